Source: an optimization exercise on an open RTL-to-GDS flow (aim: small area). Production flows keep margins and buffers that such runs may drop. At most, simulation tests tie the RTL to the original design; equivalence was not proved. Runs are listed by start time; runs that overlapped did not see each other's results, and the first one shown may already differ from the original design. Not every run is shown, and edits may drop behaviour that the tests do not exercise. Function not checked in runs 7 to 10, 13 to 18, 20 to 23, 29 to 33, 36 and 37: the RTL went through the layout flow alone.

[design/flow/fir_coeffs.hex]
0000
053D
FB52
FCF6
09ED
FAF0
F1F7
24AD
4DF3
24AD
F1F7
FAF0
09ED
FCF6
FB52
053D
0000
[design/flow/run.sh]
#!/bin/bash
# synth_recipe.tcl (not shown) runs the flow's synth.tcl, then flattens the netlist and writes it again
# the make line also repeats each setting of config.mk as NAME=value (left out here)
make -C /OpenROAD-flow-scripts/flow DESIGN_CONFIG=/design/flow/config.mk WORK_HOME=/design/flow/orfs CLKGATE_MAP_FILE= SYNTH_SCRIPT=/design/flow/synth_recipe.tcl finish
[design/flow/config.mk]
export PLATFORM = sky130hd
export DESIGN_NAME = fir
export DESIGN_NICKNAME = fir
export VERILOG_FILES = /design/flow/design.v
export SDC_FILE = /design/flow/constraint.sdc
export NUM_CORES = 4
export LEC_CHECK = 0
export CAP_MARGIN = 20
export CORE_MARGIN = 2
export CORE_UTILIZATION = 40
export PLACE_DENSITY = 0.6
export SLEW_MARGIN = 20
[design/flow/constraint.sdc]
create_clock -name core_clock -period 12.0 [get_ports {clk}]
set_input_delay 2.4000 -clock core_clock [delete_from_list [all_inputs] [get_ports {clk}]]
set_output_delay 2.4000 -clock core_clock [all_outputs]
set_load 0.01 [all_outputs]
[design/flow/design.v]
module fir(
    input clk,
    input rst,
    input signed [15:0] x_in,
    output reg signed [31:0] y_out
);
    parameter N = 17;
    reg signed [15:0] coeffs [0:N-1];
    reg signed [15:0] shift_reg [0:N-1];
    integer i;
    reg signed [31:0] acc;
    initial begin
        $readmemh("fir_coeffs.hex", coeffs);
    end
    always @(posedge clk or posedge rst) begin
        if (rst) begin
            for (i = 0; i < N; i = i + 1)
                shift_reg[i] <= 16'd0;
            y_out <= 32'd0;
        end else begin
            for (i = N-1; i > 0; i = i - 1)
                shift_reg[i] <= shift_reg[i-1];
            shift_reg[0] <= x_in;
            acc = 0;
            for (i = 0; i < N; i = i + 1)
                acc = acc + $signed(shift_reg[i]) * $signed(coeffs[i]);
            y_out <= acc;
        end
    end
endmodule
==> flow_summary.toml, run 1 <==
[run_status]
status = "no timing/DRC/antenna violations"

[die]
rows = 172
die_h_um = 475
die_area_um2 = 225000
io_pins = 50
initial_utilization = 0.403
core_um2 = 220000
die_w_um = 475

[drt]
routed_wirelength_um = 250000
via_per_inst = 4.61
antenna_left = 0
drcViolationCount = 0
wl_per_cell_um = 22.8
dr_total_vias = 50300
firstDrtPassIters = 7
drt_iter0_drc = 2524

[layout]
largest_reg_flops = 256
layout_common_cells = "inv_1, fa_1, ha_1, dfrtp_1, xnor2_1"
drive_above_1_share = 0.0201
area_delta_synth_final_pct = 6.88
final_common_cell = "inv_1"
fillers = 20800
nets = 11800

[logic_synthesis]
syn_inst = 7800
ys_seq_area_frac = 0.0813
ys_ff_latch = 288
synth-async-reset-ratio = 1.00
synthFlopType = "dfrtp_1"
yosysTopAreaCellShare = 0.541
syn_nets = 11700
synth_area_um2 = 88700
synth-edff-count = 0
avgSynthCellArea_um2 = 11.4
synth_top_area_cell = "fa_1"
synthDistinctLibCells = 46
synth_area_leaders = "fa_1, ha_1, inv_1"
yosysWarnings = 2

[sta]
min_period_ns = 10.97
drv_slew = 0
setup_tns_ns = 0
tightest_slew_ns = 1.04
fin_skew_ns = 0.0435
period_share = 0.914
setup_viol = 0
hold_viol = 0
slew-limit-headroom = 0.306
fmax_mhz = 91.2
rsz0062_at_grt = "false"

[worst_hold_path]
hold_class = "flop to flop"
hold_depth = 0
hp-start = "shift_reg[0][7]$_DFF_PP0_"
min_to = "shift_reg[1][7]$_DFF_PP0_"

[critical_path]
r2r-start = "shift_reg[10][10]$_DFF_PP0_"
cpMostUsedCell = "fa_1"
reg2regPathDepth = 32
timing.rr.end = "y_out[31]$_DFF_PP0_"
startpoint = "shift_reg[10][10]$_DFF_PP0_"
regToRegSetupSlack_ns = 1.03
endpoint_kind = "flop"
worst_ep_required_time_ns = 12.57
start_kind = "flop"
critPathMaxFanout = 10
cp_data_arrival_time_ns = 11.54
max_stage_delay_ns = 0.71
crit_slowest_cell = "dfrtp_1"
path_class = "flop to flop"

[place]
dp_hpwl_um = 229000
gp_congestion = 0.928
port_buffers = 49

[clocking]
clk_path_buf_depth = 3
ctsHoldBuffers = 0
postCtsSetupRepairBufs = 0
numCtsBuffers = 46
clock_latency_ns = 0.69
cts.sinks = 288
cts_tree = "yes"
htreeDepth = 2
path_clk_slew_ns = 0.06
cts_resized = 0
cts_root_buf = "clkbuf_16"

[grt]
grt_usage = 0.234
grt_pass1_vias = 60400
grt_max_degree = 120
grt_overflow = 0
grt_pass1_wl_um = 383000
antenna_found_initial = 4

[flow_run]
drv_cap = 0
worst max-delay path by stage:
stage,slack [ns],cells after the start,to
finish,1.03,32,y_out[31]$_DFF_PP0_
floorplan,0.70,29,y_out[30]$_DFF_PP0_
detailed placement,1.14,30,y_out[31]$_DFF_PP0_
CTS,1.06,30,y_out[31]$_DFF_PP0_
global route,0.75,28,y_out[31]$_DFF_PP0_
global placement,1.09,30,y_out[31]$_DFF_PP0_
routing by layer:
metal  global-route usage  up-vias  wire (um)
li1                     -    21900          -
met1                0.305    27200     105000
met2                0.409      906     126000
met3               0.0243      350       9170
met4               0.0723        0       9080
met5                    0        -          0
Yosys cell counts (2+ instances only):
cell type	number
a21oi_2	2
o31ai_2	2
ha_1	1453
fa_1	2398
o211ai_1	2
a21o_1	24
dfrtp_1	288
mux2i_1	15
a211oi_1	6
xor2_1	49
nand3_1	5
a31o_2	3
nor3_1	4
and2_1	3
nand2_1	20
and4_1	2
nor2b_1	2
a21oi_1	18
clkbuf_1	11
o21ai_0	20
a221o_1	3
inv_2	2
nand2b_1	2
o21bai_1	3
a31oi_1	2
inv_1	3250
xnor2_1	152
a211o_1	3
or2_2	14
o21a_1	2
nor2_1	24
and3_1	2
area by class of cell:
type | count | area [um2] | share of cell area
inverter | 3252 | 12200 | 0.129
clock buffer | 64 | 1340 | 0.0141
timing repair buffer | 93 | 833 | 0.00879
tap | 2958 | 3700 | 0.0391
multi-input combinational | 4247 | 69200 | 0.730
antenna | 2 | 5.00 | 0.0000528
clock inverter | 22 | 256 | 0.00271
sequential | 288 | 7210 | 0.0761
kinds of logic (layout without fill, tap and decap cells):
family	count (synthesis)	in the layout	synth area share
AO/OA/AOI/OAI	98	98	0.00796
XOR/XNOR	201	201	0.0199
adder cells (fa/ha/maj)	3851	3851	0.746
buffers and inverters	3265	3431	0.138
flip-flops	288	288	0.0813
multiplexers	16	16	0.00182
other	0	2	0
AND/OR/NAND/NOR	81	81	0.00443
per-stage QoR:
stage	setup WS, ns	utilization	hold WS, ns	instance area, um2	instances
6_report	1.03	0.431	0.352	94800	10900
5_1_grt	0.749	0.431	0.361	94800	10900
4_1_cts	1.06	0.431	0.355	94800	10900
3_5_place_dp	1.14	0.424	0.336	93200	10800
3_3_place_gp	1.09	0.424	0.344	93200	10800
2_1_floorplan	0.701	-	0.331	88700	7800
worst max-delay path, delay by kind of cell (launching register included):
kind,cells,cell delay (ns)
adder cells (fa/ha/maj),14,7.24
AO/OA/AOI/OAI,6,1.36
buffers and inverters,9,0.98
flip-flops,1,0.71
AND/OR/NAND/NOR,2,0.45
XOR/XNOR,1,0.13
Power of run 1 is not shown: default switching activity piles up to over one toggle a cycle in this logic, so the estimate is an artifact.
==> run 2: changes to the inputs <==
==> design/flow/design.v (replaced) <==
module fir(
    input clk,
    input rst,
    input signed [15:0] x_in,
    output reg signed [31:0] y_out
);
    reg [15:0] r0;
    reg [15:0] r1;
    reg [15:0] r2;
    reg [15:0] r3;
    reg [15:0] r4;
    reg [15:0] r5;
    reg [15:0] r6;
    reg [15:0] r7;
    reg [15:0] r8;
    reg [15:0] r9;
    reg [15:0] r10;
    reg [15:0] r11;
    reg [15:0] r12;
    reg [15:0] r13;
    reg [15:0] r14;
    reg [15:0] r15;
    wire s1_0 = r1[0] ^ r15[0];
    wire s1c_0 = r1[0] & r15[0];
    wire s1_1, s1c_1;
    fa u_s1_1 (.a(r1[1]), .b(r15[1]), .c(s1c_0), .s(s1_1), .co(s1c_1));
    wire s1_2, s1c_2;
    fa u_s1_2 (.a(r1[2]), .b(r15[2]), .c(s1c_1), .s(s1_2), .co(s1c_2));
    wire s1_3, s1c_3;
    fa u_s1_3 (.a(r1[3]), .b(r15[3]), .c(s1c_2), .s(s1_3), .co(s1c_3));
    wire s1_4, s1c_4;
    fa u_s1_4 (.a(r1[4]), .b(r15[4]), .c(s1c_3), .s(s1_4), .co(s1c_4));
    wire s1_5, s1c_5;
    fa u_s1_5 (.a(r1[5]), .b(r15[5]), .c(s1c_4), .s(s1_5), .co(s1c_5));
    wire s1_6, s1c_6;
    fa u_s1_6 (.a(r1[6]), .b(r15[6]), .c(s1c_5), .s(s1_6), .co(s1c_6));
    wire s1_7, s1c_7;
    fa u_s1_7 (.a(r1[7]), .b(r15[7]), .c(s1c_6), .s(s1_7), .co(s1c_7));
    wire s1_8, s1c_8;
    fa u_s1_8 (.a(r1[8]), .b(r15[8]), .c(s1c_7), .s(s1_8), .co(s1c_8));
    wire s1_9, s1c_9;
    fa u_s1_9 (.a(r1[9]), .b(r15[9]), .c(s1c_8), .s(s1_9), .co(s1c_9));
    wire s1_10, s1c_10;
    fa u_s1_10 (.a(r1[10]), .b(r15[10]), .c(s1c_9), .s(s1_10), .co(s1c_10));
    wire s1_11, s1c_11;
    fa u_s1_11 (.a(r1[11]), .b(r15[11]), .c(s1c_10), .s(s1_11), .co(s1c_11));
    wire s1_12, s1c_12;
    fa u_s1_12 (.a(r1[12]), .b(r15[12]), .c(s1c_11), .s(s1_12), .co(s1c_12));
    wire s1_13, s1c_13;
    fa u_s1_13 (.a(r1[13]), .b(r15[13]), .c(s1c_12), .s(s1_13), .co(s1c_13));
    wire s1_14, s1c_14;
    fa u_s1_14 (.a(r1[14]), .b(r15[14]), .c(s1c_13), .s(s1_14), .co(s1c_14));
    wire s1_15, s1c_15;
    fa u_s1_15 (.a(r1[15]), .b(r15[15]), .c(s1c_14), .s(s1_15), .co(s1c_15));
    wire s2_0 = r2[0] ^ r14[0];
    wire s2c_0 = r2[0] & r14[0];
    wire s2_1, s2c_1;
    fa u_s2_1 (.a(r2[1]), .b(r14[1]), .c(s2c_0), .s(s2_1), .co(s2c_1));
    wire s2_2, s2c_2;
    fa u_s2_2 (.a(r2[2]), .b(r14[2]), .c(s2c_1), .s(s2_2), .co(s2c_2));
    wire s2_3, s2c_3;
    fa u_s2_3 (.a(r2[3]), .b(r14[3]), .c(s2c_2), .s(s2_3), .co(s2c_3));
    wire s2_4, s2c_4;
    fa u_s2_4 (.a(r2[4]), .b(r14[4]), .c(s2c_3), .s(s2_4), .co(s2c_4));
    wire s2_5, s2c_5;
    fa u_s2_5 (.a(r2[5]), .b(r14[5]), .c(s2c_4), .s(s2_5), .co(s2c_5));
    wire s2_6, s2c_6;
    fa u_s2_6 (.a(r2[6]), .b(r14[6]), .c(s2c_5), .s(s2_6), .co(s2c_6));
    wire s2_7, s2c_7;
    fa u_s2_7 (.a(r2[7]), .b(r14[7]), .c(s2c_6), .s(s2_7), .co(s2c_7));
    wire s2_8, s2c_8;
    fa u_s2_8 (.a(r2[8]), .b(r14[8]), .c(s2c_7), .s(s2_8), .co(s2c_8));
    wire s2_9, s2c_9;
    fa u_s2_9 (.a(r2[9]), .b(r14[9]), .c(s2c_8), .s(s2_9), .co(s2c_9));
    wire s2_10, s2c_10;
    fa u_s2_10 (.a(r2[10]), .b(r14[10]), .c(s2c_9), .s(s2_10), .co(s2c_10));
    wire s2_11, s2c_11;
    fa u_s2_11 (.a(r2[11]), .b(r14[11]), .c(s2c_10), .s(s2_11), .co(s2c_11));
    wire s2_12, s2c_12;
    fa u_s2_12 (.a(r2[12]), .b(r14[12]), .c(s2c_11), .s(s2_12), .co(s2c_12));
    wire s2_13, s2c_13;
    fa u_s2_13 (.a(r2[13]), .b(r14[13]), .c(s2c_12), .s(s2_13), .co(s2c_13));
    wire s2_14, s2c_14;
    fa u_s2_14 (.a(r2[14]), .b(r14[14]), .c(s2c_13), .s(s2_14), .co(s2c_14));
    wire s2_15, s2c_15;
    fa u_s2_15 (.a(r2[15]), .b(r14[15]), .c(s2c_14), .s(s2_15), .co(s2c_15));
    wire s3_0 = r3[0] ^ r13[0];
    wire s3c_0 = r3[0] & r13[0];
    wire s3_1, s3c_1;
    fa u_s3_1 (.a(r3[1]), .b(r13[1]), .c(s3c_0), .s(s3_1), .co(s3c_1));
    wire s3_2, s3c_2;
    fa u_s3_2 (.a(r3[2]), .b(r13[2]), .c(s3c_1), .s(s3_2), .co(s3c_2));
    wire s3_3, s3c_3;
    fa u_s3_3 (.a(r3[3]), .b(r13[3]), .c(s3c_2), .s(s3_3), .co(s3c_3));
    wire s3_4, s3c_4;
    fa u_s3_4 (.a(r3[4]), .b(r13[4]), .c(s3c_3), .s(s3_4), .co(s3c_4));
    wire s3_5, s3c_5;
    fa u_s3_5 (.a(r3[5]), .b(r13[5]), .c(s3c_4), .s(s3_5), .co(s3c_5));
    wire s3_6, s3c_6;
    fa u_s3_6 (.a(r3[6]), .b(r13[6]), .c(s3c_5), .s(s3_6), .co(s3c_6));
    wire s3_7, s3c_7;
    fa u_s3_7 (.a(r3[7]), .b(r13[7]), .c(s3c_6), .s(s3_7), .co(s3c_7));
    wire s3_8, s3c_8;
    fa u_s3_8 (.a(r3[8]), .b(r13[8]), .c(s3c_7), .s(s3_8), .co(s3c_8));
    wire s3_9, s3c_9;
    fa u_s3_9 (.a(r3[9]), .b(r13[9]), .c(s3c_8), .s(s3_9), .co(s3c_9));
    wire s3_10, s3c_10;
    fa u_s3_10 (.a(r3[10]), .b(r13[10]), .c(s3c_9), .s(s3_10), .co(s3c_10));
    wire s3_11, s3c_11;
    fa u_s3_11 (.a(r3[11]), .b(r13[11]), .c(s3c_10), .s(s3_11), .co(s3c_11));
    wire s3_12, s3c_12;
    fa u_s3_12 (.a(r3[12]), .b(r13[12]), .c(s3c_11), .s(s3_12), .co(s3c_12));
    wire s3_13, s3c_13;
    fa u_s3_13 (.a(r3[13]), .b(r13[13]), .c(s3c_12), .s(s3_13), .co(s3c_13));
    wire s3_14, s3c_14;
    fa u_s3_14 (.a(r3[14]), .b(r13[14]), .c(s3c_13), .s(s3_14), .co(s3c_14));
    wire s3_15, s3c_15;
    fa u_s3_15 (.a(r3[15]), .b(r13[15]), .c(s3c_14), .s(s3_15), .co(s3c_15));
    wire s4_0 = r4[0] ^ r12[0];
    wire s4c_0 = r4[0] & r12[0];
    wire s4_1, s4c_1;
    fa u_s4_1 (.a(r4[1]), .b(r12[1]), .c(s4c_0), .s(s4_1), .co(s4c_1));
    wire s4_2, s4c_2;
    fa u_s4_2 (.a(r4[2]), .b(r12[2]), .c(s4c_1), .s(s4_2), .co(s4c_2));
    wire s4_3, s4c_3;
    fa u_s4_3 (.a(r4[3]), .b(r12[3]), .c(s4c_2), .s(s4_3), .co(s4c_3));
    wire s4_4, s4c_4;
    fa u_s4_4 (.a(r4[4]), .b(r12[4]), .c(s4c_3), .s(s4_4), .co(s4c_4));
    wire s4_5, s4c_5;
    fa u_s4_5 (.a(r4[5]), .b(r12[5]), .c(s4c_4), .s(s4_5), .co(s4c_5));
    wire s4_6, s4c_6;
    fa u_s4_6 (.a(r4[6]), .b(r12[6]), .c(s4c_5), .s(s4_6), .co(s4c_6));
    wire s4_7, s4c_7;
    fa u_s4_7 (.a(r4[7]), .b(r12[7]), .c(s4c_6), .s(s4_7), .co(s4c_7));
    wire s4_8, s4c_8;
    fa u_s4_8 (.a(r4[8]), .b(r12[8]), .c(s4c_7), .s(s4_8), .co(s4c_8));
    wire s4_9, s4c_9;
    fa u_s4_9 (.a(r4[9]), .b(r12[9]), .c(s4c_8), .s(s4_9), .co(s4c_9));
    wire s4_10, s4c_10;
    fa u_s4_10 (.a(r4[10]), .b(r12[10]), .c(s4c_9), .s(s4_10), .co(s4c_10));
    wire s4_11, s4c_11;
    fa u_s4_11 (.a(r4[11]), .b(r12[11]), .c(s4c_10), .s(s4_11), .co(s4c_11));
    wire s4_12, s4c_12;
    fa u_s4_12 (.a(r4[12]), .b(r12[12]), .c(s4c_11), .s(s4_12), .co(s4c_12));
    wire s4_13, s4c_13;
    fa u_s4_13 (.a(r4[13]), .b(r12[13]), .c(s4c_12), .s(s4_13), .co(s4c_13));
    wire s4_14, s4c_14;
    fa u_s4_14 (.a(r4[14]), .b(r12[14]), .c(s4c_13), .s(s4_14), .co(s4c_14));
    wire s4_15, s4c_15;
    fa u_s4_15 (.a(r4[15]), .b(r12[15]), .c(s4c_14), .s(s4_15), .co(s4c_15));
    wire s5_0 = r5[0] ^ r11[0];
    wire s5c_0 = r5[0] & r11[0];
    wire s5_1, s5c_1;
    fa u_s5_1 (.a(r5[1]), .b(r11[1]), .c(s5c_0), .s(s5_1), .co(s5c_1));
    wire s5_2, s5c_2;
    fa u_s5_2 (.a(r5[2]), .b(r11[2]), .c(s5c_1), .s(s5_2), .co(s5c_2));
    wire s5_3, s5c_3;
    fa u_s5_3 (.a(r5[3]), .b(r11[3]), .c(s5c_2), .s(s5_3), .co(s5c_3));
    wire s5_4, s5c_4;
    fa u_s5_4 (.a(r5[4]), .b(r11[4]), .c(s5c_3), .s(s5_4), .co(s5c_4));
    wire s5_5, s5c_5;
    fa u_s5_5 (.a(r5[5]), .b(r11[5]), .c(s5c_4), .s(s5_5), .co(s5c_5));
    wire s5_6, s5c_6;
    fa u_s5_6 (.a(r5[6]), .b(r11[6]), .c(s5c_5), .s(s5_6), .co(s5c_6));
    wire s5_7, s5c_7;
    fa u_s5_7 (.a(r5[7]), .b(r11[7]), .c(s5c_6), .s(s5_7), .co(s5c_7));
    wire s5_8, s5c_8;
    fa u_s5_8 (.a(r5[8]), .b(r11[8]), .c(s5c_7), .s(s5_8), .co(s5c_8));
    wire s5_9, s5c_9;
    fa u_s5_9 (.a(r5[9]), .b(r11[9]), .c(s5c_8), .s(s5_9), .co(s5c_9));
    wire s5_10, s5c_10;
    fa u_s5_10 (.a(r5[10]), .b(r11[10]), .c(s5c_9), .s(s5_10), .co(s5c_10));
    wire s5_11, s5c_11;
    fa u_s5_11 (.a(r5[11]), .b(r11[11]), .c(s5c_10), .s(s5_11), .co(s5c_11));
    wire s5_12, s5c_12;
    fa u_s5_12 (.a(r5[12]), .b(r11[12]), .c(s5c_11), .s(s5_12), .co(s5c_12));
    wire s5_13, s5c_13;
    fa u_s5_13 (.a(r5[13]), .b(r11[13]), .c(s5c_12), .s(s5_13), .co(s5c_13));
    wire s5_14, s5c_14;
    fa u_s5_14 (.a(r5[14]), .b(r11[14]), .c(s5c_13), .s(s5_14), .co(s5c_14));
    wire s5_15, s5c_15;
    fa u_s5_15 (.a(r5[15]), .b(r11[15]), .c(s5c_14), .s(s5_15), .co(s5c_15));
    wire s6_0 = r6[0] ^ r10[0];
    wire s6c_0 = r6[0] & r10[0];
    wire s6_1, s6c_1;
    fa u_s6_1 (.a(r6[1]), .b(r10[1]), .c(s6c_0), .s(s6_1), .co(s6c_1));
    wire s6_2, s6c_2;
    fa u_s6_2 (.a(r6[2]), .b(r10[2]), .c(s6c_1), .s(s6_2), .co(s6c_2));
    wire s6_3, s6c_3;
    fa u_s6_3 (.a(r6[3]), .b(r10[3]), .c(s6c_2), .s(s6_3), .co(s6c_3));
    wire s6_4, s6c_4;
    fa u_s6_4 (.a(r6[4]), .b(r10[4]), .c(s6c_3), .s(s6_4), .co(s6c_4));
    wire s6_5, s6c_5;
    fa u_s6_5 (.a(r6[5]), .b(r10[5]), .c(s6c_4), .s(s6_5), .co(s6c_5));
    wire s6_6, s6c_6;
    fa u_s6_6 (.a(r6[6]), .b(r10[6]), .c(s6c_5), .s(s6_6), .co(s6c_6));
    wire s6_7, s6c_7;
    fa u_s6_7 (.a(r6[7]), .b(r10[7]), .c(s6c_6), .s(s6_7), .co(s6c_7));
    wire s6_8, s6c_8;
    fa u_s6_8 (.a(r6[8]), .b(r10[8]), .c(s6c_7), .s(s6_8), .co(s6c_8));
    wire s6_9, s6c_9;
    fa u_s6_9 (.a(r6[9]), .b(r10[9]), .c(s6c_8), .s(s6_9), .co(s6c_9));
    wire s6_10, s6c_10;
    fa u_s6_10 (.a(r6[10]), .b(r10[10]), .c(s6c_9), .s(s6_10), .co(s6c_10));
    wire s6_11, s6c_11;
    fa u_s6_11 (.a(r6[11]), .b(r10[11]), .c(s6c_10), .s(s6_11), .co(s6c_11));
    wire s6_12, s6c_12;
    fa u_s6_12 (.a(r6[12]), .b(r10[12]), .c(s6c_11), .s(s6_12), .co(s6c_12));
    wire s6_13, s6c_13;
    fa u_s6_13 (.a(r6[13]), .b(r10[13]), .c(s6c_12), .s(s6_13), .co(s6c_13));
    wire s6_14, s6c_14;
    fa u_s6_14 (.a(r6[14]), .b(r10[14]), .c(s6c_13), .s(s6_14), .co(s6c_14));
    wire s6_15, s6c_15;
    fa u_s6_15 (.a(r6[15]), .b(r10[15]), .c(s6c_14), .s(s6_15), .co(s6c_15));
    wire s7_0 = r7[0] ^ r9[0];
    wire s7c_0 = r7[0] & r9[0];
    wire s7_1, s7c_1;
    fa u_s7_1 (.a(r7[1]), .b(r9[1]), .c(s7c_0), .s(s7_1), .co(s7c_1));
    wire s7_2, s7c_2;
    fa u_s7_2 (.a(r7[2]), .b(r9[2]), .c(s7c_1), .s(s7_2), .co(s7c_2));
    wire s7_3, s7c_3;
    fa u_s7_3 (.a(r7[3]), .b(r9[3]), .c(s7c_2), .s(s7_3), .co(s7c_3));
    wire s7_4, s7c_4;
    fa u_s7_4 (.a(r7[4]), .b(r9[4]), .c(s7c_3), .s(s7_4), .co(s7c_4));
    wire s7_5, s7c_5;
    fa u_s7_5 (.a(r7[5]), .b(r9[5]), .c(s7c_4), .s(s7_5), .co(s7c_5));
    wire s7_6, s7c_6;
    fa u_s7_6 (.a(r7[6]), .b(r9[6]), .c(s7c_5), .s(s7_6), .co(s7c_6));
    wire s7_7, s7c_7;
    fa u_s7_7 (.a(r7[7]), .b(r9[7]), .c(s7c_6), .s(s7_7), .co(s7c_7));
    wire s7_8, s7c_8;
    fa u_s7_8 (.a(r7[8]), .b(r9[8]), .c(s7c_7), .s(s7_8), .co(s7c_8));
    wire s7_9, s7c_9;
    fa u_s7_9 (.a(r7[9]), .b(r9[9]), .c(s7c_8), .s(s7_9), .co(s7c_9));
    wire s7_10, s7c_10;
    fa u_s7_10 (.a(r7[10]), .b(r9[10]), .c(s7c_9), .s(s7_10), .co(s7c_10));
    wire s7_11, s7c_11;
    fa u_s7_11 (.a(r7[11]), .b(r9[11]), .c(s7c_10), .s(s7_11), .co(s7c_11));
    wire s7_12, s7c_12;
    fa u_s7_12 (.a(r7[12]), .b(r9[12]), .c(s7c_11), .s(s7_12), .co(s7c_12));
    wire s7_13, s7c_13;
    fa u_s7_13 (.a(r7[13]), .b(r9[13]), .c(s7c_12), .s(s7_13), .co(s7c_13));
    wire s7_14, s7c_14;
    fa u_s7_14 (.a(r7[14]), .b(r9[14]), .c(s7c_13), .s(s7_14), .co(s7c_14));
    wire s7_15, s7c_15;
    fa u_s7_15 (.a(r7[15]), .b(r9[15]), .c(s7c_14), .s(s7_15), .co(s7c_15));
    wire fs1, fc2;
    fa u_fs1 (.a(~r8[0]), .b(s1_0), .c(s4_0), .s(fs1), .co(fc2));
    wire fs3, fc4;
    fa u_fs3 (.a(~s6_0), .b(s7_0), .c(fs1), .s(fs3), .co(fc4));
    wire fs5, fc6;
    fa u_fs5 (.a(r8[1]), .b(~s2_0), .c(s3_0), .s(fs5), .co(fc6));
    wire fs7, fc8;
    fa u_fs7 (.a(s1_1), .b(s4_1), .c(s7_1), .s(fs7), .co(fc8));
    wire fs9, fc10;
    fa u_fs9 (.a(s6_1), .b(~fc2), .c(fs5), .s(fs9), .co(fc10));
    wire fs11, fc12;
    fa u_fs11 (.a(fs7), .b(fc4), .c(~fs9), .s(fs11), .co(fc12));
    wire fs13, fc14;
    fa u_fs13 (.a(r8[2]), .b(s1_0), .c(s4_0), .s(fs13), .co(fc14));
    wire fs15, fc16;
    fa u_fs15 (.a(r8[0]), .b(~s7_0), .c(s2_1), .s(fs15), .co(fc16));
    wire fs17, fc18;
    fa u_fs17 (.a(s3_1), .b(fs13), .c(fc6), .s(fs17), .co(fc18));
    wire fs19, fc20;
    fa u_fs19 (.a(s1_2), .b(s4_2), .c(s7_2), .s(fs19), .co(fc20));
    wire fs21, fc22;
    fa u_fs21 (.a(s6_2), .b(~fc8), .c(fs17), .s(fs21), .co(fc22));
    wire fs23, fc24;
    fa u_fs23 (.a(fs15), .b(~fc10), .c(fs19), .s(fs23), .co(fc24));
    wire fs25, fc26;
    fa u_fs25 (.a(~fs21), .b(fc12), .c(fs23), .s(fs25), .co(fc26));
    wire fs27, fc28;
    fa u_fs27 (.a(r8[3]), .b(s3_0), .c(s6_0), .s(fs27), .co(fc28));
    wire fs29, fc30;
    fa u_fs29 (.a(fc14), .b(s1_1), .c(s4_1), .s(fs29), .co(fc30));
    wire fs31, fc32;
    fa u_fs31 (.a(~r8[1]), .b(s7_1), .c(fs27), .s(fs31), .co(fc32));
    wire fs33, fc34;
    fa u_fs33 (.a(s3_2), .b(fc18), .c(fs29), .s(fs33), .co(fc34));
    wire fs35, fc36;
    fa u_fs35 (.a(s2_2), .b(fc16), .c(fc20), .s(fs35), .co(fc36));
    wire fs37, fc38;
    fa u_fs37 (.a(~fs31), .b(s1_3), .c(s4_3), .s(fs37), .co(fc38));
    wire fs39, fc40;
    fa u_fs39 (.a(s6_3), .b(fs33), .c(fc22), .s(fs39), .co(fc40));
    wire fs41, fc42;
    fa u_fs41 (.a(s7_3), .b(fs35), .c(fc24), .s(fs41), .co(fc42));
    wire fs43, fc44;
    fa u_fs43 (.a(fs37), .b(fs41), .c(fc26), .s(fs43), .co(fc44));
    wire fs45, fc46;
    fa u_fs45 (.a(r8[4]), .b(~r8[2]), .c(r8[0]), .s(fs45), .co(fc46));
    wire fs47, fc48;
    fa u_fs47 (.a(s4_0), .b(s5_0), .c(s7_0), .s(fs47), .co(fc48));
    wire fs49, fc50;
    fa u_fs49 (.a(fs45), .b(fc28), .c(s3_1), .s(fs49), .co(fc50));
    wire fs51, fc52;
    fa u_fs51 (.a(~s2_0), .b(s6_1), .c(fs47), .s(fs51), .co(fc52));
    wire fs53, fc54;
    fa u_fs53 (.a(s1_2), .b(s4_2), .c(s7_2), .s(fs53), .co(fc54));
    wire fs55, fc56;
    fa u_fs55 (.a(fc30), .b(fs49), .c(fc32), .s(fs55), .co(fc56));
    wire fs57, fc58;
    fa u_fs57 (.a(fs51), .b(s3_3), .c(fs53), .s(fs57), .co(fc58));
    wire fs59, fc60;
    fa u_fs59 (.a(~s2_3), .b(fc34), .c(fs55), .s(fs59), .co(fc60));
    wire fs61, fc62;
    fa u_fs61 (.a(fc36), .b(s1_4), .c(s4_4), .s(fs61), .co(fc62));
    wire fs63, fc64;
    fa u_fs63 (.a(~s6_4), .b(s7_4), .c(fc38), .s(fs63), .co(fc64));
    wire fs65, fc66;
    fa u_fs65 (.a(fs57), .b(fc40), .c(fs59), .s(fs65), .co(fc66));
    wire fs67, fc68;
    fa u_fs67 (.a(fs61), .b(fc42), .c(fs63), .s(fs67), .co(fc68));
    wire fs69, fc70;
    fa u_fs69 (.a(~fs65), .b(fc44), .c(fs67), .s(fs69), .co(fc70));
    wire fs71, fc72;
    fa u_fs71 (.a(r8[5]), .b(r8[3]), .c(~r8[1]), .s(fs71), .co(fc72));
    wire fs73, fc74;
    fa u_fs73 (.a(fc46), .b(~fs71), .c(fc48), .s(fs73), .co(fc74));
    wire fs75, fc76;
    fa u_fs75 (.a(s4_1), .b(s5_1), .c(s7_1), .s(fs75), .co(fc76));
    wire fs77, fc78;
    fa u_fs77 (.a(s3_2), .b(s6_2), .c(fc50), .s(fs77), .co(fc78));
    wire fs79, fc80;
    fa u_fs79 (.a(fs75), .b(fc52), .c(fs73), .s(fs79), .co(fc80));
    wire fs81, fc82;
    fa u_fs81 (.a(fc54), .b(s1_3), .c(s4_3), .s(fs81), .co(fc82));
    wire fs83, fc84;
    fa u_fs83 (.a(s7_3), .b(fs77), .c(fc56), .s(fs83), .co(fc84));
    wire fs85, fc86;
    fa u_fs85 (.a(s2_1), .b(~fs79), .c(s2_4), .s(fs85), .co(fc86));
    wire fs87, fc88;
    fa u_fs87 (.a(s3_4), .b(fc58), .c(fs81), .s(fs87), .co(fc88));
    wire fs89, fc90;
    fa u_fs89 (.a(fs83), .b(fc60), .c(~s1_5), .s(fs89), .co(fc90));
    wire fs91, fc92;
    fa u_fs91 (.a(s4_5), .b(s7_5), .c(fc62), .s(fs91), .co(fc92));
    wire fs93, fc94;
    fa u_fs93 (.a(s6_5), .b(fs87), .c(~fs85), .s(fs93), .co(fc94));
    wire fs95, fc96;
    fa u_fs95 (.a(fc64), .b(~fc66), .c(fs91), .s(fs95), .co(fc96));
    wire fs97, fc98;
    fa u_fs97 (.a(fs89), .b(~fc68), .c(fs93), .s(fs97), .co(fc98));
    wire fs99, fc100;
    fa u_fs99 (.a(fs95), .b(fc70), .c(~fs97), .s(fs99), .co(fc100));
    wire fs101, fc102;
    fa u_fs101 (.a(r8[6]), .b(r8[2]), .c(r8[5]), .s(fs101), .co(fc102));
    wire fs103, fc104;
    fa u_fs103 (.a(r8[4]), .b(s1_0), .c(s2_0), .s(fs103), .co(fc104));
    wire fs105, fc106;
    fa u_fs105 (.a(s7_0), .b(fs101), .c(~fc72), .s(fs105), .co(fc106));
    wire fs107, fc108;
    fa u_fs107 (.a(fs103), .b(~fs105), .c(s2_2), .s(fs107), .co(fc108));
    wire fs109, fc110;
    fa u_fs109 (.a(s4_2), .b(s5_2), .c(s7_2), .s(fs109), .co(fc110));
    wire fs111, fc112;
    fa u_fs111 (.a(fc76), .b(fc74), .c(fc78), .s(fs111), .co(fc112));
    wire fs113, fc114;
    fa u_fs113 (.a(s3_3), .b(s6_3), .c(fs109), .s(fs113), .co(fc114));
    wire fs115, fc116;
    fa u_fs115 (.a(fc80), .b(s1_4), .c(s4_4), .s(fs115), .co(fc116));
    wire fs117, fc118;
    fa u_fs117 (.a(s7_4), .b(fc82), .c(fs111), .s(fs117), .co(fc118));
    wire fs119, fc120;
    fa u_fs119 (.a(~fs107), .b(fc84), .c(fs113), .s(fs119), .co(fc120));
    wire fs121, fc122;
    fa u_fs121 (.a(s3_5), .b(fc88), .c(fs115), .s(fs121), .co(fc122));
    wire fs123, fc124;
    fa u_fs123 (.a(s2_5), .b(fc86), .c(~fs117), .s(fs123), .co(fc124));
    wire fs125, fc126;
    fa u_fs125 (.a(~fs119), .b(s1_6), .c(s4_6), .s(fs125), .co(fc126));
    wire fs127, fc128;
    fa u_fs127 (.a(~s6_6), .b(s7_6), .c(fc92), .s(fs127), .co(fc128));
    wire fs129, fc130;
    fa u_fs129 (.a(fc90), .b(fs121), .c(fc94), .s(fs129), .co(fc130));
    wire fs131, fc132;
    fa u_fs131 (.a(fs123), .b(fc96), .c(fs125), .s(fs131), .co(fc132));
    wire fs133, fc134;
    fa u_fs133 (.a(~fs127), .b(fs129), .c(fc98), .s(fs133), .co(fc134));
    wire fs135, fc136;
    fa u_fs135 (.a(fs131), .b(fc100), .c(~fs133), .s(fs135), .co(fc136));
    wire fs137, fc138;
    fa u_fs137 (.a(r8[7]), .b(r8[5]), .c(~r8[3]), .s(fs137), .co(fc138));
    wire fs139, fc140;
    fa u_fs139 (.a(fs137), .b(fc104), .c(s1_1), .s(fs139), .co(fc140));
    wire fs141, fc142;
    fa u_fs141 (.a(fc102), .b(s7_1), .c(fc106), .s(fs141), .co(fc142));
    wire fs143, fc144;
    fa u_fs143 (.a(s2_1), .b(fs139), .c(~fs141), .s(fs143), .co(fc144));
    wire fs145, fc146;
    fa u_fs145 (.a(fc110), .b(s4_3), .c(s5_3), .s(fs145), .co(fc146));
    wire fs147, fc148;
    fa u_fs147 (.a(s2_3), .b(fc108), .c(fs143), .s(fs147), .co(fc148));
    wire fs149, fc150;
    fa u_fs149 (.a(s7_3), .b(fc112), .c(s3_4), .s(fs149), .co(fc150));
    wire fs151, fc152;
    fa u_fs151 (.a(s6_4), .b(fc114), .c(fs145), .s(fs151), .co(fc152));
    wire fs153, fc154;
    fa u_fs153 (.a(s1_5), .b(s4_5), .c(s7_5), .s(fs153), .co(fc154));
    wire fs155, fc156;
    fa u_fs155 (.a(fc116), .b(fc118), .c(fs149), .s(fs155), .co(fc156));
    wire fs157, fc158;
    fa u_fs157 (.a(~fs147), .b(fs151), .c(fc120), .s(fs157), .co(fc158));
    wire fs159, fc160;
    fa u_fs159 (.a(s3_6), .b(fc122), .c(fs153), .s(fs159), .co(fc160));
    wire fs161, fc162;
    fa u_fs161 (.a(s2_6), .b(~fs155), .c(fc124), .s(fs161), .co(fc162));
    wire fs163, fc164;
    fa u_fs163 (.a(~fs157), .b(s1_7), .c(s4_7), .s(fs163), .co(fc164));
    wire fs165, fc166;
    fa u_fs165 (.a(s7_7), .b(fc126), .c(fc128), .s(fs165), .co(fc166));
    wire fs167, fc168;
    fa u_fs167 (.a(s6_7), .b(fs159), .c(fc130), .s(fs167), .co(fc168));
    wire fs169, fc170;
    fa u_fs169 (.a(fs161), .b(fc132), .c(fs163), .s(fs169), .co(fc170));
    wire fs171, fc172;
    fa u_fs171 (.a(~fs165), .b(fs167), .c(fc134), .s(fs171), .co(fc172));
    wire fs173, fc174;
    fa u_fs173 (.a(fs169), .b(~fs171), .c(fc136), .s(fs173), .co(fc174));
    wire fs175, fc176;
    fa u_fs175 (.a(r8[8]), .b(r8[4]), .c(r8[7]), .s(fs175), .co(fc176));
    wire fs177, fc178;
    fa u_fs177 (.a(r8[6]), .b(s1_0), .c(s3_0), .s(fs177), .co(fc178));
    wire fs179, fc180;
    fa u_fs179 (.a(s2_0), .b(s5_0), .c(fs175), .s(fs179), .co(fc180));
    wire fs181, fc182;
    fa u_fs181 (.a(s7_0), .b(fc138), .c(fs177), .s(fs181), .co(fc182));
    wire fs183, fc184;
    fa u_fs183 (.a(~fs179), .b(s1_2), .c(s2_2), .s(fs183), .co(fc184));
    wire fs185, fc186;
    fa u_fs185 (.a(~s7_2), .b(fc140), .c(fs181), .s(fs185), .co(fc186));
    wire fs187, fc188;
    fa u_fs187 (.a(fs183), .b(fs185), .c(fc144), .s(fs187), .co(fc188));
    wire fs189, fc190;
    fa u_fs189 (.a(fc142), .b(s4_4), .c(s5_4), .s(fs189), .co(fc190));
    wire fs191, fc192;
    fa u_fs191 (.a(~s2_4), .b(s7_4), .c(fc146), .s(fs191), .co(fc192));
    wire fs193, fc194;
    fa u_fs193 (.a(fc148), .b(fs187), .c(~s3_5), .s(fs193), .co(fc194));
    wire fs195, fc196;
    fa u_fs195 (.a(s6_5), .b(fc150), .c(fc152), .s(fs195), .co(fc196));
    wire fs197, fc198;
    fa u_fs197 (.a(fs189), .b(fs191), .c(s1_6), .s(fs197), .co(fc198));
    wire fs199, fc200;
    fa u_fs199 (.a(s4_6), .b(s7_6), .c(fc154), .s(fs199), .co(fc200));
    wire fs201, fc202;
    fa u_fs201 (.a(fc156), .b(fs195), .c(fc158), .s(fs201), .co(fc202));
    wire fs203, fc204;
    fa u_fs203 (.a(fs193), .b(s2_7), .c(~s3_7), .s(fs203), .co(fc204));
    wire fs205, fc206;
    fa u_fs205 (.a(fc160), .b(fs197), .c(fs199), .s(fs205), .co(fc206));
    wire fs207, fc208;
    fa u_fs207 (.a(fc162), .b(s1_8), .c(s4_8), .s(fs207), .co(fc208));
    wire fs209, fc210;
    fa u_fs209 (.a(fs201), .b(s6_8), .c(~s7_8), .s(fs209), .co(fc210));
    wire fs211, fc212;
    fa u_fs211 (.a(fc164), .b(fc166), .c(fs203), .s(fs211), .co(fc212));
    wire fs213, fc214;
    fa u_fs213 (.a(fs205), .b(fc168), .c(~fs207), .s(fs213), .co(fc214));
    wire fs215, fc216;
    fa u_fs215 (.a(fc170), .b(~fs209), .c(fs211), .s(fs215), .co(fc216));
    wire fs217, fc218;
    fa u_fs217 (.a(fc172), .b(fs213), .c(~fs215), .s(fs217), .co(fc218));
    wire fs219, fc220;
    fa u_fs219 (.a(r8[9]), .b(r8[5]), .c(r8[0]), .s(fs219), .co(fc220));
    wire fs221, fc222;
    fa u_fs221 (.a(r8[7]), .b(s4_0), .c(s6_0), .s(fs221), .co(fc222));
    wire fs223, fc224;
    fa u_fs223 (.a(fc176), .b(fs219), .c(~fc178), .s(fs223), .co(fc224));
    wire fs225, fc226;
    fa u_fs225 (.a(s1_1), .b(~s2_1), .c(s3_1), .s(fs225), .co(fc226));
    wire fs227, fc228;
    fa u_fs227 (.a(~s5_1), .b(s7_1), .c(fs221), .s(fs227), .co(fc228));
    wire fs229, fc230;
    fa u_fs229 (.a(fc180), .b(~fc182), .c(fs223), .s(fs229), .co(fc230));
    wire fs231, fc232;
    fa u_fs231 (.a(fs225), .b(fs227), .c(s1_3), .s(fs231), .co(fc232));
    wire fs233, fc234;
    fa u_fs233 (.a(s2_3), .b(fc184), .c(fc186), .s(fs233), .co(fc234));
    wire fs235, fc236;
    fa u_fs235 (.a(s7_3), .b(fs229), .c(~fs231), .s(fs235), .co(fc236));
    wire fs237, fc238;
    fa u_fs237 (.a(fs233), .b(fc188), .c(s2_5), .s(fs237), .co(fc238));
    wire fs239, fc240;
    fa u_fs239 (.a(s4_5), .b(s5_5), .c(s7_5), .s(fs239), .co(fc240));
    wire fs241, fc242;
    fa u_fs241 (.a(fc190), .b(fc192), .c(fs235), .s(fs241), .co(fc242));
    wire fs243, fc244;
    fa u_fs243 (.a(s3_6), .b(s6_6), .c(fc196), .s(fs243), .co(fc244));
    wire fs245, fc246;
    fa u_fs245 (.a(fs237), .b(~fs239), .c(fc194), .s(fs245), .co(fc246));
    wire fs247, fc248;
    fa u_fs247 (.a(fs241), .b(s1_7), .c(s4_7), .s(fs247), .co(fc248));
    wire fs249, fc250;
    fa u_fs249 (.a(s7_7), .b(fc198), .c(fc200), .s(fs249), .co(fc250));
    wire fs251, fc252;
    fa u_fs251 (.a(fs243), .b(~fs245), .c(fc202), .s(fs251), .co(fc252));
    wire fs253, fc254;
    fa u_fs253 (.a(s3_8), .b(fc206), .c(fs247), .s(fs253), .co(fc254));
    wire fs255, fc256;
    fa u_fs255 (.a(s2_8), .b(~fs249), .c(fc204), .s(fs255), .co(fc256));
    wire fs257, fc258;
    fa u_fs257 (.a(~fs251), .b(s1_9), .c(s4_9), .s(fs257), .co(fc258));
    wire fs259, fc260;
    fa u_fs259 (.a(~s6_9), .b(s7_9), .c(fc208), .s(fs259), .co(fc260));
    wire fs261, fc262;
    fa u_fs261 (.a(fc210), .b(fs253), .c(~fc212), .s(fs261), .co(fc262));
    wire fs263, fc264;
    fa u_fs263 (.a(fs255), .b(fs257), .c(fs259), .s(fs263), .co(fc264));
    wire fs265, fc266;
    fa u_fs265 (.a(fc214), .b(~fc216), .c(fs261), .s(fs265), .co(fc266));
    wire fs267, fc268;
    fa u_fs267 (.a(~fs263), .b(fc218), .c(fs265), .s(fs267), .co(fc268));
    wire fs269, fc270;
    fa u_fs269 (.a(r8[10]), .b(r8[6]), .c(r8[1]), .s(fs269), .co(fc270));
    wire fs271, fc272;
    fa u_fs271 (.a(r8[8]), .b(s1_0), .c(~s2_0), .s(fs271), .co(fc272));
    wire fs273, fc274;
    fa u_fs273 (.a(s3_0), .b(s5_0), .c(fc220), .s(fs273), .co(fc274));
    wire fs275, fc276;
    fa u_fs275 (.a(s7_0), .b(fc222), .c(s4_1), .s(fs275), .co(fc276));
    wire fs277, fc278;
    fa u_fs277 (.a(~fs269), .b(s6_1), .c(fs271), .s(fs277), .co(fc278));
    wire fs279, fc280;
    fa u_fs279 (.a(fs273), .b(~s1_2), .c(s2_2), .s(fs279), .co(fc280));
    wire fs281, fc282;
    fa u_fs281 (.a(s3_2), .b(~s5_2), .c(s7_2), .s(fs281), .co(fc282));
    wire fs283, fc284;
    fa u_fs283 (.a(fs275), .b(fc226), .c(fc228), .s(fs283), .co(fc284));
    wire fs285, fc286;
    fa u_fs285 (.a(fc224), .b(~fs277), .c(fs279), .s(fs285), .co(fc286));
    wire fs287, fc288;
    fa u_fs287 (.a(fs281), .b(fs283), .c(s1_4), .s(fs287), .co(fc288));
    wire fs289, fc290;
    fa u_fs289 (.a(fc230), .b(~s2_4), .c(s7_4), .s(fs289), .co(fc290));
    wire fs291, fc292;
    fa u_fs291 (.a(fc232), .b(fc234), .c(fs287), .s(fs291), .co(fc292));
    wire fs293, fc294;
    fa u_fs293 (.a(fs285), .b(fc236), .c(fs289), .s(fs293), .co(fc294));
    wire fs295, fc296;
    fa u_fs295 (.a(s4_6), .b(s5_6), .c(s7_6), .s(fs295), .co(fc296));
    wire fs297, fc298;
    fa u_fs297 (.a(s2_6), .b(fc238), .c(fs291), .s(fs297), .co(fc298));
    wire fs299, fc300;
    fa u_fs299 (.a(fc240), .b(fc242), .c(fs293), .s(fs299), .co(fc300));
    wire fs301, fc302;
    fa u_fs301 (.a(s3_7), .b(s6_7), .c(fc244), .s(fs301), .co(fc302));
    wire fs303, fc304;
    fa u_fs303 (.a(~fs295), .b(fs297), .c(fc246), .s(fs303), .co(fc304));
    wire fs305, fc306;
    fa u_fs305 (.a(fs299), .b(s1_8), .c(s4_8), .s(fs305), .co(fc306));
    wire fs307, fc308;
    fa u_fs307 (.a(s7_8), .b(fc248), .c(fc250), .s(fs307), .co(fc308));
    wire fs309, fc310;
    fa u_fs309 (.a(fs301), .b(~fs303), .c(fc252), .s(fs309), .co(fc310));
    wire fs311, fc312;
    fa u_fs311 (.a(s3_9), .b(fc254), .c(fs305), .s(fs311), .co(fc312));
    wire fs313, fc314;
    fa u_fs313 (.a(s2_9), .b(fc256), .c(s1_10), .s(fs313), .co(fc314));
    wire fs315, fc316;
    fa u_fs315 (.a(fs307), .b(~s4_10), .c(s6_10), .s(fs315), .co(fc316));
    wire fs317, fc318;
    fa u_fs317 (.a(s7_10), .b(fc258), .c(fc260), .s(fs317), .co(fc318));
    wire fs319, fc320;
    fa u_fs319 (.a(fs309), .b(fs311), .c(fc262), .s(fs319), .co(fc320));
    wire fs321, fc322;
    fa u_fs321 (.a(fs313), .b(fc264), .c(fs317), .s(fs321), .co(fc322));
    wire fs323, fc324;
    fa u_fs323 (.a(fs315), .b(fs319), .c(fc266), .s(fs323), .co(fc324));
    wire fs325, fc326;
    fa u_fs325 (.a(~fs321), .b(fs323), .c(fc268), .s(fs325), .co(fc326));
    wire fs327, fc328;
    fa u_fs327 (.a(r8[11]), .b(r8[7]), .c(r8[2]), .s(fs327), .co(fc328));
    wire fs329, fc330;
    fa u_fs329 (.a(r8[9]), .b(s4_0), .c(~fc270), .s(fs329), .co(fc330));
    wire fs331, fc332;
    fa u_fs331 (.a(fs327), .b(s2_1), .c(s3_1), .s(fs331), .co(fc332));
    wire fs333, fc334;
    fa u_fs333 (.a(s1_1), .b(s7_1), .c(fc272), .s(fs333), .co(fc334));
    wire fs335, fc336;
    fa u_fs335 (.a(s5_1), .b(fc274), .c(~fs329), .s(fs335), .co(fc336));
    wire fs337, fc338;
    fa u_fs337 (.a(s4_2), .b(s6_2), .c(fc276), .s(fs337), .co(fc338));
    wire fs339, fc340;
    fa u_fs339 (.a(~fs331), .b(fs333), .c(fc278), .s(fs339), .co(fc340));
    wire fs341, fc342;
    fa u_fs341 (.a(fs335), .b(~s1_3), .c(s2_3), .s(fs341), .co(fc342));
    wire fs343, fc344;
    fa u_fs343 (.a(s3_3), .b(s7_3), .c(fs337), .s(fs343), .co(fc344));
    wire fs345, fc346;
    fa u_fs345 (.a(s5_3), .b(fc280), .c(~fc282), .s(fs345), .co(fc346));
    wire fs347, fc348;
    fa u_fs347 (.a(fc284), .b(fs339), .c(fs343), .s(fs347), .co(fc348));
    wire fs349, fc350;
    fa u_fs349 (.a(fs341), .b(fc286), .c(fs345), .s(fs349), .co(fc350));
    wire fs351, fc352;
    fa u_fs351 (.a(s1_5), .b(s2_5), .c(fc288), .s(fs351), .co(fc352));
    wire fs353, fc354;
    fa u_fs353 (.a(s7_5), .b(fc290), .c(fs349), .s(fs353), .co(fc354));
    wire fs355, fc356;
    fa u_fs355 (.a(fs347), .b(fc292), .c(fs351), .s(fs355), .co(fc356));
    wire fs357, fc358;
    fa u_fs357 (.a(fc294), .b(fs353), .c(s4_7), .s(fs357), .co(fc358));
    wire fs359, fc360;
    fa u_fs359 (.a(s5_7), .b(s7_7), .c(fc296), .s(fs359), .co(fc360));
    wire fs361, fc362;
    fa u_fs361 (.a(s2_7), .b(fc298), .c(fs355), .s(fs361), .co(fc362));
    wire fs363, fc364;
    fa u_fs363 (.a(fc300), .b(s3_8), .c(s6_8), .s(fs363), .co(fc364));
    wire fs365, fc366;
    fa u_fs365 (.a(fc302), .b(fs357), .c(fs359), .s(fs365), .co(fc366));
    wire fs367, fc368;
    fa u_fs367 (.a(fs361), .b(fc304), .c(~s1_9), .s(fs367), .co(fc368));
    wire fs369, fc370;
    fa u_fs369 (.a(s4_9), .b(s7_9), .c(fc306), .s(fs369), .co(fc370));
    wire fs371, fc372;
    fa u_fs371 (.a(fc308), .b(fs363), .c(fs365), .s(fs371), .co(fc372));
    wire fs373, fc374;
    fa u_fs373 (.a(s3_10), .b(fc310), .c(fs369), .s(fs373), .co(fc374));
    wire fs375, fc376;
    fa u_fs375 (.a(s2_10), .b(~fc312), .c(fs367), .s(fs375), .co(fc376));
    wire fs377, fc378;
    fa u_fs377 (.a(~fs371), .b(s1_11), .c(s4_11), .s(fs377), .co(fc378));
    wire fs379, fc380;
    fa u_fs379 (.a(~s6_11), .b(s7_11), .c(fc314), .s(fs379), .co(fc380));
    wire fs381, fc382;
    fa u_fs381 (.a(fc316), .b(fs373), .c(fc320), .s(fs381), .co(fc382));
    wire fs383, fc384;
    fa u_fs383 (.a(fc318), .b(fs375), .c(fc322), .s(fs383), .co(fc384));
    wire fs385, fc386;
    fa u_fs385 (.a(fs377), .b(fs379), .c(~fs381), .s(fs385), .co(fc386));
    wire fs387, fc388;
    fa u_fs387 (.a(~fc324), .b(fs383), .c(fs385), .s(fs387), .co(fc388));
    wire fs389, fc390;
    fa u_fs389 (.a(r8[12]), .b(r8[8]), .c(r8[3]), .s(fs389), .co(fc390));
    wire fs391, fc392;
    fa u_fs391 (.a(r8[10]), .b(r8[0]), .c(~s6_0), .s(fs391), .co(fc392));
    wire fs393, fc394;
    fa u_fs393 (.a(fc328), .b(fs389), .c(~s4_1), .s(fs393), .co(fc394));
    wire fs395, fc396;
    fa u_fs395 (.a(fs391), .b(fc330), .c(s1_2), .s(fs395), .co(fc396));
    wire fs397, fc398;
    fa u_fs397 (.a(s2_2), .b(s3_2), .c(s5_2), .s(fs397), .co(fc398));
    wire fs399, fc400;
    fa u_fs399 (.a(s7_2), .b(~fc332), .c(fc334), .s(fs399), .co(fc400));
    wire fs401, fc402;
    fa u_fs401 (.a(fs393), .b(fc336), .c(~fc338), .s(fs401), .co(fc402));
    wire fs403, fc404;
    fa u_fs403 (.a(s4_3), .b(s6_3), .c(fs395), .s(fs403), .co(fc404));
    wire fs405, fc406;
    fa u_fs405 (.a(fs399), .b(fc340), .c(s1_4), .s(fs405), .co(fc406));
    wire fs407, fc408;
    fa u_fs407 (.a(fs397), .b(s2_4), .c(s5_4), .s(fs407), .co(fc408));
    wire fs409, fc410;
    fa u_fs409 (.a(s3_4), .b(s7_4), .c(fc344), .s(fs409), .co(fc410));
    wire fs411, fc412;
    fa u_fs411 (.a(fc342), .b(fs401), .c(fc346), .s(fs411), .co(fc412));
    wire fs413, fc414;
    fa u_fs413 (.a(fs403), .b(fs405), .c(fc348), .s(fs413), .co(fc414));
    wire fs415, fc416;
    fa u_fs415 (.a(fs407), .b(fc350), .c(fs411), .s(fs415), .co(fc416));
    wire fs417, fc418;
    fa u_fs417 (.a(fs409), .b(s1_6), .c(s2_6), .s(fs417), .co(fc418));
    wire fs419, fc420;
    fa u_fs419 (.a(~s7_6), .b(fc352), .c(fs413), .s(fs419), .co(fc420));
    wire fs421, fc422;
    fa u_fs421 (.a(fc354), .b(fs415), .c(~fc356), .s(fs421), .co(fc422));
    wire fs423, fc424;
    fa u_fs423 (.a(fs417), .b(fs419), .c(s2_8), .s(fs423), .co(fc424));
    wire fs425, fc426;
    fa u_fs425 (.a(s4_8), .b(s5_8), .c(s7_8), .s(fs425), .co(fc426));
    wire fs427, fc428;
    fa u_fs427 (.a(fc358), .b(fc360), .c(fs421), .s(fs427), .co(fc428));
    wire fs429, fc430;
    fa u_fs429 (.a(s3_9), .b(s6_9), .c(fc364), .s(fs429), .co(fc430));
    wire fs431, fc432;
    fa u_fs431 (.a(fc362), .b(~fc366), .c(fs423), .s(fs431), .co(fc432));
    wire fs433, fc434;
    fa u_fs433 (.a(fs425), .b(fs427), .c(s1_10), .s(fs433), .co(fc434));
    wire fs435, fc436;
    fa u_fs435 (.a(s4_10), .b(s7_10), .c(fc370), .s(fs435), .co(fc436));
    wire fs437, fc438;
    fa u_fs437 (.a(fs429), .b(~fc368), .c(fc372), .s(fs437), .co(fc438));
    wire fs439, fc440;
    fa u_fs439 (.a(fs431), .b(s2_11), .c(~s3_11), .s(fs439), .co(fc440));
    wire fs441, fc442;
    fa u_fs441 (.a(fc374), .b(fs433), .c(fs435), .s(fs441), .co(fc442));
    wire fs443, fc444;
    fa u_fs443 (.a(fc376), .b(s1_12), .c(s4_12), .s(fs443), .co(fc444));
    wire fs445, fc446;
    fa u_fs445 (.a(fs437), .b(s6_12), .c(~s7_12), .s(fs445), .co(fc446));
    wire fs447, fc448;
    fa u_fs447 (.a(fc378), .b(fc380), .c(fs439), .s(fs447), .co(fc448));
    wire fs449, fc450;
    fa u_fs449 (.a(fs441), .b(fc382), .c(~fs443), .s(fs449), .co(fc450));
    wire fs451, fc452;
    fa u_fs451 (.a(fc384), .b(fs447), .c(fc386), .s(fs451), .co(fc452));
    wire fs453, fc454;
    fa u_fs453 (.a(fs445), .b(fs449), .c(~fs451), .s(fs453), .co(fc454));
    wire fs455, fc456;
    fa u_fs455 (.a(r8[13]), .b(r8[11]), .c(~r8[9]), .s(fs455), .co(fc456));
    wire fs457, fc458;
    fa u_fs457 (.a(~r8[4]), .b(r8[1]), .c(s7_0), .s(fs457), .co(fc458));
    wire fs459, fc460;
    fa u_fs459 (.a(fc390), .b(~fs455), .c(s6_1), .s(fs459), .co(fc460));
    wire fs461, fc462;
    fa u_fs461 (.a(fc392), .b(fs457), .c(s4_2), .s(fs461), .co(fc462));
    wire fs463, fc464;
    fa u_fs463 (.a(fc394), .b(fs459), .c(fc398), .s(fs463), .co(fc464));
    wire fs465, fc466;
    fa u_fs465 (.a(fc396), .b(s1_3), .c(~s2_3), .s(fs465), .co(fc466));
    wire fs467, fc468;
    fa u_fs467 (.a(s3_3), .b(s5_3), .c(~s7_3), .s(fs467), .co(fc468));
    wire fs469, fc470;
    fa u_fs469 (.a(fs461), .b(fc400), .c(s4_4), .s(fs469), .co(fc470));
    wire fs471, fc472;
    fa u_fs471 (.a(s6_4), .b(~fs463), .c(fc404), .s(fs471), .co(fc472));
    wire fs473, fc474;
    fa u_fs473 (.a(fc402), .b(~fs465), .c(fs467), .s(fs473), .co(fc474));
    wire fs475, fc476;
    fa u_fs475 (.a(s1_5), .b(~s2_5), .c(s3_5), .s(fs475), .co(fc476));
    wire fs477, fc478;
    fa u_fs477 (.a(~s5_5), .b(s7_5), .c(fc406), .s(fs477), .co(fc478));
    wire fs479, fc480;
    fa u_fs479 (.a(~fc408), .b(fc410), .c(fs469), .s(fs479), .co(fc480));
    wire fs481, fc482;
    fa u_fs481 (.a(fc412), .b(~fs471), .c(fs473), .s(fs481), .co(fc482));
    wire fs483, fc484;
    fa u_fs483 (.a(fc414), .b(fs475), .c(fs477), .s(fs483), .co(fc484));
    wire fs485, fc486;
    fa u_fs485 (.a(~fs479), .b(fc416), .c(fs481), .s(fs485), .co(fc486));
    wire fs487, fc488;
    fa u_fs487 (.a(s1_7), .b(s2_7), .c(fc418), .s(fs487), .co(fc488));
    wire fs489, fc490;
    fa u_fs489 (.a(fs483), .b(fc420), .c(fs487), .s(fs489), .co(fc490));
    wire fs491, fc492;
    fa u_fs491 (.a(s7_7), .b(fs485), .c(fc422), .s(fs491), .co(fc492));
    wire fs493, fc494;
    fa u_fs493 (.a(s4_9), .b(s5_9), .c(s7_9), .s(fs493), .co(fc494));
    wire fs495, fc496;
    fa u_fs495 (.a(s2_9), .b(fc424), .c(fs489), .s(fs495), .co(fc496));
    wire fs497, fc498;
    fa u_fs497 (.a(fc426), .b(fs491), .c(fc428), .s(fs497), .co(fc498));
    wire fs499, fc500;
    fa u_fs499 (.a(s3_10), .b(s6_10), .c(fc430), .s(fs499), .co(fc500));
    wire fs501, fc502;
    fa u_fs501 (.a(~fs493), .b(fc432), .c(fs495), .s(fs501), .co(fc502));
    wire fs503, fc504;
    fa u_fs503 (.a(fs497), .b(s1_11), .c(s4_11), .s(fs503), .co(fc504));
    wire fs505, fc506;
    fa u_fs505 (.a(s7_11), .b(fc434), .c(fc436), .s(fs505), .co(fc506));
    wire fs507, fc508;
    fa u_fs507 (.a(fs499), .b(fc438), .c(~fs501), .s(fs507), .co(fc508));
    wire fs509, fc510;
    fa u_fs509 (.a(s3_12), .b(fc442), .c(fs503), .s(fs509), .co(fc510));
    wire fs511, fc512;
    fa u_fs511 (.a(s2_12), .b(fc440), .c(s1_13), .s(fs511), .co(fc512));
    wire fs513, fc514;
    fa u_fs513 (.a(fs505), .b(~s4_13), .c(s6_13), .s(fs513), .co(fc514));
    wire fs515, fc516;
    fa u_fs515 (.a(s7_13), .b(fc444), .c(~fs507), .s(fs515), .co(fc516));
    wire fs517, fc518;
    fa u_fs517 (.a(fc446), .b(fs509), .c(~fc448), .s(fs517), .co(fc518));
    wire fs519, fc520;
    fa u_fs519 (.a(~fs511), .b(fc450), .c(fs513), .s(fs519), .co(fc520));
    wire fs521, fc522;
    fa u_fs521 (.a(fs515), .b(~fs517), .c(fc452), .s(fs521), .co(fc522));
    wire fs523, fc524;
    fa u_fs523 (.a(fs519), .b(fc454), .c(~fs521), .s(fs523), .co(fc524));
    wire fs525, fc526;
    fa u_fs525 (.a(r8[14]), .b(r8[10]), .c(r8[5]), .s(fs525), .co(fc526));
    wire fs527, fc528;
    fa u_fs527 (.a(r8[12]), .b(r8[2]), .c(r8[0]), .s(fs527), .co(fc528));
    wire fs529, fc530;
    fa u_fs529 (.a(r8[13]), .b(fs525), .c(~fs527), .s(fs529), .co(fc530));
    wire fs531, fc532;
    fa u_fs531 (.a(fc456), .b(s7_1), .c(fc458), .s(fs531), .co(fc532));
    wire fs533, fc534;
    fa u_fs533 (.a(fs529), .b(s6_2), .c(fc460), .s(fs533), .co(fc534));
    wire fs535, fc536;
    fa u_fs535 (.a(fs531), .b(fc462), .c(s4_3), .s(fs535), .co(fc536));
    wire fs537, fc538;
    fa u_fs537 (.a(fs533), .b(fc464), .c(s2_4), .s(fs537), .co(fc538));
    wire fs539, fc540;
    fa u_fs539 (.a(~s1_4), .b(s3_4), .c(s5_4), .s(fs539), .co(fc540));
    wire fs541, fc542;
    fa u_fs541 (.a(s7_4), .b(fs535), .c(fc466), .s(fs541), .co(fc542));
    wire fs543, fc544;
    fa u_fs543 (.a(s4_5), .b(s6_5), .c(fc470), .s(fs543), .co(fc544));
    wire fs545, fc546;
    fa u_fs545 (.a(fc468), .b(fs537), .c(fs539), .s(fs545), .co(fc546));
    wire fs547, fc548;
    fa u_fs547 (.a(fc472), .b(fs541), .c(s1_6), .s(fs547), .co(fc548));
    wire fs549, fc550;
    fa u_fs549 (.a(fc474), .b(s2_6), .c(s5_6), .s(fs549), .co(fc550));
    wire fs551, fc552;
    fa u_fs551 (.a(s3_6), .b(s7_6), .c(fs543), .s(fs551), .co(fc552));
    wire fs553, fc554;
    fa u_fs553 (.a(fc476), .b(fc478), .c(fc480), .s(fs553), .co(fc554));
    wire fs555, fc556;
    fa u_fs555 (.a(fs545), .b(fc482), .c(fs549), .s(fs555), .co(fc556));
    wire fs557, fc558;
    fa u_fs557 (.a(fs547), .b(fs551), .c(fc484), .s(fs557), .co(fc558));
    wire fs559, fc560;
    fa u_fs559 (.a(fs553), .b(s1_8), .c(s2_8), .s(fs559), .co(fc560));
    wire fs561, fc562;
    fa u_fs561 (.a(s7_8), .b(fc486), .c(fs555), .s(fs561), .co(fc562));
    wire fs563, fc564;
    fa u_fs563 (.a(fc488), .b(fs557), .c(fc490), .s(fs563), .co(fc564));
    wire fs565, fc566;
    fa u_fs565 (.a(~fs559), .b(fc492), .c(fs561), .s(fs565), .co(fc566));
    wire fs567, fc568;
    fa u_fs567 (.a(s4_10), .b(s5_10), .c(s7_10), .s(fs567), .co(fc568));
    wire fs569, fc570;
    fa u_fs569 (.a(s2_10), .b(fc496), .c(fs563), .s(fs569), .co(fc570));
    wire fs571, fc572;
    fa u_fs571 (.a(fc494), .b(fc498), .c(fs565), .s(fs571), .co(fc572));
    wire fs573, fc574;
    fa u_fs573 (.a(s3_11), .b(s6_11), .c(fc500), .s(fs573), .co(fc574));
    wire fs575, fc576;
    fa u_fs575 (.a(~fs567), .b(fs569), .c(fc502), .s(fs575), .co(fc576));
    wire fs577, fc578;
    fa u_fs577 (.a(fs571), .b(s1_12), .c(s4_12), .s(fs577), .co(fc578));
    wire fs579, fc580;
    fa u_fs579 (.a(s7_12), .b(fc504), .c(fc506), .s(fs579), .co(fc580));
    wire fs581, fc582;
    fa u_fs581 (.a(fs573), .b(fc508), .c(~fs575), .s(fs581), .co(fc582));
    wire fs583, fc584;
    fa u_fs583 (.a(s3_13), .b(fc510), .c(fs577), .s(fs583), .co(fc584));
    wire fs585, fc586;
    fa u_fs585 (.a(s2_13), .b(s1_14), .c(s4_14), .s(fs585), .co(fc586));
    wire fs587, fc588;
    fa u_fs587 (.a(fs579), .b(s6_14), .c(~s7_14), .s(fs587), .co(fc588));
    wire fs589, fc590;
    fa u_fs589 (.a(fc512), .b(~fc514), .c(fc516), .s(fs589), .co(fc590));
    wire fs591, fc592;
    fa u_fs591 (.a(fs581), .b(fs583), .c(fc518), .s(fs591), .co(fc592));
    wire fs593, fc594;
    fa u_fs593 (.a(~fs585), .b(fs587), .c(fc520), .s(fs593), .co(fc594));
    wire fs595, fc596;
    fa u_fs595 (.a(fs589), .b(~fs591), .c(fc522), .s(fs595), .co(fc596));
    wire fs597, fc598;
    fa u_fs597 (.a(fs593), .b(fc524), .c(~fs595), .s(fs597), .co(fc598));
    wire fs599, fc600;
    fa u_fs599 (.a(r8[15]), .b(r8[13]), .c(~r8[11]), .s(fs599), .co(fc600));
    wire fs601, fc602;
    fa u_fs601 (.a(~r8[6]), .b(r8[3]), .c(r8[1]), .s(fs601), .co(fc602));
    wire fs603, fc604;
    fa u_fs603 (.a(fc528), .b(fs599), .c(fs601), .s(fs603), .co(fc604));
    wire fs605, fc606;
    fa u_fs605 (.a(fc526), .b(fc530), .c(~fs603), .s(fs605), .co(fc606));
    wire fs607, fc608;
    fa u_fs607 (.a(s7_2), .b(fc532), .c(~fs605), .s(fs607), .co(fc608));
    wire fs609, fc610;
    fa u_fs609 (.a(s6_3), .b(fc534), .c(~s4_4), .s(fs609), .co(fc610));
    wire fs611, fc612;
    fa u_fs611 (.a(fc536), .b(fs607), .c(s1_5), .s(fs611), .co(fc612));
    wire fs613, fc614;
    fa u_fs613 (.a(s2_5), .b(s3_5), .c(s5_5), .s(fs613), .co(fc614));
    wire fs615, fc616;
    fa u_fs615 (.a(~s7_5), .b(fc538), .c(fc540), .s(fs615), .co(fc616));
    wire fs617, fc618;
    fa u_fs617 (.a(fc542), .b(s4_6), .c(s6_6), .s(fs617), .co(fc618));
    wire fs619, fc620;
    fa u_fs619 (.a(~fs609), .b(fc544), .c(fs611), .s(fs619), .co(fc620));
    wire fs621, fc622;
    fa u_fs621 (.a(fs613), .b(fc546), .c(fs615), .s(fs621), .co(fc622));
    wire fs623, fc624;
    fa u_fs623 (.a(s1_7), .b(~s2_7), .c(s3_7), .s(fs623), .co(fc624));
    wire fs625, fc626;
    fa u_fs625 (.a(~s5_7), .b(s7_7), .c(fc548), .s(fs625), .co(fc626));
    wire fs627, fc628;
    fa u_fs627 (.a(fc552), .b(fs617), .c(fc554), .s(fs627), .co(fc628));
    wire fs629, fc630;
    fa u_fs629 (.a(fc550), .b(fs621), .c(fc556), .s(fs629), .co(fc630));
    wire fs631, fc632;
    fa u_fs631 (.a(fs619), .b(fc558), .c(fs623), .s(fs631), .co(fc632));
    wire fs633, fc634;
    fa u_fs633 (.a(fs625), .b(fs627), .c(s1_9), .s(fs633), .co(fc634));
    wire fs635, fc636;
    fa u_fs635 (.a(s2_9), .b(~s7_9), .c(fc560), .s(fs635), .co(fc636));
    wire fs637, fc638;
    fa u_fs637 (.a(fs629), .b(fc562), .c(~fs631), .s(fs637), .co(fc638));
    wire fs639, fc640;
    fa u_fs639 (.a(fs633), .b(fc564), .c(fs635), .s(fs639), .co(fc640));
    wire fs641, fc642;
    fa u_fs641 (.a(fc566), .b(fs637), .c(s4_11), .s(fs641), .co(fc642));
    wire fs643, fc644;
    fa u_fs643 (.a(s5_11), .b(s7_11), .c(fc568), .s(fs643), .co(fc644));
    wire fs645, fc646;
    fa u_fs645 (.a(s2_11), .b(fc570), .c(fs639), .s(fs645), .co(fc646));
    wire fs647, fc648;
    fa u_fs647 (.a(fc572), .b(s3_12), .c(s6_12), .s(fs647), .co(fc648));
    wire fs649, fc650;
    fa u_fs649 (.a(fc574), .b(fs641), .c(fs643), .s(fs649), .co(fc650));
    wire fs651, fc652;
    fa u_fs651 (.a(fs645), .b(fc576), .c(~s1_13), .s(fs651), .co(fc652));
    wire fs653, fc654;
    fa u_fs653 (.a(s4_13), .b(s7_13), .c(fc578), .s(fs653), .co(fc654));
    wire fs655, fc656;
    fa u_fs655 (.a(fc580), .b(fs647), .c(fs649), .s(fs655), .co(fc656));
    wire fs657, fc658;
    fa u_fs657 (.a(s3_14), .b(fc582), .c(fc584), .s(fs657), .co(fc658));
    wire fs659, fc660;
    fa u_fs659 (.a(s2_14), .b(~fs653), .c(fs651), .s(fs659), .co(fc660));
    wire fs661, fc662;
    fa u_fs661 (.a(~fs655), .b(s1_15), .c(s4_15), .s(fs661), .co(fc662));
    wire fs663, fc664;
    fa u_fs663 (.a(~s6_15), .b(s7_15), .c(fc586), .s(fs663), .co(fc664));
    wire fs665, fc666;
    fa u_fs665 (.a(fc588), .b(fs657), .c(fc592), .s(fs665), .co(fc666));
    wire fs667, fc668;
    fa u_fs667 (.a(fc590), .b(fs659), .c(fs661), .s(fs667), .co(fc668));
    wire fs669, fc670;
    fa u_fs669 (.a(~fs663), .b(fs665), .c(fc594), .s(fs669), .co(fc670));
    wire fs671, fc672;
    fa u_fs671 (.a(fc596), .b(fs667), .c(~fs669), .s(fs671), .co(fc672));
    wire fs673, fc674;
    fa u_fs673 (.a(r8[14]), .b(r8[12]), .c(r8[7]), .s(fs673), .co(fc674));
    wire fs675, fc676;
    fa u_fs675 (.a(r8[4]), .b(r8[2]), .c(~r8[15]), .s(fs675), .co(fc676));
    wire fs677, fc678;
    fa u_fs677 (.a(fc600), .b(fc602), .c(fs675), .s(fs677), .co(fc678));
    wire fs679, fc680;
    fa u_fs679 (.a(~fs673), .b(fc604), .c(fs677), .s(fs679), .co(fc680));
    wire fs681, fc682;
    fa u_fs681 (.a(~fc606), .b(fs679), .c(s7_3), .s(fs681), .co(fc682));
    wire fs683, fc684;
    fa u_fs683 (.a(fc608), .b(fs681), .c(s4_5), .s(fs683), .co(fc684));
    wire fs685, fc686;
    fa u_fs685 (.a(s6_4), .b(fc610), .c(s2_6), .s(fs685), .co(fc686));
    wire fs687, fc688;
    fa u_fs687 (.a(~s1_6), .b(s3_6), .c(s5_6), .s(fs687), .co(fc688));
    wire fs689, fc690;
    fa u_fs689 (.a(s7_6), .b(fc612), .c(fs683), .s(fs689), .co(fc690));
    wire fs691, fc692;
    fa u_fs691 (.a(fc614), .b(fc616), .c(~s4_7), .s(fs691), .co(fc692));
    wire fs693, fc694;
    fa u_fs693 (.a(s6_7), .b(fc618), .c(fs689), .s(fs693), .co(fc694));
    wire fs695, fc696;
    fa u_fs695 (.a(fs685), .b(fs687), .c(fc622), .s(fs695), .co(fc696));
    wire fs697, fc698;
    fa u_fs697 (.a(fc620), .b(s1_8), .c(s3_8), .s(fs697), .co(fc698));
    wire fs699, fc700;
    fa u_fs699 (.a(s2_8), .b(s5_8), .c(~s7_8), .s(fs699), .co(fc700));
    wire fs701, fc702;
    fa u_fs701 (.a(fc624), .b(fc626), .c(fc628), .s(fs701), .co(fc702));
    wire fs703, fc704;
    fa u_fs703 (.a(fs691), .b(fs695), .c(fc630), .s(fs703), .co(fc704));
    wire fs705, fc706;
    fa u_fs705 (.a(fs693), .b(fs697), .c(fc632), .s(fs705), .co(fc706));
    wire fs707, fc708;
    fa u_fs707 (.a(fs701), .b(s1_10), .c(s2_10), .s(fs707), .co(fc708));
    wire fs709, fc710;
    fa u_fs709 (.a(fs699), .b(s7_10), .c(~fc634), .s(fs709), .co(fc710));
    wire fs711, fc712;
    fa u_fs711 (.a(fc636), .b(~fs703), .c(fs705), .s(fs711), .co(fc712));
    wire fs713, fc714;
    fa u_fs713 (.a(~fc638), .b(fs707), .c(fc640), .s(fs713), .co(fc714));
    wire fs715, fc716;
    fa u_fs715 (.a(~fs709), .b(fs711), .c(s2_12), .s(fs715), .co(fc716));
    wire fs717, fc718;
    fa u_fs717 (.a(s4_12), .b(s5_12), .c(s7_12), .s(fs717), .co(fc718));
    wire fs719, fc720;
    fa u_fs719 (.a(fc642), .b(fc644), .c(~fc646), .s(fs719), .co(fc720));
    wire fs721, fc722;
    fa u_fs721 (.a(s3_13), .b(s6_13), .c(fc648), .s(fs721), .co(fc722));
    wire fs723, fc724;
    fa u_fs723 (.a(~fs713), .b(fc650), .c(fs717), .s(fs723), .co(fc724));
    wire fs725, fc726;
    fa u_fs725 (.a(fs719), .b(s1_14), .c(s4_14), .s(fs725), .co(fc726));
    wire fs727, fc728;
    fa u_fs727 (.a(s7_14), .b(fc654), .c(fs721), .s(fs727), .co(fc728));
    wire fs729, fc730;
    fa u_fs729 (.a(fs715), .b(fc652), .c(~fc656), .s(fs729), .co(fc730));
    wire fs731, fc732;
    fa u_fs731 (.a(~fs723), .b(s1c_15), .c(s4c_15), .s(fs731), .co(fc732));
    wire fs733, fc734;
    fa u_fs733 (.a(~s6c_15), .b(s7c_15), .c(s2_15), .s(fs733), .co(fc734));
    wire fs735, fc736;
    fa u_fs735 (.a(s3_15), .b(fc658), .c(fs725), .s(fs735), .co(fc736));
    wire fs737, fc738;
    fa u_fs737 (.a(fc660), .b(fs729), .c(fc662), .s(fs737), .co(fc738));
    wire fs739, fc740;
    fa u_fs739 (.a(~fs727), .b(fc664), .c(fs731), .s(fs739), .co(fc740));
    wire fs741, fc742;
    fa u_fs741 (.a(fs735), .b(~fs733), .c(fc666), .s(fs741), .co(fc742));
    wire fs743, fc744;
    fa u_fs743 (.a(fc668), .b(fs737), .c(fs739), .s(fs743), .co(fc744));
    wire fs745, fc746;
    fa u_fs745 (.a(fs741), .b(fc670), .c(~fs743), .s(fs745), .co(fc746));
    wire fs747, fc748;
    fa u_fs747 (.a(~r8[15]), .b(r8[13]), .c(r8[8]), .s(fs747), .co(fc748));
    wire fs749, fc750;
    fa u_fs749 (.a(r8[5]), .b(r8[3]), .c(r8[14]), .s(fs749), .co(fc750));
    wire fs751, fc752;
    fa u_fs751 (.a(~fc674), .b(fs749), .c(fc676), .s(fs751), .co(fc752));
    wire fs753, fc754;
    fa u_fs753 (.a(~fs747), .b(fc678), .c(fs751), .s(fs753), .co(fc754));
    wire fs755, fc756;
    fa u_fs755 (.a(fc680), .b(fs753), .c(s7_4), .s(fs755), .co(fc756));
    wire fs757, fc758;
    fa u_fs757 (.a(fc682), .b(fs755), .c(s4_6), .s(fs757), .co(fc758));
    wire fs759, fc760;
    fa u_fs759 (.a(~s6_5), .b(fc684), .c(s1_7), .s(fs759), .co(fc760));
    wire fs761, fc762;
    fa u_fs761 (.a(s2_7), .b(s3_7), .c(s5_7), .s(fs761), .co(fc762));
    wire fs763, fc764;
    fa u_fs763 (.a(s7_7), .b(fc690), .c(fs757), .s(fs763), .co(fc764));
    wire fs765, fc766;
    fa u_fs765 (.a(fc686), .b(fc688), .c(~s4_8), .s(fs765), .co(fc766));
    wire fs767, fc768;
    fa u_fs767 (.a(~s6_8), .b(fs761), .c(fc692), .s(fs767), .co(fc768));
    wire fs769, fc770;
    fa u_fs769 (.a(fc694), .b(fs763), .c(fs759), .s(fs769), .co(fc770));
    wire fs771, fc772;
    fa u_fs771 (.a(fc696), .b(~s1_9), .c(s2_9), .s(fs771), .co(fc772));
    wire fs773, fc774;
    fa u_fs773 (.a(s3_9), .b(s7_9), .c(fc698), .s(fs773), .co(fc774));
    wire fs775, fc776;
    fa u_fs775 (.a(s5_9), .b(fc700), .c(fs765), .s(fs775), .co(fc776));
    wire fs777, fc778;
    fa u_fs777 (.a(fc702), .b(fs769), .c(fs773), .s(fs777), .co(fc778));
    wire fs779, fc780;
    fa u_fs779 (.a(fs767), .b(fc704), .c(fs771), .s(fs779), .co(fc780));
    wire fs781, fc782;
    fa u_fs781 (.a(fc706), .b(s1_11), .c(s2_11), .s(fs781), .co(fc782));
    wire fs783, fc784;
    fa u_fs783 (.a(fs775), .b(s7_11), .c(fc710), .s(fs783), .co(fc784));
    wire fs785, fc786;
    fa u_fs785 (.a(fc708), .b(fs777), .c(fc712), .s(fs785), .co(fc786));
    wire fs787, fc788;
    fa u_fs787 (.a(fs779), .b(~fs781), .c(fs783), .s(fs787), .co(fc788));
    wire fs789, fc790;
    fa u_fs789 (.a(fc714), .b(fs785), .c(s2_13), .s(fs789), .co(fc790));
    wire fs791, fc792;
    fa u_fs791 (.a(s4_13), .b(s5_13), .c(s7_13), .s(fs791), .co(fc792));
    wire fs793, fc794;
    fa u_fs793 (.a(fc718), .b(fc720), .c(fs787), .s(fs793), .co(fc794));
    wire fs795, fc796;
    fa u_fs795 (.a(s3_14), .b(s6_14), .c(fc722), .s(fs795), .co(fc796));
    wire fs797, fc798;
    fa u_fs797 (.a(fc716), .b(fs789), .c(~fs791), .s(fs797), .co(fc798));
    wire fs799, fc800;
    fa u_fs799 (.a(fc724), .b(fs793), .c(s3c_15), .s(fs799), .co(fc800));
    wire fs801, fc802;
    fa u_fs801 (.a(s1_15), .b(s4_15), .c(s7_15), .s(fs801), .co(fc802));
    wire fs803, fc804;
    fa u_fs803 (.a(fc726), .b(fc728), .c(fs795), .s(fs803), .co(fc804));
    wire fs805, fc806;
    fa u_fs805 (.a(s2c_15), .b(fc730), .c(fs797), .s(fs805), .co(fc806));
    wire fs807, fc808;
    fa u_fs807 (.a(fs799), .b(fc736), .c(fs801), .s(fs807), .co(fc808));
    wire fs809, fc810;
    fa u_fs809 (.a(fc732), .b(fc734), .c(fs805), .s(fs809), .co(fc810));
    wire fs811, fc812;
    fa u_fs811 (.a(fs803), .b(~fc738), .c(fs807), .s(fs811), .co(fc812));
    wire fs813, fc814;
    fa u_fs813 (.a(fc740), .b(fs809), .c(fc744), .s(fs813), .co(fc814));
    wire fs815, fc816;
    fa u_fs815 (.a(fc742), .b(fs811), .c(fc746), .s(fs815), .co(fc816));
    wire fs817, fc818;
    fa u_fs817 (.a(r8[14]), .b(r8[9]), .c(~r8[6]), .s(fs817), .co(fc818));
    wire fs819, fc820;
    fa u_fs819 (.a(r8[4]), .b(fc750), .c(~fc748), .s(fs819), .co(fc820));
    wire fs821, fc822;
    fa u_fs821 (.a(~fs817), .b(fc752), .c(fs819), .s(fs821), .co(fc822));
    wire fs823, fc824;
    fa u_fs823 (.a(fc754), .b(fs821), .c(s7_5), .s(fs823), .co(fc824));
    wire fs825, fc826;
    fa u_fs825 (.a(fc756), .b(fs823), .c(s4_7), .s(fs825), .co(fc826));
    wire fs827, fc828;
    fa u_fs827 (.a(~s6_6), .b(fc758), .c(s1_8), .s(fs827), .co(fc828));
    wire fs829, fc830;
    fa u_fs829 (.a(s2_8), .b(s3_8), .c(s5_8), .s(fs829), .co(fc830));
    wire fs831, fc832;
    fa u_fs831 (.a(s7_8), .b(fc764), .c(fs825), .s(fs831), .co(fc832));
    wire fs833, fc834;
    fa u_fs833 (.a(fc760), .b(s4_9), .c(s6_9), .s(fs833), .co(fc834));
    wire fs835, fc836;
    fa u_fs835 (.a(fc762), .b(fs829), .c(fc766), .s(fs835), .co(fc836));
    wire fs837, fc838;
    fa u_fs837 (.a(fs831), .b(fc770), .c(fs827), .s(fs837), .co(fc838));
    wire fs839, fc840;
    fa u_fs839 (.a(fc768), .b(~s1_10), .c(s2_10), .s(fs839), .co(fc840));
    wire fs841, fc842;
    fa u_fs841 (.a(s3_10), .b(s7_10), .c(fc774), .s(fs841), .co(fc842));
    wire fs843, fc844;
    fa u_fs843 (.a(s5_10), .b(fc772), .c(fc776), .s(fs843), .co(fc844));
    wire fs845, fc846;
    fa u_fs845 (.a(fs833), .b(fs837), .c(fc778), .s(fs845), .co(fc846));
    wire fs847, fc848;
    fa u_fs847 (.a(fs835), .b(fc780), .c(fs839), .s(fs847), .co(fc848));
    wire fs849, fc850;
    fa u_fs849 (.a(fs841), .b(s1_12), .c(s2_12), .s(fs849), .co(fc850));
    wire fs851, fc852;
    fa u_fs851 (.a(fs843), .b(s7_12), .c(fc784), .s(fs851), .co(fc852));
    wire fs853, fc854;
    fa u_fs853 (.a(fc782), .b(fs845), .c(fc786), .s(fs853), .co(fc854));
    wire fs855, fc856;
    fa u_fs855 (.a(fs847), .b(fs851), .c(fc788), .s(fs855), .co(fc856));
    wire fs857, fc858;
    fa u_fs857 (.a(fs849), .b(fs853), .c(s2_14), .s(fs857), .co(fc858));
    wire fs859, fc860;
    fa u_fs859 (.a(s4_14), .b(s5_14), .c(s7_14), .s(fs859), .co(fc860));
    wire fs861, fc862;
    fa u_fs861 (.a(fc792), .b(fc794), .c(fs855), .s(fs861), .co(fc862));
    wire fs863, fc864;
    fa u_fs863 (.a(s1c_15), .b(s4c_15), .c(s7c_15), .s(fs863), .co(fc864));
    wire fs865, fc866;
    fa u_fs865 (.a(s3_15), .b(s6_15), .c(fc796), .s(fs865), .co(fc866));
    wire fs867, fc868;
    fa u_fs867 (.a(fc790), .b(fs857), .c(fc798), .s(fs867), .co(fc868));
    wire fs869, fc870;
    fa u_fs869 (.a(fs859), .b(fs861), .c(fc800), .s(fs869), .co(fc870));
    wire fs871, fc872;
    fa u_fs871 (.a(fc802), .b(fs863), .c(fc804), .s(fs871), .co(fc872));
    wire fs873, fc874;
    fa u_fs873 (.a(~fs865), .b(fc806), .c(fs867), .s(fs873), .co(fc874));
    wire fs875, fc876;
    fa u_fs875 (.a(fs869), .b(fc808), .c(fs871), .s(fs875), .co(fc876));
    wire fs877, fc878;
    fa u_fs877 (.a(fc810), .b(fs873), .c(~fs875), .s(fs877), .co(fc878));
    wire fs879, fc880;
    fa u_fs879 (.a(~fc812), .b(fc814), .c(fs877), .s(fs879), .co(fc880));
    wire fs881, fc882;
    fa u_fs881 (.a(r8[15]), .b(r8[10]), .c(~r8[7]), .s(fs881), .co(fc882));
    wire fs883, fc884;
    fa u_fs883 (.a(~r8[5]), .b(fc818), .c(fs881), .s(fs883), .co(fc884));
    wire fs885, fc886;
    fa u_fs885 (.a(fc820), .b(~fs883), .c(fc822), .s(fs885), .co(fc886));
    wire fs887, fc888;
    fa u_fs887 (.a(fs885), .b(s7_6), .c(fc824), .s(fs887), .co(fc888));
    wire fs889, fc890;
    fa u_fs889 (.a(fs887), .b(s4_8), .c(fc826), .s(fs889), .co(fc890));
    wire fs891, fc892;
    fa u_fs891 (.a(s6_7), .b(s2_9), .c(s3_9), .s(fs891), .co(fc892));
    wire fs893, fc894;
    fa u_fs893 (.a(s1_9), .b(~s5_9), .c(s7_9), .s(fs893), .co(fc894));
    wire fs895, fc896;
    fa u_fs895 (.a(fc832), .b(fs889), .c(fc828), .s(fs895), .co(fc896));
    wire fs897, fc898;
    fa u_fs897 (.a(s4_10), .b(s6_10), .c(fc834), .s(fs897), .co(fc898));
    wire fs899, fc900;
    fa u_fs899 (.a(fc830), .b(fs891), .c(fc836), .s(fs899), .co(fc900));
    wire fs901, fc902;
    fa u_fs901 (.a(fs893), .b(fc838), .c(fs895), .s(fs901), .co(fc902));
    wire fs903, fc904;
    fa u_fs903 (.a(s1_11), .b(~s2_11), .c(s3_11), .s(fs903), .co(fc904));
    wire fs905, fc906;
    fa u_fs905 (.a(s7_11), .b(fc842), .c(fs897), .s(fs905), .co(fc906));
    wire fs907, fc908;
    fa u_fs907 (.a(s5_11), .b(fc840), .c(fc844), .s(fs907), .co(fc908));
    wire fs909, fc910;
    fa u_fs909 (.a(fs901), .b(fc846), .c(fs905), .s(fs909), .co(fc910));
    wire fs911, fc912;
    fa u_fs911 (.a(fs899), .b(fc848), .c(fs907), .s(fs911), .co(fc912));
    wire fs913, fc914;
    fa u_fs913 (.a(fs903), .b(s1_13), .c(s2_13), .s(fs913), .co(fc914));
    wire fs915, fc916;
    fa u_fs915 (.a(s7_13), .b(~fc850), .c(fc852), .s(fs915), .co(fc916));
    wire fs917, fc918;
    fa u_fs917 (.a(fs909), .b(fc854), .c(fs913), .s(fs917), .co(fc918));
    wire fs919, fc920;
    fa u_fs919 (.a(fs911), .b(fc856), .c(fs915), .s(fs919), .co(fc920));
    wire fs921, fc922;
    fa u_fs921 (.a(s3c_15), .b(s6c_15), .c(s4_15), .s(fs921), .co(fc922));
    wire fs923, fc924;
    fa u_fs923 (.a(~s2_15), .b(s5_15), .c(s7_15), .s(fs923), .co(fc924));
    wire fs925, fc926;
    fa u_fs925 (.a(fc858), .b(~fc860), .c(fs917), .s(fs925), .co(fc926));
    wire fs927, fc928;
    fa u_fs927 (.a(fc862), .b(fs919), .c(fc864), .s(fs927), .co(fc928));
    wire fs929, fc930;
    fa u_fs929 (.a(fc866), .b(fs921), .c(fs923), .s(fs929), .co(fc930));
    wire fs931, fc932;
    fa u_fs931 (.a(fc868), .b(fs925), .c(~fc870), .s(fs931), .co(fc932));
    wire fs933, fc934;
    fa u_fs933 (.a(fs927), .b(fc872), .c(fs929), .s(fs933), .co(fc934));
    wire fs935, fc936;
    fa u_fs935 (.a(fc874), .b(fs931), .c(~fc876), .s(fs935), .co(fc936));
    wire fs937, fc938;
    fa u_fs937 (.a(~fs933), .b(fc878), .c(fs935), .s(fs937), .co(fc938));
    wire fs939, fc940;
    fa u_fs939 (.a(r8[11]), .b(r8[8]), .c(r8[6]), .s(fs939), .co(fc940));
    wire fs941, fc942;
    fa u_fs941 (.a(~fs939), .b(fc882), .c(fc884), .s(fs941), .co(fc942));
    wire fs943, fc944;
    fa u_fs943 (.a(fc886), .b(s7_7), .c(fc888), .s(fs943), .co(fc944));
    wire fs945, fc946;
    fa u_fs945 (.a(fs941), .b(s6_8), .c(~fs943), .s(fs945), .co(fc946));
    wire fs947, fc948;
    fa u_fs947 (.a(s4_9), .b(fc890), .c(s1_10), .s(fs947), .co(fc948));
    wire fs949, fc950;
    fa u_fs949 (.a(fs945), .b(s2_10), .c(s3_10), .s(fs949), .co(fc950));
    wire fs951, fc952;
    fa u_fs951 (.a(s5_10), .b(~s7_10), .c(fc892), .s(fs951), .co(fc952));
    wire fs953, fc954;
    fa u_fs953 (.a(fc894), .b(fc896), .c(s4_11), .s(fs953), .co(fc954));
    wire fs955, fc956;
    fa u_fs955 (.a(s6_11), .b(fc898), .c(fs947), .s(fs955), .co(fc956));
    wire fs957, fc958;
    fa u_fs957 (.a(fs949), .b(fc900), .c(fs951), .s(fs957), .co(fc958));
    wire fs959, fc960;
    fa u_fs959 (.a(fc902), .b(s1_12), .c(s3_12), .s(fs959), .co(fc960));
    wire fs961, fc962;
    fa u_fs961 (.a(s2_12), .b(s5_12), .c(~s7_12), .s(fs961), .co(fc962));
    wire fs963, fc964;
    fa u_fs963 (.a(fc906), .b(fs953), .c(fc904), .s(fs963), .co(fc964));
    wire fs965, fc966;
    fa u_fs965 (.a(~fs955), .b(fc908), .c(fs957), .s(fs965), .co(fc966));
    wire fs967, fc968;
    fa u_fs967 (.a(fs959), .b(fc910), .c(fs963), .s(fs967), .co(fc968));
    wire fs969, fc970;
    fa u_fs969 (.a(fs961), .b(fc912), .c(fs965), .s(fs969), .co(fc970));
    wire fs971, fc972;
    fa u_fs971 (.a(s1_14), .b(s2_14), .c(fc914), .s(fs971), .co(fc972));
    wire fs973, fc974;
    fa u_fs973 (.a(s7_14), .b(fc916), .c(~fs967), .s(fs973), .co(fc974));
    wire fs975, fc976;
    fa u_fs975 (.a(s4c_15), .b(s5c_15), .c(s7c_15), .s(fs975), .co(fc976));
    wire fs977, fc978;
    fa u_fs977 (.a(s2c_15), .b(fc918), .c(fs971), .s(fs977), .co(fc978));
    wire fs979, fc980;
    fa u_fs979 (.a(fs969), .b(fc920), .c(fs973), .s(fs979), .co(fc980));
    wire fs981, fc982;
    fa u_fs981 (.a(fc922), .b(fs975), .c(fc924), .s(fs981), .co(fc982));
    wire fs983, fc984;
    fa u_fs983 (.a(fs977), .b(fc926), .c(~fc928), .s(fs983), .co(fc984));
    wire fs985, fc986;
    fa u_fs985 (.a(fs979), .b(fc930), .c(fs981), .s(fs985), .co(fc986));
    wire fs987, fc988;
    fa u_fs987 (.a(fc932), .b(fs983), .c(~fc934), .s(fs987), .co(fc988));
    wire fs989, fc990;
    fa u_fs989 (.a(~fs985), .b(fc936), .c(fs987), .s(fs989), .co(fc990));
    wire fs991, fc992;
    fa u_fs991 (.a(~r8[12]), .b(r8[9]), .c(r8[7]), .s(fs991), .co(fc992));
    wire fs993, fc994;
    fa u_fs993 (.a(~r8[11]), .b(fc940), .c(fs991), .s(fs993), .co(fc994));
    wire fs995, fc996;
    fa u_fs995 (.a(fs993), .b(s7_8), .c(fc944), .s(fs995), .co(fc996));
    wire fs997, fc998;
    fa u_fs997 (.a(fc942), .b(s6_9), .c(fc946), .s(fs997), .co(fc998));
    wire fs999, fc1000;
    fa u_fs999 (.a(fs995), .b(s4_10), .c(s1_11), .s(fs999), .co(fc1000));
    wire fs1001, fc1002;
    fa u_fs1001 (.a(fs997), .b(s2_11), .c(s3_11), .s(fs1001), .co(fc1002));
    wire fs1003, fc1004;
    fa u_fs1003 (.a(~s5_11), .b(s7_11), .c(fc948), .s(fs1003), .co(fc1004));
    wire fs1005, fc1006;
    fa u_fs1005 (.a(fc950), .b(fc952), .c(~s4_12), .s(fs1005), .co(fc1006));
    wire fs1007, fc1008;
    fa u_fs1007 (.a(s6_12), .b(fc954), .c(fc956), .s(fs1007), .co(fc1008));
    wire fs1009, fc1010;
    fa u_fs1009 (.a(~fs999), .b(fs1001), .c(fc958), .s(fs1009), .co(fc1010));
    wire fs1011, fc1012;
    fa u_fs1011 (.a(fs1003), .b(s1_13), .c(s3_13), .s(fs1011), .co(fc1012));
    wire fs1013, fc1014;
    fa u_fs1013 (.a(s2_13), .b(s5_13), .c(~s7_13), .s(fs1013), .co(fc1014));
    wire fs1015, fc1016;
    fa u_fs1015 (.a(fc960), .b(fc964), .c(fs1007), .s(fs1015), .co(fc1016));
    wire fs1017, fc1018;
    fa u_fs1017 (.a(fc962), .b(fs1005), .c(fc966), .s(fs1017), .co(fc1018));
    wire fs1019, fc1020;
    fa u_fs1019 (.a(~fs1009), .b(fs1011), .c(fc968), .s(fs1019), .co(fc1020));
    wire fs1021, fc1022;
    fa u_fs1021 (.a(fs1013), .b(fc970), .c(fs1017), .s(fs1021), .co(fc1022));
    wire fs1023, fc1024;
    fa u_fs1023 (.a(fs1015), .b(s1_15), .c(s2_15), .s(fs1023), .co(fc1024));
    wire fs1025, fc1026;
    fa u_fs1025 (.a(s7_15), .b(~fc972), .c(fc974), .s(fs1025), .co(fc1026));
    wire fs1027, fc1028;
    fa u_fs1027 (.a(~fs1019), .b(fc976), .c(fs1021), .s(fs1027), .co(fc1028));
    wire fs1029, fc1030;
    fa u_fs1029 (.a(fc978), .b(fs1023), .c(~fc980), .s(fs1029), .co(fc1030));
    wire fs1031, fc1032;
    fa u_fs1031 (.a(fs1025), .b(fc982), .c(fs1027), .s(fs1031), .co(fc1032));
    wire fs1033, fc1034;
    fa u_fs1033 (.a(fc984), .b(fs1029), .c(~fc986), .s(fs1033), .co(fc1034));
    wire fs1035, fc1036;
    fa u_fs1035 (.a(~fs1031), .b(fc988), .c(fs1033), .s(fs1035), .co(fc1036));
    wire fs1037, fc1038;
    fa u_fs1037 (.a(r8[13]), .b(r8[10]), .c(r8[8]), .s(fs1037), .co(fc1038));
    wire fs1039, fc1040;
    fa u_fs1039 (.a(fs1037), .b(fc992), .c(fc994), .s(fs1039), .co(fc1040));
    wire fs1041, fc1042;
    fa u_fs1041 (.a(fs1039), .b(s7_9), .c(fc996), .s(fs1041), .co(fc1042));
    wire fs1043, fc1044;
    fa u_fs1043 (.a(s6_10), .b(~fs1041), .c(fc998), .s(fs1043), .co(fc1044));
    wire fs1045, fc1046;
    fa u_fs1045 (.a(s4_11), .b(~fs1043), .c(s1_12), .s(fs1045), .co(fc1046));
    wire fs1047, fc1048;
    fa u_fs1047 (.a(s2_12), .b(s3_12), .c(s5_12), .s(fs1047), .co(fc1048));
    wire fs1049, fc1050;
    fa u_fs1049 (.a(s7_12), .b(fc1000), .c(fc1004), .s(fs1049), .co(fc1050));
    wire fs1051, fc1052;
    fa u_fs1051 (.a(s4_13), .b(s6_13), .c(fc1008), .s(fs1051), .co(fc1052));
    wire fs1053, fc1054;
    fa u_fs1053 (.a(fc1002), .b(fs1047), .c(fc1006), .s(fs1053), .co(fc1054));
    wire fs1055, fc1056;
    fa u_fs1055 (.a(fs1045), .b(fs1049), .c(s1_14), .s(fs1055), .co(fc1056));
    wire fs1057, fc1058;
    fa u_fs1057 (.a(fc1010), .b(s2_14), .c(s5_14), .s(fs1057), .co(fc1058));
    wire fs1059, fc1060;
    fa u_fs1059 (.a(s3_14), .b(s7_14), .c(fc1012), .s(fs1059), .co(fc1060));
    wire fs1061, fc1062;
    fa u_fs1061 (.a(~fc1014), .b(fc1016), .c(fs1051), .s(fs1061), .co(fc1062));
    wire fs1063, fc1064;
    fa u_fs1063 (.a(fs1053), .b(fc1018), .c(~s1c_15), .s(fs1063), .co(fc1064));
    wire fs1065, fc1066;
    fa u_fs1065 (.a(s2c_15), .b(~s7c_15), .c(fs1055), .s(fs1065), .co(fc1066));
    wire fs1067, fc1068;
    fa u_fs1067 (.a(fs1059), .b(fc1020), .c(fs1061), .s(fs1067), .co(fc1068));
    wire fs1069, fc1070;
    fa u_fs1069 (.a(fs1057), .b(fc1022), .c(fs1063), .s(fs1069), .co(fc1070));
    wire fs1071, fc1072;
    fa u_fs1071 (.a(fc1024), .b(fs1065), .c(fs1067), .s(fs1071), .co(fc1072));
    wire fs1073, fc1074;
    fa u_fs1073 (.a(fc1026), .b(fc1028), .c(fs1069), .s(fs1073), .co(fc1074));
    wire fs1075, fc1076;
    fa u_fs1075 (.a(fs1071), .b(fc1030), .c(~fc1032), .s(fs1075), .co(fc1076));
    wire fs1077, fc1078;
    fa u_fs1077 (.a(~fs1073), .b(fc1034), .c(fs1075), .s(fs1077), .co(fc1078));
    wire fs1079, fc1080;
    fa u_fs1079 (.a(r8[14]), .b(r8[11]), .c(r8[9]), .s(fs1079), .co(fc1080));
    wire fs1081, fc1082;
    fa u_fs1081 (.a(~r8[13]), .b(fc1038), .c(fs1079), .s(fs1081), .co(fc1082));
    wire fs1083, fc1084;
    fa u_fs1083 (.a(fs1081), .b(fc1040), .c(s7_10), .s(fs1083), .co(fc1084));
    wire fs1085, fc1086;
    fa u_fs1085 (.a(fc1042), .b(~s6_11), .c(fs1083), .s(fs1085), .co(fc1086));
    wire fs1087, fc1088;
    fa u_fs1087 (.a(s4_12), .b(fs1085), .c(s1_13), .s(fs1087), .co(fc1088));
    wire fs1089, fc1090;
    fa u_fs1089 (.a(fc1044), .b(s2_13), .c(s3_13), .s(fs1089), .co(fc1090));
    wire fs1091, fc1092;
    fa u_fs1091 (.a(s5_13), .b(~s7_13), .c(fc1048), .s(fs1091), .co(fc1092));
    wire fs1093, fc1094;
    fa u_fs1093 (.a(fc1046), .b(fc1050), .c(s4_14), .s(fs1093), .co(fc1094));
    wire fs1095, fc1096;
    fa u_fs1095 (.a(s6_14), .b(fc1052), .c(fs1087), .s(fs1095), .co(fc1096));
    wire fs1097, fc1098;
    fa u_fs1097 (.a(fs1089), .b(fc1054), .c(fs1091), .s(fs1097), .co(fc1098));
    wire fs1099, fc1100;
    fa u_fs1099 (.a(s1_15), .b(~s2_15), .c(s3_15), .s(fs1099), .co(fc1100));
    wire fs1101, fc1102;
    fa u_fs1101 (.a(~s5_15), .b(s7_15), .c(fc1056), .s(fs1101), .co(fc1102));
    wire fs1103, fc1104;
    fa u_fs1103 (.a(fc1060), .b(fs1093), .c(fs1095), .s(fs1103), .co(fc1104));
    wire fs1105, fc1106;
    fa u_fs1105 (.a(fc1058), .b(fs1097), .c(fc1064), .s(fs1105), .co(fc1106));
    wire fs1107, fc1108;
    fa u_fs1107 (.a(fc1062), .b(fc1066), .c(fs1099), .s(fs1107), .co(fc1108));
    wire fs1109, fc1110;
    fa u_fs1109 (.a(fs1101), .b(fs1103), .c(fc1068), .s(fs1109), .co(fc1110));
    wire fs1111, fc1112;
    fa u_fs1111 (.a(fc1070), .b(fs1105), .c(~fs1107), .s(fs1111), .co(fc1112));
    wire fs1113, fc1114;
    fa u_fs1113 (.a(fc1072), .b(fs1109), .c(~fc1074), .s(fs1113), .co(fc1114));
    wire fs1115, fc1116;
    fa u_fs1115 (.a(~fs1111), .b(fc1076), .c(fs1113), .s(fs1115), .co(fc1116));
    wire fs1117, fc1118;
    fa u_fs1117 (.a(~r8[15]), .b(r8[12]), .c(r8[10]), .s(fs1117), .co(fc1118));
    wire fs1119, fc1120;
    fa u_fs1119 (.a(~r8[14]), .b(fc1080), .c(fs1117), .s(fs1119), .co(fc1120));
    wire fs1121, fc1122;
    fa u_fs1121 (.a(fc1082), .b(fs1119), .c(s7_11), .s(fs1121), .co(fc1122));
    wire fs1123, fc1124;
    fa u_fs1123 (.a(fc1084), .b(fs1121), .c(fc1086), .s(fs1123), .co(fc1124));
    wire fs1125, fc1126;
    fa u_fs1125 (.a(s4_13), .b(fs1123), .c(s1_14), .s(fs1125), .co(fc1126));
    wire fs1127, fc1128;
    fa u_fs1127 (.a(s6_12), .b(s2_14), .c(s3_14), .s(fs1127), .co(fc1128));
    wire fs1129, fc1130;
    fa u_fs1129 (.a(~s5_14), .b(s7_14), .c(fc1088), .s(fs1129), .co(fc1130));
    wire fs1131, fc1132;
    fa u_fs1131 (.a(fc1090), .b(fc1092), .c(s2c_15), .s(fs1131), .co(fc1132));
    wire fs1133, fc1134;
    fa u_fs1133 (.a(s1c_15), .b(s3c_15), .c(s7c_15), .s(fs1133), .co(fc1134));
    wire fs1135, fc1136;
    fa u_fs1135 (.a(s4_15), .b(s6_15), .c(fc1094), .s(fs1135), .co(fc1136));
    wire fs1137, fc1138;
    fa u_fs1137 (.a(~s5c_15), .b(fc1096), .c(fs1125), .s(fs1137), .co(fc1138));
    wire fs1139, fc1140;
    fa u_fs1139 (.a(fs1127), .b(fc1098), .c(fs1131), .s(fs1139), .co(fc1140));
    wire fs1141, fc1142;
    fa u_fs1141 (.a(fs1129), .b(fs1133), .c(fs1135), .s(fs1141), .co(fc1142));
    wire fs1143, fc1144;
    fa u_fs1143 (.a(fc1100), .b(fc1102), .c(fc1104), .s(fs1143), .co(fc1144));
    wire fs1145, fc1146;
    fa u_fs1145 (.a(~fs1137), .b(fc1106), .c(fs1139), .s(fs1145), .co(fc1146));
    wire fs1147, fc1148;
    fa u_fs1147 (.a(fs1141), .b(fc1108), .c(fs1143), .s(fs1147), .co(fc1148));
    wire fs1149, fc1150;
    fa u_fs1149 (.a(fc1110), .b(~fs1145), .c(fs1147), .s(fs1149), .co(fc1150));
    wire fs1151, fc1152;
    fa u_fs1151 (.a(~fc1112), .b(fc1114), .c(fs1149), .s(fs1151), .co(fc1152));
    wire fs1153, fc1154;
    fa u_fs1153 (.a(r8[13]), .b(r8[11]), .c(fc1118), .s(fs1153), .co(fc1154));
    wire fs1155, fc1156;
    fa u_fs1155 (.a(fs1153), .b(fc1120), .c(s7_12), .s(fs1155), .co(fc1156));
    wire fs1157, fc1158;
    fa u_fs1157 (.a(fc1122), .b(fs1155), .c(fc1124), .s(fs1157), .co(fc1158));
    wire fs1159, fc1160;
    fa u_fs1159 (.a(s4_14), .b(fs1157), .c(s4c_15), .s(fs1159), .co(fc1160));
    wire fs1161, fc1162;
    fa u_fs1161 (.a(~s6_13), .b(s6c_15), .c(s1_15), .s(fs1161), .co(fc1162));
    wire fs1163, fc1164;
    fa u_fs1163 (.a(s2_15), .b(s3_15), .c(s5_15), .s(fs1163), .co(fc1164));
    wire fs1165, fc1166;
    fa u_fs1165 (.a(s7_15), .b(fc1126), .c(fc1130), .s(fs1165), .co(fc1166));
    wire fs1167, fc1168;
    fa u_fs1167 (.a(fc1128), .b(fc1132), .c(~fc1134), .s(fs1167), .co(fc1168));
    wire fs1169, fc1170;
    fa u_fs1169 (.a(fc1136), .b(fs1159), .c(fc1138), .s(fs1169), .co(fc1170));
    wire fs1171, fc1172;
    fa u_fs1171 (.a(~fs1163), .b(fs1161), .c(fs1165), .s(fs1171), .co(fc1172));
    wire fs1173, fc1174;
    fa u_fs1173 (.a(fc1140), .b(~fc1142), .c(fs1167), .s(fs1173), .co(fc1174));
    wire fs1175, fc1176;
    fa u_fs1175 (.a(fc1144), .b(fs1169), .c(fs1171), .s(fs1175), .co(fc1176));
    wire fs1177, fc1178;
    fa u_fs1177 (.a(fc1146), .b(~fc1148), .c(fs1173), .s(fs1177), .co(fc1178));
    wire fs1179, fc1180;
    fa u_fs1179 (.a(fs1175), .b(fc1150), .c(~fs1177), .s(fs1179), .co(fc1180));
    wire fs1181, fc1182;
    fa u_fs1181 (.a(r8[14]), .b(r8[12]), .c(fc1154), .s(fs1181), .co(fc1182));
    wire fs1183, fc1184;
    fa u_fs1183 (.a(fs1181), .b(s7_13), .c(fc1156), .s(fs1183), .co(fc1184));
    wire fs1185, fc1186;
    fa u_fs1185 (.a(fs1183), .b(fc1158), .c(s1c_15), .s(fs1185), .co(fc1186));
    wire fs1187, fc1188;
    fa u_fs1187 (.a(s6_14), .b(s2c_15), .c(s3c_15), .s(fs1187), .co(fc1188));
    wire fs1189, fc1190;
    fa u_fs1189 (.a(s7c_15), .b(s4_15), .c(fc1160), .s(fs1189), .co(fc1190));
    wire fs1191, fc1192;
    fa u_fs1191 (.a(s5c_15), .b(fc1164), .c(fs1187), .s(fs1191), .co(fc1192));
    wire fs1193, fc1194;
    fa u_fs1193 (.a(fs1185), .b(fc1162), .c(fc1166), .s(fs1193), .co(fc1194));
    wire fs1195, fc1196;
    fa u_fs1195 (.a(~fs1189), .b(fc1168), .c(fs1191), .s(fs1195), .co(fc1196));
    wire fs1197, fc1198;
    fa u_fs1197 (.a(fc1170), .b(fs1193), .c(fc1172), .s(fs1197), .co(fc1198));
    wire fs1199, fc1200;
    fa u_fs1199 (.a(fc1174), .b(fs1195), .c(~fc1176), .s(fs1199), .co(fc1200));
    wire fs1201, fc1202;
    fa u_fs1201 (.a(~fs1197), .b(fc1178), .c(fs1199), .s(fs1201), .co(fc1202));
    wire fs1203, fc1204;
    fa u_fs1203 (.a(r8[15]), .b(r8[13]), .c(fc1182), .s(fs1203), .co(fc1204));
    wire fs1205, fc1206;
    fa u_fs1205 (.a(fs1203), .b(s7_14), .c(fc1184), .s(fs1205), .co(fc1206));
    wire fs1207, fc1208;
    fa u_fs1207 (.a(s4c_15), .b(fs1205), .c(fc1186), .s(fs1207), .co(fc1208));
    wire fs1209, fc1210;
    fa u_fs1209 (.a(s6_15), .b(fc1188), .c(fc1192), .s(fs1209), .co(fc1210));
    wire fs1211, fc1212;
    fa u_fs1211 (.a(fc1190), .b(fs1207), .c(fc1194), .s(fs1211), .co(fc1212));
    wire fs1213, fc1214;
    fa u_fs1213 (.a(fs1209), .b(fc1196), .c(~fs1211), .s(fs1213), .co(fc1214));
    wire fs1215, fc1216;
    fa u_fs1215 (.a(~fc1198), .b(fs1213), .c(fc1200), .s(fs1215), .co(fc1216));
    wire fs1217, fc1218;
    fa u_fs1217 (.a(r8[14]), .b(fc1204), .c(s7_15), .s(fs1217), .co(fc1218));
    wire fs1219, fc1220;
    fa u_fs1219 (.a(fc1206), .b(fs1217), .c(fc1208), .s(fs1219), .co(fc1220));
    wire fs1221, fc1222;
    fa u_fs1221 (.a(s6c_15), .b(fc1210), .c(~fs1219), .s(fs1221), .co(fc1222));
    wire fs1223, fc1224;
    fa u_fs1223 (.a(~fc1212), .b(fs1221), .c(fc1214), .s(fs1223), .co(fc1224));
    wire fs1225, fc1226;
    fa u_fs1225 (.a(r8[15]), .b(s7c_15), .c(fc1218), .s(fs1225), .co(fc1226));
    wire fs1227, fc1228;
    fa u_fs1227 (.a(fs1225), .b(fc1220), .c(~fc1222), .s(fs1227), .co(fc1228));
    wire [31:0] ra = {1'b0, fc1226, ~fc1224, ~fc1216, ~fc1202, fc1180, fc1152, fc1116, fc1078, fc1036, fc990, fc938, fc880, ~fc816, fs813, fc672, ~fc598, ~fs597, ~fs523, fc388, ~fc326, ~fs325, ~fs267, fc174, fs173, fs135, fs99, fs69, ~fs39, fs25, fs11, fs3};
    wire [31:0] rb = {1'b0, fc1228, fs1227, ~fs1223, ~fs1215, ~fs1201, fs1179, fs1151, fs1115, fs1077, fs1035, fs989, fs937, fs879, ~fs815, ~fs745, fs671, 1'b0, 1'b0, ~fs453, fs387, 1'b0, 1'b0, ~fs217, 1'b0, 1'b0, 1'b0, 1'b0, fs43, 1'b0, 1'b0, 1'b0};
    wire [31:0] ysum = ra + rb + 32'd2147483648;
    always @(posedge clk or posedge rst) begin
        if (rst) begin
            r0 <= 16'h8000;
            r1 <= 16'h8000;
            r2 <= 16'h8000;
            r3 <= 16'h8000;
            r4 <= 16'h8000;
            r5 <= 16'h8000;
            r6 <= 16'h8000;
            r7 <= 16'h8000;
            r8 <= 16'h8000;
            r9 <= 16'h8000;
            r10 <= 16'h8000;
            r11 <= 16'h8000;
            r12 <= 16'h8000;
            r13 <= 16'h8000;
            r14 <= 16'h8000;
            r15 <= 16'h8000;
            y_out <= 32'd0;
        end else begin
            r0 <= {~x_in[15], x_in[14:0]};
            r1 <= r0;
            r2 <= r1;
            r3 <= r2;
            r4 <= r3;
            r5 <= r4;
            r6 <= r5;
            r7 <= r6;
            r8 <= r7;
            r9 <= r8;
            r10 <= r9;
            r11 <= r10;
            r12 <= r11;
            r13 <= r12;
            r14 <= r13;
            r15 <= r14;
            y_out <= ysum;
        end
    end
endmodule
module fa(input a, input b, input c, output s, output co);
    assign s = a ^ b ^ c;
    assign co = (a & b) | (c & (a | b));
endmodule
--- a/design/flow/config.mk
+++ b/design/flow/config.mk
@@ -12 +12,3 @@
 export SLEW_MARGIN = 20
+export SYNTH_HIERARCHICAL = 1
+export SYNTH_MINIMUM_KEEP_SIZE = 0
removed: design/flow/fir_coeffs.hex
==> flow_summary.toml, run 2 <==
[run_status]
status = "no timing/DRC/antenna violations"

[grt]
grt_max_degree = 186
grt_pass1_vias = 13800
antenna_found_initial = 0
grt_overflow = 0
grt_usage = 0.194
grt_pass1_wl_um = 84400

[sta]
setup_tns_ns = 0
fmax_mhz = 86.5
setup_viol = 0
tightest_slew_ns = 1.01
slew-limit-headroom = 0.328
hold_viol = 0
min_period_ns = 11.56
period_share = 0.964
drv_slew = 0
rsz0062_at_grt = "false"
fin_skew_ns = 0.0290

[worst_hold_path]
hold_depth = 0
hp-start = "r0[10]$_DFF_PP0_"
min_to = "r1[10]$_DFF_PP0_"
hold_class = "flop to flop"

[drt]
routed_wirelength_um = 55500
drcViolationCount = 0
dr_total_vias = 11500
drt_iter0_drc = 793
antenna_left = 0
firstDrtPassIters = 5
wl_per_cell_um = 23.7
via_per_inst = 4.91

[logic_synthesis]
synth_area_um2 = 23900
synthTopCellsByCount = "fa_1, dfrtp_1, inv_1"
synthFlopType = "dfrtp_1"
synthDistinctLibCells = 47
yosysTopAreaCellShare = 0.603
synth_area_leaders = "fa_1, dfrtp_1, inv_1"
yosysWarnings = 7
ys_ff_latch = 288
ys_seq_area_frac = 0.303
synth_top_area_cell = "fa_1"
synth-edff-count = 0
syn_inst = 1425
synth-async-reset-ratio = 1.00
syn_nets = 2190
avgSynthCellArea_um2 = 16.7
yosysMostFrequentCell = "fa_1"

[clocking]
clock_latency_ns = 0.59
cts_root_buf = "clkbuf_16"
cts.sinks = 288
htreeDepth = 1
cts_resized = 0
cts_tree = "yes"
clk_path_buf_depth = 3
ctsHoldBuffers = 0
path_clk_slew_ns = 0.06
numCtsBuffers = 31
postCtsSetupRepairBufs = 0

[place]
gp_congestion = 0.887
port_buffers = 49
dp_hpwl_um = 49700

[critical_path]
max_stage_delay_ns = 0.78
reg2regPathDepth = 28
cpMostUsedCell = "fa_1"
r2r-start = "r7[0]$_DFF_PP0_"
timing.rr.end = "y_out[25]$_DFF_PP0_"
cp_data_arrival_time_ns = 12.04
endpoint_kind = "flop"
crit_slowest_cell = "fa_1"
critPathMaxFanout = 7
worst_ep_required_time_ns = 12.48
regToRegSetupSlack_ns = 0.44
path_class = "flop to flop"
start_kind = "flop"

[layout]
fillers = 5201
drive_above_1_share = 0.0761
largest_reg_flops = 32
final_common_cell = "fa_1"
n_antenna_cell = 0
layout_common_cells = "fa_1, dfrtp_1, inv_1, clkdlybuf4s50_1, buf_4"
nets = 2304
area_delta_synth_final_pct = 11.7

[flow_run]
drv_cap = 0

[die]
rows = 89
initial_utilization = 0.404
io_pins = 50
die_w_um = 248
core_um2 = 59000
die_area_um2 = 61600
die_h_um = 248
[run 2: cell count changes after synthesis, sizes merged, moves of 10 or more]
cell    before  now
dfstp        0   16
nor2        24   11
dfrtp      288  272
fa        2398  719
xor2        49    8
a21o        24    9
or2         14    0
inv       3252  251
o21ai       22    6
ha        1453   28
mux2i       15    1
clkbuf      11    1
xnor2      152   16
[run 2: per-stage QoR]
stage	std cells	hold slack (ns)	setup WS [ns]	instance area, um2	utilization
2_1_floorplan	1425	0.331	1.24	23900	-
3_3_place_gp	2279	0.332	0.542	25600	0.433
3_5_place_dp	2279	0.335	0.421	25600	0.433
4_1_cts	2336	0.349	0.428	26600	0.451
5_1_grt	2336	0.357	0.0417	26600	0.451
6_report	2336	0.347	0.438	26600	0.451
[run 2: how the worst max path moves through the flow]
stage,startpoint,to,slack (ns),cells past startpoint
after floorplan,r7[0]$_DFF_PP0_,y_out[25]$_DFF_PP0_,1.24,30
after global placement,r4[0]$_DFF_PP0_,y_out[25]$_DFF_PP0_,0.54,30
after detailed placement,r7[0]$_DFF_PP0_,y_out[25]$_DFF_PP0_,0.42,28
after CTS,r9[0]$_DFF_PP0_,y_out[25]$_DFF_PP0_,0.43,28
after global routing,r7[0]$_DFF_PP0_,y_out[25]$_DFF_PP0_,0.04,28
final,r7[0]$_DFF_PP0_,y_out[25]$_DFF_PP0_,0.44,28
[run 2: critical path: cells and delay by family, from the launching register on]
kind,cells,cell delay (ns)
adder cells (fa/ha/maj),22,9.67
AO/OA/AOI/OAI,3,1.05
flip-flops,1,0.38
multiplexers,1,0.17
AND/OR/NAND/NOR,1,0.12
buffers and inverters,1,0.05
[run 2: per-module statistics from Yosys (local to each module, per instance)]
module  cells  flops+latches  cell area [um2]
fir       706            288             9460
fa          1              0             20.0
[run 2: final cells by class]
cell class | instances | area, um2 | share of cell area
Tap cell | 773 | 967 | 0.0363
Sequential cell | 288 | 7230 | 0.271
Multi-Input combinational cell | 882 | 15700 | 0.588
Clock inverter | 20 | 234 | 0.00879
Timing Repair Buffer | 85 | 773 | 0.0290
Inverter | 251 | 950 | 0.0357
Clock buffer | 37 | 828 | 0.0311
[run 2: per-layer routing]
metal  vias to the layer above  part of all wire  wire length [um]  global-route usage
li1                       4462                 -                 -                   -
met5                         -                 0                 0                   0
met3                        49             0.065              3610              0.0421
met4                         0             0.015               851              0.0347
met1                      6670              0.45             25000               0.293
met2                       281              0.47             26000               0.293
[run 2: kinds of logic after synthesis]
kind of cell | after synthesis | synth area share
flip-flops | 288 | 0.303
AO/OA/AOI/OAI | 57 | 0.0168
XOR/XNOR | 24 | 0.00881
buffers and inverters | 255 | 0.0408
multiplexers | 1 | 0.000420
adder cells (fa/ha/maj) | 747 | 0.618
AND/OR/NAND/NOR | 53 | 0.0121
Power of run 2 is left out for the same reason.
==> run 3: too many edits to list; what changed since run 2 <==
design/flow/design.v: 1521 -> 1347 lines; modules unchanged: 1
  fir: edited, 1517 -> 1335 lines, shown in part
  ha: new, 4 lines
  hn: new, 4 lines
==> module fir as of run 3, first 55 of 1335 lines <==
module fir(
    input clk,
    input rst,
    input signed [15:0] x_in,
    output reg signed [31:0] y_out
);
    reg [15:0] r0;
    reg [15:0] r1;
    reg [15:0] r2;
    reg [15:0] r3;
    reg [15:0] r4;
    reg [15:0] r5;
    reg [15:0] r6;
    reg [15:0] r7;
    reg [15:0] r8;
    reg [15:0] r9;
    reg [15:0] r10;
    reg [15:0] r11;
    reg [15:0] r12;
    reg [15:0] r13;
    reg [15:0] r14;
    reg [15:0] r15;
    wire n1, n2;
    ha un1 (.a(r1[0]), .b(r15[0]), .s(n1), .co(n2));
    wire n3, n4;
    fa un3 (.a(r1[1]), .b(r15[1]), .c(n2), .s(n3), .co(n4));
    wire n5, n6;
    fa un5 (.a(r1[2]), .b(r15[2]), .c(n4), .s(n5), .co(n6));
    wire n7, n8;
    fa un7 (.a(r1[3]), .b(r15[3]), .c(n6), .s(n7), .co(n8));
    wire n9, n10;
    fa un9 (.a(r1[4]), .b(r15[4]), .c(n8), .s(n9), .co(n10));
    wire n11, n12;
    fa un11 (.a(r1[5]), .b(r15[5]), .c(n10), .s(n11), .co(n12));
    wire n13, n14;
    fa un13 (.a(r1[6]), .b(r15[6]), .c(n12), .s(n13), .co(n14));
    wire n15, n16;
    fa un15 (.a(r1[7]), .b(r15[7]), .c(n14), .s(n15), .co(n16));
    wire n17, n18;
    fa un17 (.a(r1[8]), .b(r15[8]), .c(n16), .s(n17), .co(n18));
    wire n19, n20;
    fa un19 (.a(r1[9]), .b(r15[9]), .c(n18), .s(n19), .co(n20));
    wire n21, n22;
    ha un21 (.a(r1[10]), .b(r15[10]), .s(n21), .co(n22));
    wire n23, n24;
    fa un23 (.a(r1[11]), .b(r15[11]), .c(n22), .s(n23), .co(n24));
    wire n25, n26;
    fa un25 (.a(r1[12]), .b(r15[12]), .c(n24), .s(n25), .co(n26));
    wire n27, n28;
    fa un27 (.a(r1[13]), .b(r15[13]), .c(n26), .s(n27), .co(n28));
    wire n29, n30;
    fa un29 (.a(r1[14]), .b(r15[14]), .c(n28), .s(n29), .co(n30));
    wire n31, n32;
    fa un31 (.a(r1[15]), .b(r15[15]), .c(n30), .s(n31), .co(n32));
    wire n33, n34;
==> module ha as of run 3 <==
module ha(input a, input b, output s, output co);
    assign s = a ^ b;
    assign co = a & b;
endmodule
==> module hn as of run 3 <==
module hn(input a, input b, output s, output co);
    assign s = a ^ b;
    assign co = ~(a | b);
endmodule
==> flow_summary.toml, run 3 <==
[place]
dpl_cell_area_um2 = 22500
port_buffers = 49
dp_hpwl_um = 46800
gp_congestion = 0.910
post-place-ws_ns = 0.966

[sta]
tightest_slew_ns = 1.01
rsz0062_at_grt = "false"
fin_ws_ns = 1.01
setup_viol = 0
period_share = 0.916
setup_tns_ns = 0
drv_slew = 0
hold_viol = 0
slew-limit-headroom = 0.329
fin_skew_ns = 0.0211
fmax_mhz = 91.0
min_period_ns = 10.99

[grt]
grt_overflow = 0
grt_pass1_vias = 12000
grt_usage = 0.206
antenna_found_initial = 0
grt_max_degree = 147
grtUsageMet1 = 0.289
met3_usage = 0.0565
use_met2 = 0.315
gr-max-usage-layer = "met2"
grt_pass1_wl_um = 78300

[clocking]
ctsHoldBuffers = 0
cts_root_buf = "clkbuf_16"
clock_latency_ns = 0.56
cts.sinks = 288
path_clk_slew_ns = 0.06
htreeDepth = 2
postCtsSetupRepairBufs = 0
cts_tree = "yes"
clk_path_buf_depth = 3
numCtsBuffers = 34
cts_resized = 0

[layout]
nets = 1923
n_antenna_cell = 0
drive_above_1_share = 0.0667
area_delta_synth_final_pct = 12.0
largest_reg_flops = 32
layout_common_cells = "fa_1, dfrtp_1, inv_1, ha_1, clkdlybuf4s50_1"
fillers = 4484
final_common_cell = "fa_1"
final-seq-area_um2 = 7230
fin_area_um2 = 23700
multi_input_area_um2 = 13600

[die]
die_area_um2 = 54800
initial_utilization = 0.403
core_um2 = 52400
io_pins = 50
rows = 84
die_h_um = 234
die_w_um = 234

[logic_synthesis]
synthTopCellsByCount = "fa_1, dfrtp_1, inv_1"
ys_seq_area_frac = 0.342
yosysMostFrequentCell = "fa_1"
yosysWarnings = 7
ys_ff_latch = 288
syn_inst = 1165
yosysTopAreaCellShare = 0.568
synth-edff-count = 0
synth-async-reset-ratio = 1.00
synthDistinctLibCells = 44
synth_area_um2 = 21200
syn_nets = 1839
synth_area_leaders = "fa_1, dfrtp_1, ha_1"
synth_top_area_cell = "fa_1"
avgSynthCellArea_um2 = 18.2
synthFlopType = "dfrtp_1"

[drt]
dr_total_vias = 9809
via_per_inst = 5.00
firstDrtPassIters = 5
drt_iter0_drc = 747
wl_per_cell_um = 26.8
drcViolationCount = 0
antenna_left = 0
routed_wirelength_um = 52700

[critical_path]
path_class = "flop to flop"
worst_ep_required_time_ns = 12.47
cp_data_arrival_time_ns = 11.47
r2r-start = "r12[0]$_DFF_PP0_"
crit_slowest_cell = "fa_1"
critPathMaxFanout = 7
max_stage_delay_ns = 0.64
start_kind = "flop"
cpMostUsedCell = "fa_1"
regToRegSetupSlack_ns = 1.01
timing.rr.end = "y_out[31]$_DFF_PP0_"
reg2regPathDepth = 29
endpoint_kind = "flop"

[worst_hold_path]
hold_depth = 0
hold_class = "flop to flop"
hp-start = "r0[2]$_DFF_PP0_"
min_to = "r1[2]$_DFF_PP0_"

[flow_run]
drv_cap = 0

[run_status]
status = "no timing/DRC/antenna violations"
-- run 3: cell types whose count changed after synthesis, sizes merged, moves of 4 or more --
cell and delta:
o21ai +5, xor2 +4, nor2 +4, a211oi +4
ha +28, fa -119, a21oi -6, inv -167
-- run 3: per-module statistics from Yosys (local to each module, per instance) --
module / flip-flops and latches / times used / cells
ha: 0 / 36 / 1
fir: 288 / 1 / 530
fa: 0 / 599 / 1
-- run 3: kinds of logic (layout without fill, tap and decap cells) --
kind of cell / after synthesis / after routing / share of synthesized area
flip-flops: 288 / 288 / 0.342
XOR/XNOR: 27 / 27 / 0.0112
buffers and inverters: 87 / 197 / 0.0156
adder cells (fa/ha/maj): 656 / 656 / 0.601
AO/OA/AOI/OAI: 55 / 55 / 0.0180
AND/OR/NAND/NOR: 52 / 52 / 0.0129
-- run 3: how the worst max path moves through the flow --
stage | slack [ns] | from | cells past startpoint | to
global route | 0.48 | r4[0]$_DFF_PP0_ | 29 | y_out[31]$_DFF_PP0_
finish | 1.01 | r12[0]$_DFF_PP0_ | 29 | y_out[31]$_DFF_PP0_
CTS | 0.97 | r12[0]$_DFF_PP0_ | 29 | y_out[31]$_DFF_PP0_
global placement | 0.97 | r12[0]$_DFF_PP0_ | 29 | y_out[31]$_DFF_PP0_
detailed placement | 0.97 | r4[0]$_DFF_PP0_ | 29 | y_out[31]$_DFF_PP0_
floorplan | 1.68 | rst | 1 | r0[0]$_DFF_PP0_
-- run 3: final cells by class --
cell class              instances  share of cell area
multi-input cells             790               0.574
flip-flops and latches        288               0.305
clock buffers                  46              0.0399
well taps                     688              0.0363
repair buffers                 51              0.0213
inverters                      84              0.0136
clock inverters                16             0.00972
-- run 3: worst max-delay path, delay by kind of cell (launching register included) --
kind,cells,cell delay [ns]
AO/OA/AOI/OAI,3,0.68
XOR/XNOR,1,0.15
buffers and inverters,1,0.05
flip-flops,1,0.40
adder cells (fa/ha/maj),21,9.13
AND/OR/NAND/NOR,3,0.52
-- run 3: per-stage QoR --
stage          hold slack, ns  instances   util
3_5_place_dp            0.335       1901  0.429
4_1_cts                 0.347       1963  0.452
3_3_place_gp            0.333       1901  0.429
6_report                0.341       1963  0.452
2_1_floorplan           0.331       1165      -
5_1_grt                 0.346       1963  0.452
-- run 3: routing by layer --
layer	wire length, um	vias to the layer above
li1	-	3791
met2	24600	316
met1	22900	5628
met5	0	-
met3	3490	74
met4	1710	0
Power of run 3 is left out for the same reason.
==> run 4: too many edits to list; what changed since run 3 <==
design/flow/design.v: 1347 -> 1375 lines; modules unchanged: 3
  fir: edited, 1335 -> 1363 lines, shown in part
==> module fir, changes in run 4, first 35 of 1255 lines <==
@@ -479,817 +479,845 @@
     wire n457, n458;
-    fa un457 (.a(n33), .b(n325), .c(n163), .s(n457), .co(n458));
+    ha un457 (.a(n225), .b(~n455), .s(n457), .co(n458));
     wire n459, n460;
-    fa un459 (.a(n99), .b(~n456), .c(n227), .s(n459), .co(n460));
+    fa un459 (.a(n33), .b(n325), .c(n163), .s(n459), .co(n460));
     wire n461, n462;
-    fa un461 (.a(n97), .b(~n33), .c(n225), .s(n461), .co(n462));
+    fa un461 (.a(n99), .b(n227), .c(n458), .s(n461), .co(n462));
     wire n463, n464;
-    fa un463 (.a(n461), .b(n165), .c(n458), .s(n463), .co(n464));
+    fa un463 (.a(n456), .b(n459), .c(~n461), .s(n463), .co(n464));
     wire n465, n466;
-    fa un465 (.a(n35), .b(n101), .c(~n327), .s(n465), .co(n466));
+    fa un465 (.a(n97), .b(~n33), .c(n225), .s(n465), .co(n466));
     wire n467, n468;
-    fa un467 (.a(n460), .b(n465), .c(n293), .s(n467), .co(n468));
+    fa un467 (.a(n465), .b(n165), .c(n460), .s(n467), .co(n468));
     wire n469, n470;
-    fa un469 (.a(n65), .b(n99), .c(n462), .s(n469), .co(n470));
+    fa un469 (.a(n35), .b(n101), .c(~n327), .s(n469), .co(n470));
     wire n471, n472;
-    fa un471 (.a(n227), .b(n469), .c(n464), .s(n471), .co(n472));
+    fa un471 (.a(n462), .b(n469), .c(n293), .s(n471), .co(n472));
     wire n473, n474;
-    fa un473 (.a(n37), .b(n103), .c(n466), .s(n473), .co(n474));
+    fa un473 (.a(n467), .b(n464), .c(~n471), .s(n473), .co(n474));
     wire n475, n476;
-    fa un475 (.a(n167), .b(n393), .c(n471), .s(n475), .co(n476));
+    fa un475 (.a(n65), .b(n99), .c(n466), .s(n475), .co(n476));
     wire n477, n478;
-    fa un477 (.a(n473), .b(n468), .c(n295), .s(n477), .co(n478));
+    fa un477 (.a(n227), .b(n475), .c(n468), .s(n477), .co(n478));
     wire n479, n480;
--- a/design/flow/config.mk
+++ b/design/flow/config.mk
@@ -10,2 +10,5 @@
 export CORE_UTILIZATION = 40
+export CTS_BUF_LIST = sky130_fd_sc_hd__clkbuf_8
+export CTS_CLUSTER_DIAMETER = 80
+export CTS_CLUSTER_SIZE = 20
 export PLACE_DENSITY = 0.6
==> flow_summary.toml, run 4 <==
[critical_path]
critPathMaxFanout = 3
max_stage_delay_ns = 0.70
worst_ep_required_time_ns = 12.51
path_buf_inv = 1
cp.depth = 27
path_class = "flop to flop"
endpoint_kind = "flop"
crit_slowest_cell = "fa_1"
cp_data_arrival_time_ns = 11.56
start_kind = "flop"
reg2regPathDepth = 27
cpMostUsedCell = "fa_1"
critPathTopFamily = "adder cells"

[sta]
drv_slew = 0
setup_tns_ns = 0
rsz0062_at_grt = "false"
setup_viol = 0
fmax_mhz = 90.5
fin_skew_ns = 0.0511
min_period_ns = 11.06
hold_viol = 0
tightest_slew_ns = 0.932
period_share = 0.921
slew-limit-headroom = 0.379

[layout]
multi_input_area_um2 = 13300
largest_reg_flops = 32
nets = 1854
layout_common_cells = "fa_1, dfrtp_1, inv_1, ha_1, clkdlybuf4s50_1"
drive_above_1_share = 0.0473
final-seq-area_um2 = 7230
utilization = 0.440
fillers = 4521
area_delta_synth_final_pct = 8.50
final_common_cell = "fa_1"

[clocking]
cts_tree = "yes"
clock_latency_ns = 0.62
numCtsBuffers = 21
ctsHoldBuffers = 0
postCtsSetupRepairBufs = 0
clk_path_buf_depth = 3
path_clk_slew_ns = 0.11
cts_resized = 0
htreeDepth = 1
cts_root_buf = "clkbuf_8"
cts.sinks = 288

[logic_synthesis]
ys_seq_area_frac = 0.346
synthFlopType = "dfrtp_1"
synthSimpleGateAreaFrac = 0.00677
synth-async-reset-ratio = 1.00
synthTopCellsByCount = "fa_1, dfrtp_1, inv_1"
muxShareOfSynthArea = 0
synth_area_um2 = 20900
synthDistinctLibCells = 37
yosysMostFrequentCell = "fa_1"
syn_nets = 1782
synth_compound_area_frac = 0.0111
syn_inst = 1104
synth-edff-count = 0
ys_ff_latch = 288
yosysWarnings = 7
avgSynthCellArea_um2 = 18.9
synth_top_family_by_area = "adder cells"
synth_xor_area_frac = 0.00587
synth_area_leaders = "fa_1, dfrtp_1, ha_1"
synth-adder-area-share = 0.614
synth_top_area_cell = "fa_1"
yosysTopAreaCellShare = 0.584

[die]
rows = 83
die_w_um = 232
die_area_um2 = 54000
core_um2 = 51500
initial_utilization = 0.405
io_pins = 50
die_h_um = 232

[grt]
grt_pass1_wl_um = 76200
antenna_found_initial = 2
grt_overflow = 0
grt_pass1_vias = 11400
grt_usage = 0.202
grt_max_degree = 139

[place]
port_buffers = 49
gp_congestion = 0.866
dp_hpwl_um = 45400

[worst_hold_path]
hold_class = "flop to flop"
hold_depth = 0

[drt]
routed_wirelength_um = 50700
dr_total_vias = 9291
drt_iter0_drc = 712
via_per_inst = 4.98
drcViolationCount = 0
antenna_left = 0
firstDrtPassIters = 4
wl_per_cell_um = 27.2

[run_status]
status = "no timing/DRC/antenna violations"

[flow_run]
drv_cap = 0
[run 4: cell count changes after synthesis, sizes merged, moves of 4 or more]
cell   before  now
a21oi      13    7
xor2       12    3
ha         56   51
nor2       15    6
o21ai      11    1
xnor2      15   11
nand2      14    9
fa        600  609
o21a        4    0
[run 4: per-stage QoR]
| stage | setup WS [ns] | cells | area [um2] | hold slack [ns] |
|---|---|---|---|---|
| after floorplan | 1.68 | 1104 | 20900 | 0.331 |
| after global placement | 0.898 | 1833 | 22200 | 0.333 |
| after detailed placement | 0.905 | 1833 | 22200 | 0.335 |
| after CTS | 0.943 | 1864 | 22600 | 0.343 |
| after global routing | 0.631 | 1865 | 22700 | 0.365 |
| final | 0.945 | 1865 | 22700 | 0.359 |
[run 4: modules after synthesis (local to each module, per instance)]
module	cell area, um2	copies in the design	flip-flops and latches
ha	12.5	40	0
fir	8190	1	288
fa	20.0	609	0
[run 4: cells by family after synthesis]
kind of cell | after synthesis
AO/OA/AOI/OAI | 27
flip-flops | 288
XOR/XNOR | 14
buffers and inverters | 86
adder cells (fa/ha/maj) | 660
AND/OR/NAND/NOR | 29
[run 4: worst paths after layout]
check	from	endpoint	slack [ns]
min in group asynchronous	rst	r0[7]$_DFF_PP0_	2.35
max reg2reg	r4[0]$_DFF_PP0_	y_out[26]$_DFF_PP0_	0.94
min	r0[0]$_DFF_PP0_	r1[0]$_DFF_PP0_	0.36
max	r4[0]$_DFF_PP0_	y_out[26]$_DFF_PP0_	0.94
min reg2reg	r0[0]$_DFF_PP0_	r1[0]$_DFF_PP0_	0.36
max in group asynchronous	rst	y_out[6]$_DFF_PP0_	8.13
[run 4: cell type report]
type                            instances  share of cell area
Antenna cell                            1            0.000110
Multi-Input combinational cell        730               0.588
Clock buffer                           21              0.0128
Sequential cell                       288               0.319
Inverter                               84              0.0142
Tap cell                              680              0.0376
Timing Repair Buffer                   51              0.0225
Clock inverter                         10             0.00558
[run 4: per-layer routing]
metal  GRT usage  vias up  part of all wire
met5           0        -           0.00026
met4      0.0430        2             0.021
met3      0.0377       50             0.057
met2       0.307      248              0.47
met1       0.305     5473              0.45
li1            -     3518                 -
[run 4: worst register-to-register path, cell delays in order, from the launching register on]
cell and delay (ns):
dfrtp_1 0.40, ha_1 0.21, fa_1 0.41, fa_1 0.44
fa_1 0.41, fa_1 0.65, fa_1 0.56, fa_1 0.43
fa_1 0.40, fa_1 0.39, fa_1 0.70, fa_1 0.54
fa_1 0.50, fa_1 0.40, fa_1 0.42, fa_1 0.40
fa_1 0.47, fa_1 0.40, fa_1 0.49, inv_1 0.05
fa_1 0.37, fa_1 0.37, ha_1 0.33, and2_1 0.17
a211oi_2 0.09, a211oi_1 0.61, o21ai_0 0.21, xnor2_1 0.17
Power of run 4 is left out for the same reason.
==> run 5: changes to the inputs <==
--- a/design/flow/config.mk
+++ b/design/flow/config.mk
@@ -11,4 +11,4 @@
 export CTS_BUF_LIST = sky130_fd_sc_hd__clkbuf_8
-export CTS_CLUSTER_DIAMETER = 80
-export CTS_CLUSTER_SIZE = 20
+export CTS_CLUSTER_DIAMETER = 60
+export CTS_CLUSTER_SIZE = 16
 export PLACE_DENSITY = 0.6
==> flow_summary.toml, run 5 <==
[critical_path]
timing.rr.end = "y_out[26]$_DFF_PP0_"
cp_data_arrival_time_ns = 11.60
r2r-start = "r12[0]$_DFF_PP0_"
start_kind = "flop"
reg2regPathDepth = 27
regToRegSetupSlack_ns = 0.92
worst_ep_required_time_ns = 12.53
endpoint_kind = "flop"
path_class = "flop to flop"
critPathMaxFanout = 3

[sta]
drv_slew = 0
hold_viol = 0
setup_tns_ns = 0
min_period_ns = 11.08
rsz0062_at_grt = "false"
setup_viol = 0
tightest_slew_ns = 0.964
slew-limit-headroom = 0.357
fmax_mhz = 90.3
fin_skew_ns = 0.0548
period_share = 0.923
fin_hold_ws_ns = 0.351

[clocking]
cts_resized = 0
clk_path_buf_depth = 3
cts.sinks = 288
cts_root_buf = "clkbuf_8"
numCtsBuffers = 28
clock_latency_ns = 0.66
ctsHoldBuffers = 0
path_clk_slew_ns = 0.09
cts_tree = "yes"
postCtsSetupRepairBufs = 0
htreeDepth = 1

[worst_hold_path]
hold_depth = 0
hp-start = "r6[10]$_DFF_PP0_"
min_to = "r7[10]$_DFF_PP0_"
hold_class = "flop to flop"

[logic_synthesis]
synth_area_leaders = "fa_1, dfrtp_1, ha_1"
syn_nets = 1782
synth_area_um2 = 20900
ys_ff_latch = 288
yosysTopAreaCellShare = 0.584
synth-edff-count = 0
yosysWarnings = 7
syn_inst = 1104
synthFlopType = "dfrtp_1"
synthDistinctLibCells = 37
avgSynthCellArea_um2 = 18.9
synthTopCellsByCount = "fa_1, dfrtp_1, inv_1"
synth_top_area_cell = "fa_1"
synth-async-reset-ratio = 1.00
yosysMostFrequentCell = "fa_1"
ys_seq_area_frac = 0.346

[grt]
antenna_found_initial = 1
grt_usage = 0.202
grt_pass1_vias = 11500
grt_pass1_wl_um = 76400
grt_max_degree = 139
grt_overflow = 0

[die]
io_pins = 50
die_area_um2 = 54000
rows = 83
initial_utilization = 0.405
core_um2 = 51500
die_h_um = 232
die_w_um = 232

[drt]
drcViolationCount = 0
wl_met3_um = 2870
routed_wirelength_um = 50800
antenna_left = 0
via_per_inst = 4.97
dr_wl_met2_um = 23800
wl_met1_um = 23100
drt_iter0_drc = 750
top_layer = "met4"
dr_total_vias = 9333
wl_per_cell_um = 27.1
firstDrtPassIters = 5

[layout]
drive_above_1_share = 0.0569
utilization = 0.443
final_common_cell = "fa_1"
layout_common_cells = "fa_1, dfrtp_1, inv_1, ha_1, clkdlybuf4s50_1"
area_delta_synth_final_pct = 9.25
instances_no_fill = 1877
largest_reg_flops = 32
nets = 1861

[place]
dp_hpwl_um = 45400
port_buffers = 49
gp_congestion = 0.866
numPlacedInstances = 1833

[flow_run]
drv_cap = 0

[run_status]
status = "no timing/DRC/antenna violations"
-- run 5: stage by stage --
| step | worst slack [ns] | area [um2] |
|---|---|---|
| after floorplan | 1.68 | 20900 |
| after global placement | 0.898 | 22200 |
| after detailed placement | 0.905 | 22200 |
| after CTS | 0.899 | 22800 |
| after global routing | 0.601 | 22800 |
| final | 0.925 | 22800 |
-- run 5: logic make-up (layout without fill, tap and decap cells) --
| logic type | after synthesis | count (layout) | synth area share |
|---|---|---|---|
| AND/OR/NAND/NOR | 29 | 29 | 0.00677 |
| flip-flops | 288 | 288 | 0.346 |
| adder cells (fa/ha/maj) | 660 | 660 | 0.614 |
| other | 0 | 1 | 0 |
| buffers and inverters | 86 | 178 | 0.0156 |
| AO/OA/AOI/OAI | 27 | 27 | 0.0111 |
| XOR/XNOR | 14 | 14 | 0.00587 |
-- run 5: final cells by class --
type                    count  area (um2)
flip-flops and latches    288        7230
inverters                  84         323
fillers                  4517       28700
clock buffers              29         399
well taps                 680         851
clock inverters            14         173
repair buffers             51         509
multi-input cells         730       13300
diodes                      1        2.50
-- run 5: per-layer routing --
metal	vias up	global-route usage
met3	50	0.0415
met4	0	0.0410
met2	235	0.309
li1	3544	-
met5	-	0
met1	5504	0.304
-- run 5: worst max path at each step --
stage,startpoint,to,slack [ns]
finish,r12[0]$_DFF_PP0_,y_out[26]$_DFF_PP0_,0.92
detailed placement,r12[0]$_DFF_PP0_,y_out[26]$_DFF_PP0_,0.90
floorplan,rst,r0[0]$_DFF_PP0_,1.68
global route,r12[0]$_DFF_PP0_,y_out[26]$_DFF_PP0_,0.60
global placement,r12[0]$_DFF_PP0_,y_out[26]$_DFF_PP0_,0.90
CTS,r12[0]$_DFF_PP0_,y_out[26]$_DFF_PP0_,0.90
-- run 5: modules after synthesis, one instance, submodules excluded --
module / flip-flops and latches / times used / cells / cell area [um2]
fa: 0 / 609 / 1 / 20.0
ha: 0 / 40 / 1 / 12.5
fir: 288 / 1 / 455 / 8190
-- run 5: worst max-delay path, cell delays in order, from the launching register on --
cell,delay [ns]
dfrtp_1,0.41
ha_1,0.20
fa_1,0.41
fa_1,0.44
fa_1,0.41
fa_1,0.65
fa_1,0.56
fa_1,0.43
fa_1,0.40
fa_1,0.39
fa_1,0.71
fa_1,0.54
fa_1,0.49
fa_1,0.40
fa_1,0.42
fa_1,0.40
fa_1,0.47
fa_1,0.40
fa_1,0.49
inv_1,0.05
fa_1,0.37
fa_1,0.37
ha_1,0.33
and2_1,0.17
a211oi_2,0.09
a211oi_1,0.63
o21ai_0,0.21
xnor2_1,0.17
Power of run 5 is left out for the same reason.
==> run 6: changes to the inputs <==
--- a/design/flow/config.mk
+++ b/design/flow/config.mk
@@ -9,7 +9,7 @@
 export CORE_MARGIN = 2
-export CORE_UTILIZATION = 40
+export CORE_UTILIZATION = 60
 export CTS_BUF_LIST = sky130_fd_sc_hd__clkbuf_8
-export CTS_CLUSTER_DIAMETER = 60
-export CTS_CLUSTER_SIZE = 16
-export PLACE_DENSITY = 0.6
+export CTS_CLUSTER_DIAMETER = 80
+export CTS_CLUSTER_SIZE = 20
+export PLACE_DENSITY = 0.75
 export SLEW_MARGIN = 20
==> flow_summary.toml, run 6 <==
[run_status]
status = "no timing/DRC/antenna violations"

[critical_path]
reg2regPathDepth = 27
cpMostUsedCell = "fa_1"
r2r-start = "r12[0]$_DFF_PP0_"
timing.rr.end = "y_out[26]$_DFF_PP0_"
critPathTopFamily = "adder cells"
path_class = "flop to flop"
worst_ep_required_time_ns = 12.48
crit_slowest_cell = "fa_1"
max_stage_delay_ns = 0.70
path_buf_inv = 1
cp_data_arrival_time_ns = 11.53
start_kind = "flop"
endpoint_kind = "flop"
critPathMaxFanout = 3
regToRegSetupSlack_ns = 0.95

[clocking]
path_clk_slew_ns = 0.11
ctsHoldBuffers = 0
htreeDepth = 1
clock_latency_ns = 0.59
numCtsBuffers = 20
cts_resized = 0
cts_root_buf = "clkbuf_8"
clk_path_buf_depth = 3
cts_tree = "yes"
postCtsSetupRepairBufs = 0
cts.sinks = 288

[drt]
dr_total_vias = 9568
via_per_inst = 5.84
drcViolationCount = 0
firstDrtPassIters = 5
antenna_left = 0
drt_iter0_drc = 955
routed_wirelength_um = 49200
wl_per_cell_um = 30.0

[grt]
antenna_found_initial = 0
grt_usage = 0.295
grt_max_degree = 112
grt_overflow = 0
grt_pass1_wl_um = 73000
grt_pass1_vias = 11400

[layout]
area_delta_synth_final_pct = 6.94
drive_above_1_share = 0.0448
final_common_cell = "fa_1"
fin_area_um2 = 22300
largest_reg_flops = 32
nets = 1854
layout_common_cells = "fa_1, dfrtp_1, inv_1, ha_1, clkdlybuf4s50_1"
utilization = 0.650
final-seq-area_um2 = 7230
fillers = 2354
n_antenna_cell = 0
multi_input_area_um2 = 13300

[die]
die_w_um = 191
rows = 68
die_h_um = 191
core_um2 = 34400
initial_utilization = 0.607
die_area_um2 = 36300
io_pins = 50

[worst_hold_path]
hold_class = "flop to flop"
hold_depth = 0
hp-start = "r0[8]$_DFF_PP0_"
min_to = "r1[8]$_DFF_PP0_"

[logic_synthesis]
synth-async-reset-ratio = 1.00
ys_seq_area_frac = 0.346
yosysTopAreaCellShare = 0.584
avgSynthCellArea_um2 = 18.9
syn_inst = 1104
synth_top_area_cell = "fa_1"
yosysWarnings = 7
yosysMostFrequentCell = "fa_1"
synth_area_um2 = 20900
synthDistinctLibCells = 37
ys_ff_latch = 288
synthFlopType = "dfrtp_1"
synthTopCellsByCount = "fa_1, dfrtp_1, inv_1"
synth-edff-count = 0
synth_area_leaders = "fa_1, dfrtp_1, ha_1"
syn_nets = 1782

[place]
dpl_cell_area_um2 = 22000
dp_hpwl_um = 44100
port_buffers = 49
gp_congestion = 0.993

[flow_run]
drv_cap = 0

[sta]
tightest_slew_ns = 0.796
drv_slew = 0
setup_viol = 0
rsz0062_at_grt = "false"
period_share = 0.921
fmax_mhz = 90.5
hold_viol = 0
slew-limit-headroom = 0.470
min_period_ns = 11.05
fin_hold_ws_ns = 0.360
fin_skew_ns = 0.0208
setup_tns_ns = 0
## run 6: how the worst max path moves through the flow
stage	start	end	slack, ns	depth (start not counted)
final	r12[0]$_DFF_PP0_	y_out[26]$_DFF_PP0_	0.95	27
after global routing	r12[0]$_DFF_PP0_	y_out[26]$_DFF_PP0_	0.67	27
after CTS	r12[0]$_DFF_PP0_	y_out[26]$_DFF_PP0_	1.04	27
after detailed placement	r12[0]$_DFF_PP0_	y_out[26]$_DFF_PP0_	1.04	27
after global placement	r12[0]$_DFF_PP0_	y_out[26]$_DFF_PP0_	1.14	27
after floorplan	rst	r0[0]$_DFF_PP0_	1.68	1
## run 6: metal layers
| layer | vias to the layer above | GRT usage | wire [um] |
|---|---|---|---|
| met4 | 0 | 0.0683 | 1190 |
| li1 | 3505 | - | - |
| met5 | - | 0 | 0 |
| met1 | 5534 | 0.465 | 21200 |
| met2 | 468 | 0.413 | 21500 |
| met3 | 61 | 0.0946 | 5380 |
## run 6: through the flow
stage	setup slack [ns]	instances
floorplan	1.68	1104
global placement	1.14	1609
detailed placement	1.04	1609
CTS	1.04	1639
global route	0.673	1639
finish	0.947	1639
## run 6: layout make-up
cell class	count	share of cell area
multi-input combinational	730	0.597
sequential	288	0.324
tap	455	0.0255
timing repair buffer	52	0.0233
inverter	84	0.0145
clock buffer	20	0.0123
clock inverter	10	0.00387
## run 6: cells by family (layout without fill, tap and decap cells)
kind of cell | after synthesis | count (layout) | share of synthesized area
buf+inv | 86 | 166 | 0.0156
xor+xnor | 14 | 14 | 0.00587
compound gates | 27 | 27 | 0.0111
simple gates | 29 | 29 | 0.00677
fa+ha+maj | 660 | 660 | 0.614
flops | 288 | 288 | 0.346
## run 6: Yosys stat by module (local to each module, per instance)
module | flip-flops and latches | copies in the design | cells inside | cell area [um2]
fir | 288 | 1 | 455 | 8190
fa | 0 | 609 | 1 | 20.0
ha | 0 | 40 | 1 | 12.5
Power of run 6 is left out for the same reason.
## Run 7: large edit since run 6, in outline
design/flow/design.v: 1375 -> 1307 lines; modules unchanged: 3
  fir: edited, 1363 -> 1295 lines, shown in part
==> module fir, changes in run 7, first 48 of 1616 lines <==
@@ -27,3 +27,3 @@
     wire n5, n6;
-    fa un5 (.a(r1[2]), .b(r15[2]), .c(n4), .s(n5), .co(n6));
+    ha un5 (.a(r1[2]), .b(r15[2]), .s(n5), .co(n6));
     wire n7, n8;
@@ -43,3 +43,3 @@
     wire n21, n22;
-    ha un21 (.a(r1[10]), .b(r15[10]), .s(n21), .co(n22));
+    fa un21 (.a(r1[10]), .b(r15[10]), .c(n20), .s(n21), .co(n22));
     wire n23, n24;
@@ -75,3 +75,3 @@
     wire n53, n54;
-    ha un53 (.a(r2[10]), .b(r14[10]), .s(n53), .co(n54));
+    fa un53 (.a(r2[10]), .b(r14[10]), .c(n52), .s(n53), .co(n54));
     wire n55, n56;
@@ -93,3 +93,3 @@
     wire n71, n72;
-    fa un71 (.a(r3[3]), .b(r13[3]), .c(n70), .s(n71), .co(n72));
+    ha un71 (.a(r3[3]), .b(r13[3]), .s(n71), .co(n72));
     wire n73, n74;
@@ -101,3 +101,3 @@
     wire n79, n80;
-    fa un79 (.a(r3[7]), .b(r13[7]), .c(n78), .s(n79), .co(n80));
+    ha un79 (.a(r3[7]), .b(r13[7]), .s(n79), .co(n80));
     wire n81, n82;
@@ -107,3 +107,3 @@
     wire n85, n86;
-    ha un85 (.a(r3[10]), .b(r13[10]), .s(n85), .co(n86));
+    fa un85 (.a(r3[10]), .b(r13[10]), .c(n84), .s(n85), .co(n86));
     wire n87, n88;
@@ -127,3 +127,3 @@
     wire n105, n106;
-    fa un105 (.a(r4[4]), .b(r12[4]), .c(n104), .s(n105), .co(n106));
+    ha un105 (.a(r4[4]), .b(r12[4]), .s(n105), .co(n106));
     wire n107, n108;
@@ -139,3 +139,3 @@
     wire n117, n118;
-    ha un117 (.a(r4[10]), .b(r12[10]), .s(n117), .co(n118));
+    fa un117 (.a(r4[10]), .b(r12[10]), .c(n116), .s(n117), .co(n118));
     wire n119, n120;
@@ -171,3 +171,3 @@
     wire n149, n150;
-    ha un149 (.a(r5[10]), .b(r11[10]), .s(n149), .co(n150));
+    fa un149 (.a(r5[10]), .b(r11[10]), .c(n148), .s(n149), .co(n150));
     wire n151, n152;
@@ -203,3 +203,3 @@
     wire n181, n182;
-    ha un181 (.a(r6[10]), .b(r10[10]), .s(n181), .co(n182));
==> flow_summary.toml, run 7 <==
[layout]
nets = 1779
layout_common_cells = "fa_1, dfrtp_1, inv_1, clkdlybuf4s50_1, ha_1"
n_antenna_cell = 0
final_common_cell = "fa_1"
largest_reg_flops = 32
drive_above_1_share = 0.0438
area_delta_synth_final_pct = 6.92

[place]
post-place-ws_ns = 0.426
dp_hpwl_um = 38300
port_buffers = 49
gp_congestion = 0.914

[logic_synthesis]
yosysWarnings = 7
synthDistinctLibCells = 27
ys_ff_latch = 288
synthFlopType = "dfrtp_1"
avgSynthCellArea_um2 = 19.0
ys_seq_area_frac = 0.358
yosysTopAreaCellShare = 0.579
syn_inst = 1062
yosysMostFrequentCell = "fa_1"
synthTopCellsByCount = "fa_1, dfrtp_1, inv_1"
syn_nets = 1707
synth-edff-count = 0
synth_area_um2 = 20200
synth-async-reset-ratio = 1.00
synth_top_area_cell = "fa_1"
synth_area_leaders = "fa_1, dfrtp_1, ha_1"

[worst_hold_path]
min_to = "r1[4]$_DFF_PP0_"
hold_depth = 0
hp-start = "r0[4]$_DFF_PP0_"
hold_class = "flop to flop"

[grt]
grt_max_degree = 147
grt_pass1_vias = 11000
grt_overflow = 0
grt_pass1_wl_um = 66800
grt_usage = 0.270
antenna_found_initial = 0

[drt]
routed_wirelength_um = 43400
drcViolationCount = 0
wl_met3_um = 3780
drt_iter0_drc = 710
via_per_inst = 5.61
firstDrtPassIters = 5
top_layer = "met4"
wl_met1_um = 20000
wl_per_cell_um = 27.3
antenna_left = 0
dr_total_vias = 8912
dr_wl_met2_um = 19000

[critical_path]
critPathMaxFanout = 4
cpMostUsedCell = "fa_1"
start_kind = "flop"
reg2regPathDepth = 29
cp_data_arrival_time_ns = 12.07
crit_slowest_cell = "fa_1"
r2r-start = "r9[0]$_DFF_PP0_"
path_class = "flop to flop"
regToRegSetupSlack_ns = 0.40
max_stage_delay_ns = 0.66
endpoint_kind = "flop"
worst_ep_required_time_ns = 12.47
timing.rr.end = "y_out[25]$_DFF_PP0_"

[sta]
min_period_ns = 11.60
period_share = 0.967
setup_viol = 0
rsz0062_at_grt = "false"
hold_viol = 0
tightest_slew_ns = 0.945
drv_slew = 0
fmax_mhz = 86.2
slew-limit-headroom = 0.370
fin_ws_ns = 0.401
fin_skew_ns = 0.0236
setup_tns_ns = 0

[die]
die_area_um2 = 35100
io_pins = 50
die_w_um = 187
die_h_um = 187
rows = 67
core_um2 = 33300
initial_utilization = 0.606

[clocking]
htreeDepth = 1
cts_tree = "yes"
ctsHoldBuffers = 0
numCtsBuffers = 19
clk_path_buf_depth = 3
path_clk_slew_ns = 0.12
cts.sinks = 288
cts_resized = 0
postCtsSetupRepairBufs = 0
cts_root_buf = "clkbuf_8"
clock_latency_ns = 0.58

[flow_run]
drv_cap = 0

[run_status]
status = "no timing/DRC/antenna violations"
-- run 7: cell count changes after synthesis, moves of 3 or more --
cell	before	now
a21oi_2	0	3
a21o_1	4	1
inv_1	84	90
xor2_1	3	6
ha_1	51	44
o21ai_1	0	4
nor2_1	6	1
fa_1	609	583
-- run 7: worst max-delay path: cells and delay by family, from the launching register on --
kind	cells	cell delay [ns]
adder cells (fa/ha/maj)	24	10.13
AO/OA/AOI/OAI	2	0.50
flip-flops	1	0.42
AND/OR/NAND/NOR	1	0.25
XOR/XNOR	1	0.15
buffers and inverters	1	0.05
-- run 7: layout make-up --
type | instances | area (um2)
clock inverters | 9 | 61.3
clock buffers | 19 | 262
multi-input cells | 684 | 12600
repair buffers | 51 | 505
well taps | 448 | 561
inverters | 90 | 345
flip-flops and latches | 288 | 7230
fillers | 2327 | 11700
-- run 7: per-module statistics from Yosys, one instance, submodules excluded --
| module | flip-flops and latches | times used |
|---|---|---|
| fir | 288 | 1 |
| fa | 0 | 583 |
| ha | 0 | 32 |
-- run 7: worst max path at each step --
| stage | slack [ns] | to | startpoint | cells after the start |
|---|---|---|---|---|
| 2_1_floorplan | 1.16 | y_out[28]$_DFF_PP0_ | r7[0]$_DFF_PP0_ | 30 |
| 3_3_place_gp | 0.56 | y_out[30]$_DFF_PP0_ | r9[0]$_DFF_PP0_ | 30 |
| 3_5_place_dp | 0.43 | y_out[30]$_DFF_PP0_ | r9[0]$_DFF_PP0_ | 30 |
| 4_1_cts | 0.41 | y_out[25]$_DFF_PP0_ | r9[0]$_DFF_PP0_ | 29 |
| 5_1_grt | 0.04 | y_out[26]$_DFF_PP0_ | r7[0]$_DFF_PP0_ | 30 |
| 6_report | 0.40 | y_out[25]$_DFF_PP0_ | r9[0]$_DFF_PP0_ | 29 |
-- run 7: through the flow --
step                       util  hold slack (ns)  instances  cell area (um2)
after CTS                 0.648            0.361       1589            21600
after global placement    0.638            0.332       1561            21200
final                     0.648            0.356       1589            21600
after floorplan               -            0.331       1062            20200
after global routing      0.648            0.367       1589            21600
after detailed placement  0.638            0.336       1561            21200
-- run 7: cells by family after synthesis --
family | after synthesis | share of synthesized area
flip-flops | 288 | 0.358
adder cells (fa/ha/maj) | 627 | 0.606
XOR/XNOR | 15 | 0.00651
buffers and inverters | 90 | 0.0167
AND/OR/NAND/NOR | 19 | 0.00447
AO/OA/AOI/OAI | 23 | 0.00813
-- run 7: metal layers --
| layer | track usage | up-vias |
|---|---|---|
| li1 | - | 3360 |
| met4 | 0.0455 | 0 |
| met3 | 0.0818 | 33 |
| met5 | 0.00824 | - |
| met2 | 0.375 | 306 |
| met1 | 0.439 | 5213 |
Power of run 7 is left out for the same reason.
==> run 8: changes to the inputs <==
--- a/design/flow/config.mk
+++ b/design/flow/config.mk
@@ -11,4 +11,4 @@
 export CTS_BUF_LIST = sky130_fd_sc_hd__clkbuf_8
-export CTS_CLUSTER_DIAMETER = 80
-export CTS_CLUSTER_SIZE = 20
+export CTS_CLUSTER_DIAMETER = 70
+export CTS_CLUSTER_SIZE = 18
 export PLACE_DENSITY = 0.75
==> flow_summary.toml, run 8 <==
[run_status]
status = "no timing/DRC/antenna violations"

[die]
die_w_um = 187
die_area_um2 = 35100
rows = 67
initial_utilization = 0.606
die_h_um = 187
core_um2 = 33300
io_pins = 50

[drt]
firstDrtPassIters = 5
antenna_left = 0
via_per_inst = 5.64
drt_iter0_drc = 673
wl_per_cell_um = 27.3
routed_wirelength_um = 43400
drcViolationCount = 0
dr_total_vias = 8973

[logic_synthesis]
yosysWarnings = 7
synth-async-reset-ratio = 1.00
synth-edff-count = 0
yosysTopAreaCellShare = 0.579
ys_ff_latch = 288
synthFlopType = "dfrtp_1"
synthDistinctLibCells = 27
syn_nets = 1707
syn_inst = 1062
synth_area_um2 = 20200
ys_seq_area_frac = 0.358
synthTopCellsByCount = "fa_1, dfrtp_1, inv_1"
synth_area_leaders = "fa_1, dfrtp_1, ha_1"
avgSynthCellArea_um2 = 19.0
synth_top_area_cell = "fa_1"
yosysMostFrequentCell = "fa_1"

[sta]
fin_skew_ns = 0.0654
slew-limit-headroom = 0.365
drv_slew = 0
fmax_mhz = 86.4
min_period_ns = 11.57
setup_tns_ns = 0
period_share = 0.965
hold_viol = 0
setup_viol = 0
tightest_slew_ns = 0.952
rsz0062_at_grt = "false"

[grt]
antenna_found_initial = 0
grt_usage = 0.270
grt_pass1_vias = 11100
grt_max_degree = 147
grt_pass1_wl_um = 66700
grt_overflow = 0

[place]
dp_hpwl_um = 38300
port_buffers = 49
gp_congestion = 0.914

[critical_path]
max_stage_delay_ns = 0.57
cpMostUsedCell = "fa_1"
r2r-start = "r9[0]$_DFF_PP0_"
worst_ep_required_time_ns = 12.51
timing.rr.end = "y_out[31]$_DFF_PP0_"
start_kind = "flop"
endpoint = "y_out[31]$_DFF_PP0_"
startpoint = "r9[0]$_DFF_PP0_"
critPathMaxFanout = 4
cp_data_arrival_time_ns = 12.09
crit_slowest_cell = "fa_1"
path_class = "flop to flop"
reg2regPathDepth = 30
regToRegSetupSlack_ns = 0.43
endpoint_kind = "flop"

[clocking]
cts.sinks = 288
path_clk_slew_ns = 0.11
clock_latency_ns = 0.62
clk_path_buf_depth = 3
cts_tree = "yes"
postCtsSetupRepairBufs = 0
ctsHoldBuffers = 0
cts_resized = 0
cts_root_buf = "clkbuf_8"
numCtsBuffers = 22
htreeDepth = 1

[flow_run]
drv_cap = 0

[worst_hold_path]
hold_class = "flop to flop"

[layout]
largest_reg_flops = 32
layout_common_cells = "fa_1, dfrtp_1, inv_1, clkdlybuf4s50_1, ha_1"
nets = 1782
area_delta_synth_final_pct = 7.35
final_common_cell = "fa_1"
drive_above_1_share = 0.0490
n_antenna_cell = 0
fillers = 2321
-- run 8: worst min-delay path by stage --
stage | end | depth (start not counted) | from | slack [ns]
3_3_place_gp | r1[6]$_DFF_PP0_ | 0 | r0[6]$_DFF_PP0_ | 0.33
2_1_floorplan | r1[0]$_DFF_PP0_ | 0 | r0[0]$_DFF_PP0_ | 0.33
4_1_cts | r12[0]$_DFF_PP0_ | 0 | r11[0]$_DFF_PP0_ | 0.34
3_5_place_dp | r1[4]$_DFF_PP0_ | 0 | r0[4]$_DFF_PP0_ | 0.34
5_1_grt | r1[5]$_DFF_PP0_ | 0 | r0[5]$_DFF_PP0_ | 0.35
6_report | r12[0]$_DFF_PP0_ | 0 | r11[0]$_DFF_PP0_ | 0.34
-- run 8: per-stage QoR --
step / utilization / hold WS, ns / cells / setup slack, ns / instance area (um2)
2_1_floorplan: - / 0.331 / 1062 / 1.16 / 20200
3_3_place_gp: 0.638 / 0.332 / 1561 / 0.564 / 21200
3_5_place_dp: 0.638 / 0.336 / 1561 / 0.426 / 21200
4_1_cts: 0.651 / 0.340 / 1591 / 0.407 / 21700
5_1_grt: 0.651 / 0.350 / 1591 / 0.0420 / 21700
6_report: 0.651 / 0.337 / 1591 / 0.426 / 21700
-- run 8: logic make-up after synthesis --
| kind of cell | Yosys count | synth area share |
|---|---|---|
| buf+inv | 90 | 0.0167 |
| xor+xnor | 15 | 0.00651 |
| compound gates | 23 | 0.00813 |
| simple gates | 19 | 0.00447 |
| fa+ha+maj | 627 | 0.606 |
| flops | 288 | 0.358 |
-- run 8: area by class of cell --
| type | count | area, um2 | area share |
|---|---|---|---|
| repair buffers | 51 | 505 | 0.0233 |
| clock buffers | 22 | 303 | 0.0140 |
| inverters | 90 | 345 | 0.0159 |
| clock inverters | 8 | 106 | 0.00491 |
| well taps | 448 | 561 | 0.0259 |
| flip-flops and latches | 288 | 7230 | 0.334 |
| multi-input cells | 684 | 12600 | 0.582 |
-- run 8: per-layer routing --
| layer | up-vias | track usage | part of all wire |
|---|---|---|---|
| met4 | 0 | 0.0446 | 0.017 |
| met2 | 332 | 0.376 | 0.44 |
| met3 | 34 | 0.0865 | 0.093 |
| met1 | 5239 | 0.434 | 0.45 |
| met5 | - | 0 | 0 |
| li1 | 3368 | - | - |
-- run 8: worst max-delay path: cells and delay by family (launching register included) --
family,cells,cell delay [ns]
compound gates,4,0.83
xor+xnor,1,0.14
fa+ha+maj,24,10.01
buf+inv,1,0.05
flops,1,0.42
-- run 8: Yosys stat by module, one instance, submodules excluded --
module	times used	flops+latches	cells	cell area [um2]
ha	32	0	1	12.5
fa	583	0	1	20.0
fir	1	288	447	8100
Power of run 8 is left out for the same reason.
==> run 9: changes to the inputs <==
--- a/design/flow/config.mk
+++ b/design/flow/config.mk
@@ -11,4 +11,4 @@
 export CTS_BUF_LIST = sky130_fd_sc_hd__clkbuf_8
-export CTS_CLUSTER_DIAMETER = 70
-export CTS_CLUSTER_SIZE = 18
+export CTS_CLUSTER_DIAMETER = 60
+export CTS_CLUSTER_SIZE = 16
 export PLACE_DENSITY = 0.75
==> flow_summary.toml, run 9 <==
[critical_path]
worst_ep_required_time_ns = 12.49
cpMostUsedCell = "fa_1"
path_class = "flop to flop"
r2r-start = "r9[0]$_DFF_PP0_"
timing.rr.end = "y_out[30]$_DFF_PP0_"
max_stage_delay_ns = 0.67
start_kind = "flop"
cp_data_arrival_time_ns = 12.07
endpoint_kind = "flop"
crit_slowest_cell = "fa_1"
regToRegSetupSlack_ns = 0.42
critPathMaxFanout = 4
reg2regPathDepth = 30

[drt]
drt_iter0_drc = 668
antenna_left = 0
routed_wirelength_um = 43600
dr_total_vias = 8952
drcViolationCount = 0
firstDrtPassIters = 5
via_per_inst = 5.61
wl_per_cell_um = 27.3

[sta]
setup_tns_ns = 0
drv_slew = 0
period_share = 0.965
min_period_ns = 11.58
setup_viol = 0
tightest_slew_ns = 0.961
rsz0062_at_grt = "false"
fin_skew_ns = 0.0320
slew-limit-headroom = 0.359
fmax_mhz = 86.3
hold_viol = 0

[layout]
drive_above_1_share = 0.0540
nets = 1785
layout_common_cells = "fa_1, dfrtp_1, inv_1, clkdlybuf4s50_1, ha_1"
n_antenna_cell = 0
instances_no_fill = 1597
area_delta_synth_final_pct = 7.76
largest_reg_flops = 32
final_common_cell = "fa_1"

[worst_hold_path]
hold_class = "flop to flop"
hold_depth = 0
hp-start = "r0[14]$_DFF_PP0_"
min_to = "r1[14]$_DFF_PP0_"

[grt]
use_met2 = 0.376
grt_pass1_vias = 11100
grt_max_degree = 147
grt_overflow = 0
met3_usage = 0.0812
grt_usage = 0.271
gr-max-usage-layer = "met1"
antenna_found_initial = 0
grt_pass1_wl_um = 66900
grtUsageMet1 = 0.436

[clocking]
clock_latency_ns = 0.62
htreeDepth = 1
clk_path_buf_depth = 3
cts_resized = 0
cts_tree = "yes"
cts_root_buf = "clkbuf_8"
numCtsBuffers = 25
cts.sinks = 288
path_clk_slew_ns = 0.10
postCtsSetupRepairBufs = 0
ctsHoldBuffers = 0

[run_status]
status = "no timing/DRC/antenna violations"

[logic_synthesis]
avgSynthCellArea_um2 = 19.0
ys_seq_area_frac = 0.358
yosysMostFrequentCell = "fa_1"
yosysTopAreaCellShare = 0.579
yosysWarnings = 7
syn_nets = 1707
synthTopCellsByCount = "fa_1, dfrtp_1, inv_1"
synth_area_leaders = "fa_1, dfrtp_1, ha_1"
synth_top_area_cell = "fa_1"
synthFlopType = "dfrtp_1"
synth-edff-count = 0
synth-async-reset-ratio = 1.00
synth_area_um2 = 20200
synthDistinctLibCells = 27
syn_inst = 1062
ys_ff_latch = 288

[die]
die_w_um = 187
die_h_um = 187
core_um2 = 33300
io_pins = 50
rows = 67
initial_utilization = 0.606
die_area_um2 = 35100

[flow_run]
drv_cap = 0

[place]
port_buffers = 49
dp_hpwl_um = 38300
numPlacedInstances = 1561
gp_congestion = 0.914
[run 9: critical path, delay by kind of cell, from the launching register on]
| family | cells | cell delay [ns] |
|---|---|---|
| adders and majority gates | 24 | 10.12 |
| AOI/OAI and AO/OA | 4 | 0.73 |
| DFF | 1 | 0.41 |
| xor gates and xnor gates | 1 | 0.15 |
| buffers and inverters | 1 | 0.05 |
[run 9: modules after synthesis, one instance, submodules excluded]
module  flip-flops and latches  area [um2]
fa                           0        20.0
fir                        288        8100
ha                           0        12.5
[run 9: cells by family (layout without fill, tap and decap cells)]
| group | after synthesis | in the layout | share of synthesized area |
|---|---|---|---|
| fa+ha+maj | 627 | 627 | 0.606 |
| flops | 288 | 288 | 0.358 |
| buf+inv | 90 | 177 | 0.0167 |
| compound gates | 23 | 23 | 0.00813 |
| simple gates | 19 | 19 | 0.00447 |
| xor+xnor | 15 | 15 | 0.00651 |
[run 9: per-layer routing]
metal	up-vias	wire [um]	share of wire
met5	-	0	0
met4	0	769	0.018
met3	48	3970	0.091
met2	323	19000	0.44
met1	5205	19800	0.45
li1	3376	-	-
[run 9: final cells by class]
type / instances / area (um2)
Clock buffer: 25 / 344
Clock inverter: 11 / 148
Fill cell: 2306 / 11500
Inverter: 90 / 345
Multi-Input combinational cell: 684 / 12600
Sequential cell: 288 / 7230
Tap cell: 448 / 561
Timing Repair Buffer: 51 / 505
[run 9: worst max path at each step]
stage                     slack (ns)                   to             from  depth (start not counted)
after floorplan                 1.16  y_out[28]$_DFF_PP0_  r7[0]$_DFF_PP0_                         30
after global placement          0.56  y_out[30]$_DFF_PP0_  r9[0]$_DFF_PP0_                         30
after detailed placement        0.43  y_out[30]$_DFF_PP0_  r9[0]$_DFF_PP0_                         30
after CTS                       0.40  y_out[31]$_DFF_PP0_  r9[0]$_DFF_PP0_                         29
after global routing            0.04  y_out[26]$_DFF_PP0_  r7[0]$_DFF_PP0_                         30
final                           0.42  y_out[30]$_DFF_PP0_  r9[0]$_DFF_PP0_                         30
[run 9: metrics by stage]
| step | hold WS, ns | area [um2] | util | worst slack [ns] |
|---|---|---|---|---|
| 6_report | 0.350 | 21700 | 0.653 | 0.415 |
| 3_5_place_dp | 0.336 | 21200 | 0.638 | 0.426 |
| 4_1_cts | 0.358 | 21700 | 0.653 | 0.403 |
| 2_1_floorplan | 0.331 | 20200 | - | 1.16 |
| 5_1_grt | 0.362 | 21700 | 0.653 | 0.0381 |
| 3_3_place_gp | 0.332 | 21200 | 0.638 | 0.564 |
Power of run 9 is left out for the same reason.
==> run 10: changes to the inputs <==
==> design/flow/flow/run.sh (new file) <==
#!/bin/bash
# Own flow: the standard layout, except that the port buffers that
# global placement inserts are the smallest buffer cell (buf_1) instead of
# the default choice.  Everything else (synthesis, floorplan, power grid,
# CTS, routing) is the standard flow run through standard.sh.
set -euo pipefail
export BUFFER_PORTS_ARGS="-buffer_cell sky130_fd_sc_hd__buf_1"
bash standard.sh > standard.log 2>&1
==> design/flow/standard.sh (new file) <==
#!/bin/bash
# synth_recipe.tcl (not shown) runs the flow's synth.tcl, then flattens the netlist and writes it again
# the make line also repeats each setting of config.mk as NAME=value (left out here)
make -C /OpenROAD-flow-scripts/flow DESIGN_CONFIG=/design/flow/config.mk WORK_HOME=/design/flow/orfs CLKGATE_MAP_FILE= SYNTH_SCRIPT=/design/flow/synth_recipe.tcl "${@:-finish}"
--- a/design/flow/config.mk
+++ b/design/flow/config.mk
@@ -11,4 +11,4 @@
 export CTS_BUF_LIST = sky130_fd_sc_hd__clkbuf_8
-export CTS_CLUSTER_DIAMETER = 60
-export CTS_CLUSTER_SIZE = 16
+export CTS_CLUSTER_DIAMETER = 70
+export CTS_CLUSTER_SIZE = 18
 export PLACE_DENSITY = 0.75
removed: design/flow/run.sh
==> flow_summary.toml, run 10 <==
[run_status]
status = "no timing/DRC/antenna violations"

[clocking]
htreeDepth = 1
postCtsSetupRepairBufs = 0
cts.sinks = 288
ctsHoldBuffers = 0
cts_resized = 0
numCtsBuffers = 22
path_clk_slew_ns = 0.10
cts_tree = "yes"
cts_root_buf = "clkbuf_8"
clk_path_buf_depth = 3
clock_latency_ns = 0.62

[layout]
utilization = 0.641
largest_reg_flops = 32
drive_above_1_share = 0.0480
nets = 1782
area_delta_synth_final_pct = 5.77
final_common_cell = "fa_1"
layout_common_cells = "fa_1, dfrtp_1, inv_1, buf_1, ha_1"
n_antenna_cell = 0

[logic_synthesis]
synth_area_um2 = 20200
synth_area_leaders = "fa_1, dfrtp_1, ha_1"
synthDistinctLibCells = 27
synthFlopType = "dfrtp_1"
synthTopCellsByCount = "fa_1, dfrtp_1, inv_1"
yosysMostFrequentCell = "fa_1"
syn_nets = 1707
synth-async-reset-ratio = 1.00
syn_inst = 1062
ys_seq_area_frac = 0.358
yosysTopAreaCellShare = 0.579
synth-edff-count = 0
avgSynthCellArea_um2 = 19.0
synth_top_area_cell = "fa_1"
ys_ff_latch = 288
yosysWarnings = 7

[sta]
setup_viol = 0
setup_tns_ns = 0
fmax_mhz = 86.0
hold_viol = 0
fin_hold_ws_ns = 0.356
slew-limit-headroom = 0.387
rsz0062_at_grt = "false"
drv_slew = 0
period_share = 0.969
min_period_ns = 11.63
fin_skew_ns = 0.0329
tightest_slew_ns = 0.920

[critical_path]
path_class = "flop to flop"
cpMostUsedCell = "fa_1"
endpoint_kind = "flop"
critPathMaxFanout = 4
max_stage_delay_ns = 0.74
start_kind = "flop"
worst_ep_required_time_ns = 12.48
crit_slowest_cell = "fa_1"
path_buf_inv = 1
cp_data_arrival_time_ns = 12.11
critPathTopFamily = "adder cells"

[place]
dp_hpwl_um = 37600
gp_congestion = 0.920
port_buffers = 49

[grt]
grt_pass1_vias = 10900
grt_pass1_wl_um = 66000
grt_max_degree = 140
antenna_found_initial = 0
grt_overflow = 0
grt_usage = 0.267

[die]
die_w_um = 187
die_h_um = 187
core_um2 = 33300
rows = 67
io_pins = 50
initial_utilization = 0.606
die_area_um2 = 35100

[drt]
drcViolationCount = 0
antenna_left = 0
via_per_inst = 5.60
wl_per_cell_um = 26.8
routed_wirelength_um = 42700
firstDrtPassIters = 5
dr_total_vias = 8919
drt_iter0_drc = 758

[flow_run]
drv_cap = 0

[worst_hold_path]
hold_class = "flop to flop"
[run 10: cell counts after synthesis]
Identical to the previous run, type by type.
[run 10: final cells by class]
cell class / count / area [um2]
Multi-Input combinational cell: 684 / 12600
Fill cell: 2316 / 11900
Sequential cell: 288 / 7230
Tap cell: 448 / 561
Inverter: 90 / 345
Clock buffer: 22 / 303
Timing Repair Buffer: 51 / 203
Clock inverter: 11 / 90.1
[run 10: worst paths after layout]
kind                            startpoint                   to  slack [ns]  cells after the start
setup / recovery           r7[0]$_DFF_PP0_  y_out[31]$_DFF_PP0_        0.37                     30
hold / removal             r0[5]$_DFF_PP0_      r1[5]$_DFF_PP0_        0.36                      0
setup reg to reg           r7[0]$_DFF_PP0_  y_out[31]$_DFF_PP0_        0.37                     30
hold reg to reg            r0[5]$_DFF_PP0_      r1[5]$_DFF_PP0_        0.36                      0
max in group asynchronous              rst  y_out[30]$_DFF_PP0_        8.65                      3
min in group asynchronous              rst      r1[3]$_DFF_PP0_        1.99                      2
[run 10: logic make-up after synthesis]
family	synth area share
AOI/OAI and AO/OA	0.00813
xor gates and xnor gates	0.00651
adders and majority gates	0.606
buffers and inverters	0.0167
DFF	0.358
and+or+nand+nor	0.00447
[run 10: per-stage QoR]
step / std cells / setup slack [ns] / area, um2
4_1_cts: 1594 / 0.446 / 21300
5_1_grt: 1594 / 0.0366 / 21300
2_1_floorplan: 1062 / 1.16 / 20200
3_5_place_dp: 1561 / 0.486 / 20900
6_report: 1594 / 0.369 / 21300
3_3_place_gp: 1561 / 0.612 / 20900
[run 10: per-module statistics from Yosys (local to each module, per instance)]
module  flip-flops and latches  area, um2  cells inside
fa                           0       20.0             1
fir                        288       8100           447
ha                           0       12.5             1
[run 10: layer usage]
metal,wire length (um),global-route usage
met5,0,0
met4,567,0.0418
met3,4140,0.0886
met2,19100,0.376
met1,18800,0.426
Power of run 10 is left out for the same reason.
==> run 11: too many edits to list; what changed since run 10 <==
design/flow/design.v: 1307 -> 1288 lines; modules unchanged: 3
  fir: edited, 1295 -> 1276 lines, shown in part
==> module fir, changes in run 11, first 47 of 1923 lines <==
@@ -27,5 +27,5 @@
     wire n5, n6;
-    ha un5 (.a(r1[2]), .b(r15[2]), .s(n5), .co(n6));
+    fa un5 (.a(r1[2]), .b(r15[2]), .c(n4), .s(n5), .co(n6));
     wire n7, n8;
-    fa un7 (.a(r1[3]), .b(r15[3]), .c(n6), .s(n7), .co(n8));
+    ha un7 (.a(r1[3]), .b(r15[3]), .s(n7), .co(n8));
     wire n9, n10;
@@ -63,3 +63,3 @@
     wire n41, n42;
-    fa un41 (.a(r2[4]), .b(r14[4]), .c(n40), .s(n41), .co(n42));
+    ha un41 (.a(r2[4]), .b(r14[4]), .s(n41), .co(n42));
     wire n43, n44;
@@ -79,3 +79,3 @@
     wire n57, n58;
-    fa un57 (.a(r2[12]), .b(r14[12]), .c(n56), .s(n57), .co(n58));
+    ha un57 (.a(r2[12]), .b(r14[12]), .s(n57), .co(n58));
     wire n59, n60;
@@ -93,3 +93,3 @@
     wire n71, n72;
-    ha un71 (.a(r3[3]), .b(r13[3]), .s(n71), .co(n72));
+    fa un71 (.a(r3[3]), .b(r13[3]), .c(n70), .s(n71), .co(n72));
     wire n73, n74;
@@ -101,3 +101,3 @@
     wire n79, n80;
-    ha un79 (.a(r3[7]), .b(r13[7]), .s(n79), .co(n80));
+    fa un79 (.a(r3[7]), .b(r13[7]), .c(n78), .s(n79), .co(n80));
     wire n81, n82;
@@ -123,3 +123,3 @@
     wire n101, n102;
-    fa un101 (.a(r4[2]), .b(r12[2]), .c(n100), .s(n101), .co(n102));
+    ha un101 (.a(r4[2]), .b(r12[2]), .s(n101), .co(n102));
     wire n103, n104;
@@ -127,3 +127,3 @@
     wire n105, n106;
-    ha un105 (.a(r4[4]), .b(r12[4]), .s(n105), .co(n106));
+    fa un105 (.a(r4[4]), .b(r12[4]), .c(n104), .s(n105), .co(n106));
     wire n107, n108;
@@ -237,3 +237,3 @@
     wire n215, n216;
-    fa un215 (.a(r7[11]), .b(r9[11]), .c(n214), .s(n215), .co(n216));
+    ha un215 (.a(r7[11]), .b(r9[11]), .s(n215), .co(n216));
     wire n217, n218;
@@ -245,1011 +245,992 @@
     wire n223, n224;
-    ha un223 (.a(r7[15]), .b(r9[15]), .s(n223), .co(n224));
-    wire n225, n226;
==> flow_summary.toml, run 11 <==
[run_status]
status = "no timing/DRC/antenna violations"

[place]
post-place-ws_ns = -0.0548
dp_hpwl_um = 38300
gp_congestion = 0.950
port_buffers = 49
numPlacedInstances = 1611

[logic_synthesis]
synth-async-reset-ratio = 1.00
synthFlopType = "dfrtp_1"
avgSynthCellArea_um2 = 17.7
yosysMostFrequentCell = "fa_1"
yosysWarnings = 7
syn_nets = 1722
synth_top_area_cell = "fa_1"
syn_inst = 1116
yosysTopAreaCellShare = 0.542
synthDistinctLibCells = 39
synth_area_leaders = "fa_1, dfrtp_1, ha_1"
synthTopCellsByCount = "fa_1, dfrtp_1, inv_1"
synth-edff-count = 0
ys_seq_area_frac = 0.365
ys_ff_latch = 288
synth_area_um2 = 19800

[clocking]
clk_path_buf_depth = 3
cts_tree = "yes"
cts.sinks = 288
path_clk_slew_ns = 0.10
ctsHoldBuffers = 0
numCtsBuffers = 22
htreeDepth = 1
cts_root_buf = "clkbuf_8"
clock_latency_ns = 0.59

[layout]
utilization = 0.652
area_delta_synth_final_pct = 7.10
layout_common_cells = "fa_1, dfrtp_1, inv_1, buf_1, ha_1"
instances_no_fill = 1664
largest_reg_flops = 32
n_antenna_cell = 0
final_common_cell = "fa_1"
nets = 1812
drive_above_1_share = 0.0761

[die]
die_w_um = 186
initial_utilization = 0.609
rows = 66
die_area_um2 = 34500
core_um2 = 32500
die_h_um = 186
io_pins = 50

[sta]
fin_ws_ns = 0.272
fin_skew_ns = 0.0232
period_share = 0.977
fmax_mhz = 85.3
hold_viol = 0
tightest_slew_ns = 1.01
setup_tns_ns = 0
min_period_ns = 11.73
rsz0062_at_grt = "false"
drv_slew = 0
slew-limit-headroom = 0.326
setup_viol = 0

[critical_path]
reg2regPathDepth = 30
cpMostUsedCell = "fa_1"
critPathMaxFanout = 4
path_class = "flop to flop"
cp_data_arrival_time_ns = 12.19
start_kind = "flop"
max_stage_delay_ns = 0.61
crit_slowest_cell = "fa_2"
worst_ep_required_time_ns = 12.47
endpoint_kind = "flop"

[flow_run]
drv_cap = 0

[worst_hold_path]
hold_class = "flop to flop"
hold_depth = 0

[grt]
antenna_found_initial = 0
grt_overflow = 0
grt_usage = 0.276
grt_pass1_wl_um = 65900
grt_max_degree = 176
grt_pass1_vias = 10700

[drt]
top_layer = "met4"
dr_total_vias = 9237
drcViolationCount = 0
routed_wirelength_um = 43200
firstDrtPassIters = 7
wl_met3_um = 4670
wl_per_cell_um = 26.0
via_per_inst = 5.55
wl_met1_um = 19200
dr_wl_met2_um = 18600
antenna_left = 0
drt_iter0_drc = 747
## run 11: cell count changes after synthesis, sizes merged, moves of 4 or more
| cell | before | now |
|---|---|---|
| a211oi | 0 | 4 |
| a21o | 1 | 5 |
| a21oi | 8 | 14 |
| fa | 583 | 536 |
| ha | 44 | 52 |
| inv | 90 | 144 |
| nand2 | 9 | 4 |
| nor2 | 1 | 11 |
| o21a | 0 | 5 |
## run 11: worst max-delay path: cells and delay by family, from the launching register on
family / cells / cell delay (ns)
DFF: 1 / 0.42
buffers and inverters: 3 / 0.34
AOI/OAI and AO/OA: 4 / 0.81
adders and majority gates: 22 / 9.63
and+or+nand+nor: 1 / 0.39
## run 11: area by class of cell
| type | count | area (um2) |
|---|---|---|
| multi-input combinational | 684 | 12100 |
| fill | 2308 | 11300 |
| sequential | 288 | 7230 |
| tap | 442 | 553 |
| inverter | 144 | 548 |
| timing repair buffer | 66 | 324 |
| clock buffer | 22 | 303 |
| clock inverter | 18 | 128 |
## run 11: worst paths after layout
check	slack [ns]	to	from
worst max-delay path	0.27	y_out[31]$_DFF_PP0_	r7[0]$_DFF_PP0_
worst min-delay path	0.36	r1[6]$_DFF_PP0_	r0[6]$_DFF_PP0_
worst max register to register	0.27	y_out[31]$_DFF_PP0_	r7[0]$_DFF_PP0_
worst min register to register	0.36	r1[6]$_DFF_PP0_	r0[6]$_DFF_PP0_
max in group asynchronous	8.69	r14[6]$_DFF_PP0_	rst
min in group asynchronous	1.92	y_out[6]$_DFF_PP0_	rst
## run 11: per-stage QoR
step	hold slack (ns)	cell area [um2]
finish	0.355	21200
global route	0.364	21200
CTS	0.357	21000
detailed placement	0.335	20600
global placement	0.332	20600
floorplan	0.331	19800
## run 11: kinds of logic after synthesis
kind of cell / after synthesis / synth area share
flip-flops: 288 / 0.365
XOR/XNOR: 12 / 0.00531
multiplexers: 2 / 0.00114
AO/OA/AOI/OAI: 48 / 0.0171
adder cells (fa/ha/maj): 588 / 0.575
AND/OR/NAND/NOR: 34 / 0.00935
buffers and inverters: 144 / 0.0273
## run 11: Yosys stat by module, one instance, submodules excluded
module / copies in the design / flops+latches / cell area, um2
fir: 1 / 288 / 8620
fa: 536 / 0 / 20.0
ha: 36 / 0 / 12.5
## run 11: repair_timing
action                                  in CTS  in global routing
endpoints found under the setup margin       1                  7
gates resized for setup                      4                 22
pin swaps                                    0                 10
buffers inserted                             0                 13
## run 11: routing by layer
metal  up-vias  GRT usage
li1       3578          -
met1      5257      0.440
met2       359      0.378
met3        43      0.101
met4         0     0.0444
met5         -          0
Power of run 11 is left out for the same reason.
==> run 12: changes to the inputs <==
==> design/flow/flow/run.sh (replaced) <==
#!/bin/bash
# Own flow: the standard layout (standard.sh) with two changes:
#  - the port buffers that global placement inserts are the smallest buffer
#    cell (buf_1) instead of the default choice;
#  - clock tree synthesis does not add dummy loads.
set -euo pipefail
export BUFFER_PORTS_ARGS="-buffer_cell sky130_fd_sc_hd__buf_1"
export CTS_ARGS="-sink_clustering_enable -repair_clock_nets -sink_clustering_size 18 -sink_clustering_max_diameter 70 -buf_list sky130_fd_sc_hd__clkbuf_8 -dont_use_dummy_load"
bash standard.sh > standard.log 2>&1
==> flow_summary.toml, run 12 <==
[grt]
grt_overflow = 0
grt_pass1_vias = 10700
grt_pass1_wl_um = 65800
grt_usage = 0.276
grt_max_degree = 176
antenna_found_initial = 0

[sta]
min_period_ns = 11.72
drv_slew = 0
fmax_mhz = 85.3
setup_viol = 0
fin_hold_ws_ns = 0.351
hold_viol = 0
period_share = 0.976
fin_skew_ns = 0.0713
tightest_slew_ns = 0.997
slew-limit-headroom = 0.335
rsz0062_at_grt = "false"

[layout]
n_antenna_cell = 0
area_delta_synth_final_pct = 6.50
instances_no_fill = 1646
final_common_cell = "fa_1"
largest_reg_flops = 32
nets = 1812
drive_above_1_share = 0.0723
layout_common_cells = "fa_1, dfrtp_1, inv_1, buf_1, ha_1"

[critical_path]
cpMostUsedCell = "fa_1"
cp_data_arrival_time_ns = 12.12
path_class = "flop to flop"
path_buf_inv = 3
critPathMaxFanout = 4
crit_slowest_cell = "fa_2"
reg2regPathDepth = 30
critPathTopFamily = "adder cells"
endpoint_kind = "flop"
start_kind = "flop"
worst_ep_required_time_ns = 12.41
max_stage_delay_ns = 0.61
cp.depth = 30

[worst_hold_path]
hold_class = "flop to flop"
hold_depth = 0

[die]
die_h_um = 186
die_w_um = 186
die_area_um2 = 34500
rows = 66
initial_utilization = 0.609
io_pins = 50
core_um2 = 32500

[drt]
via_per_inst = 5.59
antenna_left = 0
wl_per_cell_um = 26.2
routed_wirelength_um = 43100
drcViolationCount = 0
dr_total_vias = 9209
drt_iter0_drc = 796
firstDrtPassIters = 5

[logic_synthesis]
yosysWarnings = 7
synthFlopType = "dfrtp_1"
synth-adder-area-share = 0.575
avgSynthCellArea_um2 = 17.7
synth_compound_area_frac = 0.0171
ys_ff_latch = 288
synthDistinctLibCells = 39
synth_xor_area_frac = 0.00531
syn_nets = 1722
synth_area_leaders = "fa_1, dfrtp_1, ha_1"
syn_inst = 1116
synthTopCellsByCount = "fa_1, dfrtp_1, inv_1"
synth-edff-count = 0
synth-async-reset-ratio = 1.00
muxShareOfSynthArea = 0.00114
yosysTopAreaCellShare = 0.542
synthSimpleGateAreaFrac = 0.00935
synth_area_um2 = 19800
yosysMostFrequentCell = "fa_1"
synth_top_family_by_area = "adder cells"
synth_top_area_cell = "fa_1"
ys_seq_area_frac = 0.365

[flow_run]
drv_cap = 0

[clocking]
cts_tree = "yes"
cts_root_buf = "clkbuf_8"
clock_latency_ns = 0.59
numCtsBuffers = 22
path_clk_slew_ns = 0.10
clk_path_buf_depth = 3
ctsHoldBuffers = 0
cts.sinks = 288
htreeDepth = 1

[place]
port_buffers = 49
dp_hpwl_um = 38300
gp_congestion = 0.950
numPlacedInstances = 1611

[run_status]
status = "no timing/DRC/antenna violations"
run 12: cell counts after synthesis:
No cell type changed its count.
run 12: worst paths after layout:
path	start	to	slack, ns
max	r7[0]$_DFF_PP0_	y_out[31]$_DFF_PP0_	0.28
min	r0[6]$_DFF_PP0_	r1[6]$_DFF_PP0_	0.35
max reg2reg	r7[0]$_DFF_PP0_	y_out[31]$_DFF_PP0_	0.28
min reg2reg	r0[6]$_DFF_PP0_	r1[6]$_DFF_PP0_	0.35
max in group asynchronous	rst	r10[7]$_DFF_PP0_	8.68
min in group asynchronous	rst	y_out[6]$_DFF_PP0_	1.96
run 12: cell type report:
class                   count  area (um2)
multi-input cells         684       12100
repair buffers             66         324
well taps                 442         553
inverters                 144         548
flip-flops and latches    288        7230
fillers                  2312       11400
clock buffers              22         303
run 12: metrics by stage:
| step | util | setup WS (ns) | instance area, um2 | setup TNS (ns) |
|---|---|---|---|---|
| final | 0.648 | 0.283 | 21100 | 0 |
| after floorplan | - | 0.875 | 19800 | 0 |
| after detailed placement | 0.633 | -0.0548 | 20600 | -0.0548 |
| after global placement | 0.633 | 0.0308 | 20600 | 0 |
| after CTS | 0.643 | 0.0206 | 20900 | 0 |
| after global routing | 0.648 | 0.0153 | 21100 | 0 |
run 12: kinds of logic (layout without fill, tap and decap cells):
| kind of cell | after synthesis | in the layout |
|---|---|---|
| and+or+nand+nor | 34 | 34 |
| buffers and inverters | 144 | 232 |
| xor gates and xnor gates | 12 | 12 |
| DFF | 288 | 288 |
| AOI/OAI and AO/OA | 48 | 48 |
| muxes | 2 | 2 |
| adders and majority gates | 588 | 588 |
run 12: metal layers:
layer / vias to the layer above / GRT usage / part of all wire
met5: - / 0 / 0
met4: 0 / 0.0463 / 0.016
met3: 48 / 0.100 / 0.11
met2: 356 / 0.377 / 0.43
met1: 5245 / 0.441 / 0.45
li1: 3560 / - / -
run 12: per-module statistics from Yosys (local to each module, per instance):
| module | flip-flops and latches | cells inside | times used | area, um2 |
|---|---|---|---|---|
| fa | 0 | 1 | 536 | 20.0 |
| ha | 0 | 1 | 36 | 12.5 |
| fir | 288 | 544 | 1 | 8620 |
run 12: timing repair:
item,in CTS,in global routing
setup buffers,0,13
pin swaps,0,10
endpoints found under the setup margin,2,7
resized for setup,6,22
Power of run 12 is left out for the same reason.
==> run 13: too many edits to list; what changed since run 12 <==
design/flow/design.v: 1288 -> 1267 lines; modules unchanged: 3
  fir: edited, 1276 -> 1255 lines, shown in part
==> module fir, changes in run 13, first 42 of 1761 lines <==
@@ -29,3 +29,3 @@
     wire n7, n8;
-    ha un7 (.a(r1[3]), .b(r15[3]), .s(n7), .co(n8));
+    fa un7 (.a(r1[3]), .b(r15[3]), .c(n6), .s(n7), .co(n8));
     wire n9, n10;
@@ -63,3 +63,3 @@
     wire n41, n42;
-    ha un41 (.a(r2[4]), .b(r14[4]), .s(n41), .co(n42));
+    fa un41 (.a(r2[4]), .b(r14[4]), .c(n40), .s(n41), .co(n42));
     wire n43, n44;
@@ -123,3 +123,3 @@
     wire n101, n102;
-    ha un101 (.a(r4[2]), .b(r12[2]), .s(n101), .co(n102));
+    fa un101 (.a(r4[2]), .b(r12[2]), .c(n100), .s(n101), .co(n102));
     wire n103, n104;
@@ -273,5 +273,5 @@
     wire n251, n252;
-    fa un251 (.a(n41), .b(n40), .c(ni229), .s(n251), .co(n252));
+    fa un251 (.a(n41), .b(ni229), .c(n250), .s(n251), .co(n252));
     wire n253, n254;
-    fa un253 (.a(n43), .b(n252), .c(ni230), .s(n253), .co(n254));
+    fa un253 (.a(n43), .b(ni230), .c(n252), .s(n253), .co(n254));
     wire n255, n256;
@@ -287,3 +287,3 @@
     wire n265, n266;
-    fa un265 (.a(ni237), .b(n55), .c(ni236), .s(n265), .co(n266));
+    fa un265 (.a(ni237), .b(ni236), .c(n55), .s(n265), .co(n266));
     wire n267, n268;
@@ -303,27 +303,27 @@
     wire n281, n282;
-    fa un281 (.a(n7), .b(n101), .c(n100), .s(n281), .co(n282));
+    fa un281 (.a(n101), .b(n280), .c(n7), .s(n281), .co(n282));
     wire n283, n284;
-    fa un283 (.a(n9), .b(n103), .c(n282), .s(n283), .co(n284));
+    fa un283 (.a(n103), .b(n9), .c(n282), .s(n283), .co(n284));
     wire n285, n286;
-    fa un285 (.a(n11), .b(n105), .c(n284), .s(n285), .co(n286));
+    fa un285 (.a(n105), .b(n11), .c(n284), .s(n285), .co(n286));
     wire n287, n288;
-    fa un287 (.a(n13), .b(n107), .c(n286), .s(n287), .co(n288));
+    fa un287 (.a(n107), .b(n13), .c(n286), .s(n287), .co(n288));
     wire n289, n290;
==> flow_summary.toml, run 13 <==
[grt]
antenna_found_initial = 0
grt_usage = 0.270
grt_max_degree = 87
grt_overflow = 0
grt_pass1_wl_um = 63900
grt_pass1_vias = 10500

[layout]
area_delta_synth_final_pct = 8.29
utilization = 0.655
fin_area_um2 = 21100
drive_above_1_share = 0.136
final_common_cell = "fa_1"
n_antenna_cell = 0
fillers = 2226
layout_common_cells = "fa_1, dfrtp_1, inv_1, fa_2, buf_1"
instances_no_fill = 1644
largest_reg_flops = 32
nets = 1802

[critical_path]
max_stage_delay_ns = 0.65
cp_data_arrival_time_ns = 12.17
start_kind = "flop"
regToRegSetupSlack_ns = 0.31
critPathMaxFanout = 6
crit_slowest_cell = "fa_1"
worst_ep_required_time_ns = 12.48
path_class = "flop to flop"
endpoint_kind = "flop"
cpMostUsedCell = "fa_1"

[logic_synthesis]
synth_area_leaders = "fa_1, dfrtp_1, ha_1"
syn_nets = 1684
synthTopCellsByCount = "fa_1, dfrtp_1, inv_1"
yosysWarnings = 7
synth_top_area_cell = "fa_1"
synth-edff-count = 0
yosysTopAreaCellShare = 0.542
yosysMostFrequentCell = "fa_1"
ys_seq_area_frac = 0.370
synth-async-reset-ratio = 1.00
avgSynthCellArea_um2 = 18.0
synthFlopType = "dfrtp_1"
synth_area_um2 = 19500
synthDistinctLibCells = 37
ys_ff_latch = 288
syn_inst = 1086

[flow_run]
drv_cap = 0

[drt]
firstDrtPassIters = 5
drcViolationCount = 0
wl_per_cell_um = 25.5
via_per_inst = 5.51
routed_wirelength_um = 42000
antenna_left = 0
dr_total_vias = 9066
drt_iter0_drc = 666

[clocking]
clock_latency_ns = 0.58
cts_tree = "yes"
cts.sinks = 288
path_clk_slew_ns = 0.10
clk_path_buf_depth = 3
numCtsBuffers = 23
cts_root_buf = "clkbuf_8"
ctsHoldBuffers = 0
htreeDepth = 1

[sta]
period_share = 0.974
fmax_mhz = 85.5
fin_ws_ns = 0.310
slew-limit-headroom = 0.435
drv_slew = 0
min_period_ns = 11.69
fin_skew_ns = 0.0541
tightest_slew_ns = 0.847
hold_viol = 0
setup_viol = 0

[place]
post-place-ws_ns = -0.231
gp_congestion = 0.925
numPlacedInstances = 1596
port_buffers = 49
dp_hpwl_um = 37300
dpl_cell_area_um2 = 20400

[run_status]
status = "no timing/DRC/antenna violations"

[die]
core_um2 = 32300
die_w_um = 184
io_pins = 50
initial_utilization = 0.605
rows = 66
die_h_um = 184
die_area_um2 = 34000

[worst_hold_path]
hold_class = "flop to flop"
## run 13: logic make-up (layout without fill, tap and decap cells)
kind of cell,after synthesis,count (layout),share of synthesized area
buffers and inverters,138,254,0.0265
XOR/XNOR,15,15,0.00673
adder cells (fa/ha/maj),580,580,0.575
AND/OR/NAND/NOR,21,21,0.00557
flip-flops,288,288,0.370
AO/OA/AOI/OAI,44,44,0.0161
## run 13: metal layers
layer,track usage,part of all wire,vias to the layer above,routed length [um]
li1,-,-,3521,-
met1,0.424,0.45,5158,19000
met2,0.369,0.43,341,18100
met3,0.105,0.099,46,4150
met4,0.0486,0.017,0,710
met5,0,0,-,0
## run 13: path summary, 6_finish.rpt
| check | cells past startpoint | end | from |
|---|---|---|---|
| max reg2reg | 29 | y_out[29]$_DFF_PP0_ | r5[0]$_DFF_PP0_ |
| min in group asynchronous | 2 | y_out[14]$_DFF_PP0_ | rst |
| min reg2reg | 0 | r1[5]$_DFF_PP0_ | r0[5]$_DFF_PP0_ |
| max | 29 | y_out[29]$_DFF_PP0_ | r5[0]$_DFF_PP0_ |
| max in group asynchronous | 4 | r3[10]$_DFF_PP0_ | rst |
| min | 0 | r1[5]$_DFF_PP0_ | r0[5]$_DFF_PP0_ |
## run 13: per-stage QoR
step / setup TNS (ns) / hold WS, ns
CTS: 0 / 0.286
global route: -0.00597 / 0.292
finish: 0 / 0.286
detailed placement: -0.231 / 0.336
floorplan: 0 / 0.331
global placement: -0.134 / 0.332
## run 13: what timing repair did
action                     CTS  global route
cloned                       0             0
setup endpoints to repair    5             9
pin swaps                    0            18
resized for setup           11            62
buffers inserted             0            25
## run 13: layout make-up
class,instances,area [um2],share of cell area
multi-input combinational,660,12000,0.566
sequential,288,7230,0.342
tap,442,553,0.0262
timing repair buffer,94,551,0.0260
inverter,137,522,0.0247
clock buffer,23,317,0.0150
## run 13: critical path: cells and delay by family, from the launching register on
| kind | cells | cell delay, ns |
|---|---|---|
| buf+inv | 1 | 0.04 |
| fa+ha+maj | 23 | 10.22 |
| xor+xnor | 1 | 0.15 |
| flops | 1 | 0.41 |
| compound gates | 4 | 0.76 |
## run 13: Yosys stat by module (local to each module, per instance)
module  cells inside  flip-flops and latches
fa                 1                       0
fir              522                     288
ha                 1                       0
Power of run 13 is left out for the same reason.
--- run 14: outline of the changes from run 13 ---
design/flow/design.v: 1267 -> 1341 lines; modules unchanged: 3
  fir: edited, 1255 -> 1329 lines, shown in part
==> module fir, changes in run 14, first 54 of 1630 lines <==
@@ -29,3 +29,3 @@
     wire n7, n8;
-    fa un7 (.a(r1[3]), .b(r15[3]), .c(n6), .s(n7), .co(n8));
+    ha un7 (.a(r1[3]), .b(r15[3]), .s(n7), .co(n8));
     wire n9, n10;
@@ -63,3 +63,3 @@
     wire n41, n42;
-    fa un41 (.a(r2[4]), .b(r14[4]), .c(n40), .s(n41), .co(n42));
+    ha un41 (.a(r2[4]), .b(r14[4]), .s(n41), .co(n42));
     wire n43, n44;
@@ -123,3 +123,3 @@
     wire n101, n102;
-    fa un101 (.a(r4[2]), .b(r12[2]), .c(n100), .s(n101), .co(n102));
+    ha un101 (.a(r4[2]), .b(r12[2]), .s(n101), .co(n102));
     wire n103, n104;
@@ -157,3 +157,3 @@
     wire n135, n136;
-    fa un135 (.a(r5[3]), .b(r11[3]), .c(n134), .s(n135), .co(n136));
+    ha un135 (.a(r5[3]), .b(r11[3]), .s(n135), .co(n136));
     wire n137, n138;
@@ -189,3 +189,3 @@
     wire n167, n168;
-    fa un167 (.a(r6[3]), .b(r10[3]), .c(n166), .s(n167), .co(n168));
+    ha un167 (.a(r6[3]), .b(r10[3]), .s(n167), .co(n168));
     wire n169, n170;
@@ -217,3 +217,3 @@
     wire n195, n196;
-    fa un195 (.a(r7[1]), .b(r9[1]), .c(n194), .s(n195), .co(n196));
+    ha un195 (.a(r7[1]), .b(r9[1]), .s(n195), .co(n196));
     wire n197, n198;
@@ -247,969 +247,1043 @@
     wire ni225 = ~n193;
-    wire ni226 = ~n195;
-    wire ni227 = ~n197;
-    wire ni228 = ~n199;
-    wire ni229 = ~n201;
-    wire ni230 = ~n203;
-    wire ni231 = ~n205;
-    wire ni232 = ~n207;
-    wire ni233 = ~n209;
-    wire ni234 = ~n211;
-    wire ni235 = ~n213;
-    wire ni236 = ~n214;
-    wire ni237 = ~n215;
-    wire ni238 = ~n217;
-    wire ni239 = ~n219;
-    wire ni240 = ~n221;
-    wire ni241 = ~n223;
-    wire ni242 = ~n224;
-    wire n243, n244;
-    ha un243 (.a(n33), .b(ni225), .s(n243), .co(n244));
-    wire n245, n246;
-    fa un245 (.a(n244), .b(n35), .c(ni226), .s(n245), .co(n246));
-    wire n247, n248;
==> flow_summary.toml, run 14 <==
[run_status]
status = "no timing/DRC/antenna violations"

[drt]
wl_per_cell_um = 26.1
routed_wirelength_um = 43300
firstDrtPassIters = 7
via_per_inst = 5.61
drt_iter0_drc = 734
dr_total_vias = 9283
drcViolationCount = 0
antenna_left = 0

[logic_synthesis]
synth_area_leaders = "fa_1, dfrtp_1, ha_1"
synth-edff-count = 0
synth-async-reset-ratio = 1.00
synthFlopType = "dfrtp_1"
avgSynthCellArea_um2 = 17.8
ys_seq_area_frac = 0.358
ys_ff_latch = 288
syn_inst = 1134
yosysTopAreaCellShare = 0.548
yosysWarnings = 7
synthDistinctLibCells = 39
yosysMostFrequentCell = "fa_1"
syn_nets = 1764
synthTopCellsByCount = "fa_1, dfrtp_1, inv_1"
synth_area_um2 = 20200
synth_top_area_cell = "fa_1"

[die]
die_h_um = 187
io_pins = 50
initial_utilization = 0.605
rows = 67
die_w_um = 187
core_um2 = 33400
die_area_um2 = 35100

[sta]
period_share = 0.963
slew-limit-headroom = 0.440
min_period_ns = 11.55
setup_viol = 0
setup_tns_ns = 0
tightest_slew_ns = 0.841
hold_viol = 0
fin_skew_ns = 0.0413
fmax_mhz = 86.6
drv_slew = 0
rsz0062_at_grt = "false"

[place]
dp_hpwl_um = 38900
gp_congestion = 0.947
port_buffers = 49

[grt]
grt_usage = 0.267
grt_pass1_vias = 10900
grt_overflow = 0
antenna_found_initial = 0
grt_pass1_wl_um = 66200
grt_max_degree = 90

[clocking]
htreeDepth = 1
numCtsBuffers = 22
postCtsSetupRepairBufs = 0
clock_latency_ns = 0.60
path_clk_slew_ns = 0.10
cts.sinks = 288
ctsHoldBuffers = 0
cts_tree = "yes"
clk_path_buf_depth = 3
cts_resized = 0
cts_root_buf = "clkbuf_8"

[layout]
drive_above_1_share = 0.0447
area_delta_synth_final_pct = 5.35
largest_reg_flops = 32
nets = 1840
final_common_cell = "fa_1"
layout_common_cells = "fa_1, dfrtp_1, inv_1, ha_1, buf_1"
n_antenna_cell = 0

[flow_run]
drv_cap = 0

[critical_path]
cpMostUsedCell = "fa_1"
path_class = "flop to flop"
critPathMaxFanout = 3
start_kind = "flop"
endpoint_kind = "flop"
cp_data_arrival_time_ns = 11.99
max_stage_delay_ns = 0.73
regToRegSetupSlack_ns = 0.45
crit_slowest_cell = "fa_1"
worst_ep_required_time_ns = 12.43

[worst_hold_path]
hold_class = "flop to flop"
==> run 14: layout make-up <==
type	count	area, um2
multi-input combinational	698	12400
fill	2438	12100
sequential	288	7230
inverter	148	563
tap	448	561
clock buffer	22	303
timing repair buffer	52	210
==> run 14: critical path, delay by kind of cell, from the launching register on <==
kind            cells  cell delay, ns
compound gates      2            0.38
simple gates        3            0.61
buf+inv             4            0.27
flops               1            0.40
fa+ha+maj          22            9.70
==> run 14: worst paths after layout <==
check	start	to	cells after the start
worst min register to register	r9[15]$_DFF_PP1_	r10[15]$_DFF_PP1_	0
max in group asynchronous	rst	r9[5]$_DFF_PP0_	4
worst max-delay path	r7[1]$_DFF_PP0_	y_out[28]$_DFF_PP0_	31
worst max register to register	r7[1]$_DFF_PP0_	y_out[28]$_DFF_PP0_	31
min in group asynchronous	rst	r9[13]$_DFF_PP0_	2
worst min-delay path	r9[15]$_DFF_PP1_	r10[15]$_DFF_PP1_	0
==> run 14: metrics by stage <==
stage	hold WS, ns	cell area, um2	worst slack (ns)	cells	utilization
after CTS	0.323	21300	0.418	1656	0.637
after global placement	0.332	21000	0.584	1634	0.628
after floorplan	0.331	20200	1.26	1134	-
after global routing	0.325	21300	0.0632	1656	0.638
final	0.324	21300	0.446	1656	0.638
after detailed placement	0.336	21000	0.474	1634	0.628
==> run 14: logic make-up (layout without fill, tap and decap cells) <==
family | after synthesis | in the layout | share of synthesized area
compound gates | 37 | 37 | 0.0136
mux | 1 | 1 | 0.000743
flops | 288 | 288 | 0.358
xor+xnor | 13 | 13 | 0.00564
simple gates | 35 | 35 | 0.00973
fa+ha+maj | 612 | 612 | 0.585
buf+inv | 148 | 222 | 0.0275
==> run 14: layer usage <==
metal / share of wire / wire length [um] / up-vias / GRT usage
li1: - / - / 3563 / -
met1: 0.46 / 19800 / 5342 / 0.438
met2: 0.43 / 18400 / 332 / 0.361
met3: 0.097 / 4220 / 46 / 0.0861
met4: 0.018 / 800 / 0 / 0.0503
met5: 0 / 0 / - / 0.00549
==> run 14: Yosys stat by module (local to each module, per instance) <==
module / flip-flops and latches / copies in the design / cells / area (um2)
fa: 0 / 552 / 1 / 20.0
ha: 0 / 44 / 1 / 12.5
fir: 288 / 1 / 538 / 8590
Power of run 14 is left out for the same reason.
--- run 15: outline of the changes from run 14 ---
design/flow/design.v: 1341 -> 1310 lines; modules unchanged: 3
  fir: edited, 1329 -> 1298 lines, shown in part
==> module fir, changes in run 15, first 49 of 2011 lines <==
@@ -29,3 +29,3 @@
     wire n7, n8;
-    ha un7 (.a(r1[3]), .b(r15[3]), .s(n7), .co(n8));
+    fa un7 (.a(r1[3]), .b(r15[3]), .c(n6), .s(n7), .co(n8));
     wire n9, n10;
@@ -33,3 +33,3 @@
     wire n11, n12;
-    fa un11 (.a(r1[5]), .b(r15[5]), .c(n10), .s(n11), .co(n12));
+    ha un11 (.a(r1[5]), .b(r15[5]), .s(n11), .co(n12));
     wire n13, n14;
@@ -79,3 +79,3 @@
     wire n57, n58;
-    ha un57 (.a(r2[12]), .b(r14[12]), .s(n57), .co(n58));
+    fa un57 (.a(r2[12]), .b(r14[12]), .c(n56), .s(n57), .co(n58));
     wire n59, n60;
@@ -85,3 +85,3 @@
     wire n63, n64;
-    fa un63 (.a(r2[15]), .b(r14[15]), .c(n62), .s(n63), .co(n64));
+    ha un63 (.a(r2[15]), .b(r14[15]), .s(n63), .co(n64));
     wire n65, n66;
@@ -123,3 +123,3 @@
     wire n101, n102;
-    ha un101 (.a(r4[2]), .b(r12[2]), .s(n101), .co(n102));
+    fa un101 (.a(r4[2]), .b(r12[2]), .c(n100), .s(n101), .co(n102));
     wire n103, n104;
@@ -129,3 +129,3 @@
     wire n107, n108;
-    fa un107 (.a(r4[5]), .b(r12[5]), .c(n106), .s(n107), .co(n108));
+    ha un107 (.a(r4[5]), .b(r12[5]), .s(n107), .co(n108));
     wire n109, n110;
@@ -157,3 +157,3 @@
     wire n135, n136;
-    ha un135 (.a(r5[3]), .b(r11[3]), .s(n135), .co(n136));
+    fa un135 (.a(r5[3]), .b(r11[3]), .c(n134), .s(n135), .co(n136));
     wire n137, n138;
@@ -189,3 +189,3 @@
     wire n167, n168;
-    ha un167 (.a(r6[3]), .b(r10[3]), .s(n167), .co(n168));
+    fa un167 (.a(r6[3]), .b(r10[3]), .c(n166), .s(n167), .co(n168));
     wire n169, n170;
@@ -217,3 +217,3 @@
     wire n195, n196;
-    ha un195 (.a(r7[1]), .b(r9[1]), .s(n195), .co(n196));
+    fa un195 (.a(r7[1]), .b(r9[1]), .c(n194), .s(n195), .co(n196));
     wire n197, n198;
@@ -247,251 +247,251 @@
     wire ni225 = ~n193;
-    wire ni226 = ~n194;
-    wire ni227 = ~n195;
==> flow_summary.toml, run 15 <==
[die]
die_area_um2 = 34600
die_w_um = 186
rows = 66
initial_utilization = 0.610
core_um2 = 32500
die_h_um = 186
io_pins = 50

[worst_hold_path]
hold_class = "flop to flop"

[sta]
period_share = 0.981
hold_viol = 0
setup_viol = 0
fin_hold_ws_ns = 0.354
fin_skew_ns = 0.0382
slew-limit-headroom = 0.370
fmax_mhz = 84.9
drv_slew = 0
tightest_slew_ns = 0.945
min_period_ns = 11.77

[place]
port_buffers = 49
gp_congestion = 0.968
numPlacedInstances = 1601
dpl_cell_area_um2 = 20600
dp_hpwl_um = 37300

[layout]
fin_area_um2 = 21000
layout_common_cells = "fa_1, dfrtp_1, inv_1, ha_1, buf_1"
largest_reg_flops = 32
multi_input_area_um2 = 12100
instances_no_fill = 1622
nets = 1795
area_delta_synth_final_pct = 5.65
final_common_cell = "fa_1"
final-seq-area_um2 = 7230
n_antenna_cell = 0
drive_above_1_share = 0.0542
fillers = 2307

[grt]
antenna_found_initial = 0
grt_max_degree = 168
grt_pass1_vias = 10600
grt_usage = 0.268
grt_overflow = 0
grt_pass1_wl_um = 65100

[logic_synthesis]
syn_nets = 1722
synthTopCellsByCount = "fa_1, dfrtp_1, inv_1"
synth_area_um2 = 19900
yosysTopAreaCellShare = 0.547
synthFlopType = "dfrtp_1"
synthDistinctLibCells = 43
synth-async-reset-ratio = 1.00
synth-edff-count = 0
ys_seq_area_frac = 0.364
yosysMostFrequentCell = "fa_1"
synth_top_area_cell = "fa_1"
ys_ff_latch = 288
synth_area_leaders = "fa_1, dfrtp_1, ha_1"
avgSynthCellArea_um2 = 17.9
yosysWarnings = 7
syn_inst = 1109

[clocking]
htreeDepth = 1
postCtsSetupRepairBufs = 0
cts_root_buf = "clkbuf_8"
cts_tree = "yes"
clk_path_buf_depth = 3
cts.sinks = 288
clock_latency_ns = 0.56
path_clk_slew_ns = 0.11
numCtsBuffers = 21

[drt]
drcViolationCount = 0
wl_per_cell_um = 25.7
drt_iter0_drc = 783
antenna_left = 0
dr_total_vias = 9058
via_per_inst = 5.58
firstDrtPassIters = 5
routed_wirelength_um = 41700

[flow_run]
drv_cap = 0

[critical_path]
critPathMaxFanout = 6
path_class = "flop to flop"
crit_slowest_cell = "fa_2"
endpoint_kind = "flop"
cp_data_arrival_time_ns = 12.23
start_kind = "flop"
cpMostUsedCell = "fa_1"
max_stage_delay_ns = 0.60
worst_ep_required_time_ns = 12.46

[run_status]
status = "no timing/DRC/antenna violations"
## run 15: cell count changes after synthesis, sizes merged, moves of 5 or more
cell	delta
a21oi	-5
a21o	-6
nor2	-8
fa	-10
ha	-7
## run 15: timing repair
action                                  4_1_cts  5_1_grt
pin swaps                                     0        3
resized for setup                             1       18
hold endpoints to repair                      0        0
endpoints found under the setup margin        1        9
hold buffers                                  0        0
## run 15: modules after synthesis (local to each module, per instance)
module,copies in the design,flops+latches
fa,542,0
fir,1,288
ha,41,0
## run 15: cell families (layout without fill, tap and decap cells)
kind of cell               count (synthesis)  after routing  share of synthesized area
buffers and inverters                    151            222                     0.0290
and+or+nand+nor                           35             35                     0.0103
muxes                                      2              2                    0.00101
xor gates and xnor gates                  10             10                    0.00441
adders and majority gates                595            595                      0.580
DFF                                      288            288                      0.364
AOI/OAI and AO/OA                         28             28                     0.0112
## run 15: path summary, 6_finish.rpt
check | from | endpoint | slack (ns) | cells past startpoint
hold reg to reg | r13[15]$_DFF_PP1_ | r14[15]$_DFF_PP1_ | 0.35 | 0
setup reg to reg | r3[0]$_DFF_PP0_ | y_out[29]$_DFF_PP0_ | 0.23 | 30
hold / removal | r13[15]$_DFF_PP1_ | r14[15]$_DFF_PP1_ | 0.35 | 0
setup / recovery | r3[0]$_DFF_PP0_ | y_out[29]$_DFF_PP0_ | 0.23 | 30
min in group asynchronous | rst | y_out[23]$_DFF_PP0_ | 2.00 | 2
max in group asynchronous | rst | r7[7]$_DFF_PP0_ | 8.63 | 3
## run 15: stage by stage
stage | utilization | TNS [ns] | setup slack, ns
2_1_floorplan | - | 0 | 0.880
3_3_place_gp | 0.634 | 0 | 0.157
5_1_grt | 0.645 | -0.00254 | -0.00254
4_1_cts | 0.643 | 0 | 0.0356
6_report | 0.645 | 0 | 0.228
3_5_place_dp | 0.634 | 0 | 0.0206
## run 15: area by class of cell
type                    instances  share of cell area
multi-input cells             670               0.578
clock buffers                  21              0.0138
inverters                     149              0.0270
repair buffers                 52              0.0104
well taps                     442              0.0264
flip-flops and latches        288               0.344
## run 15: worst max-delay path, delay by kind of cell, from the launching register on
kind / cells / cell delay [ns]
DFF: 1 / 0.41
buffers and inverters: 1 / 0.06
adders and majority gates: 25 / 10.26
AOI/OAI and AO/OA: 3 / 0.42
and+or+nand+nor: 1 / 0.53
## run 15: per-layer routing
metal / wire (um) / part of all wire / vias to the layer above / track usage
met1: 19000 / 0.46 / 5207 / 0.448
met4: 642 / 0.015 / 0 / 0.0431
li1: - / - / 3489 / -
met2: 18700 / 0.45 / 317 / 0.380
met3: 3360 / 0.081 / 45 / 0.0558
met5: 0 / 0 / - / 0
Power of run 15 is left out for the same reason.
## Run 16: large edit since run 15, in outline
design/flow/design.v: 1310 -> 1366 lines; modules unchanged: 3
  fir: edited, 1298 -> 1354 lines, shown in part
==> module fir, changes in run 16, first 47 of 1784 lines <==
@@ -25,5 +25,5 @@
     wire n3, n4;
-    fa un3 (.a(r1[1]), .b(r15[1]), .c(n2), .s(n3), .co(n4));
+    ha un3 (.a(r1[1]), .b(r15[1]), .s(n3), .co(n4));
     wire n5, n6;
-    fa un5 (.a(r1[2]), .b(r15[2]), .c(n4), .s(n5), .co(n6));
+    ha un5 (.a(r1[2]), .b(r15[2]), .s(n5), .co(n6));
     wire n7, n8;
@@ -85,3 +85,3 @@
     wire n63, n64;
-    ha un63 (.a(r2[15]), .b(r14[15]), .s(n63), .co(n64));
+    fa un63 (.a(r2[15]), .b(r14[15]), .c(n62), .s(n63), .co(n64));
     wire n65, n66;
@@ -89,3 +89,3 @@
     wire n67, n68;
-    fa un67 (.a(r3[1]), .b(r13[1]), .c(n66), .s(n67), .co(n68));
+    ha un67 (.a(r3[1]), .b(r13[1]), .s(n67), .co(n68));
     wire n69, n70;
@@ -95,3 +95,3 @@
     wire n73, n74;
-    fa un73 (.a(r3[4]), .b(r13[4]), .c(n72), .s(n73), .co(n74));
+    ha un73 (.a(r3[4]), .b(r13[4]), .s(n73), .co(n74));
     wire n75, n76;
@@ -99,3 +99,3 @@
     wire n77, n78;
-    fa un77 (.a(r3[6]), .b(r13[6]), .c(n76), .s(n77), .co(n78));
+    ha un77 (.a(r3[6]), .b(r13[6]), .s(n77), .co(n78));
     wire n79, n80;
@@ -125,3 +125,3 @@
     wire n103, n104;
-    fa un103 (.a(r4[3]), .b(r12[3]), .c(n102), .s(n103), .co(n104));
+    ha un103 (.a(r4[3]), .b(r12[3]), .s(n103), .co(n104));
     wire n105, n106;
@@ -129,3 +129,3 @@
     wire n107, n108;
-    ha un107 (.a(r4[5]), .b(r12[5]), .s(n107), .co(n108));
+    fa un107 (.a(r4[5]), .b(r12[5]), .c(n106), .s(n107), .co(n108));
     wire n109, n110;
@@ -195,3 +195,3 @@
     wire n173, n174;
-    fa un173 (.a(r6[6]), .b(r10[6]), .c(n172), .s(n173), .co(n174));
+    ha un173 (.a(r6[6]), .b(r10[6]), .s(n173), .co(n174));
     wire n175, n176;
@@ -221,3 +221,3 @@
     wire n199, n200;
-    fa un199 (.a(r7[3]), .b(r9[3]), .c(n198), .s(n199), .co(n200));
+    ha un199 (.a(r7[3]), .b(r9[3]), .s(n199), .co(n200));
==> flow_summary.toml, run 16 <==
[logic_synthesis]
synth-edff-count = 0
yosysTopAreaCellShare = 0.561
avgSynthCellArea_um2 = 18.4
synthTopCellsByCount = "fa_1, dfrtp_1, inv_1"
yosysWarnings = 7
yosysMostFrequentCell = "fa_1"
synth_area_um2 = 20000
ys_ff_latch = 288
synth_top_area_cell = "fa_1"
synth-async-reset-ratio = 1.00
synth_area_leaders = "fa_1, dfrtp_1, ha_1"
synthDistinctLibCells = 30
synthFlopType = "dfrtp_1"
syn_nets = 1724
syn_inst = 1088
ys_seq_area_frac = 0.361

[critical_path]
path_class = "flop to flop"
max_stage_delay_ns = 0.53
start_kind = "flop"
worst_ep_required_time_ns = 12.44
cpMostUsedCell = "fa_1"
r2r-start = "r1[2]$_DFF_PP0_"
endpoint_kind = "flop"
cp_data_arrival_time_ns = 11.44
crit_slowest_cell = "fa_1"
critPathMaxFanout = 3
startpoint = "r1[2]$_DFF_PP0_"

[clocking]
cts_root_buf = "clkbuf_8"
path_clk_slew_ns = 0.11
numCtsBuffers = 22
htreeDepth = 1
cts_tree = "yes"
postCtsSetupRepairBufs = 0
clock_latency_ns = 0.58
cts_resized = 0
ctsHoldBuffers = 0
cts.sinks = 288
clk_path_buf_depth = 3

[place]
dp_hpwl_um = 36800
port_buffers = 49
gp_congestion = 0.948

[sta]
period_share = 0.917
setup_tns_ns = 0
fmax_mhz = 90.9
rsz0062_at_grt = "false"
min_period_ns = 11.00
tightest_slew_ns = 1.09
drv_slew = 0
setup_viol = 0
fin_skew_ns = 0.0697
slew-limit-headroom = 0.276
hold_viol = 0

[layout]
drive_above_1_share = 0.0397
largest_reg_flops = 32
final_common_cell = "fa_1"
layout_common_cells = "fa_1, dfrtp_1, inv_1, ha_1, buf_1"
fillers = 2325
nets = 1798
area_delta_synth_final_pct = 5.33
n_antenna_cell = 0

[grt]
grt_overflow = 0
grt_usage = 0.255
grt_pass1_wl_um = 63600
antenna_found_initial = 0
grtUsageMet1 = 0.405
gr-max-usage-layer = "met1"
grt_pass1_vias = 10700
met3_usage = 0.0655
use_met2 = 0.373
grt_max_degree = 180

[die]
die_w_um = 187
core_um2 = 32700
initial_utilization = 0.612
io_pins = 50
rows = 66
die_h_um = 187
die_area_um2 = 34800

[flow_run]
drv_cap = 0

[drt]
wl_per_cell_um = 25.7
drt_iter0_drc = 530
antenna_left = 0
routed_wirelength_um = 41200
dr_total_vias = 8714
drcViolationCount = 0
firstDrtPassIters = 5
via_per_inst = 5.44

[run_status]
status = "no timing/DRC/antenna violations"

[worst_hold_path]
hold_class = "flop to flop"
hp-start = "r3[15]$_DFF_PP1_"
## run 16: changes by cell type after synthesis, sizes merged, moves of 3 or more
cell and change:
a21oi -5, inv -7, nand4 -3, ha +5
a21o +3, nand3b -3, fa +18, nand2b -4
nand2 -3, o21ai -6, nor2 -3
## run 16: final timing paths
path | endpoint | slack (ns) | depth (start not counted)
max in group asynchronous | r9[5]$_DFF_PP0_ | 8.59 | 3
max reg2reg | y_out[30]$_DFF_PP0_ | 1.00 | 30
min | r4[15]$_DFF_PP1_ | 0.34 | 0
min reg2reg | r4[15]$_DFF_PP1_ | 0.34 | 0
min in group asynchronous | y_out[26]$_DFF_PP0_ | 1.95 | 2
max | y_out[30]$_DFF_PP0_ | 1.00 | 30
## run 16: worst max-delay path, delay by kind of cell (launching register included)
| family | cells | cell delay (ns) |
|---|---|---|
| AOI/OAI and AO/OA | 3 | 0.69 |
| xor gates and xnor gates | 1 | 0.14 |
| adders and majority gates | 23 | 9.46 |
| buffers and inverters | 3 | 0.16 |
| DFF | 1 | 0.41 |
## run 16: final cells by class
type / instances / area (um2) / share of cell area
well taps: 442 / 553 / 0.0262
flip-flops and latches: 288 / 7230 / 0.343
inverters: 142 / 541 / 0.0256
clock buffers: 22 / 303 / 0.0144
multi-input cells: 658 / 12300 / 0.581
repair buffers: 50 / 204 / 0.00967
## run 16: stage by stage
step,util,cells,worst slack (ns),cell area (um2),hold slack [ns]
3_5_place_dp,0.635,1580,0.987,20800,0.337
4_1_cts,0.645,1602,0.999,21100,0.352
3_3_place_gp,0.635,1580,1.13,20800,0.333
2_1_floorplan,-,1088,1.47,20000,0.331
5_1_grt,0.645,1602,0.676,21100,0.359
6_report,0.645,1602,1.00,21100,0.343
## run 16: per-module statistics from Yosys (local to each module, per instance)
module | flops+latches | copies in the design | cells | cell area, um2
fa | 0 | 561 | 1 | 20.0
ha | 0 | 49 | 1 | 12.5
fir | 288 | 1 | 478 | 8170
## run 16: metal layers
layer | wire length, um | vias to the layer above | share of wire
li1 | - | 3390 | -
met1 | 18500 | 4994 | 0.45
met2 | 18700 | 294 | 0.45
met3 | 3440 | 36 | 0.083
met4 | 555 | 0 | 0.013
met5 | 0 | - | 0
## run 16: cell families (layout without fill, tap and decap cells)
family / Yosys count / after routing / synth area share
adders and majority gates: 618 / 618 / 0.597
buffers and inverters: 142 / 214 / 0.0266
xor gates and xnor gates: 8 / 8 / 0.00350
AOI/OAI and AO/OA: 17 / 17 / 0.00732
DFF: 288 / 288 / 0.361
and+or+nand+nor: 15 / 15 / 0.00463
Power of run 16 is left out for the same reason.
--- run 17: outline of the changes from run 16 ---
design/flow/design.v: 1366 -> 1299 lines; modules unchanged: 3
  fir: edited, 1354 -> 1287 lines, shown in part
==> module fir, changes in run 17, first 48 of 2030 lines <==
@@ -25,5 +25,5 @@
     wire n3, n4;
-    ha un3 (.a(r1[1]), .b(r15[1]), .s(n3), .co(n4));
+    fa un3 (.a(r1[1]), .b(r15[1]), .c(n2), .s(n3), .co(n4));
     wire n5, n6;
-    ha un5 (.a(r1[2]), .b(r15[2]), .s(n5), .co(n6));
+    fa un5 (.a(r1[2]), .b(r15[2]), .c(n4), .s(n5), .co(n6));
     wire n7, n8;
@@ -33,5 +33,5 @@
     wire n11, n12;
-    ha un11 (.a(r1[5]), .b(r15[5]), .s(n11), .co(n12));
+    fa un11 (.a(r1[5]), .b(r15[5]), .c(n10), .s(n11), .co(n12));
     wire n13, n14;
-    fa un13 (.a(r1[6]), .b(r15[6]), .c(n12), .s(n13), .co(n14));
+    ha un13 (.a(r1[6]), .b(r15[6]), .s(n13), .co(n14));
     wire n15, n16;
@@ -63,3 +63,3 @@
     wire n41, n42;
-    ha un41 (.a(r2[4]), .b(r14[4]), .s(n41), .co(n42));
+    fa un41 (.a(r2[4]), .b(r14[4]), .c(n40), .s(n41), .co(n42));
     wire n43, n44;
@@ -77,3 +77,3 @@
     wire n55, n56;
-    fa un55 (.a(r2[11]), .b(r14[11]), .c(n54), .s(n55), .co(n56));
+    ha un55 (.a(r2[11]), .b(r14[11]), .s(n55), .co(n56));
     wire n57, n58;
@@ -89,3 +89,3 @@
     wire n67, n68;
-    ha un67 (.a(r3[1]), .b(r13[1]), .s(n67), .co(n68));
+    fa un67 (.a(r3[1]), .b(r13[1]), .c(n66), .s(n67), .co(n68));
     wire n69, n70;
@@ -95,3 +95,3 @@
     wire n73, n74;
-    ha un73 (.a(r3[4]), .b(r13[4]), .s(n73), .co(n74));
+    fa un73 (.a(r3[4]), .b(r13[4]), .c(n72), .s(n73), .co(n74));
     wire n75, n76;
@@ -99,3 +99,3 @@
     wire n77, n78;
-    ha un77 (.a(r3[6]), .b(r13[6]), .s(n77), .co(n78));
+    fa un77 (.a(r3[6]), .b(r13[6]), .c(n76), .s(n77), .co(n78));
     wire n79, n80;
@@ -195,3 +195,3 @@
     wire n173, n174;
-    ha un173 (.a(r6[6]), .b(r10[6]), .s(n173), .co(n174));
+    fa un173 (.a(r6[6]), .b(r10[6]), .c(n172), .s(n173), .co(n174));
     wire n175, n176;
@@ -221,7 +221,7 @@
     wire n199, n200;
==> flow_summary.toml, run 17 <==
[die]
io_pins = 50
die_w_um = 184
die_h_um = 184
core_um2 = 31700
initial_utilization = 0.614
rows = 65
die_area_um2 = 33900

[logic_synthesis]
yosysTopAreaCellShare = 0.556
synthDistinctLibCells = 31
yosysWarnings = 7
syn_inst = 1055
synthFlopType = "dfrtp_1"
synth_area_leaders = "fa_1, dfrtp_1, ha_1"
synthTopCellsByCount = "fa_1, dfrtp_1, inv_1"
yosysMostFrequentCell = "fa_1"
ys_ff_latch = 288
synth_top_area_cell = "fa_1"
avgSynthCellArea_um2 = 18.4
synth-edff-count = 0
synth-async-reset-ratio = 1.00
synth_area_um2 = 19500
syn_nets = 1659
ys_seq_area_frac = 0.371

[drt]
wl_met1_um = 18600
wl_per_cell_um = 26.2
drt_iter0_drc = 654
via_per_inst = 5.54
dr_wl_met2_um = 18400
wl_met3_um = 4370
drcViolationCount = 0
top_layer = "met4"
antenna_left = 0
routed_wirelength_um = 42100
dr_total_vias = 8900
firstDrtPassIters = 4

[layout]
fin_area_um2 = 21300
instances_no_fill = 1607
fillers = 2115
utilization = 0.673
final_common_cell = "fa_1"
layout_common_cells = "fa_1, dfrtp_1, inv_1, fa_2, buf_4"
final-seq-area_um2 = 7230
multi_input_area_um2 = 12000
nets = 1811
largest_reg_flops = 32
drive_above_1_share = 0.187
area_delta_synth_final_pct = 9.71
n_antenna_cell = 0

[critical_path]
critPathMaxFanout = 4
critPathTopFamily = "adder cells"
crit_slowest_cell = "fa_2"
max_stage_delay_ns = 0.64
start_kind = "flop"
path_buf_inv = 1
path_class = "flop to flop"
regToRegSetupSlack_ns = 0.33
worst_ep_required_time_ns = 12.40
cpMostUsedCell = "fa_2"
cp_data_arrival_time_ns = 12.07
endpoint_kind = "flop"

[place]
dpl_cell_area_um2 = 20600
post-place-ws_ns = -0.285
dp_hpwl_um = 37100
port_buffers = 49
gp_congestion = 0.943
numPlacedInstances = 1559

[clocking]
clock_latency_ns = 0.57
htreeDepth = 1
cts.sinks = 288
cts_tree = "yes"
path_clk_slew_ns = 0.10
clk_path_buf_depth = 3
numCtsBuffers = 21
cts_root_buf = "clkbuf_8"

[sta]
rsz0062_at_grt = "true"
slew-limit-headroom = 0.375
fmax_mhz = 85.7
fin_skew_ns = 0.0345
drv_slew = 0
min_period_ns = 11.67
fin_ws_ns = 0.326
tightest_slew_ns = 0.937
setup_viol = 0
hold_viol = 0
period_share = 0.973

[grt]
grt_usage = 0.272
grt_overflow = 0
grt_pass1_vias = 10800
grt_pass1_wl_um = 64300
grt_max_degree = 165
antenna_found_initial = 0

[worst_hold_path]
hold_class = "flop to flop"

[run_status]
status = "no timing/DRC/antenna violations"

[flow_run]
drv_cap = 0
run 17: cell types whose count changed after synthesis, moves of 2 or more:
cell	delta
ha_1	-11
nand3b_1	+2
a21o_1	-3
fa_1	-21
nor2_1	+2
or3_1	-2
nand3_1	-2
nor2b_1	+2
run 17: final timing paths:
kind | start | end | cells after the start
min in group asynchronous | rst | y_out[20]$_DFF_PP0_ | 2
worst max-delay path | r3[0]$_DFF_PP0_ | y_out[28]$_DFF_PP0_ | 31
worst min register to register | r3[15]$_DFF_PP1_ | r4[15]$_DFF_PP1_ | 0
worst min-delay path | r3[15]$_DFF_PP1_ | r4[15]$_DFF_PP1_ | 0
worst max register to register | r3[0]$_DFF_PP0_ | y_out[28]$_DFF_PP0_ | 31
max in group asynchronous | rst | r15[7]$_DFF_PP0_ | 3
run 17: modules after synthesis (local to each module, per instance):
| module | times used | flops+latches | cells |
|---|---|---|---|
| fa | 540 | 0 | 1 |
| fir | 1 | 288 | 476 |
| ha | 39 | 0 | 1 |
run 17: layout make-up:
type                            count  share of cell area
Clock buffer                       21              0.0135
Sequential cell                   288               0.339
Inverter                          141              0.0251
Tap cell                          402              0.0236
Multi-Input combinational cell    626               0.562
Timing Repair Buffer              129              0.0373
run 17: cell families (layout without fill, tap and decap cells):
group           count (synthesis)  count (layout)  share of synthesized area
xor+xnor                        9               9                    0.00405
buf+inv                       141             291                     0.0272
flops                         288             288                      0.371
compound gates                 15              15                    0.00649
fa+ha+maj                     586             586                      0.585
simple gates                   16              16                    0.00579
run 17: timing repair:
item	4_1_cts	5_1_grt
hold buffers	0	0
endpoints found under the setup margin	8	8
buffers inserted	5	22
gates cloned	0	0
pin swaps	8	39
resized for setup	30	73
run 17: per-layer routing:
metal,vias to the layer above,global-route usage
li1,3440,-
met1,5077,0.427
met2,330,0.381
met3,53,0.100
met4,0,0.0451
met5,-,0
run 17: per-stage QoR:
stage	hold slack [ns]	setup TNS (ns)
floorplan	0.331	0
global placement	0.332	-0.453
detailed placement	0.336	-1.12
CTS	0.343	-0.00354
global route	0.345	-0.0139
finish	0.343	0
run 17: worst register-to-register path, delay by kind of cell (launching register included):
family	cells	cell delay [ns]
simple gates	1	0.15
compound gates	3	0.69
fa+ha+maj	26	10.19
flops	1	0.40
buf+inv	1	0.05
Power of run 17 is left out for the same reason.
==> run 18: too many edits to list; what changed since run 17 <==
design/flow/design.v: 1299 -> 1260 lines; modules unchanged: 3
  fir: edited, 1287 -> 1248 lines, shown in part
==> module fir, changes in run 18, first 54 of 1820 lines <==
@@ -35,3 +35,3 @@
     wire n13, n14;
-    ha un13 (.a(r1[6]), .b(r15[6]), .s(n13), .co(n14));
+    fa un13 (.a(r1[6]), .b(r15[6]), .c(n12), .s(n13), .co(n14));
     wire n15, n16;
@@ -77,3 +77,3 @@
     wire n55, n56;
-    ha un55 (.a(r2[11]), .b(r14[11]), .s(n55), .co(n56));
+    fa un55 (.a(r2[11]), .b(r14[11]), .c(n54), .s(n55), .co(n56));
     wire n57, n58;
@@ -125,3 +125,3 @@
     wire n103, n104;
-    ha un103 (.a(r4[3]), .b(r12[3]), .s(n103), .co(n104));
+    fa un103 (.a(r4[3]), .b(r12[3]), .c(n102), .s(n103), .co(n104));
     wire n105, n106;
@@ -223,3 +223,3 @@
     wire n201, n202;
-    ha un201 (.a(r7[4]), .b(r9[4]), .s(n201), .co(n202));
+    fa un201 (.a(r7[4]), .b(r9[4]), .c(n200), .s(n201), .co(n202));
     wire n203, n204;
@@ -241,3 +241,3 @@
     wire n219, n220;
-    fa un219 (.a(r7[13]), .b(r9[13]), .c(n218), .s(n219), .co(n220));
+    ha un219 (.a(r7[13]), .b(r9[13]), .s(n219), .co(n220));
     wire n221, n222;
@@ -250,12 +250,12 @@
     wire ni228 = ~n199;
-    wire ni229 = ~n200;
-    wire ni230 = ~n201;
-    wire ni231 = ~n203;
-    wire ni232 = ~n205;
-    wire ni233 = ~n207;
-    wire ni234 = ~n209;
-    wire ni235 = ~n211;
-    wire ni236 = ~n213;
-    wire ni237 = ~n215;
-    wire ni238 = ~n217;
+    wire ni229 = ~n201;
+    wire ni230 = ~n203;
+    wire ni231 = ~n205;
+    wire ni232 = ~n207;
+    wire ni233 = ~n209;
+    wire ni234 = ~n211;
+    wire ni235 = ~n213;
+    wire ni236 = ~n215;
+    wire ni237 = ~n217;
+    wire ni238 = ~n218;
     wire ni239 = ~n219;
@@ -273,27 +273,27 @@
     wire n251, n252;
-    fa un251 (.a(ni230), .b(ni229), .c(n41), .s(n251), .co(n252));
+    fa un251 (.a(n41), .b(ni229), .c(n250), .s(n251), .co(n252));
     wire n253, n254;
-    fa un253 (.a(ni231), .b(n43), .c(n252), .s(n253), .co(n254));
==> flow_summary.toml, run 18 <==
[run_status]
status = "no timing/DRC/antenna violations"

[logic_synthesis]
ys_ff_latch = 288
synth_top_family_by_area = "adder cells"
ys_seq_area_frac = 0.374
yosysTopAreaCellShare = 0.548
synthDistinctLibCells = 32
synthSimpleGateAreaFrac = 0.00687
synth_area_um2 = 19300
yosysMostFrequentCell = "fa_1"
muxShareOfSynthArea = 0.000518
synthTopCellsByCount = "fa_1, dfrtp_1, inv_1"
synth-adder-area-share = 0.578
syn_nets = 1651
synth_xor_area_frac = 0.00499
synth-async-reset-ratio = 1.00
synth_compound_area_frac = 0.00907
synth-edff-count = 0
synth_top_area_cell = "fa_1"
synthFlopType = "dfrtp_1"
yosysWarnings = 7
synth_area_leaders = "fa_1, dfrtp_1, ha_1"
syn_inst = 1059
avgSynthCellArea_um2 = 18.2

[layout]
layout_common_cells = "fa_1, dfrtp_1, inv_1, fa_2, buf_4"
final_common_cell = "fa_1"
drive_above_1_share = 0.216
area_delta_synth_final_pct = 11.0
final-seq-area_um2 = 7230
n_antenna_cell = 0
largest_reg_flops = 32
fillers = 2080
multi_input_area_um2 = 11900
nets = 1828

[critical_path]
crit_slowest_cell = "fa_2"
endpoint_kind = "flop"
cp_data_arrival_time_ns = 12.27
worst_ep_required_time_ns = 12.45
path_class = "flop to flop"
cpMostUsedCell = "fa_1"
max_stage_delay_ns = 0.60
start_kind = "flop"
critPathMaxFanout = 4

[grt]
grt_pass1_vias = 10500
grt_pass1_wl_um = 62400
grt_overflow = 0
grt_max_degree = 86
grt_usage = 0.263
antenna_found_initial = 0

[die]
initial_utilization = 0.610
core_um2 = 31600
die_area_um2 = 33600
io_pins = 50
rows = 65
die_h_um = 183
die_w_um = 183

[sta]
fin_skew_ns = 0.0381
min_period_ns = 11.82
hold_viol = 0
period_share = 0.985
tightest_slew_ns = 0.868
drv_slew = 0
setup_viol = 0
fin_hold_ws_ns = 0.341
fmax_mhz = 84.6
slew-limit-headroom = 0.421

[clocking]
cts_root_buf = "clkbuf_8"
numCtsBuffers = 21
cts.sinks = 288
clock_latency_ns = 0.56
cts_tree = "yes"
clk_path_buf_depth = 3
ctsHoldBuffers = 0
path_clk_slew_ns = 0.11
htreeDepth = 1

[drt]
routed_wirelength_um = 40600
via_per_inst = 5.47
antenna_left = 0
wl_per_cell_um = 24.8
drcViolationCount = 0
drt_iter0_drc = 667
dr_total_vias = 8946
firstDrtPassIters = 5

[place]
port_buffers = 49
gp_congestion = 0.963
dp_hpwl_um = 36100

[worst_hold_path]
hold_class = "flop to flop"

[flow_run]
drv_cap = 0
## run 18: cell types whose count changed after synthesis, sizes merged, moves of 3 or more
| cell | change |
|---|---|
| nand3 | +3 |
| nor2 | +3 |
| fa | -11 |
| inv | -4 |
| nand3b | -3 |
| a21oi | +3 |
| nand2 | +4 |
## run 18: final cells by class
cell class	count	share of cell area
Clock buffer	21	0.0135
Inverter	137	0.0244
Multi-Input combinational cell	634	0.556
Sequential cell	288	0.337
Tap cell	402	0.0235
Timing Repair Buffer	154	0.0454
## run 18: routing by layer
layer	GRT usage	share of wire	vias to the layer above
met4	0.0490	0.018	0
met1	0.431	0.46	5057
met5	0	0	-
met3	0.0719	0.086	45
li1	-	-	3505
met2	0.366	0.44	339
## run 18: worst max-delay path, delay by kind of cell, from the launching register on
family | cells | cell delay [ns]
AO/OA/AOI/OAI | 1 | 0.13
adder cells (fa/ha/maj) | 26 | 10.55
AND/OR/NAND/NOR | 1 | 0.53
flip-flops | 1 | 0.41
buffers and inverters | 2 | 0.11
## run 18: logic make-up (layout without fill, tap and decap cells)
| group | after synthesis | in the layout |
|---|---|---|
| buffers and inverters | 137 | 312 |
| adder cells (fa/ha/maj) | 574 | 574 |
| multiplexers | 1 | 1 |
| AO/OA/AOI/OAI | 23 | 23 |
| AND/OR/NAND/NOR | 25 | 25 |
| flip-flops | 288 | 288 |
| XOR/XNOR | 11 | 11 |
## run 18: final timing paths
path	cells past startpoint	start	slack (ns)	to
max	30	r3[0]$_DFF_PP0_	0.18	y_out[30]$_DFF_PP0_
min	0	r0[0]$_DFF_PP0_	0.34	r1[0]$_DFF_PP0_
max reg2reg	30	r3[0]$_DFF_PP0_	0.18	y_out[30]$_DFF_PP0_
min reg2reg	0	r0[0]$_DFF_PP0_	0.34	r1[0]$_DFF_PP0_
max in group asynchronous	4	rst	8.03	r9[2]$_DFF_PP0_
min in group asynchronous	2	rst	1.92	y_out[16]$_DFF_PP0_
## run 18: modules after synthesis (local to each module, per instance)
module	cell area, um2	flip-flops and latches
fir	8310	288
fa	20.0	0
ha	12.5	0
## run 18: through the flow
step	setup TNS, ns	cell area [um2]	std cells	utilization	setup WS, ns
final	0	21400	1636	0.677	0.184
after global routing	-0.0616	21400	1636	0.677	-0.0292
after CTS	0	21100	1632	0.668	0.00119
after detailed placement	-1.19	20800	1611	0.656	-0.250
after global placement	-0.275	20800	1611	0.656	-0.0898
after floorplan	0	19300	1059	-	0.395
## run 18: repair_timing
| item | CTS | global route |
|---|---|---|
| buffers inserted | 0 | 4 |
| setup endpoints to repair | 8 | 10 |
| resized for setup | 33 | 87 |
| pin swaps | 7 | 26 |
Power of run 18 is left out for the same reason.
==> run 19: too many edits to list; what changed since run 18 <==
design/flow/design.v: 1260 -> 1277 lines; modules unchanged: 3
  fir: edited, 1248 -> 1265 lines, shown in part
==> module fir, changes in run 19, first 41 of 1793 lines <==
@@ -41,3 +41,3 @@
     wire n19, n20;
-    fa un19 (.a(r1[9]), .b(r15[9]), .c(n18), .s(n19), .co(n20));
+    ha un19 (.a(r1[9]), .b(r15[9]), .s(n19), .co(n20));
     wire n21, n22;
@@ -73,3 +73,3 @@
     wire n51, n52;
-    fa un51 (.a(r2[9]), .b(r14[9]), .c(n50), .s(n51), .co(n52));
+    ha un51 (.a(r2[9]), .b(r14[9]), .s(n51), .co(n52));
     wire n53, n54;
@@ -283,3 +283,3 @@
     wire n261, n262;
-    fa un261 (.a(n51), .b(ni234), .c(n260), .s(n261), .co(n262));
+    fa un261 (.a(n51), .b(n50), .c(ni234), .s(n261), .co(n262));
     wire n263, n264;
@@ -291,3 +291,3 @@
     wire n269, n270;
-    fa un269 (.a(ni239), .b(ni238), .c(n59), .s(n269), .co(n270));
+    fa un269 (.a(ni239), .b(n59), .c(ni238), .s(n269), .co(n270));
     wire n271, n272;
@@ -315,15 +315,15 @@
     wire n293, n294;
-    fa un293 (.a(n113), .b(n19), .c(n292), .s(n293), .co(n294));
+    fa un293 (.a(n19), .b(n18), .c(n113), .s(n293), .co(n294));
     wire n295, n296;
-    fa un295 (.a(n115), .b(n21), .c(n294), .s(n295), .co(n296));
+    fa un295 (.a(n21), .b(n115), .c(n294), .s(n295), .co(n296));
     wire n297, n298;
-    fa un297 (.a(n117), .b(n23), .c(n296), .s(n297), .co(n298));
+    fa un297 (.a(n23), .b(n117), .c(n296), .s(n297), .co(n298));
     wire n299, n300;
-    fa un299 (.a(n119), .b(n25), .c(n298), .s(n299), .co(n300));
+    fa un299 (.a(n25), .b(n119), .c(n298), .s(n299), .co(n300));
     wire n301, n302;
-    fa un301 (.a(n121), .b(n27), .c(n300), .s(n301), .co(n302));
+    fa un301 (.a(n27), .b(n121), .c(n300), .s(n301), .co(n302));
     wire n303, n304;
-    fa un303 (.a(n123), .b(n29), .c(n302), .s(n303), .co(n304));
+    fa un303 (.a(n29), .b(n123), .c(n302), .s(n303), .co(n304));
     wire n305, n306;
-    fa un305 (.a(n125), .b(n31), .c(n304), .s(n305), .co(n306));
==> flow_summary.toml, run 19 <==
[critical_path]
worst_ep_required_time_ns = 12.46
cpMostUsedCell = "fa_1"
start_kind = "flop"
r2r-start = "r6[0]$_DFF_PP0_"
endpoint_kind = "flop"
crit_slowest_cell = "fa_1"
path_class = "flop to flop"
timing.rr.end = "y_out[31]$_DFF_PP0_"
cp_data_arrival_time_ns = 12.18
regToRegSetupSlack_ns = 0.27
reg2regPathDepth = 30
critPathMaxFanout = 4
max_stage_delay_ns = 0.59

[logic_synthesis]
syn_nets = 1668
ys_seq_area_frac = 0.371
yosysTopAreaCellShare = 0.550
synthFlopType = "dfrtp_1"
synthTopCellsByCount = "fa_1, dfrtp_1, inv_1"
synth-async-reset-ratio = 1.00
synth_top_area_cell = "fa_1"
ys_ff_latch = 288
yosysWarnings = 7
synth_area_leaders = "fa_1, dfrtp_1, ha_1"
synth_area_um2 = 19500
yosysMostFrequentCell = "fa_1"
avgSynthCellArea_um2 = 18.2
syn_inst = 1069
synth-edff-count = 0
synthDistinctLibCells = 33

[worst_hold_path]
hp-start = "r4[15]$_DFF_PP1_"
min_to = "r5[15]$_DFF_PP1_"
hold_depth = 0
hold_class = "flop to flop"

[clocking]
cts_tree = "yes"
htreeDepth = 1
numCtsBuffers = 21
cts.sinks = 288
path_clk_slew_ns = 0.11
ctsHoldBuffers = 0
clk_path_buf_depth = 3
cts_root_buf = "clkbuf_8"
clock_latency_ns = 0.59

[sta]
fmax_mhz = 85.3
fin_ws_ns = 0.275
setup_tns_ns = 0
fin_skew_ns = 0.0394
slew-limit-headroom = 0.406
setup_viol = 0
drv_slew = 0
period_share = 0.977
hold_viol = 0
tightest_slew_ns = 0.891
min_period_ns = 11.73

[drt]
firstDrtPassIters = 6
via_per_inst = 5.56
routed_wirelength_um = 42000
drcViolationCount = 0
antenna_left = 0
wl_per_cell_um = 26.4
drt_iter0_drc = 747
dr_total_vias = 8870

[layout]
area_delta_synth_final_pct = 6.60
drive_above_1_share = 0.0854
final_common_cell = "fa_1"
fillers = 2195
n_antenna_cell = 0
layout_common_cells = "fa_1, dfrtp_1, inv_1, buf_1, ha_1"
largest_reg_flops = 32
nets = 1760

[grt]
grt_max_degree = 81
grt_overflow = 0
grt_pass1_vias = 10500
grt_usage = 0.273
grt_pass1_wl_um = 64300
antenna_found_initial = 0

[die]
die_area_um2 = 33900
core_um2 = 31800
rows = 65
initial_utilization = 0.613
io_pins = 50
die_h_um = 184
die_w_um = 184

[place]
dp_hpwl_um = 37200
gp_congestion = 0.976
post-place-ws_ns = 0.0750
port_buffers = 49

[flow_run]
drv_cap = 0

[run_status]
status = "no timing/DRC/antenna violations"
## run 19: what timing repair did
item,4_1_cts,5_1_grt
resized for setup,0,36
setup buffers,0,2
endpoints found under the setup margin,0,9
## run 19: worst max path at each step
stage	start	cells past startpoint	to
floorplan	r7[0]$_DFF_PP0_	31	y_out[31]$_DFF_PP0_
global route	r3[0]$_DFF_PP0_	31	y_out[30]$_DFF_PP0_
global placement	r7[0]$_DFF_PP0_	31	y_out[31]$_DFF_PP0_
finish	r6[0]$_DFF_PP0_	30	y_out[31]$_DFF_PP0_
detailed placement	r3[0]$_DFF_PP0_	30	y_out[31]$_DFF_PP0_
CTS	r3[0]$_DFF_PP0_	30	y_out[31]$_DFF_PP0_
## run 19: cell type report
| cell class | count | area [um2] | area share |
|---|---|---|---|
| tap | 435 | 544 | 0.0262 |
| sequential | 288 | 7230 | 0.348 |
| clock buffer | 21 | 289 | 0.0139 |
| timing repair buffer | 69 | 334 | 0.0161 |
| multi-input combinational | 639 | 11800 | 0.570 |
| inverter | 142 | 541 | 0.0260 |
## run 19: cells by family (layout without fill, tap and decap cells)
| group | Yosys count | count (layout) | synth area share |
|---|---|---|---|
| compound gates | 26 | 26 | 0.0110 |
| xor+xnor | 12 | 12 | 0.00540 |
| fa+ha+maj | 581 | 581 | 0.579 |
| simple gates | 20 | 20 | 0.00585 |
| buf+inv | 142 | 232 | 0.0274 |
| flops | 288 | 288 | 0.371 |
## run 19: per-module statistics from Yosys (local to each module, per instance)
module / cells / area, um2
fa: 1 / 20.0
fir: 500 / 8350
ha: 1 / 12.5
## run 19: worst max-delay path: cells and delay by family, from the launching register on
kind | cells | cell delay [ns]
simple gates | 2 | 0.24
compound gates | 3 | 0.83
buf+inv | 1 | 0.04
flops | 1 | 0.41
fa+ha+maj | 24 | 10.08
## run 19: stage by stage
| stage | cells | hold slack (ns) | utilization | instance area, um2 |
|---|---|---|---|---|
| 2_1_floorplan | 1069 | 0.331 | - | 19500 |
| 3_3_place_gp | 1571 | 0.333 | 0.640 | 20300 |
| 5_1_grt | 1594 | 0.347 | 0.653 | 20800 |
| 4_1_cts | 1592 | 0.347 | 0.649 | 20600 |
| 6_report | 1594 | 0.346 | 0.653 | 20800 |
| 3_5_place_dp | 1571 | 0.335 | 0.640 | 20300 |
## run 19: metal layers
metal / wire [um] / track usage / up-vias / share of wire
li1: - / - / 3369 / -
met1: 18000 / 0.427 / 5024 / 0.43
met2: 17900 / 0.369 / 422 / 0.43
met3: 5130 / 0.110 / 55 / 0.12
met4: 1050 / 0.0592 / 0 / 0.025
met5: 0 / 0 / - / 0
Power of run 19 is left out for the same reason.
==> run 20: too many edits to list; what changed since run 19 <==
design/flow/design.v: 1277 -> 1279 lines; modules unchanged: 3
  fir: edited, 1265 -> 1267 lines, shown in part
==> module fir, changes in run 20, first 48 of 1598 lines <==
@@ -41,3 +41,3 @@
     wire n19, n20;
-    ha un19 (.a(r1[9]), .b(r15[9]), .s(n19), .co(n20));
+    fa un19 (.a(r1[9]), .b(r15[9]), .c(n18), .s(n19), .co(n20));
     wire n21, n22;
@@ -59,3 +59,3 @@
     wire n37, n38;
-    fa un37 (.a(r2[2]), .b(r14[2]), .c(n36), .s(n37), .co(n38));
+    ha un37 (.a(r2[2]), .b(r14[2]), .s(n37), .co(n38));
     wire n39, n40;
@@ -73,3 +73,3 @@
     wire n51, n52;
-    ha un51 (.a(r2[9]), .b(r14[9]), .s(n51), .co(n52));
+    fa un51 (.a(r2[9]), .b(r14[9]), .c(n50), .s(n51), .co(n52));
     wire n53, n54;
@@ -85,3 +85,3 @@
     wire n63, n64;
-    fa un63 (.a(r2[15]), .b(r14[15]), .c(n62), .s(n63), .co(n64));
+    ha un63 (.a(r2[15]), .b(r14[15]), .s(n63), .co(n64));
     wire n65, n66;
@@ -239,5 +239,5 @@
     wire n217, n218;
-    fa un217 (.a(r7[12]), .b(r9[12]), .c(n216), .s(n217), .co(n218));
+    ha un217 (.a(r7[12]), .b(r9[12]), .s(n217), .co(n218));
     wire n219, n220;
-    ha un219 (.a(r7[13]), .b(r9[13]), .s(n219), .co(n220));
+    fa un219 (.a(r7[13]), .b(r9[13]), .c(n218), .s(n219), .co(n220));
     wire n221, n222;
@@ -258,4 +258,4 @@
     wire ni236 = ~n215;
-    wire ni237 = ~n217;
-    wire ni238 = ~n218;
+    wire ni237 = ~n216;
+    wire ni238 = ~n217;
     wire ni239 = ~n219;
@@ -269,3 +269,3 @@
     wire n247, n248;
-    fa un247 (.a(n37), .b(ni227), .c(n246), .s(n247), .co(n248));
+    fa un247 (.a(n37), .b(n36), .c(ni227), .s(n247), .co(n248));
     wire n249, n250;
@@ -283,3 +283,3 @@
     wire n261, n262;
-    fa un261 (.a(n51), .b(n50), .c(ni234), .s(n261), .co(n262));
+    fa un261 (.a(n51), .b(ni234), .c(n260), .s(n261), .co(n262));
     wire n263, n264;
@@ -289,5 +289,5 @@
     wire n267, n268;
-    fa un267 (.a(n57), .b(ni237), .c(n266), .s(n267), .co(n268));
==> flow_summary.toml, run 20 <==
[logic_synthesis]
ys_seq_area_frac = 0.372
avgSynthCellArea_um2 = 18.2
synthTopCellsByCount = "fa_1, dfrtp_1, inv_1"
synthDistinctLibCells = 33
yosysMostFrequentCell = "fa_1"
yosysTopAreaCellShare = 0.544
yosysWarnings = 7
synth_top_area_cell = "fa_1"
synth-edff-count = 0
syn_inst = 1067
synthFlopType = "dfrtp_1"
synth-async-reset-ratio = 1.00
syn_nets = 1670
synth_area_um2 = 19400
synth_area_leaders = "fa_1, dfrtp_1, ha_1"
ys_ff_latch = 288

[place]
dpl_cell_area_um2 = 21300
dp_hpwl_um = 38100
gp_congestion = 0.962
port_buffers = 49

[sta]
fin_skew_ns = 0.0965
setup_viol = 0
fmax_mhz = 84.8
hold_viol = 0
drv_slew = 0
slew-limit-headroom = 0.370
period_share = 0.983
min_period_ns = 11.80
tightest_slew_ns = 0.945
rsz0062_at_grt = "true"

[die]
initial_utilization = 0.612
core_um2 = 31700
rows = 65
die_w_um = 184
io_pins = 50
die_area_um2 = 33800
die_h_um = 184

[grt]
antenna_found_initial = 1
grt_overflow = 0
grt_usage = 0.280
grt_max_degree = 88
grt_pass1_vias = 11400
grt_pass1_wl_um = 66700

[clocking]
cts_tree = "yes"
htreeDepth = 1
cts.sinks = 288
path_clk_slew_ns = 0.10
cts_root_buf = "clkbuf_8"
clk_path_buf_depth = 3
clock_latency_ns = 0.59
numCtsBuffers = 22

[drt]
drcViolationCount = 0
firstDrtPassIters = 4
drt_iter0_drc = 664
wl_per_cell_um = 25.3
via_per_inst = 5.48
dr_total_vias = 9516
antenna_left = 0
routed_wirelength_um = 43900

[critical_path]
critPathMaxFanout = 3
start_kind = "flop"
path_class = "flop to flop"
max_stage_delay_ns = 0.59
cpMostUsedCell = "fa_2"
endpoint_kind = "flop"
crit_slowest_cell = "fa_2"
worst_ep_required_time_ns = 12.40
cp_data_arrival_time_ns = 12.20

[layout]
final_common_cell = "fa_1"
largest_reg_flops = 32
fin_area_um2 = 22500
nets = 1939
drive_above_1_share = 0.332
fillers = 1962
n_antenna_cell = 0
utilization = 0.710
layout_common_cells = "fa_1, dfrtp_1, buf_4, fa_2, inv_1"
multi_input_area_um2 = 12300
final-seq-area_um2 = 7230
area_delta_synth_final_pct = 16.0

[worst_hold_path]
hold_class = "flop to flop"

[flow_run]
drv_cap = 0

[run_status]
status = "no timing/DRC/antenna violations"
-- run 20: cell types whose count changed after synthesis, moves of 5 or more --
cell     change
inv_1       -17
xnor2_1      +5
xor2_1       -5
nand2_1      +6
ha_1        +11
fa_1         -7
-- run 20: layer usage --
layer,share of wire,GRT usage,routed length (um)
met3,0.083,0.0844,3630
met2,0.46,0.415,20400
met5,0,0,0
met1,0.43,0.422,18700
met4,0.025,0.0678,1110
-- run 20: stage by stage --
| stage | setup slack (ns) | hold WS, ns | cells | setup TNS (ns) |
|---|---|---|---|---|
| after global placement | -0.577 | 0.331 | 1678 | -4.52 |
| after global routing | -0.0609 | 0.306 | 1736 | -0.239 |
| after detailed placement | -0.724 | 0.335 | 1678 | -6.01 |
| after CTS | 0.00202 | 0.309 | 1714 | 0 |
| after floorplan | 0.0273 | 0.331 | 1067 | 0 |
| final | 0.201 | 0.310 | 1736 | 0 |
-- run 20: cells by family (layout without fill, tap and decap cells) --
kind of cell | count (synthesis) | in the layout | synth area share
and+or+nand+nor | 29 | 29 | 0.00741
buffers and inverters | 126 | 393 | 0.0247
AOI/OAI and AO/OA | 27 | 27 | 0.00947
adders and majority gates | 585 | 585 | 0.581
DFF | 288 | 288 | 0.372
xor gates and xnor gates | 12 | 12 | 0.00541
-- run 20: timing repair --
action                     CTS  global route
hold buffers                 0             0
buffers inserted            14            22
setup endpoints to repair   11            10
resized for setup          108           100
pin swaps                   45            81
-- run 20: path summary, 6_finish.rpt --
kind / from / to / slack [ns] / cells after the start
hold reg to reg: r2[15]$_DFF_PP1_ / r3[15]$_DFF_PP1_ / 0.31 / 0
min in group asynchronous: rst / r11[14]$_DFF_PP0_ / 1.89 / 2
setup reg to reg: r3[0]$_DFF_PP0_ / y_out[28]$_DFF_PP0_ / 0.20 / 34
setup / recovery: r3[0]$_DFF_PP0_ / y_out[28]$_DFF_PP0_ / 0.20 / 34
max in group asynchronous: rst / r10[7]$_DFF_PP0_ / 8.01 / 4
hold / removal: r2[15]$_DFF_PP1_ / r3[15]$_DFF_PP1_ / 0.31 / 0
-- run 20: cell type report --
class | count | area share
Clock buffer | 22 | 0.0134
Inverter | 125 | 0.0212
Multi-Input combinational cell | 653 | 0.548
Sequential cell | 288 | 0.321
Tap cell | 402 | 0.0223
Timing Repair Buffer | 246 | 0.0747
-- run 20: modules after synthesis, one instance, submodules excluded --
| module | area, um2 | cells |
|---|---|---|
| fir | 8310 | 495 |
| ha | 12.5 | 1 |
| fa | 20.0 | 1 |
-- run 20: critical path, delay by kind of cell (launching register included) --
kind            cells  cell delay [ns]
fa+ha+maj          26            10.20
flops               1             0.41
simple gates        3             0.36
buf+inv             3             0.31
xor+xnor            1             0.20
compound gates      1             0.17
Power of run 20 is left out for the same reason.
==> run 21: too many edits to list; what changed since run 20 <==
design/flow/design.v: 1279 -> 1269 lines; modules unchanged: 3
  fir: edited, 1267 -> 1257 lines, shown in part
==> module fir, changes in run 21, first 47 of 1500 lines <==
@@ -59,3 +59,3 @@
     wire n37, n38;
-    ha un37 (.a(r2[2]), .b(r14[2]), .s(n37), .co(n38));
+    fa un37 (.a(r2[2]), .b(r14[2]), .c(n36), .s(n37), .co(n38));
     wire n39, n40;
@@ -73,3 +73,3 @@
     wire n51, n52;
-    fa un51 (.a(r2[9]), .b(r14[9]), .c(n50), .s(n51), .co(n52));
+    ha un51 (.a(r2[9]), .b(r14[9]), .s(n51), .co(n52));
     wire n53, n54;
@@ -85,3 +85,3 @@
     wire n63, n64;
-    ha un63 (.a(r2[15]), .b(r14[15]), .s(n63), .co(n64));
+    fa un63 (.a(r2[15]), .b(r14[15]), .c(n62), .s(n63), .co(n64));
     wire n65, n66;
@@ -239,5 +239,5 @@
     wire n217, n218;
-    ha un217 (.a(r7[12]), .b(r9[12]), .s(n217), .co(n218));
+    fa un217 (.a(r7[12]), .b(r9[12]), .c(n216), .s(n217), .co(n218));
     wire n219, n220;
-    fa un219 (.a(r7[13]), .b(r9[13]), .c(n218), .s(n219), .co(n220));
+    ha un219 (.a(r7[13]), .b(r9[13]), .s(n219), .co(n220));
     wire n221, n222;
@@ -258,4 +258,4 @@
     wire ni236 = ~n215;
-    wire ni237 = ~n216;
-    wire ni238 = ~n217;
+    wire ni237 = ~n217;
+    wire ni238 = ~n218;
     wire ni239 = ~n219;
@@ -269,3 +269,3 @@
     wire n247, n248;
-    fa un247 (.a(n37), .b(n36), .c(ni227), .s(n247), .co(n248));
+    fa un247 (.a(n37), .b(ni227), .c(n246), .s(n247), .co(n248));
     wire n249, n250;
@@ -283,3 +283,3 @@
     wire n261, n262;
-    fa un261 (.a(n51), .b(ni234), .c(n260), .s(n261), .co(n262));
+    fa un261 (.a(n51), .b(n50), .c(ni234), .s(n261), .co(n262));
     wire n263, n264;
@@ -289,5 +289,5 @@
     wire n267, n268;
-    fa un267 (.a(ni238), .b(n57), .c(ni237), .s(n267), .co(n268));
+    fa un267 (.a(n57), .b(ni237), .c(n266), .s(n267), .co(n268));
     wire n269, n270;
-    fa un269 (.a(ni239), .b(n59), .c(n268), .s(n269), .co(n270));
+    fa un269 (.a(ni239), .b(n59), .c(ni238), .s(n269), .co(n270));
==> flow_summary.toml, run 21 <==
[layout]
fin_area_um2 = 21300
instances_no_fill = 1621
nets = 1815
final_common_cell = "fa_1"
layout_common_cells = "fa_1, dfrtp_1, inv_1, fa_2, buf_4"
n_antenna_cell = 0
largest_reg_flops = 32
area_delta_synth_final_pct = 10.8
drive_above_1_share = 0.218

[flow_run]
drv_cap = 0

[clocking]
htreeDepth = 1
cts.sinks = 288
cts_tree = "yes"
cts_root_buf = "clkbuf_8"
clk_path_buf_depth = 3
clock_latency_ns = 0.58
ctsHoldBuffers = 0
path_clk_slew_ns = 0.10
numCtsBuffers = 21

[drt]
firstDrtPassIters = 5
dr_total_vias = 8761
drcViolationCount = 0
antenna_left = 0
routed_wirelength_um = 40800
via_per_inst = 5.40
drt_iter0_drc = 621
wl_per_cell_um = 25.2

[place]
numPlacedInstances = 1568
gp_congestion = 0.975
port_buffers = 49
dpl_cell_area_um2 = 20500
dp_hpwl_um = 36100

[logic_synthesis]
synthTopCellsByCount = "fa_1, dfrtp_1, inv_1"
syn_inst = 1050
avgSynthCellArea_um2 = 18.3
ys_ff_latch = 288
synth-async-reset-ratio = 1.00
yosysWarnings = 7
synth_area_um2 = 19300
yosysTopAreaCellShare = 0.553
synth-edff-count = 0
synthDistinctLibCells = 27
ys_seq_area_frac = 0.375
synth_top_area_cell = "fa_1"
synthFlopType = "dfrtp_1"
synth_area_leaders = "fa_1, dfrtp_1, ha_1"
syn_nets = 1644
yosysMostFrequentCell = "fa_1"

[die]
io_pins = 50
core_um2 = 31600
die_h_um = 183
rows = 65
die_area_um2 = 33600
initial_utilization = 0.610
die_w_um = 183

[sta]
drv_slew = 0
rsz0062_at_grt = "true"
min_period_ns = 11.72
tightest_slew_ns = 0.955
period_share = 0.976
hold_viol = 0
fin_skew_ns = 0.0586
slew-limit-headroom = 0.363
fmax_mhz = 85.3
setup_viol = 0

[critical_path]
worst_ep_required_time_ns = 12.45
max_stage_delay_ns = 0.60
critPathMaxFanout = 2
crit_slowest_cell = "fa_2"
path_class = "flop to flop"
cp_data_arrival_time_ns = 12.17
cpMostUsedCell = "fa_2"
endpoint_kind = "flop"
start_kind = "flop"
reg2regPathDepth = 32

[grt]
grt_pass1_wl_um = 62300
antenna_found_initial = 0
grt_max_degree = 121
grt_overflow = 0
grt_usage = 0.264
grt_pass1_vias = 10300

[run_status]
status = "no timing/DRC/antenna violations"

[worst_hold_path]
hold_class = "flop to flop"
hold_depth = 0
==> run 21: final timing paths <==
| path | startpoint | slack, ns | to |
|---|---|---|---|
| setup / recovery | r7[0]$_DFF_PP0_ | 0.28 | y_out[28]$_DFF_PP0_ |
| hold / removal | r0[8]$_DFF_PP0_ | 0.33 | r1[8]$_DFF_PP0_ |
| setup reg to reg | r7[0]$_DFF_PP0_ | 0.28 | y_out[28]$_DFF_PP0_ |
| hold reg to reg | r0[8]$_DFF_PP0_ | 0.33 | r1[8]$_DFF_PP0_ |
| max in group asynchronous | rst | 8.58 | r9[2]$_DFF_PP0_ |
| min in group asynchronous | rst | 1.97 | y_out[1]$_DFF_PP0_ |
==> run 21: per-module statistics from Yosys, one instance, submodules excluded <==
module,flip-flops and latches,area [um2],copies in the design,cells inside
fa,0,20.0,532,1
fir,288,8190,1,484
ha,0,12.5,34,1
==> run 21: logic make-up (layout without fill, tap and decap cells) <==
family                     Yosys count  in the layout  synth area share
AOI/OAI and AO/OA                   17             17           0.00617
xor gates and xnor gates            12             12           0.00546
adders and majority gates          576            576             0.581
buffers and inverters              141            310            0.0275
DFF                                288            288             0.375
and+or+nand+nor                     16             16           0.00422
==> run 21: critical path, delay by kind of cell (launching register included) <==
family | cells | cell delay (ns)
xor+xnor | 1 | 0.13
compound gates | 3 | 0.86
simple gates | 1 | 0.09
fa+ha+maj | 24 | 9.94
flops | 1 | 0.39
buf+inv | 3 | 0.16
==> run 21: timing repair <==
item | 4_1_cts | 5_1_grt
pin swaps | 12 | 50
setup endpoints to repair | 10 | 10
resized for setup | 40 | 87
setup buffers | 5 | 27
==> run 21: final cells by class <==
class | count | area [um2]
clock buffer | 21 | 289
inverter | 141 | 537
sequential | 288 | 7230
timing repair buffer | 148 | 943
fill | 2086 | 10200
tap | 402 | 503
multi-input combinational | 621 | 11800
==> run 21: per-stage QoR <==
step	worst slack, ns	setup TNS [ns]	hold slack (ns)	util
after global placement	-0.240	-1.16	0.334	0.649
after floorplan	0.522	0	0.331	-
after CTS	0.000566	0	0.330	0.663
after detailed placement	-0.353	-2.28	0.335	0.649
after global routing	-0.0321	-0.0321	0.335	0.676
final	0.282	0	0.328	0.676
==> run 21: metal layers <==
metal	routed length [um]	vias to the layer above	part of all wire	global-route usage
li1	-	3456	-	-
met1	18100	4926	0.44	0.421
met2	17500	329	0.43	0.359
met3	4410	50	0.11	0.0967
met4	830	0	0.020	0.0538
met5	0	-	0	0
Power of run 21 is left out for the same reason.
==> run 22: too many edits to list; what changed since run 21 <==
design/flow/design.v: 1269 -> 1267 lines; modules unchanged: 3
  fir: edited, 1257 -> 1255 lines, shown in part
==> module fir, changes in run 22, first 38 of 1056 lines <==
@@ -25,3 +25,3 @@
     wire n3, n4;
-    fa un3 (.a(r1[1]), .b(r15[1]), .c(n2), .s(n3), .co(n4));
+    ha un3 (.a(r1[1]), .b(r15[1]), .s(n3), .co(n4));
     wire n5, n6;
@@ -299,31 +299,31 @@
     wire n277, n278;
-    ha un277 (.a(n97), .b(n3), .s(n277), .co(n278));
+    fa un277 (.a(n2), .b(n3), .c(n97), .s(n277), .co(n278));
     wire n279, n280;
-    fa un279 (.a(n99), .b(n278), .c(n5), .s(n279), .co(n280));
+    fa un279 (.a(n278), .b(n5), .c(n99), .s(n279), .co(n280));
     wire n281, n282;
-    fa un281 (.a(n101), .b(n7), .c(n280), .s(n281), .co(n282));
+    fa un281 (.a(n7), .b(n101), .c(n280), .s(n281), .co(n282));
     wire n283, n284;
-    fa un283 (.a(n103), .b(n9), .c(n282), .s(n283), .co(n284));
+    fa un283 (.a(n9), .b(n103), .c(n282), .s(n283), .co(n284));
     wire n285, n286;
-    fa un285 (.a(n105), .b(n11), .c(n284), .s(n285), .co(n286));
+    fa un285 (.a(n11), .b(n105), .c(n284), .s(n285), .co(n286));
     wire n287, n288;
-    fa un287 (.a(n107), .b(n13), .c(n286), .s(n287), .co(n288));
+    fa un287 (.a(n13), .b(n107), .c(n286), .s(n287), .co(n288));
     wire n289, n290;
-    fa un289 (.a(n109), .b(n15), .c(n288), .s(n289), .co(n290));
+    fa un289 (.a(n15), .b(n109), .c(n288), .s(n289), .co(n290));
     wire n291, n292;
-    fa un291 (.a(n111), .b(n17), .c(n290), .s(n291), .co(n292));
+    fa un291 (.a(n17), .b(n111), .c(n290), .s(n291), .co(n292));
     wire n293, n294;
-    fa un293 (.a(n113), .b(n19), .c(n292), .s(n293), .co(n294));
+    fa un293 (.a(n19), .b(n113), .c(n292), .s(n293), .co(n294));
     wire n295, n296;
-    fa un295 (.a(n115), .b(n21), .c(n294), .s(n295), .co(n296));
+    fa un295 (.a(n21), .b(n115), .c(n294), .s(n295), .co(n296));
     wire n297, n298;
-    fa un297 (.a(n117), .b(n23), .c(n296), .s(n297), .co(n298));
==> flow_summary.toml, run 22 <==
[run_status]
status = "no timing/DRC/antenna violations"

[clocking]
cts_tree = "yes"
numCtsBuffers = 23
htreeDepth = 1
cts.sinks = 288
cts_root_buf = "clkbuf_8"
clk_path_buf_depth = 3
clock_latency_ns = 0.57
path_clk_slew_ns = 0.10
ctsHoldBuffers = 0

[drt]
antenna_left = 0
via_per_inst = 5.48
drcViolationCount = 0
wl_per_cell_um = 24.8
dr_total_vias = 8888
firstDrtPassIters = 5
routed_wirelength_um = 40200
drt_iter0_drc = 705

[place]
port_buffers = 49
dp_hpwl_um = 35700
gp_congestion = 0.989
numPlacedInstances = 1575
post-place-ws_ns = -0.198

[critical_path]
r2r-start = "r4[0]$_DFF_PP0_"
start_kind = "flop"
path_class = "flop to flop"
worst_ep_required_time_ns = 12.42
regToRegSetupSlack_ns = 0.27
endpoint_kind = "flop"
reg2regPathDepth = 30
cpMostUsedCell = "fa_1"
cp_data_arrival_time_ns = 12.15
crit_slowest_cell = "fa_2"
startpoint = "r4[0]$_DFF_PP0_"
max_stage_delay_ns = 0.66
critPathMaxFanout = 3
timing.rr.end = "y_out[28]$_DFF_PP0_"

[die]
die_h_um = 184
io_pins = 50
initial_utilization = 0.611
core_um2 = 31700
die_w_um = 184
rows = 65
die_area_um2 = 33800

[logic_synthesis]
synth_area_leaders = "fa_1, dfrtp_1, ha_1"
synth_area_um2 = 19400
syn_inst = 1060
yosysMostFrequentCell = "fa_1"
synthFlopType = "dfrtp_1"
synthTopCellsByCount = "fa_1, dfrtp_1, inv_1"
ys_ff_latch = 288
ys_seq_area_frac = 0.373
synthDistinctLibCells = 34
yosysWarnings = 7
syn_nets = 1654
avgSynthCellArea_um2 = 18.3
synth-edff-count = 0
synth-async-reset-ratio = 1.00
yosysTopAreaCellShare = 0.552
synth_top_area_cell = "fa_1"

[sta]
min_period_ns = 11.73
tightest_slew_ns = 1.07
setup_viol = 0
drv_slew = 0
slew-limit-headroom = 0.284
hold_viol = 0
fin_skew_ns = 0.0589
fin_ws_ns = 0.274
fmax_mhz = 85.3
period_share = 0.977

[layout]
layout_common_cells = "fa_1, dfrtp_1, inv_1, fa_2, buf_4"
area_delta_synth_final_pct = 10.1
n_antenna_cell = 0
nets = 1816
drive_above_1_share = 0.193
final_common_cell = "fa_1"
instances_no_fill = 1622
largest_reg_flops = 32

[grt]
grt_pass1_vias = 10600
antenna_found_initial = 0
grt_usage = 0.260
grt_pass1_wl_um = 62200
grt_max_degree = 167
grt_overflow = 0

[worst_hold_path]
hold_depth = 0
hold_class = "flop to flop"
min_to = "r10[15]$_DFF_PP1_"
hp-start = "r9[15]$_DFF_PP1_"

[flow_run]
drv_cap = 0
-- run 22: cells by family after synthesis --
kind of cell    after synthesis  synth area share
fa+ha+maj                   576             0.579
flops                       288             0.373
buf+inv                     138            0.0267
simple gates                 25           0.00723
compound gates               18           0.00755
xor+xnor                     14           0.00633
mux                           1          0.000517
-- run 22: what timing repair did --
action	CTS	global route
buffers inserted	4	20
pin swaps	9	37
endpoints found under the setup margin	5	7
gates resized for setup	22	79
-- run 22: how the worst max path moves through the flow --
stage | cells past startpoint | slack [ns] | end
after floorplan | 32 | 0.30 | y_out[28]$_DFF_PP0_
after global routing | 30 | -0.02 | y_out[28]$_DFF_PP0_
after CTS | 31 | 0.0009 | y_out[31]$_DFF_PP0_
final | 30 | 0.27 | y_out[28]$_DFF_PP0_
after detailed placement | 31 | -0.20 | y_out[31]$_DFF_PP0_
after global placement | 31 | 0.01 | y_out[31]$_DFF_PP0_
-- run 22: worst max-delay path: cells and delay by family (launching register included) --
kind            cells  cell delay [ns]
flops               1             0.41
buf+inv             1             0.07
xor+xnor            1             0.14
simple gates        2             0.65
fa+ha+maj          24             9.97
compound gates      2             0.34
-- run 22: final cells by class --
type                    instances  area (um2)
clock buffers                  23         317
fillers                      2098       10400
inverters                     138         526
multi-input cells             634       11900
flip-flops and latches        288        7230
well taps                     402         503
repair buffers                137         857
-- run 22: metrics by stage --
step                      utilization  hold slack, ns  area, um2  TNS [ns]
after global placement          0.648           0.331      20600         0
after CTS                       0.661           0.349      21000         0
after global routing            0.673           0.344      21300   -0.0315
final                           0.673           0.350      21300         0
after floorplan                     -           0.331      19400         0
after detailed placement        0.648           0.336      20600    -0.648
-- run 22: modules after synthesis (local to each module, per instance) --
module / flops+latches / cells inside / copies in the design / area [um2]
fa: 0 / 1 / 533 / 20.0
fir: 288 / 495 / 1 / 8310
ha: 0 / 1 / 32 / 12.5
-- run 22: metal layers --
metal | vias up | part of all wire | GRT usage
met5 | - | 0 | 0
met4 | 0 | 0.018 | 0.0458
met3 | 48 | 0.095 | 0.0767
met2 | 350 | 0.44 | 0.361
met1 | 5012 | 0.45 | 0.425
li1 | 3478 | - | -
Power of run 22 is left out for the same reason.
==> run 23: changes to the inputs <==
==> design/flow/design.v: back to that of run 21 <==
--- a/design/flow/config.mk
+++ b/design/flow/config.mk
@@ -13,2 +13,3 @@
 export CTS_CLUSTER_SIZE = 18
+export GPL_TIMING_DRIVEN = 0
 export PLACE_DENSITY = 0.75
==> flow_summary.toml, run 23 <==
[grt]
antenna_found_initial = 0
grt_pass1_wl_um = 60700
grt_usage = 0.258
grt_max_degree = 117
grt_overflow = 0
grt_pass1_vias = 10300

[drt]
drcViolationCount = 0
via_per_inst = 5.49
antenna_left = 0
routed_wirelength_um = 39500
dr_total_vias = 8635
wl_per_cell_um = 25.1
firstDrtPassIters = 4
drt_iter0_drc = 672

[layout]
nets = 1768
layout_common_cells = "fa_1, dfrtp_1, inv_1, fa_2, buf_1"
fillers = 2175
fin_area_um2 = 21000
drive_above_1_share = 0.189
largest_reg_flops = 32
final_common_cell = "fa_1"
n_antenna_cell = 0
utilization = 0.667
instances_no_fill = 1574
area_delta_synth_final_pct = 9.26

[critical_path]
path_class = "flop to flop"
endpoint = "y_out[30]$_DFF_PP0_"
crit_slowest_cell = "fa_1"
max_stage_delay_ns = 0.52
reg2regPathDepth = 33
endpoint_kind = "flop"
regToRegSetupSlack_ns = 0.24
start_kind = "flop"
critPathMaxFanout = 4
cpMostUsedCell = "fa_1"
cp_data_arrival_time_ns = 12.22
r2r-start = "r6[0]$_DFF_PP0_"
timing.rr.end = "y_out[30]$_DFF_PP0_"
worst_ep_required_time_ns = 12.47
startpoint = "r6[0]$_DFF_PP0_"

[sta]
fmax_mhz = 85.1
drv_slew = 0
period_share = 0.980
setup_viol = 0
rsz0062_at_grt = "true"
tightest_slew_ns = 0.686
fin_ws_ns = 0.244
slew-limit-headroom = 0.542
hold_viol = 0
min_period_ns = 11.76
fin_skew_ns = 0.0620

[logic_synthesis]
synthFlopType = "dfrtp_1"
synth_area_leaders = "fa_1, dfrtp_1, ha_1"
synth-edff-count = 0
synth_area_um2 = 19300
yosysTopAreaCellShare = 0.553
synth-async-reset-ratio = 1.00
syn_nets = 1644
yosysMostFrequentCell = "fa_1"
syn_inst = 1050
synthTopCellsByCount = "fa_1, dfrtp_1, inv_1"
ys_ff_latch = 288
synth_top_area_cell = "fa_1"
avgSynthCellArea_um2 = 18.3
ys_seq_area_frac = 0.375
yosysWarnings = 7
synthDistinctLibCells = 27

[die]
die_area_um2 = 33600
die_h_um = 183
io_pins = 50
rows = 65
core_um2 = 31600
die_w_um = 183
initial_utilization = 0.610

[clocking]
cts_root_buf = "clkbuf_8"
ctsHoldBuffers = 0
cts_tree = "yes"
numCtsBuffers = 24
cts.sinks = 288
clock_latency_ns = 0.58
htreeDepth = 1
path_clk_slew_ns = 0.10
clk_path_buf_depth = 3

[place]
port_buffers = 49
post-place-ws_ns = -0.453
gp_congestion = 0.916
numPlacedInstances = 1503
dpl_cell_area_um2 = 20000
dp_hpwl_um = 34500

[run_status]
status = "no timing/DRC/antenna violations"

[worst_hold_path]
hold_class = "flop to flop"
hold_depth = 0

[flow_run]
drv_cap = 0
-- run 23: area by class of cell --
class                   count  area (um2)  share of cell area
multi-input cells         621       11900               0.563
flip-flops and latches    288        7230               0.343
repair buffers             98         592              0.0281
inverters                 141         537              0.0255
well taps                 402         503              0.0239
clock buffers              24         330              0.0157
-- run 23: metal layers --
metal	track usage	up-vias	share of wire
met4	0.0349	0	0.011
met3	0.0776	30	0.084
met2	0.354	281	0.43
met1	0.428	4969	0.47
met5	0	-	0
li1	-	3355	-
-- run 23: worst min path at each step --
| stage | slack [ns] | endpoint | start |
|---|---|---|---|
| 6_report | 0.34 | r10[15]$_DFF_PP1_ | r9[15]$_DFF_PP1_ |
| 5_1_grt | 0.33 | r1[1]$_DFF_PP0_ | r0[1]$_DFF_PP0_ |
| 4_1_cts | 0.34 | r10[15]$_DFF_PP1_ | r9[15]$_DFF_PP1_ |
| 3_5_place_dp | 0.33 | r1[5]$_DFF_PP0_ | r0[5]$_DFF_PP0_ |
| 3_3_place_gp | 0.33 | r1[1]$_DFF_PP0_ | r0[1]$_DFF_PP0_ |
| 2_1_floorplan | 0.33 | r1[0]$_DFF_PP0_ | r0[0]$_DFF_PP0_ |
-- run 23: repair_timing --
item                                   4_1_cts  5_1_grt
endpoints found under the hold margin        0        0
setup endpoints to repair                    9        8
setup buffers                               27       20
resized for setup                           72       57
pin swaps                                   37       34
-- run 23: stage by stage --
| step | TNS, ns | hold slack (ns) |
|---|---|---|
| after floorplan | 0 | 0.331 |
| after global placement | -211.28 | 0.332 |
| after detailed placement | -1.93 | 0.335 |
| after CTS | 0 | 0.336 |
| after global routing | -0.121 | 0.330 |
| final | 0 | 0.336 |
-- run 23: kinds of logic after synthesis --
logic type      share of synthesized area
compound gates                    0.00617
xor+xnor                          0.00546
fa+ha+maj                           0.581
buf+inv                            0.0275
flops                               0.375
simple gates                      0.00422
-- run 23: Yosys stat by module (local to each module, per instance) --
module | cells inside | flip-flops and latches | times used
fir | 484 | 288 | 1
fa | 1 | 0 | 532
ha | 1 | 0 | 34
-- run 23: worst max-delay path: cells and delay by family, from the launching register on --
| kind | cells | cell delay, ns |
|---|---|---|
| compound gates | 4 | 0.84 |
| xor+xnor | 1 | 0.12 |
| fa+ha+maj | 26 | 10.08 |
| buf+inv | 2 | 0.22 |
| flops | 1 | 0.39 |
Power of run 23 is left out for the same reason.
==> run 24: changes to the inputs <==
==> design/flow/design.v: back to that of run 19 <==
==> flow_summary.toml, run 24 <==
[die]
die_h_um = 184
core_um2 = 31800
io_pins = 50
die_w_um = 184
initial_utilization = 0.613
rows = 65
die_area_um2 = 33900

[drt]
antenna_left = 0
wl_per_cell_um = 25.0
via_per_inst = 5.47
dr_total_vias = 8732
firstDrtPassIters = 5
routed_wirelength_um = 39900
drcViolationCount = 0
drt_iter0_drc = 679

[logic_synthesis]
syn_inst = 1069
ys_ff_latch = 288
syn_nets = 1668
yosysMostFrequentCell = "fa_1"
synth_area_um2 = 19500
avgSynthCellArea_um2 = 18.2
synth-edff-count = 0
synthDistinctLibCells = 33
synth_top_area_cell = "fa_1"
synth-async-reset-ratio = 1.00
ys_seq_area_frac = 0.371
synthTopCellsByCount = "fa_1, dfrtp_1, inv_1"
synthFlopType = "dfrtp_1"
yosysWarnings = 7
synth_area_leaders = "fa_1, dfrtp_1, ha_1"
yosysTopAreaCellShare = 0.550

[clocking]
clk_path_buf_depth = 3
clock_latency_ns = 0.59
cts.sinks = 288
cts_root_buf = "clkbuf_8"
ctsHoldBuffers = 0
path_clk_slew_ns = 0.11
numCtsBuffers = 23
cts_tree = "yes"
htreeDepth = 1

[layout]
drive_above_1_share = 0.113
layout_common_cells = "fa_1, dfrtp_1, inv_1, fa_2, buf_1"
n_antenna_cell = 0
fillers = 2190
final_common_cell = "fa_1"
area_delta_synth_final_pct = 7.47
nets = 1763
instances_no_fill = 1597
largest_reg_flops = 32

[critical_path]
path_class = "flop to flop"
path_buf_inv = 2
timing.rr.end = "y_out[29]$_DFF_PP0_"
cpMostUsedCell = "fa_1"
regToRegSetupSlack_ns = 0.26
reg2regPathDepth = 31
critPathMaxFanout = 4
endpoint_kind = "flop"
startpoint = "r4[0]$_DFF_PP0_"
critPathTopFamily = "adder cells"
r2r-start = "r4[0]$_DFF_PP0_"
start_kind = "flop"
max_stage_delay_ns = 0.58
crit_slowest_cell = "fa_2"
endpoint = "y_out[29]$_DFF_PP0_"
cp_data_arrival_time_ns = 12.15
worst_ep_required_time_ns = 12.42
cp.depth = 31

[place]
numPlacedInstances = 1555
gp_congestion = 0.924
port_buffers = 49
dp_hpwl_um = 34800

[grt]
grt_pass1_wl_um = 61600
grt_overflow = 0
grt_usage = 0.260
grt_pass1_vias = 10300
antenna_found_initial = 0
grt_max_degree = 114

[sta]
fmax_mhz = 85.2
tightest_slew_ns = 0.927
rsz0062_at_grt = "true"
fin_skew_ns = 0.0525
min_period_ns = 11.74
hold_viol = 0
slew-limit-headroom = 0.382
setup_viol = 0
drv_slew = 0
period_share = 0.978
fin_hold_ws_ns = 0.355

[run_status]
status = "no timing/DRC/antenna violations"

[worst_hold_path]
hold_class = "flop to flop"

[flow_run]
drv_cap = 0
==> run 24: changes by cell type in the layout (fill, tap and decap cells not counted), sizes merged, moves of 3 or more <==
cell   before  now
buf        98   70
fa        532  535
xnor2       9    6
xor2        3    6
==> run 24: worst min path at each step <==
| stage | cells after the start | startpoint | to |
|---|---|---|---|
| 6_report | 0 | r0[7]$_DFF_PP0_ | r1[7]$_DFF_PP0_ |
| 3_3_place_gp | 0 | r0[1]$_DFF_PP0_ | r1[1]$_DFF_PP0_ |
| 2_1_floorplan | 0 | r0[0]$_DFF_PP0_ | r1[0]$_DFF_PP0_ |
| 4_1_cts | 0 | r0[3]$_DFF_PP0_ | r1[3]$_DFF_PP0_ |
| 3_5_place_dp | 0 | r0[3]$_DFF_PP0_ | r1[3]$_DFF_PP0_ |
| 5_1_grt | 0 | r0[12]$_DFF_PP0_ | r1[12]$_DFF_PP0_ |
==> run 24: worst register-to-register path: cells and delay by family, from the launching register on <==
kind / cells / cell delay [ns]
adder cells (fa/ha/maj): 24 / 10.21
AND/OR/NAND/NOR: 3 / 0.64
flip-flops: 1 / 0.39
buffers and inverters: 2 / 0.13
XOR/XNOR: 1 / 0.12
AO/OA/AOI/OAI: 1 / 0.11
==> run 24: logic make-up after synthesis <==
family	count (synthesis)	share of synthesized area
simple gates	20	0.00585
compound gates	26	0.0110
xor+xnor	12	0.00540
fa+ha+maj	581	0.579
flops	288	0.371
buf+inv	142	0.0274
==> run 24: cell type report <==
type	count	area, um2	area share
Clock buffer	23	317	0.0151
Inverter	142	541	0.0258
Multi-Input combinational cell	639	11900	0.570
Sequential cell	288	7230	0.345
Tap cell	435	544	0.0260
Timing Repair Buffer	70	382	0.0182
==> run 24: timing repair <==
item / CTS / global route
resized for setup: 16 / 51
buffers inserted: 1 / 18
pin swaps: 1 / 16
setup endpoints to repair: 3 / 9
==> run 24: per-stage QoR <==
step	worst slack, ns	setup TNS, ns	util	cell area, um2
global placement	-0.826	-210.71	0.635	20200
CTS	0.00749	0	0.649	20600
finish	0.263	0	0.658	20900
global route	-0.0213	-0.0382	0.658	20900
detailed placement	-0.107	-0.177	0.637	20300
floorplan	0.662	0	-	19500
==> run 24: layer usage <==
| layer | vias to the layer above | wire length (um) | GRT usage |
|---|---|---|---|
| li1 | 3376 | - | - |
| met1 | 5016 | 18300 | 0.429 |
| met2 | 289 | 17300 | 0.362 |
| met3 | 51 | 3420 | 0.0640 |
| met4 | 0 | 804 | 0.0490 |
| met5 | - | 0 | 0 |
==> run 24: modules after synthesis, one instance, submodules excluded <==
module	copies in the design	cells inside	flops+latches
fa	534	1	0
fir	1	500	288
ha	35	1	0
Power of run 24 is left out for the same reason.
==> run 25: changes to the inputs <==
--- a/design/flow/config.mk
+++ b/design/flow/config.mk
@@ -9,3 +9,3 @@
 export CORE_MARGIN = 2
-export CORE_UTILIZATION = 60
+export CORE_UTILIZATION = 70
 export CTS_BUF_LIST = sky130_fd_sc_hd__clkbuf_8
@@ -13,4 +13,3 @@
 export CTS_CLUSTER_SIZE = 18
-export GPL_TIMING_DRIVEN = 0
-export PLACE_DENSITY = 0.75
+export PLACE_DENSITY = 0.85
 export SLEW_MARGIN = 20
==> flow_summary.toml, run 25 <==
[place]
gp_congestion = 0.939
dp_hpwl_um = 35700
numPlacedInstances = 1507
port_buffers = 49
post-place-ws_ns = 0.0534

[sta]
setup_viol = 0
slew-limit-headroom = 0.459
fin_skew_ns = 0.0504
hold_viol = 0
fmax_mhz = 85.3
setup_tns_ns = 0
tightest_slew_ns = 0.811
period_share = 0.977
drv_slew = 0
rsz0062_at_grt = "false"
fin_ws_ns = 0.273
min_period_ns = 11.73

[layout]
area_delta_synth_final_pct = 6.19
n_antenna_cell = 0
drive_above_1_share = 0.0867
final_common_cell = "fa_1"
nets = 1754
largest_reg_flops = 32
instances_no_fill = 1531
layout_common_cells = "fa_1, dfrtp_1, inv_1, buf_1, ha_1"

[critical_path]
cp_data_arrival_time_ns = 12.12
endpoint_kind = "flop"
max_stage_delay_ns = 0.60
r2r-start = "r13[0]$_DFF_PP0_"
regToRegSetupSlack_ns = 0.27
startpoint = "r13[0]$_DFF_PP0_"
critPathMaxFanout = 4
endpoint = "y_out[30]$_DFF_PP0_"
critPathTopFamily = "adder cells"
cpMostUsedCell = "fa_1"
crit_slowest_cell = "fa_2"
path_buf_inv = 1
path_class = "flop to flop"
cp.depth = 31
timing.rr.end = "y_out[30]$_DFF_PP0_"
reg2regPathDepth = 31
worst_ep_required_time_ns = 12.40
start_kind = "flop"

[drt]
antenna_left = 0
via_per_inst = 5.81
dr_total_vias = 8889
wl_per_cell_um = 26.4
drt_iter0_drc = 825
drcViolationCount = 0
firstDrtPassIters = 5
routed_wirelength_um = 40400

[logic_synthesis]
synth_area_leaders = "fa_1, dfrtp_1, ha_1"
ys_ff_latch = 288
yosysTopAreaCellShare = 0.550
yosysMostFrequentCell = "fa_1"
synth_area_um2 = 19500
synthTopCellsByCount = "fa_1, dfrtp_1, inv_1"
synthDistinctLibCells = 33
synth-async-reset-ratio = 1.00
avgSynthCellArea_um2 = 18.2
synth-edff-count = 0
syn_inst = 1069
synth_top_area_cell = "fa_1"
synthFlopType = "dfrtp_1"
ys_seq_area_frac = 0.371
syn_nets = 1668
yosysWarnings = 7

[die]
rows = 61
io_pins = 50
initial_utilization = 0.707
core_um2 = 27600
die_w_um = 171
die_area_um2 = 29200
die_h_um = 171

[grt]
grt_usage = 0.307
grt_overflow = 0
antenna_found_initial = 0
grt_max_degree = 122
grt_pass1_vias = 10500
grt_pass1_wl_um = 62200

[clocking]
htreeDepth = 1
path_clk_slew_ns = 0.11
numCtsBuffers = 22
clock_latency_ns = 0.57
cts_tree = "yes"
cts_root_buf = "clkbuf_8"
clk_path_buf_depth = 3
cts.sinks = 288

[run_status]
status = "no timing/DRC/antenna violations"

[worst_hold_path]
hold_class = "flop to flop"

[flow_run]
drv_cap = 0
-- run 25: cell count changes in the layout (fill, tap and decap cells not counted), moves of 2 or more --
cell / change
buf_4: -8
fa_1: +18
fa_2: -18
ha_1: +2
ha_4: -3
-- run 25: logic make-up (layout without fill, tap and decap cells) --
kind of cell / after synthesis / in the layout / synth area share
AND/OR/NAND/NOR: 20 / 20 / 0.00585
adder cells (fa/ha/maj): 581 / 581 / 0.579
buffers and inverters: 142 / 226 / 0.0274
AO/OA/AOI/OAI: 26 / 26 / 0.0110
flip-flops: 288 / 288 / 0.371
XOR/XNOR: 12 / 12 / 0.00540
-- run 25: timing repair --
item | CTS | global route
pin swaps | 0 | 4
hold buffers | 0 | 0
buffers inserted | 0 | 1
setup endpoints to repair | 2 | 8
gates resized for setup | 3 | 40
-- run 25: worst min path at each step --
stage                                 from                to  slack [ns]  cells after the start
after global placement     r0[5]$_DFF_PP0_   r1[5]$_DFF_PP0_        0.33                      0
final                     r6[15]$_DFF_PP1_  r7[15]$_DFF_PP1_        0.34                      0
after CTS                 r6[15]$_DFF_PP1_  r7[15]$_DFF_PP1_        0.34                      0
after detailed placement   r0[6]$_DFF_PP0_   r1[6]$_DFF_PP0_        0.34                      0
after global routing      r6[15]$_DFF_PP1_  r7[15]$_DFF_PP1_        0.34                      0
after floorplan            r0[0]$_DFF_PP0_   r1[0]$_DFF_PP0_        0.33                      0
-- run 25: per-stage QoR --
stage | hold WS, ns | instance area (um2) | utilization
2_1_floorplan | 0.331 | 19500 | -
3_3_place_gp | 0.332 | 20200 | 0.734
3_5_place_dp | 0.336 | 20200 | 0.734
4_1_cts | 0.341 | 20500 | 0.745
5_1_grt | 0.341 | 20700 | 0.751
6_report | 0.338 | 20700 | 0.751
-- run 25: routing by layer --
metal	GRT usage	routed length [um]	vias to the layer above
met1	0.481	16700	5019
met4	0.0667	951	2
li1	-	-	3360
met3	0.129	5110	60
met2	0.419	17600	448
met5	0	65	-
-- run 25: area by class of cell --
cell class                 count  area (um2)
fill                        1575        6870
multi-input combinational    639       11800
clock buffer                  22         303
sequential                   288        7230
tap                          378         473
timing repair buffer          62         305
inverter                     142         541
-- run 25: per-module statistics from Yosys (local to each module, per instance) --
module  flops+latches  cell area [um2]
fir               288             8350
fa                  0             20.0
ha                  0             12.5
Power of run 25 is left out for the same reason.
==> run 26: changes to the inputs <==
--- a/design/flow/flow/run.sh
+++ b/design/flow/flow/run.sh
@@ -7,3 +7,3 @@
 export BUFFER_PORTS_ARGS="-buffer_cell sky130_fd_sc_hd__buf_1"
-export CTS_ARGS="-sink_clustering_enable -repair_clock_nets -sink_clustering_size 18 -sink_clustering_max_diameter 70 -buf_list sky130_fd_sc_hd__clkbuf_8 -dont_use_dummy_load"
+export CTS_ARGS="-sink_clustering_enable -repair_clock_nets -sink_clustering_size 22 -sink_clustering_max_diameter 80 -buf_list sky130_fd_sc_hd__clkbuf_8 -dont_use_dummy_load"
 bash standard.sh > standard.log 2>&1
--- a/design/flow/config.mk
+++ b/design/flow/config.mk
@@ -9,7 +9,7 @@
 export CORE_MARGIN = 2
-export CORE_UTILIZATION = 70
+export CORE_UTILIZATION = 60
 export CTS_BUF_LIST = sky130_fd_sc_hd__clkbuf_8
-export CTS_CLUSTER_DIAMETER = 70
-export CTS_CLUSTER_SIZE = 18
-export PLACE_DENSITY = 0.85
+export CTS_CLUSTER_DIAMETER = 80
+export CTS_CLUSTER_SIZE = 22
+export PLACE_DENSITY = 0.75
 export SLEW_MARGIN = 20
==> flow_summary.toml, run 26 <==
[run_status]
status = "no timing/DRC/antenna violations"

[place]
gp_congestion = 0.976
numPlacedInstances = 1571
port_buffers = 49
dp_hpwl_um = 37200
dpl_cell_area_um2 = 20300

[drt]
drcViolationCount = 0
drt_iter0_drc = 723
antenna_left = 0
routed_wirelength_um = 41900
dr_total_vias = 8842
via_per_inst = 5.54
firstDrtPassIters = 5
wl_per_cell_um = 26.3

[die]
die_w_um = 184
initial_utilization = 0.613
core_um2 = 31800
die_h_um = 184
io_pins = 50
rows = 65
die_area_um2 = 33900

[worst_hold_path]
hold_class = "flop to flop"
hold_depth = 0
hp-start = "r3[15]$_DFF_PP1_"
min_to = "r4[15]$_DFF_PP1_"

[logic_synthesis]
avgSynthCellArea_um2 = 18.2
synthDistinctLibCells = 33
ys_seq_area_frac = 0.371
ys_ff_latch = 288
yosysWarnings = 7
synth-edff-count = 0
synthFlopType = "dfrtp_1"
syn_nets = 1668
synth_top_area_cell = "fa_1"
synthTopCellsByCount = "fa_1, dfrtp_1, inv_1"
yosysMostFrequentCell = "fa_1"
synth_area_um2 = 19500
synth_area_leaders = "fa_1, dfrtp_1, ha_1"
yosysTopAreaCellShare = 0.550
syn_inst = 1069
synth-async-reset-ratio = 1.00

[layout]
fillers = 2191
nets = 1762
final_common_cell = "fa_1"
multi_input_area_um2 = 11900
final-seq-area_um2 = 7230
largest_reg_flops = 32
drive_above_1_share = 0.0999
area_delta_synth_final_pct = 6.84
fin_area_um2 = 20800
n_antenna_cell = 0
instances_no_fill = 1596
layout_common_cells = "fa_1, dfrtp_1, inv_1, buf_1, fa_2"

[critical_path]
r2r-start = "r6[0]$_DFF_PP0_"
max_stage_delay_ns = 0.59
reg2regPathDepth = 30
crit_slowest_cell = "fa_1"
cpMostUsedCell = "fa_1"
cp_data_arrival_time_ns = 12.09
regToRegSetupSlack_ns = 0.30
critPathMaxFanout = 4
start_kind = "flop"
timing.rr.end = "y_out[31]$_DFF_PP0_"
path_class = "flop to flop"
worst_ep_required_time_ns = 12.39
endpoint_kind = "flop"

[sta]
period_share = 0.975
rsz0062_at_grt = "false"
fmax_mhz = 85.5
hold_viol = 0
tightest_slew_ns = 0.896
setup_viol = 0
slew-limit-headroom = 0.403
setup_tns_ns = 0
min_period_ns = 11.70
fin_hold_ws_ns = 0.314
drv_slew = 0
fin_skew_ns = 0.0789

[flow_run]
drv_cap = 0

[clocking]
numCtsBuffers = 19
cts_root_buf = "clkbuf_8"
clk_path_buf_depth = 3
cts.sinks = 288
path_clk_slew_ns = 0.12
clock_latency_ns = 0.58
htreeDepth = 1
cts_tree = "yes"

[grt]
grt_pass1_vias = 10500
grt_pass1_wl_um = 64000
grt_usage = 0.271
antenna_found_initial = 0
grt_overflow = 0
grt_max_degree = 81
-- run 26: kinds of logic after synthesis --
group / after synthesis / share of synthesized area
AO/OA/AOI/OAI: 26 / 0.0110
buffers and inverters: 142 / 0.0274
flip-flops: 288 / 0.371
XOR/XNOR: 12 / 0.00540
AND/OR/NAND/NOR: 20 / 0.00585
adder cells (fa/ha/maj): 581 / 0.579
-- run 26: worst max-delay path by stage --
| stage | startpoint | end | slack (ns) | cells after the start |
|---|---|---|---|---|
| 3_5_place_dp | r3[0]$_DFF_PP0_ | y_out[31]$_DFF_PP0_ | 0.08 | 30 |
| 6_report | r6[0]$_DFF_PP0_ | y_out[31]$_DFF_PP0_ | 0.30 | 30 |
| 5_1_grt | r4[0]$_DFF_PP0_ | y_out[29]$_DFF_PP0_ | 0.005 | 32 |
| 2_1_floorplan | r7[0]$_DFF_PP0_ | y_out[31]$_DFF_PP0_ | 0.66 | 31 |
| 4_1_cts | r3[0]$_DFF_PP0_ | y_out[31]$_DFF_PP0_ | 0.02 | 30 |
| 3_3_place_gp | r7[0]$_DFF_PP0_ | y_out[31]$_DFF_PP0_ | 0.21 | 31 |
-- run 26: modules after synthesis (local to each module, per instance) --
module  cells  flip-flops and latches  cell area, um2  times used
ha          1                       0            12.5          35
fa          1                       0            20.0         534
fir       500                     288            8350           1
-- run 26: worst max-delay path, delay by kind of cell, from the launching register on --
kind            cells  cell delay (ns)
fa+ha+maj          24             9.96
buf+inv             1             0.04
flops               1             0.42
simple gates        2             0.23
compound gates      3             0.85
-- run 26: repair_timing --
action | CTS | global route
setup buffers | 0 | 6
hold buffers | 0 | 0
gates resized for setup | 4 | 46
pin swaps | 1 | 10
endpoints found under the setup margin | 1 | 8
cloned | 0 | 0
-- run 26: area by class of cell --
class | instances | share of cell area
clock buffer | 19 | 0.0126
multi-input combinational | 639 | 0.571
inverter | 142 | 0.0260
timing repair buffer | 73 | 0.0175
tap | 435 | 0.0262
sequential | 288 | 0.347
-- run 26: through the flow --
stage | utilization | setup slack (ns)
final | 0.654 | 0.305
after global routing | 0.654 | 0.00500
after CTS | 0.648 | 0.0156
after detailed placement | 0.640 | 0.0750
after global placement | 0.640 | 0.215
after floorplan | - | 0.662
-- run 26: metal layers --
| layer | track usage | routed length [um] |
|---|---|---|
| met5 | 0 | 0 |
| met3 | 0.111 | 4900 |
| met4 | 0.0528 | 770 |
| met2 | 0.368 | 18000 |
| met1 | 0.425 | 18300 |
Power of run 26 is left out for the same reason.
==> run 27: changes to the inputs <==
--- a/design/flow/flow/run.sh
+++ b/design/flow/flow/run.sh
@@ -7,3 +7,3 @@
 export BUFFER_PORTS_ARGS="-buffer_cell sky130_fd_sc_hd__buf_1"
-export CTS_ARGS="-sink_clustering_enable -repair_clock_nets -sink_clustering_size 22 -sink_clustering_max_diameter 80 -buf_list sky130_fd_sc_hd__clkbuf_8 -dont_use_dummy_load"
+export CTS_ARGS="-sink_clustering_enable -repair_clock_nets -sink_clustering_size 12 -sink_clustering_max_diameter 50 -buf_list {sky130_fd_sc_hd__clkbuf_4 sky130_fd_sc_hd__clkbuf_8} -dont_use_dummy_load"
 bash standard.sh > standard.log 2>&1
--- a/design/flow/config.mk
+++ b/design/flow/config.mk
@@ -11,4 +11,4 @@
 export CTS_BUF_LIST = sky130_fd_sc_hd__clkbuf_8
-export CTS_CLUSTER_DIAMETER = 80
-export CTS_CLUSTER_SIZE = 22
+export CTS_CLUSTER_DIAMETER = 70
+export CTS_CLUSTER_SIZE = 18
 export PLACE_DENSITY = 0.75
==> flow_summary.toml, run 27 <==
[logic_synthesis]
synthDistinctLibCells = 33
synthTopCellsByCount = "fa_1, dfrtp_1, inv_1"
syn_inst = 1069
synth_area_leaders = "fa_1, dfrtp_1, ha_1"
yosysWarnings = 7
syn_nets = 1668
yosysMostFrequentCell = "fa_1"
synth-edff-count = 0
synth_area_um2 = 19500
avgSynthCellArea_um2 = 18.2
ys_ff_latch = 288
ys_seq_area_frac = 0.371
synth-async-reset-ratio = 1.00
yosysTopAreaCellShare = 0.550
synth_top_area_cell = "fa_1"
synthFlopType = "dfrtp_1"

[die]
rows = 65
die_area_um2 = 33900
io_pins = 50
die_w_um = 184
die_h_um = 184
initial_utilization = 0.613
core_um2 = 31800

[grt]
grt_pass1_wl_um = 64300
met3_usage = 0.115
antenna_found_initial = 0
grtUsageMet1 = 0.423
grt_max_degree = 81
gr-max-usage-layer = "met1"
grt_usage = 0.273
grt_overflow = 0
use_met2 = 0.369
grt_pass1_vias = 10700

[drt]
wl_per_cell_um = 26.3
firstDrtPassIters = 5
via_per_inst = 5.56
antenna_left = 0
drcViolationCount = 0
dr_total_vias = 8926
routed_wirelength_um = 42100
drt_iter0_drc = 742

[critical_path]
crit_slowest_cell = "fa_1"
path_class = "flop to flop"
cpMostUsedCell = "fa_1"
cp_data_arrival_time_ns = 12.15
start_kind = "flop"
endpoint_kind = "flop"
max_stage_delay_ns = 0.56
worst_ep_required_time_ns = 12.46
critPathMaxFanout = 4

[run_status]
status = "no timing/DRC/antenna violations"

[clocking]
cts_root_buf = "clkbuf_8"
htreeDepth = 1
clock_latency_ns = 0.60
cts.sinks = 288
cts_tree = "yes"
clk_path_buf_depth = 3
path_clk_slew_ns = 0.08
numCtsBuffers = 31

[layout]
drive_above_1_share = 0.0924
largest_reg_flops = 32
utilization = 0.657
nets = 1770
final_common_cell = "fa_1"
fillers = 2184
layout_common_cells = "fa_1, dfrtp_1, inv_1, buf_1, ha_1"
area_delta_synth_final_pct = 7.29
n_antenna_cell = 0

[place]
port_buffers = 49
dp_hpwl_um = 37200
post-place-ws_ns = 0.0750
gp_congestion = 0.976

[sta]
slew-limit-headroom = 0.406
min_period_ns = 11.69
fin_skew_ns = 0.0349
setup_viol = 0
fin_ws_ns = 0.312
hold_viol = 0
setup_tns_ns = 0
period_share = 0.974
tightest_slew_ns = 0.890
drv_slew = 0
fmax_mhz = 85.6

[flow_run]
drv_cap = 0

[worst_hold_path]
hold_class = "flop to flop"
## run 27: repair_timing
action,4_1_cts,5_1_grt
endpoints found under the hold margin,0,0
buffers inserted,0,2
gates resized for setup,0,35
hold buffers,0,0
setup endpoints to repair,0,9
## run 27: modules after synthesis, one instance, submodules excluded
module / cells inside / cell area [um2] / times used / flops+latches
fa: 1 / 20.0 / 534 / 0
ha: 1 / 12.5 / 35 / 0
fir: 500 / 8350 / 1 / 288
## run 27: layout make-up
class                      count  area [um2]  share of cell area
tap                          435         544              0.0260
timing repair buffer          69         334              0.0160
multi-input combinational    639       11800               0.566
sequential                   288        7230               0.346
clock buffer                  31         427              0.0204
inverter                     142         541              0.0259
## run 27: per-layer routing
metal / part of all wire / wire, um
met2: 0.43 / 18000
met4: 0.023 / 956
met3: 0.12 / 5220
met1: 0.43 / 18000
met5: 0 / 0
## run 27: cells by family (layout without fill, tap and decap cells)
family | count (synthesis) | in the layout | share of synthesized area
buffers and inverters | 142 | 242 | 0.0274
AO/OA/AOI/OAI | 26 | 26 | 0.0110
adder cells (fa/ha/maj) | 581 | 581 | 0.579
XOR/XNOR | 12 | 12 | 0.00540
AND/OR/NAND/NOR | 20 | 20 | 0.00585
flip-flops | 288 | 288 | 0.371
## run 27: critical path, delay by kind of cell (launching register included)
| family | cells | cell delay, ns |
|---|---|---|
| buf+inv | 1 | 0.08 |
| compound gates | 4 | 0.79 |
| fa+ha+maj | 25 | 10.14 |
| xor+xnor | 1 | 0.14 |
| flops | 1 | 0.40 |
## run 27: metrics by stage
stage	instances	hold WS [ns]	instance area (um2)
global route	1604	0.341	20900
finish	1604	0.338	20900
floorplan	1069	0.331	19500
detailed placement	1571	0.335	20300
CTS	1602	0.337	20800
global placement	1571	0.333	20300
## run 27: final timing paths
path | start | endpoint | slack [ns] | cells past startpoint
worst min-delay path | r0[14]$_DFF_PP0_ | r1[14]$_DFF_PP0_ | 0.34 | 0
min in group asynchronous | rst | y_out[20]$_DFF_PP0_ | 1.90 | 2
max in group asynchronous | rst | r12[14]$_DFF_PP0_ | 8.02 | 4
worst min register to register | r0[14]$_DFF_PP0_ | r1[14]$_DFF_PP0_ | 0.34 | 0
worst max-delay path | r3[0]$_DFF_PP0_ | y_out[30]$_DFF_PP0_ | 0.31 | 31
worst max register to register | r3[0]$_DFF_PP0_ | y_out[30]$_DFF_PP0_ | 0.31 | 31
Power of run 27 is left out for the same reason.
==> run 28: changes to the inputs <==
==> design/flow/flow/run.sh (replaced) <==
#!/bin/bash
# Own flow: the standard layout (standard.sh) with two changes:
#  - the port buffers that global placement inserts are the smallest buffer
#    cell (buf_1) instead of the default choice;
#  - clock tree synthesis does not add dummy loads.
set -euo pipefail
export BUFFER_PORTS_ARGS="-buffer_cell sky130_fd_sc_hd__buf_1"
export CTS_ARGS="-sink_clustering_enable -repair_clock_nets -sink_clustering_size 10 -sink_clustering_max_diameter 40 -buf_list sky130_fd_sc_hd__clkbuf_4 -dont_use_dummy_load"
bash standard.sh > standard.log 2>&1
==> flow_summary.toml, run 28 <==
[drt]
firstDrtPassIters = 5
routed_wirelength_um = 42100
antenna_left = 0
drt_iter0_drc = 770
drcViolationCount = 0
dr_total_vias = 8893
via_per_inst = 5.51
wl_per_cell_um = 26.1

[worst_hold_path]
hold_depth = 0
hold_class = "flop to flop"

[grt]
grt_overflow = 0
grt_pass1_vias = 10700
grt_usage = 0.275
antenna_found_initial = 1
grt_max_degree = 81
grt_pass1_wl_um = 64500

[layout]
nets = 1780
drive_above_1_share = 0.109
largest_reg_flops = 32
area_delta_synth_final_pct = 6.83
instances_no_fill = 1615
final_common_cell = "fa_1"
layout_common_cells = "fa_1, dfrtp_1, inv_1, buf_1, ha_1"
fillers = 2203

[flow_run]
drv_cap = 0

[die]
rows = 65
die_w_um = 184
io_pins = 50
die_h_um = 184
initial_utilization = 0.613
core_um2 = 31800
die_area_um2 = 33900

[clocking]
clock_latency_ns = 0.69
cts_root_buf = "clkbuf_4"
path_clk_slew_ns = 0.10
cts.sinks = 288
ctsHoldBuffers = 0
cts_tree = "yes"
htreeDepth = 2
numCtsBuffers = 41
clk_path_buf_depth = 3

[sta]
rsz0062_at_grt = "true"
tightest_slew_ns = 0.900
slew-limit-headroom = 0.400
drv_slew = 0
min_period_ns = 11.69
period_share = 0.975
setup_viol = 0
hold_viol = 0
fmax_mhz = 85.5
fin_skew_ns = 0.0593

[logic_synthesis]
synth-async-reset-ratio = 1.00
synthFlopType = "dfrtp_1"
synthDistinctLibCells = 33
ys_seq_area_frac = 0.371
ys_ff_latch = 288
yosysWarnings = 7
syn_inst = 1069
yosysTopAreaCellShare = 0.550
synth_area_leaders = "fa_1, dfrtp_1, ha_1"
synthTopCellsByCount = "fa_1, dfrtp_1, inv_1"
synth-edff-count = 0
avgSynthCellArea_um2 = 18.2
yosysMostFrequentCell = "fa_1"
synth_top_area_cell = "fa_1"
synth_area_um2 = 19500
syn_nets = 1668

[place]
port_buffers = 49
numPlacedInstances = 1571
gp_congestion = 0.976
dp_hpwl_um = 37200

[run_status]
status = "no timing/DRC/antenna violations"

[critical_path]
max_stage_delay_ns = 0.59
start_kind = "flop"
reg2regPathDepth = 31
critPathMaxFanout = 4
cp_data_arrival_time_ns = 12.26
endpoint_kind = "flop"
crit_slowest_cell = "fa_1"
worst_ep_required_time_ns = 12.57
path_class = "flop to flop"
cpMostUsedCell = "fa_1"
==> run 28: cell counts after synthesis <==
No cell type changed its count.
==> run 28: layer usage <==
| metal | wire length, um | vias up | GRT usage |
|---|---|---|---|
| met5 | 0 | - | 0 |
| met4 | 923 | 0 | 0.0653 |
| met3 | 5090 | 58 | 0.118 |
| met2 | 17900 | 410 | 0.369 |
| met1 | 18200 | 4986 | 0.426 |
| li1 | - | 3439 | - |
==> run 28: kinds of logic (layout without fill, tap and decap cells) <==
| family | count (synthesis) | after routing | synth area share |
|---|---|---|---|
| xor gates and xnor gates | 12 | 12 | 0.00540 |
| adders and majority gates | 581 | 581 | 0.579 |
| and+or+nand+nor | 20 | 20 | 0.00585 |
| AOI/OAI and AO/OA | 26 | 26 | 0.0110 |
| buffers and inverters | 142 | 252 | 0.0274 |
| DFF | 288 | 288 | 0.371 |
| other | 0 | 1 | 0 |
==> run 28: worst max-delay path: cells and delay by family (launching register included) <==
| family | cells | cell delay, ns |
|---|---|---|
| flip-flops | 1 | 0.40 |
| AND/OR/NAND/NOR | 3 | 0.50 |
| XOR/XNOR | 1 | 0.19 |
| adder cells (fa/ha/maj) | 24 | 10.20 |
| buffers and inverters | 2 | 0.12 |
| AO/OA/AOI/OAI | 1 | 0.17 |
==> run 28: final cells by class <==
cell class / count / area (um2) / share of cell area
antenna: 1 / 2.50 / 0.000120
clock buffer: 41 / 308 / 0.0148
inverter: 142 / 541 / 0.0260
multi-input combinational: 639 / 11900 / 0.570
sequential: 288 / 7230 / 0.347
tap: 435 / 544 / 0.0262
timing repair buffer: 69 / 334 / 0.0161
==> run 28: worst paths after layout <==
check	from	endpoint	slack [ns]
max	r6[0]$_DFF_PP0_	y_out[27]$_DFF_PP0_	0.31
min	r3[15]$_DFF_PP1_	r4[15]$_DFF_PP1_	0.33
max reg2reg	r6[0]$_DFF_PP0_	y_out[27]$_DFF_PP0_	0.31
min reg2reg	r3[15]$_DFF_PP1_	r4[15]$_DFF_PP1_	0.33
max in group asynchronous	rst	r0[6]$_DFF_PP0_	8.09
min in group asynchronous	rst	y_out[16]$_DFF_PP0_	1.81
==> run 28: metrics by stage <==
step | worst slack [ns] | area (um2) | utilization | setup TNS [ns] | hold slack (ns)
global route | -0.00724 | 20800 | 0.654 | -0.00724 | 0.330
finish | 0.306 | 20800 | 0.654 | 0 | 0.330
floorplan | 0.662 | 19500 | - | 0 | 0.331
CTS | 0.00492 | 20700 | 0.650 | 0 | 0.335
global placement | 0.215 | 20300 | 0.640 | 0 | 0.333
detailed placement | 0.0750 | 20300 | 0.640 | 0 | 0.335
==> run 28: modules after synthesis, one instance, submodules excluded <==
module	copies in the design	area (um2)
fa	534	20.0
ha	35	12.5
fir	1	8350
==> run 28: repair_timing <==
action | 4_1_cts | 5_1_grt
resized for setup | 0 | 46
setup endpoints to repair | 0 | 9
setup buffers | 0 | 2
Power of run 28 is left out for the same reason.
--- run 29: outline of the changes from run 28 ---
design/flow/design.v: 1277 -> 1253 lines; modules unchanged: 3
  fir: edited, 1265 -> 1241 lines, shown in part
==> module fir, changes in run 29, first 44 of 1479 lines <==
@@ -25,3 +25,3 @@
     wire n3, n4;
-    fa un3 (.a(r1[1]), .b(r15[1]), .c(n2), .s(n3), .co(n4));
+    ha un3 (.a(r1[1]), .b(r15[1]), .s(n3), .co(n4));
     wire n5, n6;
@@ -41,3 +41,3 @@
     wire n19, n20;
-    ha un19 (.a(r1[9]), .b(r15[9]), .s(n19), .co(n20));
+    fa un19 (.a(r1[9]), .b(r15[9]), .c(n18), .s(n19), .co(n20));
     wire n21, n22;
@@ -73,3 +73,3 @@
     wire n51, n52;
-    ha un51 (.a(r2[9]), .b(r14[9]), .s(n51), .co(n52));
+    fa un51 (.a(r2[9]), .b(r14[9]), .c(n50), .s(n51), .co(n52));
     wire n53, n54;
@@ -269,3 +269,3 @@
     wire n247, n248;
-    fa un247 (.a(n37), .b(ni227), .c(n246), .s(n247), .co(n248));
+    fa un247 (.a(n37), .b(n246), .c(ni227), .s(n247), .co(n248));
     wire n249, n250;
@@ -283,3 +283,3 @@
     wire n261, n262;
-    fa un261 (.a(n51), .b(n50), .c(ni234), .s(n261), .co(n262));
+    fa un261 (.a(n51), .b(ni234), .c(n260), .s(n261), .co(n262));
     wire n263, n264;
@@ -291,3 +291,3 @@
     wire n269, n270;
-    fa un269 (.a(ni239), .b(n59), .c(ni238), .s(n269), .co(n270));
+    fa un269 (.a(ni239), .b(ni238), .c(n59), .s(n269), .co(n270));
     wire n271, n272;
@@ -299,19 +299,19 @@
     wire n277, n278;
-    ha un277 (.a(n97), .b(n3), .s(n277), .co(n278));
+    fa un277 (.a(n2), .b(n3), .c(n97), .s(n277), .co(n278));
     wire n279, n280;
-    fa un279 (.a(n99), .b(n278), .c(n5), .s(n279), .co(n280));
+    fa un279 (.a(n278), .b(n5), .c(n99), .s(n279), .co(n280));
     wire n281, n282;
-    fa un281 (.a(n101), .b(n7), .c(n280), .s(n281), .co(n282));
+    fa un281 (.a(n7), .b(n101), .c(n280), .s(n281), .co(n282));
     wire n283, n284;
-    fa un283 (.a(n103), .b(n9), .c(n282), .s(n283), .co(n284));
+    fa un283 (.a(n9), .b(n103), .c(n282), .s(n283), .co(n284));
     wire n285, n286;
--- a/design/flow/flow/run.sh
+++ b/design/flow/flow/run.sh
@@ -7,3 +7,3 @@
 export BUFFER_PORTS_ARGS="-buffer_cell sky130_fd_sc_hd__buf_1"
-export CTS_ARGS="-sink_clustering_enable -repair_clock_nets -sink_clustering_size 10 -sink_clustering_max_diameter 40 -buf_list sky130_fd_sc_hd__clkbuf_4 -dont_use_dummy_load"
+export CTS_ARGS="-sink_clustering_enable -repair_clock_nets -sink_clustering_size 18 -sink_clustering_max_diameter 70 -buf_list sky130_fd_sc_hd__clkbuf_8 -dont_use_dummy_load"
 bash standard.sh > standard.log 2>&1
==> flow_summary.toml, run 29 <==
[logic_synthesis]
ys_seq_area_frac = 0.376
synth-async-reset-ratio = 1.00
syn_inst = 1048
synth_area_um2 = 19200
yosysMostFrequentCell = "fa_1"
ys_ff_latch = 288
synthTopCellsByCount = "fa_1, dfrtp_1, inv_1"
synth_area_leaders = "fa_1, dfrtp_1, inv_1"
yosysWarnings = 7
yosysTopAreaCellShare = 0.553
syn_nets = 1636
synthDistinctLibCells = 27
synth-edff-count = 0
synth_top_area_cell = "fa_1"
avgSynthCellArea_um2 = 18.3
synthFlopType = "dfrtp_1"

[sta]
fmax_mhz = 85.3
min_period_ns = 11.72
slew-limit-headroom = 0.366
setup_viol = 0
rsz0062_at_grt = "true"
fin_skew_ns = 0.0618
period_share = 0.977
tightest_slew_ns = 0.951
fin_hold_ws_ns = 0.300
drv_slew = 0
hold_viol = 0

[layout]
fin_area_um2 = 20700
utilization = 0.657
area_delta_synth_final_pct = 8.00
nets = 1742
multi_input_area_um2 = 11700
n_antenna_cell = 0
largest_reg_flops = 32
final_common_cell = "fa_1"
fillers = 2118
drive_above_1_share = 0.141
layout_common_cells = "fa_1, dfrtp_1, inv_1, fa_2, buf_1"
final-seq-area_um2 = 7230

[critical_path]
reg2regPathDepth = 31
cp_data_arrival_time_ns = 12.13
cpMostUsedCell = "fa_1"
critPathMaxFanout = 3
endpoint_kind = "flop"
path_class = "flop to flop"
critPathTopFamily = "adder cells"
r2r-start = "r3[0]$_DFF_PP0_"
start_kind = "flop"
startpoint = "r3[0]$_DFF_PP0_"
max_stage_delay_ns = 0.62
path_buf_inv = 1
crit_slowest_cell = "fa_2"
worst_ep_required_time_ns = 12.41
regToRegSetupSlack_ns = 0.28
cp.depth = 31
timing.rr.end = "y_out[28]$_DFF_PP0_"

[grt]
grt_max_degree = 83
antenna_found_initial = 0
grt_usage = 0.259
grt_pass1_vias = 10200
grt_pass1_wl_um = 60800
grt_overflow = 0

[place]
dpl_cell_area_um2 = 20000
dp_hpwl_um = 35100
port_buffers = 49
gp_congestion = 0.969

[worst_hold_path]
hold_depth = 0
hold_class = "flop to flop"
min_to = "r1[15]$_DFF_PP1_"
hp-start = "r0[15]$_DFF_PP1_"

[drt]
drcViolationCount = 0
drt_iter0_drc = 656
routed_wirelength_um = 39600
firstDrtPassIters = 5
wl_per_cell_um = 25.5
via_per_inst = 5.51
antenna_left = 0
dr_total_vias = 8563

[die]
die_w_um = 183
die_area_um2 = 33400
io_pins = 50
core_um2 = 31600
initial_utilization = 0.608
die_h_um = 183
rows = 65

[clocking]
ctsHoldBuffers = 0
numCtsBuffers = 23
cts_root_buf = "clkbuf_8"
cts.sinks = 288
path_clk_slew_ns = 0.10
clock_latency_ns = 0.59
htreeDepth = 1
clk_path_buf_depth = 3
cts_tree = "yes"

[flow_run]
drv_cap = 0

[run_status]
status = "no timing/DRC/antenna violations"
run 29: cell count changes in the layout (fill, tap and decap cells not counted), moves of 3 or more:
| cell | change |
|---|---|
| fa_1 | -41 |
| xnor2_1 | +4 |
| buf_4 | +11 |
| fa_2 | +36 |
| ha_1 | -9 |
| ha_4 | +3 |
| clkbuf_4 | -41 |
| nor2_1 | -4 |
| clkbuf_8 | +23 |
run 29: repair_timing:
item,CTS,global route
gates cloned,0,0
endpoints found under the hold margin,0,0
endpoints found under the setup margin,3,9
gates resized for setup,12,75
buffers inserted,0,13
pin swaps,0,15
run 29: layout make-up:
| type | count | share of cell area |
|---|---|---|
| flip-flops and latches | 288 | 0.348 |
| clock buffers | 23 | 0.0153 |
| repair buffers | 81 | 0.0214 |
| multi-input cells | 617 | 0.564 |
| inverters | 143 | 0.0262 |
| well taps | 402 | 0.0243 |
run 29: modules after synthesis, one instance, submodules excluded:
module  cells  cell area (um2)  flops+latches  times used
fa          1             20.0              0         529
ha          1             12.5              0          30
fir       489             8240            288           1
run 29: through the flow:
step / setup WS (ns) / std cells / TNS [ns]
floorplan: 0.651 / 1048 / 0
global placement: -0.00553 / 1517 / -0.00553
detailed placement: -0.108 / 1517 / -0.178
CTS: 0.0167 / 1540 / 0
global route: -0.0542 / 1554 / -0.0809
finish: 0.280 / 1554 / 0
run 29: kinds of logic (layout without fill, tap and decap cells):
| group | count (synthesis) | in the layout | share of synthesized area |
|---|---|---|---|
| adder cells (fa/ha/maj) | 570 | 570 | 0.579 |
| AND/OR/NAND/NOR | 16 | 16 | 0.00456 |
| buffers and inverters | 143 | 247 | 0.0280 |
| flip-flops | 288 | 288 | 0.376 |
| XOR/XNOR | 14 | 14 | 0.00639 |
| AO/OA/AOI/OAI | 17 | 17 | 0.00606 |
run 29: metal layers:
layer	vias up	GRT usage	wire length [um]
li1	3307	-	-
met1	4885	0.422	17800
met2	333	0.357	17300
met3	38	0.0886	4010
met4	0	0.0349	512
met5	-	0	0
run 29: worst max path at each step:
stage / to / slack (ns)
2_1_floorplan: y_out[31]$_DFF_PP0_ / 0.65
3_3_place_gp: y_out[28]$_DFF_PP0_ / -0.006
3_5_place_dp: y_out[28]$_DFF_PP0_ / -0.11
4_1_cts: y_out[28]$_DFF_PP0_ / 0.02
5_1_grt: y_out[28]$_DFF_PP0_ / -0.05
6_report: y_out[28]$_DFF_PP0_ / 0.28
Power of run 29 is left out for the same reason.
--- run 30: outline of the changes from run 29 ---
design/flow/design.v: 1253 -> 1284 lines; modules unchanged: 3
  fir: edited, 1241 -> 1272 lines, shown in part
==> module fir, changes in run 30, first 47 of 1676 lines <==
@@ -49,3 +49,3 @@
     wire n27, n28;
-    fa un27 (.a(r1[13]), .b(r15[13]), .c(n26), .s(n27), .co(n28));
+    ha un27 (.a(r1[13]), .b(r15[13]), .s(n27), .co(n28));
     wire n29, n30;
@@ -141,3 +141,3 @@
     wire n119, n120;
-    fa un119 (.a(r4[11]), .b(r12[11]), .c(n118), .s(n119), .co(n120));
+    ha un119 (.a(r4[11]), .b(r12[11]), .s(n119), .co(n120));
     wire n121, n122;
@@ -321,5 +321,5 @@
     wire n299, n300;
-    fa un299 (.a(n25), .b(n119), .c(n298), .s(n299), .co(n300));
+    fa un299 (.a(n119), .b(n118), .c(n25), .s(n299), .co(n300));
     wire n301, n302;
-    fa un301 (.a(n27), .b(n121), .c(n300), .s(n301), .co(n302));
+    fa un301 (.a(n27), .b(n121), .c(n26), .s(n301), .co(n302));
     wire n303, n304;
@@ -345,857 +345,888 @@
     wire ni323 = ~n299;
-    wire ni324 = ~n301;
-    wire ni325 = ~n303;
-    wire ni326 = ~n305;
-    wire ni327 = ~n307;
-    wire ni328 = ~n309;
-    wire ni329 = ~n310;
-    wire n330, n331;
-    ha un330 (.a(ni311), .b(n243), .s(n330), .co(n331));
+    wire ni324 = ~n298;
+    wire ni325 = ~n301;
+    wire ni326 = ~n300;
+    wire ni327 = ~n303;
+    wire ni328 = ~n305;
+    wire ni329 = ~n307;
+    wire ni330 = ~n309;
+    wire ni331 = ~n310;
     wire n332, n333;
-    fa un332 (.a(ni312), .b(n331), .c(n245), .s(n332), .co(n333));
+    ha un332 (.a(ni311), .b(n243), .s(n332), .co(n333));
     wire n334, n335;
-    fa un334 (.a(ni313), .b(n333), .c(n247), .s(n334), .co(n335));
+    fa un334 (.a(ni312), .b(n333), .c(n245), .s(n334), .co(n335));
     wire n336, n337;
-    fa un336 (.a(ni314), .b(n249), .c(n335), .s(n336), .co(n337));
+    fa un336 (.a(ni313), .b(n335), .c(n247), .s(n336), .co(n337));
     wire n338, n339;
-    fa un338 (.a(ni315), .b(n251), .c(n337), .s(n338), .co(n339));
==> flow_summary.toml, run 30 <==
[grt]
antenna_found_initial = 0
grt_usage = 0.262
grt_pass1_vias = 10400
grt_pass1_wl_um = 62300
grt_max_degree = 175
grt_overflow = 0

[logic_synthesis]
synth_area_um2 = 19500
synth-async-reset-ratio = 1.00
yosysMostFrequentCell = "fa_1"
synthDistinctLibCells = 29
yosysTopAreaCellShare = 0.553
syn_nets = 1682
ys_ff_latch = 288
synth-edff-count = 0
yosysWarnings = 7
synthFlopType = "dfrtp_1"
synth_top_area_cell = "fa_1"
synth_area_leaders = "fa_1, dfrtp_1, inv_1"
avgSynthCellArea_um2 = 18.1
ys_seq_area_frac = 0.370
synthTopCellsByCount = "fa_1, dfrtp_1, inv_1"
syn_inst = 1081

[sta]
fin_ws_ns = 0.294
drv_slew = 0
period_share = 0.976
min_period_ns = 11.71
setup_tns_ns = 0
tightest_slew_ns = 0.999
hold_viol = 0
slew-limit-headroom = 0.334
setup_viol = 0
fmax_mhz = 85.4
fin_skew_ns = 0.0533

[critical_path]
worst_ep_required_time_ns = 12.45
cp_data_arrival_time_ns = 12.16
max_stage_delay_ns = 0.57
timing.rr.end = "y_out[30]$_DFF_PP0_"
critPathMaxFanout = 3
r2r-start = "r6[0]$_DFF_PP0_"
endpoint_kind = "flop"
regToRegSetupSlack_ns = 0.29
crit_slowest_cell = "fa_2"
path_class = "flop to flop"
reg2regPathDepth = 31
cpMostUsedCell = "fa_1"
start_kind = "flop"

[flow_run]
drv_cap = 0

[die]
die_w_um = 184
initial_utilization = 0.604
rows = 66
io_pins = 50
die_h_um = 184
core_um2 = 32300
die_area_um2 = 34000

[layout]
largest_reg_flops = 32
area_delta_synth_final_pct = 7.82
final_common_cell = "fa_1"
layout_common_cells = "fa_1, dfrtp_1, inv_1, buf_1, fa_2"
utilization = 0.652
drive_above_1_share = 0.116
n_antenna_cell = 0
nets = 1789

[place]
dp_hpwl_um = 35500
gp_congestion = 0.964
port_buffers = 49
post-place-ws_ns = -0.115

[drt]
drcViolationCount = 0
drt_iter0_drc = 806
antenna_left = 0
routed_wirelength_um = 40400
wl_per_cell_um = 24.8
via_per_inst = 5.39
firstDrtPassIters = 5
dr_total_vias = 8782

[clocking]
cts.sinks = 288
cts_root_buf = "clkbuf_8"
htreeDepth = 1
cts_tree = "yes"
numCtsBuffers = 23
ctsHoldBuffers = 0
clock_latency_ns = 0.59
clk_path_buf_depth = 3
path_clk_slew_ns = 0.10

[worst_hold_path]
hold_depth = 0
min_to = "r2[15]$_DFF_PP1_"
hold_class = "flop to flop"
hp-start = "r1[15]$_DFF_PP1_"

[run_status]
status = "no timing/DRC/antenna violations"
run 30: worst max-delay path by stage:
| stage | endpoint | startpoint | slack [ns] |
|---|---|---|---|
| 2_1_floorplan | y_out[31]$_DFF_PP0_ | r6[0]$_DFF_PP0_ | 0.77 |
| 3_3_place_gp | y_out[31]$_DFF_PP0_ | r6[0]$_DFF_PP0_ | 0.003 |
| 3_5_place_dp | y_out[31]$_DFF_PP0_ | r6[0]$_DFF_PP0_ | -0.12 |
| 4_1_cts | y_out[31]$_DFF_PP0_ | r1[1]$_DFF_PP0_ | 0.02 |
| 5_1_grt | y_out[31]$_DFF_PP0_ | r3[0]$_DFF_PP0_ | -0.01 |
| 6_report | y_out[30]$_DFF_PP0_ | r6[0]$_DFF_PP0_ | 0.29 |
run 30: timing repair:
item	4_1_cts	5_1_grt
pin swaps	0	14
endpoints found under the setup margin	4	7
buffers inserted	0	4
gates resized for setup	13	48
run 30: logic make-up (layout without fill, tap and decap cells):
group | count (synthesis) | count (layout) | synth area share
xor gates and xnor gates | 12 | 12 | 0.00538
DFF | 288 | 288 | 0.370
buffers and inverters | 164 | 269 | 0.0315
adders and majority gates | 583 | 583 | 0.581
AOI/OAI and AO/OA | 20 | 20 | 0.00782
and+or+nand+nor | 14 | 14 | 0.00391
run 30: Yosys stat by module, one instance, submodules excluded:
module	copies in the design	flops+latches
fir	1	288
ha	33	0
fa	539	0
run 30: final cells by class:
| class | count | area, um2 |
|---|---|---|
| Tap cell | 442 | 553 |
| Multi-Input combinational cell | 629 | 11900 |
| Timing Repair Buffer | 82 | 444 |
| Sequential cell | 288 | 7230 |
| Clock buffer | 23 | 317 |
| Fill cell | 2222 | 11200 |
| Inverter | 164 | 623 |
run 30: critical path: cells and delay by family (launching register included):
| kind | cells | cell delay (ns) |
|---|---|---|
| compound gates | 4 | 0.82 |
| buf+inv | 1 | 0.06 |
| fa+ha+maj | 25 | 10.15 |
| flops | 1 | 0.41 |
| xor+xnor | 1 | 0.14 |
run 30: layer usage:
layer | routed length, um | up-vias | GRT usage
met3 | 3850 | 54 | 0.0806
li1 | - | 3408 | -
met4 | 1010 | 0 | 0.0659
met5 | 0 | - | 0
met2 | 17600 | 332 | 0.364
met1 | 17900 | 4988 | 0.414
run 30: per-stage QoR:
stage | area, um2 | instances | hold slack (ns)
2_1_floorplan | 19500 | 1081 | 0.331
3_3_place_gp | 20500 | 1601 | 0.332
3_5_place_dp | 20500 | 1601 | 0.335
4_1_cts | 20900 | 1624 | 0.328
5_1_grt | 21000 | 1628 | 0.333
6_report | 21000 | 1628 | 0.327
Power of run 30 is left out for the same reason.
## Run 31: large edit since run 30, in outline
design/flow/design.v: 1284 -> 1266 lines; modules unchanged: 3
  fir: edited, 1272 -> 1254 lines, shown in part
==> module fir, changes in run 31, first 48 of 1518 lines <==
@@ -25,5 +25,5 @@
     wire n3, n4;
-    ha un3 (.a(r1[1]), .b(r15[1]), .s(n3), .co(n4));
+    fa un3 (.a(r1[1]), .b(r15[1]), .c(n2), .s(n3), .co(n4));
     wire n5, n6;
-    fa un5 (.a(r1[2]), .b(r15[2]), .c(n4), .s(n5), .co(n6));
+    ha un5 (.a(r1[2]), .b(r15[2]), .s(n5), .co(n6));
     wire n7, n8;
@@ -49,3 +49,3 @@
     wire n27, n28;
-    ha un27 (.a(r1[13]), .b(r15[13]), .s(n27), .co(n28));
+    fa un27 (.a(r1[13]), .b(r15[13]), .c(n26), .s(n27), .co(n28));
     wire n29, n30;
@@ -107,3 +107,3 @@
     wire n85, n86;
-    fa un85 (.a(r3[10]), .b(r13[10]), .c(n84), .s(n85), .co(n86));
+    ha un85 (.a(r3[10]), .b(r13[10]), .s(n85), .co(n86));
     wire n87, n88;
@@ -141,3 +141,3 @@
     wire n119, n120;
-    ha un119 (.a(r4[11]), .b(r12[11]), .s(n119), .co(n120));
+    fa un119 (.a(r4[11]), .b(r12[11]), .c(n118), .s(n119), .co(n120));
     wire n121, n122;
@@ -241,3 +241,3 @@
     wire n219, n220;
-    ha un219 (.a(r7[13]), .b(r9[13]), .s(n219), .co(n220));
+    fa un219 (.a(r7[13]), .b(r9[13]), .c(n218), .s(n219), .co(n220));
     wire n221, n222;
@@ -259,236 +259,236 @@
     wire ni237 = ~n217;
-    wire ni238 = ~n218;
-    wire ni239 = ~n219;
-    wire ni240 = ~n221;
-    wire ni241 = ~n223;
-    wire ni242 = ~n224;
-    wire n243, n244;
-    ha un243 (.a(n33), .b(ni225), .s(n243), .co(n244));
-    wire n245, n246;
-    fa un245 (.a(n244), .b(n35), .c(ni226), .s(n245), .co(n246));
-    wire n247, n248;
-    fa un247 (.a(n37), .b(n246), .c(ni227), .s(n247), .co(n248));
-    wire n249, n250;
-    fa un249 (.a(n39), .b(ni228), .c(n248), .s(n249), .co(n250));
-    wire n251, n252;
-    fa un251 (.a(n41), .b(ni229), .c(n250), .s(n251), .co(n252));
-    wire n253, n254;
-    fa un253 (.a(n43), .b(ni230), .c(n252), .s(n253), .co(n254));
-    wire n255, n256;
==> flow_summary.toml, run 31 <==
[run_status]
status = "no timing/DRC/antenna violations"

[layout]
nets = 1768
instances_no_fill = 1574
utilization = 0.660
final-seq-area_um2 = 7230
final_common_cell = "fa_1"
fillers = 2130
multi_input_area_um2 = 11700
n_antenna_cell = 0
area_delta_synth_final_pct = 8.17
drive_above_1_share = 0.147
layout_common_cells = "fa_1, dfrtp_1, inv_1, fa_2"
largest_reg_flops = 32

[grt]
antenna_found_initial = 1
met3_usage = 0.0687
grt_pass1_vias = 10500
use_met2 = 0.367
grt_overflow = 0
grt_usage = 0.268
gr-max-usage-layer = "met1"
grt_pass1_wl_um = 63200
grtUsageMet1 = 0.452
grt_max_degree = 119

[die]
core_um2 = 31600
rows = 65
die_w_um = 183
initial_utilization = 0.610
die_h_um = 183
die_area_um2 = 33500
io_pins = 50

[clocking]
numCtsBuffers = 21
htreeDepth = 1
cts_root_buf = "clkbuf_8"
cts.sinks = 288
cts_tree = "yes"
clock_latency_ns = 0.58
clk_path_buf_depth = 3
path_clk_slew_ns = 0.10

[sta]
hold_viol = 0
fin_ws_ns = 0.193
period_share = 0.984
tightest_slew_ns = 0.821
fmax_mhz = 84.7
drv_slew = 0
fin_skew_ns = 0.0515
fin_hold_ws_ns = 0.356
slew-limit-headroom = 0.453
min_period_ns = 11.81
setup_viol = 0

[place]
post-place-ws_ns = -0.236
gp_congestion = 0.940
dp_hpwl_um = 36200
port_buffers = 49
numPlacedInstances = 1544

[drt]
dr_total_vias = 8832
antenna_left = 0
drt_iter0_drc = 678
drcViolationCount = 0
wl_per_cell_um = 26.0
firstDrtPassIters = 5
routed_wirelength_um = 40900
via_per_inst = 5.61

[critical_path]
r2r-start = "r3[0]$_DFF_PP0_"
cpMostUsedCell = "fa_1"
regToRegSetupSlack_ns = 0.19
path_buf_inv = 1
worst_ep_required_time_ns = 12.44
endpoint_kind = "flop"
max_stage_delay_ns = 0.53
start_kind = "flop"
cp.depth = 31
startpoint = "r3[0]$_DFF_PP0_"
path_class = "flop to flop"
cp_data_arrival_time_ns = 12.25
timing.rr.end = "y_out[31]$_DFF_PP0_"
crit_slowest_cell = "fa_2"
critPathTopFamily = "adder cells"
critPathMaxFanout = 4
endpoint = "y_out[31]$_DFF_PP0_"
reg2regPathDepth = 31

[logic_synthesis]
yosysTopAreaCellShare = 0.548
syn_nets = 1646
synthDistinctLibCells = 29
yosysWarnings = 7
synthTopCellsByCount = "fa_1, dfrtp_1, inv_1"
synth_area_leaders = "fa_1, dfrtp_1, ha_1"
avgSynthCellArea_um2 = 18.3
synth-edff-count = 0
yosysMostFrequentCell = "fa_1"
ys_ff_latch = 288
synth_top_area_cell = "fa_1"
synth-async-reset-ratio = 1.00
synthFlopType = "dfrtp_1"
synth_area_um2 = 19300
ys_seq_area_frac = 0.375
syn_inst = 1052

[worst_hold_path]
hold_class = "flop to flop"

[flow_run]
drv_cap = 0
-- run 31: changes by cell type after synthesis, moves of 3 or more --
cell / before / now
a21oi_1: 6 / 9
ha_1: 44 / 49
nand2_1: 2 / 6
fa_1: 539 / 527
inv_1: 164 / 135
nand3_1: 1 / 4
-- run 31: cell families after synthesis --
group	synth area share
AO/OA/AOI/OAI	0.00819
XOR/XNOR	0.00546
adder cells (fa/ha/maj)	0.580
buffers and inverters	0.0269
flip-flops	0.375
AND/OR/NAND/NOR	0.00461
-- run 31: area by class of cell --
| class | instances | area share |
|---|---|---|
| clock buffer | 21 | 0.0139 |
| inverter | 135 | 0.0247 |
| multi-input combinational | 628 | 0.563 |
| sequential | 288 | 0.347 |
| tap | 402 | 0.0241 |
| timing repair buffer | 100 | 0.0276 |
-- run 31: how the worst min path moves through the flow --
stage               depth (start not counted)  slack, ns                to        startpoint
finish                                      0       0.36   r1[9]$_DFF_PP0_   r0[9]$_DFF_PP0_
floorplan                                   0       0.33   r1[0]$_DFF_PP0_   r0[0]$_DFF_PP0_
global route                                0       0.37  r1[15]$_DFF_PP1_  r0[15]$_DFF_PP1_
global placement                            0       0.33   r1[1]$_DFF_PP0_   r0[1]$_DFF_PP0_
detailed placement                          0       0.34   r1[9]$_DFF_PP0_   r0[9]$_DFF_PP0_
CTS                                         0       0.36   r1[9]$_DFF_PP0_   r0[9]$_DFF_PP0_
-- run 31: layer usage --
metal	part of all wire	up-vias
met5	0	-
met4	0.014	0
met3	0.088	39
met2	0.43	306
met1	0.47	5104
li1	-	3383
-- run 31: through the flow --
stage          setup TNS (ns)  area [um2]
2_1_floorplan               0       19300
3_3_place_gp                0       20300
3_5_place_dp           -0.650       20300
4_1_cts                     0       20600
5_1_grt                -0.103       20800
6_report                    0       20800
-- run 31: repair_timing --
action	CTS	global route
endpoints found under the setup margin	7	9
setup buffers	3	6
gates resized for setup	22	61
pin swaps	7	19
hold buffers	0	0
-- run 31: per-module statistics from Yosys (local to each module, per instance) --
module	copies in the design	cells inside	flip-flops and latches	area, um2
fa	526	1	0	20.0
ha	39	1	0	12.5
fir	1	487	288	8240
Power of run 31 is left out for the same reason.
--- run 32: outline of the changes from run 31 ---
design/flow/design.v: 1266 -> 1276 lines; modules unchanged: 3
  fir: edited, 1254 -> 1264 lines, shown in part
==> module fir, changes in run 32, first 45 of 1608 lines <==
@@ -25,5 +25,5 @@
     wire n3, n4;
-    fa un3 (.a(r1[1]), .b(r15[1]), .c(n2), .s(n3), .co(n4));
+    ha un3 (.a(r1[1]), .b(r15[1]), .s(n3), .co(n4));
     wire n5, n6;
-    ha un5 (.a(r1[2]), .b(r15[2]), .s(n5), .co(n6));
+    fa un5 (.a(r1[2]), .b(r15[2]), .c(n4), .s(n5), .co(n6));
     wire n7, n8;
@@ -107,3 +107,3 @@
     wire n85, n86;
-    ha un85 (.a(r3[10]), .b(r13[10]), .s(n85), .co(n86));
+    fa un85 (.a(r3[10]), .b(r13[10]), .c(n84), .s(n85), .co(n86));
     wire n87, n88;
@@ -149,3 +149,3 @@
     wire n127, n128;
-    fa un127 (.a(r4[15]), .b(r12[15]), .c(n126), .s(n127), .co(n128));
+    ha un127 (.a(r4[15]), .b(r12[15]), .s(n127), .co(n128));
     wire n129, n130;
@@ -245,3 +245,3 @@
     wire n223, n224;
-    fa un223 (.a(r7[15]), .b(r9[15]), .c(n222), .s(n223), .co(n224));
+    ha un223 (.a(r7[15]), .b(r9[15]), .s(n223), .co(n224));
     wire ni225 = ~n193;
@@ -261,486 +261,486 @@
     wire ni239 = ~n221;
-    wire ni240 = ~n223;
-    wire ni241 = ~n224;
-    wire n242, n243;
-    ha un242 (.a(n33), .b(ni225), .s(n242), .co(n243));
-    wire n244, n245;
-    fa un244 (.a(n35), .b(n243), .c(ni226), .s(n244), .co(n245));
-    wire n246, n247;
-    fa un246 (.a(n37), .b(ni227), .c(n245), .s(n246), .co(n247));
-    wire n248, n249;
-    fa un248 (.a(n39), .b(ni228), .c(n247), .s(n248), .co(n249));
-    wire n250, n251;
-    fa un250 (.a(n41), .b(ni229), .c(n249), .s(n250), .co(n251));
-    wire n252, n253;
-    fa un252 (.a(n43), .b(ni230), .c(n251), .s(n252), .co(n253));
-    wire n254, n255;
-    fa un254 (.a(n45), .b(ni231), .c(n253), .s(n254), .co(n255));
-    wire n256, n257;
-    fa un256 (.a(n47), .b(ni232), .c(n255), .s(n256), .co(n257));
-    wire n258, n259;
-    fa un258 (.a(n49), .b(ni233), .c(n257), .s(n258), .co(n259));
==> flow_summary.toml, run 32 <==
[die]
io_pins = 50
core_um2 = 31700
die_h_um = 184
die_area_um2 = 33800
rows = 65
initial_utilization = 0.612
die_w_um = 184

[logic_synthesis]
synth-async-reset-ratio = 1.00
avgSynthCellArea_um2 = 18.3
synth-edff-count = 0
synth_area_um2 = 19400
synthDistinctLibCells = 34
syn_inst = 1061
ys_ff_latch = 288
synthFlopType = "dfrtp_1"
yosysMostFrequentCell = "fa_1"
synthTopCellsByCount = "fa_1, dfrtp_1, inv_1"
yosysWarnings = 7
synth_area_leaders = "fa_1, dfrtp_1, ha_1"
synth_top_area_cell = "fa_1"
yosysTopAreaCellShare = 0.550
ys_seq_area_frac = 0.372
syn_nets = 1658

[critical_path]
path_class = "flop to flop"
critPathMaxFanout = 4
endpoint_kind = "flop"
cpMostUsedCell = "fa_1"
cp_data_arrival_time_ns = 12.18
r2r-start = "r10[0]$_DFF_PP0_"
start_kind = "flop"
critPathTopFamily = "adder cells"
crit_slowest_cell = "fa_2"
path_buf_inv = 1
startpoint = "r10[0]$_DFF_PP0_"
max_stage_delay_ns = 0.59
worst_ep_required_time_ns = 12.46

[clocking]
cts_tree = "yes"
cts.sinks = 288
path_clk_slew_ns = 0.11
clk_path_buf_depth = 3
numCtsBuffers = 22
clock_latency_ns = 0.60
cts_root_buf = "clkbuf_8"
ctsHoldBuffers = 0
htreeDepth = 1

[drt]
via_per_inst = 5.44
antenna_left = 0
wl_per_cell_um = 25.2
drcViolationCount = 0
firstDrtPassIters = 4
dr_total_vias = 8650
routed_wirelength_um = 40000
drt_iter0_drc = 654

[grt]
met3_usage = 0.0679
antenna_found_initial = 0
grtUsageMet1 = 0.417
grt_usage = 0.259
grt_pass1_vias = 10400
grt_pass1_wl_um = 61600
gr-max-usage-layer = "met1"
grt_overflow = 0
grt_max_degree = 165
use_met2 = 0.371

[sta]
min_period_ns = 11.72
hold_viol = 0
slew-limit-headroom = 0.286
drv_slew = 0
fmax_mhz = 85.3
setup_viol = 0
rsz0062_at_grt = "false"
fin_skew_ns = 0.0851
tightest_slew_ns = 1.07
fin_ws_ns = 0.276
period_share = 0.977

[layout]
drive_above_1_share = 0.158
multi_input_area_um2 = 11900
nets = 1786
n_antenna_cell = 0
fillers = 2162
final_common_cell = "fa_1"
final-seq-area_um2 = 7230
largest_reg_flops = 32
layout_common_cells = "fa_1, dfrtp_1, inv_1, fa_2, buf_4"
area_delta_synth_final_pct = 8.62

[place]
post-place-ws_ns = -0.187
port_buffers = 49
gp_congestion = 0.936
dp_hpwl_um = 35300

[worst_hold_path]
hold_class = "flop to flop"
hp-start = "r12[15]$_DFF_PP1_"

[run_status]
status = "no timing/DRC/antenna violations"

[flow_run]
drv_cap = 0
==> run 32: cell types whose count changed in the layout (fill, tap and decap cells not counted), sizes merged, moves of 3 or more <==
cell and delta:
a21o +3, nor2 +4, a211oi +3, ha -3, nand3 -4, nand2 -4, buf +5, fa +6
a21oi -3
==> run 32: kinds of logic (layout without fill, tap and decap cells) <==
group	count (synthesis)	count (layout)	share of synthesized area
fa+ha+maj	579	579	0.579
flops	288	288	0.372
mux	1	1	0.000516
buf+inv	135	261	0.0262
xor+xnor	10	10	0.00451
compound gates	28	28	0.0110
simple gates	20	20	0.00644
==> run 32: cell type report <==
type                    instances  share of cell area
multi-input cells             638               0.566
flip-flops and latches        288               0.343
repair buffers                105              0.0292
inverters                     134              0.0242
well taps                     402              0.0238
clock buffers                  22              0.0144
==> run 32: final timing paths <==
kind	endpoint	slack, ns	cells past startpoint
worst max-delay path	y_out[31]$_DFF_PP0_	0.28	30
worst min-delay path	r13[15]$_DFF_PP1_	0.30	0
worst max register to register	y_out[31]$_DFF_PP0_	0.28	30
worst min register to register	r13[15]$_DFF_PP1_	0.30	0
max in group asynchronous	r9[7]$_DFF_PP0_	8.51	3
min in group asynchronous	y_out[19]$_DFF_PP0_	1.99	2
==> run 32: per-stage QoR <==
step | setup TNS [ns] | cell area (um2) | utilization | instances | hold WS [ns]
floorplan | 0 | 19400 | - | 1061 | 0.331
global placement | -0.492 | 20400 | 0.643 | 1549 | 0.333
detailed placement | -0.598 | 20400 | 0.643 | 1549 | 0.336
CTS | -0.000626 | 20800 | 0.656 | 1573 | 0.295
global route | 0 | 21100 | 0.665 | 1589 | 0.287
finish | 0 | 21100 | 0.665 | 1589 | 0.301
==> run 32: what timing repair did <==
action                                  4_1_cts  5_1_grt
gates cloned                                  0        0
gates resized for setup                      22       65
endpoints found under the setup margin        7        9
pin swaps                                     3       25
buffers inserted                              2       16
==> run 32: per-layer routing <==
metal / routed length [um] / vias to the layer above
li1: - / 3433
met1: 18200 / 4927
met2: 17900 / 247
met3: 3060 / 43
met4: 719 / 0
met5: 0 / -
==> run 32: worst reg2reg max path: cells and delay by family (launching register included) <==
family | cells | cell delay, ns
buffers and inverters | 1 | 0.06
adder cells (fa/ha/maj) | 25 | 10.22
AND/OR/NAND/NOR | 2 | 0.73
AO/OA/AOI/OAI | 2 | 0.18
flip-flops | 1 | 0.43
==> run 32: per-module statistics from Yosys (local to each module, per instance) <==
module / copies in the design / area [um2] / flops+latches
fir: 1 / 8300 / 288
fa: 533 / 20.0 / 0
ha: 36 / 12.5 / 0
Power of run 32 is left out for the same reason.
## Run 33: large edit since run 32, in outline
design/flow/design.v: 1276 -> 1269 lines; modules unchanged: 3
  fir: edited, 1264 -> 1257 lines, shown in part
==> module fir, changes in run 33, first 48 of 1408 lines <==
@@ -65,3 +65,3 @@
     wire n43, n44;
-    fa un43 (.a(r2[5]), .b(r14[5]), .c(n42), .s(n43), .co(n44));
+    ha un43 (.a(r2[5]), .b(r14[5]), .s(n43), .co(n44));
     wire n45, n46;
@@ -275,3 +275,3 @@
     wire n253, n254;
-    fa un253 (.a(n43), .b(ni230), .c(n252), .s(n253), .co(n254));
+    fa un253 (.a(n43), .b(n42), .c(ni230), .s(n253), .co(n254));
     wire n255, n256;
@@ -295,3 +295,3 @@
     wire n273, n274;
-    fa un273 (.a(ni241), .b(ni240), .c(n63), .s(n273), .co(n274));
+    fa un273 (.a(ni241), .b(n63), .c(ni240), .s(n273), .co(n274));
     wire n275, n276;
@@ -363,3 +363,3 @@
     wire n341, n342;
-    fa un341 (.a(ni316), .b(n253), .c(n340), .s(n341), .co(n342));
+    fa un341 (.a(n252), .b(ni316), .c(n253), .s(n341), .co(n342));
     wire n343, n344;
@@ -383,3 +383,3 @@
     wire n361, n362;
-    fa un361 (.a(n272), .b(ni326), .c(n273), .s(n361), .co(n362));
+    fa un361 (.a(n273), .b(n272), .c(ni326), .s(n361), .co(n362));
     wire n363, n364;
@@ -469,5 +469,5 @@
     wire n447, n448;
-    fa un447 (.a(n139), .b(n341), .c(n446), .s(n447), .co(n448));
+    fa un447 (.a(n139), .b(n340), .c(n341), .s(n447), .co(n448));
     wire n449, n450;
-    fa un449 (.a(n141), .b(n343), .c(n448), .s(n449), .co(n450));
+    fa un449 (.a(n141), .b(n448), .c(n343), .s(n449), .co(n450));
     wire n451, n452;
@@ -491,3 +491,3 @@
     wire n469, n470;
-    fa un469 (.a(n160), .b(n362), .c(n468), .s(n469), .co(n470));
+    fa un469 (.a(n160), .b(n362), .c(n363), .s(n469), .co(n470));
     wire n471, n472;
@@ -536,689 +536,682 @@
     wire ni514 = ~n447;
-    wire ni515 = ~n449;
-    wire ni516 = ~n451;
-    wire ni517 = ~n453;
-    wire ni518 = ~n455;
-    wire ni519 = ~n457;
-    wire ni520 = ~n459;
-    wire ni521 = ~n461;
-    wire ni522 = ~n463;
==> flow_summary.toml, run 33 <==
[run_status]
status = "no timing/DRC/antenna violations"

[die]
core_um2 = 31700
die_area_um2 = 33800
die_h_um = 184
rows = 65
initial_utilization = 0.612
die_w_um = 184
io_pins = 50

[clocking]
path_clk_slew_ns = 0.10
cts.sinks = 288
cts_tree = "yes"
ctsHoldBuffers = 0
numCtsBuffers = 21
clock_latency_ns = 0.56
clk_path_buf_depth = 3
cts_root_buf = "clkbuf_8"
htreeDepth = 1

[critical_path]
r2r-start = "r6[0]$_DFF_PP0_"
cpMostUsedCell = "fa_1"
reg2regPathDepth = 30
crit_slowest_cell = "fa_2"
endpoint_kind = "flop"
start_kind = "flop"
path_class = "flop to flop"
max_stage_delay_ns = 0.52
worst_ep_required_time_ns = 12.49
cp_data_arrival_time_ns = 12.28
regToRegSetupSlack_ns = 0.21
critPathMaxFanout = 8
timing.rr.end = "y_out[30]$_DFF_PP0_"

[logic_synthesis]
ys_ff_latch = 288
avgSynthCellArea_um2 = 18.2
ys_seq_area_frac = 0.372
synthDistinctLibCells = 37
synth_top_area_cell = "fa_1"
yosysTopAreaCellShare = 0.551
synthTopCellsByCount = "fa_1, dfrtp_1, inv_1"
syn_nets = 1662
yosysMostFrequentCell = "fa_1"
synth_area_um2 = 19400
synthFlopType = "dfrtp_1"
synth_area_leaders = "fa_1, dfrtp_1, ha_1"
syn_inst = 1068
yosysWarnings = 7
synth-edff-count = 0
synth-async-reset-ratio = 1.00

[worst_hold_path]
hold_depth = 0
hp-start = "r1[15]$_DFF_PP1_"
hold_class = "flop to flop"
min_to = "r2[15]$_DFF_PP1_"

[place]
dp_hpwl_um = 36800
post-place-ws_ns = -0.205
port_buffers = 49
gp_congestion = 0.957
numPlacedInstances = 1552

[layout]
instances_no_fill = 1592
nets = 1786
layout_common_cells = "fa_1, dfrtp_1, inv_1, fa_2, buf_4"
final_common_cell = "fa_1"
largest_reg_flops = 32
utilization = 0.663
n_antenna_cell = 0
drive_above_1_share = 0.142
fillers = 2131
area_delta_synth_final_pct = 8.27

[drt]
drt_iter0_drc = 644
antenna_left = 0
wl_per_cell_um = 26.2
dr_total_vias = 8900
via_per_inst = 5.59
drcViolationCount = 0
routed_wirelength_um = 41800
firstDrtPassIters = 4

[sta]
min_period_ns = 11.79
fmax_mhz = 84.9
drv_slew = 0
fin_skew_ns = 0.0521
slew-limit-headroom = 0.465
hold_viol = 0
period_share = 0.982
tightest_slew_ns = 0.803
setup_viol = 0
setup_tns_ns = 0
fin_ws_ns = 0.215

[flow_run]
drv_cap = 0

[grt]
antenna_found_initial = 0
grt_usage = 0.271
grt_pass1_vias = 10600
grt_pass1_wl_um = 64200
grt_overflow = 0
grt_max_degree = 112
[run 33: cell count changes in the layout (fill, tap and decap cells not counted), moves of 3 or more]
cell and change:
a21oi_1 +3, fa_1 +21, fa_2 -20, ha_1 -7, ha_2 +3, nand2_1 +5
[run 33: worst max-delay path by stage]
stage	start	to	slack, ns	cells after the start
final	r6[0]$_DFF_PP0_	y_out[30]$_DFF_PP0_	0.21	30
after global routing	r12[0]$_DFF_PP0_	y_out[30]$_DFF_PP0_	-0.03	31
after CTS	r7[0]$_DFF_PP0_	y_out[29]$_DFF_PP0_	0.003	30
after detailed placement	r7[0]$_DFF_PP0_	y_out[27]$_DFF_PP0_	-0.20	31
after global placement	r7[0]$_DFF_PP0_	y_out[27]$_DFF_PP0_	-0.02	31
after floorplan	r7[0]$_DFF_PP0_	y_out[29]$_DFF_PP0_	0.65	30
[run 33: cell families after synthesis]
kind of cell	Yosys count	synth area share
AND/OR/NAND/NOR	27	0.00703
adder cells (fa/ha/maj)	576	0.578
buffers and inverters	137	0.0265
AO/OA/AOI/OAI	31	0.0122
XOR/XNOR	8	0.00361
multiplexers	1	0.000516
flip-flops	288	0.372
[run 33: through the flow]
step / cell area (um2) / hold WS (ns)
finish: 21000 / 0.339
floorplan: 19400 / 0.331
global route: 21000 / 0.346
CTS: 20700 / 0.344
detailed placement: 20400 / 0.335
global placement: 20400 / 0.333
[run 33: modules after synthesis, one instance, submodules excluded]
module,cells inside,copies in the design,flip-flops and latches
fa,1,534,0
ha,1,31,0
fir,503,1,288
[run 33: repair_timing]
item / 4_1_cts / 5_1_grt
setup buffers: 3 / 16
setup endpoints to repair: 5 / 8
pin swaps: 3 / 26
resized for setup: 12 / 65
[run 33: final cells by class]
cell class / count / area (um2) / area share
clock buffers: 21 / 289 / 0.0138
inverters: 136 / 518 / 0.0246
multi-input cells: 643 / 11900 / 0.566
flip-flops and latches: 288 / 7230 / 0.344
well taps: 402 / 503 / 0.0239
repair buffers: 102 / 582 / 0.0277
[run 33: worst max-delay path, delay by kind of cell, from the launching register on]
kind | cells | cell delay [ns]
fa+ha+maj | 25 | 10.21
mux | 1 | 0.27
buf+inv | 1 | 0.16
flops | 1 | 0.41
compound gates | 3 | 0.61
[run 33: layer usage]
layer | up-vias | GRT usage | part of all wire
met2 | 331 | 0.365 | 0.43
li1 | 3450 | - | -
met5 | - | 0 | 0
met3 | 33 | 0.0937 | 0.10
met1 | 5086 | 0.444 | 0.46
met4 | 0 | 0.0381 | 0.014
Power of run 33 is left out for the same reason.
==> run 34: changes to the inputs <==
==> design/flow/design.v: back to that of run 19 <==
--- a/design/flow/config.mk
+++ b/design/flow/config.mk
@@ -7,3 +7,3 @@
 export LEC_CHECK = 0
-export CAP_MARGIN = 20
+export CAP_MARGIN = 0
 export CORE_MARGIN = 2
@@ -14,3 +14,3 @@
 export PLACE_DENSITY = 0.75
-export SLEW_MARGIN = 20
+export SLEW_MARGIN = 0
 export SYNTH_HIERARCHICAL = 1
==> flow_summary.toml, run 34 <==
[grt]
grt_max_degree = 81
grt_pass1_vias = 10500
antenna_found_initial = 0
grt_pass1_wl_um = 64300
grt_usage = 0.273
grt_overflow = 0

[critical_path]
cpMostUsedCell = "fa_1"
cp_data_arrival_time_ns = 12.18
endpoint_kind = "flop"
path_class = "flop to flop"
crit_slowest_cell = "fa_1"
critPathMaxFanout = 4
regToRegSetupSlack_ns = 0.27
max_stage_delay_ns = 0.59
path_buf_inv = 1
start_kind = "flop"
critPathTopFamily = "adder cells"
worst_ep_required_time_ns = 12.46

[sta]
tightest_slew_ns = 0.891
hold_viol = 0
slew-limit-headroom = 0.406
drv_slew = 0
fmax_mhz = 85.3
setup_viol = 0
min_period_ns = 11.73
fin_skew_ns = 0.0394
fin_ws_ns = 0.275
period_share = 0.977

[layout]
utilization = 0.653
layout_common_cells = "fa_1, dfrtp_1, inv_1, buf_1, ha_1"
drive_above_1_share = 0.0854
nets = 1760
area_delta_synth_final_pct = 6.60
final_common_cell = "fa_1"
fillers = 2195
n_antenna_cell = 0
instances_no_fill = 1594
largest_reg_flops = 32

[die]
die_h_um = 184
die_w_um = 184
core_um2 = 31800
initial_utilization = 0.613
die_area_um2 = 33900
rows = 65
io_pins = 50

[drt]
antenna_left = 0
drcViolationCount = 0
routed_wirelength_um = 42000
drt_iter0_drc = 747
via_per_inst = 5.56
dr_total_vias = 8870
wl_per_cell_um = 26.4
firstDrtPassIters = 6

[clocking]
cts_tree = "yes"
numCtsBuffers = 21
clk_path_buf_depth = 3
cts_root_buf = "clkbuf_8"
clock_latency_ns = 0.59
cts.sinks = 288
htreeDepth = 1
path_clk_slew_ns = 0.11

[logic_synthesis]
yosysWarnings = 7
ys_ff_latch = 288
synthDistinctLibCells = 33
synth_area_um2 = 19500
synthTopCellsByCount = "fa_1, dfrtp_1, inv_1"
ys_seq_area_frac = 0.371
yosysMostFrequentCell = "fa_1"
syn_inst = 1069
synth_area_leaders = "fa_1, dfrtp_1, ha_1"
synth_top_area_cell = "fa_1"
synthFlopType = "dfrtp_1"
synth-edff-count = 0
synth-async-reset-ratio = 1.00
yosysTopAreaCellShare = 0.550
syn_nets = 1668
avgSynthCellArea_um2 = 18.2

[place]
port_buffers = 49
dp_hpwl_um = 37200
numPlacedInstances = 1571
post-place-ws_ns = 0.0750
gp_congestion = 0.976

[flow_run]
drv_cap = 0

[worst_hold_path]
hold_class = "flop to flop"

[run_status]
status = "no timing/DRC/antenna violations"
==> run 34: repair_timing <==
item	4_1_cts	5_1_grt
endpoints found under the setup margin	0	9
hold endpoints to repair	0	0
hold buffers	0	0
setup buffers	0	2
gates resized for setup	0	36
==> run 34: cells by family after synthesis <==
group,Yosys count,synth area share
fa+ha+maj,581,0.579
flops,288,0.371
buf+inv,142,0.0274
compound gates,26,0.0110
simple gates,20,0.00585
xor+xnor,12,0.00540
==> run 34: path summary, 6_finish.rpt <==
path	from	to	depth (start not counted)
setup / recovery	r6[0]$_DFF_PP0_	y_out[31]$_DFF_PP0_	30
hold reg to reg	r4[15]$_DFF_PP1_	r5[15]$_DFF_PP1_	0
min in group asynchronous	rst	y_out[22]$_DFF_PP0_	2
hold / removal	r4[15]$_DFF_PP1_	r5[15]$_DFF_PP1_	0
setup reg to reg	r6[0]$_DFF_PP0_	y_out[31]$_DFF_PP0_	30
max in group asynchronous	rst	r12[12]$_DFF_PP0_	4
==> run 34: layer usage <==
metal  part of all wire  global-route usage  up-vias
met5                  0                   0        -
met4              0.025              0.0592        0
met3               0.12               0.110       55
met2               0.43               0.369      422
met1               0.43               0.427     5024
li1                   -                   -     3369
==> run 34: area by class of cell <==
cell class / count / area (um2) / area share
clock buffer: 21 / 289 / 0.0139
inverter: 142 / 541 / 0.0260
multi-input combinational: 639 / 11800 / 0.570
sequential: 288 / 7230 / 0.348
tap: 435 / 544 / 0.0262
timing repair buffer: 69 / 334 / 0.0161
==> run 34: stage by stage <==
step / hold slack [ns] / setup TNS, ns / cell area (um2)
2_1_floorplan: 0.331 / 0 / 19500
3_3_place_gp: 0.333 / 0 / 20300
4_1_cts: 0.347 / 0 / 20600
6_report: 0.346 / 0 / 20800
5_1_grt: 0.347 / -0.0534 / 20800
3_5_place_dp: 0.335 / 0 / 20300
==> run 34: per-module statistics from Yosys, one instance, submodules excluded <==
module / cell area (um2) / copies in the design / flip-flops and latches / cells
ha: 12.5 / 35 / 0 / 1
fir: 8350 / 1 / 288 / 500
fa: 20.0 / 534 / 0 / 1
Power of run 34 is left out for the same reason.
==> run 35: changes to the inputs <==
--- a/design/flow/config.mk
+++ b/design/flow/config.mk
@@ -7,3 +7,3 @@
 export LEC_CHECK = 0
-export CAP_MARGIN = 0
+export CAP_MARGIN = 8
 export CORE_MARGIN = 2
@@ -14,3 +14,3 @@
 export PLACE_DENSITY = 0.75
-export SLEW_MARGIN = 0
+export SLEW_MARGIN = 8
 export SYNTH_HIERARCHICAL = 1
==> flow_summary.toml, run 35 <==
[run_status]
status = "no timing/DRC/antenna violations"

[clocking]
cts_tree = "yes"
clk_path_buf_depth = 3
path_clk_slew_ns = 0.11
numCtsBuffers = 21
clock_latency_ns = 0.59
cts_root_buf = "clkbuf_8"
htreeDepth = 1
cts.sinks = 288

[logic_synthesis]
synth_compound_area_frac = 0.0110
synth-async-reset-ratio = 1.00
synth_top_area_cell = "fa_1"
synth_xor_area_frac = 0.00540
syn_inst = 1069
synth_top_family_by_area = "adder cells"
yosysWarnings = 7
synthSimpleGateAreaFrac = 0.00585
muxShareOfSynthArea = 0
avgSynthCellArea_um2 = 18.2
synthDistinctLibCells = 33
yosysMostFrequentCell = "fa_1"
synthTopCellsByCount = "fa_1, dfrtp_1, inv_1"
yosysTopAreaCellShare = 0.550
synth_area_um2 = 19500
synth-adder-area-share = 0.579
ys_seq_area_frac = 0.371
ys_ff_latch = 288
synth_area_leaders = "fa_1, dfrtp_1, ha_1"
synth-edff-count = 0
syn_nets = 1668
synthFlopType = "dfrtp_1"

[critical_path]
cpMostUsedCell = "fa_1"
max_stage_delay_ns = 0.59
endpoint_kind = "flop"
path_class = "flop to flop"
critPathMaxFanout = 4
worst_ep_required_time_ns = 12.46
start_kind = "flop"
cp_data_arrival_time_ns = 12.18
crit_slowest_cell = "fa_1"

[sta]
tightest_slew_ns = 0.891
fmax_mhz = 85.3
setup_tns_ns = 0
period_share = 0.977
fin_skew_ns = 0.0394
min_period_ns = 11.73
drv_slew = 0
hold_viol = 0
setup_viol = 0
slew-limit-headroom = 0.406

[die]
io_pins = 50
die_w_um = 184
rows = 65
die_h_um = 184
die_area_um2 = 33900
initial_utilization = 0.613
core_um2 = 31800

[drt]
drt_iter0_drc = 747
dr_total_vias = 8870
drcViolationCount = 0
wl_per_cell_um = 26.4
firstDrtPassIters = 6
routed_wirelength_um = 42000
via_per_inst = 5.56
antenna_left = 0

[place]
gp_congestion = 0.976
dp_hpwl_um = 37200
port_buffers = 49
numPlacedInstances = 1571

[layout]
final_common_cell = "fa_1"
nets = 1760
drive_above_1_share = 0.0854
instances_no_fill = 1594
area_delta_synth_final_pct = 6.60
final-seq-area_um2 = 7230
fillers = 2195
n_antenna_cell = 0
layout_common_cells = "fa_1, dfrtp_1, inv_1, buf_1, ha_1"
largest_reg_flops = 32
multi_input_area_um2 = 11800

[grt]
antenna_found_initial = 0
grt_usage = 0.273
grt_max_degree = 81
grt_pass1_wl_um = 64300
grt_overflow = 0
grt_pass1_vias = 10500

[worst_hold_path]
hold_class = "flop to flop"

[flow_run]
drv_cap = 0
## run 35: cell counts in the layout (fill, tap and decap cells not counted)
No cell type changed its count.
## run 35: metrics by stage
stage                     utilization  setup slack, ns  hold WS (ns)  instance area [um2]
after global placement          0.640            0.215         0.333                20300
after detailed placement        0.640           0.0750         0.335                20300
final                           0.653            0.275         0.346                20800
after global routing            0.653          -0.0399         0.347                20800
after CTS                       0.649           0.0249         0.347                20600
after floorplan                     -            0.662         0.331                19500
## run 35: per-module statistics from Yosys, one instance, submodules excluded
module,times used,area (um2)
fa,534,20.0
ha,35,12.5
fir,1,8350
## run 35: repair_timing
| action | in CTS | in global routing |
|---|---|---|
| resized for setup | 0 | 36 |
| setup endpoints to repair | 0 | 9 |
| hold buffers | 0 | 0 |
| buffers inserted | 0 | 2 |
## run 35: logic make-up (layout without fill, tap and decap cells)
group	after synthesis	in the layout
adder cells (fa/ha/maj)	581	581
buffers and inverters	142	232
AND/OR/NAND/NOR	20	20
flip-flops	288	288
XOR/XNOR	12	12
AO/OA/AOI/OAI	26	26
## run 35: critical path, delay by kind of cell (launching register included)
kind                     cells  cell delay [ns]
AND/OR/NAND/NOR              2             0.24
flip-flops                   1             0.41
buffers and inverters        1             0.04
AO/OA/AOI/OAI                3             0.83
adder cells (fa/ha/maj)     24            10.08
## run 35: worst paths after layout
kind	slack, ns	start	end	cells after the start
max	0.27	r6[0]$_DFF_PP0_	y_out[31]$_DFF_PP0_	30
min	0.35	r4[15]$_DFF_PP1_	r5[15]$_DFF_PP1_	0
max reg2reg	0.27	r6[0]$_DFF_PP0_	y_out[31]$_DFF_PP0_	30
min reg2reg	0.35	r4[15]$_DFF_PP1_	r5[15]$_DFF_PP1_	0
max in group asynchronous	8.00	rst	r12[12]$_DFF_PP0_	4
min in group asynchronous	1.91	rst	y_out[22]$_DFF_PP0_	2
## run 35: cell type report
cell class,instances,area share
Sequential cell,288,0.348
Tap cell,435,0.0262
Timing Repair Buffer,69,0.0161
Inverter,142,0.0260
Clock buffer,21,0.0139
Multi-Input combinational cell,639,0.570
## run 35: metal layers
metal / track usage / wire length, um
met1: 0.427 / 18000
met2: 0.369 / 17900
met3: 0.110 / 5130
met4: 0.0592 / 1050
met5: 0 / 0
Power of run 35 is left out for the same reason.
==> run 36: changes to the inputs <==
==> design/flow/design.v: back to that of run 29 <==
--- a/design/flow/config.mk
+++ b/design/flow/config.mk
@@ -7,5 +7,5 @@
 export LEC_CHECK = 0
-export CAP_MARGIN = 8
+export CAP_MARGIN = 20
 export CORE_MARGIN = 2
-export CORE_UTILIZATION = 60
+export CORE_UTILIZATION = 70
 export CTS_BUF_LIST = sky130_fd_sc_hd__clkbuf_8
@@ -13,4 +13,4 @@
 export CTS_CLUSTER_SIZE = 18
-export PLACE_DENSITY = 0.75
-export SLEW_MARGIN = 8
+export PLACE_DENSITY = 0.85
+export SLEW_MARGIN = 20
 export SYNTH_HIERARCHICAL = 1
==> flow_summary.toml, run 36 <==
[run_status]
status = "no timing/DRC/antenna violations"

[critical_path]
cp_data_arrival_time_ns = 12.24
start_kind = "flop"
timing.rr.end = "y_out[29]$_DFF_PP0_"
path_class = "flop to flop"
r2r-start = "r6[0]$_DFF_PP0_"
endpoint_kind = "flop"
cpMostUsedCell = "fa_1"
reg2regPathDepth = 31
regToRegSetupSlack_ns = 0.19
max_stage_delay_ns = 0.58
crit_slowest_cell = "fa_1"
worst_ep_required_time_ns = 12.43
critPathMaxFanout = 4

[place]
dp_hpwl_um = 36800
numPlacedInstances = 1470
gp_congestion = 1.01
port_buffers = 49

[layout]
instances_no_fill = 1505
fillers = 1494
largest_reg_flops = 32
layout_common_cells = "fa_1, dfrtp_1, inv_1, fa_2, buf_1"
final_common_cell = "fa_1"
drive_above_1_share = 0.166
nets = 1754
area_delta_synth_final_pct = 8.05
n_antenna_cell = 0

[drt]
drcViolationCount = 0
via_per_inst = 5.88
antenna_left = 0
dr_total_vias = 8851
firstDrtPassIters = 5
wl_per_cell_um = 27.7
drt_iter0_drc = 822
routed_wirelength_um = 41700

[die]
die_w_um = 170
die_area_um2 = 28800
initial_utilization = 0.712
die_h_um = 170
core_um2 = 27000
rows = 60
io_pins = 50

[sta]
min_period_ns = 11.81
drv_slew = 0
fin_skew_ns = 0.0649
fmax_mhz = 84.7
slew-limit-headroom = 0.329
hold_viol = 0
fin_hold_ws_ns = 0.320
period_share = 0.984
setup_viol = 0
tightest_slew_ns = 1.01

[logic_synthesis]
synthTopCellsByCount = "fa_1, dfrtp_1, inv_1"
yosysMostFrequentCell = "fa_1"
yosysWarnings = 7
synth-async-reset-ratio = 1.00
syn_nets = 1636
syn_inst = 1048
avgSynthCellArea_um2 = 18.3
ys_ff_latch = 288
synth_top_area_cell = "fa_1"
synth_area_leaders = "fa_1, dfrtp_1, inv_1"
synthFlopType = "dfrtp_1"
ys_seq_area_frac = 0.376
synthDistinctLibCells = 27
yosysTopAreaCellShare = 0.553
synth_area_um2 = 19200
synth-edff-count = 0

[clocking]
cts_tree = "yes"
htreeDepth = 1
numCtsBuffers = 21
path_clk_slew_ns = 0.10
clk_path_buf_depth = 3
ctsHoldBuffers = 0
clock_latency_ns = 0.58
cts.sinks = 288
cts_root_buf = "clkbuf_8"

[worst_hold_path]
hold_depth = 0
hold_class = "flop to flop"
hp-start = "r0[14]$_DFF_PP0_"
min_to = "r1[14]$_DFF_PP0_"

[grt]
grt_pass1_wl_um = 63100
grt_max_degree = 175
grt_usage = 0.317
antenna_found_initial = 1
grt_overflow = 0
grt_pass1_vias = 10500

[flow_run]
drv_cap = 0
-- run 36: worst max-delay path by stage --
stage                          start                   to  slack [ns]
floorplan            r2[0]$_DFF_PP0_  y_out[31]$_DFF_PP0_        0.65
global placement     r7[0]$_DFF_PP0_  y_out[28]$_DFF_PP0_       -0.03
detailed placement   r7[0]$_DFF_PP0_  y_out[28]$_DFF_PP0_       -0.16
CTS                 r12[0]$_DFF_PP0_  y_out[28]$_DFF_PP0_      0.0007
global route         r3[0]$_DFF_PP0_  y_out[29]$_DFF_PP0_       -0.08
finish               r6[0]$_DFF_PP0_  y_out[29]$_DFF_PP0_        0.19
-- run 36: cell type report --
class                      instances  area (um2)  share of cell area
clock buffer                      21         289              0.0139
inverter                         143         544              0.0262
multi-input combinational        617       11700               0.565
sequential                       288        7230               0.348
tap                              341         427              0.0206
timing repair buffer              95         542              0.0261
-- run 36: logic make-up (layout without fill, tap and decap cells) --
group           Yosys count  after routing  share of synthesized area
fa+ha+maj               570            570                      0.579
flops                   288            288                      0.376
buf+inv                 143            259                     0.0280
compound gates           17             17                    0.00606
simple gates             16             16                    0.00456
xor+xnor                 14             14                    0.00639
-- run 36: repair_timing --
item	4_1_cts	5_1_grt
resized for setup	24	81
setup endpoints to repair	4	9
setup buffers	2	12
pin swaps	2	24
-- run 36: through the flow --
step                      utilization  TNS (ns)  cell area (um2)  setup slack (ns)
after floorplan                     -         0            19200             0.651
after global placement          0.745   -0.0252            20100           -0.0252
final                           0.770         0            20700             0.188
after CTS                       0.758         0            20400          0.000731
after global routing            0.770    -0.164            20700           -0.0812
after detailed placement        0.745    -0.317            20100            -0.159
-- run 36: worst max-delay path, delay by kind of cell, from the launching register on --
family                   cells  cell delay, ns
buffers and inverters        2            0.12
flip-flops                   1            0.40
XOR/XNOR                     1            0.12
AND/OR/NAND/NOR              1            0.27
adder cells (fa/ha/maj)     24           10.07
AO/OA/AOI/OAI                3            0.65
-- run 36: Yosys stat by module, one instance, submodules excluded --
module	cells	copies in the design	area (um2)
fa	1	529	20.0
fir	489	1	8240
ha	1	30	12.5
-- run 36: per-layer routing --
metal / up-vias / track usage / wire [um]
li1: 3328 / - / -
met4: 2 / 0.0424 / 423
met3: 36 / 0.103 / 4640
met2: 399 / 0.441 / 18600
met1: 5086 / 0.523 / 18000
met5: - / 0.0157 / 55
Power of run 36 is left out for the same reason.
==> run 37: changes to the inputs <==
==> design/flow/design.v: back to that of run 21 <==
==> flow_summary.toml, run 37 <==
[logic_synthesis]
synth_compound_area_frac = 0.00617
synth-async-reset-ratio = 1.00
avgSynthCellArea_um2 = 18.3
syn_inst = 1050
yosysTopAreaCellShare = 0.553
synth_xor_area_frac = 0.00546
ys_ff_latch = 288
synthTopCellsByCount = "fa_1, dfrtp_1, inv_1"
synthSimpleGateAreaFrac = 0.00422
ys_seq_area_frac = 0.375
synth-adder-area-share = 0.581
yosysMostFrequentCell = "fa_1"
synth_area_um2 = 19300
synth_top_area_cell = "fa_1"
synth_area_leaders = "fa_1, dfrtp_1, ha_1"
synthDistinctLibCells = 27
muxShareOfSynthArea = 0
syn_nets = 1644
yosysWarnings = 7
synth_top_family_by_area = "adder cells"
synth-edff-count = 0
synthFlopType = "dfrtp_1"

[clocking]
numCtsBuffers = 21
cts_root_buf = "clkbuf_8"
path_clk_slew_ns = 0.11
htreeDepth = 1
clock_latency_ns = 0.57
ctsHoldBuffers = 0
cts_tree = "yes"
clk_path_buf_depth = 3
cts.sinks = 288

[layout]
fin_area_um2 = 21000
final_common_cell = "fa_1"
fillers = 1445
largest_reg_flops = 32
layout_common_cells = "fa_1, dfrtp_1, inv_1, fa_2, buf_4"
n_antenna_cell = 0
multi_input_area_um2 = 11800
area_delta_synth_final_pct = 9.01
final-seq-area_um2 = 7230
nets = 1789
drive_above_1_share = 0.184

[die]
core_um2 = 27000
die_w_um = 170
die_h_um = 170
io_pins = 50
rows = 60
die_area_um2 = 28900
initial_utilization = 0.715

[drt]
via_per_inst = 5.85
wl_per_cell_um = 27.1
antenna_left = 0
drt_iter0_drc = 725
firstDrtPassIters = 5
drcViolationCount = 0
routed_wirelength_um = 41600
dr_total_vias = 8974

[sta]
period_share = 0.982
fin_skew_ns = 0.0415
min_period_ns = 11.78
drv_slew = 0
hold_viol = 0
setup_viol = 0
fin_hold_ws_ns = 0.335
setup_tns_ns = 0
tightest_slew_ns = 0.786
fmax_mhz = 84.9
slew-limit-headroom = 0.476

[place]
dpl_cell_area_um2 = 20300
dp_hpwl_um = 36100
gp_congestion = 0.984
port_buffers = 49

[critical_path]
endpoint_kind = "flop"
cp_data_arrival_time_ns = 12.20
crit_slowest_cell = "fa_2"
max_stage_delay_ns = 0.57
start_kind = "flop"
cpMostUsedCell = "fa_1"
critPathMaxFanout = 3
r2r-start = "r7[0]$_DFF_PP0_"
path_class = "flop to flop"
path_buf_inv = 4
worst_ep_required_time_ns = 12.42
critPathTopFamily = "adder cells"
startpoint = "r7[0]$_DFF_PP0_"

[grt]
grt_overflow = 0
grt_max_degree = 119
grt_pass1_wl_um = 62500
grt_usage = 0.312
antenna_found_initial = 0
grt_pass1_vias = 10500

[worst_hold_path]
hp-start = "r4[15]$_DFF_PP1_"
hold_class = "flop to flop"

[run_status]
status = "no timing/DRC/antenna violations"

[flow_run]
drv_cap = 0
run 37: cell types whose count changed in the layout (fill, tap and decap cells not counted), moves of 2 or more:
cell,before,now
inv_2,3,1
and3_2,2,0
buf_4,45,71
ha_2,3,0
fa_1,435,429
or2b_1,2,0
ha_1,36,43
nor2_1,2,5
nor3_1,2,0
buf_6,0,2
o21a_1,0,2
o21ai_0,2,0
a21o_1,2,0
fa_2,95,103
run 37: per-stage QoR:
step / std cells / setup slack [ns] / util
floorplan: 1050 / 0.522 / -
global placement: 1497 / -0.0773 / 0.754
detailed placement: 1497 / -0.205 / 0.754
CTS: 1520 / 0.0146 / 0.767
global route: 1534 / -0.0737 / 0.779
finish: 1534 / 0.221 / 0.779
run 37: logic make-up (layout without fill, tap and decap cells):
logic type / after synthesis / in the layout
DFF: 288 / 288
buffers and inverters: 141 / 284
AOI/OAI and AO/OA: 17 / 17
xor gates and xnor gates: 12 / 12
and+or+nand+nor: 16 / 16
adders and majority gates: 576 / 576
run 37: routing by layer:
metal	wire length [um]	part of all wire	track usage
met5	51	0.0012	0.0139
met4	861	0.021	0.0602
met3	4860	0.12	0.119
met2	18700	0.45	0.431
met1	17100	0.41	0.497
run 37: layout make-up:
class                      count  share of cell area
clock buffer                  21              0.0138
sequential                   288               0.344
timing repair buffer         122              0.0352
tap                          341              0.0203
inverter                     141              0.0256
multi-input combinational    621               0.561
run 37: what timing repair did:
action,4_1_cts,5_1_grt
buffers inserted,2,14
resized for setup,21,85
endpoints found under the setup margin,9,9
pin swaps,6,27
run 37: worst paths after layout:
check	cells past startpoint	to	slack [ns]
worst max-delay path	33	y_out[31]$_DFF_PP0_	0.22
worst min-delay path	0	r5[15]$_DFF_PP1_	0.34
worst max register to register	33	y_out[31]$_DFF_PP0_	0.22
worst min register to register	0	r5[15]$_DFF_PP1_	0.34
max in group asynchronous	3	r11[8]$_DFF_PP0_	8.73
min in group asynchronous	2	y_out[11]$_DFF_PP0_	2.02
run 37: per-module statistics from Yosys (local to each module, per instance):
module  cells  flip-flops and latches
fir       484                     288
fa          1                       0
ha          1                       0
run 37: worst reg2reg max path, delay by kind of cell (launching register included):
family | cells | cell delay (ns)
compound gates | 2 | 0.35
xor+xnor | 1 | 0.13
fa+ha+maj | 24 | 10.08
buf+inv | 4 | 0.31
flops | 1 | 0.40
simple gates | 2 | 0.33
Power of run 37 is left out for the same reason.

re-timing with driven ports:
How much do the figures lean on ideal ports? The routed layouts below were timed once more, with nothing changed but the port constraints.
Step 1 sets driving cells, clkbuf_16 on the clock port and buf_2 on the other inputs (assumed; they add their load-dependent delay and slew).
Step 2 times the ports against the registers' clock, not the clock port: input delays grow and output delays shrink by t, the midpoint of the rising clock arrivals with the driver on.
Slacks: ideal ports / drivers / drivers and shift; pairs: ideal ports / drivers.
| run | t (ns) | slack for setup (ns) | worst hold slack (ns) | worst setup path at the end |
|---|---|---|---|---|
| run 1 | 0.746 | 1.032 / 1.032 / 1.032 | 0.352 / 0.352 / 0.352 | register to register |
| run 2 | 0.643 | 0.438 / 0.438 / 0.438 | 0.347 / 0.347 / 0.347 | register to register |
| run 3 | 0.601 | 1.006 / 1.006 / 1.006 | 0.341 / 0.341 / 0.341 | register to register |
| run 4 | 0.653 | 0.945 / 0.945 / 0.945 | 0.359 / 0.359 / 0.359 | register to register |
| run 5 | 0.679 | 0.925 / 0.925 / 0.925 | 0.351 / 0.351 / 0.351 | register to register |
| run 6 | 0.629 | 0.947 / 0.947 / 0.947 | 0.360 / 0.360 / 0.360 | register to register |
| run 7 | 0.621 | 0.401 / 0.401 / 0.401 | 0.356 / 0.356 / 0.356 | register to register |
| run 8 | 0.645 | 0.426 / 0.426 / 0.426 | 0.337 / 0.337 / 0.337 | register to register |
| run 9 | 0.652 | 0.415 / 0.415 / 0.415 | 0.350 / 0.350 / 0.350 | register to register |
| run 10 | 0.651 | 0.369 / 0.369 / 0.369 | 0.356 / 0.356 / 0.356 | register to register |
| run 11 | 0.628 | 0.272 / 0.272 / 0.272 | 0.355 / 0.355 / 0.355 | register to register |
| run 12 | 0.604 | 0.283 / 0.283 / 0.283 | 0.351 / 0.351 / 0.351 | register to register |
| run 13 | 0.601 | 0.310 / 0.310 / 0.310 | 0.286 / 0.286 / 0.286 | register to register |
| run 14 | 0.627 | 0.446 / 0.446 / 0.446 | 0.324 / 0.324 / 0.324 | register to register |
| run 15 | 0.591 | 0.228 / 0.228 / 0.228 | 0.354 / 0.354 / 0.354 | register to register |
| run 16 | 0.600 | 1.001 / 1.001 / 1.001 | 0.343 / 0.343 / 0.343 | register to register |
| run 17 | 0.594 | 0.326 / 0.326 / 0.326 | 0.343 / 0.343 / 0.343 | register to register |
| run 18 | 0.587 | 0.184 / 0.184 / 0.184 | 0.341 / 0.341 / 0.341 | register to register |
| run 19 | 0.605 | 0.275 / 0.275 / 0.275 | 0.346 / 0.346 / 0.346 | register to register |
| run 20 | 0.588 | 0.201 / 0.201 / 0.201 | 0.310 / 0.310 / 0.310 | register to register |
| run 21 | 0.603 | 0.282 / 0.282 / 0.282 | 0.328 / 0.328 / 0.328 | register to register |
| run 22 | 0.593 | 0.274 / 0.274 / 0.274 | 0.350 / 0.350 / 0.350 | register to register |
| run 23 | 0.594 | 0.244 / 0.244 / 0.244 | 0.336 / 0.336 / 0.336 | register to register |
| run 24 | 0.608 | 0.263 / 0.263 / 0.263 | 0.355 / 0.355 / 0.355 | register to register |
| run 25 | 0.591 | 0.273 / 0.273 / 0.273 | 0.338 / 0.338 / 0.338 | register to register |
| run 26 | 0.587 | 0.305 / 0.305 / 0.305 | 0.314 / 0.314 / 0.314 | register to register |
| run 27 | 0.636 | 0.312 / 0.312 / 0.312 | 0.338 / 0.338 / 0.338 | register to register |
| run 28 | 0.696 | 0.306 / 0.306 / 0.306 | 0.330 / 0.330 / 0.330 | register to register |
| run 29 | 0.597 | 0.280 / 0.281 / 0.281 | 0.300 / 0.300 / 0.300 | register to register |
| run 30 | 0.609 | 0.294 / 0.294 / 0.294 | 0.327 / 0.327 / 0.327 | register to register |
| run 31 | 0.607 | 0.193 / 0.193 / 0.193 | 0.356 / 0.356 / 0.356 | register to register |
| run 32 | 0.602 | 0.276 / 0.276 / 0.276 | 0.301 / 0.301 / 0.301 | register to register |
| run 33 | 0.595 | 0.215 / 0.215 / 0.215 | 0.339 / 0.339 / 0.339 | register to register |
| run 34 | 0.605 | 0.275 / 0.275 / 0.275 | 0.346 / 0.346 / 0.346 | register to register |
| run 35 | 0.605 | 0.275 / 0.275 / 0.275 | 0.346 / 0.346 / 0.346 | register to register |
| run 36 | 0.593 | 0.188 / 0.188 / 0.188 | 0.320 / 0.320 / 0.320 | register to register |
| run 37 | 0.591 | 0.221 / 0.221 / 0.221 | 0.335 / 0.335 / 0.335 | register to register |
After both steps every run listed still meets setup and hold.
